From an optimization exercise on the open Yosys and OpenROAD flow, aimed at small area and a short achievable clock period; shortcuts taken in it are not production practice.
At most, simulation tests tie the RTL to the original design; equivalence was not proved.
The runs stand in the order in which they began. Some may have run side by side, so a run need not build on the results above it, and the first need not be the original design.
The series may have gaps, and a smaller design here may also do less where the tests do not look.
For runs 6, 7, 11, 13 to 21, 24 and 26 to 28, only the layout was checked, not whether the RTL still works.

File: flow/run.sh
#!/bin/bash
# synth_recipe.tcl (not shown) runs the flow's synth.tcl, then flattens the netlist and writes it again
# the make line also repeats each setting of config.mk as NAME=value (left out here)
make -C /OpenROAD-flow-scripts/flow DESIGN_CONFIG=/design/flow/config.mk WORK_HOME=/design/flow/orfs CLKGATE_MAP_FILE= SYNTH_SCRIPT=/design/flow/synth_recipe.tcl finish
File: flow/config.mk
export PLATFORM = sky130hd
export DESIGN_NAME = MyComputer
export DESIGN_NICKNAME = MyComputer
export VERILOG_FILES = /design/flow/design.v
export SDC_FILE = /design/flow/constraint.sdc
export NUM_CORES = 4
export LEC_CHECK = 0
export CAP_MARGIN = 20
export CORE_MARGIN = 2
export CORE_UTILIZATION = 40
export PLACE_DENSITY = 0.6
export SLEW_MARGIN = 20
File: flow/constraint.sdc
create_clock -name core_clock -period 11.0 [get_ports {Clock}]
set_input_delay 2.2000 -clock core_clock [delete_from_list [all_inputs] [get_ports {Clock}]]
set_output_delay 2.2000 -clock core_clock [all_outputs]
set_load 0.01 [all_outputs]
File: flow/design.v
module Synchroniser(clk, x, y);
	parameter n = 1;
	input clk;
	input [n-1:0] x;
	output reg [n-1:0] y;
	reg [n-1:0] buff;
	always @(posedge clk) begin
		buff <= x;
		y <= buff;
	end
endmodule
module Debounce(input clk, x, output reg y);
	localparam millisecond = 1;
	localparam period = 30*millisecond-1;
	localparam size = $clog2(period);
	reg [size-1:0] cnt;
	wire x_syn;
	Synchroniser sync(.clk(clk), .x(x), .y(x_syn));
	always @(posedge clk) begin
		cnt <= ((y == x_syn)|(cnt == period)) ? 1'b0 : cnt + 1'b1;
	end
	always @(posedge clk) begin
		if (cnt == period) y <= !y;
	end
endmodule
module Disp2cNum(input enable, input signed [7:0]x, output [6:0]H0, H1, H2, H3);
	wire neg = (x < 0);
	wire [7:0] ux = neg ? -x : x;
	wire [7:0] xo0, xo1, xo2, xo3;
	wire eno0, eno1, eno2, eno3;
    DispDec dd0(.x(ux), .neg(neg), .enable(enable), .xo(xo0), .eno(eno0), .segs(H0));
    DispDec dd1(.x(xo0), .neg(neg), .enable(eno0), .xo(xo1), .eno(eno1), .segs(H1));
    DispDec dd2(.x(xo1), .neg(neg), .enable(eno1), .xo(xo2), .eno(eno2), .segs(H2));
    DispDec dd3(.x(xo2), .neg(neg), .enable(eno2), .xo(xo3), .eno(eno3), .segs(H3));
endmodule
module DispDec(input [7:0] x, input neg, enable, output reg [7:0] xo, output reg eno, 
					output [6:0] segs);
	wire [3:0] digit = x % 10;   
	wire n = (neg) && (x == 0);   
	SSeg converter(digit, n, enable, segs);
	always @(*) begin
		xo = x / 10;
		eno = (enable != 0) & ((xo != 0) | ((neg)&&(x != 0)));   
	end
endmodule
module DispHex(input [7:0]x, output [6:0]H0, H1);
	SSeg disp0(.bin(x[3:0]), .neg(1'b0), .enable(1'b1), .segs(H0));
   SSeg disp1(.bin(x[7:4]), .neg(1'b0), .enable(1'b1), .segs(H1));
endmodule
module SSeg(input [3:0] bin, input neg, input enable, output reg [6:0] segs);
	always @(*)
		if (enable) begin
			if (neg) segs = 7'b011_1111;
			else begin
				case (bin)
					0: segs = 7'b100_0000;
					1: segs = 7'b111_1001;
					2: segs = 7'b010_0100;
					3: segs = 7'b011_0000;
					4: segs = 7'b001_1001;
					5: segs = 7'b001_0010;
					6: segs = 7'b000_0010;
					7: segs = 7'b111_1000;
					8: segs = 7'b000_0000;
					9: segs = 7'b001_1000;
					10: segs = 7'b000_1000;
					11: segs = 7'b000_0011;
					12: segs = 7'b100_0110;
					13: segs = 7'b010_0001;
					14: segs = 7'b000_0110;
					15: segs = 7'b000_1110;
				endcase
			end
		end
		else segs = 7'b111_1111;
endmodule
module DetectFallingEdge(input clk, x, output y);
    reg buff;
    always @(posedge clk) begin
        buff <= x;
    end
	 assign y = buff && ~x; 
endmodule
module AsyncROM(input [7:0] addr, output reg [34:0] data);
	always @(addr)
		case (addr)
			0  : data = set(8'd29, 8'd0);								 
			1  : data = set(8'd0, 8'd0);  							
			2  : data = set(8'd1, 8'd0);
			3  : data = set(8'd2, 8'd0);
			4  : data = set(8'd3, 8'd0);
			5  : data = set(8'd4, 8'd0);  							 
			6  : data = set(8'd30, 8'd0);
			7  : data = jmp(10);             	 					 
			10 : data = atc(3'd3, 20);  								 
			11 : data = atc(8'd2, 50);									 
			12 : data = atc(8'd1, 70);    							 
			13 : data = atc(8'd0, 90);									 
			14 : data = jmp(10);											 
			20 : data = mov(8'd2, 8'd3);  					 
			21 : data = mov(8'd1, 8'd2);
			22 : data = mov(8'd0, 8'd1);
			23 : data = mov(8'd28, 8'd0);  						 
			24 : data = mov(8'd0, 8'd30);  						 
			25 : data = jmp_eq(8'd4, 8, 40);						 
			26 : data = clr_bit(8'd29, 3'd4);  					 
			27 : data = clr_bit(8'd29, 3'd5);  					 
			28 : data = jmp_eq(8'd4, 0, 31);						 
			29 : data = mov_shift(3'b001, 8'd4, 8'd4);      
			30 : data = jmp(110);		
			31 : data = mov_shift(3'b010, 8'd4, 8'd4);		 
			32 : data = set(8'd4, 1);     						 
			33 : data = jmp(110);						             
			40 : data = set_bit(8'd29, 3'd4);  					 
			41 : data = clr_bit(8'd29, 3'd5);  					 
			42 : data = jmp(10);											 
			50 : data = jmp_eq(8'd4, 0, 10);						 
			51 : data = clr_bit(8'd29, 3'd4);  					 
			52 : data = clr_bit(8'd29, 3'd5);  					 
			53 : data = mov(8'd1, 8'd0);                  
			54 : data = mov(8'd2, 8'd1);
			55 : data = mov(8'd3, 8'd2);
			56 : data = mov_shift(3'b010, 8'd4, 8'd4);		 
			57 : data = set_bit(8'd4, 3'd7);             	 
			58 : data = mov(8'd4, 8'd29);
			59 : data = clr_bit(8'd4, 3'd7);		
			60 : data = clr_bit(8'd29, 3'd7);						 
			61 : data = mov(8'd0, 8'd30);							 
			62 : data = jmp_eq(8'd4, 0, 10); 					 
			63 : data = set_bit(8'd29, 3'd7);						 
			64 : data = jmp(10);											 
			70 : data = clr_bit(8'd29, 3'd5);						 
			71 : data = jmp_eq(8'd4, 0, 10);						 
			72 : data = jmp_eq(8'd4, 1, 10);
			73 : data = acc_reg(3'b001, 8'd0, 8'd1);			 
			74 : data = mov(8'd0, 8'd30);							 
			75 : data = jmp_eq(8'd31, 8'b0000_0000, 78);			 
			76 : data = set_bit(8'd29, 3'd5);  					 
			77 : data = clr_bit(8'd29, 3'd4);  					 
			78 : data = mov(8'd2, 8'd1);						 
			79 : data = mov(8'd3, 8'd2);																
			80 : data = mov_shift(3'b010, 8'd4, 8'd4);		 
			81 : data = jmp_eq(8'd31, 8'b0000_0000, 83);			 
			82 : data = set_bit(8'd4, 3'd5); 
			83 : data = jmp(110);										 
			90 : data = jmp_eq(8'd4, 0, 10);						 
			91 : data = clr_bit(8'd29, 3'd5);						 
			92 : data = jmp_eq(8'd4, 2, 100);					 
			93 : data = jmp_eq(8'd4, 4, 100);
			94 : data = jmp_eq(8'd4, 8, 100);
			95 : data = set(8'd0, 8'd0); 							 
			96 : data = set(8'd30, 8'd0);								 
			97 : data = jmp(10);											 
			100: data = acc_reg(3'b011, 8'd0, 8'd1); 		 
			101: data = jmp_eq(8'd31, 8'b0000_0000, 104);		 
			102: data = set_bit(8'd29, 3'd5);  					 
			103: data = clr_bit(8'd29, 3'd4);  					 
			104: data = mov(8'd0, 8'd30);							 
			105: data = mov(8'd2, 8'd1);						 
			106: data = mov(8'd3, 8'd2);																
			107: data = mov_shift(3'b010, 8'd4, 8'd4);		 
			108: data = jmp_eq(8'd31, 8'b0000_0000, 110);		 
			109: data = set_bit(8'd4, 3'd5); 
			110: data = set_bit(8'd4, 3'd7);             	
			111: data = mov(8'd4, 8'd29);
			112: data = clr_bit(8'd4, 3'd7);
			113: data = clr_bit(8'd4, 3'd5);
			114: data = jmp(10);
			default: data = 35'b0;
		endcase
	function [34:0] set;
		input [7:0] reg_num;
		input [7:0] value;
		set = {4'b0010, 3'b000, 2'b00, value, 2'b01, reg_num, 8'd0};
	endfunction
	function [34:0] mov;
		input [7:0] src_reg;
		input [7:0] dst_reg;
		mov = {4'b0010, 3'b000, 2'b01, src_reg, 2'b01, dst_reg, 8'd0};
	endfunction
	function [34:0] jmp;
		input [7:0] addr;
		jmp = {4'b1000, 3'b000, 10'd0, 10'd0, addr};
	endfunction
	function [34:0] atc;
		input [2:0] bitn;
		input [7:0] addr;
		atc = {4'b0100, bitn, 10'd0, 10'd0, addr};
	endfunction
	function [34:0] acc;
		input [2:0] op;
		input [7:0] reg_num;
		input [7:0] value;
		acc = {4'b0001, op, 2'b01, reg_num, 2'b01, value, 8'd0};
	endfunction
	function [34:0] set_bit;
		input [7:0] reg_num;
		input [2:0] bitn;
		set_bit = {4'b0001, 3'b101, 2'b01, reg_num, 2'b00, 8'b1 << bitn, 8'd0};
	endfunction
	function [34:0] clr_bit;
		input [7:0] reg_num;
		input [2:0] bitn;
		clr_bit = {4'b0001, 3'b100, 2'b01, reg_num, 2'b00, ~(8'b1 << bitn), 8'd0};
	endfunction
	function [34:0] jmp_eq;
		 input [7:0] reg_num;
		 input [7:0] value;
		 input [7:0] addr;
		 jmp_eq = {4'b1000, 3'b010, 2'b01, reg_num, 2'b00, value, addr};
	endfunction
	function [34:0] mov_shift;
		 input [2:0] op;
		 input [7:0] src_reg;
		 input [7:0] dst_reg;
		 mov_shift = {4'b0010, op, 2'b01, src_reg, 2'b01, dst_reg, 8'd0};
	endfunction	
	function [34:0] acc_reg;
		 input [2:0] op;
		 input [7:0] reg1;
		 input [7:0] reg2;
		 acc_reg = {4'b0001, op, 2'b01, reg1, 2'b01, reg2, 8'd0};
	endfunction
endmodule
module CPU(
	input [2:0]Btns,
	input Clock,
	input [7:0]Din,
	input Reset,
	input Sample,
	input Turbo,
	output [3:0]Debug,
	output [7:0]Dout,
	output Dval,
	output [5:0]GPO,
	output reg [7:0]IP_OUT
);	
	wire [7:0] din_safe;
	wire [3:0] pb_safe;
	Synchroniser #(.n(8)) sync_din(.clk(Clock), .x(Din), .y(din_safe));
   Synchroniser #(.n(4)) sync_btns(.clk(Clock), .x({Sample, Btns}), .y(pb_safe));
	genvar i;
	integer j;
	wire [3:0] pb_activated;
	generate
		for(i=0; i<=3; i=i+1) begin :pb
			DetectFallingEdge dfe(Clock, pb_safe[i], pb_activated[i]);
		end
	endgenerate
	wire turbo_safe;
	Synchroniser tbo(Clock, Turbo, turbo_safe);
	reg [7:0]IP;
	reg [23:0] cnt;
	localparam CntMax = 250;
	always @(posedge Clock)
		cnt <= Reset ? 24'd1 : (cnt == CntMax) ? 0 : cnt + 1;
	wire go = !Reset && ((cnt == 0) || turbo_safe);
	wire [34:0] instruction;
	AsyncROM Pmem(IP, instruction);
	reg [7:0] Reg [0:31];
	reg [7:0] cnum, cnum1, cnum2;   
	reg [5:0] cloc;  					  
	reg cond;  							  
	reg [15:0] word, s_word;  		  
	wire [7:0] Rgout = Reg[29];
	wire [7:0] Rdout = Reg[30];
	wire [7:0] Rflag = Reg[31];
	assign Dout = Rdout;
	assign GPO = Rgout[5:0];
	assign Dval = Rgout[3'd7];
	assign Debug[3] = Rflag[3'd5];
	assign Debug[2] = Rflag[3'd4];
	assign Debug[1] = Rflag[3'd3];
	assign Debug[0] = go;
	wire [3:0] cmd_grp = instruction[34:31];
	wire [2:0] cmd = instruction[30:28];
	wire [1:0] arg1_typ = instruction[27:26];
	wire [7:0] arg1 = instruction[25:18];
	wire [1:0] arg2_typ = instruction[17:16];
	wire [7:0] arg2 = instruction[15:8];
	wire [7:0] addr = instruction[7:0];
	always @(posedge Clock) begin		
		if (go) begin 
			IP <= IP + 8'b1;  																 
			case (cmd_grp)
					4'b0010: begin																	 
							cnum = get_number(arg1_typ, arg1);
							case (cmd)
								3'b001: begin  													 
									Reg[31][3'd5] <= cnum[7];
									cnum = {cnum[6:0], 1'b0};
								end
								3'b010: begin  													 
									Reg[31][3'd5] <= cnum[0];
									cnum = {1'b0, cnum[7:1]};
								end
							endcase
							Reg[get_location(arg2_typ, arg2)] <= cnum;
					end
					4'b0001: begin  																 
						cnum = get_number(arg2_typ, arg2);
						cloc = get_location(arg1_typ, arg1);
						case (cmd)
							3'b000: word = Reg[cloc] + cnum;  							 	 
							3'b001: s_word = $signed(Reg[cloc]) + $signed(cnum);     
							3'b010: word = Reg[cloc] * cnum;  								 
							3'b011: s_word = $signed(Reg[cloc] ) * $signed(cnum);    
							3'b100: cnum = Reg[cloc] & cnum;  								 
							3'b101: cnum = Reg[cloc] | cnum;  								 
							3'b110: cnum = Reg[cloc] ^ cnum;  								 
						endcase
						if (cmd[2] == 0)
							if (cmd[0] == 0) begin 											 
								cnum = word[7:0];
								Reg[31][3'd4] <= (word > 255);
							end
							else begin 															 
								cnum = s_word[7:0];
								Reg[31][3'd4] <= ($signed(s_word) > 127 || $signed(s_word) < -128);
							end
						Reg[cloc] <= cnum;
					end
					4'b1000: begin																	 
					cnum1 = get_number(arg1_typ, arg1);
					cnum2 = get_number(arg2_typ, arg2);
						case (cmd)
							3'b000: cond = 1;  													 
							3'b010 : cond = cnum1 == cnum2;  								 
							3'b100: cond = cnum1 < cnum2;  									 
							3'b101: cond = $signed(cnum1) < $signed(cnum2);  			 
							3'b110: cond = cnum1 <= cnum2;  								 
							3'b111: cond = $signed(cnum1) <= $signed(cnum2);  		 
							default: cond = 0;
						endcase
							if (cond) IP <= addr;
					end
					4'b0100: begin  																 
						if (Reg[31][cmd]) IP <= addr;
						Reg[31][cmd] <= 0;
					end
			endcase
		end
		if (Reset) begin
			IP <= 8'b0;
			Reg[31] <= 0;
		end
		else begin
			for(j=0; j<=3; j=j+1)
				if (pb_activated[j]) Reg[31][j] <= 1;
			if (pb_activated[3]) Reg[28] <= din_safe;
		end
	end
	always @(posedge Clock) begin
		IP_OUT <= IP;
	end
	function [7:0] get_number;
		input [1:0] arg_type;
		input [7:0] arg;
		begin
			case (arg_type)
				2'b01: get_number = Reg[arg[4:0]];
				2'b10: get_number = Reg[ Reg[arg[4:0]][4:0] ];
				default: get_number = arg;
			endcase
		end
	endfunction
	function [5:0] get_location;
		input [1:0] arg_type;
		input [7:0] arg;
		begin
			case (arg_type)
				2'b01: get_location = arg[4:0];
				2'b10: get_location = Reg[arg[4:0]][4:0];
				default: get_location = 0;
			endcase
		end
	endfunction
endmodule
module MyComputer(
	input Clock,
	output [9:0]LEDR,
	input [9:0]SW,
	input [3:0]KEY,
	output [6:0]HEX0,
	output [6:0]HEX1,
	output [6:0]HEX2,
	output [6:0]HEX3,
	output [6:0]HEX4,
	output [6:0]HEX5
);
	wire [2:0]Btns;   
	wire [7:0]Din;   
	wire Rest;   
	wire Sample;   
	wire Turbo;   
	wire Reset;
	wire [3:0]Debug;   
	wire [7:0]Dout;   
	wire Dval;   
	wire [5:0]GPO;   
	wire [7:0]IP;   
	Debounce db(.clk(Clock), .x(SW[9]), .y(Reset));
	CPU cpu(.Btns(~KEY[2:0]), .Clock(Clock), .Din(SW[7:0]), .Reset(Reset), .Sample(KEY[3]), 
			.Turbo(SW[8]), .Debug(Debug), .Dout(Dout), .Dval(Dval), .GPO(GPO), .IP_OUT(IP));
	Disp2cNum dnum(.enable(Dval), .x(Dout), .H0(HEX0), .H1(HEX1), .H2(HEX2), .H3(HEX3));
	DispHex dh(.x(IP), .H0(HEX4), .H1(HEX5));
	assign LEDR = {Debug, GPO};
endmodule
==> results of run 1 <==
worst register-to-register path: stages (launching register included):
cell	delay, ns
dfxtp_4	0.51
buf_4	0.43
nor2b_1	0.80
nand2_1	0.56
nor2_2	0.87
a32oi_1	0.27
a31oi_1	0.85
inv_1	0.37
ha_1	0.41
fa_1	0.49
ha_1	0.35
inv_1	0.08
fa_1	0.51
fa_1	0.57
inv_1	0.05
ha_1	0.30
a21oi_1	0.36
o21a_1	0.19
o21ai_0	0.24
a211oi_1	0.36
xor2_1	0.17
o21ai_0	0.11
or4_1	0.55
o31ai_1	0.26
o21bai_1	0.15
o22ai_1	0.09
flip-flops by register name, summed over array words and instances, names as in the netlist, 4 cells and up, named ones only:
register and cells:
cpu.pb.dfe.buff 4, cpu.s_word 9, cpu.sync_btns.buff 4, cpu.IP 8, cpu.cnt 24, cpu.Reg 256
cpu.sync_din.buff 8, db.cnt 5, HEX5 7, cpu.word 8, HEX4 7, cpu.sync_btns.y 4
cpu.sync_din.y 8
synthesized netlist by cell type, types with 19 or more instances:
library cell	n	area, um2
a21oi_1	135	676
and3_1	21	131
nand3_1	69	345
nand2_1	260	976
o22ai_1	31	194
edfxtp_1	274	8230
nor2_1	376	1410
buf_4	22	165
ha_1	134	1680
buf_2	46	230
a221oi_1	19	166
nor3_1	52	260
mux4_2	83	1870
fa_1	86	1720
a21o_1	23	173
xor2_1	23	201
a211oi_1	28	210
inv_1	208	781
o21ai_0	116	581
clkbuf_1	111	417
o221ai_1	20	175
dfxtp_1	111	2220
xnor2_1	40	350
o31ai_1	20	150
or3_1	23	144
mux2i_1	83	831
o211ai_1	36	270
nor2b_1	32	200
a31oi_1	22	138
nor4_1	20	125
nand2b_1	45	282
routing by layer:
layer	share of wire [%]	vias up	track usage, %
met1	41	11700	35.7
met2	45	1428	41.1
li1	-	10500	-
met3	9.7	275	5.33
met4	4.4	0	10.7
met5	0	-	0
final cells by class:
class	instances	area [um2]	area share, %
Clock buffer	57	1150	3.70
Tap cell	940	1180	3.79
Sequential cell	385	10500	33.7
Clock inverter	21	267	0.859
Multi-Input combinational cell	2121	16100	51.8
Timing Repair Buffer	122	1100	3.56
Inverter	213	800	2.58
per-stage QoR:
| step | hold WS [ns] | worst slack [ns] |
|---|---|---|
| after CTS | 0.325 | 1.16 |
| after detailed placement | 0.312 | 1.21 |
| after global placement | 0.312 | 0.849 |
| after floorplan | 0.310 | 3.64 |
| final | 0.325 | 0.826 |
| after global routing | 0.330 | 0.591 |
cells by family after synthesis:
family | count (synthesis)
other | 1
DFF | 385
muxes | 176
and+or+nand+nor | 993
AOI/OAI and AO/OA | 660
buffers and inverters | 413
xor gates and xnor gates | 64
adders and majority gates | 221
worst min-delay path by stage:
stage                     slack (ns)                    endpoint                          start
after floorplan                 0.31  cpu.sync_btns.y[0]$_DFF_P_  cpu.sync_btns.buff[0]$_DFF_P_
after global placement          0.31  cpu.sync_btns.y[2]$_DFF_P_  cpu.sync_btns.buff[2]$_DFF_P_
after detailed placement        0.31   cpu.sync_din.y[7]$_DFF_P_   cpu.sync_din.buff[7]$_DFF_P_
after CTS                       0.33   cpu.sync_din.y[1]$_DFF_P_   cpu.sync_din.buff[1]$_DFF_P_
after global routing            0.33   cpu.sync_din.y[1]$_DFF_P_   cpu.sync_din.buff[1]$_DFF_P_
final                           0.32   cpu.sync_din.y[1]$_DFF_P_   cpu.sync_din.buff[1]$_DFF_P_
==> results.cfg, run 1 <==
[setup_path]
endpoint_kind = register
ff2ff_path_depth = 25
setup.worst_path.class = reg2reg
required_ns = 11.31
start_kind = register
r2r-end = cpu.Reg[31][4]$_DFFE_PP_
critPathSlowestCell = nor2_2
cp_max_fo = 47
cp.arrival_ns = 10.49
cp.buffers_inverters = 4
endpoint = cpu.Reg[31][4]$_DFFE_PP_
cp_top_family = compound AO/OA/AOI/OAI gates
r2r_slack_ns = 0.83
max_stage_delay_ns = 0.87
r2r-start = cpu.IP[7]$_SDFFE_PP0P_
crit_cells = 25
startpoint = cpu.IP[7]$_SDFFE_PP0P_

[drt]
drtPass1Iterations = 7
wl_per_cell_um = 25.3
drt_iter0_markers = 3079
drt.antenna.violating_nets = 0
vias = 24000
routed_via_density = 6.21
drcViolationCount = 0
routed_wl_um = 97500

[clock_network]
clk-insertion-delay-late_ns = 0.60
cts_setup_buffers = 0
clkTransAtPathRegs_ns = 0.06
ctsHtreeMaxLevel = 2
cts_root_buffer = clkbuf_16
cts_num_sinks = 385
cts_resized = 0
hold_buffers = 0
tritoncts = built
cts_buffer_depth = 3
cts-buffers-inserted = 42

[worst_hold_path]
min_path_type = reg2reg
holdPathStages = 0

[placed_design]
gp_congestion = 0.988
detailed_place_hpwl_um = 70600
dp.cells = 3780
place_area_um2 = 29600
port_buffers = 59

[synth]
syn_avg_cell_area_um2 = 9.66
synthFlopType = edfxtp_1
synth_compound_area_share_pct = 16.3
synth_edf_count = 274
synthMuxAreaShare_pct = 10.0
ys_seq_area_share_pct = 37.1
synth_area_um2 = 28100
ys_types = 104
synth_xor_area_share_pct = 2.02
synthCells = 2913
yosysWarnings = 9
async_reset_ff_share_pct = 0
synth_simple_gate_area_share_pct = 16.3
synth_top_family_by_area = simple AND/OR/NAND/NOR gates
ys_ff_latch = 385
synthAdderAreaFrac_pct = 12.1

[die]
dieArea_um2 = 72500
start_util_pct = 40.3
die_h_um = 269
rows = 97
core_um2 = 69800
die_w_um = 269
io_pins = 67

[run]
maxCapViolCount = 0

[global_route]
antenna_found_initial = 2
grt_pass1_wl_um = 148000
track_usage_pct = 26.3
grt_max_degree = 48
grt_pass1_vias = 23500
grt_overflow = 0

[timing]
tightest_slew_ns = 1.23
fin_setup_tns_ns = 0
hold_viol_final = 0
finalCritPeriodShare_pct = 92.5
rsz0062_at_grt = no
report.final.slew_viol_count = 0
skew_ns = 0.0408
max_freq_mhz = 98.3
maxSlewHeadroom_pct = 17.6
setup_viol = 0
period_needed_ns = 10.17

[cells_and_area]
nets = 3120
nFillCells = 6611
diodes = 0
syn_to_final_growth_pct = 10.2
mostFrequentLayoutCell = nor2_1
fin_util_pct = 44.5
final_cell_mix = nor2_1, edfxtp_1, nand2_1
design_area_um2 = 31000
final_cells = 3859
layout-drive-gt1-share_pct = 9.90

[status]
status = complete, no violations
Power of run 1 is not shown: the default activity estimate is doubtful for this run.
==> run 2, diff against run 1 <==
==> flow/design.v (replaced) <==
module Disp2cNum(input enable, input signed [7:0]x, output [6:0]H0, H1, H2, H3);
	wire neg = (x < 0);
	wire [7:0] ux = neg ? -x : x;
	wire [7:0] xo0, xo1, xo2, xo3;
	wire eno0, eno1, eno2, eno3;
    DispDec dd0(.x(ux), .neg(neg), .enable(enable), .xo(xo0), .eno(eno0), .segs(H0));
    DispDec dd1(.x(xo0), .neg(neg), .enable(eno0), .xo(xo1), .eno(eno1), .segs(H1));
    DispDec dd2(.x(xo1), .neg(neg), .enable(eno1), .xo(xo2), .eno(eno2), .segs(H2));
    DispDec dd3(.x(xo2), .neg(neg), .enable(eno2), .xo(xo3), .eno(eno3), .segs(H3));
endmodule
module DispDec(input [7:0] x, input neg, enable, output reg [7:0] xo, output reg eno, 
					output [6:0] segs);
	wire [3:0] digit = x % 10;   
	wire n = (neg) && (x == 0);   
	SSeg converter(digit, n, enable, segs);
	always @(*) begin
		xo = x / 10;
		eno = (enable != 0) & ((xo != 0) | ((neg)&&(x != 0)));   
	end
endmodule
module DispHex(input [7:0]x, output [6:0]H0, H1);
	SSeg disp0(.bin(x[3:0]), .neg(1'b0), .enable(1'b1), .segs(H0));
   SSeg disp1(.bin(x[7:4]), .neg(1'b0), .enable(1'b1), .segs(H1));
endmodule
module SSeg(input [3:0] bin, input neg, input enable, output reg [6:0] segs);
	always @(*)
		if (enable) begin
			if (neg) segs = 7'b011_1111;
			else begin
				case (bin)
					0: segs = 7'b100_0000;
					1: segs = 7'b111_1001;
					2: segs = 7'b010_0100;
					3: segs = 7'b011_0000;
					4: segs = 7'b001_1001;
					5: segs = 7'b001_0010;
					6: segs = 7'b000_0010;
					7: segs = 7'b111_1000;
					8: segs = 7'b000_0000;
					9: segs = 7'b001_1000;
					10: segs = 7'b000_1000;
					11: segs = 7'b000_0011;
					12: segs = 7'b100_0110;
					13: segs = 7'b010_0001;
					14: segs = 7'b000_0110;
					15: segs = 7'b000_1110;
				endcase
			end
		end
		else segs = 7'b111_1111;
endmodule
module DetectFallingEdge(input clk, x, output y);
    reg buff;
    always @(posedge clk) begin
        buff <= x;
    end
	 assign y = buff && ~x; 
endmodule
module MyComputer(
	input Clock,
	output [9:0] LEDR,
	input [9:0] SW,
	input [3:0] KEY,
	output [6:0] HEX0,
	output [6:0] HEX1,
	output [6:0] HEX2,
	output [6:0] HEX3,
	output [6:0] HEX4,
	output [6:0] HEX5
);
	reg rs1, rs2, rst;
	reg [4:0] dcnt;
	always @(posedge Clock) begin
		rs1 <= SW[9];
		rs2 <= rs1;
		dcnt <= ((rst == rs2) | (dcnt == 5'd29)) ? 5'd0 : dcnt + 5'd1;
		if (dcnt == 5'd29) rst <= !rst;
	end
	reg ts1, turbo;
	reg [7:0] ds1, din;
	reg [3:0] ks1, ks2, ks3;
	always @(posedge Clock) begin
		ts1 <= SW[8];
		turbo <= ts1;
		ds1 <= SW[7:0];
		din <= ds1;
		ks1 <= {KEY[3], ~KEY[2:0]};
		ks2 <= ks1;
		ks3 <= ks2;
	end
	wire [3:0] pb = ks3 & ~ks2;
	reg [7:0] cnt;
	always @(posedge Clock)
		cnt <= rst ? 8'd1 : (cnt == 8'd250) ? 8'd0 : cnt + 8'd1;
	wire go = !rst && ((cnt == 8'd0) || turbo);
	reg [6:0] ip, ipo;
	reg [7:0] s0, s1, s2, s3;    
	reg [3:0] sz;                
	reg sz5;                     
	reg [7:0] dinp;
	reg [7:0] dout;
	reg [7:0] gout;              
	reg [5:0] flag;
	wire sz0 = (sz == 4'd0);
	wire fz = (flag == 6'd0);
	wire [8:0] sum = {s0[7], s0} + {s1[7], s1};
	wire sum_ov = sum[8] ^ sum[7];
	wire signed [15:0] prod = $signed(s0) * $signed(s1);
	wire prod_ov = (prod[15:7] != 9'd0) && (prod[15:7] != 9'h1ff);
	reg [6:0] nip;
	always @(*) begin
		nip = ip + 7'd1;
		case (ip)
			7'd7, 7'd14, 7'd42, 7'd64, 7'd97, 7'd114: nip = 7'd10;
			7'd30, 7'd33, 7'd83: nip = 7'd110;
			7'd10: if (flag[3]) nip = 7'd20;
			7'd11: if (flag[2]) nip = 7'd50;
			7'd12: if (flag[1]) nip = 7'd70;
			7'd13: if (flag[0]) nip = 7'd90;
			7'd25: if (sz[3]) nip = 7'd40;
			7'd28: if (sz0) nip = 7'd31;
			7'd50, 7'd62, 7'd71, 7'd90: if (sz0) nip = 7'd10;
			7'd72: if (sz == 4'd1) nip = 7'd10;
			7'd75: if (fz) nip = 7'd78;
			7'd81: if (fz) nip = 7'd83;
			7'd101: if (fz) nip = 7'd104;
			7'd108: if (fz) nip = 7'd110;
			7'd92: if (sz[1]) nip = 7'd100;
			7'd93: if (sz[2]) nip = 7'd100;
			7'd94: if (sz[3]) nip = 7'd100;
			default: ;
		endcase
	end
	always @(posedge Clock) begin
		ipo <= ip;
		if (go) begin
			ip <= nip;
			case (ip)
				7'd0: gout <= 8'd0;
				7'd1: s0 <= 8'd0;
				7'd2: s1 <= 8'd0;
				7'd3: s2 <= 8'd0;
				7'd4: s3 <= 8'd0;
				7'd5: begin sz <= 4'd0; sz5 <= 1'b0; end
				7'd6: dout <= 8'd0;
				7'd10: flag[3] <= 1'b0;
				7'd11: flag[2] <= 1'b0;
				7'd12: flag[1] <= 1'b0;
				7'd13: flag[0] <= 1'b0;
				7'd20: s3 <= s2;
				7'd21: s2 <= s1;
				7'd22: s1 <= s0;
				7'd23: s0 <= dinp;
				7'd24: dout <= s0;
				7'd26: gout[4] <= 1'b0;
				7'd27: gout[5] <= 1'b0;
				7'd29: begin flag[5] <= 1'b0; sz <= {sz[2:0], 1'b0}; end
				7'd31: begin flag[5] <= sz[0]; sz <= {1'b0, sz[3:1]}; end
				7'd32: sz <= 4'd1;
				7'd40: gout[4] <= 1'b1;
				7'd41: gout[5] <= 1'b0;
				7'd51: gout[4] <= 1'b0;
				7'd52: gout[5] <= 1'b0;
				7'd53: s0 <= s1;
				7'd54: s1 <= s2;
				7'd55: s2 <= s3;
				7'd56: begin flag[5] <= sz[0]; sz <= {1'b0, sz[3:1]}; end
				7'd58: gout <= {1'b1, 1'b0, sz5, 1'b0, sz};
				7'd60: gout[7] <= 1'b0;
				7'd61: dout <= s0;
				7'd63: gout[7] <= 1'b1;
				7'd70: gout[5] <= 1'b0;
				7'd73: begin s0 <= sum[7:0]; flag[4] <= sum_ov; end
				7'd74: dout <= s0;
				7'd76: gout[5] <= 1'b1;
				7'd77: gout[4] <= 1'b0;
				7'd78: s1 <= s2;
				7'd79: s2 <= s3;
				7'd80: begin flag[5] <= sz[0]; sz <= {1'b0, sz[3:1]}; end
				7'd82: sz5 <= 1'b1;
				7'd91: gout[5] <= 1'b0;
				7'd95: s0 <= 8'd0;
				7'd96: dout <= 8'd0;
				7'd100: begin s0 <= prod[7:0]; flag[4] <= prod_ov; end
				7'd102: gout[5] <= 1'b1;
				7'd103: gout[4] <= 1'b0;
				7'd104: dout <= s0;
				7'd105: s1 <= s2;
				7'd106: s2 <= s3;
				7'd107: begin flag[5] <= sz[0]; sz <= {1'b0, sz[3:1]}; end
				7'd109: sz5 <= 1'b1;
				7'd111: gout <= {1'b1, 1'b0, sz5, 1'b0, sz};
				7'd113: sz5 <= 1'b0;
				default: ;
			endcase
		end
		if (rst) begin
			ip <= 7'd0;
			flag <= 6'd0;
		end else begin
			if (pb[0]) flag[0] <= 1'b1;
			if (pb[1]) flag[1] <= 1'b1;
			if (pb[2]) flag[2] <= 1'b1;
			if (pb[3]) begin flag[3] <= 1'b1; dinp <= din; end
		end
	end
	assign LEDR = {flag[5], flag[4], flag[3], go, gout[5:0]};
	Disp2cNum dnum(.enable(gout[7]), .x(dout), .H0(HEX0), .H1(HEX1), .H2(HEX2), .H3(HEX3));
	SSeg hx0(.bin(ipo[3:0]), .neg(1'b0), .enable(1'b1), .segs(HEX4));
	SSeg hx1(.bin({1'b0, ipo[6:4]}), .neg(1'b0), .enable(1'b1), .segs(HEX5));
endmodule
==> run 2 against run 1 <==
Synthesized cell count shrank 60%. Flip-flop and latch count fell by 252. Wire length shrank 73%. Via count is 63% lower. Non-clock buffer count shrank 57. Critical path type is now reg2out. Largest cell class unchanged. Highest routed layer unchanged.
==> results.cfg, run 2 <==
[die]
start_util_pct = 40.6
die_w_um = 166
dieArea_um2 = 27700
die_h_um = 166
rows = 59
io_pins = 67
core_um2 = 26000

[setup_path]
endpoint_kind = primary output
cp.arrival_ns = 7.33
r2r_slack_ns = 5.25
start_kind = register
ff2ff_path_depth = 18
r2r-end = flag[4]$_SDFFE_PP0P_
r2r-start = s1[7]$_DFFE_PP_
setup.worst_path.class = reg2out
cp_max_fo = 14
required_ns = 8.80

[global_route]
grt_overflow = 0
grt_pass1_vias = 8531
grt_max_degree = 32
grt_pass1_wl_um = 44400
antenna_found_initial = 0
track_usage_pct = 19.6

[drt]
vias = 8759
drt.antenna.violating_nets = 0
drt_iter0_markers = 603
drcViolationCount = 0
routed_wl_um = 26700
routed_via_density = 5.63
drtPass1Iterations = 5
wl_per_cell_um = 17.2

[clock_network]
cts_root_buffer = clkbuf_16
hold_buffers = 0
cts_setup_buffers = 0
cts_resized = 0
cts-buffers-inserted = 17
ctsHtreeMaxLevel = 4
cts_num_sinks = 133
tritoncts = built
clkTransAtPathRegs_ns = 0.06
cts_buffer_depth = 2
clk-insertion-delay-late_ns = 0.42

[synth]
synthTopCellsByArea = edfxtp_1, dfxtp_1, fa_1
synth_edf_count = 61
synth_area_um2 = 10600
syn_avg_cell_area_um2 = 8.99
synthCells = 1175
synthFlopType = dfxtp_1
async_reset_ff_share_pct = 0
synth_top_area_share_pct = 17.3
ys_seq_area_share_pct = 31.0
yosysWarnings = 3
yosysMostFrequentCell = inv_1
yosys.area.top_type = edfxtp_1
ys_types = 90
ys_ff_latch = 133
synth_common_cells = inv_1, nor2_1, nand2_1

[worst_hold_path]
hold-path-endpoint = ks2[3]$_DFF_P_
min_path_type = reg2reg
min_from = ks1[3]$_DFF_P_
holdPathStages = 0

[placed_design]
detailed_place_hpwl_um = 20200
port_buffers = 59
gp_congestion = 0.944

[timing]
maxSlewHeadroom_pct = 36.4
skew_ns = 0.00804
period_needed_ns = 9.53
finalCritPeriodShare_pct = 86.6
hold_viol_final = 0
max_freq_mhz = 105
fin_setup_tns_ns = 0
rsz0062_at_grt = no
setup_viol = 0
report.final.slew_viol_count = 0
tightest_slew_ns = 0.954

[cells_and_area]
final_cell_mix = inv_1, nor2_1, nand2_1
mostFrequentLayoutCell = inv_1
nets = 1350
syn_to_final_growth_pct = 13.0
layout-drive-gt1-share_pct = 5.49
nFillCells = 2509
diodes = 0

[status]
status = complete, no violations

[run]
maxCapViolCount = 0
[run 2: layout make-up]
| cell class | instances | area [um2] | share of cell area, % |
|---|---|---|---|
| multi-input combinational | 879 | 6580 | 55.1 |
| timing repair buffer | 65 | 636 | 5.33 |
| clock inverter | 15 | 183 | 1.53 |
| tap | 335 | 419 | 3.51 |
| inverter | 112 | 420 | 3.52 |
| sequential | 133 | 3270 | 27.4 |
| clock buffer | 17 | 425 | 3.57 |
[run 2: cells by family after synthesis]
kind of cell / synth area share [%]
buffers and inverters: 6.99
adders and majority gates: 19.1
DFF: 31.0
AOI/OAI and AO/OA: 18.7
and+or+nand+nor: 19.5
muxes: 0.806
xor gates and xnor gates: 3.81
other: 0.0355
[run 2: per-layer routing]
layer | wire (um) | up-vias | track usage [%]
li1 | - | 4206 | -
met1 | 12600 | 4209 | 27.6
met2 | 12000 | 305 | 30.4
met3 | 1680 | 39 | 3.94
met4 | 397 | 0 | 6.03
met5 | 0 | - | 0
[run 2: worst max path at each step]
stage	startpoint	endpoint	slack, ns	cells after the start
2_1_floorplan	dout[0]$_SDFFCE_PP0P_	HEX1[3]	3.07	28
3_3_place_gp	dout[0]$_SDFFCE_PP0P_	HEX1[3]	2.15	21
3_5_place_dp	dout[0]$_SDFFCE_PP0P_	HEX1[3]	1.95	21
4_1_cts	dout[0]$_SDFFCE_PP0P_	HEX1[3]	1.47	21
5_1_grt	dout[0]$_SDFFCE_PP0P_	HEX1[3]	0.85	21
6_report	dout[0]$_SDFFCE_PP0P_	HEX1[3]	1.47	21
[run 2: worst max-delay path: stages (launching register included)]
cell and delay, ns:
edfxtp_1 0.51, inv_1 0.22, ha_1 0.26, or3b_2 0.55, nor2_1 0.20, a21oi_1 0.10
o32ai_1 0.44, inv_1 0.09, ha_1 0.34, nand2b_1 0.27, xnor2_1 0.18, o22ai_1 0.26
a21oi_1 0.08, o32ai_1 0.31, nand2_1 0.13, ha_1 0.19, o31ai_1 0.64, nor2_1 0.08
a21oi_1 0.78, mux4_2 0.59, or2_1 0.21, clkdlybuf4s50_1 0.47
[run 2: per-stage QoR]
| step | hold WS, ns | cell area, um2 | util, % | setup WS (ns) | cells |
|---|---|---|---|---|---|
| after floorplan | 0.310 | 10600 | - | 3.07 | 1181 |
| after global placement | 0.311 | 11300 | 43.6 | 2.15 | 1524 |
| after detailed placement | 0.312 | 11300 | 43.6 | 1.95 | 1524 |
| after CTS | 0.327 | 11900 | 45.9 | 1.47 | 1556 |
| after global routing | 0.333 | 11900 | 45.9 | 0.846 | 1556 |
| final | 0.325 | 11900 | 45.9 | 1.47 | 1556 |
Power of run 2 is not shown: the default activity estimate is doubtful for this run.
==> run 3, diff against run 2 <==
==> flow/design.v (replaced) <==
module DecTab(input [7:0] m, output reg [3:0] ones, output reg [3:0] tens,
	output reg ge10, output reg ge100);
	always @(*)
		case (m)
			8'd0: begin ones = 4'd0; tens = 4'd0; ge10 = 1'b0; ge100 = 1'b0; end
			8'd1: begin ones = 4'd1; tens = 4'd0; ge10 = 1'b0; ge100 = 1'b0; end
			8'd2: begin ones = 4'd2; tens = 4'd0; ge10 = 1'b0; ge100 = 1'b0; end
			8'd3: begin ones = 4'd3; tens = 4'd0; ge10 = 1'b0; ge100 = 1'b0; end
			8'd4: begin ones = 4'd4; tens = 4'd0; ge10 = 1'b0; ge100 = 1'b0; end
			8'd5: begin ones = 4'd5; tens = 4'd0; ge10 = 1'b0; ge100 = 1'b0; end
			8'd6: begin ones = 4'd6; tens = 4'd0; ge10 = 1'b0; ge100 = 1'b0; end
			8'd7: begin ones = 4'd7; tens = 4'd0; ge10 = 1'b0; ge100 = 1'b0; end
			8'd8: begin ones = 4'd8; tens = 4'd0; ge10 = 1'b0; ge100 = 1'b0; end
			8'd9: begin ones = 4'd9; tens = 4'd0; ge10 = 1'b0; ge100 = 1'b0; end
			8'd10: begin ones = 4'd0; tens = 4'd1; ge10 = 1'b1; ge100 = 1'b0; end
			8'd11: begin ones = 4'd1; tens = 4'd1; ge10 = 1'b1; ge100 = 1'b0; end
			8'd12: begin ones = 4'd2; tens = 4'd1; ge10 = 1'b1; ge100 = 1'b0; end
			8'd13: begin ones = 4'd3; tens = 4'd1; ge10 = 1'b1; ge100 = 1'b0; end
			8'd14: begin ones = 4'd4; tens = 4'd1; ge10 = 1'b1; ge100 = 1'b0; end
			8'd15: begin ones = 4'd5; tens = 4'd1; ge10 = 1'b1; ge100 = 1'b0; end
			8'd16: begin ones = 4'd6; tens = 4'd1; ge10 = 1'b1; ge100 = 1'b0; end
			8'd17: begin ones = 4'd7; tens = 4'd1; ge10 = 1'b1; ge100 = 1'b0; end
			8'd18: begin ones = 4'd8; tens = 4'd1; ge10 = 1'b1; ge100 = 1'b0; end
			8'd19: begin ones = 4'd9; tens = 4'd1; ge10 = 1'b1; ge100 = 1'b0; end
			8'd20: begin ones = 4'd0; tens = 4'd2; ge10 = 1'b1; ge100 = 1'b0; end
			8'd21: begin ones = 4'd1; tens = 4'd2; ge10 = 1'b1; ge100 = 1'b0; end
			8'd22: begin ones = 4'd2; tens = 4'd2; ge10 = 1'b1; ge100 = 1'b0; end
			8'd23: begin ones = 4'd3; tens = 4'd2; ge10 = 1'b1; ge100 = 1'b0; end
			8'd24: begin ones = 4'd4; tens = 4'd2; ge10 = 1'b1; ge100 = 1'b0; end
			8'd25: begin ones = 4'd5; tens = 4'd2; ge10 = 1'b1; ge100 = 1'b0; end
			8'd26: begin ones = 4'd6; tens = 4'd2; ge10 = 1'b1; ge100 = 1'b0; end
			8'd27: begin ones = 4'd7; tens = 4'd2; ge10 = 1'b1; ge100 = 1'b0; end
			8'd28: begin ones = 4'd8; tens = 4'd2; ge10 = 1'b1; ge100 = 1'b0; end
			8'd29: begin ones = 4'd9; tens = 4'd2; ge10 = 1'b1; ge100 = 1'b0; end
			8'd30: begin ones = 4'd0; tens = 4'd3; ge10 = 1'b1; ge100 = 1'b0; end
			8'd31: begin ones = 4'd1; tens = 4'd3; ge10 = 1'b1; ge100 = 1'b0; end
			8'd32: begin ones = 4'd2; tens = 4'd3; ge10 = 1'b1; ge100 = 1'b0; end
			8'd33: begin ones = 4'd3; tens = 4'd3; ge10 = 1'b1; ge100 = 1'b0; end
			8'd34: begin ones = 4'd4; tens = 4'd3; ge10 = 1'b1; ge100 = 1'b0; end
			8'd35: begin ones = 4'd5; tens = 4'd3; ge10 = 1'b1; ge100 = 1'b0; end
			8'd36: begin ones = 4'd6; tens = 4'd3; ge10 = 1'b1; ge100 = 1'b0; end
			8'd37: begin ones = 4'd7; tens = 4'd3; ge10 = 1'b1; ge100 = 1'b0; end
			8'd38: begin ones = 4'd8; tens = 4'd3; ge10 = 1'b1; ge100 = 1'b0; end
			8'd39: begin ones = 4'd9; tens = 4'd3; ge10 = 1'b1; ge100 = 1'b0; end
			8'd40: begin ones = 4'd0; tens = 4'd4; ge10 = 1'b1; ge100 = 1'b0; end
			8'd41: begin ones = 4'd1; tens = 4'd4; ge10 = 1'b1; ge100 = 1'b0; end
			8'd42: begin ones = 4'd2; tens = 4'd4; ge10 = 1'b1; ge100 = 1'b0; end
			8'd43: begin ones = 4'd3; tens = 4'd4; ge10 = 1'b1; ge100 = 1'b0; end
			8'd44: begin ones = 4'd4; tens = 4'd4; ge10 = 1'b1; ge100 = 1'b0; end
			8'd45: begin ones = 4'd5; tens = 4'd4; ge10 = 1'b1; ge100 = 1'b0; end
			8'd46: begin ones = 4'd6; tens = 4'd4; ge10 = 1'b1; ge100 = 1'b0; end
			8'd47: begin ones = 4'd7; tens = 4'd4; ge10 = 1'b1; ge100 = 1'b0; end
			8'd48: begin ones = 4'd8; tens = 4'd4; ge10 = 1'b1; ge100 = 1'b0; end
			8'd49: begin ones = 4'd9; tens = 4'd4; ge10 = 1'b1; ge100 = 1'b0; end
			8'd50: begin ones = 4'd0; tens = 4'd5; ge10 = 1'b1; ge100 = 1'b0; end
			8'd51: begin ones = 4'd1; tens = 4'd5; ge10 = 1'b1; ge100 = 1'b0; end
			8'd52: begin ones = 4'd2; tens = 4'd5; ge10 = 1'b1; ge100 = 1'b0; end
			8'd53: begin ones = 4'd3; tens = 4'd5; ge10 = 1'b1; ge100 = 1'b0; end
			8'd54: begin ones = 4'd4; tens = 4'd5; ge10 = 1'b1; ge100 = 1'b0; end
			8'd55: begin ones = 4'd5; tens = 4'd5; ge10 = 1'b1; ge100 = 1'b0; end
			8'd56: begin ones = 4'd6; tens = 4'd5; ge10 = 1'b1; ge100 = 1'b0; end
			8'd57: begin ones = 4'd7; tens = 4'd5; ge10 = 1'b1; ge100 = 1'b0; end
			8'd58: begin ones = 4'd8; tens = 4'd5; ge10 = 1'b1; ge100 = 1'b0; end
			8'd59: begin ones = 4'd9; tens = 4'd5; ge10 = 1'b1; ge100 = 1'b0; end
			8'd60: begin ones = 4'd0; tens = 4'd6; ge10 = 1'b1; ge100 = 1'b0; end
			8'd61: begin ones = 4'd1; tens = 4'd6; ge10 = 1'b1; ge100 = 1'b0; end
			8'd62: begin ones = 4'd2; tens = 4'd6; ge10 = 1'b1; ge100 = 1'b0; end
			8'd63: begin ones = 4'd3; tens = 4'd6; ge10 = 1'b1; ge100 = 1'b0; end
			8'd64: begin ones = 4'd4; tens = 4'd6; ge10 = 1'b1; ge100 = 1'b0; end
			8'd65: begin ones = 4'd5; tens = 4'd6; ge10 = 1'b1; ge100 = 1'b0; end
			8'd66: begin ones = 4'd6; tens = 4'd6; ge10 = 1'b1; ge100 = 1'b0; end
			8'd67: begin ones = 4'd7; tens = 4'd6; ge10 = 1'b1; ge100 = 1'b0; end
			8'd68: begin ones = 4'd8; tens = 4'd6; ge10 = 1'b1; ge100 = 1'b0; end
			8'd69: begin ones = 4'd9; tens = 4'd6; ge10 = 1'b1; ge100 = 1'b0; end
			8'd70: begin ones = 4'd0; tens = 4'd7; ge10 = 1'b1; ge100 = 1'b0; end
			8'd71: begin ones = 4'd1; tens = 4'd7; ge10 = 1'b1; ge100 = 1'b0; end
			8'd72: begin ones = 4'd2; tens = 4'd7; ge10 = 1'b1; ge100 = 1'b0; end
			8'd73: begin ones = 4'd3; tens = 4'd7; ge10 = 1'b1; ge100 = 1'b0; end
			8'd74: begin ones = 4'd4; tens = 4'd7; ge10 = 1'b1; ge100 = 1'b0; end
			8'd75: begin ones = 4'd5; tens = 4'd7; ge10 = 1'b1; ge100 = 1'b0; end
			8'd76: begin ones = 4'd6; tens = 4'd7; ge10 = 1'b1; ge100 = 1'b0; end
			8'd77: begin ones = 4'd7; tens = 4'd7; ge10 = 1'b1; ge100 = 1'b0; end
			8'd78: begin ones = 4'd8; tens = 4'd7; ge10 = 1'b1; ge100 = 1'b0; end
			8'd79: begin ones = 4'd9; tens = 4'd7; ge10 = 1'b1; ge100 = 1'b0; end
			8'd80: begin ones = 4'd0; tens = 4'd8; ge10 = 1'b1; ge100 = 1'b0; end
			8'd81: begin ones = 4'd1; tens = 4'd8; ge10 = 1'b1; ge100 = 1'b0; end
			8'd82: begin ones = 4'd2; tens = 4'd8; ge10 = 1'b1; ge100 = 1'b0; end
			8'd83: begin ones = 4'd3; tens = 4'd8; ge10 = 1'b1; ge100 = 1'b0; end
			8'd84: begin ones = 4'd4; tens = 4'd8; ge10 = 1'b1; ge100 = 1'b0; end
			8'd85: begin ones = 4'd5; tens = 4'd8; ge10 = 1'b1; ge100 = 1'b0; end
			8'd86: begin ones = 4'd6; tens = 4'd8; ge10 = 1'b1; ge100 = 1'b0; end
			8'd87: begin ones = 4'd7; tens = 4'd8; ge10 = 1'b1; ge100 = 1'b0; end
			8'd88: begin ones = 4'd8; tens = 4'd8; ge10 = 1'b1; ge100 = 1'b0; end
			8'd89: begin ones = 4'd9; tens = 4'd8; ge10 = 1'b1; ge100 = 1'b0; end
			8'd90: begin ones = 4'd0; tens = 4'd9; ge10 = 1'b1; ge100 = 1'b0; end
			8'd91: begin ones = 4'd1; tens = 4'd9; ge10 = 1'b1; ge100 = 1'b0; end
			8'd92: begin ones = 4'd2; tens = 4'd9; ge10 = 1'b1; ge100 = 1'b0; end
			8'd93: begin ones = 4'd3; tens = 4'd9; ge10 = 1'b1; ge100 = 1'b0; end
			8'd94: begin ones = 4'd4; tens = 4'd9; ge10 = 1'b1; ge100 = 1'b0; end
			8'd95: begin ones = 4'd5; tens = 4'd9; ge10 = 1'b1; ge100 = 1'b0; end
			8'd96: begin ones = 4'd6; tens = 4'd9; ge10 = 1'b1; ge100 = 1'b0; end
			8'd97: begin ones = 4'd7; tens = 4'd9; ge10 = 1'b1; ge100 = 1'b0; end
			8'd98: begin ones = 4'd8; tens = 4'd9; ge10 = 1'b1; ge100 = 1'b0; end
			8'd99: begin ones = 4'd9; tens = 4'd9; ge10 = 1'b1; ge100 = 1'b0; end
			8'd100: begin ones = 4'd0; tens = 4'd0; ge10 = 1'b1; ge100 = 1'b1; end
			8'd101: begin ones = 4'd1; tens = 4'd0; ge10 = 1'b1; ge100 = 1'b1; end
			8'd102: begin ones = 4'd2; tens = 4'd0; ge10 = 1'b1; ge100 = 1'b1; end
			8'd103: begin ones = 4'd3; tens = 4'd0; ge10 = 1'b1; ge100 = 1'b1; end
			8'd104: begin ones = 4'd4; tens = 4'd0; ge10 = 1'b1; ge100 = 1'b1; end
			8'd105: begin ones = 4'd5; tens = 4'd0; ge10 = 1'b1; ge100 = 1'b1; end
			8'd106: begin ones = 4'd6; tens = 4'd0; ge10 = 1'b1; ge100 = 1'b1; end
			8'd107: begin ones = 4'd7; tens = 4'd0; ge10 = 1'b1; ge100 = 1'b1; end
			8'd108: begin ones = 4'd8; tens = 4'd0; ge10 = 1'b1; ge100 = 1'b1; end
			8'd109: begin ones = 4'd9; tens = 4'd0; ge10 = 1'b1; ge100 = 1'b1; end
			8'd110: begin ones = 4'd0; tens = 4'd1; ge10 = 1'b1; ge100 = 1'b1; end
			8'd111: begin ones = 4'd1; tens = 4'd1; ge10 = 1'b1; ge100 = 1'b1; end
			8'd112: begin ones = 4'd2; tens = 4'd1; ge10 = 1'b1; ge100 = 1'b1; end
			8'd113: begin ones = 4'd3; tens = 4'd1; ge10 = 1'b1; ge100 = 1'b1; end
			8'd114: begin ones = 4'd4; tens = 4'd1; ge10 = 1'b1; ge100 = 1'b1; end
			8'd115: begin ones = 4'd5; tens = 4'd1; ge10 = 1'b1; ge100 = 1'b1; end
			8'd116: begin ones = 4'd6; tens = 4'd1; ge10 = 1'b1; ge100 = 1'b1; end
			8'd117: begin ones = 4'd7; tens = 4'd1; ge10 = 1'b1; ge100 = 1'b1; end
			8'd118: begin ones = 4'd8; tens = 4'd1; ge10 = 1'b1; ge100 = 1'b1; end
			8'd119: begin ones = 4'd9; tens = 4'd1; ge10 = 1'b1; ge100 = 1'b1; end
			8'd120: begin ones = 4'd0; tens = 4'd2; ge10 = 1'b1; ge100 = 1'b1; end
			8'd121: begin ones = 4'd1; tens = 4'd2; ge10 = 1'b1; ge100 = 1'b1; end
			8'd122: begin ones = 4'd2; tens = 4'd2; ge10 = 1'b1; ge100 = 1'b1; end
			8'd123: begin ones = 4'd3; tens = 4'd2; ge10 = 1'b1; ge100 = 1'b1; end
			8'd124: begin ones = 4'd4; tens = 4'd2; ge10 = 1'b1; ge100 = 1'b1; end
			8'd125: begin ones = 4'd5; tens = 4'd2; ge10 = 1'b1; ge100 = 1'b1; end
			8'd126: begin ones = 4'd6; tens = 4'd2; ge10 = 1'b1; ge100 = 1'b1; end
			8'd127: begin ones = 4'd7; tens = 4'd2; ge10 = 1'b1; ge100 = 1'b1; end
			8'd128: begin ones = 4'd8; tens = 4'd2; ge10 = 1'b1; ge100 = 1'b1; end
			default: begin ones = 4'd0; tens = 4'd0; ge10 = 1'b0; ge100 = 1'b0; end
		endcase
endmodule
module SSeg(input [3:0] bin, output reg [6:0] segs);
	always @(*)
		case (bin)
			4'd0: segs = 7'b100_0000;
			4'd1: segs = 7'b111_1001;
			4'd2: segs = 7'b010_0100;
			4'd3: segs = 7'b011_0000;
			4'd4: segs = 7'b001_1001;
			4'd5: segs = 7'b001_0010;
			4'd6: segs = 7'b000_0010;
			4'd7: segs = 7'b111_1000;
			4'd8: segs = 7'b000_0000;
			4'd9: segs = 7'b001_1000;
			4'd10: segs = 7'b000_1000;
			4'd11: segs = 7'b000_0011;
			4'd12: segs = 7'b100_0110;
			4'd13: segs = 7'b010_0001;
			4'd14: segs = 7'b000_0110;
			default: segs = 7'b000_1110;
		endcase
endmodule
module MyComputer(
	input Clock,
	output [9:0] LEDR,
	input [9:0] SW,
	input [3:0] KEY,
	output [6:0] HEX0,
	output [6:0] HEX1,
	output [6:0] HEX2,
	output [6:0] HEX3,
	output [6:0] HEX4,
	output [6:0] HEX5
);
	reg rs1, rs2, rst;
	reg [4:0] dcnt;
	wire dtog = (dcnt == 5'd29);
	wire rst_n = dtog ? !rst : rst;      
	always @(posedge Clock) begin
		rs1 <= SW[9];
		rs2 <= rs1;
		dcnt <= ((rst == rs2) | dtog) ? 5'd0 : dcnt + 5'd1;
		rst <= rst_n;
	end
	reg ts1;
	reg [3:0] k1, k2, k3;
	always @(posedge Clock) begin
		ts1 <= SW[8];
		k1 <= {KEY[3], ~KEY[2:0]};
		k2 <= k1;
		k3 <= k2;
	end
	wire [3:0] pb = k3 & ~k2;
	reg [7:0] pdat, dinp;
	always @(posedge Clock)
		if (k1[3] & ~KEY[3]) pdat <= SW[7:0];
	reg [7:0] cnt;
	reg go;
	wire cwrap = (cnt == 8'd250);
	always @(posedge Clock) begin
		cnt <= rst ? 8'd1 : cwrap ? 8'd0 : cnt + 8'd1;
		go <= !rst_n && ((!rst && cwrap) || ts1);
	end
	reg [6:0] ip;
	reg [7:0] s0, s1, s2, s3;    
	reg [3:0] sz;                
	reg sz5;                     
	reg [6:0] gout;              
	reg [5:0] flag;
	wire sz0 = (sz == 4'd0);
	wire fz = (flag == 6'd0);
	reg [8:0] ma;
	reg [7:0] mq;
	reg [3:0] mc;
	wire mdone = mc[3];
	wire we0 = go && (ip == 7'd1 || ip == 7'd23 || ip == 7'd53 || ip == 7'd73 || ip == 7'd95 || ip == 7'd100);
	wire we1 = go && (ip == 7'd2 || ip == 7'd22 || ip == 7'd54 || ip == 7'd78 || ip == 7'd105);
	wire mb = s1[mc[2:0]];
	wire msub = !mdone && mb && (mc[2:0] == 3'd7);
	wire [8:0] aa = mdone ? {s1[7], s1} : ma;
	wire [8:0] ab = (mdone || mb) ? ({s0[7], s0} ^ {9{msub}}) : 9'd0;
	wire [8:0] msum = aa + ab + msub;
	wire sum_ov = msum[8] ^ msum[7];
	always @(posedge Clock) begin
		if (we0 | we1) begin
			ma <= 9'd0;
			mc <= 4'd0;
		end else if (!mdone) begin
			ma <= {msum[8], msum[8:1]};
			mq <= {msum[0], mq[7:1]};
			mc <= mc + 4'd1;
		end
	end
	wire prod_ov = !((&{ma[7:0], mq[7]}) | ~(|{ma[7:0], mq[7]}));
	reg [6:0] nip;
	always @(*) begin
		nip = ip + 7'd1;
		case (ip)
			7'd7, 7'd14, 7'd42, 7'd64, 7'd97, 7'd114: nip = 7'd10;
			7'd30, 7'd33, 7'd83: nip = 7'd110;
			7'd10: if (flag[3]) nip = 7'd20;
			7'd11: if (flag[2]) nip = 7'd50;
			7'd12: if (flag[1]) nip = 7'd70;
			7'd13: if (flag[0]) nip = 7'd90;
			7'd25: if (sz[3]) nip = 7'd40;
			7'd28: if (sz0) nip = 7'd31;
			7'd50, 7'd62, 7'd71, 7'd90: if (sz0) nip = 7'd10;
			7'd72: if (sz == 4'd1) nip = 7'd10;
			7'd75: if (fz) nip = 7'd78;
			7'd81: if (fz) nip = 7'd83;
			7'd101: if (fz) nip = 7'd104;
			7'd108: if (fz) nip = 7'd110;
			7'd92: if (sz[1]) nip = 7'd100;
			7'd93: if (sz[2]) nip = 7'd100;
			7'd94: if (sz[3]) nip = 7'd100;
			default: ;
		endcase
	end
	reg [3:0] d_o, d_t;    
	reg [1:0] d_h;         
	reg d_m;               
	wire neg = s0[7];
	wire [7:0] mag = neg ? -s0 : s0;
	wire [3:0] ones, tens;
	wire ge10, ge100;
	DecTab dec(.m(mag), .ones(ones), .tens(tens), .ge10(ge10), .ge100(ge100));
	always @(posedge Clock) begin
		if (go) begin
			ip <= nip;
			case (ip)
				7'd0: gout <= 7'd0;
				7'd1: s0 <= 8'd0;
				7'd2: s1 <= 8'd0;
				7'd3: s2 <= 8'd0;
				7'd4: s3 <= 8'd0;
				7'd5: begin sz <= 4'd0; sz5 <= 1'b0; end
				7'd10: flag[3] <= 1'b0;
				7'd11: flag[2] <= 1'b0;
				7'd12: flag[1] <= 1'b0;
				7'd13: flag[0] <= 1'b0;
				7'd20: s3 <= s2;
				7'd21: s2 <= s1;
				7'd22: s1 <= s0;
				7'd23: s0 <= dinp;
				7'd26: gout[4] <= 1'b0;
				7'd27: gout[5] <= 1'b0;
				7'd29: begin flag[5] <= 1'b0; sz <= {sz[2:0], 1'b0}; end
				7'd31: begin flag[5] <= sz[0]; sz <= {1'b0, sz[3:1]}; end
				7'd32: sz <= 4'd1;
				7'd40: gout[4] <= 1'b1;
				7'd41: gout[5] <= 1'b0;
				7'd51: gout[4] <= 1'b0;
				7'd52: gout[5] <= 1'b0;
				7'd53: s0 <= s1;
				7'd54: s1 <= s2;
				7'd55: s2 <= s3;
				7'd56: begin flag[5] <= sz[0]; sz <= {1'b0, sz[3:1]}; end
				7'd58: gout <= {1'b1, sz5, 1'b0, sz};
				7'd60: gout[6] <= 1'b0;
				7'd63: gout[6] <= 1'b1;
				7'd70: gout[5] <= 1'b0;
				7'd73: begin s0 <= msum[7:0]; flag[4] <= sum_ov; end
				7'd76: gout[5] <= 1'b1;
				7'd77: gout[4] <= 1'b0;
				7'd78: s1 <= s2;
				7'd79: s2 <= s3;
				7'd80: begin flag[5] <= sz[0]; sz <= {1'b0, sz[3:1]}; end
				7'd82: sz5 <= 1'b1;
				7'd91: gout[5] <= 1'b0;
				7'd95: s0 <= 8'd0;
				7'd100: begin s0 <= mq; flag[4] <= prod_ov; end
				7'd102: gout[5] <= 1'b1;
				7'd103: gout[4] <= 1'b0;
				7'd105: s1 <= s2;
				7'd106: s2 <= s3;
				7'd107: begin flag[5] <= sz[0]; sz <= {1'b0, sz[3:1]}; end
				7'd109: sz5 <= 1'b1;
				7'd111: gout <= {1'b1, sz5, 1'b0, sz};
				7'd113: sz5 <= 1'b0;
				7'd6, 7'd24, 7'd61, 7'd74, 7'd96, 7'd104: begin
					d_o <= ones;
					d_t <= ge10 ? tens : neg ? 4'd10 : 4'd11;
					d_h <= ge100 ? 2'd2 : (neg && ge10) ? 2'd1 : 2'd0;
					d_m <= neg && ge100;
				end
				default: ;
			endcase
		end
		if (rst) begin
			ip <= 7'd0;
			flag <= 6'd0;
		end else begin
			if (pb[0]) flag[0] <= 1'b1;
			if (pb[1]) flag[1] <= 1'b1;
			if (pb[2]) flag[2] <= 1'b1;
			if (pb[3]) begin flag[3] <= 1'b1; dinp <= pdat; end
		end
	end
	reg [6:0] hx4, hx5;
	wire [6:0] hx4_n, hx5_n;
	SSeg sg4(.bin(ip[3:0]), .segs(hx4_n));
	SSeg sg5(.bin({1'b0, ip[6:4]}), .segs(hx5_n));
	always @(posedge Clock) begin
		hx4 <= hx4_n;
		hx5 <= hx5_n;
	end
	wire en = gout[6];
	assign LEDR = {flag[5], flag[4], flag[3], go, gout[5:0]};
	wire [6:0] so, st;
	SSeg sg0(.bin(d_o), .segs(so));
	SSeg sg1(.bin(d_t), .segs(st));
	assign HEX0 = en ? so : 7'h7f;
	assign HEX1 = en ? (d_t == 4'd10 ? 7'h3f : d_t == 4'd11 ? 7'h7f : st) : 7'h7f;
	assign HEX2 = {!(en && d_h == 2'd1), 3'b111, !(en && d_h == 2'd2), !(en && d_h == 2'd2), 1'b1};
	assign HEX3 = {!(en && d_m), 6'h3f};
	assign HEX4 = hx4;
	assign HEX5 = hx5;
endmodule
==> run 3 against run 2 <==
Still clean. Core utilization grew 0.33 points. Area after synthesis down 8.9%. First-iteration DRC count increased by 41%. Worst hold slack improved by 0.0020 ns. Critical path depth shrank 13. Design area down 8.8%. Final cell count shrank 11%. Synthesized cell count shrank 12%. Clock skew is 0.0015 ns lower. Worst setup slack improved by 5.0 ns. Die area down 8.7%. Critical endpoint is now HEX1[0].
==> results.cfg, run 3 <==
[status]
status = complete, no violations

[clock_network]
tritoncts = built
cts_resized = 0
ctsHtreeMaxLevel = 4
cts_root_buffer = clkbuf_16
cts-buffers-inserted = 17
cts_buffer_depth = 2
cts_setup_buffers = 0
clkTransAtPathRegs_ns = 0.06
hold_buffers = 0
clk-insertion-delay-late_ns = 0.42
cts_num_sinks = 155

[die]
io_pins = 67
die_w_um = 159
die_h_um = 159
dieArea_um2 = 25300
core_um2 = 23500
rows = 56
start_util_pct = 40.9

[setup_path]
cp_common_cell = inv_1
cp_max_fo = 5
path_cells = inv_1 -> ha_1 -> nor2_1 -> o31a_1 -> inv_1 -> a31oi_1 -> o21ai_0 -> clkdlybuf4s50_1
r2r_slack_ns = 6.77
cp_top_family = buffers and inverters
cp.buffers_inverters = 3
setup.worst_path.class = reg2out
critPathSlowestCell = clkdlybuf4s50_1
max_stage_delay_ns = 0.55
startpoint = d_t[0]$_DFFE_PP_
cp.arrival_ns = 2.35
r2r-start = s0[0]$_DFFE_PP_
endpoint_kind = primary output
required_ns = 8.80
start_kind = register

[timing]
rsz0062_at_grt = no
maxSlewHeadroom_pct = 39.6
setup_viol = 0
fin_setup_tns_ns = 0
finalCritPeriodShare_pct = 41.4
tightest_slew_ns = 0.905
whs_ns = 0.327
max_freq_mhz = 220
hold_viol_final = 0
period_needed_ns = 4.55
report.final.slew_viol_count = 0
skew_ns = 0.00654

[global_route]
grt_overflow = 0
track_usage_pct = 19.1
grt_pass1_wl_um = 39300
antenna_found_initial = 0
grt_pass1_vias = 7308
grt_max_degree = 51

[synth]
synth_simple_gate_area_share_pct = 19.6
yosysWarnings = 3
synth_common_cells = nor2_1, edfxtp_1, nand2_1
synth_compound_area_share_pct = 20.7
syn_avg_cell_area_um2 = 9.33
synthCells = 1031
synthTopCellsByArea = edfxtp_1, dfxtp_1, ha_1
synth_edf_count = 79
synth_top_family_by_area = compound AO/OA/AOI/OAI gates
synthFlopType = edfxtp_1
synth_top_area_share_pct = 24.7
yosysMostFrequentCell = nor2_1
ys_seq_area_share_pct = 40.5
synth_xor_area_share_pct = 3.25
synth_area_um2 = 9620
async_reset_ff_share_pct = 0
synthAdderAreaFrac_pct = 5.23
yosys.area.top_type = edfxtp_1
ys_types = 96
ys_ff_latch = 155
synthMuxAreaShare_pct = 4.42

[cells_and_area]
nets = 1102
syn_to_final_growth_pct = 13.2
layout-drive-gt1-share_pct = 9.61
final_cell_mix = nor2_1, edfxtp_1, nand2_1
diodes = 0
mostFrequentLayoutCell = nor2_1
nFillCells = 2275

[drt]
routed_wl_um = 24400
routed_via_density = 5.78
drtPass1Iterations = 8
vias = 7975
drt.antenna.violating_nets = 0
drt_iter0_markers = 852
wl_per_cell_um = 17.7
drcViolationCount = 0

[worst_hold_path]
min_from = k1[0]$_DFF_P_
min_path_type = reg2reg

[run]
maxCapViolCount = 0

[placed_design]
detailed_place_hpwl_um = 17300
gp_congestion = 0.940
port_buffers = 56
## run 3: cell types whose count changed after synthesis, sizes merged, moves of 18 or more
cell,change
edfxtp,+18
inv,-68
buf,+19
ha,-34
fa,-54
and2,-41
## run 3: routing by layer
layer	up-vias	share of wire (%)	track usage, %
li1	3832	-	-
met1	3729	47	27.3
met2	368	43	28.8
met3	46	7.5	3.59
met4	0	2.5	7.23
met5	-	0	0
## run 3: cell families (layout without fill, tap and decap cells)
logic type,count (synthesis),in the layout
AND/OR/NAND/NOR,365,365
adder cells (fa/ha/maj),39,39
AO/OA/AOI/OAI,278,278
other,1,10
XOR/XNOR,31,31
buffers and inverters,126,147
flip-flops,155,155
multiplexers,36,36
## run 3: metrics by stage
step	std cells	worst slack (ns)	utilization [%]	area, um2
floorplan	1040	7.14	-	9650
global placement	1348	6.89	43.8	10300
detailed placement	1348	6.79	43.8	10300
CTS	1380	6.43	46.2	10900
global route	1380	6.19	46.2	10900
finish	1380	6.45	46.2	10900
## run 3: final cells by class
| class | instances | area, um2 | area share [%] |
|---|---|---|---|
| inverter | 41 | 154 | 1.41 |
| multi-input combinational | 759 | 5160 | 47.4 |
| clock buffer | 18 | 429 | 3.94 |
| sequential | 155 | 3890 | 35.8 |
| timing repair buffer | 74 | 696 | 6.39 |
| clock inverter | 14 | 159 | 1.46 |
| tap | 319 | 399 | 3.67 |
## run 3: path summary, 6_finish.rpt
path                                      end  cells after the start
worst max-delay path                  HEX1[0]                      8
worst min-delay path            k2[0]$_DFF_P_                      0
worst min register to register  k2[0]$_DFF_P_                      0
worst max register to register  so[3]$_DFF_P_                     14
Power of run 3 is not shown: the default activity estimate is doubtful for this run.
==> run 4, diff against run 3 <==
==> flow/flow/run.sh (new file) <==
#!/bin/bash
# Standard layout with fast port buffers and timing repair aimed well below the clock period.
bash standard.sh "BUFFER_PORTS_ARGS=-buffer_cell sky130_fd_sc_hd__buf_4" SETUP_SLACK_MARGIN=7.5 finish > standard.log 2>&1
==> flow/standard.sh (new file) <==
#!/bin/bash
# synth_recipe.tcl (not shown) runs the flow's synth.tcl, then flattens the netlist and writes it again
# the make line also repeats each setting of config.mk as NAME=value (left out here)
make -C /OpenROAD-flow-scripts/flow DESIGN_CONFIG=/design/flow/config.mk WORK_HOME=/design/flow/orfs CLKGATE_MAP_FILE= SYNTH_SCRIPT=/design/flow/synth_recipe.tcl "${@:-finish}"
removed: flow/run.sh
==> run 4 against run 3 <==
Global-route usage is 0.93 points higher. Design area is 6.0% higher. Critical path type unchanged. Sequential share of layout area is 2.0 points lower. Count of clock-buffer cells in the layout is 1 lower. Still clean on timing, DRC and antenna. Die area stayed put. Critical path depth is 1 lower. Clock skew is 0.0027 ns higher. Area after synthesis stayed put. Synthesized cell count stayed put.
==> results.cfg, run 4 <==
[status]
status = complete, no violations

[clock_network]
cts_root_buffer = clkbuf_16
clk-insertion-delay-late_ns = 0.43
clkTransAtPathRegs_ns = 0.07
cts_buffer_depth = 2
cts_num_sinks = 155
ctsHtreeMaxLevel = 4
cts-buffers-inserted = 17
tritoncts = built

[timing]
rsz0062_at_grt = yes
tightest_slew_ns = 0.909
fin_setup_tns_ns = 0
skew_ns = 0.00928
period_needed_ns = 4.10
hold_viol_final = 0
maxSlewHeadroom_pct = 39.4
timing.final.ws_setup_ns = 6.90
max_freq_mhz = 244
setup_viol = 0
report.final.slew_viol_count = 0
finalCritPeriodShare_pct = 37.2

[setup_path]
cp_max_fo = 4
setup.worst_path.class = reg2out
r2r-start = s1[3]$_DFFE_PP_
r2r-end = s0[7]$_DFFE_PP_
start_kind = register
r2r_slack_ns = 7.52
cp.arrival_ns = 1.90
ff2ff_path_depth = 15
required_ns = 8.80
endpoint_kind = primary output

[drt]
drcViolationCount = 0
routed_wl_um = 26000
drt_iter0_markers = 799
routed_via_density = 5.79
drt.antenna.violating_nets = 0
wl_per_cell_um = 18.0
drtPass1Iterations = 6
vias = 8360

[placed_design]
detailed_place_hpwl_um = 17000
place_area_um2 = 10100
port_buffers = 56
pre_cts_ws_ns = 6.88
gp_congestion = 0.962

[synth]
synthFlopType = edfxtp_1
synthCells = 1031
yosysWarnings = 3
yosys.area.top_type = edfxtp_1
synth_area_um2 = 9620
yosysMostFrequentCell = nor2_1
ys_seq_area_share_pct = 40.5
async_reset_ff_share_pct = 0
synth_top_area_share_pct = 24.7
synth_simple_gate_area_share_pct = 19.6
synthAdderAreaFrac_pct = 5.23
synth_common_cells = nor2_1, edfxtp_1, nand2_1
synthTopCellsByArea = edfxtp_1, dfxtp_1, ha_1
ys_ff_latch = 155
ys_types = 96
syn_avg_cell_area_um2 = 9.33
synth_xor_area_share_pct = 3.25
synth_top_family_by_area = compound AO/OA/AOI/OAI gates
synth_compound_area_share_pct = 20.7
synth_edf_count = 79
synthMuxAreaShare_pct = 4.42

[cells_and_area]
design_area_um2 = 11500
final_cell_mix = buf_4, nor2_1, edfxtp_1
diodes = 0
layout-drive-gt1-share_pct = 23.7
nets = 1166
syn_to_final_growth_pct = 20.0
mostFrequentLayoutCell = buf_4

[global_route]
grt_overflow = 0
grt_pass1_wl_um = 41100
track_usage_pct = 20.0
grt_pass1_vias = 7601
grt_max_degree = 51
antenna_found_initial = 0

[die]
rows = 56
die_h_um = 159
core_um2 = 23500
io_pins = 67
die_w_um = 159
start_util_pct = 40.9
dieArea_um2 = 25300

[worst_hold_path]
hold-path-endpoint = k2[2]$_DFF_P_
holdPathStages = 0
min_path_type = reg2reg
min_from = k1[2]$_DFF_P_

[run]
maxCapViolCount = 0
## run 4: cell counts after synthesis
Identical to the previous run, type by type.
## run 4: cells by family (layout without fill, tap and decap cells)
logic type | count (synthesis) | in the layout
other cells | 1 | 10
compound gates | 278 | 279
xor+xnor | 31 | 31
flops | 155 | 155
simple gates | 365 | 365
mux | 36 | 36
buf+inv | 126 | 210
fa+ha+maj | 39 | 39
## run 4: cell type report
cell class                 instances  area [um2]
fill                            2189       12000
clock inverter                    15         176
timing repair buffer             137        1040
clock buffer                      17         425
inverter                          41         154
tap                              319         399
multi-input combinational        760        5450
sequential                       155        3890
## run 4: repair_timing
action,in CTS,in global routing
pin swaps,16,20
hold buffers,0,0
setup buffers,49,20
cloned,0,1
endpoints found under the setup margin,38,43
gates resized for setup,36,28
## run 4: worst max-delay path by stage
| stage | start | end | slack (ns) | depth (start not counted) |
|---|---|---|---|---|
| finish | d_t[1]$_SDFFCE_PP1P_ | HEX1[5] | 6.90 | 7 |
| global route | d_t[1]$_SDFFCE_PP1P_ | HEX1[5] | 6.79 | 7 |
| CTS | d_t[1]$_SDFFCE_PP1P_ | HEX1[5] | 6.92 | 7 |
| detailed placement | s0[0]$_DFFE_PP_ | so[3]$_DFF_P_ | 6.88 | 14 |
| global placement | s0[0]$_DFFE_PP_ | so[3]$_DFF_P_ | 6.95 | 14 |
| floorplan | d_t[0]$_DFFE_PP_ | HEX1[0] | 7.50 | 7 |
## run 4: per-stage QoR
| step | hold WS, ns | util (%) | instances |
|---|---|---|---|
| after floorplan | 0.310 | - | 1040 |
| after global placement | 0.310 | 43.0 | 1342 |
| after detailed placement | 0.312 | 43.1 | 1342 |
| after CTS | 0.323 | 47.9 | 1423 |
| after global routing | 0.332 | 49.0 | 1444 |
| final | 0.323 | 49.0 | 1444 |
## run 4: critical path, stage by stage (launching register included)
cell	delay (ns)
edfxtp_1	0.50
ha_2	0.25
nor2_2	0.07
o31a_1	0.17
inv_1	0.05
a31oi_1	0.16
o21ai_1	0.10
buf_4	0.15
## run 4: routing by layer
metal / global-route usage (%) / wire length (um) / vias up
met5: 0 / 0 / -
met3: 3.46 / 1860 / 46
met1: 27.7 / 11600 / 3994
met2: 32.0 / 12100 / 371
met4: 6.49 / 497 / 0
li1: - / - / 3949
Power of run 4 is not shown: the default activity estimate is doubtful for this run.
==> run 5, diff against run 4 <==
--- a/flow/config.mk
+++ b/flow/config.mk
@@ -7,2 +7,3 @@
 export LEC_CHECK = 0
+export ABC_CLOCK_PERIOD_IN_PS = 3000
 export CAP_MARGIN = 20
==> run 5 against run 4 <==
Area after synthesis did not move. Worst hold slack stayed put. Non-clock buffer count unchanged. Final cell count is the same. Highest routed layer unchanged.
==> results.cfg, run 5 <==
[status]
status = complete, no violations

[drt]
drcViolationCount = 0
vias = 8360
drt_iter0_markers = 799
drtPass1Iterations = 6
drt.antenna.violating_nets = 0
routed_wl_um = 26000
routed_via_density = 5.79
wl_per_cell_um = 18.0

[worst_hold_path]
min_path_type = reg2reg

[die]
die_h_um = 159
die_w_um = 159
rows = 56
core_um2 = 23500
dieArea_um2 = 25300
io_pins = 67
start_util_pct = 40.9

[synth]
ys_types = 96
syn_avg_cell_area_um2 = 9.33
synth_common_cells = nor2_1, edfxtp_1, nand2_1
synth_edf_count = 79
yosysWarnings = 3
ys_seq_area_share_pct = 40.5
ys_ff_latch = 155
synth_area_um2 = 9620
synth_top_area_share_pct = 24.7
synthCells = 1031
yosys.area.top_type = edfxtp_1
synthFlopType = edfxtp_1
synthTopCellsByArea = edfxtp_1, dfxtp_1, ha_1
yosysMostFrequentCell = nor2_1
async_reset_ff_share_pct = 0

[setup_path]
start_kind = register
required_ns = 8.80
startpoint = d_t[1]$_SDFFCE_PP1P_
r2r-start = s1[3]$_DFFE_PP_
endpoint = HEX1[5]
r2r_slack_ns = 7.52
ff2ff_path_depth = 15
cp.arrival_ns = 1.90
setup.worst_path.class = reg2out
r2r-end = s0[7]$_DFFE_PP_
endpoint_kind = primary output
cp_max_fo = 4

[global_route]
track_usage_pct = 20.0
grt_pass1_vias = 7601
grt_max_degree = 51
antenna_found_initial = 0
grt_overflow = 0
grt_pass1_wl_um = 41100

[placed_design]
port_buffers = 56
gp_congestion = 0.962
place_area_um2 = 10100
detailed_place_hpwl_um = 17000

[cells_and_area]
final_cell_mix = buf_4, nor2_1, edfxtp_1
layout-drive-gt1-share_pct = 23.7
nets = 1166
diodes = 0
seq_area_um2 = 3890
mostFrequentLayoutCell = buf_4
multi_input_area_um2 = 5450
syn_to_final_growth_pct = 20.0
nFillCells = 2189
fin_util_pct = 49.0
design_area_um2 = 11500

[timing]
setup_viol = 0
finalCritPeriodShare_pct = 37.2
rsz0062_at_grt = yes
period_needed_ns = 4.10
maxSlewHeadroom_pct = 39.4
max_freq_mhz = 244
report.final.slew_viol_count = 0
fin_setup_tns_ns = 0
skew_ns = 0.00928
tightest_slew_ns = 0.909
hold_viol_final = 0

[clock_network]
cts_num_sinks = 155
cts_buffer_depth = 2
cts-buffers-inserted = 17
clk-insertion-delay-late_ns = 0.43
tritoncts = built
hold_buffers = 0
ctsHtreeMaxLevel = 4
clkTransAtPathRegs_ns = 0.07
cts_root_buffer = clkbuf_16

[run]
maxCapViolCount = 0
run 5: cell counts after synthesis:
Identical to the previous run, type by type.
run 5: critical path, cell delays in order (launching register included):
cell	delay (ns)
edfxtp_1	0.50
ha_2	0.25
nor2_2	0.07
o31a_1	0.17
inv_1	0.05
a31oi_1	0.16
o21ai_1	0.10
buf_4	0.15
run 5: routing by layer:
metal	up-vias	routed length [um]	global-route usage [%]
li1	3949	-	-
met3	46	1860	3.46
met1	3994	11600	27.7
met2	371	12100	32.0
met5	-	0	0
met4	0	497	6.49
run 5: final cells by class:
class                           count  share of cell area (%)
Clock buffer                       17                    3.69
Clock inverter                     15                    1.53
Inverter                           41                    1.33
Multi-Input combinational cell    760                    47.2
Sequential cell                   155                    33.8
Tap cell                          319                    3.46
Timing Repair Buffer              137                    9.01
run 5: through the flow:
| stage | hold slack, ns | cells | setup WS, ns |
|---|---|---|---|
| final | 0.323 | 1444 | 6.90 |
| after CTS | 0.323 | 1423 | 6.92 |
| after detailed placement | 0.312 | 1342 | 6.88 |
| after global placement | 0.310 | 1342 | 6.95 |
| after global routing | 0.332 | 1444 | 6.79 |
| after floorplan | 0.310 | 1040 | 7.50 |
run 5: logic make-up (layout without fill, tap and decap cells):
| family | count (synthesis) | in the layout | synth area share (%) |
|---|---|---|---|
| compound gates | 278 | 279 | 20.7 |
| xor+xnor | 31 | 31 | 3.25 |
| fa+ha+maj | 39 | 39 | 5.23 |
| buf+inv | 126 | 210 | 6.24 |
| flops | 155 | 155 | 40.5 |
| mux | 36 | 36 | 4.42 |
| other cells | 1 | 10 | 0.0390 |
| simple gates | 365 | 365 | 19.6 |
run 5: worst min-delay path by stage:
stage | slack [ns] | startpoint | depth (start not counted) | to
finish | 0.32 | k1[2]$_DFF_P_ | 0 | k2[2]$_DFF_P_
global route | 0.33 | k1[1]$_DFF_P_ | 0 | k2[1]$_DFF_P_
CTS | 0.32 | k1[2]$_DFF_P_ | 0 | k2[2]$_DFF_P_
detailed placement | 0.31 | k1[1]$_DFF_P_ | 0 | k2[1]$_DFF_P_
global placement | 0.31 | k1[0]$_DFF_P_ | 0 | k2[0]$_DFF_P_
floorplan | 0.31 | k1[0]$_DFF_P_ | 0 | k2[0]$_DFF_P_
run 5: repair_timing:
action                                  4_1_cts  5_1_grt
endpoints found under the hold margin         0        0
endpoints found under the setup margin       38       43
buffers inserted                             49       20
pin swaps                                    16       20
gates cloned                                  0        1
resized for setup                            36       28
Power of run 5 is not shown: the default activity estimate is doubtful for this run.
==> run 6, diff against run 5 <==
==> flow/design.v (replaced) <==
module DecTab(input [7:0] x, output [3:0] ones, output [3:0] tens,
	output ge10, output ge100);
	wire [7:0] z = {x[7], x[6:0] ^ {7{x[7]}}};
	wire [9:0] y;
	wire n0 = z[7];
	wire n1 = !z[7];
	wire n2 = z[0] ? n1 : n0;
	wire n3 = z[0] & n0;
	wire n4 = !z[0] | n1;
	wire n5 = z[1] ? n4 : n3;
	wire n6 = z[1] & n3;
	wire n7 = z[1] ? n3 : n4;
	wire n8 = z[2] ? n7 : n6;
	wire n9 = z[3] ? n8 : n5;
	wire n10 = !z[1] & n4;
	wire n11 = z[2] ? n5 : n10;
	wire n12 = z[2] ? n6 : n5;
	wire n13 = z[3] ? n12 : n11;
	wire n14 = z[4] ? n13 : n9;
	wire n15 = z[2] ? n10 : n7;
	wire n16 = z[3] ? n5 : n15;
	wire n17 = z[3] ? n11 : n8;
	wire n18 = z[4] ? n17 : n16;
	wire n19 = z[5] ? n18 : n14;
	wire n20 = z[3] ? n15 : n12;
	wire n21 = z[4] ? n9 : n20;
	wire n22 = z[4] ? n16 : n13;
	wire n23 = z[5] ? n22 : n21;
	wire n24 = z[6] ? n23 : n19;
	wire n25 = !z[1] | n4;
	wire n26 = z[2] ? n25 : n6;
	wire n27 = z[1] | n3;
	wire n28 = z[2] & n27;
	wire n29 = z[3] ? n28 : n26;
	wire n30 = z[2] ? n6 : n10;
	wire n31 = !z[2] & n25;
	wire n32 = z[3] ? n31 : n30;
	wire n33 = z[4] ? n32 : n29;
	wire n34 = z[2] ? n10 : n27;
	wire n35 = z[3] ? n26 : n34;
	wire n36 = z[3] ? n30 : n28;
	wire n37 = z[4] ? n36 : n35;
	wire n38 = z[5] ? n37 : n33;
	wire n39 = z[3] ? n34 : n31;
	wire n40 = z[4] ? n29 : n39;
	wire n41 = z[4] ? n35 : n32;
	wire n42 = z[5] ? n41 : n40;
	wire n43 = z[6] ? n42 : n38;
	wire n44 = z[2] & n6;
	wire n45 = !z[2] & n10;
	wire n46 = z[3] ? n45 : n44;
	wire n47 = !z[2] & n5;
	wire n48 = z[2] ? n10 : n6;
	wire n49 = z[3] ? n48 : n47;
	wire n50 = z[4] ? n49 : n46;
	wire n51 = z[2] & n5;
	wire n52 = z[3] ? n44 : n51;
	wire n53 = z[3] ? n47 : n45;
	wire n54 = z[4] ? n53 : n52;
	wire n55 = z[5] ? n54 : n50;
	wire n56 = z[3] ? n51 : n48;
	wire n57 = z[4] ? n46 : n56;
	wire n58 = z[4] ? n52 : n49;
	wire n59 = z[5] ? n58 : n57;
	wire n60 = z[6] ? n59 : n55;
	wire n61 = z[2] | n27;
	wire n62 = z[3] & n61;
	wire n63 = z[3] ? n28 : n31;
	wire n64 = z[4] ? n63 : n62;
	wire n65 = !z[2] | n25;
	wire n66 = !z[3] & n65;
	wire n67 = z[3] ? n31 : n61;
	wire n68 = z[4] ? n67 : n66;
	wire n69 = z[5] ? n68 : n64;
	wire n70 = z[3] ? n65 : n28;
	wire n71 = z[4] ? n62 : n70;
	wire n72 = z[4] ? n66 : n63;
	wire n73 = z[5] ? n72 : n71;
	wire n74 = z[6] ? n73 : n69;
	wire n75 = z[2] | n6;
	wire n76 = z[3] | n75;
	wire n77 = z[4] & n76;
	wire n78 = z[3] & n75;
	wire n79 = z[4] ? n78 : n66;
	wire n80 = z[5] ? n79 : n77;
	wire n81 = !z[3] | n65;
	wire n82 = !z[4] & n81;
	wire n83 = z[3] | n44;
	wire n84 = z[4] & n83;
	wire n85 = z[5] ? n84 : n82;
	wire n86 = z[6] ? n85 : n80;
	wire n87 = z[4] | n83;
	wire n88 = z[5] & n87;
	wire n89 = !z[5] & n82;
	wire n90 = z[6] ? n89 : n88;
	wire n91 = z[3] & n44;
	wire n92 = z[4] | n91;
	wire n93 = !z[3] & n31;
	wire n94 = !z[4] & n93;
	wire n95 = z[5] ? n94 : n92;
	wire n96 = z[6] & n95;
	wire n97 = z[4] | n62;
	wire n98 = z[5] | n97;
	wire n99 = z[6] | n98;
	wire n100 = z[4] | n76;
	wire n101 = z[5] & n100;
	wire n102 = z[6] & n101;
	assign y[0] = n2;
	assign y[1] = n24;
	assign y[2] = n43;
	assign y[3] = n60;
	assign y[4] = n74;
	assign y[5] = n86;
	assign y[6] = n90;
	assign y[7] = n96;
	assign y[8] = n99;
	assign y[9] = n102;
	assign ones = y[3:0];
	assign tens = y[7:4];
	assign ge10 = y[8];
	assign ge100 = y[9];
endmodule
module BcdSeg(input [3:0] d, output [6:0] segs);
	wire A = d[3], B = d[2], C = d[1], D = d[0];
	assign segs[0] = !(A | C | (B & D) | (!B & !D));
	assign segs[1] = !(!B | (!C & !D) | (C & D));
	assign segs[2] = !(B | !C | D);
	assign segs[3] = !((!B & !D) | (!B & C) | (C & !D) | (B & !C & D));
	assign segs[4] = !((!B & !D) | (C & !D));
	assign segs[5] = !(A | (!C & !D) | (B & !C) | (B & !D));
	assign segs[6] = !(A | (B & !C) | (!B & C) | (C & !D));
endmodule
module HexSeg(input [3:0] bin, output [6:0] segs);
	wire n0 = bin[0];
	wire n1 = !bin[1] & n0;
	wire n2 = !bin[0];
	wire n3 = !bin[1] & n2;
	wire n4 = bin[2] ? n3 : n1;
	wire n5 = bin[1] & n0;
	wire n6 = bin[2] ? n1 : n5;
	wire n7 = bin[3] ? n6 : n4;
	wire n8 = bin[1] ? n2 : n0;
	wire n9 = bin[2] & n8;
	wire n10 = bin[1] | n2;
	wire n11 = bin[2] ? n10 : n5;
	wire n12 = bin[3] ? n11 : n9;
	wire n13 = bin[1] & n2;
	wire n14 = !bin[2] & n13;
	wire n15 = bin[2] & n10;
	wire n16 = bin[3] ? n15 : n14;
	wire n17 = bin[1] ? n0 : n2;
	wire n18 = bin[2] ? n17 : n1;
	wire n19 = bin[2] ? n5 : n8;
	wire n20 = bin[3] ? n19 : n18;
	wire n21 = !bin[1] | n0;
	wire n22 = bin[2] ? n21 : n0;
	wire n23 = !bin[2] & n1;
	wire n24 = bin[3] ? n23 : n22;
	wire n25 = bin[1] | n0;
	wire n26 = bin[2] ? n5 : n25;
	wire n27 = bin[2] & n1;
	wire n28 = bin[3] ? n27 : n26;
	wire n29 = !bin[1];
	wire n30 = bin[2] ? n5 : n29;
	wire n31 = bin[2] & n3;
	wire n32 = bin[3] ? n31 : n30;
	assign segs[0] = n7;
	assign segs[1] = n12;
	assign segs[2] = n16;
	assign segs[3] = n20;
	assign segs[4] = n24;
	assign segs[5] = n28;
	assign segs[6] = n32;
endmodule
module MyComputer(
	input Clock,
	output [9:0] LEDR,
	input [9:0] SW,
	input [3:0] KEY,
	output [6:0] HEX0,
	output [6:0] HEX1,
	output [6:0] HEX2,
	output [6:0] HEX3,
	output [6:0] HEX4,
	output [6:0] HEX5
);
	reg rs1, rs2, rst;
	reg [4:0] dcnt;
	wire dtog = (dcnt == 5'd29);
	wire rst_n = dtog ? !rst : rst;      
	always @(posedge Clock) begin
		rs1 <= SW[9];
		rs2 <= rs1;
		dcnt <= ((rst == rs2) | dtog) ? 5'd0 : dcnt + 5'd1;
		rst <= rst_n;
	end
	reg ts1;
	reg [3:0] k1, k2, k3;
	always @(posedge Clock) begin
		ts1 <= SW[8];
		k1 <= {KEY[3], ~KEY[2:0]};
		k2 <= k1;
		k3 <= k2;
	end
	wire [3:0] pb = k3 & ~k2;
	reg [7:0] pdat, dinp;
	always @(posedge Clock)
		if (k1[3] & ~KEY[3]) pdat <= SW[7:0];
	reg [7:0] cnt;
	reg go;
	wire cwrap = (cnt == 8'd250);
	always @(posedge Clock) begin
		cnt <= rst ? 8'd1 : cwrap ? 8'd0 : cnt + 8'd1;
		go <= !rst_n && ((!rst && cwrap) || ts1);
	end
	reg [6:0] ip;
	reg [7:0] s0, s1, s2, s3;    
	reg [3:0] sz;                
	reg sz5;                     
	reg [6:0] gout;              
	reg [5:0] flag;
	wire sz0 = (sz == 4'd0);
	wire fz = (flag == 6'd0);
	reg [8:0] ma;
	reg [7:0] mq;
	reg [3:0] mc;
	reg mrst;
	wire mdone = mc[3];
	wire we0 = go && (ip == 7'd1 || ip == 7'd23 || ip == 7'd53 || ip == 7'd73 || ip == 7'd95 || ip == 7'd100);
	wire we1 = go && (ip == 7'd2 || ip == 7'd22 || ip == 7'd54 || ip == 7'd78 || ip == 7'd105);
	wire msub = !mdone && mq[0] && (mc[2:0] == 3'd7);
	wire [8:0] aa = mdone ? {s1[7], s1} : ma;
	wire [8:0] ab = ({s0[7], s0} ^ {9{msub}}) & {9{mdone | mq[0]}};
	wire [8:0] msum;
	Add9 add(.a(aa), .b(ab), .cin(msub), .s(msum));
	wire sum_ov = msum[8] ^ msum[7];
	always @(posedge Clock) begin
		mrst <= we0 | we1;
		if (mrst) begin
			ma <= 9'd0;
			mq <= s1;
			mc <= 4'd0;
		end else if (!mdone) begin
			ma <= {msum[8], msum[8:1]};
			mq <= {msum[0], mq[7:1]};
			mc <= mc + 4'd1;
		end
	end
	wire prod_ov = !((&{ma[7:0], mq[7]}) | ~(|{ma[7:0], mq[7]}));
	reg [6:0] nip;
	always @(*) begin
		nip = ip + 7'd1;
		case (ip)
			7'd7, 7'd14, 7'd42, 7'd64, 7'd97, 7'd114: nip = 7'd10;
			7'd30, 7'd33, 7'd83: nip = 7'd110;
			7'd10: if (flag[3]) nip = 7'd20;
			7'd11: if (flag[2]) nip = 7'd50;
			7'd12: if (flag[1]) nip = 7'd70;
			7'd13: if (flag[0]) nip = 7'd90;
			7'd25: if (sz[3]) nip = 7'd40;
			7'd28: if (sz0) nip = 7'd31;
			7'd50, 7'd62, 7'd71, 7'd90: if (sz0) nip = 7'd10;
			7'd72: if (sz == 4'd1) nip = 7'd10;
			7'd75: if (fz) nip = 7'd78;
			7'd81: if (fz) nip = 7'd83;
			7'd101: if (fz) nip = 7'd104;
			7'd108: if (fz) nip = 7'd110;
			7'd92: if (sz[1]) nip = 7'd100;
			7'd93: if (sz[2]) nip = 7'd100;
			7'd94: if (sz[3]) nip = 7'd100;
			default: ;
		endcase
	end
	reg [6:0] so, st;      
	reg h2one, h2neg;      
	reg h3neg;             
	wire neg = s0[7];
	wire [3:0] ones, tens;
	wire ge10, ge100;
	wire [6:0] so_n, st_n;
	DecTab dec(.x(s0), .ones(ones), .tens(tens), .ge10(ge10), .ge100(ge100));
	BcdSeg sg0(.d(ones), .segs(so_n));
	BcdSeg sg1(.d(tens), .segs(st_n));
	always @(posedge Clock) begin
		if (go) begin
			ip <= nip;
			case (ip)
				7'd0: gout <= 7'd0;
				7'd1: s0 <= 8'd0;
				7'd2: s1 <= 8'd0;
				7'd3: s2 <= 8'd0;
				7'd4: s3 <= 8'd0;
				7'd5: begin sz <= 4'd0; sz5 <= 1'b0; end
				7'd10: flag[3] <= 1'b0;
				7'd11: flag[2] <= 1'b0;
				7'd12: flag[1] <= 1'b0;
				7'd13: flag[0] <= 1'b0;
				7'd20: s3 <= s2;
				7'd21: s2 <= s1;
				7'd22: s1 <= s0;
				7'd23: s0 <= dinp;
				7'd26: gout[4] <= 1'b0;
				7'd27: gout[5] <= 1'b0;
				7'd29: begin flag[5] <= 1'b0; sz <= {sz[2:0], 1'b0}; end
				7'd31: begin flag[5] <= sz[0]; sz <= {1'b0, sz[3:1]}; end
				7'd32: sz <= 4'd1;
				7'd40: gout[4] <= 1'b1;
				7'd41: gout[5] <= 1'b0;
				7'd51: gout[4] <= 1'b0;
				7'd52: gout[5] <= 1'b0;
				7'd53: s0 <= s1;
				7'd54: s1 <= s2;
				7'd55: s2 <= s3;
				7'd56: begin flag[5] <= sz[0]; sz <= {1'b0, sz[3:1]}; end
				7'd58: gout <= {1'b1, sz5, 1'b0, sz};
				7'd60: gout[6] <= 1'b0;
				7'd63: gout[6] <= 1'b1;
				7'd70: gout[5] <= 1'b0;
				7'd73: begin s0 <= msum[7:0]; flag[4] <= sum_ov; end
				7'd76: gout[5] <= 1'b1;
				7'd77: gout[4] <= 1'b0;
				7'd78: s1 <= s2;
				7'd79: s2 <= s3;
				7'd80: begin flag[5] <= sz[0]; sz <= {1'b0, sz[3:1]}; end
				7'd82: sz5 <= 1'b1;
				7'd91: gout[5] <= 1'b0;
				7'd95: s0 <= 8'd0;
				7'd100: begin s0 <= mq; flag[4] <= prod_ov; end
				7'd102: gout[5] <= 1'b1;
				7'd103: gout[4] <= 1'b0;
				7'd105: s1 <= s2;
				7'd106: s2 <= s3;
				7'd107: begin flag[5] <= sz[0]; sz <= {1'b0, sz[3:1]}; end
				7'd109: sz5 <= 1'b1;
				7'd111: gout <= {1'b1, sz5, 1'b0, sz};
				7'd113: sz5 <= 1'b0;
				7'd6, 7'd24, 7'd61, 7'd74, 7'd96, 7'd104: begin
					so <= so_n;
					st <= ge10 ? st_n : neg ? 7'h3f : 7'h7f;
					h2one <= ge100;
					h2neg <= neg && ge10 && !ge100;
					h3neg <= neg && ge100;
				end
				default: ;
			endcase
		end
		if (rst) begin
			ip <= 7'd0;
			flag <= 6'd0;
		end else begin
			if (pb[0]) flag[0] <= 1'b1;
			if (pb[1]) flag[1] <= 1'b1;
			if (pb[2]) flag[2] <= 1'b1;
			if (pb[3]) begin flag[3] <= 1'b1; dinp <= pdat; end
		end
	end
	reg [6:0] hx4, hx5;
	wire [6:0] hx4_n, hx5_n;
	HexSeg sg4(.bin(ip[3:0]), .segs(hx4_n));
	HexSeg sg5(.bin({1'b0, ip[6:4]}), .segs(hx5_n));
	always @(posedge Clock) begin
		hx4 <= hx4_n;
		hx5 <= hx5_n;
	end
	wire en = gout[6];
	assign LEDR = {flag[5], flag[4], flag[3], go, gout[5:0]};
	assign HEX0 = so | {7{!en}};
	assign HEX1 = st | {7{!en}};
	assign HEX2 = {!(en && h2neg), 3'b111, !(en && h2one), !(en && h2one), 1'b1};
	assign HEX3 = {!(en && h3neg), 6'h3f};
	assign HEX4 = hx4;
	assign HEX5 = hx5;
endmodule
module Add9(input [8:0] a, input [8:0] b, input cin, output [8:0] s);
	wire [8:0] p = a ^ b;
	wire [8:0] g0 = a & b;
	wire [8:0] G0 = {g0[8:1], g0[0] | (p[0] & cin)};
	wire [8:0] P0 = {p[8:1], 1'b0};
	wire [8:0] G1, P1;
	wire [8:0] G2, P2, G3, P3, G4;
	genvar i;
	generate
		for (i = 0; i < 9; i = i + 1) begin : pf
			if (i % 2 == 1) begin : l1c
				assign G1[i] = G0[i] | (P0[i] & G0[i-1]);
				assign P1[i] = P0[i] & P0[i-1];
			end else begin : l1p
				assign G1[i] = G0[i];
				assign P1[i] = P0[i];
			end
			if ((i / 2) % 2 == 1) begin : l2c
				assign G2[i] = G1[i] | (P1[i] & G1[(i/4)*4+1]);
				assign P2[i] = P1[i] & P1[(i/4)*4+1];
			end else begin : l2p
				assign G2[i] = G1[i];
				assign P2[i] = P1[i];
			end
			if ((i / 4) % 2 == 1) begin : l3c
				assign G3[i] = G2[i] | (P2[i] & G2[(i/8)*8+3]);
				assign P3[i] = P2[i] & P2[(i/8)*8+3];
			end else begin : l3p
				assign G3[i] = G2[i];
				assign P3[i] = P2[i];
			end
			if (i == 8) begin : l4c
				assign G4[i] = G3[i] | (P3[i] & G3[7]);
			end else begin : l4p
				assign G4[i] = G3[i];
			end
		end
	endgenerate
	assign s = p ^ {G4[7:0], cin};
endmodule
==> flow/flow/run.sh (replaced) <==
#!/bin/bash
# The standard layout (standard.sh), with buf_4 cells as the port buffers
# instead of the default delay buffers.
bash standard.sh "BUFFER_PORTS_ARGS=-buffer_cell sky130_fd_sc_hd__buf_4" finish > standard.log 2>&1
--- a/flow/config.mk
+++ b/flow/config.mk
@@ -7,3 +7,2 @@
 export LEC_CHECK = 0
-export ABC_CLOCK_PERIOD_IN_PS = 3000
 export CAP_MARGIN = 20
==> run 6 against run 5 <==
Still clean on timing, DRC and antenna. Flip-flop and latch count did not move. Die area rose by 1.7%. First-iteration DRC count is 6.8% higher. Wire length shrank 0.32%. Register-to-register slack worse by 0.45 ns. Count of clock-buffer cells in the layout increased by 3. Non-clock buffer count is 68 lower. Area after synthesis grew 1.7%. Worst hold slack improved by 0.0050 ns. Worst setup slack improved by 0.17 ns. Core utilization decreased by 4.2 points. Critical path depth up 7. Critical path type is now reg2reg. Critical endpoint is now s0[7]$_DFFE_PP_.
==> results.cfg, run 6 <==
[status]
status = complete, no violations

[global_route]
grt_max_degree = 62
grt_overflow = 0
track_usage_pct = 20.1
antenna_found_initial = 0
grt_pass1_wl_um = 41500
grt_pass1_vias = 7526

[placed_design]
place_area_um2 = 10200
gp_congestion = 0.935
port_buffers = 56
detailed_place_hpwl_um = 18200

[synth]
synth_top_area_share_pct = 26.1
ys_seq_area_share_pct = 40.4
synth_area_um2 = 9780
yosys.area.top_type = edfxtp_1
syn_avg_cell_area_um2 = 9.17
async_reset_ff_share_pct = 0
yosysMostFrequentCell = nor2_1
synthCells = 1067
synthFlopType = edfxtp_1
ys_ff_latch = 155
synth_edf_count = 85
ys_types = 86
synthTopCellsByArea = edfxtp_1, dfxtp_1, nor2_1
yosysWarnings = 1
synth_common_cells = nor2_1, edfxtp_1, nand2_1

[clock_network]
cts_resized = 0
ctsHtreeMaxLevel = 4
clk-insertion-delay-late_ns = 0.43
clkTransAtPathRegs_ns = 0.07
cts_setup_buffers = 0
cts-buffers-inserted = 17
cts_buffer_depth = 2
cts_num_sinks = 155
tritoncts = built
cts_root_buffer = clkbuf_16
hold_buffers = 0

[timing]
tightest_slew_ns = 0.890
maxSlewHeadroom_pct = 40.7
max_freq_mhz = 255
setup_viol = 0
rsz0062_at_grt = no
whs_ns = 0.328
report.final.slew_viol_count = 0
finalCritPeriodShare_pct = 35.7
skew_ns = 0.0125
fin_setup_tns_ns = 0
hold_viol_final = 0
period_needed_ns = 3.93

[cells_and_area]
multi_input_area_um2 = 5250
nets = 1119
layout-drive-gt1-share_pct = 12.2
design_area_um2 = 10800
mostFrequentLayoutCell = nor2_1
syn_to_final_growth_pct = 10.8
diodes = 0
fin_util_pct = 44.8
final_cell_mix = nor2_1, edfxtp_1, nand2_1
nFillCells = 2306
seq_area_um2 = 3950

[drt]
drcViolationCount = 0
drt.antenna.violating_nets = 0
drtPass1Iterations = 6
routed_wl_um = 26000
wl_per_cell_um = 18.4
routed_via_density = 5.77
met1Wirelength_um = 11900
met2WireLength_um = 11600
vias = 8129
routed.top_layer = met4
drt_iter0_markers = 853
wl_met3_um = 2100

[setup_path]
max_stage_delay_ns = 0.48
ff2ff_path_depth = 14
cp_max_fo = 10
setup.worst_path.class = reg2reg
critPathSlowestCell = fa_1
cp.arrival_ns = 4.08
path_cells = ha_1 -> ha_1 -> nand2b_1 -> mux2i_1 -> a22oi_1 -> fa_1 -> fa_1 -> nor2b_1 -> o21ai_0 -> a21boi_0 -> o41ai_2 -> xnor2_1 -> a222oi_1 -> a21oi_1
start_kind = register
r2r-end = s0[7]$_DFFE_PP_
r2r-start = mc[0]$_SDFFE_PP0N_
required_ns = 11.15
r2r_slack_ns = 7.07
endpoint_kind = register

[worst_hold_path]
min_from = rs1$_DFF_P_
min_path_type = reg2reg
holdPathStages = 0
hold-path-endpoint = rs2$_DFF_P_

[die]
rows = 57
dieArea_um2 = 25700
core_um2 = 24200
die_w_um = 160
die_h_um = 160
io_pins = 67
start_util_pct = 40.5

[run]
maxCapViolCount = 0
## run 6: cell types whose count changed after synthesis, moves of 9 or more
| cell | previous run | this run |
|---|---|---|
| buf_2 | 12 | 21 |
| inv_1 | 40 | 28 |
| nand2b_1 | 25 | 38 |
| ha_1 | 37 | 27 |
| o21ai_0 | 52 | 41 |
| mux2i_1 | 20 | 32 |
| nor3_1 | 15 | 24 |
## run 6: worst max path at each step
stage               slack, ns  depth (start not counted)              end          startpoint
floorplan                7.34                         16  s0[7]$_DFFE_PP_  mc[0]$_SDFFE_PP0N_
global placement         7.25                         14  s0[7]$_DFFE_PP_  mc[0]$_SDFFE_PP0N_
detailed placement       7.11                         14  s0[7]$_DFFE_PP_  mc[0]$_SDFFE_PP0N_
CTS                      7.10                         14  s0[7]$_DFFE_PP_  mc[0]$_SDFFE_PP0N_
global route             6.71                         14  s0[7]$_DFFE_PP_  mc[0]$_SDFFE_PP0N_
finish                   7.07                         14  s0[7]$_DFFE_PP_  mc[0]$_SDFFE_PP0N_
## run 6: logic make-up after synthesis
group | synth area share (%)
buf+inv | 6.22
flops | 40.4
compound gates | 18.6
fa+ha+maj | 4.39
xor+xnor | 2.97
other cells | 0.0383
simple gates | 22.0
mux | 5.35
## run 6: routing by layer
metal,vias to the layer above,global-route usage [%]
met5,-,0
li1,3906,-
met3,28,5.09
met2,312,30.0
met4,0,5.81
met1,3883,28.9
## run 6: final cells by class
type	count	area share [%]
Timing Repair Buffer	69	4.78
Tap cell	324	3.74
Clock buffer	20	4.52
Sequential cell	155	36.5
Multi-Input combinational cell	799	48.5
Inverter	31	1.07
Clock inverter	12	0.901
## run 6: per-stage QoR
stage,cells,setup slack [ns]
final,1410,7.07
after global placement,1378,7.25
after detailed placement,1378,7.11
after floorplan,1076,7.34
after global routing,1410,6.71
after CTS,1410,7.10
## run 6: worst max-delay path, delay by kind of cell, from the launching register on
family	cells	cell delay, ns
mux	1	0.18
flops	1	0.38
simple gates	2	0.36
compound gates	6	1.11
fa+ha+maj	4	1.44
xor+xnor	1	0.16
Power of run 6 is not shown: the default activity estimate is doubtful for this run.
==> run 7, diff against run 6 <==
==> flow/flow/run.sh (replaced) <==
#!/bin/bash
# The standard layout (standard.sh), with buf_2 cells as the port buffers
# instead of the default delay buffers.
bash standard.sh "BUFFER_PORTS_ARGS=-buffer_cell sky130_fd_sc_hd__buf_2" finish > standard.log 2>&1
==> run 7 against run 6 <==
Final cell count did not move. Critical path depth is the same. Count of clock-buffer cells in the layout did not move. Area after synthesis did not move. Wire length rose by 1.6%. Global-route usage grew 0.46 points. Clock skew shrank 0.0017 ns. Via count rose by 1.1%. Worst setup slack lost 0.017 ns. Critical path type unchanged. Largest cell class unchanged.
==> results.cfg, run 7 <==
[drt]
drt.antenna.violating_nets = 0
routed_via_density = 5.83
routed_wl_um = 26400
wl_per_cell_um = 18.7
drcViolationCount = 0
drtPass1Iterations = 6
drt_iter0_markers = 875
vias = 8216

[synth]
yosysMostFrequentCell = nor2_1
syn_avg_cell_area_um2 = 9.17
synth_top_area_share_pct = 26.1
synthFlopType = edfxtp_1
yosysWarnings = 1
ys_seq_area_share_pct = 40.4
synth_area_um2 = 9780
ys_types = 86
synth_edf_count = 85
async_reset_ff_share_pct = 0
synth_common_cells = nor2_1, edfxtp_1, nand2_1
ys_ff_latch = 155
yosys.area.top_type = edfxtp_1
synthCells = 1067
synthTopCellsByArea = edfxtp_1, dfxtp_1, nor2_1

[worst_hold_path]
holdPathStages = 0
hold-path-endpoint = k2[1]$_DFF_P_
min_path_type = reg2reg
min_from = k1[1]$_DFF_P_

[timing]
skew_ns = 0.0108
setup_viol = 0
finalCritPeriodShare_pct = 35.8
maxSlewHeadroom_pct = 41.3
fin_setup_tns_ns = 0
period_needed_ns = 3.94
tightest_slew_ns = 0.880
hold_viol_final = 0
max_freq_mhz = 254
report.final.slew_viol_count = 0
rsz0062_at_grt = no

[die]
die_w_um = 160
io_pins = 67
rows = 57
die_h_um = 160
core_um2 = 24200
start_util_pct = 40.5
dieArea_um2 = 25700

[clock_network]
cts_setup_buffers = 0
cts_root_buffer = clkbuf_16
ctsHtreeMaxLevel = 4
cts_resized = 0
clkTransAtPathRegs_ns = 0.07
cts_buffer_depth = 2
clk-insertion-delay-late_ns = 0.43
cts_num_sinks = 155
cts-buffers-inserted = 17
tritoncts = built
hold_buffers = 0

[cells_and_area]
diodes = 0
syn_to_final_growth_pct = 9.30
design_area_um2 = 10700
layout-drive-gt1-share_pct = 12.2
final_cell_mix = nor2_1, edfxtp_1, nand2_1
nets = 1119
nFillCells = 2314
mostFrequentLayoutCell = nor2_1

[global_route]
antenna_found_initial = 0
grt_max_degree = 62
grt_pass1_wl_um = 42300
grt_pass1_vias = 7642
track_usage_pct = 20.6
grt_overflow = 0

[status]
status = complete, no violations

[setup_path]
r2r_slack_ns = 7.06
endpoint_kind = register
cp.arrival_ns = 4.10
start_kind = register
crit_cells = 14
cp_top_family = adder cells
critPathSlowestCell = fa_1
setup.worst_path.class = reg2reg
required_ns = 11.16
max_stage_delay_ns = 0.48
cp_max_fo = 10
startpoint = mc[0]$_SDFFE_PP0N_
r2r-start = mc[0]$_SDFFE_PP0N_
ff2ff_path_depth = 14
path_cells = ha_1 -> ha_1 -> nand2b_1 -> mux2i_1 -> a22oi_1 -> fa_1 -> fa_1 -> nor2b_1 -> o21ai_0 -> a21boi_0 -> o41ai_2 -> xnor2_1 -> a222oi_1 -> a21oi_1
r2r-end = s0[7]$_DFFE_PP_
cp.buffers_inverters = 0

[placed_design]
detailed_place_hpwl_um = 18200
gp_congestion = 0.930
place_area_um2 = 10100
port_buffers = 56

[run]
maxCapViolCount = 0
run 7: cell counts after synthesis:
Identical to the previous run, type by type.
run 7: worst register-to-register path, stage by stage (launching register included):
cell and delay, ns:
dfxtp_1 0.37, ha_1 0.17, ha_1 0.34, nand2b_1 0.24, mux2i_1 0.19, a22oi_1 0.11
fa_1 0.48, fa_1 0.48, nor2b_1 0.13, o21ai_0 0.11, a21boi_0 0.32, o41ai_2 0.15
xnor2_1 0.17, a222oi_1 0.32, a21oi_1 0.11
run 7: cells by family after synthesis:
| kind of cell | share of synthesized area, % |
|---|---|
| other cells | 0.0383 |
| fa+ha+maj | 4.39 |
| xor+xnor | 2.97 |
| flops | 40.4 |
| simple gates | 22.0 |
| buf+inv | 6.22 |
| mux | 5.35 |
| compound gates | 18.6 |
run 7: worst max path at each step:
stage	endpoint	slack (ns)
after floorplan	s0[7]$_DFFE_PP_	7.34
after global placement	s0[7]$_DFFE_PP_	7.22
after detailed placement	s0[7]$_DFFE_PP_	7.08
after CTS	s0[7]$_DFFE_PP_	7.06
after global routing	s0[7]$_DFFE_PP_	6.67
final	s0[7]$_DFFE_PP_	7.06
run 7: layer usage:
metal  vias to the layer above  GRT usage, %  wire length [um]
met2                       361          30.5             11600
li1                       3913             -                 -
met5                         -             0                 0
met4                         0          7.04               476
met3                        34          4.42              2210
met1                      3908          29.8             12000
run 7: final cells by class:
class,instances,area [um2],share of cell area (%)
clock buffers,20,478,4.47
clock inverters,12,106,0.995
inverters,31,116,1.09
multi-input cells,799,5250,49.1
flip-flops and latches,155,3950,37.0
well taps,324,405,3.79
repair buffers,69,378,3.53
run 7: metrics by stage:
step                      hold slack [ns]  util [%]  setup slack (ns)  instances
after global routing                0.331      44.2              6.67       1410
after detailed placement            0.312      41.8              7.08       1378
final                               0.326      44.2              7.06       1410
after global placement              0.311      41.8              7.22       1378
after CTS                           0.328      44.2              7.06       1410
after floorplan                     0.310         -              7.34       1076
Power of run 7 is not shown: the default activity estimate is doubtful for this run.
==> run 8, diff against run 7 <==
--- a/flow/design.v
+++ b/flow/design.v
@@ -174,2 +174,63 @@
 endmodule
+module Ctrl(input [6:0] ip, output [6:0] tgt,
+	output g_ld0, g_ldsz, g4_set, g4_clr, g5_set, g5_clr,
+	output g6_set, g6_clr, s0_we, s1_we, s2_we, s3_we,
+	output d_we, f0_clr, f1_clr, f2_clr, f3_clr, f4_we,
+	output f5_we, sz_clr, sz_shl, sz_shr, sz_one, sz5_set,
+	output sz5_clr, s0_dinp, s0_s1, s0_sum, s0_mq, s1_s0,
+	output s2_s1, f4_sum, f5_shr, c_f0, c_f1, c_f2,
+	output c_f3, c_sz0, c_szeq1, c_sz1, c_sz2, c_sz3,
+	output c_fz, c_go);
+	assign g_ld0 = (!ip[6] & !ip[5] & !ip[3] & !ip[2] & !ip[1] & !ip[0]);
+	assign g_ldsz = (ip[6] & ip[5] & ip[3] & ip[2] & ip[1] & ip[0]) | (ip[5] & ip[4] & ip[3] & !ip[2] & ip[1] & !ip[0]);
+	assign g4_set = (!ip[6] & !ip[4] & ip[3] & !ip[2] & !ip[1] & !ip[0]);
+	assign g4_clr = (ip[5] & !ip[4] & !ip[3] & ip[1] & ip[0]) | (ip[5] & !ip[3] & !ip[2] & ip[1] & ip[0]) | (ip[6] & !ip[5] & !ip[4] & ip[2] & !ip[1] & ip[0]) | (!ip[6] & !ip[5] & ip[4] & !ip[2] & ip[1] & !ip[0]);
+	assign g5_set = (ip[5] & !ip[4] & !ip[3] & ip[1] & !ip[0]) | (ip[6] & !ip[5] & !ip[4] & ip[2] & !ip[1] & !ip[0]);
+	assign g5_clr = (!ip[5] & ip[4] & ip[3] & !ip[2] & ip[1] & ip[0]) | (!ip[6] & ip[5] & !ip[4] & ip[3] & ip[0]) | (ip[6] & !ip[5] & !ip[3] & ip[2] & !ip[0]) | (!ip[6] & ip[5] & ip[4] & !ip[3] & !ip[1] & !ip[0]);
+	assign g6_set = (!ip[6] & ip[5] & ip[3] & ip[2] & ip[1] & ip[0]);
+	assign g6_clr = (!ip[6] & ip[5] & ip[3] & ip[2] & !ip[1] & !ip[0]);
+	assign s0_we = (ip[6] & !ip[3] & ip[2] & !ip[1] & !ip[0]) | (ip[6] & ip[4] & ip[2] & ip[1] & ip[0]) | (ip[6] & !ip[5] & !ip[4] & !ip[2] & !ip[1] & ip[0]) | (ip[5] & ip[4] & !ip[3] & ip[2] & !ip[1] & ip[0]) | (!ip[6] & !ip[5] & ip[4] & !ip[3] & ip[1] & ip[0]);
+	assign s1_we = (ip[4] & !ip[3] & ip[2] & ip[1] & !ip[0]) | (ip[6] & ip[5] & ip[3] & !ip[2] & !ip[1] & ip[0]) | (ip[6] & !ip[5] & !ip[4] & ip[3] & ip[2] & ip[1] & !ip[0]);
+	assign s2_we = (ip[6] & ip[5] & !ip[4] & !ip[2] & ip[1] & !ip[0]) | (!ip[6] & ip[5] & !ip[3] & ip[2] & ip[1] & ip[0]) | (!ip[6] & !ip[5] & ip[4] & !ip[3] & !ip[1] & ip[0]) | (!ip[5] & !ip[4] & ip[3] & ip[2] & ip[1] & ip[0]);
+	assign s3_we = (!ip[5] & ip[4] & !ip[3] & ip[2] & !ip[1] & !ip[0]);
+	assign d_we = (ip[6] & ip[5] & !ip[4] & !ip[2] & !ip[1] & !ip[0]) | (!ip[6] & ip[5] & ip[3] & ip[2] & !ip[1] & ip[0]) | (ip[6] & !ip[5] & !ip[4] & !ip[2] & ip[1] & !ip[0]) | (!ip[6] & !ip[5] & ip[3] & !ip[2] & !ip[1] & !ip[0]);
+	assign f0_clr = (!ip[6] & !ip[4] & ip[3] & ip[2] & ip[0]);
+	assign f1_clr = (!ip[6] & !ip[5] & !ip[4] & ip[3] & !ip[1] & !ip[0]);
+	assign f2_clr = (!ip[6] & !ip[4] & ip[3] & ip[1] & ip[0]);
+	assign f3_clr = (!ip[6] & !ip[5] & !ip[4] & ip[3] & !ip[2] & !ip[0]);
+	assign f4_we = (ip[6] & !ip[3] & ip[2] & !ip[1] & !ip[0]) | (ip[6] & !ip[5] & !ip[4] & !ip[2] & !ip[1] & ip[0]);
+	assign f5_we = (!ip[6] & !ip[5] & ip[4] & ip[3] & ip[2] & ip[0]) | (ip[5] & !ip[4] & !ip[2] & ip[1] & ip[0]) | (ip[6] & !ip[5] & ip[4] & !ip[3] & !ip[1] & !ip[0]) | (!ip[6] & ip[5] & ip[4] & !ip[2] & !ip[1] & !ip[0]);
+	assign sz_clr = (!ip[6] & !ip[4] & !ip[3] & ip[2] & !ip[1] & ip[0]);
+	assign sz_shl = (!ip[6] & !ip[5] & ip[4] & ip[3] & ip[2] & !ip[1] & ip[0]);
+	assign sz_shr = (ip[5] & !ip[4] & !ip[2] & ip[1] & ip[0]) | (ip[6] & !ip[5] & ip[4] & !ip[3] & !ip[1] & !ip[0]) | (!ip[6] & !ip[5] & ip[3] & ip[2] & ip[1] & ip[0]) | (!ip[6] & ip[5] & ip[4] & !ip[2] & !ip[1] & !ip[0]);
+	assign sz_one = (!ip[6] & ip[5] & !ip[4] & !ip[3] & !ip[0]);
+	assign sz5_set = (ip[6] & ip[5] & ip[3] & ip[2] & !ip[1] & ip[0]) | (ip[6] & !ip[5] & !ip[3] & !ip[2] & ip[1] & !ip[0]);
+	assign sz5_clr = (ip[6] & ip[5] & ip[4] & ip[0]) | (!ip[6] & !ip[4] & !ip[3] & ip[2] & !ip[1] & ip[0]);
+	assign s0_dinp = (!ip[5] & !ip[3]);
+	assign s0_s1 = (!ip[6] & ip[5]);
+	assign s0_sum = (!ip[2]);
+	assign s0_mq = (!ip[0]);
+	assign s1_s0 = (!ip[5] & !ip[3]);
+	assign s2_s1 = (!ip[1]);
+	assign f4_sum = (ip[0]);
+	assign f5_shr = (!ip[2]) | (ip[1]);
+	assign c_f0 = (!ip[6] & !ip[4] & ip[3] & ip[2] & ip[0]);
+	assign c_f1 = (!ip[6] & !ip[4] & ip[3] & ip[2] & !ip[0]);
+	assign c_f2 = (!ip[6] & !ip[4] & ip[3] & ip[1] & ip[0]);
+	assign c_f3 = (!ip[6] & !ip[4] & ip[3] & ip[1] & !ip[0]);
+	assign c_sz0 = (ip[5] & !ip[3] & !ip[2] & ip[1] & !ip[0]) | (!ip[6] & ip[3] & ip[2] & ip[1] & !ip[0]) | (ip[6] & !ip[5] & !ip[4] & !ip[3] & ip[0]) | (ip[6] & ip[4] & ip[3] & !ip[2] & !ip[0]) | (!ip[6] & !ip[5] & ip[4] & ip[3] & ip[2] & !ip[0]);
+	assign c_szeq1 = (!ip[5] & !ip[4] & ip[3] & !ip[2] & !ip[1] & !ip[0]);
+	assign c_sz1 = (ip[6] & ip[4] & ip[3] & !ip[1] & !ip[0]);
+	assign c_sz2 = (ip[6] & ip[4] & ip[2] & !ip[1] & ip[0]);
+	assign c_sz3 = (ip[6] & ip[4] & ip[2] & ip[1] & !ip[0]) | (!ip[6] & !ip[5] & ip[3] & !ip[2] & !ip[1] & ip[0]);
+	assign c_fz = (ip[5] & !ip[4] & !ip[3] & !ip[1] & ip[0]) | (ip[6] & !ip[5] & !ip[3] & !ip[1] & ip[0]) | (ip[6] & ip[5] & ip[3] & ip[2] & !ip[1] & !ip[0]) | (ip[6] & !ip[5] & !ip[4] & !ip[2] & ip[1] & ip[0]);
+	assign c_go = (ip[5] & !ip[4] & !ip[3] & !ip[2] & ip[0]) | (!ip[6] & !ip[5] & ip[3] & ip[2] & ip[1] & !ip[0]) | (!ip[6] & ip[5] & !ip[4] & ip[1]) | (ip[6] & ip[5] & ip[4] & ip[1]) | (ip[6] & !ip[5] & !ip[4] & !ip[3] & !ip[1]) | (ip[6] & !ip[3] & !ip[2] & ip[1] & ip[0]) | (!ip[6] & !ip[4] & ip[2] & ip[1] & ip[0]);
+	assign tgt[0] = (ip[4] & !ip[3] & !ip[1]) | (!ip[6] & ip[4] & !ip[1] & !ip[0]);
+	assign tgt[1] = (ip[6] & !ip[2]) | (!ip[6] & ip[2]) | (!ip[6] & ip[5]) | (ip[1] & ip[0]) | (ip[5] & ip[3]);
+	assign tgt[2] = (!ip[5] & ip[4] & ip[2]) | (ip[2] & !ip[1] & !ip[0]) | (ip[6] & !ip[2] & ip[1] & ip[0]) | (!ip[6] & !ip[3] & !ip[1]) | (!ip[6] & !ip[5] & !ip[2] & !ip[0]);
+	assign tgt[3] = (ip[5]) | (ip[6] & !ip[4]) | (!ip[6] & ip[4]) | (!ip[3] & ip[1]) | (!ip[4] & ip[2] & ip[1]) | (!ip[6] & !ip[1] & ip[0]) | (ip[6] & !ip[2] & !ip[0]);
+	assign tgt[4] = (!ip[6] & !ip[5] & !ip[4] & !ip[2]) | (ip[4] & !ip[3] & !ip[1]) | (!ip[6] & ip[4] & !ip[1] & !ip[0]) | (!ip[6] & ip[3] & ip[2] & ip[0]);
+	assign tgt[5] = (ip[6] & ip[2] & !ip[1]) | (!ip[6] & !ip[2] & ip[0]) | (!ip[5] & ip[4] & ip[2] & ip[1]) | (ip[4] & ip[1] & ip[0]);
+	assign tgt[6] = (ip[6] & ip[2] & !ip[1]) | (!ip[6] & !ip[4] & !ip[1]) | (ip[6] & !ip[5] & !ip[2] & ip[0]) | (!ip[5] & ip[4] & ip[2] & ip[1]);
+endmodule
 module MyComputer(
@@ -221,4 +282,28 @@
 	reg [5:0] flag;
+	wire [6:0] tgt;
+	wire g_ld0, g_ldsz, g4_set, g4_clr, g5_set, g5_clr, g6_set, g6_clr;
+	wire s0_we, s1_we, s2_we, s3_we, d_we;
+	wire f0_clr, f1_clr, f2_clr, f3_clr, f4_we, f5_we;
+	wire sz_clr, sz_shl, sz_shr, sz_one, sz5_set, sz5_clr;
+	wire s0_dinp, s0_s1, s0_sum, s0_mq, s1_s0, s2_s1, f4_sum, f5_shr;
+	wire c_f0, c_f1, c_f2, c_f3, c_sz0, c_szeq1, c_sz1, c_sz2, c_sz3, c_fz, c_go;
+	Ctrl ctl(.ip(ip), .tgt(tgt),
+		.g_ld0(g_ld0), .g_ldsz(g_ldsz), .g4_set(g4_set), .g4_clr(g4_clr),
+		.g5_set(g5_set), .g5_clr(g5_clr), .g6_set(g6_set), .g6_clr(g6_clr),
+		.s0_we(s0_we), .s1_we(s1_we), .s2_we(s2_we), .s3_we(s3_we), .d_we(d_we),
+		.f0_clr(f0_clr), .f1_clr(f1_clr), .f2_clr(f2_clr), .f3_clr(f3_clr),
+		.f4_we(f4_we), .f5_we(f5_we),
+		.sz_clr(sz_clr), .sz_shl(sz_shl), .sz_shr(sz_shr), .sz_one(sz_one),
+		.sz5_set(sz5_set), .sz5_clr(sz5_clr),
+		.s0_dinp(s0_dinp), .s0_s1(s0_s1), .s0_sum(s0_sum), .s0_mq(s0_mq),
+		.s1_s0(s1_s0), .s2_s1(s2_s1), .f4_sum(f4_sum), .f5_shr(f5_shr),
+		.c_f0(c_f0), .c_f1(c_f1), .c_f2(c_f2), .c_f3(c_f3), .c_sz0(c_sz0),
+		.c_szeq1(c_szeq1), .c_sz1(c_sz1), .c_sz2(c_sz2), .c_sz3(c_sz3),
+		.c_fz(c_fz), .c_go(c_go));
 	wire sz0 = (sz == 4'd0);
 	wire fz = (flag == 6'd0);
+	wire taken = c_go | (c_f0 & flag[0]) | (c_f1 & flag[1]) | (c_f2 & flag[2]) |
+		(c_f3 & flag[3]) | (c_sz0 & sz0) | (c_szeq1 & (sz == 4'd1)) |
+		(c_sz1 & sz[1]) | (c_sz2 & sz[2]) | (c_sz3 & sz[3]) | (c_fz & fz);
+	wire [6:0] nip = taken ? tgt : ip + 7'd1;
 	reg [8:0] ma;
@@ -226,7 +311,5 @@
 	reg [3:0] mc;
-	reg mrst;
+	reg mrst, mlast;
 	wire mdone = mc[3];
-	wire we0 = go && (ip == 7'd1 || ip == 7'd23 || ip == 7'd53 || ip == 7'd73 || ip == 7'd95 || ip == 7'd100);
-	wire we1 = go && (ip == 7'd2 || ip == 7'd22 || ip == 7'd54 || ip == 7'd78 || ip == 7'd105);
-	wire msub = !mdone && mq[0] && (mc[2:0] == 3'd7);
+	wire msub = mlast & mq[0];
 	wire [8:0] aa = mdone ? {s1[7], s1} : ma;
@@ -237,3 +320,4 @@
 	always @(posedge Clock) begin
-		mrst <= we0 | we1;
+		mrst <= go & (s0_we | s1_we);
+		mlast <= !mrst && (mc == 4'd6);
 		if (mrst) begin
@@ -249,26 +333,2 @@
 	wire prod_ov = !((&{ma[7:0], mq[7]}) | ~(|{ma[7:0], mq[7]}));
-	reg [6:0] nip;
-	always @(*) begin
-		nip = ip + 7'd1;
-		case (ip)
-			7'd7, 7'd14, 7'd42, 7'd64, 7'd97, 7'd114: nip = 7'd10;
-			7'd30, 7'd33, 7'd83: nip = 7'd110;
-			7'd10: if (flag[3]) nip = 7'd20;
-			7'd11: if (flag[2]) nip = 7'd50;
-			7'd12: if (flag[1]) nip = 7'd70;
-			7'd13: if (flag[0]) nip = 7'd90;
-			7'd25: if (sz[3]) nip = 7'd40;
-			7'd28: if (sz0) nip = 7'd31;
-			7'd50, 7'd62, 7'd71, 7'd90: if (sz0) nip = 7'd10;
-			7'd72: if (sz == 4'd1) nip = 7'd10;
-			7'd75: if (fz) nip = 7'd78;
-			7'd81: if (fz) nip = 7'd83;
-			7'd101: if (fz) nip = 7'd104;
-			7'd108: if (fz) nip = 7'd110;
-			7'd92: if (sz[1]) nip = 7'd100;
-			7'd93: if (sz[2]) nip = 7'd100;
-			7'd94: if (sz[3]) nip = 7'd100;
-			default: ;
-		endcase
-	end
 	reg [6:0] so, st;      
@@ -286,61 +346,30 @@
 			ip <= nip;
-			case (ip)
-				7'd0: gout <= 7'd0;
-				7'd1: s0 <= 8'd0;
-				7'd2: s1 <= 8'd0;
-				7'd3: s2 <= 8'd0;
-				7'd4: s3 <= 8'd0;
-				7'd5: begin sz <= 4'd0; sz5 <= 1'b0; end
-				7'd10: flag[3] <= 1'b0;
-				7'd11: flag[2] <= 1'b0;
-				7'd12: flag[1] <= 1'b0;
-				7'd13: flag[0] <= 1'b0;
-				7'd20: s3 <= s2;
-				7'd21: s2 <= s1;
-				7'd22: s1 <= s0;
-				7'd23: s0 <= dinp;
-				7'd26: gout[4] <= 1'b0;
-				7'd27: gout[5] <= 1'b0;
-				7'd29: begin flag[5] <= 1'b0; sz <= {sz[2:0], 1'b0}; end
-				7'd31: begin flag[5] <= sz[0]; sz <= {1'b0, sz[3:1]}; end
-				7'd32: sz <= 4'd1;
-				7'd40: gout[4] <= 1'b1;
-				7'd41: gout[5] <= 1'b0;
-				7'd51: gout[4] <= 1'b0;
-				7'd52: gout[5] <= 1'b0;
-				7'd53: s0 <= s1;
-				7'd54: s1 <= s2;
-				7'd55: s2 <= s3;
-				7'd56: begin flag[5] <= sz[0]; sz <= {1'b0, sz[3:1]}; end
-				7'd58: gout <= {1'b1, sz5, 1'b0, sz};
-				7'd60: gout[6] <= 1'b0;
-				7'd63: gout[6] <= 1'b1;
-				7'd70: gout[5] <= 1'b0;
-				7'd73: begin s0 <= msum[7:0]; flag[4] <= sum_ov; end
-				7'd76: gout[5] <= 1'b1;
-				7'd77: gout[4] <= 1'b0;
-				7'd78: s1 <= s2;
-				7'd79: s2 <= s3;
-				7'd80: begin flag[5] <= sz[0]; sz <= {1'b0, sz[3:1]}; end
-				7'd82: sz5 <= 1'b1;
-				7'd91: gout[5] <= 1'b0;
-				7'd95: s0 <= 8'd0;
-				7'd100: begin s0 <= mq; flag[4] <= prod_ov; end
-				7'd102: gout[5] <= 1'b1;
-				7'd103: gout[4] <= 1'b0;
-				7'd105: s1 <= s2;
-				7'd106: s2 <= s3;
-				7'd107: begin flag[5] <= sz[0]; sz <= {1'b0, sz[3:1]}; end
-				7'd109: sz5 <= 1'b1;
-				7'd111: gout <= {1'b1, sz5, 1'b0, sz};
-				7'd113: sz5 <= 1'b0;
-				7'd6, 7'd24, 7'd61, 7'd74, 7'd96, 7'd104: begin
-					so <= so_n;
-					st <= ge10 ? st_n : neg ? 7'h3f : 7'h7f;
-					h2one <= ge100;
-					h2neg <= neg && ge10 && !ge100;
-					h3neg <= neg && ge100;
-				end
-				default: ;
-			endcase
+			if (s0_we) s0 <= ({8{s0_dinp}} & dinp) | ({8{s0_s1}} & s1) |
+				({8{s0_sum}} & msum[7:0]) | ({8{s0_mq}} & mq);
+			if (s1_we) s1 <= s1_s0 ? s0 : s2;
+			if (s2_we) s2 <= s2_s1 ? s1 : s3;
+			if (s3_we) s3 <= s2;
+			if (d_we) begin
+				so <= so_n;
+				st <= ge10 ? st_n : neg ? 7'h3f : 7'h7f;
+				h2one <= ge100;
+				h2neg <= neg && ge10 && !ge100;
+				h3neg <= neg && ge100;
+			end
+			if (g_ld0 | g_ldsz) gout[3:0] <= g_ldsz ? sz : 4'd0;
+			if (g_ld0 | g_ldsz | g4_clr | g4_set) gout[4] <= g4_set;
+			if (g_ld0 | g_ldsz | g5_clr | g5_set) gout[5] <= g5_set | (g_ldsz & sz5);
+			if (g_ld0 | g_ldsz | g6_clr | g6_set) gout[6] <= g6_set | g_ldsz;
+			if (f0_clr) flag[0] <= 1'b0;
+			if (f1_clr) flag[1] <= 1'b0;
+			if (f2_clr) flag[2] <= 1'b0;
+			if (f3_clr) flag[3] <= 1'b0;
+			if (f4_we) flag[4] <= f4_sum ? sum_ov : prod_ov;
+			if (f5_we) flag[5] <= f5_shr & sz[0];
+			if (sz_clr) sz <= 4'd0;
+			if (sz_shl) sz <= {sz[2:0], 1'b0};
+			if (sz_shr) sz <= {1'b0, sz[3:1]};
+			if (sz_one) sz <= 4'd1;
+			if (sz5_clr) sz5 <= 1'b0;
+			if (sz5_set) sz5 <= 1'b1;
 		end
==> flow/flow/run.sh (replaced) <==
#!/bin/bash
# The standard layout (standard.sh), with buf_4 cells as the port buffers
# instead of the default delay buffers.
bash standard.sh "BUFFER_PORTS_ARGS=-buffer_cell sky130_fd_sc_hd__buf_4" finish > standard.log 2>&1
==> run 8 against run 7 <==
Count of clock-buffer cells in the layout fell by 1. Wire length fell by 18%. Critical endpoint is now HEX2[2]. Critical path type is now reg2out. Worst hold slack improved by 0.0012 ns. Maximum frequency rose by 9.7%. Clock skew rose by 0.0019 ns. First-iteration DRC count fell by 26%. Flip-flop and latch count rose by 1. Still clean. Via count fell by 14%. Synthesized cell count fell by 13%. Non-clock buffer count rose by 2.
==> results.cfg, run 8 <==
[placed_design]
detailed_place_hpwl_um = 14500
place_area_um2 = 9480
port_buffers = 56
gp_congestion = 0.876

[global_route]
grt_overflow = 0
track_usage_pct = 18.4
grt_pass1_wl_um = 35000
grt_max_degree = 45
antenna_found_initial = 0
grt_pass1_vias = 6756

[cells_and_area]
seq_area_um2 = 3970
mostFrequentLayoutCell = edfxtp_1
nets = 1003
multi_input_area_um2 = 4500
final_cell_mix = edfxtp_1, nand2_1, nor2_1
design_area_um2 = 10100
diodes = 0
nFillCells = 2121
fin_util_pct = 45.9
layout-drive-gt1-share_pct = 15.4
syn_to_final_growth_pct = 12.6

[synth]
yosys.area.top_type = edfxtp_1
synthCells = 932
synth_simple_gate_area_share_pct = 18.0
synth_edf_count = 85
ys_seq_area_share_pct = 44.5
synth_common_cells = edfxtp_1, nand2_1, nor2_1
synth_area_um2 = 8930
synth_compound_area_share_pct = 16.6
async_reset_ff_share_pct = 0
synth_xor_area_share_pct = 3.40
ys_types = 79
synthFlopType = edfxtp_1
syn_avg_cell_area_um2 = 9.58
synthMuxAreaShare_pct = 6.73
yosysMostFrequentCell = edfxtp_1
yosysWarnings = 1
synthAdderAreaFrac_pct = 5.21
synth_top_area_share_pct = 28.6
ys_ff_latch = 156
synthTopCellsByArea = edfxtp_1, dfxtp_1, ha_1
synth_top_family_by_area = simple AND/OR/NAND/NOR gates

[die]
rows = 54
core_um2 = 21900
die_h_um = 153
start_util_pct = 40.8
dieArea_um2 = 23500
io_pins = 67
die_w_um = 153

[clock_network]
cts-buffers-inserted = 17
tritoncts = built
ctsHtreeMaxLevel = 4
cts_buffer_depth = 2
cts_resized = 0
clk-insertion-delay-late_ns = 0.44
cts_root_buffer = clkbuf_16
hold_buffers = 0
cts_setup_buffers = 0
clkTransAtPathRegs_ns = 0.07
cts_num_sinks = 156

[setup_path]
cp.buffers_inverters = 1
cp_top_family = flip-flops
critPathSlowestCell = edfxtp_1
required_ns = 8.80
endpoint_kind = primary output
path_cells = nand2_1 -> buf_4
cp_max_fo = 17
setup.worst_path.class = reg2out
max_stage_delay_ns = 0.66
start_kind = register
cp.arrival_ns = 1.39

[drt]
drt.antenna.violating_nets = 0
wl_per_cell_um = 17.2
routed_wl_um = 21500
drt_iter0_markers = 651
drtPass1Iterations = 8
drcViolationCount = 0
routed_via_density = 5.70
vias = 7102

[timing]
period_needed_ns = 3.59
setup_viol = 0
maxSlewHeadroom_pct = 30.1
rsz0062_at_grt = no
max_freq_mhz = 278
tightest_slew_ns = 1.05
fin_setup_tns_ns = 0
finalCritPeriodShare_pct = 32.7
report.final.slew_viol_count = 0
skew_ns = 0.0127
hold_viol_final = 0

[run]
maxCapViolCount = 0

[status]
status = complete, no violations

[worst_hold_path]
min_path_type = reg2reg
==> run 8: changes by cell type after synthesis, moves of 6 or more <==
| cell | previous run | this run |
|---|---|---|
| and2_1 | 22 | 13 |
| nand3_1 | 37 | 23 |
| nand2b_1 | 38 | 31 |
| mux2_2 | 12 | 29 |
| a22o_1 | 25 | 2 |
| mux2i_1 | 32 | 24 |
| nor3_1 | 24 | 30 |
| o22ai_1 | 18 | 5 |
| buf_6 | 6 | 0 |
| nor2_1 | 104 | 73 |
| nand3b_1 | 17 | 4 |
==> run 8: per-layer routing <==
layer | vias up | global-route usage [%] | routed length, um
met5 | - | 0 | 0
met4 | 0 | 4.76 | 236
met3 | 21 | 5.64 | 1620
met2 | 270 | 28.0 | 9710
met1 | 3375 | 25.4 | 9940
li1 | 3436 | - | -
==> run 8: per-stage QoR <==
step	cells	hold WS (ns)	setup slack, ns
after detailed placement	1215	0.314	7.61
after floorplan	941	0.310	7.49
after CTS	1247	0.330	7.36
final	1247	0.328	7.41
after global routing	1247	0.338	7.26
after global placement	1215	0.310	7.72
==> run 8: cell type report <==
class	count	area share [%]
tap	280	3.48
multi-input combinational	675	44.7
clock buffer	19	4.61
timing repair buffer	71	5.30
sequential	156	39.5
clock inverter	13	1.14
inverter	33	1.23
==> run 8: kinds of logic (layout without fill, tap and decap cells) <==
family / count (synthesis) / after routing
XOR/XNOR: 33 / 33
AND/OR/NAND/NOR: 318 / 318
flip-flops: 156 / 156
AO/OA/AOI/OAI: 224 / 224
multiplexers: 55 / 55
adder cells (fa/ha/maj): 35 / 35
buffers and inverters: 110 / 136
other: 1 / 10
==> run 8: worst paths after layout <==
kind                                         from  slack, ns  cells after the start         endpoint
worst max-delay path            gout[6]$_DFFE_PP_       7.41                      2          HEX2[2]
worst min-delay path                k1[1]$_DFF_P_       0.33                      0    k2[1]$_DFF_P_
worst max register to register    mq[0]$_DFFE_PP_       7.57                     11  s0[4]$_DFFE_PP_
worst min register to register      k1[1]$_DFF_P_       0.33                      0    k2[1]$_DFF_P_
Power of run 8 is not shown: the default activity estimate is doubtful for this run.
==> run 9, diff against run 8 <==
--- a/flow/config.mk
+++ b/flow/config.mk
@@ -10,2 +10,4 @@
 export CORE_UTILIZATION = 40
+export CTS_BUF_LIST = sky130_fd_sc_hd__clkbuf_8
+export CTS_CLUSTER_SIZE = 20
 export PLACE_DENSITY = 0.6
==> run 9 against run 8 <==
Core utilization fell by 0.85 points. Clock skew rose by 0.00070 ns. Highest routed layer unchanged. Worst setup slack worse by 0.035 ns. Critical path depth did not move. Design area decreased by 1.9%. Worst hold slack better by 0.0058 ns. Final cell count unchanged. Via count is 0.20% lower.
==> results.cfg, run 9 <==
[timing]
finalCritPeriodShare_pct = 33.0
fin_setup_tns_ns = 0
rsz0062_at_grt = no
period_needed_ns = 3.63
max_freq_mhz = 276
setup_viol = 0
maxSlewHeadroom_pct = 34.2
tightest_slew_ns = 0.984
skew_ns = 0.0134
hold_viol_final = 0
report.final.slew_viol_count = 0

[clock_network]
cts-buffers-inserted = 17
hold_buffers = 0
tritoncts = built
cts_num_sinks = 156
cts_root_buffer = clkbuf_8
cts_setup_buffers = 0
clkTransAtPathRegs_ns = 0.09
ctsHtreeMaxLevel = 4
cts_resized = 0
cts_buffer_depth = 2
clk-insertion-delay-late_ns = 0.46

[setup_path]
start_kind = register
cp_max_fo = 17
required_ns = 8.80
cp.arrival_ns = 1.43
setup.worst_path.class = reg2out
endpoint_kind = primary output

[synth]
synth_compound_area_share_pct = 16.6
synthMuxAreaShare_pct = 6.73
synthAdderAreaFrac_pct = 5.21
synthCells = 932
synth_area_um2 = 8930
syn_avg_cell_area_um2 = 9.58
yosysWarnings = 1
synthTopCellsByArea = edfxtp_1, dfxtp_1, ha_1
ys_types = 79
synth_simple_gate_area_share_pct = 18.0
synth_edf_count = 85
ys_ff_latch = 156
synthFlopType = edfxtp_1
async_reset_ff_share_pct = 0
synth_xor_area_share_pct = 3.40
synth_common_cells = edfxtp_1, nand2_1, nor2_1
yosys.area.top_type = edfxtp_1
synth_top_family_by_area = simple AND/OR/NAND/NOR gates
ys_seq_area_share_pct = 44.5
synth_top_area_share_pct = 28.6
yosysMostFrequentCell = edfxtp_1

[die]
start_util_pct = 40.8
io_pins = 67
rows = 54
die_h_um = 153
dieArea_um2 = 23500
die_w_um = 153
core_um2 = 21900

[global_route]
grt_pass1_vias = 6698
grt_pass1_wl_um = 34800
grt_overflow = 0
grt_max_degree = 45
grt-busiest-layer = met2
met2_usage_pct = 27.6
track_usage_pct = 18.2
use_met3_pct = 5.02
use_met1_pct = 25.5
antenna_found_initial = 0

[drt]
drt.antenna.violating_nets = 0
drcViolationCount = 0
drtPass1Iterations = 6
wl_per_cell_um = 17.0
routed_wl_um = 21200
vias = 7088
routed_via_density = 5.68
drt_iter0_markers = 729

[placed_design]
port_buffers = 56
gp_congestion = 0.876
detailed_place_hpwl_um = 14500

[cells_and_area]
diodes = 0
syn_to_final_growth_pct = 10.6
mostFrequentLayoutCell = edfxtp_1
final_cell_mix = edfxtp_1, nand2_1, nor2_1
nets = 1003
layout-drive-gt1-share_pct = 15.4

[run]
maxCapViolCount = 0

[worst_hold_path]
min_path_type = reg2reg

[status]
status = complete, no violations
-- run 9: cell count changes in the layout (fill, tap and decap cells not counted), sizes merged --
| cell | delta |
|---|---|
| bufinv | +1 |
| clkbuf | -1 |
-- run 9: stage by stage --
| stage | utilization [%] | worst slack (ns) | area, um2 | hold slack [ns] | std cells |
|---|---|---|---|---|---|
| 6_report | 45.1 | 7.37 | 9870 | 0.333 | 1247 |
| 5_1_grt | 45.1 | 7.21 | 9870 | 0.346 | 1247 |
| 4_1_cts | 45.1 | 7.31 | 9870 | 0.337 | 1247 |
| 3_5_place_dp | 43.3 | 7.61 | 9480 | 0.314 | 1215 |
| 3_3_place_gp | 43.3 | 7.72 | 9480 | 0.310 | 1215 |
| 2_1_floorplan | - | 7.49 | 8960 | 0.310 | 941 |
-- run 9: worst paths after layout --
path	depth (start not counted)	to	slack (ns)	startpoint
setup / recovery	2	HEX2[2]	7.37	gout[6]$_DFFE_PP_
hold reg to reg	0	k2[1]$_DFF_P_	0.33	k1[1]$_DFF_P_
hold / removal	0	k2[1]$_DFF_P_	0.33	k1[1]$_DFF_P_
setup reg to reg	11	s0[4]$_DFFE_PP_	7.55	mq[0]$_DFFE_PP_
-- run 9: critical path: stages, from the launching register on --
cell	delay (ns)
edfxtp_1	0.67
nand2_1	0.13
buf_4	0.17
-- run 9: final cells by class --
cell class                 count  area (um2)
sequential                   156        3970
multi-input combinational    675        4500
tap                          280         350
clock inverter                14         145
timing repair buffer          71         533
inverter                      33         124
clock buffer                  18         248
fill                        2154       12000
-- run 9: layer usage --
metal	wire [um]	part of all wire (%)
met5	0	0
met4	275	1.3
met3	1680	7.9
met2	9510	45
met1	9700	46
-- run 9: cell families after synthesis --
kind of cell | Yosys count
and+or+nand+nor | 318
AOI/OAI and AO/OA | 224
DFF | 156
buffers and inverters | 110
muxes | 55
adders and majority gates | 35
xor gates and xnor gates | 33
other | 1
Power of run 9 is not shown: the default activity estimate is doubtful for this run.
==> run 10, diff against run 9 <==
==> flow/flow/run.sh (replaced) <==
#!/bin/bash
# The standard layout (standard.sh), with buf_4 cells as the port buffers
# instead of the default delay buffers, and timing repair aimed below the
# clock period.
bash standard.sh "BUFFER_PORTS_ARGS=-buffer_cell sky130_fd_sc_hd__buf_4" SETUP_SLACK_MARGIN=7.7 finish > standard.log 2>&1
==> run 10 against run 9 <==
Critical endpoint unchanged. First-iteration DRC count grew 1.5%. Synthesized cell count is the same. Non-clock buffer count grew 8.
==> results.cfg, run 10 <==
[setup_path]
cp.arrival_ns = 1.22
critPathSlowestCell = edfxtp_1
cp_max_fo = 17
setup.worst_path.class = reg2out
path_cells = buf_12 -> nand2_1 -> buf_4
start_kind = register
endpoint_kind = primary output
required_ns = 8.80
max_stage_delay_ns = 0.42

[cells_and_area]
final_cell_mix = edfxtp_1, buf_4, nand2_1
multi_input_area_um2 = 4550
mostFrequentLayoutCell = edfxtp_1
fin_util_pct = 45.8
diodes = 0
nFillCells = 2113
syn_to_final_growth_pct = 12.3
nets = 1011
layout-drive-gt1-share_pct = 17.1
seq_area_um2 = 3980

[synth]
synth_common_cells = edfxtp_1, nand2_1, nor2_1
async_reset_ff_share_pct = 0
synth_area_um2 = 8930
yosysWarnings = 1
synth_edf_count = 85
synthCells = 932
synth_top_area_share_pct = 28.6
yosys.area.top_type = edfxtp_1
syn_avg_cell_area_um2 = 9.58
synthFlopType = edfxtp_1
ys_ff_latch = 156
ys_seq_area_share_pct = 44.5
yosysMostFrequentCell = edfxtp_1
ys_types = 79
synthTopCellsByArea = edfxtp_1, dfxtp_1, ha_1

[timing]
hold_viol_final = 0
maxSlewHeadroom_pct = 35.7
fin_setup_tns_ns = 0
finalCritPeriodShare_pct = 31.1
setup_viol = 0
tightest_slew_ns = 0.964
rsz0062_at_grt = yes
max_freq_mhz = 292
report.final.slew_viol_count = 0
timing.final.ws_setup_ns = 7.58
skew_ns = 0.0166
period_needed_ns = 3.42

[die]
die_h_um = 153
start_util_pct = 40.8
dieArea_um2 = 23500
core_um2 = 21900
io_pins = 67
die_w_um = 153
rows = 54

[drt]
routed_wl_um = 21300
vias = 7053
routed.top_layer = met4
drt_iter0_markers = 740
wl_per_cell_um = 17.0
drtPass1Iterations = 5
met2WireLength_um = 9620
routed_via_density = 5.62
met1Wirelength_um = 9820
wl_met3_um = 1520
drt.antenna.violating_nets = 0
drcViolationCount = 0

[placed_design]
port_buffers = 56
gp_congestion = 0.891
detailed_place_hpwl_um = 14400
pre_cts_ws_ns = 7.55

[clock_network]
tritoncts = built
clk-insertion-delay-late_ns = 0.46
ctsHtreeMaxLevel = 4
cts_root_buffer = clkbuf_8
cts-buffers-inserted = 17
cts_num_sinks = 156
clkTransAtPathRegs_ns = 0.10
cts_buffer_depth = 2

[global_route]
antenna_found_initial = 0
grt_pass1_wl_um = 34700
grt_max_degree = 45
grt_overflow = 0
grt_pass1_vias = 6566
track_usage_pct = 18.1

[run]
maxCapViolCount = 0

[worst_hold_path]
min_path_type = reg2reg

[status]
status = complete, no violations
run 10: cell counts after synthesis:
No cell type changed its count.
run 10: layout make-up:
| cell class | count | share of cell area (%) |
|---|---|---|
| Multi-Input combinational cell | 675 | 45.4 |
| Timing Repair Buffer | 79 | 6.16 |
| Clock inverter | 15 | 1.73 |
| Clock buffer | 17 | 2.33 |
| Inverter | 33 | 1.24 |
| Tap cell | 280 | 3.49 |
| Sequential cell | 156 | 39.7 |
run 10: logic make-up after synthesis:
logic type	count (synthesis)	share of synthesized area, %
AO/OA/AOI/OAI	224	16.6
XOR/XNOR	33	3.40
adder cells (fa/ha/maj)	35	5.21
buffers and inverters	110	5.53
flip-flops	156	44.5
multiplexers	55	6.73
other	1	0.0420
AND/OR/NAND/NOR	318	18.0
run 10: critical path, delay by kind of cell, from the launching register on:
kind,cells,cell delay (ns)
DFF,1,0.42
buffers and inverters,2,0.29
and+or+nand+nor,1,0.07
run 10: timing repair:
item,in CTS,in global routing
pin swaps,0,0
gates resized for setup,4,11
hold buffers,0,0
setup endpoints to repair,22,34
setup buffers,1,7
run 10: path summary, 6_finish.rpt:
kind / cells past startpoint / endpoint / slack [ns] / start
max: 3 / HEX2[2] / 7.58 / gout[6]$_DFFE_PP_
min: 0 / k2[1]$_DFF_P_ / 0.33 / k1[1]$_DFF_P_
max reg2reg: 11 / s0[4]$_DFFE_PP_ / 7.70 / mq[0]$_DFFE_PP_
min reg2reg: 0 / k2[1]$_DFF_P_ / 0.33 / k1[1]$_DFF_P_
run 10: stage by stage:
stage               hold slack [ns]  area [um2]  instances
finish                        0.335       10000       1255
global route                  0.350       10000       1255
CTS                           0.335        9930       1248
detailed placement            0.312        9490       1215
global placement              0.311        9490       1215
floorplan                     0.310        8980        941
run 10: routing by layer:
layer,vias to the layer above,GRT usage (%)
met4,0,6.29
li1,3438,-
met1,3324,26.0
met5,-,0
met2,259,27.0
met3,32,4.00
Power of run 10 is not shown: the default activity estimate is doubtful for this run.
==> run 11, diff against run 10 <==
--- a/flow/design.v
+++ b/flow/design.v
@@ -280,3 +280,4 @@
 	reg sz5;                     
-	reg [6:0] gout;              
+	reg [5:0] gout;              
+	reg enA, enB_n, enC, enD_n;  
 	reg [5:0] flag;
@@ -311,10 +312,9 @@
 	reg [3:0] mc;
-	reg mrst, mlast;
-	wire mdone = mc[3];
+	reg mrst, mlast, povr;
+	wire mdone = mc[3] & mc[0];
 	wire msub = mlast & mq[0];
-	wire [8:0] aa = mdone ? {s1[7], s1} : ma;
-	wire [8:0] ab = ({s0[7], s0} ^ {9{msub}}) & {9{mdone | mq[0]}};
+	wire [8:0] aa = mc[3] ? {s1[7], s1} : ma;
+	wire [8:0] ab = ({s0[7], s0} ^ {9{msub}}) & {9{mc[3] | mq[0]}};
 	wire [8:0] msum;
 	Add9 add(.a(aa), .b(ab), .cin(msub), .s(msum));
-	wire sum_ov = msum[8] ^ msum[7];
 	always @(posedge Clock) begin
@@ -327,4 +327,9 @@
 		end else if (!mdone) begin
-			ma <= {msum[8], msum[8:1]};
-			mq <= {msum[0], mq[7:1]};
+			if (mc[3]) begin
+				ma <= msum;
+				povr <= !((&{ma[7:0], mq[7]}) | ~(|{ma[7:0], mq[7]}));
+			end else begin
+				ma <= {msum[8], msum[8:1]};
+				mq <= {msum[0], mq[7:1]};
+			end
 			mc <= mc + 4'd1;
@@ -332,3 +337,3 @@
 	end
-	wire prod_ov = !((&{ma[7:0], mq[7]}) | ~(|{ma[7:0], mq[7]}));
+	wire sum_ov = ma[8] ^ ma[7];
 	reg [6:0] so, st;      
@@ -347,3 +352,3 @@
 			if (s0_we) s0 <= ({8{s0_dinp}} & dinp) | ({8{s0_s1}} & s1) |
-				({8{s0_sum}} & msum[7:0]) | ({8{s0_mq}} & mq);
+				({8{s0_sum}} & ma[7:0]) | ({8{s0_mq}} & mq);
 			if (s1_we) s1 <= s1_s0 ? s0 : s2;
@@ -361,3 +366,10 @@
 			if (g_ld0 | g_ldsz | g5_clr | g5_set) gout[5] <= g5_set | (g_ldsz & sz5);
-			if (g_ld0 | g_ldsz | g6_clr | g6_set) gout[6] <= g6_set | g_ldsz;
+			if (g_ld0 | g_ldsz | g6_clr | g6_set) begin
+				enA <= g6_set | g_ldsz;
+				enB_n <= !(g6_set | g_ldsz);
+			end
+			if (ip == 7'd0 || ip == 7'd58 || ip == 7'd60 || ip == 7'd63 || ip == 7'd111) begin
+				enC <= ip == 7'd58 || ip == 7'd63 || ip == 7'd111;
+				enD_n <= !(ip == 7'd58 || ip == 7'd63 || ip == 7'd111);
+			end
 			if (f0_clr) flag[0] <= 1'b0;
@@ -366,3 +378,3 @@
 			if (f3_clr) flag[3] <= 1'b0;
-			if (f4_we) flag[4] <= f4_sum ? sum_ov : prod_ov;
+			if (f4_we) flag[4] <= f4_sum ? sum_ov : povr;
 			if (f5_we) flag[5] <= f5_shr & sz[0];
@@ -393,8 +405,7 @@
 	end
-	wire en = gout[6];
-	assign LEDR = {flag[5], flag[4], flag[3], go, gout[5:0]};
-	assign HEX0 = so | {7{!en}};
-	assign HEX1 = st | {7{!en}};
-	assign HEX2 = {!(en && h2neg), 3'b111, !(en && h2one), !(en && h2one), 1'b1};
-	assign HEX3 = {!(en && h3neg), 6'h3f};
+	assign LEDR = {flag[5], flag[4], flag[3], go, gout};
+	assign HEX0 = {so[6:4] | {3{!enC}}, so[3:0] | {4{!enA}}};
+	assign HEX1 = {st[6:4] | {3{enD_n}}, st[3:0] | {4{enB_n}}};
+	assign HEX2 = {!(enC && h2neg), 3'b111, !(enC && h2one), !(enC && h2one), 1'b1};
+	assign HEX3 = {!(!enD_n && h3neg), 6'h3f};
 	assign HEX4 = hx4;
==> flow/flow/run.sh (replaced) <==
#!/bin/bash
# The standard layout (standard.sh), with buf_4 cells as the port buffers
# instead of the default delay buffers.
bash standard.sh "BUFFER_PORTS_ARGS=-buffer_cell sky130_fd_sc_hd__buf_4" finish > standard.log 2>&1
--- a/flow/config.mk
+++ b/flow/config.mk
@@ -7,2 +7,3 @@
 export LEC_CHECK = 0
+export ABC_AREA = 1
 export CAP_MARGIN = 20
==> run 11 against run 10 <==
Still clean on timing, DRC and antenna. Sequential share of layout area up 2.1 points. Maximum frequency down 3.7%. Register-to-register slack about the same. Clock skew down 0.0027 ns. First-iteration DRC count up 4.1%. Via count up 8.0%. Flip-flop and latch count up 5. Design area down 1.8%. Die area down 0.29%. Area after synthesis down 0.29%. Wire length up 7.2%. Synthesized cell count up 20%. Critical path type unchanged. Largest cell class is now flip-flops and latches.
==> results.cfg, run 11 <==
[drt]
routed_via_density = 5.24
drcViolationCount = 0
drt_iter0_markers = 770
drtPass1Iterations = 6
routed_wl_um = 22800
drt.antenna.violating_nets = 0
wl_per_cell_um = 15.7
vias = 7619

[setup_path]
setup.worst_path.class = reg2out
critPathSlowestCell = dfxtp_1
start_kind = register
endpoint = LEDR[6]
crit_cells = 1
cp.arrival_ns = 1.35
r2r-start = mc[3]$_SDFFE_PP0N_
cp_max_fo = 13
startpoint = go$_DFF_P_
r2r_slack_ns = 7.69
path_cells = buf_4
cp.buffers_inverters = 1
max_stage_delay_ns = 0.68
ff2ff_path_depth = 10
endpoint_kind = primary output
cp_top_family = flip-flops
r2r-end = ma[3]$_SDFFE_PP0N_
required_ns = 8.80

[clock_network]
cts_resized = 0
cts_buffer_depth = 2
tritoncts = built
ctsHtreeMaxLevel = 4
clkTransAtPathRegs_ns = 0.10
cts_root_buffer = clkbuf_8
cts_setup_buffers = 0
cts-buffers-inserted = 17
cts_num_sinks = 161
hold_buffers = 0
clk-insertion-delay-late_ns = 0.46

[synth]
ys_types = 50
synthFlopType = edfxtp_1
synth_edf_count = 89
ys_ff_latch = 161
syn_avg_cell_area_um2 = 7.94
async_reset_ff_share_pct = 0
synth_top_area_share_pct = 30.0
synthCells = 1122
yosysWarnings = 1
yosys.area.top_type = edfxtp_1
ys_seq_area_share_pct = 46.2
yosysMostFrequentCell = nand2_1
synth_common_cells = nand2_1, inv_1, nor2_1
synthTopCellsByArea = edfxtp_1, dfxtp_1, nand2_1
synth_area_um2 = 8900

[worst_hold_path]
holdPathStages = 0
min_path_type = reg2reg

[die]
dieArea_um2 = 23500
core_um2 = 21800
start_util_pct = 40.8
die_w_um = 153
io_pins = 67
die_h_um = 153
rows = 54

[timing]
report.final.slew_viol_count = 0
rsz0062_at_grt = no
timing.final.ws_setup_ns = 7.45
hold_viol_final = 0
fin_setup_tns_ns = 0
finalCritPeriodShare_pct = 32.3
skew_ns = 0.0139
period_needed_ns = 3.55
maxSlewHeadroom_pct = 34.3
max_freq_mhz = 281
setup_viol = 0
tightest_slew_ns = 0.986

[cells_and_area]
seq_area_um2 = 4110
final_cell_mix = nand2_1, inv_1, nor2_1
layout-drive-gt1-share_pct = 11.3
mostFrequentLayoutCell = nand2_1
multi_input_area_um2 = 4000
largest_reg_flops = 9
nFillCells = 2208
syn_to_final_growth_pct = 10.6
nets = 1209
diodes = 0
regMostFlops = ma
fin_util_pct = 45.1
final_cells = 1453

[placed_design]
detailed_place_hpwl_um = 17000
dp.cells = 1421
pre_cts_ws_ns = 7.70
port_buffers = 56
gp_congestion = 0.973

[global_route]
grt_pass1_vias = 7175
grt_overflow = 0
grt_pass1_wl_um = 37400
grt_max_degree = 37
track_usage_pct = 19.7
antenna_found_initial = 0

[status]
status = complete, no violations

[run]
maxCapViolCount = 0
-- run 11: cell types whose count changed in the layout (fill, tap and decap cells not counted), moves of 31 or more --
| cell | delta |
|---|---|
| nand2_1 | +189 |
| inv_1 | +103 |
| nand3_1 | +48 |
| nor2_1 | +40 |
| o21ai_0 | +33 |
| nand2b_1 | -31 |
-- run 11: cell type report --
class | instances | area share (%)
sequential | 161 | 41.8
multi-input combinational | 776 | 40.6
inverter | 139 | 5.30
timing repair buffer | 65 | 4.96
tap | 280 | 3.56
clock buffer | 17 | 2.38
clock inverter | 15 | 1.41
-- run 11: worst min-delay path by stage --
stage	from	endpoint	slack (ns)
floorplan	k1[0]$_DFF_P_	k2[0]$_DFF_P_	0.31
global placement	k1[0]$_DFF_P_	k2[0]$_DFF_P_	0.31
detailed placement	k1[0]$_DFF_P_	k2[0]$_DFF_P_	0.31
CTS	k1[1]$_DFF_P_	k2[1]$_DFF_P_	0.34
global route	rs1$_DFF_P_	rs2$_DFF_P_	0.35
finish	k1[1]$_DFF_P_	k2[1]$_DFF_P_	0.34
-- run 11: logic make-up (layout without fill, tap and decap cells) --
logic type | after synthesis | after routing | synth area share, %
simple gates | 522 | 522 | 24.9
buf+inv | 194 | 236 | 9.27
compound gates | 190 | 190 | 12.1
flops | 161 | 161 | 46.2
fa+ha+maj | 34 | 34 | 5.12
xor+xnor | 20 | 20 | 2.35
other cells | 1 | 10 | 0.0421
-- run 11: per-stage QoR --
stage                     instance area, um2  hold WS, ns
after CTS                               9840        0.337
after detailed placement                9470        0.312
after floorplan                         8940        0.310
after global placement                  9470        0.311
final                                   9840        0.335
after global routing                    9840        0.349
-- run 11: layer usage --
layer	wire [um]	GRT usage, %
met4	384	6.04
met5	0	0
met1	10700	28.3
met2	10000	29.9
met3	1750	4.37
Power of run 11 is not shown: the default activity estimate is doubtful for this run.
==> run 12, diff against run 11 <==
==> flow/design.v: back to that of run 8 <==
==> flow/flow/run.sh (replaced) <==
#!/bin/bash
# The standard layout (standard.sh), with buf_4 cells as the port buffers
# instead of the default delay buffers, and timing repair aimed below the
# clock period.
bash standard.sh "BUFFER_PORTS_ARGS=-buffer_cell sky130_fd_sc_hd__buf_4" SETUP_SLACK_MARGIN=7.7 finish > standard.log 2>&1
==> run 12 against run 11 <==
Worst setup slack better by 0.12 ns. Synthesized cell count down 3.9%. Critical path depth up 2. Maximum frequency up 3.5%. Sequential share of layout area about the same. Flip-flop and latch count down 5. Critical path type unchanged. Die area down 3.8%. Worst hold slack worse by 0.0097 ns. Design area down 3.2%. Core utilization up 0.21 points.
==> results.cfg, run 12 <==
[synth]
synth_compound_area_share_pct = 11.8
synthAdderAreaFrac_pct = 5.32
ys_ff_latch = 156
ys_types = 55
synth_top_family_by_area = simple AND/OR/NAND/NOR gates
async_reset_ff_share_pct = 0
synthFlopType = edfxtp_1
synth_xor_area_share_pct = 2.44
ys_seq_area_share_pct = 46.5
synth_simple_gate_area_share_pct = 24.8
synth_edf_count = 85
yosysWarnings = 1
synth_area_um2 = 8550
synth_top_area_share_pct = 29.8
synthTopCellsByArea = edfxtp_1, dfxtp_1, nand2_1
synthCells = 1078
yosys.area.top_type = edfxtp_1
syn_avg_cell_area_um2 = 7.93
yosysMostFrequentCell = nand2_1
synthMuxAreaShare_pct = 0
synth_common_cells = nand2_1, inv_1, nor2_1

[status]
status = complete, no violations

[cells_and_area]
nets = 1164
mostFrequentLayoutCell = nand2_1
layout-drive-gt1-share_pct = 12.1
diodes = 0
final_cell_mix = nand2_1, inv_1, nor2_1
fin_util_pct = 45.3
syn_to_final_growth_pct = 11.4
design_area_um2 = 9530

[timing]
timing.final.ws_setup_ns = 7.57
finalCritPeriodShare_pct = 31.2
rsz0062_at_grt = yes
fin_setup_tns_ns = 0
max_freq_mhz = 291
maxSlewHeadroom_pct = 41.3
report.final.slew_viol_count = 0
period_needed_ns = 3.43
skew_ns = 0.0151
setup_viol = 0
tightest_slew_ns = 0.877
hold_viol_final = 0

[global_route]
grt_overflow = 0
grt_pass1_wl_um = 33600
antenna_found_initial = 0
use_met3_pct = 4.85
grt-busiest-layer = met2
grt_pass1_vias = 6557
track_usage_pct = 19.0
use_met1_pct = 27.3
met2_usage_pct = 28.1
grt_max_degree = 40

[clock_network]
hold_buffers = 0
cts-buffers-inserted = 17
cts_root_buffer = clkbuf_8
tritoncts = built
ctsHtreeMaxLevel = 4
cts_num_sinks = 156
clk-insertion-delay-late_ns = 0.46
cts_buffer_depth = 2
clkTransAtPathRegs_ns = 0.09

[die]
start_util_pct = 40.7
dieArea_um2 = 22600
core_um2 = 21000
io_pins = 67
die_w_um = 150
rows = 53
die_h_um = 150

[worst_hold_path]
min_path_type = reg2reg
min_from = k1[0]$_DFF_P_

[drt]
drt_iter0_markers = 772
vias = 7207
drt.antenna.violating_nets = 0
routed_via_density = 5.14
wl_per_cell_um = 15.0
routed_wl_um = 21000
drtPass1Iterations = 8
drcViolationCount = 0

[setup_path]
endpoint_kind = primary output
max_stage_delay_ns = 0.42
path_cells = buf_12 -> nand2_1 -> buf_4
start_kind = register
startpoint = gout[6]$_DFFE_PP_
cp.buffers_inverters = 2
cp_top_family = flip-flops
required_ns = 8.80
r2r-start = ip[3]$_SDFFE_PP0P_
cp_max_fo = 17
setup.worst_path.class = reg2out
cp.arrival_ns = 1.23
critPathSlowestCell = edfxtp_1

[placed_design]
gp_congestion = 0.948
detailed_place_hpwl_um = 15400
port_buffers = 56
pre_cts_ws_ns = 7.64
place_area_um2 = 9100

[run]
maxCapViolCount = 0
run 12: cell types whose count changed after synthesis, sizes merged, moves of 3 or more:
cell    delta
nor2       -7
o31ai      -3
inv        -9
or2        -9
nand3      -5
a21oi     -11
edfxtp     -4
nor3      -12
nand2     +22
nand4      -6
run 12: timing repair:
item / in CTS / in global routing
pin swaps: 0 / 0
cloned: 0 / 0
buffers inserted: 2 / 0
gates resized for setup: 3 / 2
endpoints found under the setup margin: 20 / 21
run 12: per-layer routing:
layer	routed length, um	up-vias
met4	382	0
met2	8950	308
li1	-	3611
met5	0	-
met3	1880	34
met1	9780	3254
run 12: kinds of logic after synthesis:
family                   count (synthesis)
XOR/XNOR                                20
adder cells (fa/ha/maj)                 34
AO/OA/AOI/OAI                          176
AND/OR/NAND/NOR                        508
buffers and inverters                  183
other                                    1
flip-flops                             156
run 12: final cells by class:
class / count / area (um2)
inverters: 128 / 480
clock buffers: 17 / 234
repair buffers: 64 / 493
well taps: 275 / 344
clock inverters: 15 / 160
flip-flops and latches: 156 / 3980
multi-input cells: 748 / 3840
fillers: 2143 / 11500
run 12: per-stage QoR:
step,hold WS (ns),instances
final,0.325,1403
after global routing,0.339,1403
after CTS,0.325,1403
after detailed placement,0.314,1369
after global placement,0.311,1369
after floorplan,0.310,1087
run 12: worst paths after layout:
| kind | endpoint | slack [ns] | cells after the start |
|---|---|---|---|
| min reg2reg | k2[0]$_DFF_P_ | 0.33 | 0 |
| max | HEX2[2] | 7.57 | 3 |
| min | k2[0]$_DFF_P_ | 0.33 | 0 |
| max reg2reg | s2[2]$_DFFE_PP_ | 7.95 | 5 |
Power of run 12 is not shown: the default activity estimate is doubtful for this run.
==> run 13, diff against run 12 <==
==> flow/design.v: back to that of run 11 <==
==> flow/flow/run.sh (replaced) <==
#!/bin/bash
# The standard layout (standard.sh), with buf_4 cells as the port buffers
# instead of the default delay buffers, and timing repair aimed below the
# clock period.
bash standard.sh "BUFFER_PORTS_ARGS=-buffer_cell sky130_fd_sc_hd__buf_4" SETUP_SLACK_MARGIN=7.9 finish > standard.log 2>&1
==> run 13 against run 12 <==
Largest cell class unchanged. Critical endpoint is now HEX1[2]. Non-clock buffer count grew 11. Wire length grew 10%. Global-route usage grew 0.83 points. Maximum frequency shrank 0.65%. Still clean on timing, DRC and antenna. Sequential share of layout area shrank 0.89 points. Flip-flop and latch count grew 5.
==> results.cfg, run 13 <==
[clock_network]
hold_buffers = 0
ctsHtreeMaxLevel = 4
clk-insertion-delay-late_ns = 0.46
cts_num_sinks = 161
cts_root_buffer = clkbuf_8
clkTransAtPathRegs_ns = 0.10
cts-buffers-inserted = 17
tritoncts = built
cts_buffer_depth = 2

[synth]
synth_edf_count = 89
synthFlopType = edfxtp_1
yosys.area.top_type = edfxtp_1
yosysMostFrequentCell = nand2_1
synthTopCellsByArea = edfxtp_1, dfxtp_1, nand2_1
yosysWarnings = 1
ys_seq_area_share_pct = 46.2
synth_top_area_share_pct = 30.0
ys_ff_latch = 161
async_reset_ff_share_pct = 0
ys_types = 50
synthCells = 1122
synth_common_cells = nand2_1, inv_1, nor2_1
syn_avg_cell_area_um2 = 7.94
synth_area_um2 = 8900

[global_route]
grt_overflow = 0
grt_pass1_wl_um = 37600
use_met3_pct = 4.37
use_met1_pct = 28.3
met2_usage_pct = 30.4
antenna_found_initial = 0
track_usage_pct = 19.9
grt_pass1_vias = 7221
grt-busiest-layer = met2
grt_max_degree = 37

[cells_and_area]
nets = 1220
final_cell_mix = nand2_1, inv_1, nor2_1
largest_reg_flops = 9
diodes = 0
design_area_um2 = 10100
regMostFlops = ma
layout-drive-gt1-share_pct = 14.6
mostFrequentLayoutCell = nand2_1
syn_to_final_growth_pct = 13.8

[timing]
period_needed_ns = 3.46
tightest_slew_ns = 0.995
maxSlewHeadroom_pct = 33.7
whs_ns = 0.335
timing.final.ws_setup_ns = 7.54
setup_viol = 0
report.final.slew_viol_count = 0
rsz0062_at_grt = yes
hold_viol_final = 0
fin_setup_tns_ns = 0
max_freq_mhz = 289
finalCritPeriodShare_pct = 31.4
skew_ns = 0.0134

[placed_design]
detailed_place_hpwl_um = 17000
place_area_um2 = 9470
port_buffers = 56
pre_cts_ws_ns = 7.70
gp_congestion = 0.973

[setup_path]
cp_top_family = flip-flops
max_stage_delay_ns = 0.44
setup.worst_path.class = reg2out
start_kind = register
cp.buffers_inverters = 1
critPathSlowestCell = edfxtp_1
endpoint_kind = primary output
cp.arrival_ns = 1.26
path_cells = or2_4 -> buf_6
cp_max_fo = 4
required_ns = 8.80

[drt]
drt.antenna.violating_nets = 0
drtPass1Iterations = 6
drcViolationCount = 0
vias = 7708
drt_iter0_markers = 863
routed_wl_um = 23200
routed_via_density = 5.27
wl_per_cell_um = 15.8

[status]
status = complete, no violations

[die]
io_pins = 67
rows = 54
core_um2 = 21800
die_w_um = 153
die_h_um = 153
dieArea_um2 = 23500
start_util_pct = 40.8

[worst_hold_path]
min_path_type = reg2reg

[run]
maxCapViolCount = 0
-- run 13: changes by cell type after synthesis, sizes merged, moves of 3 or more --
cell | previous run | this run
edfxtp | 85 | 89
nand4 | 10 | 16
o31ai | 3 | 6
nor2 | 110 | 117
inv | 127 | 136
or2 | 3 | 12
a21oi | 44 | 55
nand2 | 295 | 273
nand3 | 68 | 73
nor3 | 13 | 25
-- run 13: cells by family after synthesis --
| group | count (synthesis) | share of synthesized area (%) |
|---|---|---|
| DFF | 161 | 46.2 |
| buffers and inverters | 194 | 9.27 |
| and+or+nand+nor | 522 | 24.9 |
| AOI/OAI and AO/OA | 190 | 12.1 |
| adders and majority gates | 34 | 5.12 |
| xor gates and xnor gates | 20 | 2.35 |
| other | 1 | 0.0421 |
-- run 13: layout make-up --
type,count,area [um2]
Multi-Input combinational cell,776,4050
Tap cell,280,350
Timing Repair inverter,1,5.00
Sequential cell,161,4140
Fill cell,2184,11700
Timing Repair Buffer,75,691
Inverter,139,526
Clock buffer,17,234
Clock inverter,15,139
-- run 13: worst register-to-register path: stages (launching register included) --
cell and delay, ns:
edfxtp_1 0.50, nand2_4 0.16, clkinvlp_4 0.14, nor2_1 0.10
a21oi_1 0.07, fa_2 0.38, fa_2 0.38, nand3_1 0.08
nand3_1 0.11, inv_1 0.10, fa_1 0.41, or2_2 0.29
a31oi_1 0.16
-- run 13: timing repair --
action / 4_1_cts / 5_1_grt
buffers inserted: 2 / 8
gates cloned: 0 / 1
pin swaps: 15 / 2
resized for setup: 58 / 15
endpoints found under the setup margin: 44 / 61
-- run 13: path summary, 6_finish.rpt --
path | startpoint | to | slack, ns | cells after the start
max | enB_n$_DFFE_PP_ | HEX1[2] | 7.54 | 2
min | k1[1]$_DFF_P_ | k2[1]$_DFF_P_ | 0.34 | 0
max reg2reg | mq[0]$_DFFE_PP_ | ma[3]$_SDFFE_PP0N_ | 8.07 | 12
min reg2reg | k1[1]$_DFF_P_ | k2[1]$_DFF_P_ | 0.34 | 0
-- run 13: metrics by stage --
stage               utilization, %  std cells
global route                  46.4       1464
global placement              43.4       1421
CTS                           45.9       1455
floorplan                        -       1131
detailed placement            43.4       1421
finish                        46.4       1464
-- run 13: per-layer routing --
layer | vias up | wire (um)
met5 | - | 0
met4 | 0 | 391
met3 | 33 | 1710
li1 | 3797 | -
met2 | 317 | 10300
met1 | 3561 | 10800
Power of run 13 is not shown: the default activity estimate is doubtful for this run.
==> run 14, diff against run 13 <==
--- a/flow/design.v
+++ b/flow/design.v
@@ -270,7 +270,9 @@
 	reg [7:0] cnt;
-	reg go;
+	reg go, ngo;
 	wire cwrap = (cnt == 8'd250);
+	wire go_n = !rst_n && ((!rst && cwrap) || ts1);
 	always @(posedge Clock) begin
 		cnt <= rst ? 8'd1 : cwrap ? 8'd0 : cnt + 8'd1;
-		go <= !rst_n && ((!rst && cwrap) || ts1);
+		go <= go_n;
+		ngo <= !go_n;
 	end
@@ -320,3 +322,3 @@
 	always @(posedge Clock) begin
-		mrst <= go & (s0_we | s1_we);
+		mrst <= !ngo & (s0_we | s1_we);
 		mlast <= !mrst && (mc == 4'd6);
@@ -349,3 +351,3 @@
 	always @(posedge Clock) begin
-		if (go) begin
+		if (!ngo) begin
 			ip <= nip;
==> run 14 against run 13 <==
Non-clock buffer count down 6. Global-route usage down 0.073 points. Wire length down 2.1%.
==> results.cfg, run 14 <==
[run]
maxCapViolCount = 0

[cells_and_area]
diodes = 0
layout-drive-gt1-share_pct = 13.9
regMostFlops = ma
syn_to_final_growth_pct = 13.6
largest_reg_flops = 9
mostFrequentLayoutCell = nand2_1
nets = 1225
final_cells = 1469
final_cell_mix = nand2_1, inv_1, nor2_1, edfxtp_1, nand3_1
nFillCells = 2210

[die]
core_um2 = 21900
die_h_um = 154
dieArea_um2 = 23600
die_w_um = 154
rows = 54
io_pins = 67
start_util_pct = 40.9

[clock_network]
tritoncts = built
cts-buffers-inserted = 17
ctsHtreeMaxLevel = 4
hold_buffers = 0
clk-insertion-delay-late_ns = 0.46
clkTransAtPathRegs_ns = 0.09
cts_buffer_depth = 2
cts_num_sinks = 162
cts_root_buffer = clkbuf_8

[setup_path]
ff2ff_path_depth = 12
cp_max_fo = 4
cp.arrival_ns = 1.27
start_kind = register
endpoint = HEX1[4]
r2r-start = mq[0]$_DFFE_PP_
endpoint_kind = primary output
setup.worst_path.class = reg2out
startpoint = enD_n$_DFFE_PP_
r2r_slack_ns = 8.15
r2r-end = ma[3]$_SDFFE_PP0N_
required_ns = 8.80

[synth]
async_reset_ff_share_pct = 0
synth_area_um2 = 8960
synth_edf_count = 89
yosysWarnings = 1
synth_top_area_share_pct = 29.8
yosysMostFrequentCell = nand2_1
syn_avg_cell_area_um2 = 7.90
synth_common_cells = nand2_1, inv_1, nor2_1
ys_ff_latch = 162
ys_seq_area_share_pct = 46.1
synthFlopType = edfxtp_1
ys_types = 50
synthCells = 1135
synthTopCellsByArea = edfxtp_1, dfxtp_1, nand2_1
yosys.area.top_type = edfxtp_1

[global_route]
antenna_found_initial = 1
grt_pass1_wl_um = 37700
grt_max_degree = 39
grt_overflow = 0
track_usage_pct = 19.8
grt_pass1_vias = 7209

[timing]
timing.final.ws_setup_ns = 7.53
skew_ns = 0.0158
setup_viol = 0
finalCritPeriodShare_pct = 31.6
maxSlewHeadroom_pct = 45.3
rsz0062_at_grt = yes
period_needed_ns = 3.47
hold_viol_final = 0
max_freq_mhz = 288
fin_setup_tns_ns = 0
report.final.slew_viol_count = 0
tightest_slew_ns = 0.815

[placed_design]
port_buffers = 56
dp.cells = 1429
pre_cts_ws_ns = 7.20
detailed_place_hpwl_um = 16700
gp_congestion = 0.953

[drt]
drcViolationCount = 0
drt_iter0_markers = 743
drtPass1Iterations = 6
wl_per_cell_um = 15.4
routed_wl_um = 22700
routed_via_density = 5.22
vias = 7670
drt.antenna.violating_nets = 0

[worst_hold_path]
min_from = k1[2]$_DFF_P_
min_path_type = reg2reg

[status]
status = complete, no violations
run 14: cell count changes after synthesis, sizes merged, moves of 4 or more:
cell   previous run  this run
nand3            73        86
inv             136       132
nor2            117        94
nand2           273       317
a21oi            55        48
o21ai            85        76
o31ai             6         2
run 14: through the flow:
stage	util [%]	instance area, um2	hold slack, ns
6_report	46.5	10200	0.335
5_1_grt	46.5	10200	0.342
4_1_cts	46.2	10100	0.338
3_5_place_dp	43.3	9490	0.317
3_3_place_gp	43.3	9490	0.312
2_1_floorplan	-	8990	0.310
run 14: worst min path at each step:
stage               slack, ns  cells past startpoint       endpoint
floorplan                0.31                      0  k2[0]$_DFF_P_
global placement         0.31                      0  k2[0]$_DFF_P_
detailed placement       0.32                      0  k2[1]$_DFF_P_
CTS                      0.34                      0    rs2$_DFF_P_
global route             0.34                      0  k2[1]$_DFF_P_
finish                   0.33                      0  k2[2]$_DFF_P_
run 14: cell families after synthesis:
logic type / Yosys count / synth area share, %
adder cells (fa/ha/maj): 34 / 5.08
AO/OA/AOI/OAI: 170 / 10.9
buffers and inverters: 190 / 9.15
AND/OR/NAND/NOR: 556 / 26.3
flip-flops: 162 / 46.1
other: 1 / 0.0418
XOR/XNOR: 22 / 2.44
run 14: cell type report:
cell class                      instances  area (um2)  share of cell area [%]
Timing Repair Buffer                   69         649                    6.38
Clock inverter                         15         199                    1.95
Sequential cell                       162        4160                    40.9
Clock buffer                           17         234                    2.30
Inverter                              134         510                    5.01
Multi-Input combinational cell        792        4080                    40.0
Tap cell                              280         350                    3.44
run 14: timing repair:
| action | CTS | global route |
|---|---|---|
| setup buffers | 3 | 5 |
| resized for setup | 60 | 16 |
| pin swaps | 14 | 2 |
| setup endpoints to repair | 102 | 79 |
run 14: worst max-delay path, stage by stage, from the launching register on:
cell and delay (ns):
edfxtp_1 0.45, or2_4 0.26, buf_6 0.12
run 14: layer usage:
| layer | vias to the layer above | wire length [um] | track usage, % | share of wire [%] |
|---|---|---|---|---|
| li1 | 3811 | - | - | - |
| met1 | 3542 | 10600 | 28.4 | 47 |
| met2 | 280 | 9950 | 30.1 | 44 |
| met3 | 37 | 1710 | 4.54 | 7.5 |
| met4 | 0 | 390 | 5.55 | 1.7 |
| met5 | - | 0 | 0 | 0 |
Power of run 14 is not shown: the default activity estimate is doubtful for this run.
==> run 15, diff against run 14 <==
==> flow/flow/run.sh (replaced) <==
#!/bin/bash
# The standard layout (standard.sh) with three changes to how it is made:
# buf_4 cells as the port buffers instead of the default delay buffers,
# timing repair aimed below the clock period, and an area-oriented ABC
# mapping script (flow/abc_area.script) in a copy of the ORFS scripts.
set -e
rm -rf scripts_copy
cp -r "$FLOW_HOME/scripts" scripts_copy
cp flow/abc_area.script scripts_copy/abc_area.script
bash standard.sh SCRIPTS_DIR="$PWD/scripts_copy" \
	"BUFFER_PORTS_ARGS=-buffer_cell sky130_fd_sc_hd__buf_4" \
	SETUP_SLACK_MARGIN=7.9 finish > standard.log 2>&1
==> flow/flow/abc_area.script (new file) <==
strash
dch
amap
topo
==> run 15 against run 14 <==
Still clean on timing, DRC and antenna. Register-to-register slack got worse by 0.15 ns. Area after synthesis decreased by 8.5%. Worst hold slack got worse by 0.00066 ns. Final cell count decreased by 12%. First-iteration DRC count increased by 29%. Critical path type unchanged. Largest cell class unchanged.
==> results.cfg, run 15 <==
[cells_and_area]
regMostFlops = ma
diodes = 0
nets = 1057
largest_reg_flops = 9
syn_to_final_growth_pct = 23.6
mostFrequentLayoutCell = nor2_1
final_cell_mix = nor2_1, clkinv_1, edfxtp_1
layout-drive-gt1-share_pct = 22.4

[die]
io_pins = 67
rows = 52
die_w_um = 147
dieArea_um2 = 21700
die_h_um = 147
core_um2 = 20200
start_util_pct = 40.7

[setup_path]
critPathSlowestCell = edfxtp_1
start_kind = register
setup.worst_path.class = reg2out
r2r-start = s0[7]$_DFFE_PP_
max_stage_delay_ns = 0.44
cp.buffers_inverters = 2
startpoint = enA$_DFFE_PP_
endpoint_kind = primary output
cp_top_family = flip-flops
cp_max_fo = 4
path_cells = clkinv_2 -> or2_0 -> buf_4
cp.arrival_ns = 1.36
required_ns = 8.80

[drt]
drt.antenna.violating_nets = 0
wl_per_cell_um = 17.4
vias = 7299
routed_wl_um = 22500
routed_via_density = 5.65
drtPass1Iterations = 8
drt_iter0_markers = 958
drcViolationCount = 0

[synth]
synthCells = 895
synthFlopType = edfxtp_1
synth_area_um2 = 8200
synth_top_area_share_pct = 32.6
synthTopCellsByArea = edfxtp_1, dfxtp_1, nor2_1
ys_seq_area_share_pct = 50.4
ys_types = 49
syn_avg_cell_area_um2 = 9.16
yosysWarnings = 1
async_reset_ff_share_pct = 0
ys_ff_latch = 162
yosys.area.top_type = edfxtp_1
synth_edf_count = 89
yosysMostFrequentCell = nor2_1
synth_common_cells = nor2_1, clkinv_1, edfxtp_1

[clock_network]
cts_num_sinks = 162
cts-buffers-inserted = 17
ctsHtreeMaxLevel = 4
cts_root_buffer = clkbuf_8
tritoncts = built
cts_buffer_depth = 2
clkTransAtPathRegs_ns = 0.10
clk-insertion-delay-late_ns = 0.47

[placed_design]
port_buffers = 56
gp_congestion = 0.984
pre_cts_ws_ns = 7.04
detailed_place_hpwl_um = 15600

[timing]
tightest_slew_ns = 0.946
hold_viol_final = 0
fin_setup_tns_ns = 0
finalCritPeriodShare_pct = 32.4
rsz0062_at_grt = yes
maxSlewHeadroom_pct = 36.7
skew_ns = 0.00955
period_needed_ns = 3.56
max_freq_mhz = 281
setup_viol = 0
report.final.slew_viol_count = 0
timing.final.ws_setup_ns = 7.44

[global_route]
grt_overflow = 0
track_usage_pct = 20.5
antenna_found_initial = 0
grt_pass1_vias = 6516
grt_max_degree = 36
grt_pass1_wl_um = 35300

[status]
status = complete, no violations

[worst_hold_path]
min_path_type = reg2reg
min_from = k1[2]$_DFF_P_

[run]
maxCapViolCount = 0
==> run 15: final cells by class <==
type	count	area, um2
inverters	120	510
repair buffers	100	872
fillers	1890	10000
clock inverters	15	161
flip-flops and latches	162	4170
multi-input cells	607	3850
clock buffers	17	234
well taps	270	338
==> run 15: layer usage <==
layer  share of wire, %  up-vias  GRT usage (%)
met5                  0        -              0
met4                2.6        0           6.88
met3                7.3       63           3.88
met2                 44      376           31.3
met1                 46     3349           29.4
li1                   -     3511              -
==> run 15: cells by family (layout without fill, tap and decap cells) <==
| family | count (synthesis) | in the layout | synth area share (%) |
|---|---|---|---|
| AND/OR/NAND/NOR | 308 | 308 | 16.4 |
| flip-flops | 162 | 162 | 50.4 |
| buffers and inverters | 135 | 252 | 6.87 |
| other | 1 | 10 | 0.0457 |
| AO/OA/AOI/OAI | 255 | 255 | 20.7 |
| adder cells (fa/ha/maj) | 34 | 34 | 5.55 |
==> run 15: per-stage QoR <==
stage                     area (um2)  hold slack [ns]  util, %  std cells
after CTS                       9650            0.338     47.9       1262
after detailed placement        9010            0.314     44.7       1223
after global placement          9010            0.311     44.7       1223
final                          10100            0.334     50.3       1291
after floorplan                 8290            0.310        -        904
after global routing           10100            0.346     50.3       1291
==> run 15: worst paths after layout <==
path | end | depth (start not counted) | slack, ns
worst max register to register | so[3]$_DFFE_PP_ | 15 | 8.00
worst min-delay path | k2[2]$_DFF_P_ | 0 | 0.33
worst min register to register | k2[2]$_DFF_P_ | 0 | 0.33
worst max-delay path | HEX0[1] | 3 | 7.44
==> run 15: timing repair <==
action | 4_1_cts | 5_1_grt
hold buffers | 0 | 0
endpoints found under the hold margin | 0 | 0
setup buffers | 7 | 28
gates resized for setup | 68 | 73
gates cloned | 0 | 0
endpoints found under the setup margin | 120 | 96
pin swaps | 15 | 12
Power of run 15 is not shown: the default activity estimate is doubtful for this run.
==> run 16, diff against run 15 <==
--- a/flow/design.v
+++ b/flow/design.v
@@ -340,3 +340,3 @@
 	wire sum_ov = ma[8] ^ ma[7];
-	reg [6:0] so, st;      
+	reg [6:0] so, st_n;    
 	reg h2one, h2neg;      
@@ -346,6 +346,6 @@
 	wire ge10, ge100;
-	wire [6:0] so_n, st_n;
+	wire [6:0] so_n, sgt;
 	DecTab dec(.x(s0), .ones(ones), .tens(tens), .ge10(ge10), .ge100(ge100));
 	BcdSeg sg0(.d(ones), .segs(so_n));
-	BcdSeg sg1(.d(tens), .segs(st_n));
+	BcdSeg sg1(.d(tens), .segs(sgt));
 	always @(posedge Clock) begin
@@ -360,3 +360,3 @@
 				so <= so_n;
-				st <= ge10 ? st_n : neg ? 7'h3f : 7'h7f;
+				st_n <= ge10 ? ~sgt : neg ? 7'h40 : 7'h00;
 				h2one <= ge100;
@@ -409,3 +409,3 @@
 	assign HEX0 = {so[6:4] | {3{!enC}}, so[3:0] | {4{!enA}}};
-	assign HEX1 = {st[6:4] | {3{enD_n}}, st[3:0] | {4{enB_n}}};
+	assign HEX1 = {~(st_n[6:4] & {3{!enD_n}}), ~(st_n[3:0] & {4{!enB_n}})};
 	assign HEX2 = {!(enC && h2neg), 3'b111, !(enC && h2one), !(enC && h2one), 1'b1};
==> flow/flow/run.sh (replaced) <==
#!/bin/bash
# The standard layout (standard.sh), with buf_4 cells as the port buffers
# instead of the default delay buffers, and timing repair aimed below the
# clock period.
bash standard.sh "BUFFER_PORTS_ARGS=-buffer_cell sky130_fd_sc_hd__buf_4" SETUP_SLACK_MARGIN=7.7 finish > standard.log 2>&1
removed: flow/flow/abc_area.script
==> run 16 against run 15 <==
Register-to-register slack worse by 0.04 ns. Critical path depth down 1. Core utilization down 5.2 points. Wire length rose by 7.2%. Design area grew 1.0%. Clock skew is 0.0085 ns higher. Final cell count is 18% higher. Synthesized cell count is 33% higher. Area after synthesis rose by 13%. Count of clock-buffer cells in the layout is the same. Non-clock buffer count decreased by 35.
==> results.cfg, run 16 <==
[setup_path]
start_kind = register
endpoint_kind = primary output
cp.arrival_ns = 1.15
cp_max_fo = 5
required_ns = 8.80
setup.worst_path.class = reg2out

[clock_network]
cts_buffer_depth = 2
tritoncts = built
cts_root_buffer = clkbuf_8
clk-insertion-delay-late_ns = 0.48
cts_setup_buffers = 0
cts_num_sinks = 162
ctsHtreeMaxLevel = 4
cts-buffers-inserted = 17
hold_buffers = 0
clkTransAtPathRegs_ns = 0.09

[drt]
drt.antenna.violating_nets = 0
routed_wl_um = 24100
wl_per_cell_um = 15.8
drtPass1Iterations = 6
drcViolationCount = 0
routed_via_density = 5.22
drt_iter0_markers = 1021
vias = 7936

[status]
status = complete, no violations

[timing]
setup_viol = 0
tightest_slew_ns = 0.965
max_freq_mhz = 299
finalCritPeriodShare_pct = 30.5
period_needed_ns = 3.35
skew_ns = 0.0181
hold_viol_final = 0
fin_setup_tns_ns = 0
maxSlewHeadroom_pct = 35.2
rsz0062_at_grt = yes
report.final.slew_viol_count = 0

[synth]
synthTopCellsByArea = edfxtp_1, dfxtp_1, nand2_1
synth_common_cells = nand2_1, inv_1, nor2_1
synth_edf_count = 89
synth_area_um2 = 9250
yosysMostFrequentCell = nand2_1
syn_avg_cell_area_um2 = 7.79
synthFlopType = edfxtp_1
ys_ff_latch = 162
yosys.area.top_type = edfxtp_1
synthCells = 1188
ys_types = 56
ys_seq_area_share_pct = 44.7
async_reset_ff_share_pct = 0
yosysWarnings = 1
synth_top_area_share_pct = 28.9

[placed_design]
port_buffers = 56
place_area_um2 = 9780
gp_congestion = 0.961
detailed_place_hpwl_um = 17600

[cells_and_area]
largest_reg_flops = 9
design_area_um2 = 10200
syn_to_final_growth_pct = 10.7
regMostFlops = ma
layout-drive-gt1-share_pct = 12.0
nets = 1272
fin_util_pct = 45.1
final_cell_mix = nand2_1, inv_1, nor2_1
mostFrequentLayoutCell = nand2_1
diodes = 0

[global_route]
grt_max_degree = 37
grt_pass1_vias = 7581
grt_pass1_wl_um = 39800
antenna_found_initial = 0
grt_overflow = 0
track_usage_pct = 20.7

[die]
io_pins = 67
die_h_um = 156
die_w_um = 156
start_util_pct = 40.7
dieArea_um2 = 24400
rows = 55
core_um2 = 22700

[run]
maxCapViolCount = 0

[worst_hold_path]
min_path_type = reg2reg
==> run 16: cell types whose count changed after synthesis, sizes merged, moves of 19 or more <==
cell / previous run / this run
o22ai: 48 / 9
nand2: 67 / 314
clkinv: 120 / 2
o21ai: 63 / 82
inv: 0 / 154
nor2: 141 / 118
buf: 15 / 42
nand3: 16 / 94
==> run 16: kinds of logic after synthesis <==
family / Yosys count / synth area share (%)
other cells: 1 / 0.0405
compound gates: 180 / 11.0
buf+inv: 214 / 10.2
simple gates: 575 / 26.6
flops: 162 / 44.7
fa+ha+maj: 34 / 4.92
xor+xnor: 22 / 2.61
==> run 16: metrics by stage <==
| step | hold slack, ns | setup WS [ns] | cells |
|---|---|---|---|
| floorplan | 0.310 | 8.01 | 1197 |
| global placement | 0.312 | 7.87 | 1489 |
| detailed placement | 0.312 | 7.84 | 1489 |
| CTS | 0.336 | 7.61 | 1521 |
| global route | 0.341 | 7.58 | 1521 |
| finish | 0.335 | 7.65 | 1521 |
==> run 16: final timing paths <==
check,start,to,slack (ns),cells after the start
worst max register to register,mq[0]$_DFFE_PP_,ma[3]$_SDFFE_PP0N_,7.96,12
worst min register to register,k1[1]$_DFF_P_,k2[1]$_DFF_P_,0.33,0
worst max-delay path,enC$_DFFE_PP_,HEX2[2],7.65,2
worst min-delay path,k1[1]$_DFF_P_,k2[1]$_DFF_P_,0.33,0
==> run 16: repair_timing <==
action                                  4_1_cts  5_1_grt
endpoints found under the setup margin       18       20
cloned                                        0        0
pin swaps                                     7        3
resized for setup                            16        7
==> run 16: worst max-delay path, stage by stage, from the launching register on <==
cell	delay, ns
edfxtp_1	0.45
nand2_1	0.11
buf_4	0.12
==> run 16: routing by layer <==
layer	up-vias	global-route usage [%]	share of wire (%)
met4	0	5.46	1.5
li1	3948	-	-
met1	3618	29.8	47
met3	35	4.28	7.8
met2	335	31.9	44
met5	-	0	0
==> run 16: layout make-up <==
class                           count  area [um2]
Multi-Input combinational cell    821        4240
Clock buffer                       17         234
Inverter                          156         587
Tap cell                          285         357
Clock inverter                     15         169
Sequential cell                   162        4140
Timing Repair Buffer               65         526
Fill cell                        2316       12500
Power of run 16 is not shown: the default activity estimate is doubtful for this run.
==> run 17, diff against run 16 <==
==> flow/flow/run.sh (replaced) <==
#!/bin/bash
# The standard layout (standard.sh), with buf_4 cells as the port buffers
# instead of the default delay buffers, and timing repair aimed below the
# clock period.
bash standard.sh "BUFFER_PORTS_ARGS=-buffer_cell sky130_fd_sc_hd__buf_4" SETUP_SLACK_MARGIN=7.5 finish > standard.log 2>&1
==> run 17 against run 16 <==
Critical path depth is 1 higher. Via count is 0.15% lower. First-iteration DRC count down 2.7%. Final cell count unchanged. Synthesized cell count unchanged. Core utilization down 0.28 points. Still clean. Flip-flop and latch count stayed put. Area after synthesis unchanged. Design area fell by 0.61%.
==> results.cfg, run 17 <==
[timing]
fin_setup_tns_ns = 0
report.final.slew_viol_count = 0
max_freq_mhz = 298
period_needed_ns = 3.35
rsz0062_at_grt = no
finalCritPeriodShare_pct = 30.5
skew_ns = 0.0163
hold_viol_final = 0
setup_viol = 0
maxSlewHeadroom_pct = 35.3
tightest_slew_ns = 0.964

[synth]
synthFlopType = edfxtp_1
synth_edf_count = 89
yosys.area.top_type = edfxtp_1
yosysMostFrequentCell = nand2_1
ys_seq_area_share_pct = 44.7
yosysWarnings = 1
synthTopCellsByArea = edfxtp_1, dfxtp_1, nand2_1
ys_ff_latch = 162
synth_top_area_share_pct = 28.9
async_reset_ff_share_pct = 0
synth_common_cells = nand2_1, inv_1, nor2_1
ys_types = 56
syn_avg_cell_area_um2 = 7.79
synthCells = 1188
synth_area_um2 = 9250

[drt]
drcViolationCount = 0
drt_iter0_markers = 993
drt.antenna.violating_nets = 0
vias = 7924
drtPass1Iterations = 6
routed_wl_um = 24100
routed_via_density = 5.21
wl_per_cell_um = 15.8

[run]
maxCapViolCount = 0

[global_route]
antenna_found_initial = 0
grt_overflow = 0
grt_pass1_wl_um = 39800
grt_max_degree = 37
grt_pass1_vias = 7574
track_usage_pct = 20.8

[setup_path]
setup.worst_path.class = reg2out
cp_max_fo = 4
r2r_slack_ns = 7.84
required_ns = 8.80
start_kind = register
cp.arrival_ns = 1.15
endpoint_kind = primary output

[die]
die_h_um = 156
core_um2 = 22700
rows = 55
dieArea_um2 = 24400
io_pins = 67
die_w_um = 156
start_util_pct = 40.7

[cells_and_area]
layout-drive-gt1-share_pct = 10.9
largest_reg_flops = 9
nets = 1272
diodes = 0
multi_input_area_um2 = 4210
regMostFlops = ma
nFillCells = 2326
seq_area_um2 = 4130
syn_to_final_growth_pct = 10.0
mostFrequentLayoutCell = nand2_1
final_cell_mix = nand2_1, inv_1, nor2_1

[clock_network]
hold_buffers = 0
cts_resized = 0
tritoncts = built
cts_setup_buffers = 0
ctsHtreeMaxLevel = 4
cts-buffers-inserted = 17
cts_num_sinks = 162
clk-insertion-delay-late_ns = 0.47
clkTransAtPathRegs_ns = 0.09
cts_buffer_depth = 2
cts_root_buffer = clkbuf_8

[placed_design]
port_buffers = 56
detailed_place_hpwl_um = 17600
gp_congestion = 0.961

[worst_hold_path]
min_path_type = reg2reg

[status]
status = complete, no violations
[run 17: metrics by stage]
| stage | area [um2] | worst slack, ns | instances | hold WS (ns) | util (%) |
|---|---|---|---|---|---|
| 2_1_floorplan | 9290 | 8.01 | 1197 | 0.310 | - |
| 4_1_cts | 10200 | 7.60 | 1521 | 0.336 | 44.8 |
| 6_report | 10200 | 7.65 | 1521 | 0.335 | 44.8 |
| 3_5_place_dp | 9780 | 7.84 | 1489 | 0.312 | 43.1 |
| 3_3_place_gp | 9780 | 7.87 | 1489 | 0.312 | 43.1 |
| 5_1_grt | 10200 | 7.55 | 1521 | 0.341 | 44.8 |
[run 17: worst paths after layout]
| kind | cells after the start | endpoint | from |
|---|---|---|---|
| hold / removal | 0 | k2[1]$_DFF_P_ | k1[1]$_DFF_P_ |
| setup reg to reg | 12 | ma[3]$_SDFFE_PP0N_ | mq[0]$_DFFE_PP_ |
| setup / recovery | 3 | HEX1[5] | enD_n$_DFFE_PP_ |
| hold reg to reg | 0 | k2[1]$_DFF_P_ | k1[1]$_DFF_P_ |
[run 17: layout make-up]
cell class                      count  share of cell area [%]
Inverter                          156                    5.76
Clock inverter                     15                    1.66
Sequential cell                   162                    40.6
Tap cell                          285                    3.50
Timing Repair Buffer               65                    4.79
Clock buffer                       17                    2.30
Multi-Input combinational cell    821                    41.4
[run 17: cell families (layout without fill, tap and decap cells)]
logic type	Yosys count	in the layout	share of synthesized area (%)
AOI/OAI and AO/OA	180	180	11.0
xor gates and xnor gates	22	22	2.61
adders and majority gates	34	34	4.92
buffers and inverters	214	253	10.2
DFF	162	162	44.7
other	1	10	0.0405
and+or+nand+nor	575	575	26.6
[run 17: worst max-delay path, stage by stage, from the launching register on]
cell and delay [ns]:
edfxtp_1 0.37, inv_1 0.11, nand2_1 0.06, buf_4 0.14
[run 17: routing by layer]
layer / global-route usage, % / up-vias / wire length, um
met3: 4.28 / 33 / 1940
met4: 5.46 / 0 / 326
met2: 31.9 / 346 / 10600
met5: 0 / - / 0
met1: 29.8 / 3596 / 11200
li1: - / 3949 / -
Power of run 17 is not shown: the default activity estimate is doubtful for this run.
==> run 18, diff against run 17 <==
--- a/flow/design.v
+++ b/flow/design.v
@@ -271,6 +271,6 @@
 	reg go, ngo;
-	wire cwrap = (cnt == 8'd250);
+	wire cwrap = (cnt == 8'h68);
 	wire go_n = !rst_n && ((!rst && cwrap) || ts1);
 	always @(posedge Clock) begin
-		cnt <= rst ? 8'd1 : cwrap ? 8'd0 : cnt + 8'd1;
+		cnt <= rst ? 8'h02 : cwrap ? 8'h01 : {cnt[6:0], cnt[7] ^ cnt[5] ^ cnt[4] ^ cnt[3]};
 		go <= go_n;
==> run 18 against run 17 <==
Die area fell by 3.4%. First-iteration DRC count fell by 19%. Wire length decreased by 4.2%. Count of clock-buffer cells in the layout did not move. Critical endpoint is now HEX2[1].
==> results.cfg, run 18 <==
[clock_network]
cts_root_buffer = clkbuf_8
clkTransAtPathRegs_ns = 0.09
ctsHtreeMaxLevel = 4
cts_buffer_depth = 2
cts_setup_buffers = 0
tritoncts = built
cts-buffers-inserted = 17
hold_buffers = 0
cts_resized = 0
cts_num_sinks = 162
clk-insertion-delay-late_ns = 0.46

[global_route]
grt_pass1_wl_um = 37500
grt_overflow = 0
grt_pass1_vias = 7042
track_usage_pct = 19.7
grt_max_degree = 31
antenna_found_initial = 0

[timing]
max_freq_mhz = 298
report.final.slew_viol_count = 0
finalCritPeriodShare_pct = 30.5
setup_viol = 0
maxSlewHeadroom_pct = 36.7
skew_ns = 0.0264
tightest_slew_ns = 0.943
fin_setup_tns_ns = 0
hold_viol_final = 0
rsz0062_at_grt = no
period_needed_ns = 3.36

[cells_and_area]
diodes = 0
syn_to_final_growth_pct = 10.4
regMostFlops = ma
mostFrequentLayoutCell = nand2_1
final_cell_mix = nand2_1, inv_1, nor2_1
nets = 1215
layout-drive-gt1-share_pct = 10.8
design_area_um2 = 9860
largest_reg_flops = 9

[setup_path]
cp.arrival_ns = 1.16
setup.worst_path.class = reg2out
required_ns = 8.80
cp_max_fo = 5
start_kind = register
endpoint_kind = primary output

[die]
die_w_um = 153
rows = 54
die_h_um = 153
core_um2 = 21900
start_util_pct = 40.8
io_pins = 67
dieArea_um2 = 23500

[drt]
routed_via_density = 5.26
wl_per_cell_um = 15.8
drcViolationCount = 0
drt_iter0_markers = 805
routed_wl_um = 23100
drtPass1Iterations = 5
vias = 7690
drt.antenna.violating_nets = 0

[synth]
synth_top_area_share_pct = 29.9
synthFlopType = edfxtp_1
syn_avg_cell_area_um2 = 7.91
yosysMostFrequentCell = nand2_1
ys_types = 58
synth_area_um2 = 8930
ys_seq_area_share_pct = 46.3
synthCells = 1129
synth_common_cells = nand2_1, inv_1, nor2_1
synthTopCellsByArea = edfxtp_1, dfxtp_1, nand2_1
yosysWarnings = 1
async_reset_ff_share_pct = 0
yosys.area.top_type = edfxtp_1
synth_edf_count = 89
ys_ff_latch = 162

[placed_design]
gp_congestion = 1.01
detailed_place_hpwl_um = 16600
port_buffers = 56
place_area_um2 = 9480

[run]
maxCapViolCount = 0

[worst_hold_path]
min_path_type = reg2reg

[status]
status = complete, no violations
==> run 18: final cells by class <==
| cell class | count | area [um2] |
|---|---|---|
| fillers | 2249 | 12000 |
| flip-flops and latches | 162 | 4130 |
| multi-input cells | 777 | 3970 |
| inverters | 147 | 553 |
| repair buffers | 63 | 473 |
| well taps | 280 | 350 |
| clock buffers | 17 | 234 |
| clock inverters | 15 | 145 |
==> run 18: per-layer routing <==
metal / global-route usage (%) / vias to the layer above / wire, um
li1: - / 3788 / -
met1: 28.4 / 3500 / 10700
met2: 29.5 / 357 / 9970
met3: 4.62 / 45 / 1980
met4: 5.94 / 0 / 496
met5: 0 / - / 0
==> run 18: path summary, 6_finish.rpt <==
check / start / endpoint / slack, ns / cells past startpoint
min: k1[2]$_DFF_P_ / k2[2]$_DFF_P_ / 0.34 / 0
max: enC$_DFFE_PP_ / HEX2[1] / 7.64 / 2
min reg2reg: k1[2]$_DFF_P_ / k2[2]$_DFF_P_ / 0.34 / 0
max reg2reg: ip[4]$_SDFFE_PP0N_ / ip[2]$_SDFFE_PP0N_ / 7.89 / 16
==> run 18: kinds of logic (layout without fill, tap and decap cells) <==
logic type / after synthesis / count (layout) / synth area share (%)
AND/OR/NAND/NOR: 560 / 560 / 26.9
flip-flops: 162 / 162 / 46.3
other: 1 / 10 / 0.0420
XOR/XNOR: 16 / 16 / 1.95
AO/OA/AOI/OAI: 159 / 159 / 10.3
adder cells (fa/ha/maj): 32 / 32 / 4.82
buffers and inverters: 199 / 242 / 9.74
==> run 18: critical path, stage by stage, from the launching register on <==
cell	delay (ns)
edfxtp_1	0.48
nand2_1	0.12
buf_4	0.12
==> run 18: per-stage QoR <==
stage	instances	hold slack, ns	setup WS (ns)	util [%]
finish	1461	0.335	7.64	45.0
global route	1461	0.349	7.55	45.0
CTS	1461	0.338	7.59	45.0
detailed placement	1429	0.315	7.84	43.3
global placement	1429	0.312	7.85	43.3
floorplan	1138	0.310	8.05	-
Power of run 18 is not shown: the default activity estimate is doubtful for this run.
==> run 19, diff against run 18 <==
==> flow/flow/run.sh (replaced) <==
#!/bin/bash
# The standard layout (standard.sh), with buf_4 cells as the port buffers
# instead of the default delay buffers.

bash standard.sh "BUFFER_PORTS_ARGS=-buffer_cell sky130_fd_sc_hd__buf_4" finish > standard.log 2>&1
==> run 19 against run 18 <==
Die area did not move. Largest cell class unchanged. Sequential share of layout area did not move. Wire length did not move. Non-clock buffer count did not move. Flip-flop and latch count did not move. Critical path depth did not move. Core utilization did not move. Global-route usage did not move. Maximum frequency did not move. Final cell count did not move. First-iteration DRC count did not move. Critical path type unchanged. Area after synthesis did not move.
==> results.cfg, run 19 <==
[cells_and_area]
final_cell_mix = nand2_1, inv_1, nor2_1
syn_to_final_growth_pct = 10.4
fin_util_pct = 45.0
multi_input_area_um2 = 3970
nFillCells = 2249
regMostFlops = ma
largest_reg_flops = 9
diodes = 0
nets = 1215
layout-drive-gt1-share_pct = 10.8
seq_area_um2 = 4130
mostFrequentLayoutCell = nand2_1

[timing]
maxSlewHeadroom_pct = 36.7
report.final.slew_viol_count = 0
fin_setup_tns_ns = 0
period_needed_ns = 3.36
rsz0062_at_grt = no
skew_ns = 0.0264
tightest_slew_ns = 0.943
max_freq_mhz = 298
hold_viol_final = 0
finalCritPeriodShare_pct = 30.5
setup_viol = 0

[drt]
routed_wl_um = 23100
drt.antenna.violating_nets = 0
drt_iter0_markers = 805
vias = 7690
routed_via_density = 5.26
drcViolationCount = 0
drtPass1Iterations = 5
wl_per_cell_um = 15.8

[clock_network]
cts-buffers-inserted = 17
cts_root_buffer = clkbuf_8
tritoncts = built
cts_setup_buffers = 0
cts_resized = 0
cts_buffer_depth = 2
cts_num_sinks = 162
clk-insertion-delay-late_ns = 0.46
ctsHtreeMaxLevel = 4
clkTransAtPathRegs_ns = 0.09
hold_buffers = 0

[placed_design]
port_buffers = 56
detailed_place_hpwl_um = 16600
gp_congestion = 1.01

[global_route]
grt_overflow = 0
grt_max_degree = 31
grt_pass1_wl_um = 37500
track_usage_pct = 19.7
antenna_found_initial = 0
grt_pass1_vias = 7042

[synth]
ys_ff_latch = 162
synthCells = 1129
synth_common_cells = nand2_1, inv_1, nor2_1
synthFlopType = edfxtp_1
yosysMostFrequentCell = nand2_1
synthTopCellsByArea = edfxtp_1, dfxtp_1, nand2_1
syn_avg_cell_area_um2 = 7.91
synth_edf_count = 89
ys_types = 58
synth_area_um2 = 8930
ys_seq_area_share_pct = 46.3
yosysWarnings = 1
async_reset_ff_share_pct = 0
synth_top_area_share_pct = 29.9
yosys.area.top_type = edfxtp_1

[die]
dieArea_um2 = 23500
die_h_um = 153
start_util_pct = 40.8
core_um2 = 21900
die_w_um = 153
io_pins = 67
rows = 54

[run]
maxCapViolCount = 0

[setup_path]
start_kind = register
required_ns = 8.80
setup.worst_path.class = reg2out
endpoint_kind = primary output
cp_max_fo = 5
cp.arrival_ns = 1.16

[worst_hold_path]
min_path_type = reg2reg

[status]
status = complete, no violations
## run 19: logic make-up after synthesis
group,after synthesis,share of synthesized area (%)
flip-flops,162,46.3
other,1,0.0420
buffers and inverters,199,9.74
AO/OA/AOI/OAI,159,10.3
adder cells (fa/ha/maj),32,4.82
AND/OR/NAND/NOR,560,26.9
XOR/XNOR,16,1.95
## run 19: area by class of cell
class | instances | share of cell area (%)
clock buffers | 17 | 2.37
clock inverters | 15 | 1.47
inverters | 147 | 5.61
multi-input cells | 777 | 40.3
flip-flops and latches | 162 | 41.9
well taps | 280 | 3.55
repair buffers | 63 | 4.80
## run 19: path summary, 6_finish.rpt
| check | end | from | slack (ns) | cells past startpoint |
|---|---|---|---|---|
| min | k2[2]$_DFF_P_ | k1[2]$_DFF_P_ | 0.34 | 0 |
| max reg2reg | ip[2]$_SDFFE_PP0N_ | ip[4]$_SDFFE_PP0N_ | 7.89 | 16 |
| min reg2reg | k2[2]$_DFF_P_ | k1[2]$_DFF_P_ | 0.34 | 0 |
| max | HEX2[1] | enC$_DFFE_PP_ | 7.64 | 2 |
## run 19: worst max-delay path, stage by stage (launching register included)
cell	delay, ns
edfxtp_1	0.48
nand2_1	0.12
buf_4	0.12
## run 19: through the flow
stage          area, um2  setup WS, ns  std cells  hold WS [ns]
6_report            9860          7.64       1461         0.335
3_5_place_dp        9480          7.84       1429         0.315
5_1_grt             9860          7.55       1461         0.349
3_3_place_gp        9480          7.85       1429         0.312
4_1_cts             9860          7.59       1461         0.338
2_1_floorplan       8970          8.05       1138         0.310
## run 19: routing by layer
layer  vias to the layer above  global-route usage (%)  part of all wire (%)
met5                         -                       0                     0
met4                         0                    5.94                   2.1
met3                        45                    4.62                   8.6
met2                       357                    29.5                    43
met1                      3500                    28.4                    46
li1                       3788                       -                     -
Power of run 19 is not shown: the default activity estimate is doubtful for this run.
==> run 20, diff against run 19 <==
--- a/flow/design.v
+++ b/flow/design.v
@@ -368,10 +368,2 @@
 			if (g_ld0 | g_ldsz | g5_clr | g5_set) gout[5] <= g5_set | (g_ldsz & sz5);
-			if (g_ld0 | g_ldsz | g6_clr | g6_set) begin
-				enA <= g6_set | g_ldsz;
-				enB_n <= !(g6_set | g_ldsz);
-			end
-			if (ip == 7'd0 || ip == 7'd58 || ip == 7'd60 || ip == 7'd63 || ip == 7'd111) begin
-				enC <= ip == 7'd58 || ip == 7'd63 || ip == 7'd111;
-				enD_n <= !(ip == 7'd58 || ip == 7'd63 || ip == 7'd111);
-			end
 			if (f0_clr) flag[0] <= 1'b0;
@@ -399,2 +391,12 @@
 	end
+	wire enA_set = !ngo & (g6_set | g_ldsz);
+	wire enA_clr = !ngo & (g6_clr | g_ld0);
+	wire enC_set = !ngo & (ip == 7'd58 || ip == 7'd63 || ip == 7'd111);
+	wire enC_clr = !ngo & (ip == 7'd0 || ip == 7'd60);
+	always @(posedge Clock) begin
+		enA <= enA_set | (enA & !enA_clr);
+		enB_n <= enA_clr | (enB_n & !enA_set);
+		enC <= enC_set | (enC & !enC_clr);
+		enD_n <= enC_clr | (enD_n & !enC_set);
+	end
 	reg [6:0] hx4, hx5;
==> run 20 against run 19 <==
Still clean on timing, DRC and antenna. Sequential share of layout area shrank 0.44 points. Clock skew down 0.0076 ns. First-iteration DRC count increased by 6.0%. Synthesized cell count increased by 1.9%. Register-to-register slack worse by 0.09 ns. Core utilization hardly changed. Critical endpoint is now HEX0[0]. Maximum frequency is 3.3% lower.
==> results.cfg, run 20 <==
[status]
status = complete, no violations

[cells_and_area]
diodes = 0
nFillCells = 2220
largest_reg_flops = 9
final_cell_mix = nand2_1, inv_1, nor2_1
nets = 1231
seq_area_um2 = 4090
mostFrequentLayoutCell = nand2_1
regMostFlops = ma
syn_to_final_growth_pct = 10.4
layout-drive-gt1-share_pct = 10.1
multi_input_area_um2 = 4030

[global_route]
track_usage_pct = 18.8
grt-busiest-layer = met1
antenna_found_initial = 0
grt_overflow = 0
grt_max_degree = 29
use_met3_pct = 3.86
use_met1_pct = 28.0
grt_pass1_wl_um = 35900
met2_usage_pct = 27.8
grt_pass1_vias = 6973

[synth]
synthTopCellsByArea = edfxtp_1, dfxtp_1, nand2_1
ys_seq_area_share_pct = 45.8
synth_area_um2 = 8930
syn_avg_cell_area_um2 = 7.76
ys_types = 53
synth_edf_count = 85
synth_top_area_share_pct = 28.6
yosysMostFrequentCell = nand2_1
synthCells = 1151
ys_ff_latch = 162
yosysWarnings = 1
synth_common_cells = nand2_1, inv_1, nor2_1
yosys.area.top_type = edfxtp_1
synthFlopType = edfxtp_1
async_reset_ff_share_pct = 0

[timing]
maxSlewHeadroom_pct = 41.0
period_needed_ns = 3.47
tightest_slew_ns = 0.879
fin_setup_tns_ns = 0
finalCritPeriodShare_pct = 31.5
skew_ns = 0.0188
rsz0062_at_grt = no
setup_viol = 0
max_freq_mhz = 288
report.final.slew_viol_count = 0
hold_viol_final = 0

[drt]
routed_wl_um = 22000
drtPass1Iterations = 8
wl_per_cell_um = 14.9
drt_iter0_markers = 853
drt.antenna.violating_nets = 0
drcViolationCount = 0
routed_via_density = 5.16
vias = 7622

[die]
io_pins = 67
die_h_um = 153
core_um2 = 21900
die_w_um = 153
start_util_pct = 40.8
dieArea_um2 = 23500
rows = 54

[clock_network]
clkTransAtPathRegs_ns = 0.09
cts_buffer_depth = 2
tritoncts = built
clk-insertion-delay-late_ns = 0.47
cts_num_sinks = 162
cts_resized = 0
cts_setup_buffers = 0
ctsHtreeMaxLevel = 4
cts-buffers-inserted = 17
hold_buffers = 0
cts_root_buffer = clkbuf_8

[setup_path]
critPathSlowestCell = edfxtp_1
cp.arrival_ns = 1.27
r2r-end = s2[7]$_DFFE_PP_
r2r_slack_ns = 7.80
crit_cells = 2
start_kind = register
cp_max_fo = 1
endpoint_kind = primary output
max_stage_delay_ns = 0.38
startpoint = so[0]$_DFFE_PP_
setup.worst_path.class = reg2out
r2r-start = ip[5]$_SDFFE_PP0N_
ff2ff_path_depth = 4
required_ns = 8.80
cp.buffers_inverters = 1
endpoint = HEX0[0]
path_cells = or2_2 -> buf_4
cp_top_family = flip-flops

[placed_design]
port_buffers = 56
gp_congestion = 0.941
detailed_place_hpwl_um = 16300

[run]
maxCapViolCount = 0

[worst_hold_path]
min_path_type = reg2reg
==> run 20: cell count changes after synthesis, moves of 4 or more <==
cell / before / now
nor2_1: 98 / 113
o21ai_0: 58 / 73
nand4_1: 24 / 11
nand3_1: 78 / 90
inv_1: 136 / 128
buf_2: 7 / 13
a31oi_1: 11 / 6
xnor2_1: 3 / 8
dfxtp_1: 73 / 77
edfxtp_1: 89 / 85
==> run 20: how the worst min path moves through the flow <==
| stage | start | endpoint | cells past startpoint |
|---|---|---|---|
| 3_5_place_dp | k1[1]$_DFF_P_ | k2[1]$_DFF_P_ | 0 |
| 3_3_place_gp | k1[0]$_DFF_P_ | k2[0]$_DFF_P_ | 0 |
| 4_1_cts | k1[1]$_DFF_P_ | k2[1]$_DFF_P_ | 0 |
| 6_report | k1[1]$_DFF_P_ | k2[1]$_DFF_P_ | 0 |
| 2_1_floorplan | k1[0]$_DFF_P_ | k2[0]$_DFF_P_ | 0 |
| 5_1_grt | k1[2]$_DFF_P_ | k2[2]$_DFF_P_ | 0 |
==> run 20: metal layers <==
| layer | vias up | wire, um |
|---|---|---|
| met5 | - | 0 |
| met4 | 0 | 408 |
| met3 | 39 | 1800 |
| met2 | 329 | 9350 |
| met1 | 3435 | 10400 |
| li1 | 3819 | - |
==> run 20: area by class of cell <==
type | count | area share [%]
flip-flops and latches | 162 | 41.5
multi-input cells | 801 | 40.8
inverters | 140 | 5.33
repair buffers | 62 | 4.72
well taps | 280 | 3.55
clock buffers | 18 | 2.51
clock inverters | 14 | 1.56
==> run 20: cell families after synthesis <==
kind of cell	after synthesis	share of synthesized area, %
other cells	1	0.0420
buf+inv	197	9.45
compound gates	169	10.7
flops	162	45.8
simple gates	568	26.5
fa+ha+maj	32	4.82
xor+xnor	22	2.62
==> run 20: worst reg2reg max path, cell delays in order (launching register included) <==
cell and delay (ns):
dfxtp_1 0.69, clkinv_1 0.45, nor2_1 0.78, nand3_1 0.15, a41oi_1 0.75
==> run 20: per-stage QoR <==
step / worst slack [ns] / instances / hold slack [ns] / instance area, um2 / utilization, %
after global placement: 7.86 / 1445 / 0.311 / 9460 / 43.2
after floorplan: 8.05 / 1160 / 0.310 / 8970 / -
final: 7.53 / 1477 / 0.322 / 9870 / 45.1
after CTS: 7.50 / 1477 / 0.322 / 9870 / 45.1
after global routing: 7.47 / 1477 / 0.328 / 9870 / 45.1
after detailed placement: 7.84 / 1445 / 0.312 / 9460 / 43.2
Power of run 20 is not shown: the default activity estimate is doubtful for this run.
==> run 21, diff against run 20 <==
--- a/flow/config.mk
+++ b/flow/config.mk
@@ -10,6 +10,6 @@
 export CORE_MARGIN = 2
-export CORE_UTILIZATION = 40
+export CORE_UTILIZATION = 55
 export CTS_BUF_LIST = sky130_fd_sc_hd__clkbuf_8
 export CTS_CLUSTER_SIZE = 20
-export PLACE_DENSITY = 0.6
+export PLACE_DENSITY = 0.75
 export SLEW_MARGIN = 20
==> run 21 against run 20 <==
Die area is 27% lower. Synthesized cell count stayed put. Via count is 1.4% higher. Core utilization is 17 points higher. Non-clock buffer count stayed put. Worst setup slack worse by 0.016 ns. Sequential share of layout area is 0.31 points higher. Largest cell class unchanged.
==> results.cfg, run 21 <==
[cells_and_area]
nets = 1231
diodes = 0
mostFrequentLayoutCell = nand2_1
nFillCells = 1473
regMostFlops = ma
syn_to_final_growth_pct = 9.62
layout-drive-gt1-share_pct = 10.4
largest_reg_flops = 9
final_cell_mix = nand2_1, inv_1, nor2_1

[synth]
synthCells = 1151
synth_edf_count = 85
synthFlopType = edfxtp_1
async_reset_ff_share_pct = 0
ys_seq_area_share_pct = 45.8
synth_common_cells = nand2_1, inv_1, nor2_1
ys_ff_latch = 162
synth_area_um2 = 8930
yosysMostFrequentCell = nand2_1
ys_types = 53
yosysWarnings = 1
synth_top_area_share_pct = 28.6
synthTopCellsByArea = edfxtp_1, dfxtp_1, nand2_1
syn_avg_cell_area_um2 = 7.76
yosys.area.top_type = edfxtp_1

[setup_path]
crit_cells = 2
max_stage_delay_ns = 0.37
start_kind = register
cp.buffers_inverters = 1
setup.worst_path.class = reg2out
endpoint = HEX0[1]
startpoint = so[1]$_DFFE_PP_
r2r-start = ip[5]$_SDFFE_PP0N_
cp_top_family = flip-flops
path_cells = or2_2 -> buf_4
r2r-end = s2[0]$_DFFE_PP_
required_ns = 8.80
cp_max_fo = 1
endpoint_kind = primary output
critPathSlowestCell = edfxtp_1
cp.arrival_ns = 1.29
ff2ff_path_depth = 4
r2r_slack_ns = 7.80

[clock_network]
cts_resized = 0
cts_setup_buffers = 0
clkTransAtPathRegs_ns = 0.10
hold_buffers = 0
tritoncts = built
cts-buffers-inserted = 17
clk-insertion-delay-late_ns = 0.47
cts_root_buffer = clkbuf_8
cts_buffer_depth = 2
cts_num_sinks = 162
ctsHtreeMaxLevel = 4

[timing]
rsz0062_at_grt = no
fin_setup_tns_ns = 0
max_freq_mhz = 287
finalCritPeriodShare_pct = 31.7
period_needed_ns = 3.49
report.final.slew_viol_count = 0
setup_viol = 0
skew_ns = 0.0105
hold_viol_final = 0
maxSlewHeadroom_pct = 35.7
tightest_slew_ns = 0.961

[drt]
drt_iter0_markers = 801
routed_via_density = 5.47
routed_wl_um = 21200
drtPass1Iterations = 6
drt.antenna.violating_nets = 0
vias = 7729
drcViolationCount = 0
wl_per_cell_um = 15.0

[die]
dieArea_um2 = 17300
rows = 46
start_util_pct = 56.2
die_w_um = 131
core_um2 = 15900
die_h_um = 131
io_pins = 67

[global_route]
grt_pass1_wl_um = 34600
grt_overflow = 0
track_usage_pct = 24.8
grt_pass1_vias = 6988
grt_max_degree = 33
antenna_found_initial = 0

[run]
maxCapViolCount = 0

[placed_design]
gp_congestion = 1.00
port_buffers = 56
detailed_place_hpwl_um = 15300

[status]
status = complete, no violations

[worst_hold_path]
min_path_type = reg2reg
## run 21: cell types whose count changed in the layout (fill, tap and decap cells not counted), sizes merged
cell | previous run | this run
inv | 141 | 140
clkinvlp | 3 | 1
clkinv | 8 | 14
bufinv | 2 | 0
clkbuf | 18 | 17
## run 21: cells by family (layout without fill, tap and decap cells)
logic type | count (synthesis) | in the layout | synth area share [%]
adder cells (fa/ha/maj) | 32 | 32 | 4.82
AO/OA/AOI/OAI | 169 | 169 | 10.7
buffers and inverters | 197 | 234 | 9.45
flip-flops | 162 | 162 | 45.8
AND/OR/NAND/NOR | 568 | 568 | 26.5
XOR/XNOR | 22 | 22 | 2.62
other | 1 | 10 | 0.0420
## run 21: layer usage
metal / GRT usage (%) / up-vias / share of wire [%]
met5: 0 / - / 0
met3: 5.25 / 43 / 8.6
met4: 9.66 / 0 / 2.4
li1: - / 3817 / -
met1: 35.1 / 3488 / 45
met2: 37.3 / 381 / 44
## run 21: layout make-up
type / instances / area, um2 / area share [%]
inverters: 140 / 526 / 5.37
repair buffers: 62 / 465 / 4.75
flip-flops and latches: 162 / 4090 / 41.8
clock buffers: 17 / 234 / 2.39
clock inverters: 15 / 170 / 1.74
well taps: 216 / 270 / 2.76
multi-input cells: 801 / 4030 / 41.2
## run 21: per-stage QoR
step                      cell area [um2]  cells  utilization [%]  setup slack, ns  hold slack (ns)
after floorplan                      8970   1160                -             8.05            0.310
after global placement               9380   1381             59.1             7.86            0.310
after detailed placement             9390   1381             59.1             7.85            0.314
after CTS                            9790   1413             61.6             7.48            0.337
after global routing                 9790   1413             61.6             7.44            0.349
final                                9790   1413             61.6             7.51            0.334
## run 21: worst register-to-register path, cell delays in order (launching register included)
cell,delay [ns]
dfxtp_1,0.69
clkinv_1,0.47
nor2_1,0.79
nand3_1,0.14
a41oi_1,0.76
## run 21: worst min path at each step
stage	start	end	depth (start not counted)
after CTS	k1[2]$_DFF_P_	k2[2]$_DFF_P_	0
after detailed placement	k1[2]$_DFF_P_	k2[2]$_DFF_P_	0
after global routing	k1[2]$_DFF_P_	k2[2]$_DFF_P_	0
after global placement	k1[0]$_DFF_P_	k2[0]$_DFF_P_	0
final	k1[2]$_DFF_P_	k2[2]$_DFF_P_	0
after floorplan	k1[0]$_DFF_P_	k2[0]$_DFF_P_	0
Power of run 21 is not shown: the default activity estimate is doubtful for this run.
==> run 22, diff against run 21 <==
--- a/flow/design.v
+++ b/flow/design.v
@@ -340,3 +340,3 @@
 	wire sum_ov = ma[8] ^ ma[7];
-	reg [6:0] so, st_n;    
+	reg [6:0] so_n, st_n;  
 	reg h2one, h2neg;      
@@ -346,5 +346,5 @@
 	wire ge10, ge100;
-	wire [6:0] so_n, sgt;
+	wire [6:0] sgo, sgt;
 	DecTab dec(.x(s0), .ones(ones), .tens(tens), .ge10(ge10), .ge100(ge100));
-	BcdSeg sg0(.d(ones), .segs(so_n));
+	BcdSeg sg0(.d(ones), .segs(sgo));
 	BcdSeg sg1(.d(tens), .segs(sgt));
@@ -359,3 +359,3 @@
 			if (d_we) begin
-				so <= so_n;
+				so_n <= ~sgo;
 				st_n <= ge10 ? ~sgt : neg ? 7'h40 : 7'h00;
@@ -410,3 +410,3 @@
 	assign LEDR = {flag[5], flag[4], flag[3], go, gout};
-	assign HEX0 = {so[6:4] | {3{!enC}}, so[3:0] | {4{!enA}}};
+	assign HEX0 = {~(so_n[6:4] & {3{enC}}), ~(so_n[3:0] & {4{enA}})};
 	assign HEX1 = {~(st_n[6:4] & {3{!enD_n}}), ~(st_n[3:0] & {4{!enB_n}})};
==> flow/flow/run.sh (replaced) <==
#!/bin/bash
# The standard layout (standard.sh), with buf_2 cells as the port buffers
# instead of the default delay buffers.
bash standard.sh "BUFFER_PORTS_ARGS=-buffer_cell sky130_fd_sc_hd__buf_2" finish > standard.log 2>&1
--- a/flow/config.mk
+++ b/flow/config.mk
@@ -10,6 +10,6 @@
 export CORE_MARGIN = 2
-export CORE_UTILIZATION = 55
-export CTS_BUF_LIST = sky130_fd_sc_hd__clkbuf_8
-export CTS_CLUSTER_SIZE = 20
-export PLACE_DENSITY = 0.75
+export CORE_UTILIZATION = 40
+export CTS_BUF_LIST = sky130_fd_sc_hd__clkbuf_16
+export CTS_CLUSTER_SIZE = 40
+export PLACE_DENSITY = 0.6
 export SLEW_MARGIN = 20
==> run 22 against run 21 <==
Non-clock buffer count stayed put. Still clean on timing, DRC and antenna. Final cell count rose by 2.1%. Worst hold slack worse by 0.0066 ns. Worst setup slack better by 0.19 ns. Global-route usage decreased by 5.3 points. Flip-flop and latch count unchanged. Count of clock-buffer cells in the layout stayed put. Core utilization fell by 17 points.
==> results.cfg, run 22 <==
[status]
status = complete, no violations

[global_route]
track_usage_pct = 19.6
grt_overflow = 0
grt_max_degree = 32
grt_pass1_wl_um = 36800
grt_pass1_vias = 6866
antenna_found_initial = 0

[clock_network]
cts-buffers-inserted = 17
clkTransAtPathRegs_ns = 0.06
cts_root_buffer = clkbuf_16
cts_num_sinks = 162
cts_setup_buffers = 0
ctsHtreeMaxLevel = 4
hold_buffers = 0
tritoncts = built
clk-insertion-delay-late_ns = 0.43
cts_buffer_depth = 2
cts_resized = 0

[setup_path]
endpoint_kind = primary output
start_kind = register
cp.buffers_inverters = 1
cp_max_fo = 6
setup.worst_path.class = reg2out
critPathSlowestCell = dfxtp_1
crit_cells = 2
ff2ff_path_depth = 11
cp.arrival_ns = 1.10
path_cells = nand2_1 -> buf_2
cp_top_family = flip-flops
required_ns = 8.80
max_stage_delay_ns = 0.43

[synth]
ys_ff_latch = 162
yosysWarnings = 1
synth_top_area_share_pct = 28.9
yosys.area.top_type = edfxtp_1
async_reset_ff_share_pct = 0
syn_avg_cell_area_um2 = 7.93
yosysMostFrequentCell = nand2_1
synthFlopType = edfxtp_1
synth_edf_count = 85
ys_seq_area_share_pct = 46.3
ys_types = 55
synthCells = 1114
synthTopCellsByArea = edfxtp_1, dfxtp_1, nand2_1
synth_common_cells = nand2_1, inv_1, nor2_1
synth_area_um2 = 8840

[die]
die_h_um = 153
dieArea_um2 = 23300
die_w_um = 153
core_um2 = 21800
io_pins = 67
start_util_pct = 40.6
rows = 54

[timing]
rsz0062_at_grt = no
skew_ns = 0.00946
fin_setup_tns_ns = 0
whs_ns = 0.327
maxSlewHeadroom_pct = 37.0
setup_viol = 0
finalCritPeriodShare_pct = 30.0
period_needed_ns = 3.30
report.final.slew_viol_count = 0
hold_viol_final = 0
tightest_slew_ns = 0.945
max_freq_mhz = 303

[drt]
drcViolationCount = 0
vias = 7541
wl_per_cell_um = 15.6
routed_via_density = 5.23
drtPass1Iterations = 5
routed_wl_um = 22600
drt_iter0_markers = 863
drt.antenna.violating_nets = 0

[cells_and_area]
mostFrequentLayoutCell = nand2_1
regMostFlops = ma
diodes = 0
nets = 1197
final_cell_mix = nand2_1, inv_1, nor2_1
syn_to_final_growth_pct = 10.6
largest_reg_flops = 9
layout-drive-gt1-share_pct = 10.5

[run]
maxCapViolCount = 0

[worst_hold_path]
min_path_type = reg2reg
holdPathStages = 0

[placed_design]
detailed_place_hpwl_um = 16500
port_buffers = 56
gp_congestion = 0.974
run 22: changes by cell type after synthesis, sizes merged, moves of 4 or more:
| cell | before | now |
|---|---|---|
| nand3 | 91 | 82 |
| nor3 | 16 | 27 |
| o21bai | 2 | 8 |
| o21ai | 79 | 61 |
| clkbuf | 20 | 15 |
| nor2 | 118 | 106 |
| clkinv | 6 | 2 |
| nand2 | 318 | 311 |
| inv | 134 | 129 |
run 22: layout make-up:
type,count,area (um2)
Tap cell,280,350
Inverter,131,492
Timing Repair Buffer,62,325
Clock inverter,15,109
Clock buffer,17,425
Multi-Input combinational cell,776,3980
Fill cell,2182,12000
Sequential cell,162,4090
run 22: final timing paths:
check / end / startpoint / slack, ns
worst max register to register: ip[0]$_SDFFE_PP0N_ / ip[2]$_SDFFE_PP0N_ / 7.82
worst min register to register: k2[1]$_DFF_P_ / k1[1]$_DFF_P_ / 0.33
worst min-delay path: k2[1]$_DFF_P_ / k1[1]$_DFF_P_ / 0.33
worst max-delay path: HEX2[2] / enC$_DFF_P_ / 7.70
run 22: worst register-to-register path: cells and delay by family, from the launching register on:
kind | cells | cell delay (ns)
buf+inv | 1 | 0.60
simple gates | 9 | 1.44
flops | 1 | 0.86
compound gates | 1 | 0.19
run 22: kinds of logic (layout without fill, tap and decap cells):
kind of cell               after synthesis  in the layout  share of synthesized area (%)
buffers and inverters                  185            225                           9.09
and+or+nand+nor                        554            554                           26.7
DFF                                    162            162                           46.3
AOI/OAI and AO/OA                      161            161                           10.6
xor gates and xnor gates                19             19                           2.35
adders and majority gates               32             32                           4.87
other                                    1             10                         0.0424
run 22: layer usage:
metal | vias to the layer above | track usage (%) | wire length [um]
met1 | 3450 | 29.2 | 10800
met5 | - | 0 | 0
met3 | 41 | 3.92 | 1820
met4 | 0 | 6.00 | 493
li1 | 3732 | - | -
met2 | 318 | 28.5 | 9500
run 22: stage by stage:
stage | instances | util (%) | setup slack [ns] | instance area [um2]
after global placement | 1411 | 42.5 | 7.87 | 9240
after CTS | 1443 | 44.9 | 7.68 | 9770
final | 1443 | 44.9 | 7.70 | 9770
after floorplan | 1123 | - | 8.05 | 8870
after detailed placement | 1411 | 42.5 | 7.87 | 9240
after global routing | 1443 | 44.9 | 7.52 | 9770
Power of run 22 is not shown: the default activity estimate is doubtful for this run.
==> run 23, diff against run 22 <==
--- a/flow/config.mk
+++ b/flow/config.mk
@@ -11,4 +11,4 @@
 export CORE_UTILIZATION = 40
-export CTS_BUF_LIST = sky130_fd_sc_hd__clkbuf_16
-export CTS_CLUSTER_SIZE = 40
+export CTS_BUF_LIST = sky130_fd_sc_hd__clkbuf_8
+export CTS_CLUSTER_SIZE = 20
 export PLACE_DENSITY = 0.6
==> run 23 against run 22 <==
Core utilization shrank 0.88 points. Still clean on timing, DRC and antenna. Maximum frequency shrank 1.2%. Critical path depth is the same. Die area is the same.
==> results.cfg, run 23 <==
[cells_and_area]
multi_input_area_um2 = 3980
layout-drive-gt1-share_pct = 10.5
nFillCells = 2202
seq_area_um2 = 4090
mostFrequentLayoutCell = nand2_1
syn_to_final_growth_pct = 8.43
diodes = 0
fin_util_pct = 44.0
largest_reg_flops = 9
nets = 1197
final_cell_mix = nand2_1, inv_1, nor2_1
regMostFlops = ma

[status]
status = complete, no violations

[setup_path]
required_ns = 8.80
r2r-start = ip[3]$_SDFFE_PP0N_
critPathSlowestCell = dfxtp_1
cp.arrival_ns = 1.14
start_kind = register
startpoint = enC$_DFF_P_
max_stage_delay_ns = 0.44
setup.worst_path.class = reg2out
endpoint_kind = primary output
ff2ff_path_depth = 5
path_cells = nand2_1 -> buf_2
cp_max_fo = 6

[die]
core_um2 = 21800
io_pins = 67
die_w_um = 153
dieArea_um2 = 23300
start_util_pct = 40.6
die_h_um = 153
rows = 54

[synth]
syn_avg_cell_area_um2 = 7.93
synth_common_cells = nand2_1, inv_1, nor2_1
synthCells = 1114
yosysMostFrequentCell = nand2_1
synth_edf_count = 85
ys_types = 55
ys_seq_area_share_pct = 46.3
yosys.area.top_type = edfxtp_1
synth_area_um2 = 8840
ys_ff_latch = 162
async_reset_ff_share_pct = 0
yosysWarnings = 1
synthFlopType = edfxtp_1
synthTopCellsByArea = edfxtp_1, dfxtp_1, nand2_1
synth_top_area_share_pct = 28.9

[drt]
wl_per_cell_um = 15.5
vias = 7449
routed_wl_um = 22400
drtPass1Iterations = 6
drcViolationCount = 0
drt.antenna.violating_nets = 0
drt_iter0_markers = 832
routed_via_density = 5.16

[clock_network]
clk-insertion-delay-late_ns = 0.46
ctsHtreeMaxLevel = 4
cts_setup_buffers = 0
hold_buffers = 0
cts_root_buffer = clkbuf_8
clkTransAtPathRegs_ns = 0.09
cts_buffer_depth = 2
tritoncts = built
cts_resized = 0
cts_num_sinks = 162
cts-buffers-inserted = 17

[global_route]
grt_overflow = 0
track_usage_pct = 19.6
grt_pass1_wl_um = 36800
antenna_found_initial = 0
grt_max_degree = 32
grt_pass1_vias = 6836

[timing]
finalCritPeriodShare_pct = 30.3
hold_viol_final = 0
skew_ns = 0.0142
period_needed_ns = 3.34
report.final.slew_viol_count = 0
whs_ns = 0.333
tightest_slew_ns = 0.929
fin_setup_tns_ns = 0
rsz0062_at_grt = no
max_freq_mhz = 300
setup_viol = 0
maxSlewHeadroom_pct = 38.1

[placed_design]
port_buffers = 56
gp_congestion = 0.974
detailed_place_hpwl_um = 16500

[worst_hold_path]
holdPathStages = 0
min_from = k1[1]$_DFF_P_
min_path_type = reg2reg

[run]
maxCapViolCount = 0
-- run 23: worst max-delay path, delay by kind of cell, from the launching register on --
kind	cells	cell delay, ns
buf+inv	1	0.15
simple gates	1	0.10
flops	1	0.44
-- run 23: cells by family (layout without fill, tap and decap cells) --
kind of cell               count (synthesis)  count (layout)  synth area share, %
adders and majority gates                 32              32                 4.87
buffers and inverters                    185             225                 9.09
DFF                                      162             162                 46.3
AOI/OAI and AO/OA                        161             161                 10.6
other                                      1              10               0.0424
xor gates and xnor gates                  19              19                 2.35
and+or+nand+nor                          554             554                 26.7
-- run 23: layout make-up --
class                      count  share of cell area [%]
timing repair buffer          62                    3.40
sequential                   162                    42.7
clock buffer                  17                    2.44
inverter                     131                    5.13
clock inverter                15                    1.14
multi-input combinational    776                    41.5
tap                          280                    3.66
-- run 23: worst paths after layout --
path	to	slack (ns)
max	HEX2[2]	7.66
min	k2[1]$_DFF_P_	0.33
max reg2reg	s2[7]$_DFFE_PP_	7.84
min reg2reg	k2[1]$_DFF_P_	0.33
-- run 23: routing by layer --
layer	wire (um)	GRT usage, %	part of all wire, %	vias to the layer above
met5	0	0	0	-
met4	512	6.26	2.3	0
met3	1960	3.75	8.7	38
met2	9420	28.5	42	324
met1	10500	29.3	47	3360
li1	-	-	-	3727
-- run 23: through the flow --
stage / setup WS, ns / instances / cell area [um2]
6_report: 7.66 / 1443 / 9580
5_1_grt: 7.50 / 1443 / 9580
4_1_cts: 7.61 / 1443 / 9580
3_5_place_dp: 7.87 / 1411 / 9240
3_3_place_gp: 7.87 / 1411 / 9240
2_1_floorplan: 8.05 / 1123 / 8870
Power of run 23 is not shown: the default activity estimate is doubtful for this run.
==> run 24, diff against run 23 <==
--- a/flow/design.v
+++ b/flow/design.v
@@ -283,3 +283,3 @@
 	reg [5:0] gout;              
-	reg enA, enB_n, enC, enD_n;  
+	reg enA, enB_n, enC, enD_n, enE;  
 	reg [5:0] flag;
@@ -400,2 +400,3 @@
 		enD_n <= enC_clr | (enD_n & !enC_set);
+		enE <= enC_set | (enE & !enA_clr);
 	end
@@ -412,3 +413,3 @@
 	assign HEX1 = {~(st_n[6:4] & {3{!enD_n}}), ~(st_n[3:0] & {4{!enB_n}})};
-	assign HEX2 = {!(enC && h2neg), 3'b111, !(enC && h2one), !(enC && h2one), 1'b1};
+	assign HEX2 = {!(enE && h2neg), 3'b111, !(enE && h2one), !(enE && h2one), 1'b1};
 	assign HEX3 = {!(!enD_n && h3neg), 6'h3f};
==> run 24 against run 23 <==
Area after synthesis down 0.45%. Final cell count up 0.97%. Still clean. Highest routed layer unchanged. Synthesized cell count up 0.90%. Sequential share of layout area down 0.064 points. Die area down 0.44%.
==> results.cfg, run 24 <==
[synth]
synthTopCellsByArea = edfxtp_1, dfxtp_1, nand2_1
synth_common_cells = nand2_1, inv_1, nor2_1
yosysMostFrequentCell = nand2_1
ys_seq_area_share_pct = 46.8
synth_area_um2 = 8800
synth_simple_gate_area_share_pct = 26.7
async_reset_ff_share_pct = 0
synthCells = 1124
synth_top_family_by_area = simple AND/OR/NAND/NOR gates
syn_avg_cell_area_um2 = 7.83
ys_ff_latch = 163
ys_types = 47
synthFlopType = edfxtp_1
synth_top_area_share_pct = 29.0
yosysWarnings = 1
synth_xor_area_share_pct = 2.13
synthAdderAreaFrac_pct = 4.89
synthMuxAreaShare_pct = 0
yosys.area.top_type = edfxtp_1
synth_compound_area_share_pct = 10.2
synth_edf_count = 85

[cells_and_area]
diodes = 0
layout-drive-gt1-share_pct = 10.3
design_area_um2 = 9640
nets = 1211
regMostFlops = ma
nFillCells = 2217
final_cell_mix = nand2_1, inv_1, nor2_1
final_cells = 1457
mostFrequentLayoutCell = nand2_1
syn_to_final_growth_pct = 9.62
largest_reg_flops = 9

[placed_design]
place_area_um2 = 9220
detailed_place_hpwl_um = 16300
port_buffers = 56
dp.cells = 1425
gp_congestion = 0.961

[die]
io_pins = 67
core_um2 = 21700
die_w_um = 152
die_h_um = 152
dieArea_um2 = 23200
start_util_pct = 40.6
rows = 54

[clock_network]
cts_resized = 0
cts_num_sinks = 163
ctsHtreeMaxLevel = 4
clk-insertion-delay-late_ns = 0.47
cts_setup_buffers = 0
cts-buffers-inserted = 17
clkTransAtPathRegs_ns = 0.10
cts_buffer_depth = 2
cts_root_buffer = clkbuf_8
hold_buffers = 0
tritoncts = built

[run]
maxCapViolCount = 0

[setup_path]
required_ns = 8.80
r2r-start = ip[3]$_SDFFE_PP0N_
critPathSlowestCell = dfxtp_1
cp_max_fo = 5
cp.arrival_ns = 1.11
startpoint = enD_n$_DFF_P_
setup.worst_path.class = reg2out
start_kind = register
endpoint_kind = primary output
cp.buffers_inverters = 2
path_cells = inv_1 -> nand2_1 -> buf_2
max_stage_delay_ns = 0.31
cp_top_family = flip-flops

[timing]
report.final.slew_viol_count = 0
period_needed_ns = 3.31
tightest_slew_ns = 0.847
setup_viol = 0
maxSlewHeadroom_pct = 43.3
max_freq_mhz = 302
rsz0062_at_grt = no
fin_setup_tns_ns = 0
finalCritPeriodShare_pct = 30.1
hold_viol_final = 0
skew_ns = 0.0153

[drt]
drt_iter0_markers = 882
routed_wl_um = 22500
routed_via_density = 5.18
vias = 7551
drt.antenna.violating_nets = 0
drcViolationCount = 0
drtPass1Iterations = 6
wl_per_cell_um = 15.4

[worst_hold_path]
min_from = k1[2]$_DFF_P_
min_path_type = reg2reg

[global_route]
grt_pass1_vias = 6868
grt_max_degree = 31
track_usage_pct = 19.6
antenna_found_initial = 0
grt_pass1_wl_um = 36800
grt_overflow = 0

[status]
status = complete, no violations
run 24: cell count changes in the layout (fill, tap and decap cells not counted), moves of 4 or more:
cell	previous run	this run
nor3_1	26	20
o21ai_0	58	68
a21oi_1	45	54
o21bai_1	8	3
nand4_1	14	18
nor2_1	104	110
inv_1	120	128
run 24: area by class of cell:
cell class	count	area, um2	share of cell area, %
Sequential cell	163	4110	42.7
Multi-Input combinational cell	781	3910	40.5
Inverter	137	514	5.33
Tap cell	280	350	3.63
Timing Repair Buffer	64	340	3.53
Clock buffer	17	234	2.43
Clock inverter	15	184	1.91
run 24: logic make-up after synthesis:
logic type,Yosys count
AO/OA/AOI/OAI,161
other,1
AND/OR/NAND/NOR,560
flip-flops,163
adder cells (fa/ha/maj),32
buffers and inverters,189
XOR/XNOR,18
run 24: per-stage QoR:
step,worst slack (ns),utilization (%),hold slack [ns]
floorplan,8.05,-,0.310
global placement,7.87,42.5,0.312
detailed placement,7.86,42.5,0.314
CTS,7.64,44.5,0.337
global route,7.48,44.5,0.343
finish,7.69,44.5,0.335
run 24: routing by layer:
layer	share of wire [%]	wire, um	global-route usage (%)	vias to the layer above
met5	0	0	0	-
met4	2.6	578	7.08	0
met3	8.8	1980	4.52	52
met2	41	9280	27.7	363
met1	47	10700	29.2	3376
li1	-	-	-	3760
run 24: final timing paths:
path	depth (start not counted)	slack, ns	end
worst max-delay path	3	7.69	HEX1[4]
worst min-delay path	0	0.33	k2[2]$_DFF_P_
worst max register to register	7	7.93	s2[2]$_DFFE_PP_
worst min register to register	0	0.33	k2[2]$_DFF_P_
Power of run 24 is not shown: the default activity estimate is doubtful for this run.
==> run 25, diff against run 24 <==
--- a/flow/design.v
+++ b/flow/design.v
@@ -283,3 +283,3 @@
 	reg [5:0] gout;              
-	reg enA, enB_n, enC, enD_n, enE;  
+	reg enA, enB_n, enC, enD_n;  
 	reg [5:0] flag;
@@ -400,3 +400,2 @@
 		enD_n <= enC_clr | (enD_n & !enC_set);
-		enE <= enC_set | (enE & !enA_clr);
 	end
@@ -413,3 +412,3 @@
 	assign HEX1 = {~(st_n[6:4] & {3{!enD_n}}), ~(st_n[3:0] & {4{!enB_n}})};
-	assign HEX2 = {!(enE && h2neg), 3'b111, !(enE && h2one), !(enE && h2one), 1'b1};
+	assign HEX2 = {!(enC && h2neg), 3'b111, !(enC && h2one), !(enC && h2one), 1'b1};
 	assign HEX3 = {!(!enD_n && h3neg), 6'h3f};
==> flow/flow/run.sh (replaced) <==
#!/bin/bash
# The standard layout (standard.sh), with buf_1 cells as the port buffers
# instead of the default delay buffers.
bash standard.sh "BUFFER_PORTS_ARGS=-buffer_cell sky130_fd_sc_hd__buf_1" finish > standard.log 2>&1
==> run 25 against run 24 <==
Via count down 1.3%. Sequential share of layout area increased by 0.24 points. Largest cell class unchanged. Design area shrank 1.1%. Final cell count shrank 0.96%. Core utilization is 0.60 points lower. Global-route usage is 0.33 points lower. Synthesized cell count shrank 0.89%. Die area increased by 0.44%. Flip-flop and latch count fell by 1. Worst hold slack better by 0.0011 ns. First-iteration DRC count shrank 16%.
==> results.cfg, run 25 <==
[die]
core_um2 = 21800
die_w_um = 153
start_util_pct = 40.6
rows = 54
dieArea_um2 = 23300
die_h_um = 153
io_pins = 67

[setup_path]
critPathSlowestCell = dfxtp_1
max_stage_delay_ns = 0.39
required_ns = 8.80
setup.worst_path.class = reg2out
endpoint_kind = primary output
cp_top_family = flip-flops
start_kind = register
startpoint = enB_n$_DFF_P_
r2r-end = s2[5]$_DFFE_PP_
ff2ff_path_depth = 5
cp.arrival_ns = 1.14
r2r-start = ip[3]$_SDFFE_PP0N_
cp.buffers_inverters = 2
path_cells = inv_1 -> nand2_1 -> buf_1
r2r_slack_ns = 7.76
cp_max_fo = 4

[synth]
synthCells = 1114
synthAdderAreaFrac_pct = 4.87
async_reset_ff_share_pct = 0
synth_compound_area_share_pct = 10.6
yosysMostFrequentCell = nand2_1
yosysWarnings = 1
synth_xor_area_share_pct = 2.35
synthFlopType = edfxtp_1
synth_top_area_share_pct = 28.9
synth_area_um2 = 8840
synthMuxAreaShare_pct = 0
ys_seq_area_share_pct = 46.3
yosys.area.top_type = edfxtp_1
synth_simple_gate_area_share_pct = 26.7
ys_types = 55
ys_ff_latch = 162
syn_avg_cell_area_um2 = 7.93
synth_top_family_by_area = simple AND/OR/NAND/NOR gates
synth_edf_count = 85
synth_common_cells = nand2_1, inv_1, nor2_1
synthTopCellsByArea = edfxtp_1, dfxtp_1, nand2_1

[drt]
drt.antenna.violating_nets = 0
drcViolationCount = 0
drt_iter0_markers = 742
routed_via_density = 5.16
met1Wirelength_um = 11000
drtPass1Iterations = 5
wl_per_cell_um = 15.7
routed.top_layer = met4
met2WireLength_um = 9520
wl_met3_um = 1710
routed_wl_um = 22700
vias = 7450

[clock_network]
cts_root_buffer = clkbuf_8
hold_buffers = 0
clk-insertion-delay-late_ns = 0.46
cts-buffers-inserted = 17
cts_setup_buffers = 0
cts_resized = 0
clkTransAtPathRegs_ns = 0.09
ctsHtreeMaxLevel = 4
cts_buffer_depth = 2
tritoncts = built
cts_num_sinks = 162

[cells_and_area]
regMostFlops = ma
mostFrequentLayoutCell = nand2_1
nets = 1197
layout-drive-gt1-share_pct = 5.85
syn_to_final_growth_pct = 7.97
final_cell_mix = nand2_1, inv_1, nor2_1
diodes = 0
design_area_um2 = 9540
largest_reg_flops = 9

[timing]
max_freq_mhz = 299
setup_viol = 0
hold_viol_final = 0
skew_ns = 0.0150
tightest_slew_ns = 0.938
fin_setup_tns_ns = 0
maxSlewHeadroom_pct = 37.5
report.final.slew_viol_count = 0
finalCritPeriodShare_pct = 30.4
period_needed_ns = 3.34
rsz0062_at_grt = no

[placed_design]
gp_congestion = 0.957
place_area_um2 = 9170
detailed_place_hpwl_um = 16500
port_buffers = 56

[global_route]
grt_pass1_wl_um = 36000
grt_overflow = 0
grt_pass1_vias = 6659
antenna_found_initial = 0
grt_max_degree = 32
track_usage_pct = 19.3

[run]
maxCapViolCount = 0

[worst_hold_path]
holdPathStages = 0
min_path_type = reg2reg
min_from = k1[1]$_DFF_P_
hold-path-endpoint = k2[1]$_DFF_P_

[status]
status = complete, no violations
==> run 25: changes by cell type in the layout (fill, tap and decap cells not counted), moves of 4 or more <==
cell and change:
a21oi_1 -9, nor2_1 -6, nand4_1 -4, inv_1 -8, o21bai_1 +5, buf_1 +56
nor3_1 +6, buf_2 -56, o21ai_0 -10
==> run 25: logic make-up (layout without fill, tap and decap cells) <==
group                      Yosys count  count (layout)
AOI/OAI and AO/OA                  161             161
and+or+nand+nor                    554             554
other                                1              10
buffers and inverters              185             225
xor gates and xnor gates            19              19
DFF                                162             162
adders and majority gates           32              32
==> run 25: final cells by class <==
cell class	instances	area, um2
well taps	280	350
multi-input cells	776	3980
inverters	131	492
clock inverters	15	139
repair buffers	62	255
flip-flops and latches	162	4090
fillers	2221	12200
clock buffers	17	234
==> run 25: how the worst max path moves through the flow <==
stage               cells past startpoint                 to  slack, ns
finish                                  3            HEX1[0]       7.66
global placement                        2  pdat[0]$_DFFE_PP_       7.89
detailed placement                      5    s2[3]$_DFFE_PP_       7.88
global route                            6    s0[0]$_DFFE_PP_       7.44
floorplan                               1  pdat[0]$_DFFE_PP_       8.05
CTS                                     3            HEX1[2]       7.62
==> run 25: routing by layer <==
layer  global-route usage [%]  vias to the layer above
li1                         -                     3729
met1                     28.7                     3366
met2                     28.0                      323
met3                     3.84                       32
met4                     6.17                        0
met5                        0                        -
==> run 25: per-stage QoR <==
step / setup slack, ns / util [%] / hold slack [ns] / std cells
2_1_floorplan: 8.05 / - / 0.310 / 1123
3_3_place_gp: 7.89 / 42.1 / 0.312 / 1411
3_5_place_dp: 7.88 / 42.1 / 0.313 / 1411
4_1_cts: 7.62 / 43.9 / 0.336 / 1443
5_1_grt: 7.44 / 43.9 / 0.344 / 1443
6_report: 7.66 / 43.9 / 0.336 / 1443
Power of run 25 is not shown: the default activity estimate is doubtful for this run.
==> run 26, diff against run 25 <==
--- a/flow/design.v
+++ b/flow/design.v
@@ -283,3 +283,3 @@
 	reg [5:0] gout;              
-	reg enA, enB_n, enC, enD_n;  
+	reg enA, enB_n, enC, enD_n, enE;  
 	reg [5:0] flag;
@@ -400,2 +400,3 @@
 		enD_n <= enC_clr | (enD_n & !enC_set);
+		enE <= enC_set | (enE & !enA_clr);
 	end
@@ -412,3 +413,3 @@
 	assign HEX1 = {~(st_n[6:4] & {3{!enD_n}}), ~(st_n[3:0] & {4{!enB_n}})};
-	assign HEX2 = {!(enC && h2neg), 3'b111, !(enC && h2one), !(enC && h2one), 1'b1};
+	assign HEX2 = {!(enE && h2neg), 3'b111, !(enE && h2one), !(enE && h2one), 1'b1};
 	assign HEX3 = {!(!enD_n && h3neg), 6'h3f};
==> flow/flow/run.sh (replaced) <==
#!/bin/bash
# The standard layout (standard.sh), with buf_2 cells as the port buffers
# instead of the default delay buffers.
bash standard.sh "BUFFER_PORTS_ARGS=-buffer_cell sky130_fd_sc_hd__buf_2" finish > standard.log 2>&1
--- a/flow/config.mk
+++ b/flow/config.mk
@@ -10,6 +10,6 @@
 export CORE_MARGIN = 2
-export CORE_UTILIZATION = 40
+export CORE_UTILIZATION = 50
 export CTS_BUF_LIST = sky130_fd_sc_hd__clkbuf_8
 export CTS_CLUSTER_SIZE = 20
-export PLACE_DENSITY = 0.6
+export PLACE_DENSITY = 0.7
 export SLEW_MARGIN = 20
==> run 26 against run 25 <==
Maximum frequency up 0.89%. Global-route usage up 4.6 points. Worst hold slack worse by 0.0022 ns. Via count up 0.74%. Die area down 20%. Register-to-register slack about the same. Largest cell class unchanged.
==> results.cfg, run 26 <==
[timing]
report.final.slew_viol_count = 0
skew_ns = 0.0164
finalCritPeriodShare_pct = 30.1
fin_setup_tns_ns = 0
max_freq_mhz = 302
tightest_slew_ns = 1.06
hold_viol_final = 0
whs_ns = 0.334
setup_viol = 0
rsz0062_at_grt = no
maxSlewHeadroom_pct = 29.5
period_needed_ns = 3.31

[synth]
yosys.area.top_type = edfxtp_1
yosysMostFrequentCell = nand2_1
synth_edf_count = 85
synth_top_area_share_pct = 29.0
syn_avg_cell_area_um2 = 7.83
ys_seq_area_share_pct = 46.8
synth_common_cells = nand2_1, inv_1, nor2_1
ys_ff_latch = 163
synthTopCellsByArea = edfxtp_1, dfxtp_1, nand2_1
synthCells = 1124
synthFlopType = edfxtp_1
yosysWarnings = 1
ys_types = 47
async_reset_ff_share_pct = 0
synth_area_um2 = 8800

[drt]
routed_via_density = 5.37
routed_wl_um = 21600
drtPass1Iterations = 6
vias = 7505
drcViolationCount = 0
drt.antenna.violating_nets = 0
drt_iter0_markers = 862
wl_per_cell_um = 15.4

[clock_network]
clk-insertion-delay-late_ns = 0.47
cts_num_sinks = 163
cts_resized = 0
cts_root_buffer = clkbuf_8
cts-buffers-inserted = 17
cts_setup_buffers = 0
clkTransAtPathRegs_ns = 0.09
ctsHtreeMaxLevel = 4
tritoncts = built
cts_buffer_depth = 2
hold_buffers = 0

[setup_path]
critPathSlowestCell = dfxtp_1
start_kind = register
cp.arrival_ns = 1.11
endpoint_kind = primary output
max_stage_delay_ns = 0.31
setup.worst_path.class = reg2out
path_cells = inv_1 -> nand2_1 -> buf_2
cp_max_fo = 5
required_ns = 8.80

[cells_and_area]
final_cell_mix = nand2_1, inv_1, nor2_1
multi_input_area_um2 = 3910
largest_reg_flops = 9
syn_to_final_growth_pct = 8.90
final_cells = 1397
seq_area_um2 = 4110
nets = 1206
mostFrequentLayoutCell = nand2_1
regMostFlops = ma
layout-drive-gt1-share_pct = 9.90
diodes = 0
fin_util_pct = 55.6
nFillCells = 1674

[worst_hold_path]
min_path_type = reg2reg

[die]
dieArea_um2 = 18700
core_um2 = 17200
rows = 48
die_h_um = 137
die_w_um = 137
io_pins = 67
start_util_pct = 51.0

[global_route]
grt_pass1_wl_um = 34500
grt_overflow = 0
antenna_found_initial = 0
grt_max_degree = 31
grt_pass1_vias = 6638
track_usage_pct = 23.9

[placed_design]
port_buffers = 56
detailed_place_hpwl_um = 15800
dp.cells = 1365
gp_congestion = 1.03

[run]
maxCapViolCount = 0

[status]
status = complete, no violations
-- run 26: cell types whose count changed after synthesis, sizes merged, moves of 3 or more --
cell / previous run / this run
inv: 129 / 135
buf: 39 / 34
o211ai: 7 / 4
nand3: 82 / 85
a211oi: 3 / 0
a21oi: 48 / 54
nand4: 14 / 18
clkbuf: 15 / 18
o21bai: 8 / 3
nand3b: 3 / 0
nor4: 5 / 8
nor2: 106 / 112
nor3: 27 / 20
o21ai: 61 / 73
-- run 26: metal layers --
layer / vias up / track usage, % / part of all wire (%)
li1: 3748 / - / -
met5: - / 0 / 0
met1: 3360 / 34.8 / 46
met4: 0 / 8.51 / 1.8
met2: 365 / 35.1 / 43
met3: 32 / 5.07 / 9.3
-- run 26: critical path, delay by kind of cell (launching register included) --
| family | cells | cell delay, ns |
|---|---|---|
| AND/OR/NAND/NOR | 1 | 0.07 |
| flip-flops | 1 | 0.31 |
| buffers and inverters | 2 | 0.27 |
-- run 26: per-stage QoR --
step	setup WS (ns)	instance area (um2)
after floorplan	8.05	8830
after global placement	7.88	9120
after detailed placement	7.86	9120
after CTS	7.66	9580
after global routing	7.58	9580
final	7.69	9580
-- run 26: layout make-up --
type | count | area share [%]
clock buffer | 17 | 2.44
clock inverter | 15 | 2.32
inverter | 137 | 5.37
multi-input combinational | 781 | 40.8
sequential | 163 | 42.9
tap | 225 | 2.94
timing repair buffer | 59 | 3.16
-- run 26: worst paths after layout --
kind	startpoint	to	slack [ns]	cells past startpoint
min	k1[2]$_DFF_P_	k2[2]$_DFF_P_	0.33	0
max reg2reg	ip[0]$_SDFFE_PP0N_	ip[2]$_SDFFE_PP0N_	7.75	13
max	enD_n$_DFF_P_	HEX3[6]	7.69	3
min reg2reg	k1[2]$_DFF_P_	k2[2]$_DFF_P_	0.33	0
-- run 26: cells by family after synthesis --
logic type	after synthesis	synth area share, %
AOI/OAI and AO/OA	161	10.2
xor gates and xnor gates	18	2.13
adders and majority gates	32	4.89
buffers and inverters	189	9.22
DFF	163	46.8
other	1	0.0426
and+or+nand+nor	560	26.7
Power of run 26 is not shown: the default activity estimate is doubtful for this run.
==> run 27, diff against run 26 <==
--- a/flow/design.v
+++ b/flow/design.v
@@ -283,3 +283,3 @@
 	reg [5:0] gout;              
-	reg enA, enB_n, enC, enD_n, enE;  
+	reg enA, enB, enC, enD, enE_n;  
 	reg [5:0] flag;
@@ -391,12 +391,12 @@
 	end
-	wire enA_set = !ngo & (g6_set | g_ldsz);
-	wire enA_clr = !ngo & (g6_clr | g_ld0);
-	wire enC_set = !ngo & (ip == 7'd58 || ip == 7'd63 || ip == 7'd111);
-	wire enC_clr = !ngo & (ip == 7'd0 || ip == 7'd60);
+	wire set_m = !ngo & (g6_set | g_ldsz);
+	wire clr_m = !ngo & (g6_clr | g_ld0);
+	wire set_x = !ngo & (ip == 7'd58 || ip == 7'd63 || ip == 7'd111);
+	wire clr_x = !ngo & (ip == 7'd0 || ip == 7'd60);
 	always @(posedge Clock) begin
-		enA <= enA_set | (enA & !enA_clr);
-		enB_n <= enA_clr | (enB_n & !enA_set);
-		enC <= enC_set | (enC & !enC_clr);
-		enD_n <= enC_clr | (enD_n & !enC_set);
-		enE <= enC_set | (enE & !enA_clr);
+		enA <= set_m | (enA & !clr_m);
+		enB <= set_x | (enB & !clr_x);
+		enC <= set_x | (enC & !clr_m);
+		enD <= set_m | (enD & !clr_x);
+		enE_n <= clr_m | (enE_n & !set_m);
 	end
@@ -411,6 +411,6 @@
 	assign LEDR = {flag[5], flag[4], flag[3], go, gout};
-	assign HEX0 = {~(so_n[6:4] & {3{enC}}), ~(so_n[3:0] & {4{enA}})};
-	assign HEX1 = {~(st_n[6:4] & {3{!enD_n}}), ~(st_n[3:0] & {4{!enB_n}})};
-	assign HEX2 = {!(enE && h2neg), 3'b111, !(enE && h2one), !(enE && h2one), 1'b1};
-	assign HEX3 = {!(!enD_n && h3neg), 6'h3f};
+	assign HEX0 = {~(so_n[6:4] & {3{enB}}), ~(so_n[3:0] & {4{enA}})};
+	assign HEX1 = {~(st_n[6:4] & {3{enD}}), ~(st_n[3:0] & {4{enC}})};
+	assign HEX2 = {!(!enE_n && h2neg), 3'b111, !(!enE_n && h2one), !(!enE_n && h2one), 1'b1};
+	assign HEX3 = {!(enB && h3neg), 6'h3f};
 	assign HEX4 = hx4;
--- a/flow/config.mk
+++ b/flow/config.mk
@@ -10,6 +10,6 @@
 export CORE_MARGIN = 2
-export CORE_UTILIZATION = 50
+export CORE_UTILIZATION = 40
 export CTS_BUF_LIST = sky130_fd_sc_hd__clkbuf_8
 export CTS_CLUSTER_SIZE = 20
-export PLACE_DENSITY = 0.7
+export PLACE_DENSITY = 0.6
 export SLEW_MARGIN = 20
==> run 27 against run 26 <==
Still clean on timing, DRC and antenna. Clock skew shrank 0.0050 ns. Sequential share of layout area shrank 0.40 points. Synthesized cell count down 0.44%. Critical endpoint is now HEX0[0]. Largest cell class unchanged.
==> results.cfg, run 27 <==
[status]
status = complete, no violations

[global_route]
grt_max_degree = 32
grt_overflow = 0
antenna_found_initial = 0
grt_pass1_vias = 6766
track_usage_pct = 18.6
grt_pass1_wl_um = 35200

[synth]
ys_seq_area_share_pct = 46.6
synth_common_cells = nand2_1, inv_1, nor2_1
yosys.area.top_type = edfxtp_1
synth_edf_count = 85
synth_top_area_share_pct = 28.9
syn_avg_cell_area_um2 = 7.89
synth_area_um2 = 8830
yosysWarnings = 1
synthCells = 1119
yosysMostFrequentCell = nand2_1
ys_types = 54
synthTopCellsByArea = edfxtp_1, dfxtp_1, nand2_1
async_reset_ff_share_pct = 0
synthFlopType = edfxtp_1
ys_ff_latch = 163

[setup_path]
cp.arrival_ns = 1.14
max_stage_delay_ns = 0.45
cp_max_fo = 5
r2r-start = ip[2]$_SDFFE_PP0N_
path_cells = nand2_1 -> buf_2
critPathSlowestCell = dfxtp_1
start_kind = register
endpoint_kind = primary output
ff2ff_path_depth = 7
r2r-end = s0[4]$_DFFE_PP_
cp_top_family = flip-flops
required_ns = 8.80
cp.buffers_inverters = 1
setup.worst_path.class = reg2out
r2r_slack_ns = 7.79

[drt]
wl_per_cell_um = 14.8
vias = 7458
drtPass1Iterations = 8
routed_via_density = 5.14
drt_iter0_markers = 843
drcViolationCount = 0
drt.antenna.violating_nets = 0
routed_wl_um = 21500

[placed_design]
detailed_place_hpwl_um = 15500
port_buffers = 56
gp_congestion = 0.914
place_area_um2 = 9270

[die]
rows = 54
io_pins = 67
start_util_pct = 40.6
dieArea_um2 = 23300
core_um2 = 21800
die_w_um = 153
die_h_um = 153

[timing]
maxSlewHeadroom_pct = 35.9
skew_ns = 0.0115
setup_viol = 0
hold_viol_final = 0
whs_ns = 0.335
rsz0062_at_grt = no
period_needed_ns = 3.34
max_freq_mhz = 299
finalCritPeriodShare_pct = 30.4
tightest_slew_ns = 0.960
fin_setup_tns_ns = 0
report.final.slew_viol_count = 0

[cells_and_area]
diodes = 0
mostFrequentLayoutCell = nand2_1
final_cell_mix = nand2_1, inv_1, nor2_1
regMostFlops = ma
syn_to_final_growth_pct = 9.49
design_area_um2 = 9670
nets = 1206
largest_reg_flops = 9
layout-drive-gt1-share_pct = 10.7

[clock_network]
hold_buffers = 0
cts_resized = 0
clk-insertion-delay-late_ns = 0.47
ctsHtreeMaxLevel = 4
cts_setup_buffers = 0
tritoncts = built
clkTransAtPathRegs_ns = 0.10
cts_buffer_depth = 2
cts-buffers-inserted = 17
cts_root_buffer = clkbuf_8
cts_num_sinks = 163

[worst_hold_path]
holdPathStages = 0
min_path_type = reg2reg
min_from = rs1$_DFF_P_
hold-path-endpoint = rs2$_DFF_P_

[run]
maxCapViolCount = 0
-- run 27: cell count changes after synthesis, moves of 4 or more --
| cell | delta |
|---|---|
| buf_4 | -5 |
| a21oi_1 | -4 |
| inv_1 | -4 |
| nand2_1 | +18 |
| buf_2 | +6 |
| o21ai_1 | -4 |
| nand3_1 | -4 |
| nor2_1 | -18 |
-- run 27: cell type report --
| class | count | area (um2) |
|---|---|---|
| Sequential cell | 163 | 4110 |
| Multi-Input combinational cell | 779 | 3960 |
| Tap cell | 280 | 350 |
| Timing Repair Buffer | 65 | 348 |
| Inverter | 133 | 499 |
| Clock inverter | 15 | 163 |
| Clock buffer | 17 | 234 |
| Fill cell | 2175 | 12100 |
-- run 27: worst reg2reg max path: stages (launching register included) --
cell and delay (ns):
dfxtp_1 0.96, inv_1 0.61, nand2_1 0.36, inv_1 0.14, nand2_1 0.13, a21oi_1 0.07, a221oi_1 0.38, nor2_1 0.27
-- run 27: layer usage --
layer | GRT usage (%) | vias up | routed length (um)
met5 | 0 | - | 0
met4 | 4.72 | 0 | 431
met3 | 3.90 | 43 | 1670
met2 | 28.1 | 317 | 9120
met1 | 27.3 | 3346 | 10300
li1 | - | 3752 | -
-- run 27: per-stage QoR --
| step | std cells | worst slack (ns) | util [%] |
|---|---|---|---|
| floorplan | 1128 | 8.05 | - |
| global placement | 1420 | 7.84 | 42.6 |
| detailed placement | 1420 | 7.85 | 42.6 |
| CTS | 1452 | 7.59 | 44.4 |
| global route | 1452 | 7.53 | 44.4 |
| finish | 1452 | 7.66 | 44.4 |
-- run 27: worst max-delay path by stage --
| stage | startpoint | end | slack (ns) | depth (start not counted) |
|---|---|---|---|---|
| after detailed placement | KEY[3] | pdat[0]$_DFFE_PP_ | 7.85 | 2 |
| after global routing | enA$_DFF_P_ | HEX0[1] | 7.53 | 2 |
| after CTS | enA$_DFF_P_ | HEX0[0] | 7.59 | 2 |
| after global placement | ip[1]$_SDFFE_PP0N_ | s2[1]$_DFFE_PP_ | 7.84 | 5 |
| final | enA$_DFF_P_ | HEX0[0] | 7.66 | 2 |
| after floorplan | KEY[3] | pdat[0]$_DFFE_PP_ | 8.05 | 1 |
-- run 27: cell families (layout without fill, tap and decap cells) --
kind of cell,Yosys count,count (layout),share of synthesized area [%]
and+or+nand+nor,556,556,26.8
AOI/OAI and AO/OA,162,162,10.3
other,1,10,0.0425
DFF,163,163,46.6
xor gates and xnor gates,19,19,2.48
buffers and inverters,186,230,8.94
adders and majority gates,32,32,4.87
Power of run 27 is not shown: the default activity estimate is doubtful for this run.
==> run 28, diff against run 27 <==
==> flow/flow/run.sh (replaced) <==
#!/bin/bash
# The standard layout (standard.sh), with buf_2 cells as the port buffers
# instead of the default delay buffers, and timing repair aimed below the
# clock period (repair_timing's setup margin).
bash standard.sh "BUFFER_PORTS_ARGS=-buffer_cell sky130_fd_sc_hd__buf_2" SETUP_SLACK_MARGIN=7.8 finish > standard.log 2>&1
==> run 28 against run 27 <==
Non-clock buffer count up 7. Global-route usage about the same. Maximum frequency up 2.6%. Final cell count up 0.48%. Synthesized cell count unchanged. Count of clock-buffer cells in the layout unchanged. Sequential share of layout area down 0.40 points. Design area up 1.4%. Flip-flop and latch count unchanged. First-iteration DRC count down 5.6%. Critical path depth unchanged. Clock skew about the same.
==> results.cfg, run 28 <==
[status]
status = complete, no violations

[global_route]
antenna_found_initial = 0
grt_overflow = 0
grt_pass1_wl_um = 35200
use_met1_pct = 27.3
met2_usage_pct = 28.2
track_usage_pct = 18.6
use_met3_pct = 3.90
grt_max_degree = 32
grt-busiest-layer = met2
grt_pass1_vias = 6780

[clock_network]
cts_root_buffer = clkbuf_8
clkTransAtPathRegs_ns = 0.10
cts-buffers-inserted = 17
cts_num_sinks = 163
ctsHtreeMaxLevel = 4
hold_buffers = 0
cts_buffer_depth = 2
clk-insertion-delay-late_ns = 0.47
tritoncts = built

[synth]
synthCells = 1119
ys_ff_latch = 163
synthTopCellsByArea = edfxtp_1, dfxtp_1, nand2_1
synth_edf_count = 85
synth_compound_area_share_pct = 10.3
synth_area_um2 = 8830
ys_seq_area_share_pct = 46.6
synthAdderAreaFrac_pct = 4.87
synth_simple_gate_area_share_pct = 26.7
async_reset_ff_share_pct = 0
synth_xor_area_share_pct = 2.48
syn_avg_cell_area_um2 = 7.89
synth_common_cells = nand2_1, inv_1, nor2_1
ys_types = 54
synth_top_area_share_pct = 28.9
yosysMostFrequentCell = nand2_1
synthFlopType = edfxtp_1
yosysWarnings = 1
synth_top_family_by_area = simple AND/OR/NAND/NOR gates
yosys.area.top_type = edfxtp_1
synthMuxAreaShare_pct = 0

[cells_and_area]
final_cell_mix = nand2_1, inv_1, nor2_1
diodes = 0
nFillCells = 2169
seq_area_um2 = 4130
layout-drive-gt1-share_pct = 12.6
syn_to_final_growth_pct = 11.0
regMostFlops = ma
nets = 1213
mostFrequentLayoutCell = nand2_1
multi_input_area_um2 = 3990
largest_reg_flops = 9

[timing]
period_needed_ns = 3.26
fin_setup_tns_ns = 0
report.final.slew_viol_count = 0
hold_viol_final = 0
timing.final.ws_setup_ns = 7.74
setup_viol = 0
finalCritPeriodShare_pct = 29.6
max_freq_mhz = 307
tightest_slew_ns = 0.755
maxSlewHeadroom_pct = 49.6
rsz0062_at_grt = yes
skew_ns = 0.0110

[drt]
drt_iter0_markers = 796
routed_via_density = 5.11
drcViolationCount = 0
wl_per_cell_um = 14.8
vias = 7456
drtPass1Iterations = 9
routed_wl_um = 21600
drt.antenna.violating_nets = 0

[placed_design]
pre_cts_ws_ns = 7.85
port_buffers = 56
detailed_place_hpwl_um = 15500
gp_congestion = 0.914

[setup_path]
endpoint_kind = primary output
cp.arrival_ns = 1.06
required_ns = 8.80
start_kind = register
cp_max_fo = 2
setup.worst_path.class = reg2out

[run]
maxCapViolCount = 0

[die]
die_h_um = 153
die_w_um = 153
start_util_pct = 40.6
dieArea_um2 = 23300
core_um2 = 21800
io_pins = 67
rows = 54

[worst_hold_path]
min_path_type = reg2reg
run 28: cell counts after synthesis:
No cell type changed its count.
run 28: area by class of cell:
type,count,share of cell area (%)
clock buffer,17,2.39
clock inverter,15,1.66
inverter,133,5.09
multi-input combinational,779,40.7
sequential,163,42.1
tap,280,3.57
timing repair buffer,72,4.47
run 28: metal layers:
metal | part of all wire (%) | vias up | wire (um)
li1 | - | 3764 | -
met1 | 48 | 3363 | 10400
met2 | 43 | 297 | 9200
met3 | 7.5 | 32 | 1610
met4 | 1.5 | 0 | 334
met5 | 0 | - | 0
run 28: repair_timing:
item | 4_1_cts | 5_1_grt
gates cloned | 0 | 0
hold endpoints to repair | 0 | 0
buffers inserted | 1 | 6
pin swaps | 11 | 3
gates resized for setup | 13 | 13
endpoints found under the setup margin | 22 | 49
run 28: final timing paths:
kind,slack [ns],to,start,cells past startpoint
max,7.74,HEX2[2],h2one$_DFFE_PP_,2
min,0.34,rs2$_DFF_P_,rs1$_DFF_P_,0
max reg2reg,7.96,gout[0]$_SDFFCE_PN0P_,ip[1]$_SDFFE_PP0N_,8
min reg2reg,0.34,rs2$_DFF_P_,rs1$_DFF_P_,0
run 28: per-stage QoR:
step                      cells  hold slack, ns  area, um2  util [%]
after floorplan            1128           0.310       8860         -
final                      1459           0.335       9800      45.1
after detailed placement   1420           0.313       9270      42.6
after global placement     1420           0.310       9270      42.6
after CTS                  1453           0.335       9700      44.6
after global routing       1459           0.344       9800      45.1
run 28: worst max-delay path, cell delays in order, from the launching register on:
cell	delay, ns
edfxtp_1	0.39
nand2_2	0.08
buf_2	0.12
run 28: cell families after synthesis:
group / count (synthesis)
other: 1
and+or+nand+nor: 556
DFF: 163
AOI/OAI and AO/OA: 162
buffers and inverters: 186
xor gates and xnor gates: 19
adders and majority gates: 32
Power of run 28 is not shown: the default activity estimate is doubtful for this run.
==> run 29, diff against run 28 <==
--- a/flow/design.v
+++ b/flow/design.v
@@ -283,3 +283,3 @@
 	reg [5:0] gout;              
-	reg enA, enB, enC, enD, enE_n;  
+	reg enA, enB_n, enC, enD_n;  
 	reg [5:0] flag;
@@ -391,12 +391,11 @@
 	end
-	wire set_m = !ngo & (g6_set | g_ldsz);
-	wire clr_m = !ngo & (g6_clr | g_ld0);
-	wire set_x = !ngo & (ip == 7'd58 || ip == 7'd63 || ip == 7'd111);
-	wire clr_x = !ngo & (ip == 7'd0 || ip == 7'd60);
+	wire enA_set = !ngo & (g6_set | g_ldsz);
+	wire enA_clr = !ngo & (g6_clr | g_ld0);
+	wire enC_set = !ngo & (ip == 7'd58 || ip == 7'd63 || ip == 7'd111);
+	wire enC_clr = !ngo & (ip == 7'd0 || ip == 7'd60);
 	always @(posedge Clock) begin
-		enA <= set_m | (enA & !clr_m);
-		enB <= set_x | (enB & !clr_x);
-		enC <= set_x | (enC & !clr_m);
-		enD <= set_m | (enD & !clr_x);
-		enE_n <= clr_m | (enE_n & !set_m);
+		enA <= enA_set | (enA & !enA_clr);
+		enB_n <= enA_clr | (enB_n & !enA_set);
+		enC <= enC_set | (enC & !enC_clr);
+		enD_n <= enC_clr | (enD_n & !enC_set);
 	end
@@ -411,6 +410,6 @@
 	assign LEDR = {flag[5], flag[4], flag[3], go, gout};
-	assign HEX0 = {~(so_n[6:4] & {3{enB}}), ~(so_n[3:0] & {4{enA}})};
-	assign HEX1 = {~(st_n[6:4] & {3{enD}}), ~(st_n[3:0] & {4{enC}})};
-	assign HEX2 = {!(!enE_n && h2neg), 3'b111, !(!enE_n && h2one), !(!enE_n && h2one), 1'b1};
-	assign HEX3 = {!(enB && h3neg), 6'h3f};
+	assign HEX0 = {~(so_n[6:4] & {3{enC}}), ~(so_n[3:0] & {4{enA}})};
+	assign HEX1 = {~(st_n[6:4] & {3{!enD_n}}), ~(st_n[3:0] & {4{!enB_n}})};
+	assign HEX2 = {!(enC && h2neg), 3'b111, !(enC && h2one), !(enC && h2one), 1'b1};
+	assign HEX3 = {!(!enD_n && h3neg), 6'h3f};
 	assign HEX4 = hx4;
==> run 29 against run 28 <==
Still clean. Via count increased by 1.4%. Core utilization down 0.17 points. Clock skew is 0.0031 ns higher. Count of clock-buffer cells in the layout stayed put. Synthesized cell count fell by 0.45%. Worst hold slack lost 0.0020 ns. Critical path depth is the same. Die area hardly changed. Final cell count fell by 0.48%. Area after synthesis is essentially flat. Design area down 0.37%. Non-clock buffer count down 1.
==> results.cfg, run 29 <==
[clock_network]
cts_buffer_depth = 2
cts_root_buffer = clkbuf_8
cts-buffers-inserted = 17
tritoncts = built
clkTransAtPathRegs_ns = 0.09
clk-insertion-delay-late_ns = 0.46
ctsHtreeMaxLevel = 4
hold_buffers = 0
cts_num_sinks = 162

[placed_design]
place_area_um2 = 9240
port_buffers = 56
detailed_place_hpwl_um = 16500
pre_cts_ws_ns = 7.87
gp_congestion = 0.974

[synth]
synth_top_area_share_pct = 28.9
ys_seq_area_share_pct = 46.3
yosysMostFrequentCell = nand2_1
yosysWarnings = 1
synth_common_cells = nand2_1, inv_1, nor2_1
ys_ff_latch = 162
synthTopCellsByArea = edfxtp_1, dfxtp_1, nand2_1
synthCells = 1114
syn_avg_cell_area_um2 = 7.93
synthFlopType = edfxtp_1
yosys.area.top_type = edfxtp_1
ys_types = 55
synth_area_um2 = 8840
async_reset_ff_share_pct = 0
synth_edf_count = 85

[die]
dieArea_um2 = 23300
io_pins = 67
start_util_pct = 40.6
core_um2 = 21800
rows = 54
die_h_um = 153
die_w_um = 153

[cells_and_area]
design_area_um2 = 9770
nets = 1206
layout-drive-gt1-share_pct = 13.1
diodes = 0
largest_reg_flops = 9
syn_to_final_growth_pct = 10.5
final_cell_mix = nand2_1, inv_1, nor2_1
mostFrequentLayoutCell = nand2_1
regMostFlops = ma

[timing]
tightest_slew_ns = 0.941
setup_viol = 0
skew_ns = 0.0141
rsz0062_at_grt = yes
hold_viol_final = 0
period_needed_ns = 3.26
maxSlewHeadroom_pct = 37.2
fin_setup_tns_ns = 0
max_freq_mhz = 307
timing.final.ws_setup_ns = 7.74
report.final.slew_viol_count = 0
finalCritPeriodShare_pct = 29.6

[global_route]
use_met3_pct = 3.75
grt_overflow = 0
antenna_found_initial = 0
use_met1_pct = 29.3
grt_pass1_vias = 6858
grt_pass1_wl_um = 36800
track_usage_pct = 19.6
met2_usage_pct = 28.6
grt-busiest-layer = met1
grt_max_degree = 32

[drt]
drcViolationCount = 0
vias = 7564
drtPass1Iterations = 8
routed_wl_um = 22700
wl_per_cell_um = 15.6
drt.antenna.violating_nets = 0
drt_iter0_markers = 763
routed_via_density = 5.21

[worst_hold_path]
min_path_type = reg2reg

[setup_path]
critPathSlowestCell = dfxtp_4
setup.worst_path.class = reg2out
path_cells = nand2_2 -> buf_6
cp_max_fo = 6
required_ns = 8.80
max_stage_delay_ns = 0.40
cp.arrival_ns = 1.06
start_kind = register
endpoint_kind = primary output
cp.buffers_inverters = 1
cp_top_family = flip-flops

[status]
status = complete, no violations

[run]
maxCapViolCount = 0
-- run 29: cell count changes after synthesis, sizes merged, moves of 4 or more --
cell and change:
buf +4, nor2 +10, o21bai +6, nand2 -19, nor3 +4, o21ai -11
-- run 29: per-layer routing --
metal,vias up,part of all wire [%]
met1,3425,47
met4,0,2.5
li1,3740,-
met3,50,8.1
met2,349,42
met5,-,0
-- run 29: worst reg2reg max path, stage by stage (launching register included) --
cell	delay, ns
dfxtp_1	0.68
inv_1	0.45
ha_1	0.37
inv_1	0.12
nor2_1	0.06
nor2_1	0.11
nand2_1	0.13
nor2_1	0.16
nand2_1	0.06
nor2_1	0.40
a21boi_0	0.16
nor2_1	0.15
nor2_1	0.05
-- run 29: area by class of cell --
class	instances	area, um2
clock buffer	17	234
multi-input combinational	776	4000
inverter	131	494
sequential	162	4110
fill	2198	12000
tap	280	350
clock inverter	15	109
timing repair buffer	71	462
-- run 29: worst paths after layout --
path                                    startpoint                 end  slack (ns)  cells after the start
worst max-delay path                   enC$_DFF_P_             HEX2[2]        7.74                      2
worst min-delay path                 k1[1]$_DFF_P_       k2[1]$_DFF_P_        0.33                      0
worst max register to register  ip[4]$_SDFFE_PP0N_  ip[0]$_SDFFE_PP0N_        8.00                     12
worst min register to register       k1[1]$_DFF_P_       k2[1]$_DFF_P_        0.33                      0
-- run 29: cell families after synthesis --
family	count (synthesis)	share of synthesized area [%]
buffers and inverters	185	9.09
flip-flops	162	46.3
XOR/XNOR	19	2.35
AO/OA/AOI/OAI	161	10.6
adder cells (fa/ha/maj)	32	4.87
AND/OR/NAND/NOR	554	26.7
other	1	0.0424
-- run 29: per-stage QoR --
step | hold slack (ns) | utilization (%) | instances
4_1_cts | 0.333 | 44.2 | 1445
5_1_grt | 0.351 | 44.9 | 1452
3_3_place_gp | 0.312 | 42.5 | 1411
6_report | 0.333 | 44.9 | 1452
2_1_floorplan | 0.310 | - | 1123
3_5_place_dp | 0.312 | 42.5 | 1411
-- run 29: timing repair --
action,CTS,global route
resized for setup,12,25
endpoints found under the setup margin,23,86
pin swaps,7,7
buffers inserted,2,7
Power of run 29 is not shown: the default activity estimate is doubtful for this run.
==> run 30, diff against run 29 <==
--- a/flow/design.v
+++ b/flow/design.v
@@ -175,10 +175,12 @@
 module Ctrl(input [6:0] ip, output [6:0] tgt,
-	output g_ld0, g_ldsz, g4_set, g4_clr, g5_set, g5_clr,
-	output g6_set, g6_clr, s0_we, s1_we, s2_we, s3_we,
-	output d_we, f0_clr, f1_clr, f2_clr, f3_clr, f4_we,
-	output f5_we, sz_clr, sz_shl, sz_shr, sz_one, sz5_set,
-	output sz5_clr, s0_dinp, s0_s1, s0_sum, s0_mq, s1_s0,
-	output s2_s1, f4_sum, f5_shr, c_f0, c_f1, c_f2,
-	output c_f3, c_sz0, c_szeq1, c_sz1, c_sz2, c_sz3,
-	output c_fz, c_go);
+	output h_set, h_clr, g_ld0, g_ldsz, g4_set, g4_clr,
+	output g5_set, g5_clr, g6_set, g6_clr, s0_we, s1_we,
+	output s2_we, s3_we, d_we, f0_clr, f1_clr, f2_clr,
+	output f3_clr, f4_we, f5_we, sz_clr, sz_shl, sz_shr,
+	output sz_one, sz5_set, sz5_clr, s0_dinp, s0_s1, s0_sum,
+	output s0_mq, s1_s0, s2_s1, f4_sum, f5_shr, c_f0,
+	output c_f1, c_f2, c_f3, c_sz0, c_szeq1, c_sz1,
+	output c_sz2, c_sz3, c_fz, c_go);
+	assign h_set = (ip[5] & ip[3] & ip[2] & ip[1] & ip[0]);
+	assign h_clr = (!ip[6] & !ip[5] & !ip[3] & !ip[2] & !ip[1] & !ip[0]) | (!ip[6] & ip[5] & ip[3] & ip[2] & !ip[1] & !ip[0]);
 	assign g_ld0 = (!ip[6] & !ip[5] & !ip[3] & !ip[2] & !ip[1] & !ip[0]);
@@ -283,5 +285,5 @@
 	reg [5:0] gout;              
-	reg enA, enB_n, enC, enD_n;  
 	reg [5:0] flag;
 	wire [6:0] tgt;
+	wire h_set, h_clr;
 	wire g_ld0, g_ldsz, g4_set, g4_clr, g5_set, g5_clr, g6_set, g6_clr;
@@ -292,3 +294,3 @@
 	wire c_f0, c_f1, c_f2, c_f3, c_sz0, c_szeq1, c_sz1, c_sz2, c_sz3, c_fz, c_go;
-	Ctrl ctl(.ip(ip), .tgt(tgt),
+	Ctrl ctl(.ip(ip), .tgt(tgt), .h_set(h_set), .h_clr(h_clr),
 		.g_ld0(g_ld0), .g_ldsz(g_ldsz), .g4_set(g4_set), .g4_clr(g4_clr),
@@ -340,5 +342,5 @@
 	wire sum_ov = ma[8] ^ ma[7];
-	reg [6:0] so_n, st_n;  
-	reg h2one, h2neg;      
-	reg h3neg;             
+	reg dval;                  
+	reg [6:0] h0, h1;          
+	reg h2m, h2o, h3m;         
 	wire neg = s0[7];
@@ -350,2 +352,3 @@
 	BcdSeg sg1(.d(tens), .segs(sgt));
+	wire h_ld = h_clr | h_set | (d_we & dval);    
 	always @(posedge Clock) begin
@@ -358,9 +361,10 @@
 			if (s3_we) s3 <= s2;
-			if (d_we) begin
-				so_n <= ~sgo;
-				st_n <= ge10 ? ~sgt : neg ? 7'h40 : 7'h00;
-				h2one <= ge100;
-				h2neg <= neg && ge10 && !ge100;
-				h3neg <= neg && ge100;
+			if (h_ld) begin
+				h0 <= sgo | {7{h_clr}};
+				h1 <= (ge10 ? sgt : neg ? 7'h3f : 7'h7f) | {7{h_clr}};
+				h2m <= !(neg && ge10 && !ge100) | h_clr;
+				h2o <= !ge100 | h_clr;
+				h3m <= !(neg && ge100) | h_clr;
 			end
+			if (g_ld0 | g6_clr | g6_set | g_ldsz) dval <= g6_set | g_ldsz;
 			if (g_ld0 | g_ldsz) gout[3:0] <= g_ldsz ? sz : 4'd0;
@@ -391,12 +395,2 @@
 	end
-	wire enA_set = !ngo & (g6_set | g_ldsz);
-	wire enA_clr = !ngo & (g6_clr | g_ld0);
-	wire enC_set = !ngo & (ip == 7'd58 || ip == 7'd63 || ip == 7'd111);
-	wire enC_clr = !ngo & (ip == 7'd0 || ip == 7'd60);
-	always @(posedge Clock) begin
-		enA <= enA_set | (enA & !enA_clr);
-		enB_n <= enA_clr | (enB_n & !enA_set);
-		enC <= enC_set | (enC & !enC_clr);
-		enD_n <= enC_clr | (enD_n & !enC_set);
-	end
 	reg [6:0] hx4, hx5;
@@ -410,6 +404,6 @@
 	assign LEDR = {flag[5], flag[4], flag[3], go, gout};
-	assign HEX0 = {~(so_n[6:4] & {3{enC}}), ~(so_n[3:0] & {4{enA}})};
-	assign HEX1 = {~(st_n[6:4] & {3{!enD_n}}), ~(st_n[3:0] & {4{!enB_n}})};
-	assign HEX2 = {!(enC && h2neg), 3'b111, !(enC && h2one), !(enC && h2one), 1'b1};
-	assign HEX3 = {!(!enD_n && h3neg), 6'h3f};
+	assign HEX0 = h0;
+	assign HEX1 = h1;
+	assign HEX2 = {h2m, 3'b111, h2o, h2o, 1'b1};
+	assign HEX3 = {h3m, 6'h3f};
 	assign HEX4 = hx4;
==> flow/flow/run.sh (replaced) <==
#!/bin/bash
# The standard layout (standard.sh), with buf_2 cells as the port buffers
# instead of the default delay buffers.
bash standard.sh "BUFFER_PORTS_ARGS=-buffer_cell sky130_fd_sc_hd__buf_2" finish > standard.log 2>&1
==> run 30 against run 29 <==
Synthesized cell count decreased by 2.8%. Register-to-register slack got worse by 0.31 ns. Worst setup slack got worse by 0.055 ns. Clock skew decreased by 0.0011 ns. Count of clock-buffer cells in the layout unchanged. Worst hold slack about the same. Maximum frequency decreased by 1.7%. Design area decreased by 2.6%. Critical endpoint is now h0[4]$_DFFE_PP_. Highest routed layer unchanged.
==> results.cfg, run 30 <==
[die]
rows = 54
core_um2 = 21600
dieArea_um2 = 23000
die_w_um = 152
start_util_pct = 40.3
io_pins = 67
die_h_um = 152

[setup_path]
endpoint_kind = register
required_ns = 11.07
r2r-start = ip[3]$_SDFFE_PP0N_
cp_max_fo = 17
ff2ff_path_depth = 6
cp.arrival_ns = 3.38
setup.worst_path.class = reg2reg
r2r_slack_ns = 7.69
startpoint = ip[3]$_SDFFE_PP0N_
start_kind = register
r2r-end = h0[4]$_DFFE_PP_
endpoint = h0[4]$_DFFE_PP_

[cells_and_area]
multi_input_area_um2 = 3880
seq_area_um2 = 4040
regMostFlops = ma
mostFrequentLayoutCell = nand2_1
syn_to_final_growth_pct = 9.08
nFillCells = 2234
diodes = 0
final_cell_mix = nand2_1, inv_1, nor2_1
nets = 1160
layout-drive-gt1-share_pct = 11.7
largest_reg_flops = 9

[timing]
period_needed_ns = 3.31
rsz0062_at_grt = no
maxSlewHeadroom_pct = 35.4
finalCritPeriodShare_pct = 30.1
hold_viol_final = 0
setup_viol = 0
report.final.slew_viol_count = 0
tightest_slew_ns = 0.965
fin_setup_tns_ns = 0
max_freq_mhz = 302
skew_ns = 0.0130

[clock_network]
cts_resized = 0
tritoncts = built
ctsHtreeMaxLevel = 4
cts_buffer_depth = 2
cts_root_buffer = clkbuf_8
cts-buffers-inserted = 17
cts_num_sinks = 159
cts_setup_buffers = 0
clk-insertion-delay-late_ns = 0.45
hold_buffers = 0
clkTransAtPathRegs_ns = 0.08

[status]
status = complete, no violations

[drt]
drcViolationCount = 0
routed_wl_um = 22100
routed_via_density = 5.20
drtPass1Iterations = 6
drt.antenna.violating_nets = 0
drt_iter0_markers = 578
wl_per_cell_um = 15.7
vias = 7308

[synth]
yosysWarnings = 1
synthFlopType = edfxtp_1
synth_area_um2 = 8720
synthCells = 1083
ys_types = 53
ys_seq_area_share_pct = 46.4
ys_ff_latch = 159
async_reset_ff_share_pct = 0
synth_top_area_share_pct = 29.6
synthTopCellsByArea = edfxtp_1, dfxtp_1, nand2_1
synth_edf_count = 86
yosysMostFrequentCell = nand2_1
syn_avg_cell_area_um2 = 8.05
yosys.area.top_type = edfxtp_1
synth_common_cells = nand2_1, inv_1, nor2_1

[global_route]
grt_pass1_vias = 6811
track_usage_pct = 19.8
grt_max_degree = 37
antenna_found_initial = 0
grt_overflow = 0
grt_pass1_wl_um = 35500

[worst_hold_path]
min_path_type = reg2reg
holdPathStages = 0

[placed_design]
port_buffers = 56
gp_congestion = 0.944
detailed_place_hpwl_um = 16500

[run]
maxCapViolCount = 0
## run 30: cell types whose count changed in the layout (fill, tap and decap cells not counted), moves of 7 or more
cell / previous run / this run
nor3_1: 26 / 18
nor2_1: 103 / 90
nand2_1: 296 / 265
buf_2: 45 / 56
o21bai_1: 8 / 1
o21ai_0: 58 / 80
buf_6: 11 / 0
buf_4: 15 / 5
inv_1: 118 / 126
## run 30: through the flow
stage / setup WS [ns] / hold WS, ns / instances / instance area (um2) / utilization [%]
after floorplan: 8.05 / 0.310 / 1092 / 8760 / -
after global placement: 7.69 / 0.311 / 1374 / 9100 / 42.1
after detailed placement: 7.67 / 0.315 / 1374 / 9100 / 42.1
after CTS: 7.65 / 0.337 / 1406 / 9510 / 44.0
after global routing: 7.40 / 0.343 / 1406 / 9510 / 44.0
final: 7.69 / 0.333 / 1406 / 9510 / 44.0
## run 30: layout make-up
cell class,instances,area share [%]
well taps,280,3.68
clock buffers,17,2.46
multi-input cells,740,40.8
repair buffers,61,3.34
clock inverters,15,1.93
flip-flops and latches,159,42.5
inverters,134,5.29
## run 30: worst min path at each step
stage	start	endpoint	slack [ns]
floorplan	k1[0]$_DFF_P_	k2[0]$_DFF_P_	0.31
global placement	rs1$_DFF_P_	rs2$_DFF_P_	0.31
detailed placement	k1[0]$_DFF_P_	k2[0]$_DFF_P_	0.32
CTS	k1[0]$_DFF_P_	k2[0]$_DFF_P_	0.34
global route	k1[2]$_DFF_P_	k2[2]$_DFF_P_	0.34
finish	k1[0]$_DFF_P_	k2[0]$_DFF_P_	0.33
## run 30: critical path, cell delays in order, from the launching register on
cell and delay (ns):
dfxtp_1 0.72, nand2_1 0.33, inv_1 0.28, nand3_1 0.15, o21ai_0 0.35, inv_1 0.26, a31oi_2 0.85
## run 30: cell families after synthesis
family	Yosys count	share of synthesized area [%]
and+or+nand+nor	496	24.4
buffers and inverters	193	9.60
AOI/OAI and AO/OA	181	12.0
DFF	159	46.4
adders and majority gates	32	4.93
xor gates and xnor gates	21	2.67
other	1	0.0430
## run 30: per-layer routing
| layer | share of wire [%] | wire length (um) | global-route usage [%] | vias up |
|---|---|---|---|---|
| li1 | - | - | - | 3621 |
| met1 | 47 | 10400 | 28.5 | 3375 |
| met2 | 44 | 9730 | 30.1 | 288 |
| met3 | 7.4 | 1640 | 3.86 | 24 |
| met4 | 1.6 | 345 | 5.93 | 0 |
| met5 | 0 | 0 | 0 | - |
Power of run 30 is not shown: the default activity estimate is doubtful for this run.
==> run 31, diff against run 30 <==
==> flow/flow/run.sh (replaced) <==
#!/bin/bash
# The standard layout (standard.sh), with buf_2 cells as the port buffers
# instead of the default delay buffers, and timing repair aimed below the
# clock period (repair_timing's setup margin).
bash standard.sh "BUFFER_PORTS_ARGS=-buffer_cell sky130_fd_sc_hd__buf_2" SETUP_SLACK_MARGIN=7.9 finish > standard.log 2>&1
==> run 31 against run 30 <==
Critical path depth is 5 lower. Still clean. Clock skew is 0.0038 ns lower. Non-clock buffer count is 14 higher. Register-to-register slack better by 0.41 ns. Via count is 1.1% higher. Die area stayed put. Maximum frequency is 4.1% higher.
==> results.cfg, run 31 <==
[timing]
fin_setup_tns_ns = 0
finalCritPeriodShare_pct = 28.9
timing.final.ws_setup_ns = 7.82
max_freq_mhz = 314
report.final.slew_viol_count = 0
tightest_slew_ns = 0.983
skew_ns = 0.00924
setup_viol = 0
rsz0062_at_grt = yes
period_needed_ns = 3.18
whs_ns = 0.333
maxSlewHeadroom_pct = 34.4
hold_viol_final = 0

[drt]
drt.antenna.violating_nets = 0
routed_via_density = 5.20
drt_iter0_markers = 556
drtPass1Iterations = 5
drcViolationCount = 0
routed_wl_um = 22300
vias = 7386
wl_per_cell_um = 15.7

[placed_design]
detailed_place_hpwl_um = 16500
place_area_um2 = 9100
port_buffers = 56
gp_congestion = 0.944
pre_cts_ws_ns = 7.67

[global_route]
track_usage_pct = 19.9
use_met3_pct = 4.10
grt_max_degree = 37
grt_pass1_vias = 6837
use_met1_pct = 28.6
grt_overflow = 0
met2_usage_pct = 30.3
antenna_found_initial = 0
grt-busiest-layer = met2
grt_pass1_wl_um = 35700

[setup_path]
setup.worst_path.class = reg2out
start_kind = register
critPathSlowestCell = edfxtp_1
max_stage_delay_ns = 0.39
crit_cells = 1
endpoint = HEX0[3]
path_cells = buf_2
ff2ff_path_depth = 12
cp_max_fo = 1
r2r_slack_ns = 8.10
cp.buffers_inverters = 1
cp_top_family = flip-flops
startpoint = h0[3]$_DFFE_PP_
cp.arrival_ns = 0.98
endpoint_kind = primary output
r2r-end = ma[4]$_SDFFE_PP0N_
required_ns = 8.80
r2r-start = mq[0]$_DFFE_PP_

[die]
die_w_um = 152
die_h_um = 152
core_um2 = 21600
io_pins = 67
rows = 54
start_util_pct = 40.3
dieArea_um2 = 23000

[cells_and_area]
largest_reg_flops = 9
layout-drive-gt1-share_pct = 14.3
diodes = 0
nFillCells = 2216
design_area_um2 = 9740
nets = 1174
multi_input_area_um2 = 3900
regMostFlops = ma
final_cell_mix = nand2_1, inv_1, nor2_1
mostFrequentLayoutCell = nand2_1
syn_to_final_growth_pct = 11.7
seq_area_um2 = 4060

[synth]
ys_types = 53
async_reset_ff_share_pct = 0
ys_ff_latch = 159
synthFlopType = edfxtp_1
synth_common_cells = nand2_1, inv_1, nor2_1
synth_area_um2 = 8720
yosysWarnings = 1
yosysMostFrequentCell = nand2_1
synthTopCellsByArea = edfxtp_1, dfxtp_1, nand2_1
yosys.area.top_type = edfxtp_1
synth_edf_count = 86
synth_top_area_share_pct = 29.6
ys_seq_area_share_pct = 46.4
synthCells = 1083
syn_avg_cell_area_um2 = 8.05

[worst_hold_path]
min_path_type = reg2reg

[clock_network]
clkTransAtPathRegs_ns = 0.09
cts_buffer_depth = 2
cts_num_sinks = 159
cts_root_buffer = clkbuf_8
hold_buffers = 0
ctsHtreeMaxLevel = 4
cts-buffers-inserted = 17
clk-insertion-delay-late_ns = 0.45
tritoncts = built

[status]
status = complete, no violations

[run]
maxCapViolCount = 0
run 31: worst min-delay path by stage:
stage / slack [ns] / from / depth (start not counted) / end
CTS: 0.34 / k1[0]$_DFF_P_ / 0 / k2[0]$_DFF_P_
detailed placement: 0.32 / k1[0]$_DFF_P_ / 0 / k2[0]$_DFF_P_
global placement: 0.31 / rs1$_DFF_P_ / 0 / rs2$_DFF_P_
global route: 0.34 / k1[2]$_DFF_P_ / 0 / k2[2]$_DFF_P_
finish: 0.33 / k1[0]$_DFF_P_ / 0 / k2[0]$_DFF_P_
floorplan: 0.31 / k1[0]$_DFF_P_ / 0 / k2[0]$_DFF_P_
run 31: layer usage:
layer  routed length [um]  vias to the layer above
met5                    0                        -
li1                     -                     3656
met3                 1540                       28
met2                 9900                      271
met1                10500                     3431
met4                  339                        0
run 31: cell type report:
| cell class | count | area share [%] |
|---|---|---|
| repair buffers | 75 | 5.18 |
| clock buffers | 17 | 2.40 |
| clock inverters | 15 | 1.89 |
| multi-input cells | 740 | 40.1 |
| inverters | 134 | 5.20 |
| well taps | 280 | 3.60 |
| flip-flops and latches | 159 | 41.7 |
run 31: cell families after synthesis:
group | Yosys count | synth area share [%]
adder cells (fa/ha/maj) | 32 | 4.93
other | 1 | 0.0430
buffers and inverters | 193 | 9.60
flip-flops | 159 | 46.4
AO/OA/AOI/OAI | 181 | 12.0
XOR/XNOR | 21 | 2.67
AND/OR/NAND/NOR | 496 | 24.4
run 31: metrics by stage:
step	cells	util, %
final	1420	45.1
after detailed placement	1374	42.1
after global routing	1420	45.1
after global placement	1374	42.1
after floorplan	1092	-
after CTS	1409	44.4
run 31: what timing repair did:
item	CTS	global route
setup buffers	3	11
setup endpoints to repair	74	90
pin swaps	0	1
resized for setup	15	14
Power of run 31 is not shown: the default activity estimate is doubtful for this run.
==> run 32, diff against run 31 <==
==> flow/flow/run.sh (replaced) <==
#!/bin/bash
# The standard layout (standard.sh), with buf_2 cells as the port buffers
# instead of the default delay buffers, and timing repair aimed below the
# clock period (repair_timing's setup margin).
bash standard.sh "BUFFER_PORTS_ARGS=-buffer_cell sky130_fd_sc_hd__buf_2" SETUP_SLACK_MARGIN=7.8 finish > standard.log 2>&1
==> run 32 against run 31 <==
Still clean on timing, DRC and antenna. Worst hold slack about the same. First-iteration DRC count increased by 0.18%. Flip-flop and latch count unchanged. Clock skew increased by 0.0029 ns. Wire length decreased by 0.87%. Worst setup slack got worse by 0.0011 ns. Count of clock-buffer cells in the layout unchanged. Area after synthesis unchanged. Core utilization decreased by 0.61 points. Die area unchanged. Design area decreased by 1.4%. Critical path type unchanged.
==> results.cfg, run 32 <==
[status]
status = complete, no violations

[timing]
maxSlewHeadroom_pct = 34.8
period_needed_ns = 3.18
setup_viol = 0
whs_ns = 0.333
rsz0062_at_grt = yes
report.final.slew_viol_count = 0
finalCritPeriodShare_pct = 28.9
max_freq_mhz = 314
tightest_slew_ns = 0.977
fin_setup_tns_ns = 0
skew_ns = 0.0122
hold_viol_final = 0
timing.final.ws_setup_ns = 7.82

[drt]
met1Wirelength_um = 10400
drtPass1Iterations = 5
routed_wl_um = 22100
drt_iter0_markers = 557
routed_via_density = 5.18
routed.top_layer = met4
vias = 7320
met2WireLength_um = 9770
drt.antenna.violating_nets = 0
drcViolationCount = 0
wl_per_cell_um = 15.6
wl_met3_um = 1600

[global_route]
antenna_found_initial = 0
grt_pass1_wl_um = 35600
track_usage_pct = 19.8
grt_pass1_vias = 6816
grt_max_degree = 37
grt_overflow = 0

[setup_path]
r2r_slack_ns = 8.04
max_stage_delay_ns = 0.39
r2r-start = mq[0]$_DFFE_PP_
cp_max_fo = 1
path_cells = buf_2
cp.arrival_ns = 0.98
required_ns = 8.80
setup.worst_path.class = reg2out
start_kind = register
cp_top_family = flip-flops
endpoint_kind = primary output
r2r-end = ma[4]$_SDFFE_PP0N_
ff2ff_path_depth = 13
cp.buffers_inverters = 1
critPathSlowestCell = edfxtp_1

[run]
maxCapViolCount = 0

[synth]
yosysMostFrequentCell = nand2_1
synth_area_um2 = 8720
synthTopCellsByArea = edfxtp_1, dfxtp_1, nand2_1
synth_common_cells = nand2_1, inv_1, nor2_1
ys_ff_latch = 159
async_reset_ff_share_pct = 0
syn_avg_cell_area_um2 = 8.05
synthFlopType = edfxtp_1
synthCells = 1083
synth_edf_count = 86
ys_seq_area_share_pct = 46.4
ys_types = 53
synth_top_area_share_pct = 29.6
yosysWarnings = 1
yosys.area.top_type = edfxtp_1

[cells_and_area]
mostFrequentLayoutCell = nand2_1
final_cell_mix = nand2_1, inv_1, nor2_1
syn_to_final_growth_pct = 10.2
diodes = 0
nets = 1167
layout-drive-gt1-share_pct = 12.9
largest_reg_flops = 9
nFillCells = 2225
regMostFlops = ma

[die]
core_um2 = 21600
io_pins = 67
die_h_um = 152
dieArea_um2 = 23000
rows = 54
start_util_pct = 40.3
die_w_um = 152

[clock_network]
cts_buffer_depth = 2
cts_root_buffer = clkbuf_8
clk-insertion-delay-late_ns = 0.45
cts_num_sinks = 159
hold_buffers = 0
cts-buffers-inserted = 17
clkTransAtPathRegs_ns = 0.09
ctsHtreeMaxLevel = 4
tritoncts = built

[worst_hold_path]
holdPathStages = 0
hold-path-endpoint = k2[0]$_DFF_P_
min_path_type = reg2reg
min_from = k1[0]$_DFF_P_

[placed_design]
pre_cts_ws_ns = 7.67
gp_congestion = 0.944
detailed_place_hpwl_um = 16500
port_buffers = 56
==> run 32: cell counts after synthesis <==
Identical to the previous run, type by type.
==> run 32: cells by family (layout without fill, tap and decap cells) <==
kind of cell | after synthesis | count (layout) | share of synthesized area (%)
simple gates | 496 | 496 | 24.4
buf+inv | 193 | 234 | 9.60
compound gates | 181 | 181 | 12.0
flops | 159 | 159 | 46.4
fa+ha+maj | 32 | 32 | 4.93
xor+xnor | 21 | 21 | 2.67
other cells | 1 | 10 | 0.0430
==> run 32: how the worst max path moves through the flow <==
stage | start | endpoint | slack, ns | cells after the start
2_1_floorplan | KEY[3] | pdat[0]$_DFFE_PP_ | 8.05 | 1
3_3_place_gp | ip[3]$_SDFFE_PP0N_ | h1[0]$_DFFE_PP_ | 7.69 | 6
3_5_place_dp | ip[3]$_SDFFE_PP0N_ | h1[6]$_DFFE_PP_ | 7.67 | 6
4_1_cts | h2m$_DFFE_PP_ | HEX2[6] | 7.79 | 1
5_1_grt | h2o$_DFFE_PP_ | HEX2[2] | 7.75 | 1
6_report | h2m$_DFFE_PP_ | HEX2[6] | 7.82 | 1
==> run 32: timing repair <==
item / in CTS / in global routing
endpoints found under the hold margin: 0 / 0
resized for setup: 6 / 5
cloned: 0 / 0
setup buffers: 0 / 7
pin swaps: 0 / 1
endpoints found under the setup margin: 39 / 55
==> run 32: layout make-up <==
type,instances,area [um2],share of cell area [%]
inverter,134,507,5.27
clock buffer,17,234,2.43
tap,280,350,3.65
clock inverter,15,184,1.91
sequential,159,4050,42.2
multi-input combinational,740,3900,40.5
timing repair buffer,68,385,4.01
==> run 32: routing by layer <==
layer	vias up	global-route usage, %
li1	3639	-
met3	24	4.04
met4	0	5.93
met1	3369	28.5
met2	288	30.1
met5	-	0
==> run 32: stage by stage <==
| stage | cells | utilization [%] | cell area, um2 |
|---|---|---|---|
| 2_1_floorplan | 1092 | - | 8760 |
| 3_3_place_gp | 1374 | 42.1 | 9100 |
| 3_5_place_dp | 1374 | 42.1 | 9100 |
| 4_1_cts | 1406 | 44.1 | 9530 |
| 5_1_grt | 1413 | 44.5 | 9610 |
| 6_report | 1413 | 44.5 | 9610 |
Power of run 32 is not shown: the default activity estimate is doubtful for this run.
==> run 33, diff against run 32 <==
==> flow/flow/run.sh (replaced) <==
#!/bin/bash
# The standard layout (standard.sh), with buf_4 cells as the port buffers
# instead of the default delay buffers, and timing repair aimed below the
# clock period (repair_timing's setup margin).
bash standard.sh "BUFFER_PORTS_ARGS=-buffer_cell sky130_fd_sc_hd__buf_4" SETUP_SLACK_MARGIN=7.8 finish > standard.log 2>&1
==> run 33 against run 32 <==
Still clean. Die area stayed put. Global-route usage is 0.35 points higher. Core utilization is 0.90 points higher. Register-to-register slack better by 0.02 ns. Non-clock buffer count is 2 lower. Critical path type unchanged.
==> results.cfg, run 33 <==
[setup_path]
start_kind = register
cp.buffers_inverters = 1
required_ns = 8.80
cp_max_fo = 2
cp_top_family = flip-flops
cp.arrival_ns = 1.02
endpoint_kind = primary output
crit_cells = 1
path_cells = buf_4
ff2ff_path_depth = 13
max_stage_delay_ns = 0.40
critPathSlowestCell = edfxtp_1
setup.worst_path.class = reg2out

[global_route]
grt_pass1_wl_um = 35800
antenna_found_initial = 0
grt_max_degree = 37
grt_overflow = 0
track_usage_pct = 20.2
grt_pass1_vias = 6680

[timing]
report.final.slew_viol_count = 0
setup_viol = 0
max_freq_mhz = 310
tightest_slew_ns = 0.929
period_needed_ns = 3.22
rsz0062_at_grt = yes
hold_viol_final = 0
finalCritPeriodShare_pct = 29.3
whs_ns = 0.332
fin_setup_tns_ns = 0
maxSlewHeadroom_pct = 38.0
skew_ns = 0.0125

[synth]
async_reset_ff_share_pct = 0
synthCells = 1083
ys_types = 53
synthFlopType = edfxtp_1
synth_edf_count = 86
ys_ff_latch = 159
yosysWarnings = 1
syn_avg_cell_area_um2 = 8.05
synth_area_um2 = 8720
synth_common_cells = nand2_1, inv_1, nor2_1
yosys.area.top_type = edfxtp_1
ys_seq_area_share_pct = 46.4
synth_top_area_share_pct = 29.6
synthTopCellsByArea = edfxtp_1, dfxtp_1, nand2_1
yosysMostFrequentCell = nand2_1

[cells_and_area]
layout-drive-gt1-share_pct = 13.3
fin_util_pct = 45.3
nets = 1166
syn_to_final_growth_pct = 12.4
largest_reg_flops = 9
mostFrequentLayoutCell = nand2_1
diodes = 0
regMostFlops = ma
final_cell_mix = nand2_1, inv_1, nor2_1

[die]
core_um2 = 21600
io_pins = 67
die_h_um = 152
die_w_um = 152
dieArea_um2 = 23000
rows = 54
start_util_pct = 40.3

[clock_network]
clkTransAtPathRegs_ns = 0.09
cts_buffer_depth = 2
ctsHtreeMaxLevel = 4
hold_buffers = 0
cts-buffers-inserted = 17
clk-insertion-delay-late_ns = 0.47
cts_num_sinks = 159
tritoncts = built
cts_root_buffer = clkbuf_8

[placed_design]
detailed_place_hpwl_um = 16500
gp_congestion = 1.00
port_buffers = 56

[drt]
drcViolationCount = 0
routed_via_density = 5.21
vias = 7351
wl_per_cell_um = 16.0
routed_wl_um = 22600
drt.antenna.violating_nets = 0
drt_iter0_markers = 620
drtPass1Iterations = 6

[worst_hold_path]
holdPathStages = 0
min_path_type = reg2reg

[run]
maxCapViolCount = 0

[status]
status = complete, no violations
==> run 33: cell families after synthesis <==
| family | after synthesis | share of synthesized area, % |
|---|---|---|
| AND/OR/NAND/NOR | 496 | 24.4 |
| buffers and inverters | 193 | 9.60 |
| AO/OA/AOI/OAI | 181 | 12.0 |
| flip-flops | 159 | 46.4 |
| adder cells (fa/ha/maj) | 32 | 4.93 |
| XOR/XNOR | 21 | 2.67 |
| other | 1 | 0.0430 |
==> run 33: layout make-up <==
cell class                 count  area (um2)
clock buffer                  17         234
clock inverter                15         160
fill                        2155       11800
inverter                     134         510
multi-input combinational    740        3910
sequential                   159        4060
tap                          280         350
timing repair buffer          66         576
timing repair inverter         1        5.00
==> run 33: worst paths after layout <==
kind / from / end / slack [ns]
hold reg to reg: k1[0]$_DFF_P_ / k2[0]$_DFF_P_ / 0.33
hold / removal: k1[0]$_DFF_P_ / k2[0]$_DFF_P_ / 0.33
setup / recovery: h2o$_DFFE_PP_ / HEX2[1] / 7.78
setup reg to reg: mq[0]$_DFFE_PP_ / ma[4]$_SDFFE_PP0N_ / 8.06
==> run 33: through the flow <==
step,instances,cell area (um2),worst slack (ns)
floorplan,1092,8760,8.05
global placement,1373,9230,7.50
detailed placement,1373,9230,7.47
CTS,1410,9710,7.74
global route,1412,9800,7.72
finish,1412,9800,7.78
==> run 33: timing repair <==
action                     4_1_cts  5_1_grt
setup endpoints to repair       49       89
pin swaps                        1        0
cloned                           0        1
gates resized for setup         12       22
buffers inserted                 5        1
==> run 33: layer usage <==
metal / wire length (um) / track usage [%] / part of all wire [%]
met5: 0 / 0 / 0
met3: 1710 / 3.89 / 7.6
met1: 10400 / 28.7 / 46
met4: 413 / 6.02 / 1.8
met2: 10000 / 31.2 / 45
Power of run 33 is not shown: the default activity estimate is doubtful for this run.
==> run 34, diff against run 33 <==
==> flow/flow/run.sh (replaced) <==
#!/bin/bash
# The standard layout (standard.sh), with buf_2 cells as the port buffers
# instead of the default delay buffers, and timing repair aimed below the
# clock period (repair_timing's setup margin).
bash standard.sh "BUFFER_PORTS_ARGS=-buffer_cell sky130_fd_sc_hd__buf_2" SETUP_SLACK_MARGIN=7.8 finish > standard.log 2>&1
--- a/flow/config.mk
+++ b/flow/config.mk
@@ -11,3 +11,3 @@
 export CORE_UTILIZATION = 40
-export CTS_BUF_LIST = sky130_fd_sc_hd__clkbuf_8
+export CTS_BUF_LIST = sky130_fd_sc_hd__clkbuf_8 sky130_fd_sc_hd__clkbuf_16
 export CTS_CLUSTER_SIZE = 20
==> run 34 against run 33 <==
Count of clock-buffer cells in the layout increased by 2. Final cell count is 0.14% higher. Via count up 0.16%. Non-clock buffer count increased by 3. Critical path type unchanged. Wire length down 0.96%. Global-route usage is 0.18 points lower. Core utilization decreased by 0.058 points. Area after synthesis did not move. Design area is 0.13% lower. Register-to-register slack lost 0.02 ns.
==> results.cfg, run 34 <==
[synth]
yosysMostFrequentCell = nand2_1
synthTopCellsByArea = edfxtp_1, dfxtp_1, nand2_1
ys_ff_latch = 159
synth_edf_count = 86
synth_compound_area_share_pct = 12.0
ys_seq_area_share_pct = 46.4
synth_area_um2 = 8720
synth_top_area_share_pct = 29.6
synthAdderAreaFrac_pct = 4.93
synthCells = 1083
yosys.area.top_type = edfxtp_1
synth_common_cells = nand2_1, inv_1, nor2_1
synth_xor_area_share_pct = 2.67
synthFlopType = edfxtp_1
yosysWarnings = 1
synthMuxAreaShare_pct = 0
synth_simple_gate_area_share_pct = 24.4
synth_top_family_by_area = simple AND/OR/NAND/NOR gates
async_reset_ff_share_pct = 0
ys_types = 53
syn_avg_cell_area_um2 = 8.05

[global_route]
antenna_found_initial = 0
grt_overflow = 0
grt_pass1_wl_um = 35800
grt_pass1_vias = 6815
grt_max_degree = 37
track_usage_pct = 20.0

[timing]
rsz0062_at_grt = no
report.final.slew_viol_count = 0
finalCritPeriodShare_pct = 28.7
tightest_slew_ns = 0.955
whs_ns = 0.329
fin_setup_tns_ns = 0
max_freq_mhz = 317
hold_viol_final = 0
skew_ns = 0.0113
maxSlewHeadroom_pct = 36.2
period_needed_ns = 3.16
setup_viol = 0

[setup_path]
start_kind = register
cp.arrival_ns = 0.96
cp_max_fo = 1
setup.worst_path.class = reg2out
max_stage_delay_ns = 0.38
path_cells = buf_2
endpoint_kind = primary output
critPathSlowestCell = edfxtp_1
required_ns = 8.80
cp.buffers_inverters = 1
cp_top_family = flip-flops

[die]
io_pins = 67
dieArea_um2 = 23000
core_um2 = 21600
die_h_um = 152
die_w_um = 152
rows = 54
start_util_pct = 40.3

[cells_and_area]
layout-drive-gt1-share_pct = 13.0
syn_to_final_growth_pct = 12.3
multi_input_area_um2 = 3900
largest_reg_flops = 9
fin_util_pct = 45.3
mostFrequentLayoutCell = nand2_1
nets = 1168
diodes = 0
seq_area_um2 = 4050
regMostFlops = ma
nFillCells = 2202
final_cell_mix = nand2_1, inv_1, nor2_1

[clock_network]
cts_num_sinks = 159
clkTransAtPathRegs_ns = 0.07
ctsHtreeMaxLevel = 4
cts-buffers-inserted = 17
cts_root_buffer = clkbuf_16
clk-insertion-delay-late_ns = 0.43
tritoncts = built
cts_buffer_depth = 2

[drt]
drtPass1Iterations = 6
wl_per_cell_um = 15.8
drcViolationCount = 0
routed_via_density = 5.21
drt_iter0_markers = 581
vias = 7363
drt.antenna.violating_nets = 0
routed_wl_um = 22300

[status]
status = complete, no violations

[run]
maxCapViolCount = 0

[worst_hold_path]
min_path_type = reg2reg

[placed_design]
gp_congestion = 0.944
detailed_place_hpwl_um = 16500
port_buffers = 56
## run 34: cell counts after synthesis
Identical to the previous run, type by type.
## run 34: what timing repair did
action | CTS | global route
gates resized for setup | 5 | 3
setup endpoints to repair | 28 | 33
cloned | 0 | 0
buffers inserted | 0 | 8
hold buffers | 0 | 0
pin swaps | 0 | 1
## run 34: kinds of logic (layout without fill, tap and decap cells)
family,count (synthesis),count (layout)
xor+xnor,21,21
flops,159,159
compound gates,181,181
simple gates,496,496
fa+ha+maj,32,32
buf+inv,193,235
other cells,1,10
## run 34: cell type report
| class | instances | share of cell area [%] |
|---|---|---|
| Timing Repair Buffer | 69 | 3.99 |
| Multi-Input combinational cell | 740 | 39.8 |
| Inverter | 134 | 5.18 |
| Tap cell | 280 | 3.58 |
| Clock inverter | 13 | 1.27 |
| Sequential cell | 159 | 41.3 |
| Clock buffer | 19 | 4.86 |
## run 34: path summary, 6_finish.rpt
check                                      from                 end  slack [ns]  cells past startpoint
worst max-delay path              h2m$_DFFE_PP_             HEX2[6]        7.84                      1
worst min-delay path              k1[0]$_DFF_P_       k2[0]$_DFF_P_        0.33                      0
worst max register to register  mq[0]$_DFFE_PP_  ma[4]$_SDFFE_PP0N_        8.04                     13
worst min register to register    k1[0]$_DFF_P_       k2[0]$_DFF_P_        0.33                      0
## run 34: metal layers
metal  vias to the layer above  part of all wire (%)  global-route usage (%)
li1                       3642                     -                       -
met1                      3404                    48                    28.8
met2                       283                    44                    30.3
met3                        34                   6.6                    4.07
met4                         0                   1.8                    5.93
met5                         -                     0                       0
## run 34: stage by stage
stage	instance area (um2)	instances	setup WS (ns)
global route	9790	1414	7.80
finish	9790	1414	7.84
global placement	9100	1374	7.69
floorplan	8760	1092	8.05
CTS	9710	1406	7.81
detailed placement	9100	1374	7.67
Power of run 34 is not shown: the default activity estimate is doubtful for this run.

-- afterwards: timing with drivers on the ports --
No port has a modelled driver above. Below, the same layouts with a new extraction and two added sets of constraints.
Step 1 assumes that a clkbuf_16 drives the clock port and a buf_2 every other input.
Step 2 adds t to the input delays and takes it off the output delays; t is the mean of the earliest and latest rising clock arrival at the registers after step 1. Input paths then give back, and output paths get back, about the clock's delay inside the block.
a / b / c = no drivers / after step 1 / after step 2; a / b = the first two.
run | t, ns | setup WS [ns] | worst setup path after step 2 | worst slew at a driven data input, ns | cell pins on the clock port's net
run 1 | 0.641 | 0.826 / 0.826 / 0.826 | register to register | 0.04 | 1
run 2 | 0.465 | 1.474 / 1.427 / 1.892 | register to output | 0.03 | 1
run 3 | 0.468 | 6.450 / 6.400 / 6.767 | register to register | 0.03 | 1
run 4 | 0.480 | 6.904 / 6.854 / 7.334 | register to output | 0.03 | 1
run 5 | 0.480 | 6.904 / 6.854 / 7.334 | register to output | 0.03 | 1
run 6 | 0.465 | 7.074 / 7.074 / 7.074 | register to register | 0.03 | 1
run 7 | 0.474 | 7.057 / 7.057 / 7.057 | register to register | 0.03 | 1
run 8 | 0.477 | 7.406 / 7.360 / 7.570 | register to register | 0.03 | 1
run 9 | 0.498 | 7.371 / 7.331 / 7.551 | register to register | 0.03 | 1
run 10 | 0.491 | 7.578 / 7.538 / 7.697 | register to register | 0.03 | 1
run 11 | 0.489 | 7.445 / 7.405 / 7.689 | register to register | 0.03 | 1
run 12 | 0.490 | 7.566 / 7.526 / 7.863 | input to register | 0.03 | 1
run 13 | 0.494 | 7.543 / 7.503 / 7.861 | input to register | 0.03 | 1
run 14 | 0.497 | 7.528 / 7.488 / 7.875 | input to register | 0.03 | 1
run 15 | 0.501 | 7.440 / 7.404 / 7.859 | input to register | 0.03 | 1
run 16 | 0.507 | 7.650 / 7.612 / 7.852 | input to register | 0.03 | 1
run 17 | 0.504 | 7.648 / 7.611 / 7.844 | register to register | 0.03 | 1
run 18 | 0.486 | 7.643 / 7.605 / 7.861 | input to register | 0.03 | 1
run 19 | 0.486 | 7.643 / 7.605 / 7.861 | input to register | 0.03 | 1
run 20 | 0.498 | 7.530 / 7.493 / 7.796 | register to register | 0.03 | 1
run 21 | 0.501 | 7.514 / 7.478 / 7.798 | register to register | 0.03 | 1
run 22 | 0.466 | 7.703 / 7.659 / 7.817 | register to register | 0.03 | 1
run 23 | 0.493 | 7.662 / 7.623 / 7.841 | register to register | 0.03 | 1
run 24 | 0.506 | 7.686 / 7.648 / 7.889 | input to register | 0.03 | 1
run 25 | 0.492 | 7.659 / 7.622 / 7.758 | register to register | 0.03 | 1
run 26 | 0.508 | 7.689 / 7.645 / 7.753 | register to register | 0.03 | 1
run 27 | 0.499 | 7.658 / 7.618 / 7.794 | register to register | 0.03 | 1
run 28 | 0.502 | 7.743 / 7.704 / 7.878 | input to register | 0.03 | 1
run 29 | 0.495 | 7.743 / 7.705 / 7.880 | input to register | 0.03 | 1
run 30 | 0.481 | 7.689 / 7.689 / 7.689 | register to register | 0.03 | 1
run 31 | 0.482 | 7.818 / 7.777 / 7.880 | input to register | 0.03 | 1
run 32 | 0.479 | 7.816 / 7.779 / 7.878 | input to register | 0.03 | 1
run 33 | 0.499 | 7.775 / 7.738 / 7.872 | input to register | 0.03 | 1
run 34 | 0.468 | 7.845 / 7.799 / 7.872 | input to register | 0.03 | 1
After both steps every run listed still meets setup and hold.
